Background: an optimization exercise with open tools, aiming at small area, a short achievable clock period and few clock cycles. Do not read the settings as production practice. RTL that was checked went through simulation tests only; none was proved equivalent to the original. Order is by start time. A run may have started before the one above it ended, and the first run may already hold edits. Some runs may be left out. An edit can pass the tests and still lose a function that they never use. For runs 2 to 9, 12, 15, 17 to 21, 23 to 25, 27, 28, 30, 32, 36 to 49, 51 to 53, 60, 62, 64, 68, 72, 75, 76, 83 and 84, only the layout was checked, not whether the RTL still works. The flow treats the clock pin as an ideal source, which a real chip does not have. No activity file was given, so power comes from the tool's default toggle rates.

[flow/config.mk]
export PLATFORM = sky130hd
export DESIGN_NAME = mips
export DESIGN_NICKNAME = mips
export VERILOG_FILES = /design/flow/design.v
export SDC_FILE = /design/flow/constraint.sdc
export NUM_CORES = 8
export LEC_CHECK = 0
export CAP_MARGIN = 20
export CORE_MARGIN = 2
export CORE_UTILIZATION = 40
export SLEW_MARGIN = 20
[flow/constraint.sdc]
create_clock -name core_clock -period 10.0 [get_ports {clk}]
set_input_delay 2.0000 -clock core_clock [delete_from_list [all_inputs] [get_ports {clk}]]
set_output_delay 2.0000 -clock core_clock [all_outputs]
set_load 0.01 [all_outputs]
[flow/design.v]
module register #(
    parameter NUM_OF_BITS
) (
    input wire clk_i,
    input wire rst_ni,
    input wire clear_i,
    input wire ld_i,
    input wire [NUM_OF_BITS - 1 : 0] reg_di, 
    output reg [NUM_OF_BITS - 1 : 0] reg_qo
);
    always @(posedge clk_i , negedge rst_ni) begin
        if (!rst_ni)
            reg_qo <= 0;
        else if (clear_i)
            reg_qo <= 0;
        else if (ld_i)
            reg_qo <= reg_di;
    end
endmodule
module mux3_to_1 #(parameter num_bit)(input [num_bit-1:0]data1,data2,data3, input [1:0]sel,output [num_bit-1:0]out);
	assign out=~sel[1] ? (sel[0] ? data2 : data1 ) : data3;	
endmodule
module mux2_to_1 #(parameter num_bit)(input [num_bit-1:0]data1,data2, input sel,output [num_bit-1:0]out);
	assign out=~sel?data1:data2;
endmodule
module sign_extension(input [15:0]primary,input signed_imm, output [31:0] extended);
	assign extended=(signed_imm)?{{16{primary[15]}},primary}:{16'b0,primary};
endmodule
module shl2 #(parameter num_bit)(input [num_bit-1:0]adr, output [num_bit-1:0]sh_adr);
	assign sh_adr=adr<<2;
endmodule
module alu(input [31:0]data1,data2, input [3:0]alu_op,input [4:0]shamt,input signed_imm, output reg[31:0]alu_result, output zero_flag);
	always@(*) begin
		alu_result=32'b0;
		case (alu_op)
			4'b0000: 	alu_result=data1 & data2;
			4'b0001:	alu_result=data1 | data2;
			4'b0010:	alu_result=data1 + data2;
			4'b0011:	alu_result=data1 - data2;
			4'b0110: 	alu_result=data1 ^ data2;
			4'b0111: 	alu_result={data2[15:0],16'b0};
			4'b0101:    alu_result=~(data1 | data2);
			4'b1000:	alu_result=data2 << shamt;
			4'b1001:	alu_result=data2 >> shamt;
			4'b1010:	alu_result=$signed(data2) >>> shamt;
			4'b1011:	alu_result=data2 << data1[4:0];
			4'b1100:	alu_result=data2 >> data1[4:0];
			4'b1101:	alu_result=$signed(data2) >>> data1[4:0];
			4'b0100: begin
				alu_result= (data1 - data2);
				alu_result= alu_result[31] ? 32'b1:32'b0;
			end
		endcase
	end
	assign zero_flag=(alu_result==32'b0) ? 1'b1:1'b0;
endmodule
module adder(input clk,input [31:0] data1,data2, output [31:0]sum);
	wire co;
	assign {co,sum}=data1+data2;
endmodule
module reg_file(input clk,rst,RegWrite,input [4:0] read_reg1,read_reg2,write_reg,input [31:0]write_data,
		output [31:0]read_data1,read_data2);
	reg [31:0] register[0:31];
	integer i;
	always@(negedge clk, posedge rst) begin
		if(rst) begin
			for(i=0;i<32;i=i+1) register[i]<=32'b0;
		end
		else begin
			if(RegWrite && write_reg != 5'd0) register[write_reg]<=write_data;
		end
	end
	assign read_data1=register[read_reg1];
	assign read_data2=register[read_reg2];
endmodule
module pc(input clk, input rst, input ld_en_i, input [31:0]in,output reg[31:0]out);
	always @(posedge clk, posedge rst) begin
		if(rst) 
			out <= 32'b0;
		else if (ld_en_i)
			out <= in;
	end
endmodule
module controller(
	input      [5:0] opcode,
	input      [5:0] func,
	output reg RegDst,
	output reg DataC,
	output reg RegWrite,
	output reg Branch,
	output reg MemRead,
	output reg MemWrite,
	output reg [1:0] PCSrc_o,
	output reg [3:0] AluOperation,
	output reg imm_en_o,
	output reg signed_imm
	);
	always@(opcode,func) begin
		    {signed_imm, imm_en_o, RegDst,PCSrc_o,DataC,RegWrite,Branch,MemRead,MemWrite,AluOperation}=0;
			case(opcode) 
			6'b001011: begin
                RegDst = 1;	 
				RegWrite=1;
				AluOperation=4'b0100;
				imm_en_o = 1;
            end
            6'b001100: begin
				RegDst = 1;  
                RegWrite = 1;
                imm_en_o = 1;
                AluOperation = 4'b0000; 
            end
            6'b001101: begin
				RegDst = 1;  
                RegWrite = 1;
                imm_en_o = 1;
                AluOperation = 4'b0001; 
            end
            6'b001110: begin
				RegDst = 1;  
                RegWrite = 1;
                imm_en_o = 1;
                AluOperation = 4'b0110; 
            end
            6'b001111: begin
				RegDst = 1;  
                RegWrite = 1;
                imm_en_o = 1;
                AluOperation = 4'b0111;  
            end
            6'b000101: begin
                AluOperation=4'b0011;
				Branch=1;
				signed_imm=1;
            end
			6'b000000: begin
				RegDst=1'b0;  
				RegWrite=1;
				case (func)
				6'b100010: AluOperation = 4'b0011;  
				6'b101010: AluOperation = 4'b0100;  
				6'b100000: AluOperation = 4'b0010;  
				6'b100001: AluOperation = 4'b0010;  
				6'b100011: AluOperation = 4'b0011;  
				6'b101011: AluOperation = 4'b0100;  
				6'b100100: AluOperation = 4'b0000;  
				6'b100101: AluOperation = 4'b0001;  
				6'b100110: AluOperation = 4'b0110;  
				6'b100111: AluOperation = 4'b0101;  
				6'b000000: AluOperation = 4'b1000;  
				6'b000010: AluOperation = 4'b1001;  
				6'b000011: AluOperation = 4'b1010;  
				6'b000100: AluOperation = 4'b1011;  
				6'b000110: AluOperation = 4'b1100;  
				6'b000111: AluOperation = 4'b1101;  
				6'b001000: PCSrc_o = 2'b10;		    
				6'b001001: begin				    
					PCSrc_o = 2'b10;
					DataC=1;
					RegWrite=1;
				end	
				endcase
			 end
			6'b001000: begin
				signed_imm=1;
				RegWrite=1;
				RegDst = 1;  
				AluOperation=4'b0010;
				imm_en_o = 1;
			 end
			6'b001001: begin
				RegDst = 1;	 
				RegWrite=1;
				AluOperation=4'b0010;
				imm_en_o = 1;
			 end
			6'b001010: begin
				signed_imm=1;
				RegDst = 1;	 
				RegWrite=1;
				AluOperation=4'b0100;
				imm_en_o = 1;
			 end
			6'b100011: begin
				signed_imm=1;
				RegWrite=1;
				RegDst = 1;	 
				AluOperation=4'b0010;
				MemRead=1;
				imm_en_o = 1;
			 end
			6'b101011: begin
				AluOperation=4'b0010;
				MemWrite=1;
				imm_en_o=1;
				signed_imm=1;
			 end
			6'b000100: begin
				AluOperation=4'b0011;
				Branch=1;
				signed_imm=1;
			 end
			6'b000010: begin
				PCSrc_o = 2'b01;
			 end
			6'b000011: begin
				RegDst=2'b10;
				DataC=1;
				RegWrite=1;
				PCSrc_o = 2'b01;
			 end
			endcase
	end
endmodule
module mips_stall_controller (
    input wire [4:0] rs_i,
    input wire [4:0] rt_i,
    input wire MemRead_EX_i,
    input wire MemRead_MEM_i,
    input wire [4:0] write_reg_EX_i,
    input wire [4:0] write_reg_MEM_i,
    input wire RegWrite_EX_i,
    input wire RegWrite_MEM_i,
    output reg stall_o,
    output reg [1:0] Asrc_o,
    output reg [1:0] Bsrc_o
);
    always @(*) begin
        stall_o = 0;
        if (write_reg_EX_i != 0)
            if (MemRead_EX_i & 
                ((write_reg_EX_i == rs_i) | (write_reg_EX_i == rt_i)))  
                stall_o = 1'b1;
    end
    always @(*) begin
        Asrc_o = 0;
        Bsrc_o = 0;
        if ( (write_reg_EX_i != 0) & (write_reg_EX_i == rs_i) & RegWrite_EX_i)
            Asrc_o = 01;
        else if ( (write_reg_MEM_i != 0) & (write_reg_MEM_i == rs_i) & RegWrite_MEM_i)
            Asrc_o = 10;
        if ((write_reg_EX_i != 0) & (write_reg_EX_i == rt_i) & RegWrite_EX_i)
            Bsrc_o = 01;
        else if ((write_reg_MEM_i != 0) & (write_reg_MEM_i == rt_i) & RegWrite_MEM_i)
            Bsrc_o = 10;
    end
endmodule
`timescale 1ns/1ns
module mips(
	input wire clk,
	input wire rst,
	output wire [31:0] INST_ADDR,
	input wire [31:0] INST_DATA,
	output wire [31:0] DMEM_ADDR,
	output wire DMEM_WE,
	output wire [31:0] DMEM_WDATA,
	input wire [31:0] DMEM_RDATA
	);
	wire MemRead_ID_ctrl, MemRead_ID, MemRead_EX , MemRead_MEM; 
	wire MemWrite_ID_ctrl, MemWrite_ID, MemWrite_EX , MemWrite_MEM;
	wire RegWrite_ID_ctrl, RegWrite_ID, RegWrite_EX, RegWrite_MEM, RegWrite_WB;
	wire [31:0] write_data_reg_MEM, write_data_reg_WB;
	wire [31:0] alu_result_EX, alu_result_MEM;
	wire [31:0] instruction_instmem, instruction_IF, instruction_ID,instruction_EX;
	wire [4:0] 	write_reg_EX, write_reg_MEM, write_reg_WB;
	wire [31:0] read_data1_reg_ID, read_data1_EX, read_data1_ID;
	wire [31:0] read_data_rt_ID, read_data2_ID, read_data2_EX;  
	wire [31:0] read_data2_reg_ID, read_data2_reg_EX, read_data2_reg_MEM;
	wire [31:0] imm_extended_ID, imm_extended_EX;
	wire imm_en;
	wire [4:0] write_reg;
	wire [31:0] write_data;
	wire DataC_ID_ctrl, DataC_ID, DataC_EX, DataC_MEM, DataC_WB;
	wire signed_imm_ID,signed_imm_EX;
	wire write_reg_sel_ID, write_reg_sel_EX;
	wire [31:0] read_data_mem;
	wire [3:0] AluOperation_ID, AluOperation_EX;
	wire [31:0] in_pc, pc_IF, pc_ID;
	wire [31:0] pc4_IF, pc4_ID, pc4_EX, pc4_MEM, pc4_WB;
	wire [4:0] rd_ID, rd_EX, rt_ID, rt_EX, rs_ID;
	wire [1:0] PCSrc_ID_ctrl, PCSrc_ID;
	wire Branch_ID_ctrl, Branch_ID, Branch_EX;
	wire zero_EX;
	wire stall;
	wire [1:0] Asrc, Bsrc;
	wire flush_branch, flush_jmp;
	assign flush_branch = (instruction_EX[31:26]==6'b000100 && zero_EX && Branch_EX) | 
				(instruction_EX[31:26]== 6'b000101 && (~zero_EX) && Branch_EX) ;
	assign flush_jmp = (PCSrc_ID == 2'b01) | (PCSrc_ID == 2'b10);
	mips_stall_controller stall_controller(
		.rs_i(rs_ID),
		.rt_i(rt_ID),
		.MemRead_EX_i(MemRead_EX),
		.MemRead_MEM_i(MemRead_MEM),
		.write_reg_EX_i(write_reg_EX),
		.write_reg_MEM_i(write_reg_MEM),
		.RegWrite_EX_i(RegWrite_EX),
		.RegWrite_MEM_i(RegWrite_MEM),
		.stall_o(stall),
		.Asrc_o(Asrc),
		.Bsrc_o(Bsrc)
	);
	pc PC(.clk(clk),.rst(rst),.ld_en_i(~stall), .in(in_pc),.out(pc_IF));
	adder adder_of_pc(.clk(clk),.data1(pc_IF),.data2(32'd4),.sum(pc4_IF));
	assign INST_ADDR = pc_IF;
	assign instruction_IF = INST_DATA;
	assign in_pc = (instruction_EX[31:26]==6'b000100 && zero_EX && Branch_EX) ?  (pc_ID + (imm_extended_EX << 2)) :  
				(instruction_EX[31:26]== 6'b000101 && (~zero_EX) && Branch_EX) ?  (pc_ID + (imm_extended_EX << 2)) :  
				(PCSrc_ID == 2'b00) ?  pc4_IF:
				(PCSrc_ID == 2'b01) ?  {pc_IF[31:28], instruction_ID[25:0] ,2'b00} :
				(PCSrc_ID == 2'b10) ?  read_data1_ID : 32'd0; 
	assign rs_ID = instruction_ID[25:21];
	assign rt_ID = instruction_ID[20:16];
	assign rd_ID = instruction_ID[15:11];
	register #(96) IF_ID_preg(
		.clk_i (clk),
		.rst_ni(~rst),
		.clear_i(flush_branch | flush_jmp),
		.ld_i(~stall),
		.reg_di({pc_IF, pc4_IF, instruction_IF}),
		.reg_qo({pc_ID, pc4_ID, instruction_ID})
	);
	controller CU(
		.opcode(instruction_ID[31:26]),
		.func(instruction_ID[5:0]),
		.RegDst(write_reg_sel_ID),
		.PCSrc_o(PCSrc_ID_ctrl),
		.DataC(DataC_ID_ctrl),
		.RegWrite(RegWrite_ID_ctrl),
		.Branch(Branch_ID_ctrl),
		.MemRead(MemRead_ID_ctrl),
		.MemWrite(MemWrite_ID_ctrl),
		.AluOperation(AluOperation_ID),
		.imm_en_o(imm_en),
		.signed_imm(signed_imm_ID)
		);
	assign {RegWrite_ID, Branch_ID, MemRead_ID, MemWrite_ID, DataC_ID, PCSrc_ID} = stall | flush_branch ? 0 :
					 {RegWrite_ID_ctrl, Branch_ID_ctrl, MemRead_ID_ctrl, MemWrite_ID_ctrl, DataC_ID_ctrl, PCSrc_ID_ctrl};
	reg_file RegFile(.clk(clk), .rst(rst), .RegWrite(RegWrite_WB),.read_reg1(rs_ID),
					.read_reg2(rt_ID), .write_reg(write_reg),.write_data(write_data),
					.read_data1(read_data1_reg_ID),.read_data2(read_data2_reg_ID));
	sign_extension sign_ext(.primary(instruction_ID[15:0]),.signed_imm(signed_imm_ID),.extended(imm_extended_ID));
	wire [31:0] fwd_EX, fwd_MEM;
	assign fwd_EX = DataC_EX ? pc4_EX : alu_result_EX;
	assign fwd_MEM = DataC_MEM ? pc4_MEM : write_data_reg_MEM;
	assign read_data1_ID = Asrc == 2'b00 ? read_data1_reg_ID :
						Asrc == 2'b01 ? 	fwd_EX	:
						Asrc == 2'b10 ? 	fwd_MEM : 32'b0;
	assign read_data_rt_ID = Bsrc == 2'b00 ? read_data2_reg_ID :
						Bsrc == 2'b01 ? 	fwd_EX	:
						Bsrc == 2'b10 ? 	fwd_MEM : 32'b0;
	mux2_to_1 #(32) read_data2_mux (.data1(read_data_rt_ID),.data2(imm_extended_ID),.sel(imm_en),.out(read_data2_ID));
	mux2_to_1 #(5) writereg_mux (.data1(write_reg_WB),.data2(5'd31),.sel(DataC_WB),.out(write_reg));
	mux2_to_1 #(32) writedata_mux (.data1(write_data_reg_WB),.data2(pc4_WB),.sel(DataC_WB),.out(write_data));
	register #(213) ID_EX_preg(
		.clk_i (clk),
		.rst_ni(~rst),
		.clear_i(1'b0),
		.ld_i(1'b1),
		.reg_di({pc4_ID, instruction_ID, Branch_ID, imm_extended_ID, write_reg_sel_ID, MemWrite_ID, MemRead_ID, 
				AluOperation_ID, RegWrite_ID, rd_ID, rt_ID, read_data1_ID, read_data2_ID, read_data_rt_ID,signed_imm_ID
				,DataC_ID}),
		.reg_qo({pc4_EX,instruction_EX,Branch_EX, imm_extended_EX, write_reg_sel_EX, MemWrite_EX, MemRead_EX, 
				AluOperation_EX, RegWrite_EX, rd_EX, rt_EX, read_data1_EX, read_data2_EX, read_data2_reg_EX,signed_imm_EX
				,DataC_EX})
	);
	alu ALU(
		.data1(read_data1_EX),
		.data2(read_data2_EX),
		.alu_op(AluOperation_EX),
		.alu_result(alu_result_EX),
		.zero_flag(zero_EX),
		.shamt(instruction_EX[10:6]),
		.signed_imm(signed_imm_EX)
		);
	wire [4:0] write_reg_rd_rt_EX;
	mux2_to_1 #(5) write_reg_mux (.data1(rd_EX),.data2(rt_EX),.sel(write_reg_sel_EX),.out(write_reg_rd_rt_EX));
	assign write_reg_EX = DataC_EX ? 5'd31 : write_reg_rd_rt_EX;
	register #(105) EX_MEM_preg(
		.clk_i (clk),
		.rst_ni(~rst),
		.clear_i(1'b0),
		.ld_i(1'b1),
		.reg_di({pc4_EX, MemWrite_EX, MemRead_EX, RegWrite_EX, write_reg_EX,
				 read_data2_reg_EX, alu_result_EX, DataC_EX}),
		.reg_qo({pc4_MEM,MemWrite_MEM, MemRead_MEM, RegWrite_MEM, write_reg_MEM,
				 read_data2_reg_MEM, alu_result_MEM,DataC_MEM})
	);
	assign DMEM_ADDR = alu_result_MEM;
	assign DMEM_WE = MemWrite_MEM;
	assign DMEM_WDATA = read_data2_reg_MEM;
	assign read_data_mem = MemRead_MEM ? DMEM_RDATA : 32'b0;
	mux2_to_1 #(32) write_data_reg_mux (.data1(alu_result_MEM),.data2(read_data_mem),
			.sel(MemRead_MEM),.out(write_data_reg_MEM)
			);
	register #(71) MEM_WB_preg(
		.clk_i (clk),
		.rst_ni(~rst),
		.clear_i(1'b0),
		.ld_i(1'b1),
		.reg_di({pc4_MEM,RegWrite_MEM, write_reg_MEM, write_data_reg_MEM,DataC_MEM}),
		.reg_qo({pc4_WB,RegWrite_WB, write_reg_WB, write_data_reg_WB,DataC_WB})
	);
endmodule
[flow/run.sh]
#!/bin/bash
# synth_recipe.tcl (not shown) runs the flow's synth.tcl, then flattens the netlist and writes it again
# the make line also repeats each setting of config.mk as NAME=value (left out here)
make -C /OpenROAD-flow-scripts/flow DESIGN_CONFIG=/design/flow/config.mk WORK_HOME=/design/flow/orfs CLKGATE_MAP_FILE= SYNTH_SCRIPT=/design/flow/synth_recipe.tcl finish
==> flow_metrics.env, run 1 <==
export IMPL_finalCritPeriodShare=0.936
export IMPL_slew_limit_headroom=0.0654
export IMPL_cts_tree="yes"
export IMPL_end_kind="register"
export IMPL_vias=79900
export IMPL_power_density_nw_per_um2=228
export IMPL_cp_num_buf_inv=3
export IMPL_ys_top_cells_by_area="dfrtn_1, dfrtp_1, a21oi_1"
export IMPL_grt_util_all_layers=0.421
export IMPL_ir_drop_mv=0.217
export IMPL_cpMostUsedCell="buf_4"
export IMPL_synth_async_reset_ratio=1.00
export IMPL_ys_flop_type="dfrtn_1"
export IMPL_postCtsHoldBufs=0
export IMPL_crit_path_top_delay_cell="dfrtp_1"
export IMPL_via_per_inst=7.04
export IMPL_dr_first_iter_drc_count=13800
export IMPL_cap_violations=0
export IMPL_fin_nets=8756
export IMPL_p_leak_nw=38.4
export IMPL_start_util=0.401
export IMPL_first_pass_iters=13
export IMPL_grt_pass1_wl_um=605000
export IMPL_hold_path_class="reg2reg"
export IMPL_grt_max_degree=162
export IMPL_worst_ep_required_time_ps=10750
export IMPL_clk_latency_ps=840
export IMPL_slew_violations=0
export IMPL_synth_warning_count=10
export IMPL_crit_fanout=23
export IMPL_cp_cell_sequence="and4b_1 -> mux2i_4 -> buf_4 -> nor3_1 -> nand3_1 -> and4_1 -> o2111a_1 -> nand4_1 -> or4_1 -> nor4_1 -> buf_4 -> nand4_1 -> nor4_1 -> nand4b_1 -> mux2i_4 -> nand2b_1 -> or3_1 -> ha_1 -> nor2b_1 -> and2_0 -> buf_4 -> a21oi_1 -> mux2_1 -> a21oi_1"
export IMPL_max_freq_ghz=0.107
export IMPL_rsz0062_at_grt="no"
export IMPL_wirelength_um=441000
export IMPL_core_area_um2=199000
export IMPL_areaGrowthSynthToFinish_pct=13.3
export IMPL_synthTopCellsByCount="dfrtn_1, nand2_1, a21oi_1"
export IMPL_grt_pass1_vias=75400
export IMPL_cp_arrival_ps=10110
export IMPL_die_w_um=451
export IMPL_synth_edf_count=0
export IMPL_num_io_pins=163
export IMPL_tns_ps=0
export IMPL_fin_skew_ps=114
export IMPL_min_period_ps=9360
export IMPL_stdcell_count=11400
export IMPL_root_buffer="clkbuf_16"
export IMPL_path_delay_family="simple AND/OR/NAND/NOR gates"
export IMPL_clkSinkCount=1492
export IMPL_dieArea_um2=203000
export IMPL_cpPeakStageDelay_ps=850
export IMPL_avgSynthCellArea_um2=9.11
export IMPL_syn_inst=8769
export IMPL_yosysSeqAreaShare=0.467
export IMPL_netlist_area_leader_share=0.321
export IMPL_cts_made_buffers=160
export IMPL_hold_viol_final=0
export IMPL_wl_per_cell_um=38.9
export IMPL_drive_above_1_share=0.104
export IMPL_hpwlAfterDp_um=283000
export IMPL_drc=0
export IMPL_grt_overflow_total=0
export IMPL_post_cts_setup_buffer_count=0
export IMPL_cts_resized_gates=0
export IMPL_antenna_found_initial=28
export IMPL_htreeDepth=4
export IMPL_yosysTopAreaCell="dfrtn_1"
export IMPL_path_clk_slew_ps=60
export IMPL_port_buffers=162
export IMPL_nFillCells=19100
export IMPL_worst_slew_pin_slew_ps=1400
export IMPL_synth_area_um2=79900
export IMPL_gp_congestion=1.10
export IMPL_finalSetupViolCount=0
export IMPL_clock_path_buffers=3
export IMPL_path_class="reg2reg"
export IMPL_row_count=164
export IMPL_drtAntennaViolNets=0
export IMPL_start_kind="register"
export IMPL_dpl_cell_count=11000
export IMPL_ys_seq_elements=1492
export IMPL_status="complete, no violations"
export IMPL_ys_types=92
export IMPL_synth_most_common_cell="dfrtn_1"
export IMPL_chipHeight_um=451
[path summary, 6_finish.rpt]
| path | start | end | slack, ps | depth (start not counted) |
|---|---|---|---|---|
| max | ID_EX_preg.reg_qo[112] | PC.out[12] | 640 | 24 |
| min reg2reg | ID_EX_preg.reg_qo[18] | EX_MEM_preg.reg_qo[49] | 340 | 0 |
| max reg2reg | ID_EX_preg.reg_qo[112] | PC.out[12] | 640 | 24 |
| min | ID_EX_preg.reg_qo[18] | EX_MEM_preg.reg_qo[49] | 340 | 0 |
| min in group asynchronous | rst | EX_MEM_preg.reg_qo[27] | 2110 | 3 |
| max in group asynchronous | rst | RegFile.register[2][8] | 2150 | 4 |
[state kept, by name, indices dropped and copies added, names as in the netlist]
name	count
RegFile.register	1024
MEM_WB_preg.reg_qo	71
ID_EX_preg.reg_qo	166
PC.out	32
IF_ID_preg.reg_qo	94
EX_MEM_preg.reg_qo	105
[cell type report]
class                           count  area, um^2  share of cell area
Tap cell                         2656        3320              0.0367
Sequential cell                  1492       37300               0.412
Clock buffer                      239        4820              0.0532
Inverter                          126         477             0.00526
Antenna cell                       20        50.0            0.000553
Timing Repair Buffer              508        4550              0.0503
Multi-Input combinational cell   6261       39500               0.436
Clock inverter                     50         562             0.00620
[kinds of logic (layout without fill, tap and decap cells)]
logic type,after synthesis,after routing,synth area share
DFF,1492,1492,0.467
adders and majority gates,141,141,0.0224
other,0,20,0
AOI/OAI and AO/OA,3182,3182,0.265
and+or+nand+nor,2475,2475,0.134
xor gates and xnor gates,121,121,0.0133
muxes,342,342,0.0455
buffers and inverters,1016,923,0.0524
[worst register-to-register path, delay by kind of cell, from the launching register on]
family / cells / cell delay [ps]
adders and majority gates: 1 / 260
DFF: 1 / 850
muxes: 3 / 1250
and+or+nand+nor: 14 / 5540
AOI/OAI and AO/OA: 3 / 490
buffers and inverters: 3 / 900
[cell usage in the layout, fill, tap and decap left out, types with 55 or more instances in the layout]
| master | count |
|---|---|
| nand4_1 | 149 |
| nand3_1 | 137 |
| xnor2_1 | 86 |
| clkdlybuf4s50_1 | 162 |
| a22o_1 | 330 |
| dfrtp_1 | 463 |
| a22oi_1 | 381 |
| buf_4 | 318 |
| inv_1 | 124 |
| mux2_2 | 83 |
| nor3_1 | 72 |
| dfrtn_1 | 1024 |
| a211oi_1 | 125 |
| clkbuf_16 | 166 |
| ha_1 | 137 |
| o21ai_0 | 629 |
| nand2_1 | 977 |
| a221oi_1 | 362 |
| o22ai_1 | 55 |
| nor2_1 | 790 |
| nor2_4 | 76 |
| mux2i_1 | 204 |
| o32ai_1 | 65 |
| a21oi_1 | 899 |
[power breakdown]
| part | leakage (nW) | internal [W] | switching [W] | total (W) |
|---|---|---|---|---|
| clock network | 2.66 | 0.00352 | 0.00271 | 0.00623 |
| registers | 19.8 | 0.00731 | 0.00130 | 0.00861 |
| logic | 15.9 | 0.00191 | 0.00390 | 0.00581 |
| total | 38.4 | 0.0127 | 0.00790 | 0.0206 |
[stage by stage]
step | cell area (um^2) | worst slack, ps | util | hold WS, ps | total power [W]
floorplan | 79900 | -17140 | - | 331 | 0.0115
global placement | 85100 | 982 | 0.427 | 334 | 0.0141
detailed placement | 85100 | 968 | 0.427 | 336 | 0.0142
CTS | 90500 | 885 | 0.454 | 348 | 0.0203
global route | 90500 | 477 | 0.454 | 356 | 0.0213
finish | 90600 | 635 | 0.455 | 339 | 0.0206
[routing by layer]
metal | vias to the layer above | track usage | routed length [um]
li1 | 31800 | - | -
met1 | 38900 | 0.509 | 154000
met2 | 6955 | 0.599 | 181000
met3 | 2281 | 0.163 | 62000
met4 | 20 | 0.322 | 44000
met5 | - | 0.0166 | 588
Testbench counts, summed over its fixed seeds: cycles 90,895.
==> run 2: changes to the inputs <==
==> flow/design.v (replaced) <==
`timescale 1ns/1ns
module mips(
	input wire clk,
	input wire rst,
	output wire [31:0] INST_ADDR,
	input wire [31:0] INST_DATA,
	output wire [31:0] DMEM_ADDR,
	output wire DMEM_WE,
	output wire [31:0] DMEM_WDATA,
	input wire [31:0] DMEM_RDATA
	);
	reg  [31:0] pc;
	reg  [31:0] ras;
	reg         e_ld, e_st, e_br, e_bne, e_pred, e_jr;
	reg  [4:0]  e_rd;                    
	reg         e_sub;                   
	reg         r_add, r_slt, r_log, r_sh, r_b;    
	reg  [1:0]  e_lop;                   
	reg         e_shl, e_sra;
	reg  [4:0]  e_sa;
	reg  [31:0] e_a, e_b, e_s, e_alt;
	reg         m_we, m_ld;
	reg  [4:0]  m_rd;
	reg  [31:0] m_res, m_wd;
	reg  [31:0] rf [1:31];
	reg  [31:1] rf_v;
	wire [31:0] e_bx = e_sub ? ~e_b : e_b;
	wire [31:0] sum = e_a + e_bx + {31'b0, e_sub};
	reg  [31:0] lg;
	always @(*) begin
		case (e_lop)
			2'd0: lg = e_a & e_b;
			2'd1: lg = e_a | e_b;
			2'd2: lg = e_a ^ e_b;
			default: lg = ~(e_a | e_b);
		endcase
	end
	function automatic [31:0] rev32(input [31:0] x);
		integer k;
		for (k = 0; k < 32; k = k + 1) rev32[k] = x[31-k];
	endfunction
	wire [31:0] sh_in = e_shl ? rev32(e_b) : e_b;
	wire        sh_fill = e_sra & e_b[31];
	wire [32:0] sh_ext = $signed({sh_fill, sh_in}) >>> e_sa;
	wire [31:0] sh_out = e_shl ? rev32(sh_ext[31:0]) : sh_ext[31:0];
	wire [31:0] alu = ({32{r_add}} & sum)
	                | ({32{r_slt}} & {31'b0, sum[31]})
	                | ({32{r_log}} & lg)
	                | ({32{r_sh}}  & sh_out)
	                | ({32{r_b}}   & e_b);
	wire taken  = (e_a == e_b) ^ e_bne;
	wire mis_br = e_br & (taken ^ e_pred);
	wire mis_jr = e_jr & (e_a != pc);
	wire mis    = mis_br | mis_jr;
	wire [31:0] redirect = e_jr ? e_a : e_alt;
	wire [31:0] m_val = m_ld ? DMEM_RDATA : m_res;
	assign DMEM_ADDR  = m_res;
	assign DMEM_WE    = m_we;
	assign DMEM_WDATA = m_wd;
	wire [31:0] ins = INST_DATA;
	assign INST_ADDR = pc;
	wire [5:0]  op  = ins[31:26];
	wire [4:0]  rs  = ins[25:21];
	wire [4:0]  rt  = ins[20:16];
	wire [4:0]  rdf = ins[15:11];
	wire [4:0]  shamt = ins[10:6];
	wire [5:0]  fn  = ins[5:0];
	wire [15:0] imm = ins[15:0];
	wire is_r    = (op == 6'd0);
	wire is_jr   = is_r & (fn == 6'b001000);
	wire is_jalr = is_r & (fn == 6'b001001);
	wire is_j    = (op == 6'd2);
	wire is_jal  = (op == 6'd3);
	wire is_beq  = (op == 6'd4);
	wire is_bne  = (op == 6'd5);
	wire is_br   = is_beq | is_bne;
	wire is_lw   = (op == 6'b100011);
	wire is_sw   = (op == 6'b101011);
	wire is_ia   = (op[5:3] == 3'b001);           
	wire is_lui  = (op == 6'b001111);
	wire sh_const = is_r & (fn == 6'd0 || fn == 6'd2 || fn == 6'd3);
	wire sh_var   = is_r & (fn == 6'd4 || fn == 6'd6 || fn == 6'd7);
	wire uses_rs = (is_r & ~sh_const) | (is_ia & ~is_lui) | is_lw | is_sw | is_br;
	wire uses_rt = (is_r & ~is_jalr) | is_sw | is_br;
	reg  [4:0] dst;
	always @(*) begin
		if (is_r) dst = is_jalr ? 5'd31 : rdf;
		else if (is_ia | is_lw) dst = rt;
		else if (is_jal) dst = 5'd31;
		else dst = 5'd0;
	end
	reg f_sub, f_add, f_slt, f_log, f_sh, f_b, f_shl, f_sra;
	reg [1:0] f_lop;
	always @(*) begin
		{f_sub, f_add, f_slt, f_log, f_sh, f_b, f_shl, f_sra} = 8'b0;
		f_lop = 2'd0;
		if (is_r) begin
			case (fn)
				6'b100000, 6'b100001: f_add = 1'b1;
				6'b100010, 6'b100011: begin f_add = 1'b1; f_sub = 1'b1; end
				6'b101010, 6'b101011: begin f_slt = 1'b1; f_sub = 1'b1; end
				6'b100100: f_log = 1'b1;
				6'b100101: begin f_log = 1'b1; f_lop = 2'd1; end
				6'b100110: begin f_log = 1'b1; f_lop = 2'd2; end
				6'b100111: begin f_log = 1'b1; f_lop = 2'd3; end
				6'b000000, 6'b000100: begin f_sh = 1'b1; f_shl = 1'b1; end
				6'b000010, 6'b000110: f_sh = 1'b1;
				6'b000011, 6'b000111: begin f_sh = 1'b1; f_sra = 1'b1; end
				6'b001001: f_b = 1'b1;                  
				default: f_log = 1'b1;                  
			endcase
		end else begin
			case (op)
				6'b001000, 6'b001001, 6'b100011, 6'b101011: f_add = 1'b1;
				6'b001010, 6'b001011: begin f_slt = 1'b1; f_sub = 1'b1; end
				6'b001100: f_log = 1'b1;
				6'b001101: begin f_log = 1'b1; f_lop = 2'd1; end
				6'b001110: begin f_log = 1'b1; f_lop = 2'd2; end
				default: f_b = 1'b1;                    
			endcase
		end
	end
	wire sext = (op == 6'b001000) | (op == 6'b001010) | is_lw | is_sw | is_br;
	wire [31:0] pc4 = pc + 32'd4;
	wire [31:0] immv = is_lui ? {imm, 16'b0} :
	                   (is_jal | is_jalr) ? pc4 :
	                   {{16{sext & imm[15]}}, imm};
	wire b_imm = ~((is_r & ~is_jalr) | is_br);
	function automatic [31:0] rf_read(input [4:0] r);
		integer k;
		begin
			rf_read = 32'b0;
			for (k = 1; k < 32; k = k + 1)
				rf_read = rf_read | ({32{(r == k) & rf_v[k]}} & rf[k]);
		end
	endfunction
	wire e_w = (e_rd != 5'd0);
	wire m_w = (m_rd != 5'd0);
	wire rs_e = e_w & (rs == e_rd);
	wire rt_e = e_w & (rt == e_rd);
	wire rs_m = m_w & (rs == m_rd);
	wire rt_m = m_w & (rt == m_rd);
	wire [31:0] rs_val = rs_e ? alu : rs_m ? m_val : rf_read(rs);
	wire [31:0] rt_val = rt_e ? alu : rt_m ? m_val : rf_read(rt);
	wire stall = e_ld & ((uses_rs & rs_e) | (uses_rt & rt_e));
	wire adv = ~stall & ~mis;         
	wire pred_t = is_bne | (is_beq & imm[15]);
	wire [31:0] btgt = pc4 + {{14{imm[15]}}, imm, 2'b00};
	reg [31:0] npc;
	always @(*) begin
		if (is_j | is_jal) npc = {pc4[31:28], ins[25:0], 2'b00};
		else if (is_br & pred_t) npc = btgt;
		else if (is_jr) npc = ras;
		else npc = pc4;
	end
	always @(posedge clk or posedge rst) begin
		if (rst) begin
			pc <= 32'b0;
			ras <= 32'b0;
		end else begin
			if (mis) pc <= redirect;
			else if (~stall) pc <= npc;
			if (adv & (is_jal | is_jalr)) ras <= pc4;
		end
	end
	always @(posedge clk or posedge rst) begin
		if (rst) begin
			{e_ld, e_st, e_br, e_bne, e_pred, e_jr} <= 6'b0;
			e_rd <= 5'd0;
			m_we <= 1'b0;
			m_ld <= 1'b0;
			m_rd <= 5'd0;
		end else begin
			if (adv) begin
				e_ld <= is_lw;
				e_st <= is_sw;
				e_br <= is_br;
				e_bne <= is_bne;
				e_pred <= pred_t;
				e_jr <= is_jr | is_jalr;
				e_rd <= dst;
			end else begin
				{e_ld, e_st, e_br, e_bne, e_pred, e_jr} <= 6'b0;
				e_rd <= 5'd0;
			end
			m_we <= e_st;
			m_ld <= e_ld;
			m_rd <= e_rd;
		end
	end
	always @(posedge clk) begin
		e_sub <= f_sub;
		r_add <= f_add;
		r_slt <= f_slt;
		r_log <= f_log;
		r_sh  <= f_sh;
		r_b   <= f_b;
		e_lop <= f_lop;
		e_shl <= f_shl;
		e_sra <= f_sra;
		e_sa  <= sh_var ? rs_val[4:0] : shamt;
		e_a   <= rs_val;
		e_b   <= b_imm ? immv : rt_val;
		e_s   <= rt_val;
		e_alt <= pred_t ? pc4 : btgt;
		m_res <= alu;
		m_wd  <= e_s;
	end
	always @(posedge clk or posedge rst) begin
		if (rst) rf_v <= 31'b0;
		else if (m_w) rf_v[m_rd] <= 1'b1;
	end
	always @(posedge clk) begin
		if (m_w) rf[m_rd] <= m_val;
	end
endmodule
==> run 2 against run 1 <==
Now fails the layout checks on capacitance limit; maximum frequency grew 47%; clock skew shrank 90 ps; largest cell class is now sequential cells; via count shrank 27%; utilization grew 0.085 points; area after synthesis shrank 18%; register-to-register slack gained 3400 ps; highest routed layer unchanged; wire length shrank 26%; global-route usage shrank 4.2 points; critical path depth shrank 16; sequential power shrank 25%; clock power shrank 17%.
==> flow_metrics.env, run 2 <==
export IMPL_synth_simple_area_share=0.0914
export IMPL_crit_path_top_delay_cell="o31ai_1"
export IMPL_rrSetupSlack_ps=4040
export IMPL_gr_usage_met2=0.548
export IMPL_grt_pass1_wl_um=443000
export IMPL_met3_usage=0.166
export IMPL_netlist_area_leader_share=0.455
export IMPL_cts_made_buffers=136
export IMPL_grt_util_all_layers=0.379
export IMPL_status="failed layout checks"
export IMPL_wl_met3_um=51700
export IMPL_clk_latency_ps=820
export IMPL_vias=58400
export IMPL_wirelength_um=328000
export IMPL_syn_inst=5550
export IMPL_r2r_start="m_rd[0]"
export IMPL_rsz0062_at_grt="no"
export IMPL_check_faults="capacitance limit"
export IMPL_synthMuxAreaShare=0.0475
export IMPL_cp_num_buf_inv=3
export IMPL_grt_pass1_vias=54600
export IMPL_first_pass_iters=13
export IMPL_synth_xor_area_share=0.0222
export IMPL_path_clk_slew_ps=60
export IMPL_clkSinkCount=1312
export IMPL_min_period_ps=6360
export IMPL_synth_most_common_cell="edfxtp_1"
export IMPL_wl_per_cell_um=41.8
export IMPL_ys_types=96
export IMPL_slew_violations=0
export IMPL_start_kind="input port"
export IMPL_tns_ps=0
export IMPL_wl_met2_um=135000
export IMPL_cp_startpoint="INST_DATA[23]"
export IMPL_row_count=148
export IMPL_dpl_cell_count=7575
export IMPL_chipHeight_um=408
export IMPL_yosys_area_share_adder=0.0266
export IMPL_hold_viol_final=0
export IMPL_cap_violations=1
export IMPL_drive_above_1_share=0.116
export IMPL_cp_arrival_ps=7050
export IMPL_gp_congestion=1.05
export IMPL_nFillCells=14800
export IMPL_p_leak_nw=25.7
export IMPL_cts_resized_gates=0
export IMPL_top_layer="met5"
export IMPL_ys_seq_elements=1312
export IMPL_path_class="in2reg"
## run 2: cell count changes in the layout (fill, tap and decap cells not counted), sizes merged, moves of 170 or more
cell    before  now
a21oi      900  213
nor2       867  279
dfrtn     1024    0
dfxtp        0  207
o21ai      638  240
edfxtp       0  992
buf        346  176
nand2      988  268
dfrtp      468  113
## run 2: power breakdown
group          internal [W]  switching, W  total [W]  leakage, nW
clock network       0.00289       0.00227    0.00516         2.20
registers           0.00614      0.000333    0.00648         12.1
logic              0.000829       0.00143    0.00225         11.4
total               0.00986       0.00403     0.0139         25.7
## run 2: cell type report
cell class,count,share of cell area
clock inverter,71,0.00922
antenna,8,0.000270
clock buffer,180,0.0509
inverter,162,0.00824
tap,2175,0.0367
timing repair buffer,339,0.0398
multi-input combinational,3588,0.358
sequential,1312,0.497
## run 2: per-stage QoR
stage | power, W | worst slack, ps | hold WS, ps | cell area (um^2) | util
final | 0.0139 | 3640 | 326 | 74100 | 0.455
after global routing | 0.0142 | 3900 | 329 | 74000 | 0.455
after floorplan | 0.00776 | 5010 | 310 | 65400 | -
after detailed placement | 0.00873 | 3150 | 312 | 69500 | 0.428
after CTS | 0.0138 | 4000 | 326 | 74000 | 0.455
after global placement | 0.00871 | 3210 | 314 | 69500 | 0.428
==> run 3: changes to the inputs <==
--- a/flow/config.mk
+++ b/flow/config.mk
@@ -7,2 +7,3 @@
 export LEC_CHECK = 0
+export ABC_CLOCK_PERIOD_IN_PS = 3500
 export CAP_MARGIN = 20
@@ -10,2 +11,3 @@
 export CORE_UTILIZATION = 40
+export SETUP_SLACK_MARGIN = 5
 export SLEW_MARGIN = 20
==> run 3 against run 2 <==
The run now finishes clean; area after synthesis unchanged; global-route usage is essentially flat; first-iteration DRC count is 1.3% higher; worst setup slack improved by 1100 ps; non-clock buffer count grew 8; sequential share of layout area decreased by 0.18 points; combinational power about the same; critical path type unchanged; highest routed layer unchanged.
==> flow_metrics.env, run 3 <==
export IMPL_n_all_buffers=347
export IMPL_grt_overflow_total=0
export IMPL_clk_latency_ps=820
export IMPL_dominant_cells="sequential cells"
export IMPL_largest_register_ffs=992
export IMPL_num_io_pins=163
export IMPL_min_period_ps=5230
export IMPL_core_area_um2=163000
export IMPL_clkbuf_count=180
export IMPL_clkSinkCount=1312
export IMPL_cp_num_buf_inv=2
export IMPL_end_kind="register"
export IMPL_tns_ps=0
export IMPL_finalCritPeriodShare=0.523
export IMPL_path_delay_family="simple AND/OR/NAND/NOR gates"
export IMPL_synth_edf_count=992
export IMPL_antenna_cells=10
export IMPL_clk_share=0.0599
export IMPL_yosysTopAreaCell="edfxtp_1"
export IMPL_hold_depth=0
export IMPL_synth_most_common_cell="edfxtp_1"
export IMPL_vias=58800
export IMPL_grt_pass1_wl_um=443000
export IMPL_antenna_found_initial=13
export IMPL_hpwlAfterDp_um=195000
export IMPL_rrSetupSlack_ps=5140
export IMPL_cts_tree="yes"
export IMPL_rsz0062_at_grt="yes"
export IMPL_cpPeakStageDelay_ps=990
export IMPL_ys_top_cells_by_area="edfxtp_1, dfxtp_1, a22oi_1"
export IMPL_taps=2175
export IMPL_start_kind="input port"
export IMPL_power_density_nw_per_um2=187
export IMPL_row_count=148
export IMPL_crit_fanout=19
export IMPL_drc=0
export IMPL_min_to="m_wd[2]"
export IMPL_cap_violations=0
export IMPL_holdCritStartpoint="e_s[2]"
export IMPL_multi_input_area_um2=26700
export IMPL_status="complete, no violations"
export IMPL_grt_util_all_layers=0.379
export IMPL_netlist_area_leader_share=0.455
export IMPL_synth_async_reset_ratio=0.0861
export IMPL_finalPower_w=0.0139
export IMPL_synth_area_um2=65400
export IMPL_ys_types=96
export IMPL_drive_above_1_share=0.123
export IMPL_path_class="in2reg"
-- run 3: cell counts after synthesis --
No cell type changed its count.
-- run 3: where the power goes --
group / internal (W) / leakage, nW / switching (W)
clock network: 0.00289 / 2.20 / 0.00226
registers: 0.00614 / 12.1 / 0.000336
logic: 0.000837 / 11.6 / 0.00144
total: 0.00987 / 25.9 / 0.00404
-- run 3: kinds of logic after synthesis --
family	Yosys count	synth area share
AOI/OAI and AO/OA	1855	0.211
xor gates and xnor gates	166	0.0222
adders and majority gates	138	0.0266
buffers and inverters	650	0.0388
DFF	1312	0.562
muxes	226	0.0475
and+or+nand+nor	1203	0.0914
-- run 3: per-stage QoR --
step           cell area [um^2]  setup WS [ps]  cells  hold slack [ps]
6_report                  74300           4770   7845              325
2_1_floorplan             65400           5010   5550              310
3_5_place_dp              69500           3150   7575              312
5_1_grt                   74300           4900   7835              329
3_3_place_gp              69500           3210   7573              314
4_1_cts                   74100           4950   7830              326
-- run 3: per-layer routing --
layer,track usage,wire length [um],vias up
li1,-,-,22200
met1,0.441,107000,28200
met2,0.549,135000,6285
met3,0.163,51800,2126
met4,0.293,34400,22
met5,0.00517,333,-
==> run 4: changes to the inputs <==
--- a/flow/design.v
+++ b/flow/design.v
@@ -1 +1,33 @@
+module g_a222oi(input a1, a2, b1, b2, c1, c2, output y);
+	assign y = ~((a1 & a2) | (b1 & b2) | (c1 & c2));
+endmodule
+module g_a22oi(input a1, a2, b1, b2, output y);
+	assign y = ~((a1 & a2) | (b1 & b2));
+endmodule
+module g_nand4(input a, b, c, d, output y);
+	assign y = ~(a & b & c & d);
+endmodule
+module g_nand3(input a, b, c, output y);
+	assign y = ~(a & b & c);
+endmodule
+module g_or3(input a, b, c, output y);
+	assign y = a | b | c;
+endmodule
+module g_a22o(input a1, a2, b1, b2, output y);
+	assign y = (a1 & a2) | (b1 & b2);
+endmodule
+module g_rd32(input [31:0] s, input [31:0] d, output q);
+	wire [10:0] y;
+	wire z0, z1, z2;
+	genvar i;
+	generate for (i = 0; i < 10; i = i + 1) begin : g
+		g_a222oi u(.a1(s[3*i]), .a2(d[3*i]), .b1(s[3*i+1]), .b2(d[3*i+1]),
+		           .c1(s[3*i+2]), .c2(d[3*i+2]), .y(y[i]));
+	end endgenerate
+	g_a22oi u10(.a1(s[30]), .a2(d[30]), .b1(s[31]), .b2(d[31]), .y(y[10]));
+	g_nand4 n0(.a(y[0]), .b(y[1]), .c(y[2]), .d(y[3]), .y(z0));
+	g_nand4 n1(.a(y[4]), .b(y[5]), .c(y[6]), .d(y[7]), .y(z1));
+	g_nand3 n2(.a(y[8]), .b(y[9]), .c(y[10]), .y(z2));
+	g_or3 o(.a(z0), .b(z1), .c(z2), .y(q));
+endmodule
 `timescale 1ns/1ns
@@ -15,2 +47,5 @@
 	reg  [4:0]  e_rd;                    
+	reg         e_fa, e_fb;              
+	reg         e_ui;                    
+	reg         e_sv;                    
 	reg         e_sub;                   
@@ -20,3 +55,3 @@
 	reg  [4:0]  e_sa;
-	reg  [31:0] e_a, e_b, e_s, e_alt;
+	reg  [31:0] e_a, e_b, e_imm, e_alt;
 	reg         m_we, m_ld;
@@ -26,4 +61,8 @@
 	reg  [31:1] rf_v;
-	wire [31:0] e_bx = e_sub ? ~e_b : e_b;
-	wire [31:0] sum = e_a + e_bx + {31'b0, e_sub};
+	wire [31:0] a = e_fa ? m_res : e_a;
+	wire [31:0] bf = e_fb ? m_res : e_b;
+	wire [31:0] b = e_ui ? e_imm : bf;
+	wire [4:0]  sa = e_sv ? a[4:0] : e_sa;
+	wire [31:0] bx = e_sub ? ~b : b;
+	wire [31:0] sum = a + bx + {31'b0, e_sub};
 	reg  [31:0] lg;
@@ -31,6 +70,6 @@
 		case (e_lop)
-			2'd0: lg = e_a & e_b;
-			2'd1: lg = e_a | e_b;
-			2'd2: lg = e_a ^ e_b;
-			default: lg = ~(e_a | e_b);
+			2'd0: lg = a & b;
+			2'd1: lg = a | b;
+			2'd2: lg = a ^ b;
+			default: lg = ~(a | b);
 		endcase
@@ -41,5 +80,5 @@
 	endfunction
-	wire [31:0] sh_in = e_shl ? rev32(e_b) : e_b;
-	wire        sh_fill = e_sra & e_b[31];
-	wire [32:0] sh_ext = $signed({sh_fill, sh_in}) >>> e_sa;
+	wire [31:0] sh_in = e_shl ? rev32(b) : b;
+	wire        sh_fill = e_sra & b[31];
+	wire [32:0] sh_ext = $signed({sh_fill, sh_in}) >>> sa;
 	wire [31:0] sh_out = e_shl ? rev32(sh_ext[31:0]) : sh_ext[31:0];
@@ -49,9 +88,10 @@
 	                | ({32{r_sh}}  & sh_out)
-	                | ({32{r_b}}   & e_b);
-	wire taken  = (e_a == e_b) ^ e_bne;
+	                | ({32{r_b}}   & b);
+	wire taken  = (a == bf) ^ e_bne;
 	wire mis_br = e_br & (taken ^ e_pred);
-	wire mis_jr = e_jr & (e_a != pc);
+	wire mis_jr = e_jr & (a != pc);
 	wire mis    = mis_br | mis_jr;
-	wire [31:0] redirect = e_jr ? e_a : e_alt;
+	wire [31:0] redirect = e_jr ? a : e_alt;
 	wire [31:0] m_val = m_ld ? DMEM_RDATA : m_res;
+	wire m_w = (m_rd != 5'd0);
 	assign DMEM_ADDR  = m_res;
@@ -127,19 +167,30 @@
 	                   {{16{sext & imm[15]}}, imm};
-	wire b_imm = ~((is_r & ~is_jalr) | is_br);
-	function automatic [31:0] rf_read(input [4:0] r);
-		integer k;
-		begin
-			rf_read = 32'b0;
-			for (k = 1; k < 32; k = k + 1)
-				rf_read = rf_read | ({32{(r == k) & rf_v[k]}} & rf[k]);
-		end
-	endfunction
+	wire ui = ~((is_r & ~is_jalr) | is_br);
+	wire rs_m = m_w & (rs == m_rd);
+	wire rt_m = m_w & (rt == m_rd);
+	wire [31:1] rf_en;
+	genvar gk, gb;
+	generate for (gk = 1; gk < 32; gk = gk + 1) begin : en
+		assign rf_en[gk] = rf_v[gk] & (m_rd != gk);
+	end endgenerate
+	wire [31:0] sel_a, sel_b;
+	generate for (gk = 1; gk < 32; gk = gk + 1) begin : sel
+		assign sel_a[gk-1] = (rs == gk) & rf_en[gk];
+		assign sel_b[gk-1] = (rt == gk) & rf_en[gk];
+	end endgenerate
+	assign sel_a[31] = rs_m;
+	assign sel_b[31] = rt_m;
+	wire [31:0] rs_val, rt_val;
+	generate for (gb = 0; gb < 32; gb = gb + 1) begin : rdp
+		wire [31:0] d;
+		for (gk = 1; gk < 32; gk = gk + 1) begin : c
+			assign d[gk-1] = rf[gk][gb];
+		end
+		assign d[31] = m_val[gb];
+		g_rd32 ua(.s(sel_a), .d(d), .q(rs_val[gb]));
+		g_rd32 ub(.s(sel_b), .d(d), .q(rt_val[gb]));
+	end endgenerate
 	wire e_w = (e_rd != 5'd0);
-	wire m_w = (m_rd != 5'd0);
 	wire rs_e = e_w & (rs == e_rd);
 	wire rt_e = e_w & (rt == e_rd);
-	wire rs_m = m_w & (rs == m_rd);
-	wire rt_m = m_w & (rt == m_rd);
-	wire [31:0] rs_val = rs_e ? alu : rs_m ? m_val : rf_read(rs);
-	wire [31:0] rt_val = rt_e ? alu : rt_m ? m_val : rf_read(rt);
 	wire stall = e_ld & ((uses_rs & rs_e) | (uses_rt & rt_e));
@@ -191,2 +242,6 @@
 	always @(posedge clk) begin
+		e_fa  <= rs_e;
+		e_fb  <= rt_e;
+		e_ui  <= ui;
+		e_sv  <= sh_var;
 		e_sub <= f_sub;
@@ -200,9 +255,9 @@
 		e_sra <= f_sra;
-		e_sa  <= sh_var ? rs_val[4:0] : shamt;
+		e_sa  <= shamt;
 		e_a   <= rs_val;
-		e_b   <= b_imm ? immv : rt_val;
-		e_s   <= rt_val;
+		e_b   <= rt_val;
+		e_imm <= immv;
 		e_alt <= pred_t ? pc4 : btgt;
 		m_res <= alu;
-		m_wd  <= e_s;
+		m_wd  <= bf;
 	end
@@ -212,5 +267,11 @@
 	end
-	always @(posedge clk) begin
-		if (m_w) rf[m_rd] <= m_val;
-	end
-endmodule
+	generate for (gk = 1; gk < 32; gk = gk + 1) begin : wr
+		wire we = (m_rd == gk);
+		wire wen = ~we;
+		for (gb = 0; gb < 32; gb = gb + 1) begin : b
+			wire nx;
+			g_a22o m(.a1(we), .a2(m_val[gb]), .b1(wen), .b2(rf[gk][gb]), .y(nx));
+			always @(posedge clk) rf[gk][gb] <= nx;
+		end
+	end endgenerate
+endmodule
--- a/flow/config.mk
+++ b/flow/config.mk
@@ -7,3 +7,2 @@
 export LEC_CHECK = 0
-export ABC_CLOCK_PERIOD_IN_PS = 3500
 export CAP_MARGIN = 20
@@ -13 +12,3 @@
 export SLEW_MARGIN = 20
+export SYNTH_HIERARCHICAL = 1
+export SYNTH_MINIMUM_KEEP_SIZE = 0
==> run 4 against run 3 <==
Global-route usage decreased by 2.3 points; register-to-register slack got worse by 100 ps; clock power increased by about 10%; clock-buffer cell count increased by 33; area after synthesis decreased by 4.4%.
==> flow_metrics.env, run 4 <==
export IMPL_start_kind="register"
export IMPL_hold_viol_final=0
export IMPL_grt_pass1_wl_um=417000
export IMPL_p_sw_w=0.00456
export IMPL_multi_input_area_share=0.477
export IMPL_cpMostUsedCell="mux2_2"
export IMPL_cp_startpoint="e_fb"
export IMPL_antenna_cells=8
export IMPL_ys_flop_type="dfxtp_1"
export IMPL_path_delay_family="compound AO/OA/AOI/OAI gates"
export IMPL_top_register="rf"
export IMPL_gr_usage_met2=0.514
export IMPL_sh_seq_area=0.367
export IMPL_layout_commonest_cell="dfxtp_1"
export IMPL_wl_per_cell_um=35.2
export IMPL_tns_ps=0
export IMPL_fin_skew_ps=53.4
export IMPL_drc=0
export IMPL_status="complete, no violations"
export IMPL_grt_overflow_total=0
export IMPL_grt_use_met1=0.452
export IMPL_taps=2058
export IMPL_start_util=0.402
export IMPL_drtAntennaViolNets=0
export IMPL_power_combinational_w=0.00276
export IMPL_path_class="reg2reg"
export IMPL_end_kind="register"
export IMPL_holdWs_ps=363
export IMPL_gp_congestion=1.02
export IMPL_finalPower_w=0.0149
export IMPL_netlist_area_leader_share=0.385
export IMPL_min_to="m_we"
export IMPL_p_int_w=0.0104
export IMPL_power_density_nw_per_um2=203
export IMPL_synth_warning_count=9
export IMPL_final_cell_mix="dfxtp_1, a22o_1, a222oi_1, nand2_1, nor2_1"
export IMPL_finalCritPeriodShare=0.496
export IMPL_holdCritStartpoint="e_st"
export IMPL_avgSynthCellArea_um2=10.5
export IMPL_synth_async_reset_ratio=0.0859
export IMPL_power_top_group="sequential cells"
export IMPL_fin_nets=6465
export IMPL_seq_cells=1316
export IMPL_cts_tree="yes"
export IMPL_ys_seq_elements=1316
export IMPL_vias=61500
export IMPL_synth_area_um2=62500
export IMPL_cp_cell_sequence="buf_6 -> mux2_2 -> mux2_2 -> xor2_1 -> ha_1 -> a2111oi_2 -> inv_1 -> a21oi_1 -> o41ai_1 -> o31ai_2 -> o211ai_1 -> o21ai_1 -> xnor2_1 -> a221o_1"
export IMPL_cap_violations=0
run 4: changes by cell type in the layout (fill, tap and decap cells not counted), moves of 63 or more:
| cell | delta |
|---|---|
| a221oi_1 | -252 |
| a222oi_1 | +587 |
| a22o_1 | +739 |
| a22oi_1 | -397 |
| a22oi_2 | +64 |
| dfxtp_1 | +996 |
| edfxtp_1 | -992 |
| or3_1 | +63 |
| xnor2_1 | +91 |
run 4: logic make-up (layout without fill, tap and decap cells):
kind of cell | count (synthesis) | count (layout) | share of synthesized area
mux | 293 | 293 | 0.0602
compound gates | 2430 | 2430 | 0.331
buf+inv | 372 | 789 | 0.0243
simple gates | 1162 | 1162 | 0.0912
xor+xnor | 247 | 247 | 0.0346
flops | 1316 | 1316 | 0.430
fa+ha+maj | 139 | 139 | 0.0281
other cells | 0 | 8 | 0
run 4: through the flow:
step | utilization | instance area [um^2] | worst slack [ps]
after floorplan | - | 62700 | 5000
after global placement | 0.437 | 68100 | 3980
after detailed placement | 0.437 | 68100 | 3980
after CTS | 0.470 | 73200 | 5000
after global routing | 0.471 | 73300 | 5000
final | 0.471 | 73300 | 5040
run 4: repair_timing:
action,in CTS,in global routing
resized for setup,15,21
buffers inserted,3,1
gates cloned,0,0
endpoints found under the setup margin,50,65
pin swaps,2,0
==> run 5: changes to the inputs <==
==> flow/flow/run.sh (new file) <==
#!/bin/bash
set -euo pipefail
MARGIN=7
bash standard.sh synth > synth.log 2>&1
bash standard.sh SETUP_SLACK_MARGIN=$MARGIN finish > layout.log 2>&1
==> flow/standard.sh (new file) <==
#!/bin/bash
# synth_recipe.tcl (not shown) runs the flow's synth.tcl, then flattens the netlist and writes it again
# the make line also repeats each setting of config.mk as NAME=value (left out here)
make -C /OpenROAD-flow-scripts/flow DESIGN_CONFIG=/design/flow/config.mk WORK_HOME=/design/flow/orfs CLKGATE_MAP_FILE= SYNTH_SCRIPT=/design/flow/synth_recipe.tcl "${@:-finish}"
--- a/flow/config.mk
+++ b/flow/config.mk
@@ -10,3 +10,2 @@
 export CORE_UTILIZATION = 40
-export SETUP_SLACK_MARGIN = 5
 export SLEW_MARGIN = 20
removed: flow/run.sh
==> run 5 against run 4 <==
Still clean on timing, DRC and antenna; clock skew up 0.75 ps; power up 12%; worst setup slack better by 710 ps; critical path type unchanged; critical endpoint is now m_res[12]; largest power group unchanged.
==> flow_metrics.env, run 5 <==
export IMPL_fin_nets=7124
export IMPL_path_clk_slew_ps=70
export IMPL_top_register="rf"
export IMPL_hpwlAfterDp_um=187000
export IMPL_hold_path_class="reg2reg"
export IMPL_holdCritStartpoint="e_st"
export IMPL_seq_cells=1316
export IMPL_synthTopCellsByCount="dfxtp_1, a22o_1, a222oi_1"
export IMPL_syn_inst=5959
export IMPL_max_freq_ghz=0.236
export IMPL_largest_register_ffs=992
export IMPL_power_combinational_w=0.00472
export IMPL_power_density_nw_per_um2=193
export IMPL_wl_per_cell_um=37.7
export IMPL_swShare=0.323
export IMPL_cts_resized_gates=1698
export IMPL_grt_pass1_vias=62400
export IMPL_status="complete, no violations"
export IMPL_synth_edf_count=0
export IMPL_slew_limit_headroom=0.305
export IMPL_areaGrowthSynthToFinish_pct=38.2
export IMPL_ys_types=94
export IMPL_r2r_start="e_fb"
export IMPL_synth_xor_area_share=0.0346
export IMPL_p_int_w=0.0113
export IMPL_min_to="m_we"
export IMPL_synthMuxAreaShare=0.0602
export IMPL_wl_met1_um=120000
export IMPL_multi_input_cells=4276
export IMPL_start_kind="register"
export IMPL_wirelength_um=343000
export IMPL_dominant_cells="multi-input combinational cells"
export IMPL_ys_flop_type="dfxtp_1"
export IMPL_wl_met2_um=137000
export IMPL_yosysSeqAreaShare=0.430
export IMPL_synth_area_um2=62500
export IMPL_tns_ps=0
export IMPL_reg2regPathDepth=18
export IMPL_gp_congestion=0.962
export IMPL_clock_path_buffers=3
export IMPL_synth_most_common_cell="dfxtp_1"
export IMPL_cts_made_buffers=140
export IMPL_clk_latency_ps=820
export IMPL_worst_ep_required_time_ps=10570
export IMPL_clk_share=0.0568
export IMPL_final_cell_mix="dfxtp_1, a22o_1, a222oi_1, buf_4, buf_6"
export IMPL_end_kind="register"
export IMPL_inverters=170
export IMPL_min_period_ps=4240
-- run 5: changes by cell type in the layout (fill, tap and decap cells not counted), moves of 39 or more --
cell,change
nor3_4,+43
o21ai_0,-69
buf_6,+255
dfxtp_1,-57
ha_1,-46
buf_4,+294
clkdlybuf4s50_1,-120
buf_12,+121
nand2_1,-57
buf_16,+49
a21oi_1,-60
nor2_1,-39
-- run 5: modules after synthesis (local to each module, per instance), excerpt --
module	copies in the design	flip-flops and latches
g_nand3	64	0
g_nand4	128	0
g_or3	64	0
g_a22o	992	0
g_a22oi	64	0
g_a222oi	640	0
mips	1	1316
-- run 5: worst max-delay path, cell delays in order (launching register included) --
cell and delay [ps]:
dfxtp_4 400, buf_12 140, mux2_4 360, mux2_4 330, xor2_1 160, ha_2 380
buf_6 90, buf_6 80, buf_6 90, buf_6 100, o21ai_4 60, o21ai_4 260
buf_6 140, a21oi_4 50, o221ai_2 180, a21oi_2 90, xnor2_1 130, a222oi_1 590
o221ai_1 330
-- run 5: stage by stage --
step	worst slack, ps	power [W]	instance area [um^2]	cells
floorplan	5480	0.00826	64000	5959
global placement	3810	0.00929	68800	8175
detailed placement	3780	0.00934	68800	8175
CTS	5840	0.0160	83700	8947
global route	5810	0.0171	86400	9092
finish	5760	0.0167	86400	9102
--- run 6: outline of the changes from run 5 ---
flow/design.v: 277 -> 808 lines; modules unchanged: 7
  ks_add32: new, 502 lines, not shown
  g_a21o: new, 3 lines
  g_aoi21: new, 3 lines
  g_oai21: new, 3 lines
  g_nand2: new, 3 lines
  g_nor2: new, 3 lines
  g_inv: new, 3 lines
  g_xor2: new, 3 lines
  g_xnor2: new, 3 lines
  g_ha: new, 4 lines
  mips: edited, 244 -> 245 lines, not shown
==> module g_a21o as of run 6 <==
module g_a21o(input a1, a2, b1, output y);
	assign y = (a1 & a2) | b1;
endmodule
==> module g_aoi21 as of run 6 <==
module g_aoi21(input a1, a2, b1, output y);
	assign y = ~((a1 & a2) | b1);
endmodule
==> module g_oai21 as of run 6 <==
module g_oai21(input a1, a2, b1, output y);
	assign y = ~((a1 | a2) & b1);
endmodule
==> module g_nand2 as of run 6 <==
module g_nand2(input a, b, output y);
	assign y = ~(a & b);
endmodule
==> module g_nor2 as of run 6 <==
module g_nor2(input a, b, output y);
	assign y = ~(a | b);
endmodule
==> module g_inv as of run 6 <==
module g_inv(input a, output y);
	assign y = ~a;
endmodule
==> module g_xor2 as of run 6 <==
module g_xor2(input a, b, output y);
	assign y = a ^ b;
endmodule
==> module g_xnor2 as of run 6 <==
module g_xnor2(input a, b, output y);
	assign y = ~(a ^ b);
endmodule
==> module g_ha as of run 6 <==
module g_ha(input a, b, output s, c);
	assign s = a ^ b;
	assign c = a & b;
endmodule
--- a/flow/flow/run.sh
+++ b/flow/flow/run.sh
@@ -2,3 +2,3 @@
 set -euo pipefail
-MARGIN=7
+MARGIN=6.5
 bash standard.sh synth > synth.log 2>&1
==> run 6 against run 5 <==
Cell area decreased by 4.4%; critical path type is now in2reg; still clean; final cell count down 1.5%; sequential power down 0.8%; clock-buffer cell count rose by 4; largest cell class unchanged; highest routed layer unchanged; worst setup slack improved by 290 ps.
==> flow_metrics.env, run 6 <==
export IMPL_status="complete, no violations"
export IMPL_die_w_um=397
export IMPL_crit_fanout=3
export IMPL_multi_input_area_um2=38100
export IMPL_gr_usage_met2=0.546
export IMPL_synthMuxAreaShare=0.0463
export IMPL_final_core_util=0.537
export IMPL_num_io_pins=163
export IMPL_wl_met1_um=121000
export IMPL_ys_flop_type="dfxtp_1"
export IMPL_clkSinkCount=1321
export IMPL_largest_register_ffs=992
export IMPL_dpl_cell_count=8218
export IMPL_dieArea_um2=158000
export IMPL_slew_violations=0
export IMPL_inverters=125
export IMPL_chipHeight_um=397
export IMPL_multi_input_area_share=0.462
export IMPL_clkbuf_count=206
export IMPL_n_all_buffers=848
export IMPL_yosysSeqAreaShare=0.436
export IMPL_grt_util_all_layers=0.392
export IMPL_port_buffers=162
export IMPL_cp_cell_sequence="buf_12 -> clkinv_8 -> ha_4 -> inv_2 -> fa_2 -> a211oi_2 -> o211ai_1 -> a32oi_2 -> buf_4 -> o211ai_1 -> xnor2_2 -> o211ai_1 -> a22oi_1 -> o21ai_1"
export IMPL_p_clk_w=0.00565
export IMPL_end_kind="register"
export IMPL_root_buffer="clkbuf_16"
export IMPL_first_pass_iters=14
export IMPL_hold_path_class="reg2reg"
export IMPL_synth_compound_area_frac=0.346
export IMPL_top_usage_layer="met2"
export IMPL_power_sequential_w=0.00630
export IMPL_sh_seq_area=0.329
export IMPL_pwr_share_seq=0.406
export IMPL_grt_use_met1=0.500
export IMPL_layout_commonest_cell="dfxtp_1"
export IMPL_synth_area_um2=61900
export IMPL_areaGrowthSynthToFinish_pct=33.4
export IMPL_hpwlAfterDp_um=194000
export IMPL_grt_pass1_vias=59900
export IMPL_clkPwrFrac=0.364
export IMPL_synth_most_common_cell="dfxtp_1"
export IMPL_rsz0062_at_grt="yes"
export IMPL_clock_path_buffers=3
export IMPL_top_layer="met5"
export IMPL_synth_simple_area_share=0.102
export IMPL_fin_nets=6933
export IMPL_nFillCells=13200
export IMPL_cap_violations=0
## run 6: cell count changes after synthesis, moves of 23 or more
cell / change
xnor2_1: -24
nor2_1: +61
a21oi_2: +70
ha_1: -63
nand2_1: +60
o21ai_0: -53
buf_2: +23
a22oi_1: +23
mux2_4: -30
a221oi_1: +25
a21oi_1: -30
mux2i_1: +23
inv_1: -46
o21ai_1: +47
## run 6: timing repair
action,in CTS,in global routing
setup endpoints to repair,415,216
endpoints found under the hold margin,0,0
hold buffers,0,0
resized for setup,1063,462
cloned,33,27
setup buffers,252,162
pin swaps,253,315
## run 6: worst max path at each step
stage	startpoint	to	slack, ps	cells past startpoint
after global routing	INST_DATA[0]	pc[18]	5970	14
after detailed placement	INST_DATA[23]	e_sa[3]	4160	8
after CTS	INST_DATA[0]	pc[28]	6180	15
after floorplan	INST_DATA[0]	pc[28]	5580	14
after global placement	INST_DATA[23]	e_sa[3]	4200	8
final	INST_DATA[0]	pc[22]	6050	14
## run 6: Yosys stat by module (local to each module, per instance), excerpt
module / flip-flops and latches / cells
g_oai21: 0 / 1
g_nor2: 0 / 1
g_nand3: 0 / 1
g_ha: 0 / 1
g_aoi21: 0 / 1
g_nand4: 0 / 1
g_a22oi: 0 / 1
g_xor2: 0 / 1
==> run 7: changes to the inputs <==
==> flow/run.sh (new file) <==
#!/bin/bash
# synth_recipe.tcl (not shown) runs the flow's synth.tcl, then flattens the netlist and writes it again
# the make line also repeats each setting of config.mk as NAME=value (left out here)
make -C /OpenROAD-flow-scripts/flow DESIGN_CONFIG=/design/flow/config.mk WORK_HOME=/design/flow/orfs CLKGATE_MAP_FILE= SYNTH_SCRIPT=/design/flow/synth_recipe.tcl finish
--- a/flow/config.mk
+++ b/flow/config.mk
@@ -10,2 +10,3 @@
 export CORE_UTILIZATION = 40
+export SETUP_SLACK_MARGIN = 5
 export SLEW_MARGIN = 20
removed: flow/flow/run.sh
removed: flow/standard.sh
==> run 7 against run 6 <==
Non-clock buffer count down 478; critical path depth is 1 lower; register-to-register slack worse by 1300 ps; cell area shrank 12%; wire length decreased by 9.8%; sequential share of layout area rose by 4.4 points; largest power group unchanged; worst setup slack got worse by 1100 ps.
==> flow_metrics.env, run 7 <==
export IMPL_status="complete, no violations"
export IMPL_wl_per_cell_um=36.0
export IMPL_via_per_inst=7.37
export IMPL_power_combinational_w=0.00257
export IMPL_clock_path_buffers=3
export IMPL_synth_edf_count=0
export IMPL_buffer_area_frac=0.0441
export IMPL_end_kind="register"
export IMPL_fin_nets=6451
export IMPL_wl_met2_um=126000
export IMPL_ys_flop_type="dfxtp_1"
export IMPL_synth_async_reset_ratio=0.0855
export IMPL_antenna_cells=4
export IMPL_regArea_um2=27000
export IMPL_grt_pass1_wl_um=428000
export IMPL_gr_usage_met2=0.530
export IMPL_cpPeakStageDelay_ps=1150
export IMPL_multi_input_area_share=0.476
export IMPL_synthMuxAreaShare=0.0463
export IMPL_crit_fanout=7
export IMPL_htreeDepth=4
export IMPL_yosysTopAreaCell="dfxtp_1"
export IMPL_p_clk_w=0.00539
export IMPL_grt_pass1_vias=57600
export IMPL_clk_latency_ps=810
export IMPL_final_cell_mix="dfxtp_1, a22o_1, a222oi_1, nand2_1, nor2_1"
export IMPL_synth_xor_area_share=0.0321
export IMPL_synth_warning_count=9
export IMPL_synth_simple_area_share=0.102
export IMPL_netlist_area_leader_share=0.390
export IMPL_wl_met1_um=113000
export IMPL_top_usage_layer="met2"
export IMPL_ys_top_cells_by_area="dfxtp_1, a22o_1, a222oi_1"
export IMPL_ir_drop_mv=0.164
export IMPL_final_core_util=0.471
export IMPL_top_layer="met5"
export IMPL_start_kind="register"
export IMPL_slew_violations=0
export IMPL_areaGrowthSynthToFinish_pct=16.9
export IMPL_holdCritStartpoint="e_st"
export IMPL_layout_commonest_cell="dfxtp_1"
export IMPL_combinationalPowerShare=0.178
export IMPL_drive_above_1_share=0.129
export IMPL_r2r_end="m_res[23]"
export IMPL_top_register="rf"
export IMPL_root_buffer="clkbuf_16"
export IMPL_yosys_area_share_adder=0.0153
export IMPL_tns_ps=0
export IMPL_pwr_share_seq=0.447
run 7: cell counts after synthesis:
No cell type changed its count.
run 7: worst max-delay path by stage:
stage / slack [ps] / from / end / cells past startpoint
2_1_floorplan: 5010 / rst / e_bne / 1
3_3_place_gp: 3860 / INST_DATA[1] / pc[27] / 11
3_5_place_dp: 3820 / INST_DATA[1] / pc[27] / 11
4_1_cts: 4960 / INST_DATA[1] / pc[27] / 11
5_1_grt: 4990 / e_fa / m_res[23] / 14
6_report: 4930 / m_res[19] / m_res[23] / 13
run 7: stage by stage:
| step | cell area (um^2) | std cells | total power (W) | hold slack, ps |
|---|---|---|---|---|
| floorplan | 62100 | 6015 | 0.00800 | 331 |
| global placement | 67500 | 8211 | 0.00897 | 335 |
| detailed placement | 67500 | 8211 | 0.00899 | 350 |
| CTS | 72300 | 8461 | 0.0143 | 364 |
| global route | 72400 | 8461 | 0.0149 | 364 |
| finish | 72400 | 8465 | 0.0144 | 358 |
run 7: timing repair:
| action | in CTS | in global routing |
|---|---|---|
| endpoints found under the setup margin | 31 | 36 |
| setup buffers | 0 | 0 |
| hold endpoints to repair | 0 | 0 |
| pin swaps | 0 | 3 |
| gates resized for setup | 18 | 27 |
## Run 8: large edit since run 7, in outline
flow/design.v: 808 -> 1049 lines; modules unchanged: 17
  ks_add16c: new, 196 lines, not shown
  g_buf: new, 3 lines
  g_rd32f: new, 15 lines, not shown
  mips: edited, 245 -> 272 lines, not shown
==> module g_buf as of run 8 <==
module g_buf(input a, output y);
	assign y = a;
endmodule
removed: flow/run.sh
==> flow/flow/run.sh (new file) <==
#!/bin/bash
set -euo pipefail
MARGIN=6.5
bash standard.sh synth > synth.log 2>&1
SYNTH_ODB=orfs/results/sky130hd/mips/base/1_synth.odb openroad -no_init -exit flow/downsize.tcl > downsize.log 2>&1
bash standard.sh SETUP_SLACK_MARGIN=$MARGIN finish > layout.log 2>&1
==> flow/flow/downsize.tcl (new file) <==
# Set every combinational cell that synthesis mapped to a larger drive
# strength back to its smallest variant; the timing repair later in the flow
# sizes up the cells that need it.
set odb $::env(SYNTH_ODB)
read_db $odb
set db [ord::get_db]
set n 0
foreach inst [[ord::get_db_block] getInsts] {
  set m [$inst getMaster]
  set name [$m getName]
  if {[regexp {^sky130_fd_sc_hd__(df|edf|sdf|dl|sdl|conb|tap|fill|decap|diode)} $name]} { continue }
  if {[regexp {^(sky130_fd_sc_hd__[a-z0-9]+)_([0-9]+)$} $name -> base size] && $size > 1} {
    foreach s {1 0} {
      set nm [$db findMaster ${base}_$s]
      if {$nm ne "NULL" && $nm ne ""} {
        $inst swapMaster $nm
        incr n
        break
      }
    }
  }
}
puts "downsized $n cells"
write_db $odb
==> flow/standard.sh (new file) <==
#!/bin/bash
# synth_recipe.tcl (not shown) runs the flow's synth.tcl, then flattens the netlist and writes it again
# the make line also repeats each setting of config.mk as NAME=value (left out here)
make -C /OpenROAD-flow-scripts/flow DESIGN_CONFIG=/design/flow/config.mk WORK_HOME=/design/flow/orfs CLKGATE_MAP_FILE= SYNTH_SCRIPT=/design/flow/synth_recipe.tcl "${@:-finish}"
--- a/flow/config.mk
+++ b/flow/config.mk
@@ -10,3 +10,2 @@
 export CORE_UTILIZATION = 40
-export SETUP_SLACK_MARGIN = 5
 export SLEW_MARGIN = 20
==> run 8 against run 7 <==
Register-to-register slack gained 1300 ps; global-route usage is 3.0 points higher; area after synthesis is 2.8% higher; die area rose by 2.8%; worst hold slack improved by 0.52 ps; maximum frequency is 11% higher; final cell count is 11% higher; worst setup slack gained 510 ps; critical endpoint is now pc[31].
==> flow_metrics.env, run 8 <==
export IMPL_r2r_end="pc[31]"
export IMPL_start_kind="input port"
export IMPL_hold_depth=0
export IMPL_clock_path_buffers=3
export IMPL_clkSinkCount=1330
export IMPL_grt_use_met1=0.498
export IMPL_end_kind="register"
export IMPL_cap_violations=0
export IMPL_first_pass_iters=9
export IMPL_reg2regPathDepth=17
export IMPL_tns_ps=0
export IMPL_met3_usage=0.127
export IMPL_min_period_ps=4560
export IMPL_worst_slew_pin_slew_ps=1210
export IMPL_syn_inst=6552
export IMPL_power_top_group="sequential cells"
export IMPL_path_class="in2reg"
export IMPL_finalSetupViolCount=0
export IMPL_top_register="rf"
export IMPL_combinationalPowerShare=0.274
export IMPL_dieArea_um2=162000
export IMPL_cp_depth=18
export IMPL_final_cell_mix="dfxtp_1, a22oi_1, a22o_1, buf_4, nor2_1"
export IMPL_crit_path_top_delay_cell="or3b_4"
export IMPL_status="complete, no violations"
export IMPL_dominant_cells="multi-input combinational cells"
export IMPL_multi_input_cells=4903
export IMPL_hold_viol_final=0
export IMPL_hpwlAfterDp_um=212000
export IMPL_gr_usage_met2=0.579
export IMPL_cts_tree="yes"
export IMPL_finalCritPeriodShare=0.456
export IMPL_max_freq_ghz=0.219
export IMPL_wirelength_um=346000
export IMPL_port_buffers=162
export IMPL_ir_drop_mv=0.179
export IMPL_vias=68100
export IMPL_largest_register_ffs=992
export IMPL_pwr_share_seq=0.376
export IMPL_hold_path_class="reg2reg"
export IMPL_inverters=83
export IMPL_grt_pass1_wl_um=472000
export IMPL_power_sequential_w=0.00631
export IMPL_path_delay_family="compound AO/OA/AOI/OAI gates"
export IMPL_gp_congestion=1.04
export IMPL_buffer_area_frac=0.0884
export IMPL_p_leak_nw=32.1
export IMPL_p_int_w=0.0112
export IMPL_num_io_pins=163
==> run 8: how the worst max path moves through the flow <==
stage                       from      to  slack, ps
finish              INST_DATA[0]  pc[31]       5440
global route        INST_DATA[0]  pc[31]       5320
CTS                 INST_DATA[0]  pc[31]       5440
detailed placement  INST_DATA[0]  pc[24]       3620
global placement    INST_DATA[0]  pc[24]       3590
floorplan           INST_DATA[0]  pc[24]       5100
==> run 8: stage by stage <==
| step | instances | util | setup WS [ps] | cell area, um^2 | hold slack (ps) |
|---|---|---|---|---|---|
| final | 9374 | 0.519 | 5440 | 82100 | 358 |
| after global routing | 9359 | 0.519 | 5320 | 82100 | 381 |
| after CTS | 9229 | 0.502 | 5440 | 79300 | 357 |
| after detailed placement | 8774 | 0.444 | 3620 | 70200 | 335 |
| after global placement | 8774 | 0.444 | 3590 | 70200 | 335 |
| after floorplan | 6553 | - | 5100 | 65300 | 331 |
==> run 8: repair_timing <==
item	4_1_cts	5_1_grt
endpoints found under the setup margin	411	182
gates cloned	13	9
gates resized for setup	932	414
pin swaps	54	153
setup buffers	178	120
==> run 9: changes to the inputs <==
--- a/flow/flow/run.sh
+++ b/flow/flow/run.sh
@@ -2,3 +2,3 @@
 set -euo pipefail
-MARGIN=6.5
+MARGIN=7
 bash standard.sh synth > synth.log 2>&1
==> run 9 against run 8 <==
Sequential cell count did not move; non-clock buffer count is 365 higher; utilization is 5.7 points higher; critical path type unchanged; largest cell class unchanged; still clean; global-route usage grew 2.6 points.
==> flow_metrics.env, run 9 <==
export IMPL_final_cell_mix="dfxtp_1, a22o_1, a22oi_1, buf_4, nand4_1"
export IMPL_final_core_util=0.576
export IMPL_power_density_nw_per_um2=193
export IMPL_root_buffer="clkbuf_16"
export IMPL_clkSinkCount=1330
export IMPL_grt_pass1_wl_um=501000
export IMPL_synth_warning_count=9
export IMPL_swShare=0.338
export IMPL_drive_above_1_share=0.339
export IMPL_cts_made_buffers=148
export IMPL_grt_overflow_total=0
export IMPL_holdWs_ps=366
export IMPL_die_w_um=403
export IMPL_crit_fanout=5
export IMPL_drc=0
export IMPL_fin_skew_ps=36.6
export IMPL_antenna_found_initial=19
export IMPL_port_buffers=162
export IMPL_top_layer="met5"
export IMPL_clkPwrFrac=0.332
export IMPL_dpl_cell_count=8771
export IMPL_wl_met1_um=130000
export IMPL_status="complete, no violations"
export IMPL_top_usage_layer="met2"
export IMPL_cp_arrival_ps=5190
export IMPL_vias=72100
export IMPL_p_sw_w=0.00593
export IMPL_hold_viol_final=0
export IMPL_finalPower_w=0.0176
export IMPL_start_util=0.403
export IMPL_max_freq_ghz=0.222
export IMPL_clock_path_buffers=3
export IMPL_end_kind="register"
export IMPL_path_clk_slew_ps=70
export IMPL_syn_inst=6552
export IMPL_stdcell_area_um2=91100
export IMPL_grt_pass1_vias=64800
export IMPL_hpwlAfterDp_um=211000
export IMPL_fin_nets=7682
export IMPL_areaGrowthSynthToFinish_pct=43.0
export IMPL_worst_slack_ps=5510
export IMPL_top_register="rf"
export IMPL_combinationalPowerShare=0.305
export IMPL_largest_register_ffs=992
export IMPL_finalSetupViolCount=0
export IMPL_first_pass_iters=11
export IMPL_htreeDepth=4
export IMPL_wl_met2_um=151000
export IMPL_pwr_share_seq=0.363
[run 9: power groups by stage]
stage                     Combinational, W  Sequential (W)  Clock (W)
after floorplan                    0.00233         0.00631          0
after global placement             0.00322         0.00664          0
after detailed placement           0.00324         0.00664          0
after CTS                          0.00449         0.00633    0.00580
after global routing               0.00557         0.00642    0.00603
final                              0.00536         0.00638    0.00583
[run 9: cell type report]
type | instances | area (um^2) | share of cell area
Antenna cell | 9 | 22.5 | 0.000247
Timing Repair Buffer | 1072 | 12700 | 0.140
Clock inverter | 45 | 744 | 0.00817
Clock buffer | 224 | 4410 | 0.0485
Multi-Input combinational cell | 4907 | 42700 | 0.469
Sequential cell | 1330 | 27500 | 0.302
Timing Repair inverter | 1 | 6.26 | 0.0000687
Inverter | 82 | 397 | 0.00435
Tap cell | 2072 | 2590 | 0.0285
[run 9: worst paths after layout]
kind | startpoint | end | slack, ps | cells after the start
min in group asynchronous | rst | ras[16] | 1780 | 3
hold reg to reg | e_st | m_we | 370 | 0
setup reg to reg | pc[5] | pc[24] | 6260 | 17
setup / recovery | INST_DATA[0] | pc[31] | 5510 | 18
max in group asynchronous | rst | pc[2] | 7160 | 4
hold / removal | e_st | m_we | 370 | 0
==> run 10: changes to the inputs <==
--- a/flow/design.v
+++ b/flow/design.v
@@ -744,2 +744,8 @@
 endmodule
+module g_and3(input a, b, c, output y);
+	assign y = a & b & c;
+endmodule
+module g_mux2(input a0, a1, s, output y);
+	assign y = s ? a1 : a0;
+endmodule
 module g_buf(input a, output y);
@@ -797,2 +803,3 @@
 	reg         x_b, x_bn, x_m, x_mn, x_i, x_in;
+	reg         h_b, h_br, h_m, h_mr;
 	reg         e_sub;                   
@@ -821,3 +828,4 @@
 	endfunction
-	wire [31:0] sh_in = r_sll ? rev32(bx) : bx;
+	wire [31:0] sh_in = ({32{h_b}} & e_b) | ({32{h_br}} & rev32(e_b))
+	                  | ({32{h_m}} & m_res) | ({32{h_mr}} & rev32(m_res));
 	wire        sh_fill = e_sra & bx[31];
@@ -921,6 +929,8 @@
 	end endgenerate
+	wire [3:0] rs_h = 4'b1 << rs[4:3], rt_h = 4'b1 << rt[4:3];
+	wire [7:0] rs_l = 8'b1 << rs[2:0], rt_l = 8'b1 << rt[2:0];
 	wire [31:0] sel_a, sel_b;
 	generate for (gk = 1; gk < 32; gk = gk + 1) begin : sel
-		assign sel_a[gk-1] = (rs == gk) & rf_en[gk];
-		assign sel_b[gk-1] = (rt == gk) & rf_en[gk];
+		g_and3 da(.a(rs_h[gk/8]), .b(rs_l[gk%8]), .c(rf_en[gk]), .y(sel_a[gk-1]));
+		g_and3 db(.a(rt_h[gk/8]), .b(rt_l[gk%8]), .c(rf_en[gk]), .y(sel_b[gk-1]));
 	end endgenerate
@@ -952,3 +962,8 @@
 	wire [13:0] hi_m = hi - 14'd1;
-	wire [13:0] bhi = (bco == imm[15]) ? hi : bco ? hi_p : hi_m;
+	wire [13:0] bx0 = imm[15] ? hi : hi_p;        
+	wire [13:0] bx1 = imm[15] ? hi_m : hi;        
+	wire [13:0] bhi;
+	generate for (gb = 0; gb < 14; gb = gb + 1) begin : bsel
+		g_mux2 m(.a0(bx1[gb]), .a1(bx0[gb]), .s(bco), .y(bhi[gb]));
+	end endgenerate
 	wire [31:0] btgt = {bhi, blo, pc[1:0]};
@@ -1013,2 +1028,6 @@
 		x_in  <= ui & f_sub;
+		h_b   <= ~rt_e & ~f_sll;
+		h_br  <= ~rt_e & f_sll;
+		h_m   <= rt_e & ~f_sll;
+		h_mr  <= rt_e & f_sll;
 		e_sub <= f_sub;
--- a/flow/flow/run.sh
+++ b/flow/flow/run.sh
@@ -2,3 +2,3 @@
 set -euo pipefail
-MARGIN=7
+MARGIN=6
 bash standard.sh synth > synth.log 2>&1
==> run 10 against run 9 <==
Sequential cell count grew 4; critical endpoint is now e_a[2]; power shrank 12%; still clean on timing, DRC and antenna; area after synthesis is 0.56% lower; sequential power increased by 4.9%; worst hold slack improved by 21 ps; cell area shrank 18%; via count fell by 9.5%; non-clock buffer count fell by 657; clock power fell by 2%.
==> flow_metrics.env, run 10 <==
export IMPL_path_delay_family="simple AND/OR/NAND/NOR gates"
export IMPL_cpPeakStageDelay_ps=600
export IMPL_grt_pass1_wl_um=450000
export IMPL_min_period_ps=4170
export IMPL_synth_area_um2=63300
export IMPL_cp_num_buf_inv=2
export IMPL_avgSynthCellArea_um2=9.76
export IMPL_hold_viol_final=0
export IMPL_multi_input_area_um2=35700
export IMPL_rrSetupSlack_ps=5990
export IMPL_finalPower_w=0.0155
export IMPL_worst_ep_required_time_ps=10620
export IMPL_slew_violations=0
export IMPL_hold_path_class="reg2reg"
export IMPL_cp_startpoint="INST_DATA[25]"
export IMPL_sh_seq_area=0.368
export IMPL_cts_tree="yes"
export IMPL_num_io_pins=163
export IMPL_wirelength_um=325000
export IMPL_clkbuf_count=225
export IMPL_drtAntennaViolNets=0
export IMPL_multi_input_area_share=0.477
export IMPL_worst_slack_ps=5830
export IMPL_wl_per_cell_um=36.1
export IMPL_layout_commonest_cell="dfxtp_1"
export IMPL_tns_ps=0
export IMPL_htreeDepth=4
export IMPL_reg2regPathDepth=12
export IMPL_dominant_cells="multi-input combinational cells"
export IMPL_path_class="in2reg"
export IMPL_drc=0
export IMPL_clkSinkCount=1334
export IMPL_port_buffers=162
export IMPL_finalCritPeriodShare=0.417
export IMPL_start_util=0.401
export IMPL_path_clk_slew_ps=60
export IMPL_dr_first_iter_drc_count=12000
export IMPL_stdcell_area_um2=74700
export IMPL_largest_register_ffs=992
export IMPL_gp_congestion=1.04
export IMPL_grt_overflow_total=0
export IMPL_postCtsHoldBufs=0
export IMPL_syn_inst=6490
export IMPL_top_register="rf"
export IMPL_status="complete, no violations"
export IMPL_regArea_um2=27400
export IMPL_antenna_found_initial=18
export IMPL_nFillCells=14900
export IMPL_worst_slew_pin_slew_ps=1070
run 10: repair_timing:
item | CTS | global route
cloned | 9 | 1
endpoints found under the setup margin | 263 | 148
pin swaps | 15 | 7
buffers inserted | 18 | 19
gates resized for setup | 198 | 88
run 10: per-layer routing:
layer | vias up | routed length, um | global-route usage
li1 | 26700 | - | -
met1 | 32000 | 129000 | 0.517
met2 | 5392 | 129000 | 0.524
met3 | 1040 | 47800 | 0.141
met4 | 26 | 19600 | 0.196
met5 | - | 176 | 0
run 10: worst min path at each step:
stage                     startpoint   end  slack [ps]  cells after the start
after floorplan                 e_st  m_we         330                      0
after global placement          e_st  m_we         380                      0
after detailed placement        e_st  m_we         390                      0
after CTS                       e_st  m_we         400                      0
after global routing            e_st  m_we         390                      0
final                           e_st  m_we         390                      0
run 10: stage by stage:
stage	utilization	hold WS, ps
2_1_floorplan	-	331
5_1_grt	0.473	393
3_5_place_dp	0.435	387
4_1_cts	0.471	402
3_3_place_gp	0.435	384
6_report	0.473	387
run 10: power by group:
group,switching [W],total [W],internal [W]
Sequential,0.000712,0.00669,0.00597
Clock,0.00242,0.00574,0.00332
Combinational,0.00177,0.00305,0.00128
Testbench counts for the RTL of run 10, summed over its fixed seeds: cycles 75,343.
==> run 11: changes to the inputs <==
--- a/flow/flow/run.sh
+++ b/flow/flow/run.sh
@@ -2,3 +2,3 @@
 set -euo pipefail
-MARGIN=6
+MARGIN=6.5
 bash standard.sh synth > synth.log 2>&1
==> run 11 against run 10 <==
Still clean on timing, DRC and antenna; sequential power is 3% lower; first-iteration DRC count rose by 4.5%; area after synthesis did not move; clock skew down 1.5 ps; cell area grew 2.3%; largest cell class unchanged.
==> flow_metrics.env, run 11 <==
export IMPL_grt_overflow_total=0
export IMPL_dr_first_iter_drc_count=12500
export IMPL_ir_drop_mv=0.180
export IMPL_status="complete, no violations"
export IMPL_areaGrowthSynthToFinish_pct=20.6
export IMPL_post_cts_setup_buffer_count=106
export IMPL_dpl_cell_count=8645
export IMPL_holdWs_ps=358
export IMPL_hold_viol_final=0
export IMPL_num_io_pins=163
export IMPL_finalPower_w=0.0157
export IMPL_pre_cts_slack_ps=4290
export IMPL_drtAntennaViolNets=0
export IMPL_slew_violations=0
export IMPL_stdcell_count=9063
export IMPL_place_area_um2=68700
export IMPL_wl_per_cell_um=35.7
export IMPL_cts_resized_gates=676
export IMPL_top_register="rf"
export IMPL_cp_arrival_ps=4350
export IMPL_crit_fanout=9
export IMPL_stdcell_area_um2=76400
export IMPL_worst_slew_pin_slew_ps=1080
export IMPL_wirelength_um=324000
export IMPL_final_cell_mix="dfxtp_1, a22oi_1, a22o_1, nor2_1, nand2_1"
export IMPL_hold_path_class="reg2reg"
export IMPL_max_freq_ghz=0.271
export IMPL_start_kind="input port"
export IMPL_gp_congestion=1.01
export IMPL_worst_slack_ps=6300
export IMPL_clock_path_buffers=3
export IMPL_first_pass_iters=7
export IMPL_crit_path_top_delay_cell="a222oi_1"
export IMPL_via_per_inst=7.28
export IMPL_final_core_util=0.484
export IMPL_cp_num_buf_inv=2
export IMPL_rsz0062_at_grt="yes"
export IMPL_layout_commonest_cell="dfxtp_1"
export IMPL_drc=0
export IMPL_cpMostUsedCell="o21ai_4"
export IMPL_cpPeakStageDelay_ps=330
export IMPL_antenna_found_initial=20
export IMPL_dieArea_um2=162000
export IMPL_p_leak_nw=30.0
export IMPL_grt_pass1_vias=60100
export IMPL_end_kind="register"
export IMPL_slew_limit_headroom=0.280
export IMPL_synth_warning_count=9
export IMPL_syn_inst=6490
run 11: worst paths after layout:
kind | startpoint | cells past startpoint | slack [ps] | end
max in group asynchronous | rst | 4 | 6950 | pc[20]
setup / recovery | INST_DATA[2] | 12 | 6300 | pc[23]
hold reg to reg | e_st | 0 | 360 | m_we
min in group asynchronous | rst | 3 | 1810 | m_ld
hold / removal | e_st | 0 | 360 | m_we
setup reg to reg | m_rd[3] | 9 | 6430 | e_a[16]
run 11: cell type report:
class                      count  area, um^2  area share
clock buffer                 222        4420      0.0578
tap                         2072        2590      0.0339
timing repair buffer         484        4280      0.0561
clock inverter                48         696     0.00911
multi-input combinational   4828       36600       0.479
inverter                      66         251     0.00329
antenna                        9        22.5    0.000295
sequential                  1334       27500       0.361
run 11: where the power goes:
part	leakage [nW]	switching, W	internal (W)
Clock	2.50	0.00241	0.00334
Sequential	11.4	0.000528	0.00597
Combinational	16.1	0.00202	0.00142
Total	30.0	0.00495	0.0107
run 11: routing by layer:
metal / global-route usage / part of all wire
met5: 0 / 0.00030
met4: 0.210 / 0.066
met2: 0.535 / 0.41
met1: 0.502 / 0.38
met3: 0.128 / 0.15
==> run 12: changes to the inputs <==
--- a/flow/design.v
+++ b/flow/design.v
@@ -750,2 +750,5 @@
 endmodule
+module g_a221o(input a1, a2, b1, b2, c1, output y);
+	assign y = (a1 & a2) | (b1 & b2) | c1;
+endmodule
 module g_buf(input a, output y);
@@ -833,4 +836,3 @@
 	wire [31:0] sr = sh_ext[31:0];
-	wire [31:0] oth = ({32{r_slt}} & {31'b0, sum[31]})
-	                | ({32{r_and}} & g)
+	wire [31:0] oth = ({32{r_and}} & g)
 	                | ({32{r_or}}  & pg)
@@ -842,3 +844,4 @@
 	wire [31:0] alu;
-	generate for (gb = 0; gb < 32; gb = gb + 1) begin : res
+	g_a221o r0(.a1(r_add), .a2(sum[0]), .b1(r_slt), .b2(sum[31]), .c1(oth[0]), .y(alu[0]));
+	generate for (gb = 1; gb < 32; gb = gb + 1) begin : res
 		g_a21o r(.a1(r_add), .a2(sum[gb]), .b1(oth[gb]), .y(alu[gb]));
@@ -853,3 +856,5 @@
 	wire m_w = (m_rd != 5'd0);
-	assign DMEM_ADDR  = m_res;
+	reg  [31:0] m_adr;
+	always @(posedge clk) if (e_ld | e_st) m_adr <= alu;
+	assign DMEM_ADDR  = m_adr;
 	assign DMEM_WE    = m_we;
@@ -857,3 +862,3 @@
 	wire [31:0] ins = INST_DATA;
-	assign INST_ADDR = pc;
+	assign INST_ADDR = pc_o;
 	wire [5:0]  op  = ins[31:26];
@@ -971,4 +976,5 @@
 	always @(*) begin
-		if (is_j | is_jal) npc = {pc4[31:28], ins[25:0], 2'b00};
-		else if (is_br & pred_t) npc = btgt;
+		if (mis) npc = redirect;
+		else if (stall) npc = pc;
+		else if (is_j | is_jal) npc = {pc4[31:28], ins[25:0], 2'b00};
 		else if (is_jr) npc = ras;
@@ -976,2 +982,15 @@
 	end
+	wire take_bt = ~mis & ~stall & is_br & pred_t;
+	wire [13:0] nx0 = take_bt ? bx0 : npc[31:18];    
+	wire [13:0] nx1 = take_bt ? bx1 : npc[31:18];    
+	wire [31:0] pc_d;
+	generate for (gb = 0; gb < 14; gb = gb + 1) begin : pch
+		g_mux2 m(.a0(nx1[gb]), .a1(nx0[gb]), .s(bco), .y(pc_d[18+gb]));
+	end
+	for (gb = 0; gb < 16; gb = gb + 1) begin : pcl
+		g_mux2 m(.a0(npc[2+gb]), .a1(blo[gb]), .s(take_bt), .y(pc_d[2+gb]));
+	end endgenerate
+	assign pc_d[1:0] = npc[1:0];
+	reg [31:0] pc_o;
+	always @(posedge clk) pc_o <= rst ? 32'b0 : pc_d;
 	always @(posedge clk or posedge rst) begin
@@ -981,4 +1000,3 @@
 		end else begin
-			if (mis) pc <= redirect;
-			else if (~stall) pc <= npc;
+			pc <= pc_d;
 			if (is_jal | is_jalr) ras <= pc4;
==> run 12 against run 11 <==
Still clean; critical path depth unchanged; combinational power decreased by 4%; clock skew grew 5.9 ps; worst hold slack improved by 13 ps; area after synthesis increased by 4.1%; non-clock buffer count is 19 lower; die area rose by 4.0%; largest cell class unchanged; sequential cell count is 64 higher; wire length increased by 5.0%; clock-buffer cell count rose by 3.
==> flow_metrics.env, run 12 <==
export IMPL_syn_inst=6699
export IMPL_chipHeight_um=410
export IMPL_first_pass_iters=8
export IMPL_areaGrowthSynthToFinish_pct=20.9
export IMPL_status="complete, no violations"
export IMPL_min_period_ps=3930
export IMPL_port_buffers=162
export IMPL_tns_ps=0
export IMPL_worst_slack_ps=6070
export IMPL_gp_congestion=1.02
export IMPL_drive_above_1_share=0.151
export IMPL_grt_pass1_wl_um=466000
export IMPL_start_util=0.404
export IMPL_fin_skew_ps=57.1
export IMPL_synth_warning_count=9
export IMPL_grt_pass1_vias=60500
export IMPL_drc=0
export IMPL_synth_area_um2=65900
export IMPL_wl_per_cell_um=36.3
export IMPL_clkSinkCount=1398
export IMPL_drtAntennaViolNets=0
export IMPL_pre_cts_slack_ps=3020
export IMPL_stdcell_area_um2=79700
export IMPL_worst_ep_required_time_ps=10680
export IMPL_place_area_um2=71500
export IMPL_clk_latency_ps=840
export IMPL_max_freq_ghz=0.254
export IMPL_cap_violations=0
export IMPL_core_area_um2=163000
export IMPL_crit_fanout=11
export IMPL_cp_arrival_ps=4610
export IMPL_hpwlAfterDp_um=213000
export IMPL_ir_drop_mv=0.199
export IMPL_worst_slew_pin_slew_ps=1100
export IMPL_cts_resized_gates=631
export IMPL_clock_path_buffers=3
export IMPL_slew_limit_headroom=0.266
export IMPL_top_register="rf"
export IMPL_power_density_nw_per_um2=204
export IMPL_num_io_pins=163
export IMPL_final_core_util=0.489
export IMPL_hold_path_class="reg2reg"
export IMPL_vias=66700
export IMPL_hold_viol_final=0
export IMPL_die_w_um=410
export IMPL_htreeDepth=4
export IMPL_dpl_cell_count=8964
export IMPL_path_clk_slew_ps=70
export IMPL_end_kind="register"
run 12: power breakdown:
part           internal [W]  leakage (nW)  switching [W]  total, W
registers           0.00625          12.0       0.000786   0.00704
clock network       0.00340          2.59        0.00256   0.00597
logic               0.00145          16.8        0.00184   0.00329
run 12: final timing paths:
path / cells past startpoint / start / end
max: 12 / INST_DATA[3] / pc_o[25]
min: 0 / e_st / m_we
max reg2reg: 10 / pc[12] / pc_o[25]
min reg2reg: 0 / e_st / m_we
max in group asynchronous: 3 / rst / m_rd[0]
min in group asynchronous: 2 / rst / pc[22]
run 12: layer usage:
layer,routed length [um],track usage
met5,85,0
met4,22900,0.211
met3,46700,0.126
met2,139000,0.541
met1,132000,0.507
run 12: critical path, stage by stage:
cell      delay, ps
buf_6           150
or4b_4          480
o211ai_1        310
nand3_2         190
a32o_4          430
buf_12          180
buf_16          160
nand2_2          70
a31o_1          160
o21ai_1          60
mux2_4          280
nor2b_1         130
run 12: area by class of cell:
type	count	area (um^2)
well taps	2175	2720
clock buffers	225	4510
diodes	6	15.0
clock inverters	62	779
inverters	71	274
multi-input cells	4963	38000
fillers	15100	83400
flip-flops and latches	1398	29000
repair buffers	465	4360
==> run 13: changes to the inputs <==
--- a/flow/design.v
+++ b/flow/design.v
@@ -750,5 +750,2 @@
 endmodule
-module g_a221o(input a1, a2, b1, b2, c1, output y);
-	assign y = (a1 & a2) | (b1 & b2) | c1;
-endmodule
 module g_buf(input a, output y);
@@ -836,3 +833,4 @@
 	wire [31:0] sr = sh_ext[31:0];
-	wire [31:0] oth = ({32{r_and}} & g)
+	wire [31:0] oth = ({32{r_slt}} & {31'b0, sum[31]})
+	                | ({32{r_and}} & g)
 	                | ({32{r_or}}  & pg)
@@ -844,4 +842,3 @@
 	wire [31:0] alu;
-	g_a221o r0(.a1(r_add), .a2(sum[0]), .b1(r_slt), .b2(sum[31]), .c1(oth[0]), .y(alu[0]));
-	generate for (gb = 1; gb < 32; gb = gb + 1) begin : res
+	generate for (gb = 0; gb < 32; gb = gb + 1) begin : res
 		g_a21o r(.a1(r_add), .a2(sum[gb]), .b1(oth[gb]), .y(alu[gb]));
@@ -856,5 +853,3 @@
 	wire m_w = (m_rd != 5'd0);
-	reg  [31:0] m_adr;
-	always @(posedge clk) if (e_ld | e_st) m_adr <= alu;
-	assign DMEM_ADDR  = m_adr;
+	assign DMEM_ADDR  = m_res;
 	assign DMEM_WE    = m_we;
@@ -862,3 +857,3 @@
 	wire [31:0] ins = INST_DATA;
-	assign INST_ADDR = pc_o;
+	assign INST_ADDR = pc;
 	wire [5:0]  op  = ins[31:26];
@@ -976,5 +971,4 @@
 	always @(*) begin
-		if (mis) npc = redirect;
-		else if (stall) npc = pc;
-		else if (is_j | is_jal) npc = {pc4[31:28], ins[25:0], 2'b00};
+		if (is_j | is_jal) npc = {pc4[31:28], ins[25:0], 2'b00};
+		else if (is_br & pred_t) npc = btgt;
 		else if (is_jr) npc = ras;
@@ -982,15 +976,2 @@
 	end
-	wire take_bt = ~mis & ~stall & is_br & pred_t;
-	wire [13:0] nx0 = take_bt ? bx0 : npc[31:18];    
-	wire [13:0] nx1 = take_bt ? bx1 : npc[31:18];    
-	wire [31:0] pc_d;
-	generate for (gb = 0; gb < 14; gb = gb + 1) begin : pch
-		g_mux2 m(.a0(nx1[gb]), .a1(nx0[gb]), .s(bco), .y(pc_d[18+gb]));
-	end
-	for (gb = 0; gb < 16; gb = gb + 1) begin : pcl
-		g_mux2 m(.a0(npc[2+gb]), .a1(blo[gb]), .s(take_bt), .y(pc_d[2+gb]));
-	end endgenerate
-	assign pc_d[1:0] = npc[1:0];
-	reg [31:0] pc_o;
-	always @(posedge clk) pc_o <= rst ? 32'b0 : pc_d;
 	always @(posedge clk or posedge rst) begin
@@ -1000,3 +981,4 @@
 		end else begin
-			pc <= pc_d;
+			if (mis) pc <= redirect;
+			else if (~stall) pc <= npc;
 			if (is_jal | is_jalr) ras <= pc4;
==> flow/flow/run.sh (replaced) <==
#!/bin/bash
set -euo pipefail
MARGIN=6.5
bash standard.sh synth > synth.log 2>&1
SYNTH_ODB=orfs/results/sky130hd/mips/base/1_synth.odb openroad -no_init -exit flow/downsize.tcl > downsize.log 2>&1
bash standard.sh SETUP_SLACK_MARGIN=$MARGIN "CTS_ARGS=-sink_clustering_enable -repair_clock_nets -dont_use_dummy_load" finish > layout.log 2>&1
==> run 13 against run 12 <==
Wire length decreased by 4.9%; power decreased by 10%; combinational power increased by 5%; clock-buffer cell count decreased by 77; highest routed layer unchanged; clock skew increased by 33 ps; non-clock buffer count increased by 23; largest cell class unchanged; sequential share of layout area increased by 0.33 points; worst hold slack got worse by 12 ps; area after synthesis decreased by 3.9%; synthesized cell count decreased by 3.1%; register-to-register slack improved by 260 ps.
==> flow_metrics.env, run 13 <==
export IMPL_cap_violations=0
export IMPL_cp_cell_sequence="buf_4 -> ha_4 -> a21oi_1 -> o21ai_1 -> a21oi_2 -> o21ai_4 -> buf_12 -> buf_16 -> mux2_4 -> a222oi_1 -> o211ai_1 -> o21ai_1 -> mux2i_1"
export IMPL_synth_area_um2=63300
export IMPL_min_period_ps=3670
export IMPL_final_core_util=0.475
export IMPL_status="complete, no violations"
export IMPL_path_clk_slew_ps=60
export IMPL_vias=65800
export IMPL_clkPwrFrac=0.321
export IMPL_root_buffer="clkbuf_16"
export IMPL_top_register="rf"
export IMPL_finalCritPeriodShare=0.367
export IMPL_grt_pass1_wl_um=448000
export IMPL_pre_cts_slack_ps=4290
export IMPL_stdcell_count=8942
export IMPL_stdcell_area_um2=75000
export IMPL_grt_pass1_vias=59700
export IMPL_p_leak_nw=29.4
export IMPL_power_combinational_w=0.00344
export IMPL_fin_skew_ps=90.4
export IMPL_drtAntennaViolNets=0
export IMPL_worst_slack_ps=6330
export IMPL_core_area_um2=158000
export IMPL_tns_ps=0
export IMPL_hpwlAfterDp_um=193000
export IMPL_end_kind="register"
export IMPL_avgSynthCellArea_um2=9.76
export IMPL_nFillCells=14800
export IMPL_path_delay_family="compound AO/OA/AOI/OAI gates"
export IMPL_power_density_nw_per_um2=195
export IMPL_p_clk_w=0.00471
export IMPL_rrSetupSlack_ps=6400
export IMPL_cp_arrival_ps=4300
export IMPL_largest_register_ffs=992
export IMPL_path_class="in2reg"
export IMPL_hold_path_class="reg2reg"
export IMPL_hold_viol_final=0
export IMPL_htreeDepth=4
export IMPL_cpPeakStageDelay_ps=300
export IMPL_grt_max_degree=85
export IMPL_clkSinkCount=1334
export IMPL_dpl_cell_count=8645
export IMPL_layout_commonest_cell="dfxtp_1"
export IMPL_die_w_um=402
export IMPL_rsz0062_at_grt="yes"
export IMPL_final_cell_mix="dfxtp_1, a22oi_1, a22o_1, nor2_1, nand2_1"
export IMPL_holdWs_ps=359
export IMPL_antenna_found_initial=20
export IMPL_swShare=0.319
[run 13: final cells by class]
class,count,area (um^2),area share
multi-input combinational,4827,36600,0.488
tap,2072,2590,0.0346
sequential,1334,27600,0.367
antenna,7,17.5,0.000234
clock buffer,148,3700,0.0494
inverter,66,255,0.00340
timing repair buffer,488,4300,0.0573
[run 13: final timing paths]
| kind | startpoint | to | depth (start not counted) |
|---|---|---|---|
| worst max register to register | m_rd[0] | e_b[19] | 12 |
| min in group asynchronous | rst | ras[6] | 3 |
| worst min register to register | e_st | m_we | 0 |
| worst min-delay path | e_st | m_we | 0 |
| worst max-delay path | INST_DATA[9] | pc[19] | 13 |
| max in group asynchronous | rst | pc[20] | 4 |
[run 13: repair_timing]
item | CTS | global route
cloned | 10 | 3
setup buffers | 103 | 26
setup endpoints to repair | 353 | 208
gates resized for setup | 642 | 181
pin swaps | 36 | 33
hold buffers | 0 | 0
[run 13: per-layer routing]
layer	vias to the layer above	global-route usage	part of all wire
met3	1165	0.124	0.15
met2	5571	0.536	0.41
met1	32300	0.498	0.38
met4	24	0.208	0.065
li1	26700	-	-
met5	-	0	0.00055
Testbench counts for the RTL of run 13, summed over its fixed seeds: cycles 75,343.
==> run 14: changes to the inputs <==
==> flow/flow/run.sh (replaced) <==
#!/bin/bash
set -euo pipefail
MARGIN=6.5
bash standard.sh synth > synth.log 2>&1
SYNTH_ODB=orfs/results/sky130hd/mips/base/1_synth.odb openroad -no_init -exit flow/downsize.tcl > downsize.log 2>&1
bash standard.sh SETUP_SLACK_MARGIN=$MARGIN "CTS_ARGS=-sink_clustering_enable -repair_clock_nets -dont_use_dummy_load -buf_list {sky130_fd_sc_hd__clkbuf_4 sky130_fd_sc_hd__clkbuf_8} -sink_clustering_size 30" finish > layout.log 2>&1
==> run 14 against run 13 <==
Global-route usage down 0.58 points; clock-buffer cell count up 71; first-iteration DRC count down 6.3%; worst setup slack better by 38 ps; sequential cell count unchanged; critical path type unchanged.
==> flow_metrics.env, run 14 <==
export IMPL_avgSynthCellArea_um2=9.76
export IMPL_hold_viol_final=0
export IMPL_htreeDepth=4
export IMPL_finalPower_w=0.0140
export IMPL_clock_path_buffers=3
export IMPL_clkPwrFrac=0.286
export IMPL_areaGrowthSynthToFinish_pct=17.0
export IMPL_gr_usage_met2=0.531
export IMPL_grt_overflow_total=0
export IMPL_drc=0
export IMPL_status="complete, no violations"
export IMPL_port_buffers=162
export IMPL_met3_usage=0.123
export IMPL_top_usage_layer="met2"
export IMPL_min_period_ps=3630
export IMPL_antenna_cells=10
export IMPL_finalCritPeriodShare=0.363
export IMPL_worst_ep_required_time_ps=10940
export IMPL_wl_met3_um=46000
export IMPL_r2r_end="e_a[24]"
export IMPL_end_kind="register"
export IMPL_power_density_nw_per_um2=188
export IMPL_max_freq_ghz=0.275
export IMPL_grt_pass1_vias=59500
export IMPL_buffer_area_frac=0.0561
export IMPL_path_clk_slew_ps=60
export IMPL_rsz0062_at_grt="yes"
export IMPL_min_to="m_we"
export IMPL_clkSinkCount=1334
export IMPL_place_area_um2=68700
export IMPL_regArea_um2=27600
export IMPL_holdWs_ps=359
export IMPL_synth_area_um2=63300
export IMPL_clk_latency_ps=1000
export IMPL_tns_ps=0
export IMPL_grt_pass1_wl_um=443000
export IMPL_slew_violations=0
export IMPL_antenna_found_initial=13
export IMPL_grt_max_degree=85
export IMPL_stdcell_area_um2=74100
export IMPL_r2r_start="m_rd[2]"
export IMPL_pwr_share_seq=0.466
export IMPL_drive_above_1_share=0.155
export IMPL_holdCritStartpoint="e_st"
export IMPL_inverters=66
export IMPL_taps=2072
export IMPL_rrSetupSlack_ps=6390
export IMPL_top_layer="met5"
export IMPL_p_leak_nw=28.9
-- run 14: power by group through the flow --
stage / Combinational [W] / Clock (W) / Sequential (W)
finish: 0.00346 / 0.00399 / 0.00651
global route: 0.00362 / 0.00423 / 0.00656
CTS: 0.00329 / 0.00400 / 0.00648
detailed placement: 0.00262 / 0 / 0.00686
global placement: 0.00259 / 0 / 0.00685
floorplan: 0.00197 / 0 / 0.00644
-- run 14: critical path, stage by stage --
cell           delay [ps]
dlygate4sd2_1         460
nor2b_4               550
and3_4                690
a22oi_1               220
nand4_1               260
nor2_1                220
nand2_1                90
-- run 14: per-stage QoR --
stage	instances	utilization	setup slack, ps
2_1_floorplan	6491	-	5830
3_3_place_gp	8645	0.435	4310
3_5_place_dp	8645	0.435	4290
4_1_cts	8966	0.464	6360
5_1_grt	8995	0.469	6360
6_report	9003	0.470	6370
-- run 14: timing repair --
| action | in CTS | in global routing |
|---|---|---|
| resized for setup | 835 | 180 |
| cloned | 3 | 2 |
| setup buffers | 99 | 25 |
| pin swaps | 17 | 33 |
| endpoints found under the setup margin | 347 | 208 |
==> run 15: changes to the inputs <==
--- a/flow/design.v
+++ b/flow/design.v
@@ -750,2 +750,11 @@
 endmodule
+module g_a221o(input a1, a2, b1, b2, c1, output y);
+	assign y = (a1 & a2) | (b1 & b2) | c1;
+endmodule
+module g_pcsel(input sm, r, sh, p, sb, c, b1, b0, so, o, output y);
+	assign y = (sm & r) | (sh & p) | (sb & c & b1) | (sb & ~c & b0) | (so & o);
+endmodule
+module g_pcsel_lo(input sm, r, sh, p, sb, b, so, o, output y);
+	assign y = (sm & r) | (sh & p) | (sb & b) | (so & o);
+endmodule
 module g_buf(input a, output y);
@@ -833,4 +842,3 @@
 	wire [31:0] sr = sh_ext[31:0];
-	wire [31:0] oth = ({32{r_slt}} & {31'b0, sum[31]})
-	                | ({32{r_and}} & g)
+	wire [31:0] oth = ({32{r_and}} & g)
 	                | ({32{r_or}}  & pg)
@@ -842,3 +850,4 @@
 	wire [31:0] alu;
-	generate for (gb = 0; gb < 32; gb = gb + 1) begin : res
+	g_a221o r0(.a1(r_add), .a2(sum[0]), .b1(r_slt), .b2(sum[31]), .c1(oth[0]), .y(alu[0]));
+	generate for (gb = 1; gb < 32; gb = gb + 1) begin : res
 		g_a21o r(.a1(r_add), .a2(sum[gb]), .b1(oth[gb]), .y(alu[gb]));
@@ -853,3 +862,9 @@
 	wire m_w = (m_rd != 5'd0);
-	assign DMEM_ADDR  = m_res;
+	reg  [31:0] m_adr;
+	wire [31:0] alu_o;
+	generate for (gb = 0; gb < 32; gb = gb + 1) begin : aob
+		g_buf b(.a(alu[gb]), .y(alu_o[gb]));
+	end endgenerate
+	always @(posedge clk) m_adr <= alu_o;
+	assign DMEM_ADDR  = m_adr;
 	assign DMEM_WE    = m_we;
@@ -857,3 +872,3 @@
 	wire [31:0] ins = INST_DATA;
-	assign INST_ADDR = pc;
+	assign INST_ADDR = pc_o;
 	wire [5:0]  op  = ins[31:26];
@@ -931,3 +946,3 @@
 	wire [7:0] rs_l = 8'b1 << rs[2:0], rt_l = 8'b1 << rt[2:0];
-	wire [31:0] sel_a, sel_b;
+	wire [31:0] sel_a, sel_b, sel_a2, sel_b2;
 	generate for (gk = 1; gk < 32; gk = gk + 1) begin : sel
@@ -935,3 +950,7 @@
 		g_and3 db(.a(rt_h[gk/8]), .b(rt_l[gk%8]), .c(rf_en[gk]), .y(sel_b[gk-1]));
+		g_and3 da2(.a(rs_l[gk%8]), .b(rs_h[gk/8]), .c(rf_en[gk]), .y(sel_a2[gk-1]));
+		g_and3 db2(.a(rt_l[gk%8]), .b(rt_h[gk/8]), .c(rf_en[gk]), .y(sel_b2[gk-1]));
 	end endgenerate
+	assign sel_a2[31] = rs_m;
+	assign sel_b2[31] = rt_m;
 	assign sel_a[31] = rs_m;
@@ -945,4 +964,4 @@
 		assign d[31] = m_val[gb];
-		g_rd32f ua(.s(sel_a), .d(d), .q(rs_val[gb]));
-		g_rd32f ub(.s(sel_b), .d(d), .q(rt_val[gb]));
+		g_rd32f ua(.s(gb < 16 ? sel_a : sel_a2), .d(d), .q(rs_val[gb]));
+		g_rd32f ub(.s(gb < 16 ? sel_b : sel_b2), .d(d), .q(rt_val[gb]));
 	end endgenerate
@@ -969,8 +988,31 @@
 	wire [31:0] btgt = {bhi, blo, pc[1:0]};
-	reg [31:0] npc;
-	always @(*) begin
-		if (is_j | is_jal) npc = {pc4[31:28], ins[25:0], 2'b00};
-		else if (is_br & pred_t) npc = btgt;
-		else if (is_jr) npc = ras;
-		else npc = pc4;
+	wire bt_dec = is_br & pred_t;
+	wire [31:0] oth_pc = (is_j | is_jal) ? {pc4[31:28], ins[25:0], 2'b00} :
+	                     is_jr ? ras : pc4;
+	wire s_mis = mis;
+	wire s_hold = ~mis & stall;
+	wire s_bt = ~mis & ~stall & bt_dec;
+	wire s_oth = ~mis & ~stall & ~bt_dec;
+	wire [31:0] pc_d;
+	generate for (gb = 0; gb < 14; gb = gb + 1) begin : pch
+		g_pcsel m(.sm(s_mis), .r(redirect[18+gb]), .sh(s_hold), .p(pc[18+gb]),
+		          .sb(s_bt), .c(bco), .b1(bx0[gb]), .b0(bx1[gb]),
+		          .so(s_oth), .o(oth_pc[18+gb]), .y(pc_d[18+gb]));
+	end
+	for (gb = 0; gb < 16; gb = gb + 1) begin : pcl
+		g_pcsel_lo m(.sm(s_mis), .r(redirect[2+gb]), .sh(s_hold), .p(pc[2+gb]),
+		             .sb(s_bt), .b(blo[gb]), .so(s_oth), .o(oth_pc[2+gb]), .y(pc_d[2+gb]));
+	end
+	for (gb = 0; gb < 2; gb = gb + 1) begin : pcb
+		g_pcsel_lo m(.sm(s_mis), .r(redirect[gb]), .sh(s_hold), .p(pc[gb]),
+		             .sb(s_bt), .b(pc[gb]), .so(s_oth), .o(oth_pc[gb]), .y(pc_d[gb]));
+	end endgenerate
+	reg [31:0] pc_o;
+	wire [31:0] pc_od;
+	generate for (gb = 0; gb < 32; gb = gb + 1) begin : pob
+		g_buf b(.a(pc_d[gb]), .y(pc_od[gb]));
+	end endgenerate
+	always @(posedge clk or posedge rst) begin
+		if (rst) pc_o <= 32'b0;
+		else pc_o <= pc_od;
 	end
@@ -981,4 +1023,3 @@
 		end else begin
-			if (mis) pc <= redirect;
-			else if (~stall) pc <= npc;
+			pc <= pc_d;
 			if (is_jal | is_jalr) ras <= pc4;
==> flow/flow/run.sh (replaced) <==
#!/bin/bash
set -euo pipefail
MARGIN=6.5
bash standard.sh synth > synth.log 2>&1
SYNTH_ODB=orfs/results/sky130hd/mips/base/1_synth.odb openroad -no_init -exit flow/downsize.tcl > downsize.log 2>&1
bash standard.sh SETUP_SLACK_MARGIN=$MARGIN "CTS_ARGS=-sink_clustering_enable -repair_clock_nets -dont_use_dummy_load -buf_list sky130_fd_sc_hd__clkbuf_8 -sink_clustering_size 20" finish > layout.log 2>&1
==> run 15 against run 14 <==
Maximum frequency shrank 0.55%; clock power grew 6.3%; clock skew shrank 0.90 ps; clock-buffer cell count grew 16; sequential share of layout area grew 1.3 points; critical path depth shrank 6; via count is essentially flat; power shrank 0.81%; area after synthesis grew 3.2%; combinational power shrank 23%; critical endpoint is now INST_ADDR[26]; largest power group unchanged.
==> flow_metrics.env, run 15 <==
export IMPL_areaGrowthSynthToFinish_pct=14.5
export IMPL_slew_violations=0
export IMPL_postCtsHoldBufs=0
export IMPL_die_w_um=408
export IMPL_start_kind="register"
export IMPL_via_per_inst=7.12
export IMPL_hold_viol_final=0
export IMPL_path_clk_slew_ps=60
export IMPL_p_sw_w=0.00445
export IMPL_wirelength_um=318000
export IMPL_row_count=148
export IMPL_swShare=0.322
export IMPL_pwr_share_seq=0.502
export IMPL_path_delay_family="flip-flops"
export IMPL_synth_warning_count=9
export IMPL_cpPeakStageDelay_ps=470
export IMPL_stdcell_count=9180
export IMPL_cts_tree="yes"
export IMPL_cp_cell_sequence="buf_6"
export IMPL_gp_congestion=1.02
export IMPL_htreeDepth=4
export IMPL_holdWs_ps=351
export IMPL_gr_usage_met2=0.510
export IMPL_rsz0062_at_grt="yes"
export IMPL_cp_num_buf_inv=1
export IMPL_top_register="rf"
export IMPL_largest_register_ffs=992
export IMPL_combinationalPowerShare=0.192
export IMPL_path_class="reg2out"
export IMPL_final_core_util=0.460
export IMPL_worst_slew_pin_slew_ps=1090
export IMPL_max_freq_ghz=0.274
export IMPL_start_util=0.402
export IMPL_clkPwrFrac=0.306
export IMPL_finalCritPeriodShare=0.365
export IMPL_clk_latency_ps=1030
export IMPL_status="complete, no violations"
export IMPL_hpwlAfterDp_um=207000
export IMPL_pre_cts_slack_ps=3690
export IMPL_wl_met2_um=130000
export IMPL_grt_max_degree=71
export IMPL_vias=65300
export IMPL_tns_ps=0
export IMPL_drtAntennaViolNets=0
export IMPL_clkSinkCount=1398
export IMPL_p_leak_nw=29.6
export IMPL_met3_usage=0.115
export IMPL_stdcell_area_um2=74800
export IMPL_p_int_w=0.00940
-- run 15: repair_timing --
| item | CTS | global route |
|---|---|---|
| endpoints found under the setup margin | 579 | 309 |
| gates cloned | 5 | 2 |
| gates resized for setup | 710 | 169 |
| buffers inserted | 35 | 18 |
| pin swaps | 20 | 33 |
-- run 15: layout make-up --
| class | count | area share |
|---|---|---|
| Clock buffer | 235 | 0.0433 |
| Antenna cell | 10 | 0.000335 |
| Tap cell | 2175 | 0.0364 |
| Sequential cell | 1398 | 0.385 |
| Inverter | 77 | 0.00405 |
| Multi-Input combinational cell | 4913 | 0.490 |
| Timing Repair Buffer | 372 | 0.0408 |
-- run 15: power groups by stage --
stage	registers, W	clock network, W	logic, W
floorplan	0.00668	0	0.00183
global placement	0.00700	0	0.00252
detailed placement	0.00701	0	0.00255
CTS	0.00691	0.00426	0.00255
global route	0.00700	0.00449	0.00283
finish	0.00695	0.00424	0.00266
-- run 15: worst paths after layout --
check,from,endpoint,slack [ps],cells past startpoint
max reg2reg,m_res[0],m_res[4],6460,12
max,pc_o[26],INST_ADDR[26],6350,1
max in group asynchronous,rst,pc[2],7390,3
min,e_st,m_we,350,0
min in group asynchronous,rst,pc_o[16],1330,2
min reg2reg,e_st,m_we,350,0
==> run 16: changes to the inputs <==
==> flow/design.v: back to that of run 10 <==
==> flow/flow/run.sh (replaced) <==
#!/bin/bash
set -euo pipefail
MARGIN=6.5
bash standard.sh synth > synth.log 2>&1
SYNTH_ODB=orfs/results/sky130hd/mips/base/1_synth.odb openroad -no_init -exit flow/downsize.tcl > downsize.log 2>&1
bash standard.sh SETUP_SLACK_MARGIN=$MARGIN MATCH_CELL_FOOTPRINT=0 "CTS_ARGS=-sink_clustering_enable -repair_clock_nets -dont_use_dummy_load -buf_list sky130_fd_sc_hd__clkbuf_8 -sink_clustering_size 20" finish > layout.log 2>&1
==> run 16 against run 15 <==
Register-to-register slack got worse by 110 ps; synthesized cell count fell by 3.0%; clock skew fell by 21 ps; power rose by 1.4%; first-iteration DRC count rose by 1.5%; largest power group unchanged; maximum frequency rose by 0.14%.
==> flow_metrics.env, run 16 <==
export IMPL_synth_warning_count=9
export IMPL_wl_per_cell_um=36.2
export IMPL_multi_input_area_share=0.490
export IMPL_pre_cts_slack_ps=4210
export IMPL_cp_num_buf_inv=0
export IMPL_dr_first_iter_drc_count=11600
export IMPL_clkSinkCount=1334
export IMPL_post_cts_setup_buffer_count=110
export IMPL_hpwlAfterDp_um=202000
export IMPL_worst_slew_pin_slew_ps=1240
export IMPL_multi_input_cells=4819
export IMPL_cts_tree="yes"
export IMPL_dpl_cell_count=8653
export IMPL_slew_violations=0
export IMPL_clkPwrFrac=0.285
export IMPL_cts_resized_gates=739
export IMPL_start_util=0.401
export IMPL_rrSetupSlack_ps=6350
export IMPL_drc=0
export IMPL_first_pass_iters=11
export IMPL_end_kind="register"
export IMPL_worst_ep_required_time_ps=10820
export IMPL_holdCritStartpoint="e_st"
export IMPL_num_io_pins=163
export IMPL_status="complete, no violations"
export IMPL_dieArea_um2=162000
export IMPL_place_area_um2=68600
export IMPL_root_buffer="clkbuf_8"
export IMPL_min_period_ps=3650
export IMPL_pwr_share_seq=0.465
export IMPL_ir_drop_mv=0.138
export IMPL_path_delay_family="compound AO/OA/AOI/OAI gates"
export IMPL_start_kind="register"
export IMPL_drive_above_1_share=0.153
export IMPL_antenna_found_initial=23
export IMPL_clk_latency_ps=1000
export IMPL_finalPower_w=0.0140
export IMPL_drtAntennaViolNets=0
export IMPL_grt_max_degree=85
export IMPL_max_freq_ghz=0.274
export IMPL_cp_startpoint="e_b[20]"
export IMPL_grt_util_all_layers=0.382
export IMPL_tns_ps=0
export IMPL_rsz0062_at_grt="yes"
export IMPL_grt_pass1_wl_um=453000
export IMPL_stdcell_area_um2=74300
export IMPL_areaGrowthSynthToFinish_pct=17.3
export IMPL_clkbuf_count=219
export IMPL_synth_area_um2=63300
[run 16: final timing paths]
path / cells past startpoint / endpoint
worst max-delay path: 13 / m_res[0]
worst min-delay path: 0 / m_we
worst max register to register: 13 / m_res[0]
worst min register to register: 0 / m_we
max in group asynchronous: 3 / pc[9]
min in group asynchronous: 2 / pc[17]
[run 16: worst register-to-register path, stage by stage (launching register included)]
cell and delay (ps):
dfxtp_2 540, mux2i_1 390, nand3_1 280, ha_1 490, a21oi_2 280, o21ai_1 120, a21oi_1 190, o21ai_1 110
a21oi_2 250, xnor2_1 170, a22oi_1 200, nand3_1 120, a221o_1 280, a21o_1 150
[run 16: power groups by stage]
| stage | clock [W] | combinational [W] | sequential, W |
|---|---|---|---|
| final | 0.00400 | 0.00351 | 0.00653 |
| after global routing | 0.00422 | 0.00366 | 0.00658 |
| after CTS | 0.00400 | 0.00330 | 0.00650 |
| after detailed placement | 0 | 0.00269 | 0.00685 |
| after global placement | 0 | 0.00266 | 0.00684 |
| after floorplan | 0 | 0.00195 | 0.00643 |
[run 16: metal layers]
layer	track usage	part of all wire	up-vias
li1	-	-	26800
met1	0.500	0.38	32200
met4	0.195	0.060	24
met2	0.550	0.41	5527
met3	0.137	0.14	1182
met5	0	0.00046	-
Testbench counts for the RTL of run 16, summed over its fixed seeds: cycles 75,343.
==> run 17: changes to the inputs <==
==> flow/design.v: back to that of run 15 <==
==> run 17 against run 16 <==
Still clean; combinational power down 24%; final cell count up 1.9%; clock power increased by 5.3%; maximum frequency rose by 0.64%; die area increased by 3.1%; clock skew is 7.4 ps lower; sequential power rose by 6.4%; worst setup slack improved by 23 ps; critical path type is now in2reg.
==> flow_metrics.env, run 17 <==
export IMPL_htreeDepth=4
export IMPL_min_to="m_we"
export IMPL_cp_cell_sequence="clkbuf_2 -> nand2_1 -> nor2_2 -> and3_2 -> a22oi_1 -> nand4_1 -> nor2_4 -> nand2_1"
export IMPL_drc=0
export IMPL_r2r_end="m_res[0]"
export IMPL_end_kind="register"
export IMPL_rrSetupSlack_ps=6490
export IMPL_worst_slew_pin_slew_ps=1270
export IMPL_max_freq_ghz=0.276
export IMPL_status="complete, no violations"
export IMPL_first_pass_iters=12
export IMPL_power_combinational_w=0.00266
export IMPL_clk_latency_ps=1030
export IMPL_hpwlAfterDp_um=205000
export IMPL_rsz0062_at_grt="yes"
export IMPL_vias=66100
export IMPL_crit_path_top_delay_cell="and3_2"
export IMPL_drive_above_1_share=0.132
export IMPL_via_per_inst=7.20
export IMPL_regArea_um2=28800
export IMPL_clkPwrFrac=0.305
export IMPL_top_register="rf"
export IMPL_areaGrowthSynthToFinish_pct=14.8
export IMPL_start_kind="input port"
export IMPL_p_int_w=0.00936
export IMPL_pwr_share_seq=0.503
export IMPL_finalCritPeriodShare=0.362
export IMPL_holdCritStartpoint="e_st"
export IMPL_power_top_group="sequential cells"
export IMPL_final_cell_mix="dfxtp_1, a22oi_1, a22o_1, nand2_1, nor2_1"
export IMPL_cp_depth=8
export IMPL_cts_tree="yes"
export IMPL_dieArea_um2=167000
export IMPL_syn_inst=6692
export IMPL_cpPeakStageDelay_ps=740
export IMPL_top_layer="met5"
export IMPL_clkSinkCount=1398
export IMPL_stdcell_area_um2=75000
export IMPL_path_class="in2reg"
export IMPL_fin_nets=7117
export IMPL_drtAntennaViolNets=0
export IMPL_crit_fanout=16
export IMPL_start_util=0.402
export IMPL_multi_input_area_um2=36700
export IMPL_tns_ps=0
export IMPL_avgSynthCellArea_um2=9.76
export IMPL_r2r_start="m_res[27]"
export IMPL_swShare=0.323
export IMPL_nFillCells=15400
-- run 17: through the flow --
stage / setup slack (ps) / power [W] / std cells / util / hold slack [ps]
2_1_floorplan: 5610 / 0.00851 / 6693 / - / 331
3_5_place_dp: 3490 / 0.00952 / 8871 / 0.432 / 336
3_3_place_gp: 3590 / 0.00949 / 8871 / 0.432 / 335
4_1_cts: 6360 / 0.0136 / 9143 / 0.456 / 357
6_report: 6380 / 0.0138 / 9183 / 0.462 / 357
5_1_grt: 6370 / 0.0143 / 9162 / 0.462 / 362
-- run 17: layout make-up --
| class | count | area share |
|---|---|---|
| tap | 2175 | 0.0363 |
| clock buffer | 232 | 0.0426 |
| sequential | 1398 | 0.384 |
| antenna | 22 | 0.000734 |
| inverter | 77 | 0.00407 |
| timing repair buffer | 367 | 0.0434 |
| multi-input combinational | 4912 | 0.489 |
-- run 17: timing repair --
action / CTS / global route
buffers inserted: 36 / 16
pin swaps: 19 / 53
gates cloned: 4 / 2
hold buffers: 0 / 0
endpoints found under the setup margin: 438 / 262
gates resized for setup: 462 / 223
-- run 17: per-layer routing --
layer,track usage,up-vias
met5,0,-
met4,0.170,20
met3,0.139,997
met2,0.507,5517
met1,0.495,32400
li1,-,27100
==> run 18: changes to the inputs <==
--- a/flow/config.mk
+++ b/flow/config.mk
@@ -9,3 +9,4 @@
 export CORE_MARGIN = 2
-export CORE_UTILIZATION = 40
+export CORE_UTILIZATION = 60
+export PLACE_DENSITY = 0.72
 export SLEW_MARGIN = 20
==> run 18 against run 17 <==
Utilization grew 22 points; largest power group unchanged; still clean on timing, DRC and antenna; combinational power is essentially flat; sequential share of layout area grew 0.44 points; critical endpoint is now pc[5]; highest routed layer unchanged; critical path type is now reg2reg.
==> flow_metrics.env, run 18 <==
export IMPL_dieArea_um2=112000
export IMPL_drive_above_1_share=0.121
export IMPL_num_io_pins=163
export IMPL_crit_fanout=9
export IMPL_finalPower_w=0.0137
export IMPL_avgSynthCellArea_um2=9.76
export IMPL_cp_startpoint="m_res[7]"
export IMPL_via_per_inst=8.00
export IMPL_path_clk_slew_ps=50
export IMPL_layout_commonest_cell="dfxtp_1"
export IMPL_core_area_um2=108000
export IMPL_drc=0
export IMPL_wl_per_cell_um=35.5
export IMPL_slew_limit_headroom=0.286
export IMPL_slew_violations=0
export IMPL_antenna_found_initial=32
export IMPL_hpwlAfterDp_um=191000
export IMPL_holdWs_ps=359
export IMPL_areaGrowthSynthToFinish_pct=13.5
export IMPL_finalSetupViolCount=0
export IMPL_wl_met2_um=117000
export IMPL_finalCritPeriodShare=0.371
export IMPL_r2r_end="pc[5]"
export IMPL_clock_path_buffers=3
export IMPL_tns_ps=0
export IMPL_worst_slack_ps=6290
export IMPL_hold_path_class="reg2reg"
export IMPL_p_leak_nw=30.6
export IMPL_top_register="rf"
export IMPL_grt_util_all_layers=0.504
export IMPL_nFillCells=8497
export IMPL_start_util=0.603
export IMPL_pre_cts_slack_ps=3940
export IMPL_max_freq_ghz=0.270
export IMPL_clk_latency_ps=950
export IMPL_stdcell_area_um2=74200
export IMPL_ir_drop_mv=0.224
export IMPL_final_core_util=0.684
export IMPL_die_w_um=334
export IMPL_status="complete, no violations"
export IMPL_clkSinkCount=1398
export IMPL_stdcell_count=8395
export IMPL_rrSetupSlack_ps=6290
export IMPL_hold_viol_final=0
export IMPL_grt_pass1_vias=60000
export IMPL_fin_skew_ps=101
export IMPL_vias=67200
export IMPL_first_pass_iters=13
export IMPL_wl_met3_um=55800
[run 18: repair_timing]
| action | CTS | global route |
|---|---|---|
| pin swaps | 20 | 55 |
| resized for setup | 434 | 231 |
| setup buffers | 42 | 13 |
| endpoints found under the setup margin | 497 | 231 |
| cloned | 4 | 1 |
[run 18: layout make-up]
class	count	area (um^2)	share of cell area
multi-input cells	4912	36800	0.496
flip-flops and latches	1398	28800	0.388
repair buffers	357	3470	0.0467
clock buffers	217	2990	0.0403
well taps	1414	1770	0.0239
inverters	77	297	0.00400
diodes	20	50.0	0.000675
[run 18: critical path, cell delays in order, from the launching register on]
cell,delay [ps]
dfxtp_1,830
xnor2_1,200
nand4_1,100
nor4_1,390
nand4_1,150
o221ai_1,530
xnor2_1,210
o211ai_1,250
buf_6,190
buf_4,120
buf_6,90
nor2_4,40
clkbuf_16,180
a22oi_2,180
nand2_1,100
[run 18: report_power, final]
group	leakage [nW]	total, W	switching [W]	internal, W
registers	12.1	0.00701	0.000807	0.00621
clock network	1.56	0.00399	0.00209	0.00190
logic	17.0	0.00265	0.00150	0.00115
[run 18: metal layers]
layer / up-vias / track usage
met5: - / 0.00955
met4: 54 / 0.209
met3: 1268 / 0.260
met2: 6577 / 0.680
met1: 32200 / 0.669
li1: 27100 / -
==> run 19: changes to the inputs <==
--- a/flow/design.v
+++ b/flow/design.v
@@ -815,3 +815,3 @@
 	reg         s_m, s_a, s_c;
-	reg         r_add, r_slt, r_and, r_or, r_xor, r_nor, r_srl, r_sll, r_b;
+	reg         r_add, r_slt, r_and, r_or, r_xor, r_nor, r_srl, r_sll, r_b, r_l;
 	reg         e_sra;
@@ -848,3 +848,4 @@
 	                | ({32{r_sll}} & rev32(sr))
-	                | ({32{r_b}}   & bx);
+	                | ({32{r_b}}   & bx)
+	                | ({32{r_l}}   & e_alt);
 	wire [31:0] alu;
@@ -862,2 +863,3 @@
 	wire m_w = (m_rd != 5'd0);
+	always @(posedge clk) m_we <= ~rst & e_st;
 	reg  [31:0] m_adr;
@@ -903,5 +905,5 @@
 	end
-	reg f_sub, f_add, f_slt, f_and, f_or, f_xor, f_nor, f_srl, f_sll, f_sra, f_b;
+	reg f_sub, f_add, f_slt, f_and, f_or, f_xor, f_nor, f_srl, f_sll, f_sra, f_b, f_l;
 	always @(*) begin
-		{f_sub, f_add, f_slt, f_and, f_or, f_xor, f_nor, f_srl, f_sll, f_sra, f_b} = 11'b0;
+		{f_sub, f_add, f_slt, f_and, f_or, f_xor, f_nor, f_srl, f_sll, f_sra, f_b, f_l} = 12'b0;
 		if (is_r) begin
@@ -918,3 +920,3 @@
 				6'b000011, 6'b000111: begin f_srl = 1'b1; f_sra = 1'b1; end
-				6'b001001: f_b = 1'b1;                  
+				6'b001001: f_l = 1'b1;                  
 				default: f_and = 1'b1;                  
@@ -928,3 +930,4 @@
 				6'b001110: f_xor = 1'b1;
-				default: f_b = 1'b1;                    
+				6'b001111: f_b = 1'b1;                  
+				default: f_l = 1'b1;                    
 			endcase
@@ -934,5 +937,3 @@
 	wire [31:0] pc4 = pc + 32'd4;
-	wire [31:0] immv = is_lui ? {imm, 16'b0} :
-	                   (is_jal | is_jalr) ? pc4 :
-	                   {{16{sext & imm[15]}}, imm};
+	wire [31:0] immv = is_lui ? {imm, 16'b0} : {{16{sext & imm[15]}}, imm};
 	wire ui = ~((is_r & ~is_jalr) | is_br);
@@ -1014,6 +1015,3 @@
 	end endgenerate
-	always @(posedge clk or posedge rst) begin
-		if (rst) pc_o <= 32'b0;
-		else pc_o <= pc_od;
-	end
+	always @(posedge clk) pc_o <= rst ? 32'b0 : pc_od;
 	always @(posedge clk or posedge rst) begin
@@ -1032,3 +1030,2 @@
 			e_rd <= 5'd0;
-			m_we <= 1'b0;
 			m_ld <= 1'b0;
@@ -1050,3 +1047,2 @@
 			end
-			m_we <= e_st;
 			m_ld <= e_ld;
@@ -1088,2 +1084,3 @@
 		r_b   <= f_b;
+		r_l   <= f_l;
 		e_a   <= rs_val;
@@ -1091,3 +1088,3 @@
 		e_imm <= immv;
-		e_alt <= pred_t ? pc4 : btgt;
+		e_alt <= (pred_t | is_jal | is_jalr) ? pc4 : btgt;    
 		m_res <= alu;
==> flow/flow/run.sh (replaced) <==
#!/bin/bash
set -euo pipefail
MARGIN=6.5
bash standard.sh synth > synth.log 2>&1
SYNTH_ODB=orfs/results/sky130hd/mips/base/1_synth.odb openroad -no_init -exit flow/downsize.tcl > downsize.log 2>&1
bash standard.sh SETUP_SLACK_MARGIN=$MARGIN MATCH_CELL_FOOTPRINT=0 "CTS_ARGS=-sink_clustering_enable -repair_clock_nets -dont_use_dummy_load" finish > layout.log 2>&1
--- a/flow/config.mk
+++ b/flow/config.mk
@@ -9,4 +9,3 @@
 export CORE_MARGIN = 2
-export CORE_UTILIZATION = 60
-export PLACE_DENSITY = 0.72
+export CORE_UTILIZATION = 40
 export SLEW_MARGIN = 20
==> run 19 against run 18 <==
Clock skew is 14 ps higher; combinational power is 71% higher; sequential power is 7.6% higher; maximum frequency grew 3.2%.
==> flow_metrics.env, run 19 <==
export IMPL_port_buffers=162
export IMPL_core_area_um2=162000
export IMPL_row_count=148
export IMPL_top_register="rf"
export IMPL_hold_path_class="reg2reg"
export IMPL_cap_violations=0
export IMPL_die_w_um=408
export IMPL_grt_util_all_layers=0.371
export IMPL_wl_per_cell_um=35.8
export IMPL_htreeDepth=4
export IMPL_largest_register_ffs=992
export IMPL_p_clk_w=0.00486
export IMPL_via_per_inst=7.17
export IMPL_final_core_util=0.473
export IMPL_worst_slew_pin_slew_ps=1090
export IMPL_cp_arrival_ps=4340
export IMPL_path_clk_slew_ps=60
export IMPL_worst_ep_required_time_ps=10750
export IMPL_clk_latency_ps=850
export IMPL_power_density_nw_per_um2=220
export IMPL_drtAntennaViolNets=0
export IMPL_path_class="in2reg"
export IMPL_clock_path_buffers=3
export IMPL_top_usage_layer="met1"
export IMPL_end_kind="register"
export IMPL_fin_skew_ps=116
export IMPL_syn_inst=6688
export IMPL_grt_use_met1=0.526
export IMPL_power_combinational_w=0.00452
export IMPL_antenna_found_initial=24
export IMPL_pre_cts_slack_ps=4110
export IMPL_grt_pass1_vias=59000
export IMPL_p_leak_nw=31.7
export IMPL_max_freq_ghz=0.278
export IMPL_gr_usage_met2=0.510
export IMPL_synth_warning_count=9
export IMPL_holdWs_ps=450
export IMPL_pwr_share_seq=0.446
export IMPL_power_top_group="sequential cells"
export IMPL_combinationalPowerShare=0.267
export IMPL_rrSetupSlack_ps=6470
export IMPL_min_to="m_ld"
export IMPL_holdCritStartpoint="e_ld"
export IMPL_root_buffer="clkbuf_16"
export IMPL_start_util=0.402
export IMPL_power_sequential_w=0.00754
export IMPL_wirelength_um=329000
export IMPL_status="complete, no violations"
export IMPL_first_pass_iters=7
[run 19: layout make-up]
cell class,count,area share
Multi-Input combinational cell,4902,0.479
Sequential cell,1399,0.373
Timing Repair Buffer,452,0.0584
Clock buffer,152,0.0495
Tap cell,2175,0.0354
Inverter,82,0.00410
Antenna cell,11,0.000358
[run 19: how the worst max path moves through the flow]
stage | endpoint | slack [ps] | depth (start not counted)
finish | e_a[1] | 6400 | 7
global route | pc_o[19] | 6410 | 14
CTS | pc_o[28] | 6480 | 14
detailed placement | pc_o[6] | 4110 | 13
global placement | pc_o[30] | 4250 | 13
floorplan | pc_o[18] | 5480 | 12
[run 19: metal layers]
metal  share of wire  vias to the layer above
li1                -                    27100
met1            0.41                    32500
met2            0.40                     5351
met3            0.15                      816
met4           0.048                       22
met5         0.00073                        -
[run 19: critical path: stages]
cell	delay, ps
buf_4	210
nor2b_2	740
and3_2	660
a22oi_1	190
nand4_1	280
nor2_1	150
nand2_1	70
[run 19: repair_timing]
item,4_1_cts,5_1_grt
cloned,7,6
gates resized for setup,453,238
endpoints found under the hold margin,0,0
pin swaps,32,41
setup endpoints to repair,459,218
buffers inserted,60,58
==> run 20: changes to the inputs <==
--- a/flow/design.v
+++ b/flow/design.v
@@ -744,2 +744,5 @@
 endmodule
+module g_and2(input a, b, output y);
+	assign y = a & b;
+endmodule
 module g_and3(input a, b, c, output y);
@@ -945,4 +948,17 @@
 	end endgenerate
-	wire [3:0] rs_h = 4'b1 << rs[4:3], rt_h = 4'b1 << rt[4:3];
-	wire [7:0] rs_l = 8'b1 << rs[2:0], rt_l = 8'b1 << rt[2:0];
+	wire [4:0] rs_n, rt_n;
+	wire [3:0] rs_h, rt_h;
+	wire [7:0] rs_l, rt_l;
+	generate for (gk = 0; gk < 5; gk = gk + 1) begin : lit
+		g_inv ia(.a(rs[gk]), .y(rs_n[gk]));
+		g_inv ib(.a(rt[gk]), .y(rt_n[gk]));
+	end
+	for (gk = 0; gk < 4; gk = gk + 1) begin : pdh
+		g_and2 ha(.a(gk[1] ? rs[4] : rs_n[4]), .b(gk[0] ? rs[3] : rs_n[3]), .y(rs_h[gk]));
+		g_and2 hb(.a(gk[1] ? rt[4] : rt_n[4]), .b(gk[0] ? rt[3] : rt_n[3]), .y(rt_h[gk]));
+	end
+	for (gk = 0; gk < 8; gk = gk + 1) begin : pdl
+		g_and3 la(.a(gk[2] ? rs[2] : rs_n[2]), .b(gk[1] ? rs[1] : rs_n[1]), .c(gk[0] ? rs[0] : rs_n[0]), .y(rs_l[gk]));
+		g_and3 lb(.a(gk[2] ? rt[2] : rt_n[2]), .b(gk[1] ? rt[1] : rt_n[1]), .c(gk[0] ? rt[0] : rt_n[0]), .y(rt_l[gk]));
+	end endgenerate
 	wire [31:0] sel_a, sel_b, sel_a2, sel_b2;
==> flow/flow/run.sh (replaced) <==
#!/bin/bash
set -euo pipefail
MARGIN=6.5
bash standard.sh synth > synth.log 2>&1
SYNTH_ODB=orfs/results/sky130hd/mips/base/1_synth.odb openroad -no_init -exit flow/presize.tcl > presize.log 2>&1
bash standard.sh SETUP_SLACK_MARGIN=$MARGIN MATCH_CELL_FOOTPRINT=0 "CTS_ARGS=-sink_clustering_enable -repair_clock_nets -dont_use_dummy_load -buf_list sky130_fd_sc_hd__clkbuf_8 -sink_clustering_size 20" finish > layout.log 2>&1
==> flow/flow/presize.tcl (new file) <==
# Initial sizing of the combinational cells after the standard synthesis:
# each cell gets the drive strength its fanout asks for (smallest for one or
# a few loads, larger for wide nets); timing repair later in the flow sizes
# up what still needs it.
set odb $::env(SYNTH_ODB)
read_db $odb
set db [ord::get_db]
set n 0
foreach inst [[ord::get_db_block] getInsts] {
  set m [$inst getMaster]
  set name [$m getName]
  if {[regexp {^sky130_fd_sc_hd__(df|edf|sdf|dl|sdl|conb|tap|fill|decap|diode)} $name]} { continue }
  if {![regexp {^(sky130_fd_sc_hd__[a-z0-9]+)_([0-9]+)$} $name -> base size]} { continue }
  set fo 0
  foreach it [$inst getITerms] {
    if {[$it isOutputSignal]} {
      set net [$it getNet]
      if {$net ne "NULL" && $net ne ""} {
        set fo [expr {max($fo, [llength [$net getITerms]] + [llength [$net getBTerms]] - 1)}]
      }
    }
  }
  if {$fo >= 12} { set want {4 2 1 0} } elseif {$fo >= 5} { set want {2 1 0} } else { set want {1 0} }
  foreach s $want {
    set nm [$db findMaster ${base}_$s]
    if {$nm ne "NULL" && $nm ne ""} {
      if {[$nm getName] ne $name} { $inst swapMaster $nm; incr n }
      break
    }
  }
}
puts "resized $n cells"
write_db $odb
removed: flow/flow/downsize.tcl
==> run 20 against run 19 <==
Clock power shrank 13%; synthesized cell count shrank 0.33%; worst hold slack lost 3.0 ps; clock-buffer cell count grew 80; register-to-register slack lost 60 ps; combinational power shrank 2%; utilization shrank 1.7 points; final cell count shrank 0.16%; sequential cell count is the same.
==> flow_metrics.env, run 20 <==
export IMPL_rrSetupSlack_ps=6410
export IMPL_crit_path_top_delay_cell="dfrtp_4"
export IMPL_drive_above_1_share=0.148
export IMPL_drtAntennaViolNets=0
export IMPL_place_area_um2=70900
export IMPL_vias=65300
export IMPL_swShare=0.370
export IMPL_status="complete, no violations"
export IMPL_power_density_nw_per_um2=215
export IMPL_die_w_um=413
export IMPL_cp_depth=9
export IMPL_wirelength_um=334000
export IMPL_p_sw_w=0.00605
export IMPL_worst_slew_pin_slew_ps=1070
export IMPL_core_area_um2=167000
export IMPL_clock_path_buffers=3
export IMPL_hold_viol_final=0
export IMPL_slew_violations=0
export IMPL_hpwlAfterDp_um=210000
export IMPL_cp_cell_sequence="inv_2 -> ha_4 -> nand3_4 -> and2_2 -> and3_4 -> a22oi_1 -> nand4_1 -> nor2_1 -> nand2_1"
export IMPL_cpPeakStageDelay_ps=580
export IMPL_start_kind="register"
export IMPL_avgSynthCellArea_um2=10.1
export IMPL_antenna_found_initial=14
export IMPL_power_combinational_w=0.00442
export IMPL_root_buffer="clkbuf_8"
export IMPL_final_cell_mix="dfxtp_1, a22oi_1, a22o_1, nor2_1, nand2_1"
export IMPL_first_pass_iters=9
export IMPL_finalSetupViolCount=0
export IMPL_synth_area_um2=67000
export IMPL_syn_inst=6666
export IMPL_fin_nets=7076
export IMPL_clk_latency_ps=1040
export IMPL_ir_drop_mv=0.147
export IMPL_slew_limit_headroom=0.281
export IMPL_p_leak_nw=30.5
export IMPL_min_period_ps=3590
export IMPL_power_sequential_w=0.00772
export IMPL_cts_tree="yes"
export IMPL_grt_max_degree=60
export IMPL_pre_cts_slack_ps=4380
export IMPL_cp_arrival_ps=4360
export IMPL_top_register="rf"
export IMPL_cp_startpoint="m_rd[0]"
export IMPL_rsz0062_at_grt="yes"
export IMPL_cts_made_buffers=232
export IMPL_layout_commonest_cell="dfxtp_1"
export IMPL_pwr_share_seq=0.472
export IMPL_synth_warning_count=9
## run 20: area by class of cell
cell class                 count  area, um^2
inverter                      90         418
multi-input combinational   4899       37800
tap                         2204        2760
antenna                        9        22.5
timing repair buffer         325        3180
fill                       15700       90800
clock buffer                 232        3190
sequential                  1399       28700
## run 20: timing repair
action	4_1_cts	5_1_grt
gates resized for setup	358	143
buffers inserted	60	29
hold buffers	0	0
pin swaps	22	20
endpoints found under the setup margin	372	185
gates cloned	15	4
## run 20: worst min path at each step
stage / slack [ps] / cells past startpoint / from / end
floorplan: 350 / 0 / e_ld / m_ld
global placement: 430 / 1 / rf_v[16] / rf_v[16]
detailed placement: 440 / 1 / rf_v[13] / rf_v[13]
CTS: 450 / 1 / rf_v[13] / rf_v[13]
global route: 460 / 1 / rf_v[9] / rf_v[9]
finish: 450 / 1 / rf_v[13] / rf_v[13]
## run 20: layer usage
metal  wire (um)  vias to the layer above  share of wire  track usage
met5         110                        -        0.00033            0
met4       20800                       18          0.062        0.207
met3       46500                      958           0.14        0.133
met2      136000                     5145           0.41        0.515
met1      131000                    32300           0.39        0.495
li1            -                    26900              -            -
==> run 21: changes to the inputs <==
==> flow/flow/run.sh (replaced) <==
#!/bin/bash
set -euo pipefail
MARGIN=6.5
bash standard.sh synth > synth.log 2>&1
SYNTH_ODB=orfs/results/sky130hd/mips/base/1_synth.odb openroad -no_init -exit flow/presize.tcl > presize.log 2>&1
bash standard.sh SETUP_SLACK_MARGIN=$MARGIN MATCH_CELL_FOOTPRINT=0 "CTS_ARGS=-sink_clustering_enable -repair_clock_nets -dont_use_dummy_load" finish > layout.log 2>&1
==> run 21 against run 20 <==
Still clean; combinational power grew 2%; worst hold slack worse by 0.99 ps; sequential share of layout area fell by 0.55 points; via count is 0.22% lower; global-route usage shrank 0.13 points; non-clock buffer count increased by 11; final cell count fell by 0.76%; maximum frequency is 2.1% lower; clock power increased by 16%; critical path type unchanged; critical endpoint is now j_m; largest cell class unchanged.
==> flow_metrics.env, run 21 <==
export IMPL_status="complete, no violations"
export IMPL_dieArea_um2=171000
export IMPL_cpMostUsedCell="nand4_1"
export IMPL_worst_slew_pin_slew_ps=1040
export IMPL_cp_num_buf_inv=1
export IMPL_tns_ps=0
export IMPL_num_io_pins=163
export IMPL_reg2regPathDepth=9
export IMPL_ir_drop_mv=0.189
export IMPL_grt_pass1_vias=58900
export IMPL_worst_ep_required_time_ps=10570
export IMPL_cp_arrival_ps=4240
export IMPL_crit_path_top_delay_cell="dfxtp_1"
export IMPL_drtAntennaViolNets=0
export IMPL_gp_congestion=1.04
export IMPL_power_combinational_w=0.00451
export IMPL_top_register="rf"
export IMPL_path_clk_slew_ps=60
export IMPL_pwr_share_seq=0.450
export IMPL_areaGrowthSynthToFinish_pct=15.0
export IMPL_power_sequential_w=0.00770
export IMPL_antenna_found_initial=19
export IMPL_min_to="rf_v[15]"
export IMPL_hold_path_class="reg2reg"
export IMPL_hold_depth=1
export IMPL_cts_tree="yes"
export IMPL_cp_cell_sequence="xnor2_1 -> nand4_1 -> nor4_1 -> nand4_1 -> o221ai_4 -> xor2_4 -> a211o_4 -> buf_4 -> nor3_1"
export IMPL_synth_warning_count=9
export IMPL_finalSetupViolCount=0
export IMPL_vias=65200
export IMPL_core_area_um2=167000
export IMPL_via_per_inst=7.17
export IMPL_row_count=150
export IMPL_rrSetupSlack_ps=6330
export IMPL_layout_commonest_cell="dfxtp_1"
export IMPL_p_int_w=0.0110
export IMPL_clkSinkCount=1399
export IMPL_fin_nets=7004
export IMPL_power_density_nw_per_um2=222
export IMPL_finalCritPeriodShare=0.367
export IMPL_path_delay_family="simple AND/OR/NAND/NOR gates"
export IMPL_place_area_um2=70900
export IMPL_min_period_ps=3670
export IMPL_clock_path_buffers=3
export IMPL_fin_skew_ps=106
export IMPL_cp_startpoint="e_b[24]"
export IMPL_drc=0
export IMPL_final_cell_mix="dfxtp_1, a22oi_1, a22o_1, nor2_1, nand2_1"
export IMPL_r2r_end="j_m"
run 21: cell count changes in the layout (fill, tap and decap cells not counted), sizes merged:
cell	change
clkbuf	-87
dlymetal6s2s	+30
buf	-10
nand3	-5
diode	+2
run 21: layer usage:
layer  routed length (um)  global-route usage  share of wire  vias to the layer above
met2               134000               0.515           0.41                     5165
met4                20100               0.199          0.061                       20
met5                  336             0.00791         0.0010                        -
met1               132000               0.502           0.40                    32300
met3                44500               0.119           0.13                      877
li1                     -                   -              -                    26800
run 21: stage by stage:
step | worst slack [ps] | util | total power (W) | hold slack, ps | std cells
after floorplan | 5770 | - | 0.0101 | 354 | 6667
after detailed placement | 4380 | 0.425 | 0.0119 | 436 | 8809
after CTS | 6480 | 0.458 | 0.0168 | 448 | 9046
after global routing | 6400 | 0.462 | 0.0176 | 462 | 9077
final | 6330 | 0.462 | 0.0171 | 446 | 9088
after global placement | 4470 | 0.425 | 0.0118 | 429 | 8809
run 21: area by class of cell:
type,instances,area (um^2)
sequential,1399,28600
timing repair buffer,336,3490
clock buffer,154,3850
tap,2204,2760
inverter,90,420
multi-input combinational,4894,37900
fill,15600,89800
antenna,11,27.5
==> run 22: changes to the inputs <==
==> flow/design.v: back to that of run 10 <==
==> flow/flow/run.sh (replaced) <==
#!/bin/bash
set -euo pipefail
MARGIN=6.5
bash standard.sh synth > synth.log 2>&1
SYNTH_ODB=orfs/results/sky130hd/mips/base/1_synth.odb openroad -no_init -exit flow/downsize.tcl > downsize.log 2>&1
bash standard.sh SETUP_SLACK_MARGIN=$MARGIN "CTS_ARGS=-sink_clustering_enable -repair_clock_nets -dont_use_dummy_load -buf_list sky130_fd_sc_hd__clkbuf_8 -sink_clustering_size 20" finish > layout.log 2>&1
==> flow/flow/downsize.tcl (new file) <==
# Set every combinational cell that synthesis mapped to a larger drive
# strength back to its smallest variant; the timing repair later in the flow
# sizes up the cells that need it.
set odb $::env(SYNTH_ODB)
read_db $odb
set db [ord::get_db]
set n 0
foreach inst [[ord::get_db_block] getInsts] {
  set m [$inst getMaster]
  set name [$m getName]
  if {[regexp {^sky130_fd_sc_hd__(df|edf|sdf|dl|sdl|conb|tap|fill|decap|diode)} $name]} { continue }
  if {[regexp {^(sky130_fd_sc_hd__[a-z0-9]+)_([0-9]+)$} $name -> base size] && $size > 1} {
    foreach s {1 0} {
      set nm [$db findMaster ${base}_$s]
      if {$nm ne "NULL" && $nm ne ""} {
        $inst swapMaster $nm
        incr n
        break
      }
    }
  }
}
puts "downsized $n cells"
write_db $odb
removed: flow/flow/presize.tcl
==> run 22 against run 21 <==
Still clean on timing, DRC and antenna; utilization up 0.77 points; sequential power is 15% lower; sequential cell count decreased by 65; worst setup slack better by 34 ps; maximum frequency up 0.95%; global-route usage up 0.091 points; critical path type is now in2reg.
==> flow_metrics.env, run 22 <==
export IMPL_status="complete, no violations"
export IMPL_grt_overflow_total=0
export IMPL_met3_usage=0.123
export IMPL_syn_inst=6490
export IMPL_path_delay_family="simple AND/OR/NAND/NOR gates"
export IMPL_tns_ps=0
export IMPL_hold_depth=0
export IMPL_dieArea_um2=162000
export IMPL_finalPower_w=0.0140
export IMPL_layout_commonest_cell="dfxtp_1"
export IMPL_top_register="rf"
export IMPL_gr_usage_met2=0.531
export IMPL_wl_per_cell_um=35.3
export IMPL_drtAntennaViolNets=0
export IMPL_r2r_start="m_rd[2]"
export IMPL_slew_limit_headroom=0.272
export IMPL_final_cell_mix="dfxtp_1, a22oi_1, a22o_1, nor2_1, nand2_1"
export IMPL_synth_area_um2=63300
export IMPL_grt_max_degree=85
export IMPL_areaGrowthSynthToFinish_pct=17.0
export IMPL_clock_path_buffers=3
export IMPL_largest_register_ffs=992
export IMPL_stdcell_count=9003
export IMPL_start_util=0.401
export IMPL_cp_num_buf_inv=1
export IMPL_grt_pass1_wl_um=443000
export IMPL_hpwlAfterDp_um=193000
export IMPL_cap_violations=0
export IMPL_cpPeakStageDelay_ps=690
export IMPL_htreeDepth=4
export IMPL_path_clk_slew_ps=60
export IMPL_wl_met2_um=130000
export IMPL_gp_congestion=1.01
export IMPL_top_usage_layer="met2"
export IMPL_p_leak_nw=28.9
export IMPL_top_layer="met5"
export IMPL_place_area_um2=68700
export IMPL_grt_pass1_vias=59500
export IMPL_drc=0
export IMPL_wl_met3_um=46000
export IMPL_via_per_inst=7.26
export IMPL_finalCritPeriodShare=0.363
export IMPL_cp_cell_sequence="dlygate4sd2_1 -> nor2b_4 -> and3_4 -> a22oi_1 -> nand4_1 -> nor2_1 -> nand2_1"
export IMPL_antenna_found_initial=13
export IMPL_reg2regPathDepth=9
export IMPL_vias=65400
export IMPL_finalSetupViolCount=0
export IMPL_cts_tree="yes"
export IMPL_clk_latency_ps=1000
==> run 22: power by group <==
part | total, W | leakage [nW] | switching (W) | internal, W
clock | 0.00399 | 1.57 | 0.00208 | 0.00191
combinational | 0.00346 | 16.0 | 0.00200 | 0.00146
sequential | 0.00651 | 11.4 | 0.000534 | 0.00597
==> run 22: repair_timing <==
item                                    4_1_cts  5_1_grt
gates cloned                                  3        2
gates resized for setup                     835      180
buffers inserted                             99       25
endpoints found under the setup margin      347      208
pin swaps                                    17       33
==> run 22: worst max path at each step <==
stage | startpoint | endpoint | slack (ps)
after floorplan | INST_DATA[0] | pc[26] | 5830
after global placement | INST_DATA[0] | pc[26] | 4310
after detailed placement | INST_DATA[0] | pc[26] | 4290
after CTS | pc[3] | INST_ADDR[3] | 6360
after global routing | INST_DATA[0] | pc[26] | 6360
final | INST_DATA[25] | e_a[24] | 6370
==> run 22: cell type report <==
class | count | area [um^2] | share of cell area
Sequential cell | 1334 | 27600 | 0.372
Antenna cell | 10 | 25.0 | 0.000338
Tap cell | 2072 | 2590 | 0.0350
Inverter | 66 | 251 | 0.00339
Multi-Input combinational cell | 4820 | 36500 | 0.493
Clock buffer | 219 | 3010 | 0.0407
Timing Repair Buffer | 482 | 4160 | 0.0561
Testbench counts for the RTL of run 22, summed over its fixed seeds: cycles 75,343.
==> run 23: changes to the inputs <==
--- a/flow/design.v
+++ b/flow/design.v
@@ -744,2 +744,5 @@
 endmodule
+module g_and2(input a, b, output y);
+	assign y = a & b;
+endmodule
 module g_and3(input a, b, c, output y);
@@ -750,2 +753,17 @@
 endmodule
+module g_a221o(input a1, a2, b1, b2, c1, output y);
+	assign y = (a1 & a2) | (b1 & b2) | c1;
+endmodule
+module g_pcsel(input sm, r, sh, p, sb, c, b1, b0, so, o, output y);
+	assign y = (sm & r) | (sh & p) | (sb & c & b1) | (sb & ~c & b0) | (so & o);
+endmodule
+module g_pcsel_lo(input sm, r, sh, p, sb, b, so, o, output y);
+	assign y = (sm & r) | (sh & p) | (sb & b) | (so & o);
+endmodule
+module g_pcsel3(input sm, r, sb, c, b1, b0, so, o, output y);
+	assign y = (sm & r) | (sb & c & b1) | (sb & ~c & b0) | (so & o);
+endmodule
+module g_pcsel3_lo(input sm, r, sb, b, so, o, output y);
+	assign y = (sm & r) | (sb & b) | (so & o);
+endmodule
 module g_buf(input a, output y);
@@ -797,2 +815,3 @@
 	reg         e_ld, e_st, e_br, e_bx, e_jr;      
+	reg         e_rp;                    
 	reg  [4:0]  e_rd;                    
@@ -806,3 +825,3 @@
 	reg         s_m, s_a, s_c;
-	reg         r_add, r_slt, r_and, r_or, r_xor, r_nor, r_srl, r_sll, r_b;
+	reg         r_add, r_slt, r_and, r_or, r_xor, r_nor, r_srl, r_sll, r_b, r_l;
 	reg         e_sra;
@@ -833,4 +852,3 @@
 	wire [31:0] sr = sh_ext[31:0];
-	wire [31:0] oth = ({32{r_slt}} & {31'b0, sum[31]})
-	                | ({32{r_and}} & g)
+	wire [31:0] oth = ({32{r_and}} & g)
 	                | ({32{r_or}}  & pg)
@@ -840,5 +858,7 @@
 	                | ({32{r_sll}} & rev32(sr))
-	                | ({32{r_b}}   & bx);
+	                | ({32{r_b}}   & bx)
+	                | ({32{r_l}}   & e_alt);
 	wire [31:0] alu;
-	generate for (gb = 0; gb < 32; gb = gb + 1) begin : res
+	g_a221o r0(.a1(r_add), .a2(sum[0]), .b1(r_slt), .b2(sum[31]), .c1(oth[0]), .y(alu[0]));
+	generate for (gb = 1; gb < 32; gb = gb + 1) begin : res
 		g_a21o r(.a1(r_add), .a2(sum[gb]), .b1(oth[gb]), .y(alu[gb]));
@@ -849,3 +869,3 @@
 	wire mis_jr = (j_a & (e_a != pc)) | (j_m & (m_res != pc));
-	wire mis    = mis_br | mis_jr;
+	wire mis    = mis_br | mis_jr | e_rp;
 	wire [31:0] redirect = e_jr ? a : e_alt;
@@ -853,3 +873,10 @@
 	wire m_w = (m_rd != 5'd0);
-	assign DMEM_ADDR  = m_res;
+	always @(posedge clk) m_we <= ~rst & e_st;
+	reg  [31:0] m_adr;
+	wire [31:0] alu_o;
+	generate for (gb = 0; gb < 32; gb = gb + 1) begin : aob
+		g_buf b(.a(alu[gb]), .y(alu_o[gb]));
+	end endgenerate
+	always @(posedge clk) m_adr <= alu_o;
+	assign DMEM_ADDR  = m_adr;
 	assign DMEM_WE    = m_we;
@@ -857,3 +884,3 @@
 	wire [31:0] ins = INST_DATA;
-	assign INST_ADDR = pc;
+	assign INST_ADDR = pc_o;
 	wire [5:0]  op  = ins[31:26];
@@ -888,5 +915,5 @@
 	end
-	reg f_sub, f_add, f_slt, f_and, f_or, f_xor, f_nor, f_srl, f_sll, f_sra, f_b;
+	reg f_sub, f_add, f_slt, f_and, f_or, f_xor, f_nor, f_srl, f_sll, f_sra, f_b, f_l;
 	always @(*) begin
-		{f_sub, f_add, f_slt, f_and, f_or, f_xor, f_nor, f_srl, f_sll, f_sra, f_b} = 11'b0;
+		{f_sub, f_add, f_slt, f_and, f_or, f_xor, f_nor, f_srl, f_sll, f_sra, f_b, f_l} = 12'b0;
 		if (is_r) begin
@@ -903,3 +930,3 @@
 				6'b000011, 6'b000111: begin f_srl = 1'b1; f_sra = 1'b1; end
-				6'b001001: f_b = 1'b1;                  
+				6'b001001: f_l = 1'b1;                  
 				default: f_and = 1'b1;                  
@@ -913,3 +940,4 @@
 				6'b001110: f_xor = 1'b1;
-				default: f_b = 1'b1;                    
+				6'b001111: f_b = 1'b1;                  
+				default: f_l = 1'b1;                    
 			endcase
@@ -919,5 +947,3 @@
 	wire [31:0] pc4 = pc + 32'd4;
-	wire [31:0] immv = is_lui ? {imm, 16'b0} :
-	                   (is_jal | is_jalr) ? pc4 :
-	                   {{16{sext & imm[15]}}, imm};
+	wire [31:0] immv = is_lui ? {imm, 16'b0} : {{16{sext & imm[15]}}, imm};
 	wire ui = ~((is_r & ~is_jalr) | is_br);
@@ -929,5 +955,18 @@
 	end endgenerate
-	wire [3:0] rs_h = 4'b1 << rs[4:3], rt_h = 4'b1 << rt[4:3];
-	wire [7:0] rs_l = 8'b1 << rs[2:0], rt_l = 8'b1 << rt[2:0];
-	wire [31:0] sel_a, sel_b;
+	wire [4:0] rs_n, rt_n;
+	wire [3:0] rs_h, rt_h;
+	wire [7:0] rs_l, rt_l;
+	generate for (gk = 0; gk < 5; gk = gk + 1) begin : lit
+		g_inv ia(.a(rs[gk]), .y(rs_n[gk]));
+		g_inv ib(.a(rt[gk]), .y(rt_n[gk]));
+	end
+	for (gk = 0; gk < 4; gk = gk + 1) begin : pdh
+		g_and2 ha(.a(gk[1] ? rs[4] : rs_n[4]), .b(gk[0] ? rs[3] : rs_n[3]), .y(rs_h[gk]));
+		g_and2 hb(.a(gk[1] ? rt[4] : rt_n[4]), .b(gk[0] ? rt[3] : rt_n[3]), .y(rt_h[gk]));
+	end
+	for (gk = 0; gk < 8; gk = gk + 1) begin : pdl
+		g_and3 la(.a(gk[2] ? rs[2] : rs_n[2]), .b(gk[1] ? rs[1] : rs_n[1]), .c(gk[0] ? rs[0] : rs_n[0]), .y(rs_l[gk]));
+		g_and3 lb(.a(gk[2] ? rt[2] : rt_n[2]), .b(gk[1] ? rt[1] : rt_n[1]), .c(gk[0] ? rt[0] : rt_n[0]), .y(rt_l[gk]));
+	end endgenerate
+	wire [31:0] sel_a, sel_b, sel_a2, sel_b2;
 	generate for (gk = 1; gk < 32; gk = gk + 1) begin : sel
@@ -935,3 +974,7 @@
 		g_and3 db(.a(rt_h[gk/8]), .b(rt_l[gk%8]), .c(rf_en[gk]), .y(sel_b[gk-1]));
+		g_and3 da2(.a(rs_l[gk%8]), .b(rs_h[gk/8]), .c(rf_en[gk]), .y(sel_a2[gk-1]));
+		g_and3 db2(.a(rt_l[gk%8]), .b(rt_h[gk/8]), .c(rf_en[gk]), .y(sel_b2[gk-1]));
 	end endgenerate
+	assign sel_a2[31] = rs_m;
+	assign sel_b2[31] = rt_m;
 	assign sel_a[31] = rs_m;
@@ -945,4 +988,4 @@
 		assign d[31] = m_val[gb];
-		g_rd32f ua(.s(sel_a), .d(d), .q(rs_val[gb]));
-		g_rd32f ub(.s(sel_b), .d(d), .q(rt_val[gb]));
+		g_rd32f ua(.s(gb < 16 ? sel_a : sel_a2), .d(d), .q(rs_val[gb]));
+		g_rd32f ub(.s(gb < 16 ? sel_b : sel_b2), .d(d), .q(rt_val[gb]));
 	end endgenerate
@@ -953,4 +996,4 @@
 	g_buf fab(.a(rs_e), .y(rs_e2));       
-	wire stall = e_ld & ((uses_rs & rs_e) | (uses_rt & rt_e));
-	wire adv = ~stall & ~mis;         
+	wire hazard = e_ld & ((uses_rs & rs_e) | (uses_rt & rt_e));
+	wire adv = ~hazard & ~mis;        
 	wire pred_t = is_bne | (is_beq & imm[15]);
@@ -969,9 +1012,28 @@
 	wire [31:0] btgt = {bhi, blo, pc[1:0]};
-	reg [31:0] npc;
-	always @(*) begin
-		if (is_j | is_jal) npc = {pc4[31:28], ins[25:0], 2'b00};
-		else if (is_br & pred_t) npc = btgt;
-		else if (is_jr) npc = ras;
-		else npc = pc4;
+	wire bt_dec = is_br & pred_t;
+	wire [31:0] oth_pc = (is_j | is_jal) ? {pc4[31:28], ins[25:0], 2'b00} :
+	                     is_jr ? ras : pc4;
+	wire s_mis = mis;
+	wire s_bt = ~mis & bt_dec;
+	wire s_oth = ~mis & ~bt_dec;
+	wire [31:0] pc_d;
+	generate for (gb = 0; gb < 14; gb = gb + 1) begin : pch
+		g_pcsel3 m(.sm(s_mis), .r(redirect[18+gb]),
+		           .sb(s_bt), .c(bco), .b1(bx0[gb]), .b0(bx1[gb]),
+		           .so(s_oth), .o(oth_pc[18+gb]), .y(pc_d[18+gb]));
 	end
+	for (gb = 0; gb < 16; gb = gb + 1) begin : pcl
+		g_pcsel3_lo m(.sm(s_mis), .r(redirect[2+gb]),
+		              .sb(s_bt), .b(blo[gb]), .so(s_oth), .o(oth_pc[2+gb]), .y(pc_d[2+gb]));
+	end
+	for (gb = 0; gb < 2; gb = gb + 1) begin : pcb
+		g_pcsel3_lo m(.sm(s_mis), .r(redirect[gb]),
+		              .sb(s_bt), .b(pc[gb]), .so(s_oth), .o(oth_pc[gb]), .y(pc_d[gb]));
+	end endgenerate
+	reg [31:0] pc_o;
+	wire [31:0] pc_od;
+	generate for (gb = 0; gb < 32; gb = gb + 1) begin : pob
+		g_buf b(.a(pc_d[gb]), .y(pc_od[gb]));
+	end endgenerate
+	always @(posedge clk) pc_o <= rst ? 32'b0 : pc_od;
 	always @(posedge clk or posedge rst) begin
@@ -981,4 +1043,3 @@
 		end else begin
-			if (mis) pc <= redirect;
-			else if (~stall) pc <= npc;
+			pc <= pc_d;
 			if (is_jal | is_jalr) ras <= pc4;
@@ -988,6 +1049,5 @@
 		if (rst) begin
-			{e_ld, e_st, e_br, e_bx, e_jr} <= 5'b0;
+			{e_ld, e_st, e_br, e_bx, e_jr, e_rp} <= 6'b0;
 			{j_a, j_m} <= 2'b0;
 			e_rd <= 5'd0;
-			m_we <= 1'b0;
 			m_ld <= 1'b0;
@@ -1004,3 +1064,5 @@
 				e_rd <= dst;
+				e_rp <= 1'b0;
 			end else begin
+				e_rp <= hazard & ~mis;
 				{e_ld, e_st, e_br, e_bx, e_jr} <= 5'b0;
@@ -1009,3 +1071,2 @@
 			end
-			m_we <= e_st;
 			m_ld <= e_ld;
@@ -1047,2 +1108,3 @@
 		r_b   <= f_b;
+		r_l   <= f_l;
 		e_a   <= rs_val;
@@ -1050,3 +1112,3 @@
 		e_imm <= immv;
-		e_alt <= pred_t ? pc4 : btgt;
+		e_alt <= hazard ? pc : (pred_t | is_jal | is_jalr) ? pc4 : btgt;
 		m_res <= alu;
==> flow/flow/run.sh (replaced) <==
#!/bin/bash
set -euo pipefail
MARGIN=6.5
bash standard.sh synth > synth.log 2>&1
SYNTH_ODB=orfs/results/sky130hd/mips/base/1_synth.odb openroad -no_init -exit flow/presize.tcl > presize.log 2>&1
bash standard.sh SETUP_SLACK_MARGIN=$MARGIN MATCH_CELL_FOOTPRINT=0 "CTS_ARGS=-sink_clustering_enable -repair_clock_nets -dont_use_dummy_load -buf_list sky130_fd_sc_hd__clkbuf_8 -sink_clustering_size 20" finish > layout.log 2>&1
==> flow/flow/presize.tcl (new file) <==
# Initial sizing of the cells after the standard synthesis (flip-flops keep
# their type, only their drive strength may change):
# each cell gets the drive strength its fanout asks for (smallest for one or
# a few loads, larger for wide nets); timing repair later in the flow sizes
# up what still needs it.
set odb $::env(SYNTH_ODB)
read_db $odb
set db [ord::get_db]
set n 0
foreach inst [[ord::get_db_block] getInsts] {
  set m [$inst getMaster]
  set name [$m getName]
  if {[regexp {^sky130_fd_sc_hd__(edf|sdf|dl|sdl|conb|tap|fill|decap|diode|clk)} $name]} { continue }
  if {![regexp {^(sky130_fd_sc_hd__[a-z0-9]+)_([0-9]+)$} $name -> base size]} { continue }
  set fo 0
  foreach it [$inst getITerms] {
    if {[$it isOutputSignal]} {
      set net [$it getNet]
      if {$net ne "NULL" && $net ne ""} {
        set fo [expr {max($fo, [llength [$net getITerms]] + [llength [$net getBTerms]] - 1)}]
      }
    }
  }
  if {$fo >= 12} { set want {4 2 1 0} } elseif {$fo >= 5} { set want {2 1 0} } else { set want {1 0} }
  foreach s $want {
    set nm [$db findMaster ${base}_$s]
    if {$nm ne "NULL" && $nm ne ""} {
      if {[$nm getName] ne $name} { $inst swapMaster $nm; incr n }
      break
    }
  }
}
puts "resized $n cells"
write_db $odb
removed: flow/flow/downsize.tcl
==> run 23 against run 22 <==
Largest power group unchanged; clock-buffer cell count is 13 higher; sequential share of layout area is 0.24 points higher; clock power is 5.5% higher; utilization is 0.86 points lower; power is 19% higher.
==> flow_metrics.env, run 23 <==
export IMPL_worst_slew_pin_slew_ps=875
export IMPL_max_freq_ghz=0.273
export IMPL_chipHeight_um=414
export IMPL_clock_path_buffers=3
export IMPL_cts_resized_gates=410
export IMPL_ir_drop_mv=0.165
export IMPL_drtAntennaViolNets=0
export IMPL_gp_congestion=1.04
export IMPL_dr_first_iter_drc_count=12100
export IMPL_r2r_end="pc_o[16]"
export IMPL_gr_usage_met2=0.498
export IMPL_dpl_cell_count=8838
export IMPL_first_pass_iters=9
export IMPL_finalSetupViolCount=0
export IMPL_status="complete, no violations"
export IMPL_grt_pass1_vias=60100
export IMPL_post_cts_setup_buffer_count=66
export IMPL_root_buffer="clkbuf_8"
export IMPL_hold_path_class="reg2reg"
export IMPL_clkSinkCount=1400
export IMPL_top_usage_layer="met2"
export IMPL_dieArea_um2=171000
export IMPL_crit_path_top_delay_cell="or4_4"
export IMPL_power_combinational_w=0.00447
export IMPL_worst_ep_required_time_ps=10840
export IMPL_rrSetupSlack_ps=6390
export IMPL_cp_cell_sequence="buf_12 -> or3_4 -> or4_4 -> or3_4 -> or2_4 -> buf_12 -> nand2_8 -> o21ai_2 -> a222oi_1 -> inv_1 -> nor2b_1"
export IMPL_antenna_found_initial=27
export IMPL_num_io_pins=163
export IMPL_min_to="m_ld"
export IMPL_synth_warning_count=9
export IMPL_vias=66400
export IMPL_met3_usage=0.122
export IMPL_largest_register_ffs=992
export IMPL_p_clk_w=0.00421
export IMPL_final_cell_mix="dfxtp_1, a22oi_1, a22o_1, nor2_1, nand4_1"
export IMPL_tns_ps=0
export IMPL_crit_fanout=8
export IMPL_top_register="rf"
export IMPL_avgSynthCellArea_um2=9.97
export IMPL_cap_violations=0
export IMPL_cp_num_buf_inv=3
export IMPL_cts_made_buffers=232
export IMPL_grt_overflow_total=0
export IMPL_clk_latency_ps=1070
export IMPL_crit_end="pc_o[10]"
export IMPL_layout_commonest_cell="dfxtp_1"
export IMPL_drc=0
export IMPL_path_class="in2reg"
==> run 23: changes by cell type in the layout (fill, tap and decap cells not counted), moves of 32 or more <==
cell | previous run | this run
a22oi_1 | 1119 | 1184
and3_1 | 51 | 14
and3_4 | 22 | 128
buf_2 | 59 | 3
buf_4 | 272 | 119
buf_6 | 65 | 33
dfxtp_1 | 1144 | 1209
dlymetal6s2s_1 | 0 | 75
inv_4 | 0 | 34
o21ai_0 | 58 | 0
o21ai_1 | 107 | 166
==> run 23: layout make-up <==
type	count	area (um^2)
Clock buffer	232	3190
Antenna cell	12	30.0
Inverter	115	524
Fill cell	15600	89900
Multi-Input combinational cell	4924	38000
Timing Repair Buffer	341	3620
Tap cell	2204	2760
Timing Repair inverter	1	7.51
Sequential cell	1400	28800
==> run 23: metrics by stage <==
stage | util | total power (W) | instance area, um^2 | setup slack, ps
after CTS | 0.454 | 0.0162 | 75700 | 6260
final | 0.461 | 0.0166 | 76900 | 6340
after global placement | 0.424 | 0.0119 | 70700 | 4080
after floorplan | - | 0.0101 | 67200 | 5440
after detailed placement | 0.424 | 0.0120 | 70700 | 4080
after global routing | 0.461 | 0.0171 | 76900 | 6270
==> run 24: changes to the inputs <==
--- a/flow/design.v
+++ b/flow/design.v
@@ -768,2 +768,25 @@
 endmodule
+module g_pcsel5(input sm, r, sb, c, b1, b0, sj, j, sr, q, ss, f, output y);
+	assign y = (sm & r) | (sb & c & b1) | (sb & ~c & b0) | (sj & j) | (sr & q) | (ss & f);
+endmodule
+module g_pcsel5_lo(input sm, r, sb, b, sj, j, sr, q, ss, f, output y);
+	assign y = (sm & r) | (sb & b) | (sj & j) | (sr & q) | (ss & f);
+endmodule
+module g_fdec(input [5:0] op, input [5:0] fn, input imm15,
+              output jj, output bt, output jr, output lk, output pl,
+              output urs, output urt);
+	wire r = (op == 6'd0);
+	wire beq = (op == 6'd4), bne = (op == 6'd5);
+	wire jalr = r & (fn == 6'b001001);
+	wire shc = r & (fn == 6'd0 || fn == 6'd2 || fn == 6'd3);
+	wire ia = (op[5:3] == 3'b001), lui = (op == 6'b001111);
+	wire lw = (op == 6'b100011), sw = (op == 6'b101011);
+	assign jj = (op[5:1] == 5'b00001);                   
+	assign bt = bne | (beq & imm15);                      
+	assign jr = r & (fn == 6'b001000);
+	assign lk = (op == 6'd3) | jalr;                      
+	assign pl = bt | lk;                                  
+	assign urs = (r & ~shc) | (ia & ~lui) | lw | sw | beq | bne;
+	assign urt = (r & ~jalr) | sw | beq | bne;
+endmodule
 module g_buf(input a, output y);
@@ -906,4 +929,5 @@
 	wire sh_var   = is_r & (fn == 6'd4 || fn == 6'd6 || fn == 6'd7);
-	wire uses_rs = (is_r & ~sh_const) | (is_ia & ~is_lui) | is_lw | is_sw | is_br;
-	wire uses_rt = (is_r & ~is_jalr) | is_sw | is_br;
+	wire uses_rs, uses_rt, d_jj, d_bt, d_jr, d_lk, d_pl;
+	g_fdec fdec(.op(op), .fn(fn), .imm15(imm[15]), .jj(d_jj), .bt(d_bt), .jr(d_jr),
+	            .lk(d_lk), .pl(d_pl), .urs(uses_rs), .urt(uses_rt));
 	reg  [4:0] dst;
@@ -1012,21 +1036,23 @@
 	wire [31:0] btgt = {bhi, blo, pc[1:0]};
-	wire bt_dec = is_br & pred_t;
-	wire [31:0] oth_pc = (is_j | is_jal) ? {pc4[31:28], ins[25:0], 2'b00} :
-	                     is_jr ? ras : pc4;
+	wire [31:0] jt = {pc4[31:28], ins[25:0], 2'b00};
 	wire s_mis = mis;
-	wire s_bt = ~mis & bt_dec;
-	wire s_oth = ~mis & ~bt_dec;
+	wire s_bt  = ~mis & d_bt;
+	wire s_j   = ~mis & d_jj;
+	wire s_jr  = ~mis & d_jr;
+	wire s_seq = ~mis & ~d_bt & ~d_jj & ~d_jr;
 	wire [31:0] pc_d;
 	generate for (gb = 0; gb < 14; gb = gb + 1) begin : pch
-		g_pcsel3 m(.sm(s_mis), .r(redirect[18+gb]),
-		           .sb(s_bt), .c(bco), .b1(bx0[gb]), .b0(bx1[gb]),
-		           .so(s_oth), .o(oth_pc[18+gb]), .y(pc_d[18+gb]));
+		g_pcsel5 m(.sm(s_mis), .r(redirect[18+gb]), .sb(s_bt), .c(bco), .b1(bx0[gb]), .b0(bx1[gb]),
+		           .sj(s_j), .j(jt[18+gb]), .sr(s_jr), .q(ras[18+gb]), .ss(s_seq), .f(pc4[18+gb]),
+		           .y(pc_d[18+gb]));
 	end
 	for (gb = 0; gb < 16; gb = gb + 1) begin : pcl
-		g_pcsel3_lo m(.sm(s_mis), .r(redirect[2+gb]),
-		              .sb(s_bt), .b(blo[gb]), .so(s_oth), .o(oth_pc[2+gb]), .y(pc_d[2+gb]));
+		g_pcsel5_lo m(.sm(s_mis), .r(redirect[2+gb]), .sb(s_bt), .b(blo[gb]),
+		              .sj(s_j), .j(jt[2+gb]), .sr(s_jr), .q(ras[2+gb]), .ss(s_seq), .f(pc4[2+gb]),
+		              .y(pc_d[2+gb]));
 	end
 	for (gb = 0; gb < 2; gb = gb + 1) begin : pcb
-		g_pcsel3_lo m(.sm(s_mis), .r(redirect[gb]),
-		              .sb(s_bt), .b(pc[gb]), .so(s_oth), .o(oth_pc[gb]), .y(pc_d[gb]));
+		g_pcsel5_lo m(.sm(s_mis), .r(redirect[gb]), .sb(s_bt), .b(pc[gb]),
+		              .sj(s_j), .j(jt[gb]), .sr(s_jr), .q(ras[gb]), .ss(s_seq), .f(pc4[gb]),
+		              .y(pc_d[gb]));
 	end endgenerate
@@ -1044,3 +1070,3 @@
 			pc <= pc_d;
-			if (is_jal | is_jalr) ras <= pc4;
+			if (d_lk) ras <= pc4;
 		end
@@ -1112,3 +1138,4 @@
 		e_imm <= immv;
-		e_alt <= hazard ? pc : (pred_t | is_jal | is_jalr) ? pc4 : btgt;
+		e_alt <= ({32{hazard}} & pc) | ({32{~hazard & d_pl}} & pc4)
+		       | ({32{~hazard & ~d_pl}} & btgt);
 		m_res <= alu;
==> flow/flow/run.sh (replaced) <==
#!/bin/bash
set -euo pipefail
MARGIN=6.5
bash standard.sh synth > synth.log 2>&1
SYNTH_ODB=orfs/results/sky130hd/mips/base/1_synth.odb openroad -no_init -exit flow/downsize.tcl > downsize.log 2>&1
bash standard.sh SETUP_SLACK_MARGIN=$MARGIN MATCH_CELL_FOOTPRINT=0 "CTS_ARGS=-sink_clustering_enable -repair_clock_nets -dont_use_dummy_load -buf_list sky130_fd_sc_hd__clkbuf_8 -sink_clustering_size 20" finish > layout.log 2>&1
==> flow/flow/downsize.tcl (new file) <==
# Set every combinational cell that synthesis mapped to a larger drive
# strength back to its smallest variant; the timing repair later in the flow
# sizes up the cells that need it.
set odb $::env(SYNTH_ODB)
read_db $odb
set db [ord::get_db]
set n 0
foreach inst [[ord::get_db_block] getInsts] {
  set m [$inst getMaster]
  set name [$m getName]
  if {[regexp {^sky130_fd_sc_hd__(df|edf|sdf|dl|sdl|conb|tap|fill|decap|diode)} $name]} { continue }
  if {[regexp {^(sky130_fd_sc_hd__[a-z0-9]+)_([0-9]+)$} $name -> base size] && $size > 1} {
    foreach s {1 0} {
      set nm [$db findMaster ${base}_$s]
      if {$nm ne "NULL" && $nm ne ""} {
        $inst swapMaster $nm
        incr n
        break
      }
    }
  }
}
puts "downsized $n cells"
write_db $odb
removed: flow/flow/presize.tcl
==> run 24 against run 23 <==
Via count is 1.2% higher; cell area down 1.2%; maximum frequency is 0.65% lower; clock-buffer cell count shrank 2; synthesized cell count increased by 0.58%.
==> flow_metrics.env, run 24 <==
export IMPL_status="complete, no violations"
export IMPL_grt_pass1_vias=61200
export IMPL_grt_util_all_layers=0.383
export IMPL_place_area_um2=71000
export IMPL_num_io_pins=163
export IMPL_finalPower_w=0.0165
export IMPL_row_count=149
export IMPL_pre_cts_slack_ps=4370
export IMPL_wl_per_cell_um=36.7
export IMPL_chipHeight_um=410
export IMPL_clock_path_buffers=3
export IMPL_pwr_share_seq=0.467
export IMPL_crit_fanout=16
export IMPL_ir_drop_mv=0.220
export IMPL_syn_inst=6770
export IMPL_wirelength_um=341000
export IMPL_power_combinational_w=0.00463
export IMPL_finalSetupViolCount=0
export IMPL_holdCritStartpoint="e_ld"
export IMPL_combinationalPowerShare=0.281
export IMPL_die_w_um=410
export IMPL_path_clk_slew_ps=60
export IMPL_r2r_start="m_rd[0]"
export IMPL_worst_slew_pin_slew_ps=1140
export IMPL_final_core_util=0.462
export IMPL_cts_made_buffers=230
export IMPL_cts_tree="yes"
export IMPL_drive_above_1_share=0.138
export IMPL_stdcell_count=9279
export IMPL_p_leak_nw=30.8
export IMPL_avgSynthCellArea_um2=9.76
export IMPL_hold_path_class="reg2reg"
export IMPL_cp_cell_sequence="clkbuf_2 -> inv_1 -> and3_1 -> and3_2 -> a22oi_1 -> nand4_1 -> nor2_1 -> nand2_1"
export IMPL_end_kind="register"
export IMPL_start_util=0.402
export IMPL_synth_warning_count=9
export IMPL_power_top_group="sequential cells"
export IMPL_path_class="in2reg"
export IMPL_path_delay_family="simple AND/OR/NAND/NOR gates"
export IMPL_worst_slack_ps=6310
export IMPL_core_area_um2=164000
export IMPL_cp_num_buf_inv=2
export IMPL_fin_skew_ps=117
export IMPL_first_pass_iters=10
export IMPL_gp_congestion=1.03
export IMPL_stdcell_area_um2=76000
export IMPL_dpl_cell_count=8968
export IMPL_slew_limit_headroom=0.236
export IMPL_holdWs_ps=412
==> run 24: layout make-up <==
cell class	instances	area (um^2)	share of cell area
tap	2189	2740	0.0361
sequential	1400	28800	0.379
multi-input combinational	4963	37400	0.493
antenna	17	42.5	0.000560
inverter	105	405	0.00534
timing repair buffer	375	3370	0.0444
clock buffer	230	3170	0.0417
==> run 24: what timing repair did <==
action / CTS / global route
gates cloned: 6 / 6
buffers inserted: 18 / 34
pin swaps: 11 / 25
resized for setup: 563 / 224
hold buffers: 0 / 0
endpoints found under the setup margin: 458 / 280
==> run 24: worst paths after layout <==
| check | end | slack, ps | cells after the start |
|---|---|---|---|
| max | e_a[15] | 6310 | 8 |
| min | m_ld | 410 | 0 |
| max reg2reg | e_b[2] | 6370 | 11 |
| min reg2reg | m_ld | 410 | 0 |
| max in group asynchronous | rf_v[22] | 6760 | 5 |
| min in group asynchronous | e_ld | 1780 | 3 |
==> run 24: layer usage <==
layer / vias up / share of wire / GRT usage
li1: 27500 / - / -
met1: 32700 / 0.38 / 0.503
met3: 1216 / 0.15 / 0.144
met2: 5734 / 0.40 / 0.534
met5: - / 0.00062 / 0
met4: 32 / 0.069 / 0.219
==> run 25: changes to the inputs <==
--- a/flow/flow/run.sh
+++ b/flow/flow/run.sh
@@ -2,3 +2,3 @@
 set -euo pipefail
-MARGIN=6.5
+MARGIN=7
 bash standard.sh synth > synth.log 2>&1
==> run 25 against run 24 <==
Combinational power increased by 8.6%; cell area rose by 9.9%; highest routed layer unchanged; register-to-register slack improved by 300 ps; largest power group unchanged.
==> flow_metrics.env, run 25 <==
export IMPL_status="complete, no violations"
export IMPL_hold_viol_final=0
export IMPL_cp_cell_sequence="buf_6"
export IMPL_path_class="reg2out"
export IMPL_grt_pass1_vias=62700
export IMPL_pre_cts_slack_ps=4240
export IMPL_hold_depth=1
export IMPL_final_cell_mix="dfxtp_1, a22oi_1, a22o_1, buf_4, nand2_1"
export IMPL_areaGrowthSynthToFinish_pct=26.4
export IMPL_htreeDepth=4
export IMPL_final_core_util=0.508
export IMPL_dieArea_um2=168000
export IMPL_hpwlAfterDp_um=216000
export IMPL_min_to="rf_v[14]"
export IMPL_die_w_um=410
export IMPL_via_per_inst=7.37
export IMPL_clk_latency_ps=1050
export IMPL_drtAntennaViolNets=0
export IMPL_core_area_um2=164000
export IMPL_hold_path_class="reg2reg"
export IMPL_cap_violations=0
export IMPL_clock_path_buffers=3
export IMPL_grt_overflow_total=0
export IMPL_first_pass_iters=11
export IMPL_finalSetupViolCount=0
export IMPL_start_util=0.402
export IMPL_gp_congestion=1.05
export IMPL_top_register="rf"
export IMPL_layout_commonest_cell="dfxtp_1"
export IMPL_dr_first_iter_drc_count=13400
export IMPL_slew_limit_headroom=0.229
export IMPL_path_delay_family="flip-flops"
export IMPL_cpPeakStageDelay_ps=420
export IMPL_antenna_found_initial=36
export IMPL_holdWs_ps=450
export IMPL_crit_end="DMEM_WDATA[24]"
export IMPL_root_buffer="clkbuf_8"
export IMPL_start_kind="register"
export IMPL_finalCritPeriodShare=0.352
export IMPL_syn_inst=6770
export IMPL_num_io_pins=163
export IMPL_stdcell_count=9631
export IMPL_power_density_nw_per_um2=204
export IMPL_drc=0
export IMPL_chipHeight_um=410
export IMPL_cp_arrival_ps=1520
export IMPL_cts_made_buffers=230
export IMPL_largest_register_ffs=992
export IMPL_worst_ep_required_time_ps=8000
## run 25: cell type report
cell class / instances / area [um^2]
Antenna cell: 17 / 42.5
Clock buffer: 230 / 3170
Fill cell: 14900 / 80900
Inverter: 105 / 453
Multi-Input combinational cell: 4996 / 41000
Sequential cell: 1400 / 29000
Tap cell: 2189 / 2740
Timing Repair Buffer: 694 / 7170
## run 25: repair_timing
item / in CTS / in global routing
gates resized for setup: 1440 / 603
pin swaps: 112 / 301
buffers inserted: 126 / 221
endpoints found under the setup margin: 892 / 412
hold buffers: 0 / 0
cloned: 29 / 40
## run 25: metal layers
layer | global-route usage | wire (um)
met2 | 0.537 | 142000
met1 | 0.503 | 132000
met3 | 0.162 | 58000
met5 | 0.0101 | 532
met4 | 0.239 | 29600
## run 25: power breakdown
| part | internal [W] | total, W | switching, W |
|---|---|---|---|
| sequential | 0.00655 | 0.00782 | 0.00127 |
| clock | 0.00200 | 0.00422 | 0.00222 |
| combinational | 0.00203 | 0.00503 | 0.00300 |
## run 25: per-stage QoR
step | instance area [um^2] | power, W
finish | 83500 | 0.0171
global route | 83500 | 0.0175
CTS | 78600 | 0.0163
detailed placement | 71200 | 0.0119
global placement | 71200 | 0.0119
floorplan | 66900 | 0.00994
--- run 26: outline of the changes from run 25 ---
flow/design.v: 1157 -> 1068 lines; modules unchanged: 22
  mips: edited, 333 -> 285 lines, shown in part
  removed: g_and2, g_a221o, g_pcsel, g_pcsel_lo, g_pcsel3, g_pcsel3_lo, g_pcsel5, g_pcsel5_lo, g_fdec
==> module mips, changes in run 26, first 42 of 209 lines <==
@@ -14,3 +14,2 @@
 	reg         e_ld, e_st, e_br, e_bx, e_jr;      
-	reg         e_rp;                    
 	reg  [4:0]  e_rd;                    
@@ -24,6 +23,7 @@
 	reg         s_m, s_a, s_c;
-	reg         r_add, r_slt, r_and, r_or, r_xor, r_nor, r_srl, r_sll, r_b, r_l;
+	reg         r_add, r_slt, r_and, r_or, r_xor, r_nor, r_srl, r_sll, r_b;
 	reg         e_sra;
 	reg  [4:0]  e_sa;
-	reg  [31:0] e_a, e_b, e_imm, e_alt;
+	reg  [31:0] e_a, e_b;
+	reg  [31:0] e_x;
 	reg         m_we, m_ld;
@@ -37,3 +37,3 @@
 	               | ({32{x_m}} & m_res) | ({32{x_mn}} & ~m_res)
-	               | ({32{x_i}} & e_imm) | ({32{x_in}} & ~e_imm);
+	               | ({32{x_i}} & e_x) | ({32{x_in}} & ~e_x);
 	wire [4:0]  sa = ({5{s_m}} & m_res[4:0]) | ({5{s_a}} & e_a[4:0]) | ({5{s_c}} & e_sa);
@@ -51,3 +51,4 @@
 	wire [31:0] sr = sh_ext[31:0];
-	wire [31:0] oth = ({32{r_and}} & g)
+	wire [31:0] oth = ({32{r_slt}} & {31'b0, sum[31]})
+	                | ({32{r_and}} & g)
 	                | ({32{r_or}}  & pg)
@@ -57,7 +58,5 @@
 	                | ({32{r_sll}} & rev32(sr))
-	                | ({32{r_b}}   & bx)
-	                | ({32{r_l}}   & e_alt);
+	                | ({32{r_b}}   & bx);
 	wire [31:0] alu;
-	g_a221o r0(.a1(r_add), .a2(sum[0]), .b1(r_slt), .b2(sum[31]), .c1(oth[0]), .y(alu[0]));
-	generate for (gb = 1; gb < 32; gb = gb + 1) begin : res
+	generate for (gb = 0; gb < 32; gb = gb + 1) begin : res
 		g_a21o r(.a1(r_add), .a2(sum[gb]), .b1(oth[gb]), .y(alu[gb]));
@@ -68,14 +67,7 @@
 	wire mis_jr = (j_a & (e_a != pc)) | (j_m & (m_res != pc));
-	wire mis    = mis_br | mis_jr | e_rp;
-	wire [31:0] redirect = e_jr ? a : e_alt;
+	wire mis    = mis_br | mis_jr;
+	wire [31:0] redirect = e_jr ? a : e_x;
 	wire [31:0] m_val = m_ld ? DMEM_RDATA : m_res;
==> flow/flow/run.sh (replaced) <==
#!/bin/bash
set -euo pipefail
MARGIN=6.75
bash standard.sh synth > synth.log 2>&1
SYNTH_ODB=orfs/results/sky130hd/mips/base/1_synth.odb openroad -no_init -exit flow/downsize.tcl > downsize.log 2>&1
bash standard.sh SETUP_SLACK_MARGIN=$MARGIN "CTS_ARGS=-sink_clustering_enable -repair_clock_nets -dont_use_dummy_load -buf_list sky130_fd_sc_hd__clkbuf_8 -sink_clustering_size 20" finish > layout.log 2>&1
==> run 26 against run 25 <==
Power fell by 18%; utilization rose by 0.21 points; highest routed layer unchanged; worst hold slack got worse by 60 ps; non-clock buffer count rose by 3; largest cell class unchanged; sequential power fell by about 20%; first-iteration DRC count fell by 8.7%; maximum frequency fell by 2.8%; final cell count fell by 5.0%; wire length fell by 1.9%; still clean on timing, DRC and antenna; combinational power fell by 26%; clock power fell by 5.9%.
==> flow_metrics.env, run 26 <==
export IMPL_path_clk_slew_ps=70
export IMPL_min_period_ps=3620
export IMPL_via_per_inst=7.32
export IMPL_synth_warning_count=9
export IMPL_postCtsHoldBufs=0
export IMPL_slew_limit_headroom=0.179
export IMPL_cap_violations=0
export IMPL_hpwlAfterDp_um=216000
export IMPL_stdcell_area_um2=79600
export IMPL_grt_overflow_total=0
export IMPL_dr_first_iter_drc_count=12200
export IMPL_worst_slew_pin_slew_ps=1200
export IMPL_nFillCells=14100
export IMPL_cts_tree="yes"
export IMPL_r2r_end="m_res[0]"
export IMPL_gp_congestion=1.04
export IMPL_wl_per_cell_um=38.9
export IMPL_dieArea_um2=160000
export IMPL_clkPwrFrac=0.284
export IMPL_r2r_start="m_res[30]"
export IMPL_chipHeight_um=400
export IMPL_die_w_um=400
export IMPL_pwr_share_seq=0.450
export IMPL_fin_skew_ps=98.2
export IMPL_start_kind="register"
export IMPL_final_cell_mix="dfxtp_1, a22oi_1, a22o_1, buf_4, nand4_1"
export IMPL_power_top_group="sequential cells"
export IMPL_drtAntennaViolNets=0
export IMPL_grt_max_degree=64
export IMPL_wirelength_um=356000
export IMPL_p_leak_nw=30.8
export IMPL_cp_arrival_ps=1620
export IMPL_finalSetupViolCount=0
export IMPL_path_class="reg2out"
export IMPL_p_sw_w=0.00478
export IMPL_top_register="rf"
export IMPL_drive_above_1_share=0.241
export IMPL_cp_cell_sequence="buf_6"
export IMPL_status="complete, no violations"
export IMPL_min_to="m_we"
export IMPL_clkSinkCount=1302
export IMPL_end_kind="primary output"
export IMPL_rrSetupSlack_ps=6610
export IMPL_pre_cts_slack_ps=4330
export IMPL_synth_area_um2=62800
export IMPL_port_buffers=162
export IMPL_hold_path_class="reg2reg"
export IMPL_layout_commonest_cell="dfxtp_1"
export IMPL_p_clk_w=0.00397
-- run 26: layout make-up --
| class | instances | area, um^2 | share of cell area |
|---|---|---|---|
| multi-input cells | 4810 | 38900 | 0.488 |
| flip-flops and latches | 1302 | 27000 | 0.339 |
| repair buffers | 697 | 7890 | 0.0992 |
| clock buffers | 217 | 2990 | 0.0375 |
| well taps | 2058 | 2570 | 0.0324 |
| inverters | 61 | 240 | 0.00302 |
| diodes | 5 | 12.5 | 0.000157 |
-- run 26: worst max path at each step --
stage             startpoint             to  slack [ps]  cells after the start
4_1_cts               pc[21]  INST_ADDR[21]        6320                      1
6_report              pc[11]  INST_ADDR[11]        6380                      1
3_3_place_gp   INST_DATA[21]        e_a[11]        4310                      7
5_1_grt                pc[2]   INST_ADDR[2]        6350                      1
3_5_place_dp   INST_DATA[21]         e_a[9]        4330                      7
2_1_floorplan   INST_DATA[0]         pc[19]        5870                     10
-- run 26: layer usage --
metal	part of all wire	routed length [um]	track usage	vias to the layer above
li1	-	-	-	27100
met1	0.36	127000	0.512	32700
met2	0.40	143000	0.591	5839
met3	0.15	52000	0.160	1325
met4	0.095	34000	0.315	8
met5	0.00015	52	0	-
Testbench counts for the RTL of run 26, summed over its fixed seeds: cycles 75,343.
==> run 27: changes to the inputs <==
--- a/flow/design.v
+++ b/flow/design.v
@@ -750,2 +750,5 @@
 endmodule
+module g_a221o(input a1, a2, b1, b2, c1, output y);
+	assign y = (a1 & a2) | (b1 & b2) | c1;
+endmodule
 module g_buf(input a, output y);
@@ -834,4 +837,3 @@
 	wire [31:0] sr = sh_ext[31:0];
-	wire [31:0] oth = ({32{r_slt}} & {31'b0, sum[31]})
-	                | ({32{r_and}} & g)
+	wire [31:0] oth = ({32{r_and}} & g)
 	                | ({32{r_or}}  & pg)
@@ -843,3 +845,4 @@
 	wire [31:0] alu;
-	generate for (gb = 0; gb < 32; gb = gb + 1) begin : res
+	g_a221o r0(.a1(r_add), .a2(sum[0]), .b1(r_slt), .b2(sum[31]), .c1(oth[0]), .y(alu[0]));
+	generate for (gb = 1; gb < 32; gb = gb + 1) begin : res
 		g_a21o r(.a1(r_add), .a2(sum[gb]), .b1(oth[gb]), .y(alu[gb]));
--- a/flow/flow/run.sh
+++ b/flow/flow/run.sh
@@ -2,3 +2,3 @@
 set -euo pipefail
-MARGIN=6.75
+MARGIN=6.5
 bash standard.sh synth > synth.log 2>&1
==> run 27 against run 26 <==
Global-route usage down 1.4 points; power shrank 2.2%; clock power barely moved; combinational power shrank 7.5%; first-iteration DRC count grew 0.94%; final cell count down 0.73%.
==> flow_metrics.env, run 27 <==
export IMPL_cp_num_buf_inv=2
export IMPL_nFillCells=15000
export IMPL_cts_resized_gates=949
export IMPL_multi_input_area_um2=37600
export IMPL_vias=66500
export IMPL_first_pass_iters=10
export IMPL_dr_first_iter_drc_count=12400
export IMPL_dieArea_um2=162000
export IMPL_status="complete, no violations"
export IMPL_slew_limit_headroom=0.234
export IMPL_grt_max_degree=75
export IMPL_post_cts_setup_buffer_count=103
export IMPL_wirelength_um=346000
export IMPL_clkSinkCount=1302
export IMPL_worst_slack_ps=6360
export IMPL_regArea_um2=26800
export IMPL_chipHeight_um=403
export IMPL_path_clk_slew_ps=60
export IMPL_clock_path_buffers=3
export IMPL_multi_input_cells=4911
export IMPL_slew_violations=0
export IMPL_buffer_area_frac=0.0586
export IMPL_inverters=71
export IMPL_wl_per_cell_um=38.1
export IMPL_finalSetupViolCount=0
export IMPL_path_delay_family="flip-flops"
export IMPL_fin_nets=7138
export IMPL_drive_above_1_share=0.159
export IMPL_tns_ps=0
export IMPL_p_leak_nw=29.6
export IMPL_seq_cells=1302
export IMPL_clkbuf_count=218
export IMPL_root_buffer="clkbuf_8"
export IMPL_layout_commonest_cell="dfxtp_1"
export IMPL_num_io_pins=163
export IMPL_synth_area_um2=63500
export IMPL_n_all_buffers=505
export IMPL_rsz0062_at_grt="yes"
export IMPL_holdCritStartpoint="rf_v[19]"
export IMPL_final_cell_mix="dfxtp_1, a22oi_1, a22o_1, buf_4, nand4_1"
export IMPL_core_area_um2=158000
export IMPL_pre_cts_slack_ps=4210
export IMPL_min_period_ps=3640
export IMPL_syn_inst=6557
export IMPL_fin_skew_ps=103
export IMPL_hold_path_class="reg2reg"
export IMPL_end_kind="primary output"
export IMPL_cp_arrival_ps=1640
export IMPL_port_buffers=162
-- run 27: layer usage --
metal  up-vias  GRT usage  part of all wire
met1     32600      0.526              0.38
met3      1109      0.116              0.13
met2      5509      0.575              0.41
met4        14      0.279             0.083
li1      27200          -                 -
met5         -          0           0.00033
-- run 27: per-stage QoR --
step | power [W] | instances | hold WS [ps] | util | instance area, um^2
after global placement | 0.00915 | 8715 | 432 | 0.436 | 68900
after detailed placement | 0.00918 | 8715 | 434 | 0.436 | 68900
after global routing | 0.0140 | 9080 | 457 | 0.473 | 74700
after floorplan | 0.00794 | 6558 | 331 | - | 64300
after CTS | 0.0134 | 9041 | 448 | 0.468 | 73900
final | 0.0137 | 9083 | 446 | 0.473 | 74700
-- run 27: path summary, 6_finish.rpt --
kind	to	slack (ps)	cells after the start
setup / recovery	INST_ADDR[15]	6360	2
hold / removal	rf_v[19]	450	1
setup reg to reg	e_a[14]	6410	10
hold reg to reg	rf_v[19]	450	1
max in group asynchronous	pc[23]	6860	4
min in group asynchronous	pc[10]	1730	3
-- run 27: power breakdown --
group          internal [W]  switching (W)
clock               0.00190        0.00208
combinational       0.00135        0.00210
sequential          0.00576       0.000496
==> run 28: changes to the inputs <==
--- a/flow/flow/run.sh
+++ b/flow/flow/run.sh
@@ -2,3 +2,3 @@
 set -euo pipefail
-MARGIN=6.5
+MARGIN=6.3
 bash standard.sh synth > synth.log 2>&1
==> run 28 against run 27 <==
Non-clock buffer count down 33; still clean; critical path depth up 10; first-iteration DRC count down 3.0%; final cell count down 0.31%; highest routed layer unchanged; clock power about the same; maximum frequency down 3.9%; largest power group unchanged; area after synthesis unchanged; combinational power down 7.8%; worst setup slack worse by 150 ps; clock-buffer cell count unchanged; largest cell class unchanged.
==> flow_metrics.env, run 28 <==
export IMPL_clk_latency_ps=1040
export IMPL_multi_input_cells=4910
export IMPL_fin_skew_ps=120
export IMPL_vias=67200
export IMPL_cp_num_buf_inv=3
export IMPL_port_buffers=162
export IMPL_wl_per_cell_um=38.1
export IMPL_slew_limit_headroom=0.211
export IMPL_htreeDepth=4
export IMPL_hold_depth=0
export IMPL_clkbuf_count=218
export IMPL_worst_slack_ps=6210
export IMPL_cp_cell_sequence="clkinvlp_4 -> ha_4 -> nor2b_1 -> nand3_2 -> buf_4 -> and2_1 -> and3_1 -> buf_4 -> a22oi_1 -> nand4_1 -> nor2_4 -> nand2_1"
export IMPL_synth_area_um2=63500
export IMPL_path_clk_slew_ps=60
export IMPL_path_class="reg2reg"
export IMPL_areaGrowthSynthToFinish_pct=15.8
export IMPL_cpPeakStageDelay_ps=530
export IMPL_grt_overflow_total=0
export IMPL_sh_seq_area=0.364
export IMPL_slew_violations=0
export IMPL_worst_ep_required_time_ps=10830
export IMPL_cp_startpoint="m_rd[0]"
export IMPL_n_all_buffers=472
export IMPL_nFillCells=14900
export IMPL_buffer_area_frac=0.0542
export IMPL_ir_drop_mv=0.175
export IMPL_clock_path_buffers=3
export IMPL_drc=0
export IMPL_first_pass_iters=7
export IMPL_start_util=0.402
export IMPL_hold_viol_final=0
export IMPL_postCtsHoldBufs=0
export IMPL_p_int_w=0.00888
export IMPL_crit_path_top_delay_cell="dfrtp_4"
export IMPL_clk_share=0.0408
export IMPL_antenna_found_initial=23
export IMPL_drive_above_1_share=0.128
export IMPL_synth_warning_count=9
export IMPL_largest_register_ffs=992
export IMPL_via_per_inst=7.42
export IMPL_status="complete, no violations"
export IMPL_syn_inst=6557
export IMPL_fin_nets=7104
export IMPL_row_count=146
export IMPL_multi_input_area_um2=36900
export IMPL_cap_violations=0
export IMPL_regArea_um2=26800
export IMPL_crit_fanout=34
==> run 28: through the flow <==
| step | util | hold slack, ps | instances |
|---|---|---|---|
| floorplan | - | 331 | 6558 |
| global placement | 0.436 | 354 | 8725 |
| detailed placement | 0.436 | 346 | 8726 |
| CTS | 0.464 | 357 | 9028 |
| global route | 0.466 | 384 | 9048 |
| finish | 0.466 | 359 | 9055 |
==> run 28: what timing repair did <==
| item | CTS | global route |
|---|---|---|
| cloned | 3 | 2 |
| buffers inserted | 81 | 15 |
| endpoints found under the hold margin | 0 | 0 |
| resized for setup | 542 | 101 |
| pin swaps | 10 | 9 |
| endpoints found under the setup margin | 330 | 160 |
==> run 28: worst max path at each step <==
stage                         end  slack [ps]  cells past startpoint
global placement           pc[10]        4230                      9
global route            m_res[28]        6170                      9
floorplan                  pc[30]        5830                     11
CTS                 DMEM_ADDR[12]        6080                      1
finish                    e_a[22]        6210                     12
detailed placement         pc[30]        4270                     12
==> run 28: per-layer routing <==
| metal | vias up | global-route usage | part of all wire |
|---|---|---|---|
| li1 | 27200 | - | - |
| met1 | 32700 | 0.503 | 0.36 |
| met2 | 5958 | 0.581 | 0.41 |
| met3 | 1316 | 0.132 | 0.14 |
| met4 | 16 | 0.296 | 0.089 |
| met5 | - | 0 | 0.00030 |
==> run 29: changes to the inputs <==
--- a/flow/design.v
+++ b/flow/design.v
@@ -750,5 +750,2 @@
 endmodule
-module g_a221o(input a1, a2, b1, b2, c1, output y);
-	assign y = (a1 & a2) | (b1 & b2) | c1;
-endmodule
 module g_buf(input a, output y);
@@ -837,3 +834,4 @@
 	wire [31:0] sr = sh_ext[31:0];
-	wire [31:0] oth = ({32{r_and}} & g)
+	wire [31:0] oth = ({32{r_slt}} & {31'b0, sum[31]})
+	                | ({32{r_and}} & g)
 	                | ({32{r_or}}  & pg)
@@ -845,4 +843,3 @@
 	wire [31:0] alu;
-	g_a221o r0(.a1(r_add), .a2(sum[0]), .b1(r_slt), .b2(sum[31]), .c1(oth[0]), .y(alu[0]));
-	generate for (gb = 1; gb < 32; gb = gb + 1) begin : res
+	generate for (gb = 0; gb < 32; gb = gb + 1) begin : res
 		g_a21o r(.a1(r_add), .a2(sum[gb]), .b1(oth[gb]), .y(alu[gb]));
==> flow/flow/run.sh (replaced) <==
#!/bin/bash
set -euo pipefail
MARGIN=6.5
bash standard.sh synth > synth.log 2>&1
SYNTH_ODB=orfs/results/sky130hd/mips/base/1_synth.odb openroad -no_init -exit flow/downsize.tcl > downsize.log 2>&1
bash standard.sh SETUP_SLACK_MARGIN=$MARGIN "CTS_ARGS=-sink_clustering_enable -repair_clock_nets -dont_use_dummy_load -buf_list sky130_fd_sc_hd__clkbuf_8 -sink_clustering_size 20" "BUFFER_PORTS_ARGS=-buffer_cell sky130_fd_sc_hd__buf_4" finish > layout.log 2>&1
==> run 29 against run 28 <==
Area after synthesis is 1.3% lower; worst setup slack improved by 98 ps; global-route usage shrank 2.5 points; highest routed layer unchanged; wire length is 7.5% lower; register-to-register slack better by 130 ps; utilization increased by 0.20 points; power about the same; die area shrank 1.2%; critical path type is now in2reg.
==> flow_metrics.env, run 29 <==
export IMPL_final_cell_mix="dfxtp_1, a22oi_1, a22o_1, buf_4, nor2_1"
export IMPL_finalSetupViolCount=0
export IMPL_met3_usage=0.132
export IMPL_cts_resized_gates=267
export IMPL_clkSinkCount=1302
export IMPL_top_layer="met5"
export IMPL_port_buffers=162
export IMPL_cp_arrival_ps=4610
export IMPL_stdcell_area_um2=73000
export IMPL_post_cts_setup_buffer_count=103
export IMPL_path_class="in2reg"
export IMPL_clock_path_buffers=3
export IMPL_cts_tree="yes"
export IMPL_clk_share=0.0402
export IMPL_multi_input_area_um2=36200
export IMPL_power_sequential_w=0.00631
export IMPL_hold_viol_final=0
export IMPL_slew_limit_headroom=0.225
export IMPL_gr_usage_met2=0.539
export IMPL_power_density_nw_per_um2=184
export IMPL_areaGrowthSynthToFinish_pct=16.3
export IMPL_power_top_group="sequential cells"
export IMPL_start_kind="input port"
export IMPL_hpwlAfterDp_um=194000
export IMPL_place_area_um2=67800
export IMPL_slew_violations=0
export IMPL_worst_ep_required_time_ps=10920
export IMPL_drive_above_1_share=0.154
export IMPL_path_clk_slew_ps=60
export IMPL_sh_seq_area=0.369
export IMPL_taps=2058
export IMPL_first_pass_iters=12
export IMPL_dominant_cells="multi-input combinational cells"
export IMPL_power_combinational_w=0.00321
export IMPL_p_clk_w=0.00391
export IMPL_wl_per_cell_um=35.7
export IMPL_ir_drop_mv=0.134
export IMPL_gp_congestion=0.982
export IMPL_combinationalPowerShare=0.239
export IMPL_grt_overflow_total=0
export IMPL_grt_max_degree=68
export IMPL_crit_path_top_delay_cell="and3_2"
export IMPL_postCtsHoldBufs=0
export IMPL_multi_input_cells=4803
export IMPL_p_int_w=0.00896
export IMPL_status="complete, no violations"
export IMPL_n_all_buffers=489
export IMPL_worst_slew_pin_slew_ps=1160
export IMPL_via_per_inst=7.24
==> run 29: cell count changes in the layout (fill, tap and decap cells not counted), moves of 27 or more <==
cell / previous run / this run
dfxtp_1: 1152 / 1125
o21ai_1: 79 / 109
nor3_1: 56 / 24
nand2_1: 274 / 301
buf_4: 282 / 420
o21bai_1: 1 / 31
a21o_1: 63 / 34
a21oi_2: 10 / 41
clkdlybuf4s50_1: 33 / 0
buf_6: 19 / 48
xor2_1: 187 / 157
dlygate4sd2_1: 51 / 0
==> run 29: per-stage QoR <==
stage | setup WS [ps] | total power (W) | util | hold slack, ps | std cells
floorplan | 5870 | 0.00799 | - | 331 | 6436
global placement | 4870 | 0.00902 | 0.435 | 333 | 8585
detailed placement | 4870 | 0.00905 | 0.435 | 341 | 8585
CTS | 6300 | 0.0132 | 0.463 | 352 | 8902
global route | 6320 | 0.0138 | 0.468 | 353 | 8929
finish | 6310 | 0.0134 | 0.468 | 353 | 8932
==> run 29: worst paths after layout <==
kind,from,cells after the start,endpoint
max,INST_DATA[19],7,e_b[7]
min,e_st,0,m_we
max reg2reg,e_b[0],14,m_res[0]
min reg2reg,e_st,0,m_we
max in group asynchronous,rst,4,pc[21]
min in group asynchronous,rst,3,ras[19]
Testbench counts for the RTL of run 29, summed over its fixed seeds: cycles 75,343.
==> run 30: changes to the inputs <==
--- a/flow/design.v
+++ b/flow/design.v
@@ -750,2 +750,5 @@
 endmodule
+module g_a221o(input a1, a2, b1, b2, c1, output y);
+	assign y = (a1 & a2) | (b1 & b2) | c1;
+endmodule
 module g_buf(input a, output y);
@@ -834,4 +837,3 @@
 	wire [31:0] sr = sh_ext[31:0];
-	wire [31:0] oth = ({32{r_slt}} & {31'b0, sum[31]})
-	                | ({32{r_and}} & g)
+	wire [31:0] oth = ({32{r_and}} & g)
 	                | ({32{r_or}}  & pg)
@@ -843,3 +845,4 @@
 	wire [31:0] alu;
-	generate for (gb = 0; gb < 32; gb = gb + 1) begin : res
+	g_a221o r0(.a1(r_add), .a2(sum[0]), .b1(r_slt), .b2(sum[31]), .c1(oth[0]), .y(alu[0]));
+	generate for (gb = 1; gb < 32; gb = gb + 1) begin : res
 		g_a21o r(.a1(r_add), .a2(sum[gb]), .b1(oth[gb]), .y(alu[gb]));
==> run 30 against run 29 <==
Still clean on timing, DRC and antenna; via count is 2.4% higher; area after synthesis increased by 1.3%; cell area increased by 2.0%; synthesized cell count rose by 1.9%; sequential cell count is the same; worst setup slack better by 17 ps; final cell count is 1.4% higher; clock-buffer cell count up 6; sequential power decreased by 0.6%; maximum frequency rose by 0.46%; utilization increased by 0.32 points; critical path type is now reg2out; largest cell class unchanged; largest power group unchanged.
==> flow_metrics.env, run 30 <==
export IMPL_fin_skew_ps=98.1
export IMPL_p_leak_nw=29.5
export IMPL_antenna_cells=5
export IMPL_cp_cell_sequence="buf_6"
export IMPL_dpl_cell_count=8712
export IMPL_power_sequential_w=0.00627
export IMPL_hold_path_class="reg2reg"
export IMPL_port_buffers=162
export IMPL_swShare=0.340
export IMPL_start_util=0.402
export IMPL_place_area_um2=68500
export IMPL_clkPwrFrac=0.293
export IMPL_slew_limit_headroom=0.147
export IMPL_multi_input_cells=4909
export IMPL_p_clk_w=0.00400
export IMPL_cp_num_buf_inv=1
export IMPL_dr_first_iter_drc_count=11500
export IMPL_via_per_inst=7.31
export IMPL_grt_util_all_layers=0.403
export IMPL_power_combinational_w=0.00337
export IMPL_grt_pass1_vias=60900
export IMPL_gp_congestion=1.03
export IMPL_slew_violations=0
export IMPL_tns_ps=0
export IMPL_hold_viol_final=0
export IMPL_first_pass_iters=7
export IMPL_clkSinkCount=1302
export IMPL_areaGrowthSynthToFinish_pct=17.1
export IMPL_grt_max_degree=75
export IMPL_drtAntennaViolNets=0
export IMPL_power_top_group="sequential cells"
export IMPL_worst_ep_required_time_ps=8000
export IMPL_taps=2072
export IMPL_clk_share=0.0405
export IMPL_max_freq_ghz=0.272
export IMPL_n_all_buffers=482
export IMPL_num_io_pins=163
export IMPL_dieArea_um2=162000
export IMPL_die_w_um=403
export IMPL_p_int_w=0.00900
export IMPL_wl_per_cell_um=37.9
export IMPL_avgSynthCellArea_um2=9.69
export IMPL_root_buffer="clkbuf_8"
export IMPL_drc=0
export IMPL_cpPeakStageDelay_ps=540
export IMPL_antenna_found_initial=14
export IMPL_pre_cts_slack_ps=4920
export IMPL_status="complete, no violations"
export IMPL_min_period_ps=3680
==> run 30: cell types whose count changed in the layout (fill, tap and decap cells not counted), moves of 29 or more <==
cell / previous run / this run
nor2_1: 312 / 265
nor2_4: 8 / 51
buf_4: 420 / 385
nand2_1: 301 / 270
o21bai_1: 31 / 1
a21o_1: 34 / 63
nor3_1: 24 / 53
xnor2_1: 122 / 93
==> run 30: final timing paths <==
path	startpoint	to	slack [ps]	cells past startpoint
setup / recovery	pc[30]	INST_ADDR[30]	6320	1
hold / removal	rf_v[8]	rf_v[8]	450	1
setup reg to reg	m_rd[1]	e_b[21]	6420	12
hold reg to reg	rf_v[8]	rf_v[8]	450	1
max in group asynchronous	rst	m_rd[0]	7080	4
min in group asynchronous	rst	ras[23]	1300	3
==> run 30: per-layer routing <==
metal | global-route usage | vias to the layer above | wire length, um
met2 | 0.584 | 5367 | 141000
li1 | - | 27200 | -
met4 | 0.269 | 8 | 28600
met1 | 0.512 | 32600 | 128000
met5 | 0 | - | 57
met3 | 0.127 | 1117 | 45300
==> run 30: timing repair <==
| item | in CTS | in global routing |
|---|---|---|
| resized for setup | 420 | 126 |
| cloned | 2 | 2 |
| setup buffers | 97 | 23 |
| pin swaps | 40 | 24 |
| endpoints found under the setup margin | 328 | 206 |
==> run 31: changes to the inputs <==
--- a/flow/design.v
+++ b/flow/design.v
@@ -750,5 +750,2 @@
 endmodule
-module g_a221o(input a1, a2, b1, b2, c1, output y);
-	assign y = (a1 & a2) | (b1 & b2) | c1;
-endmodule
 module g_buf(input a, output y);
@@ -837,3 +834,4 @@
 	wire [31:0] sr = sh_ext[31:0];
-	wire [31:0] oth = ({32{r_and}} & g)
+	wire [31:0] oth = ({32{r_slt}} & {31'b0, sum[31]})
+	                | ({32{r_and}} & g)
 	                | ({32{r_or}}  & pg)
@@ -845,4 +843,3 @@
 	wire [31:0] alu;
-	g_a221o r0(.a1(r_add), .a2(sum[0]), .b1(r_slt), .b2(sum[31]), .c1(oth[0]), .y(alu[0]));
-	generate for (gb = 1; gb < 32; gb = gb + 1) begin : res
+	generate for (gb = 0; gb < 32; gb = gb + 1) begin : res
 		g_a21o r(.a1(r_add), .a2(sum[gb]), .b1(oth[gb]), .y(alu[gb]));
==> flow/flow/run.sh (replaced) <==
#!/bin/bash
set -euo pipefail
MARGIN=6.5
bash standard.sh synth > synth.log 2>&1
SYNTH_ODB=orfs/results/sky130hd/mips/base/1_synth.odb openroad -no_init -exit flow/downsize.tcl > downsize.log 2>&1
bash standard.sh SETUP_SLACK_MARGIN=$MARGIN "CTS_ARGS=-sink_clustering_enable -repair_clock_nets -dont_use_dummy_load -buf_list sky130_fd_sc_hd__clkbuf_8 -sink_clustering_size 20" finish > layout.log 2>&1
==> run 31 against run 30 <==
Worst setup slack better by 21 ps; clock skew is 100 ps higher; register-to-register slack hardly changed; area after synthesis is 1.3% lower; sequential share of layout area is 0.53 points higher; wire length is 7.0% lower; power is 1.4% lower; final cell count is 1.5% lower.
==> flow_metrics.env, run 31 <==
export IMPL_status="complete, no violations"
export IMPL_worst_ep_required_time_ps=8000
export IMPL_hold_viol_final=0
export IMPL_start_util=0.402
export IMPL_multi_input_area_share=0.501
export IMPL_combinationalPowerShare=0.241
export IMPL_grt_max_degree=65
export IMPL_cap_violations=0
export IMPL_root_buffer="clkbuf_8"
export IMPL_clk_latency_ps=1030
export IMPL_sh_seq_area=0.366
export IMPL_via_per_inst=7.29
export IMPL_cts_made_buffers=213
export IMPL_dpl_cell_count=8579
export IMPL_power_combinational_w=0.00324
export IMPL_htreeDepth=4
export IMPL_tns_ps=0
export IMPL_stdcell_count=8921
export IMPL_hold_path_class="reg2reg"
export IMPL_cp_num_buf_inv=1
export IMPL_cpPeakStageDelay_ps=540
export IMPL_inverters=61
export IMPL_grt_overflow_total=0
export IMPL_ir_drop_mv=0.125
export IMPL_cp_cell_sequence="buf_6"
export IMPL_slew_violations=0
export IMPL_dieArea_um2=160000
export IMPL_pwr_share_seq=0.468
export IMPL_power_top_group="sequential cells"
export IMPL_min_period_ps=3660
export IMPL_cp_arrival_ps=1660
export IMPL_gp_congestion=1.00
export IMPL_clkbuf_count=213
export IMPL_dr_first_iter_drc_count=11900
export IMPL_finalCritPeriodShare=0.366
export IMPL_die_w_um=400
export IMPL_drtAntennaViolNets=0
export IMPL_start_kind="register"
export IMPL_slew_limit_headroom=0.239
export IMPL_vias=65100
export IMPL_wl_per_cell_um=35.8
export IMPL_swShare=0.334
export IMPL_wirelength_um=319000
export IMPL_drive_above_1_share=0.161
export IMPL_antenna_found_initial=8
export IMPL_p_int_w=0.00896
export IMPL_multi_input_area_um2=36800
export IMPL_syn_inst=6435
export IMPL_regArea_um2=26900
run 31: layer usage:
metal | up-vias | routed length (um) | GRT usage
li1 | 26600 | - | -
met2 | 5557 | 130000 | 0.536
met1 | 31800 | 122000 | 0.501
met5 | - | 81 | 0
met3 | 1133 | 46900 | 0.135
met4 | 10 | 19400 | 0.194
run 31: metrics by stage:
stage / setup slack (ps) / util / cell area, um^2 / hold slack, ps / total power [W]
floorplan: 5870 / - / 63800 / 331 / 0.00799
global placement: 4280 / 0.437 / 68200 / 335 / 0.00903
detailed placement: 4300 / 0.437 / 68200 / 335 / 0.00907
CTS: 6310 / 0.465 / 72500 / 348 / 0.0132
global route: 6330 / 0.471 / 73500 / 354 / 0.0138
finish: 6340 / 0.471 / 73500 / 348 / 0.0134
run 31: what timing repair did:
item,CTS,global route
buffers inserted,98,20
hold buffers,0,0
endpoints found under the setup margin,357,192
cloned,3,2
pin swaps,19,23
gates resized for setup,840,228
run 31: path summary, 6_finish.rpt:
path	startpoint	cells past startpoint	endpoint	slack [ps]
max reg2reg	m_res[0]	12	m_res[18]	6430
max	pc[10]	1	INST_ADDR[10]	6340
min in group asynchronous	rst	3	ras[17]	1670
min	e_st	0	m_we	350
max in group asynchronous	rst	4	pc[16]	6750
min reg2reg	e_st	0	m_we	350
Testbench counts for the RTL of run 31, summed over its fixed seeds: cycles 75,343.
==> run 32: changes to the inputs <==
--- a/flow/design.v
+++ b/flow/design.v
@@ -744,2 +744,5 @@
 endmodule
+module g_and2(input a, b, output y);
+	assign y = a & b;
+endmodule
 module g_and3(input a, b, c, output y);
@@ -930,5 +933,18 @@
 	end endgenerate
-	wire [3:0] rs_h = 4'b1 << rs[4:3], rt_h = 4'b1 << rt[4:3];
-	wire [7:0] rs_l = 8'b1 << rs[2:0], rt_l = 8'b1 << rt[2:0];
-	wire [31:0] sel_a, sel_b;
+	wire [4:0] rs_n, rt_n;
+	wire [3:0] rs_h, rt_h;
+	wire [7:0] rs_l, rt_l;
+	generate for (gk = 0; gk < 5; gk = gk + 1) begin : lit
+		g_inv ia(.a(rs[gk]), .y(rs_n[gk]));
+		g_inv ib(.a(rt[gk]), .y(rt_n[gk]));
+	end
+	for (gk = 0; gk < 4; gk = gk + 1) begin : pdh
+		g_and2 ha(.a(gk[1] ? rs[4] : rs_n[4]), .b(gk[0] ? rs[3] : rs_n[3]), .y(rs_h[gk]));
+		g_and2 hb(.a(gk[1] ? rt[4] : rt_n[4]), .b(gk[0] ? rt[3] : rt_n[3]), .y(rt_h[gk]));
+	end
+	for (gk = 0; gk < 8; gk = gk + 1) begin : pdl
+		g_and3 la(.a(gk[2] ? rs[2] : rs_n[2]), .b(gk[1] ? rs[1] : rs_n[1]), .c(gk[0] ? rs[0] : rs_n[0]), .y(rs_l[gk]));
+		g_and3 lb(.a(gk[2] ? rt[2] : rt_n[2]), .b(gk[1] ? rt[1] : rt_n[1]), .c(gk[0] ? rt[0] : rt_n[0]), .y(rt_l[gk]));
+	end endgenerate
+	wire [31:0] sel_a, sel_b, sel_a2, sel_b2;
 	generate for (gk = 1; gk < 32; gk = gk + 1) begin : sel
@@ -936,3 +952,7 @@
 		g_and3 db(.a(rt_h[gk/8]), .b(rt_l[gk%8]), .c(rf_en[gk]), .y(sel_b[gk-1]));
+		g_and3 da2(.a(rs_l[gk%8]), .b(rs_h[gk/8]), .c(rf_en[gk]), .y(sel_a2[gk-1]));
+		g_and3 db2(.a(rt_l[gk%8]), .b(rt_h[gk/8]), .c(rf_en[gk]), .y(sel_b2[gk-1]));
 	end endgenerate
+	assign sel_a2[31] = rs_m;
+	assign sel_b2[31] = rt_m;
 	assign sel_a[31] = rs_m;
@@ -946,4 +966,4 @@
 		assign d[31] = m_val[gb];
-		g_rd32f ua(.s(sel_a), .d(d), .q(rs_val[gb]));
-		g_rd32f ub(.s(sel_b), .d(d), .q(rt_val[gb]));
+		g_rd32f ua(.s(gb < 16 ? sel_a : sel_a2), .d(d), .q(rs_val[gb]));
+		g_rd32f ub(.s(gb < 16 ? sel_b : sel_b2), .d(d), .q(rt_val[gb]));
 	end endgenerate
==> flow/flow/run.sh (replaced) <==
#!/bin/bash
set -euo pipefail
MARGIN=6.5
bash standard.sh synth > synth.log 2>&1
SYNTH_ODB=orfs/results/sky130hd/mips/base/1_synth.odb openroad -no_init -exit flow/presize.tcl > presize.log 2>&1
bash standard.sh SETUP_SLACK_MARGIN=$MARGIN "CTS_ARGS=-sink_clustering_enable -repair_clock_nets -dont_use_dummy_load -buf_list sky130_fd_sc_hd__clkbuf_8 -sink_clustering_size 20" "BUFFER_PORTS_ARGS=-buffer_cell sky130_fd_sc_hd__buf_4" finish > layout.log 2>&1
==> flow/flow/presize.tcl (new file) <==
# Initial sizing of the cells after the standard synthesis (flip-flops keep
# their type, only their drive strength may change):
# each cell gets the drive strength its fanout asks for (smallest for one or
# a few loads, larger for wide nets); timing repair later in the flow sizes
# up what still needs it.
set odb $::env(SYNTH_ODB)
read_db $odb
set db [ord::get_db]
set n 0
foreach inst [[ord::get_db_block] getInsts] {
  set m [$inst getMaster]
  set name [$m getName]
  if {[regexp {^sky130_fd_sc_hd__(edf|sdf|dl|sdl|conb|tap|fill|decap|diode|clk)} $name]} { continue }
  if {![regexp {^(sky130_fd_sc_hd__[a-z0-9]+)_([0-9]+)$} $name -> base size]} { continue }
  set fo 0
  foreach it [$inst getITerms] {
    if {[$it isOutputSignal]} {
      set net [$it getNet]
      if {$net ne "NULL" && $net ne ""} {
        set fo [expr {max($fo, [llength [$net getITerms]] + [llength [$net getBTerms]] - 1)}]
      }
    }
  }
  if {$fo >= 16} { set want {4 2 1 0} } elseif {$fo >= 8} { set want {2 1 0} } else { set want {1 0} }
  foreach s $want {
    set nm [$db findMaster ${base}_$s]
    if {$nm ne "NULL" && $nm ne ""} {
      if {[$nm getName] ne $name} { $inst swapMaster $nm; incr n }
      break
    }
  }
}
puts "resized $n cells"
write_db $odb
removed: flow/flow/downsize.tcl
==> run 32 against run 31 <==
Wire length rose by 5.3%; utilization is 0.45 points lower; power is 2.5% higher; sequential cell count is the same; critical endpoint is now INST_ADDR[22]; largest cell class unchanged; highest routed layer unchanged.
==> flow_metrics.env, run 32 <==
export IMPL_status="complete, no violations"
export IMPL_top_usage_layer="met2"
export IMPL_wirelength_um=336000
export IMPL_combinationalPowerShare=0.250
export IMPL_synth_warning_count=9
export IMPL_cpPeakStageDelay_ps=540
export IMPL_path_delay_family="flip-flops"
export IMPL_cp_cell_sequence="buf_6"
export IMPL_cap_violations=0
export IMPL_worst_ep_required_time_ps=8000
export IMPL_areaGrowthSynthToFinish_pct=16.0
export IMPL_p_sw_w=0.00471
export IMPL_power_combinational_w=0.00345
export IMPL_hold_viol_final=0
export IMPL_final_cell_mix="dfxtp_1, a22oi_1, a22o_1, nor2_1, buf_4"
export IMPL_cp_startpoint="pc[22]"
export IMPL_p_clk_w=0.00401
export IMPL_drive_above_1_share=0.178
export IMPL_gr_usage_met2=0.534
export IMPL_max_freq_ghz=0.275
export IMPL_wl_per_cell_um=37.1
export IMPL_core_area_um2=161000
export IMPL_root_buffer="clkbuf_8"
export IMPL_die_w_um=406
export IMPL_finalCritPeriodShare=0.364
export IMPL_start_util=0.402
export IMPL_swShare=0.342
export IMPL_hold_path_class="reg2reg"
export IMPL_wl_met3_um=48600
export IMPL_slew_limit_headroom=0.210
export IMPL_slew_violations=0
export IMPL_fin_nets=7033
export IMPL_avgSynthCellArea_um2=9.91
export IMPL_pwr_share_seq=0.459
export IMPL_nFillCells=15200
export IMPL_clkPwrFrac=0.291
export IMPL_port_buffers=162
export IMPL_r2r_end="m_res[2]"
export IMPL_r2r_start="m_res[1]"
export IMPL_row_count=147
export IMPL_p_leak_nw=29.2
export IMPL_end_kind="primary output"
export IMPL_p_int_w=0.00907
export IMPL_rsz0062_at_grt="yes"
export IMPL_via_per_inst=7.23
export IMPL_hold_depth=0
export IMPL_grt_overflow_total=0
export IMPL_vias=65600
export IMPL_cp_arrival_ps=1640
## run 32: metrics by stage
stage	util	cell area, um^2	total power [W]	setup WS (ps)	cells
2_1_floorplan	-	65200	0.00801	5900	6520
3_3_place_gp	0.426	68500	0.00908	4900	8661
3_5_place_dp	0.426	68500	0.00912	4910	8661
4_1_cts	0.459	73600	0.0134	6310	9013
5_1_grt	0.467	74900	0.0141	6330	9065
6_report	0.467	74900	0.0138	6360	9070
## run 32: how the worst max path moves through the flow
stage               endpoint  slack (ps)  depth (start not counted)
2_1_floorplan         pc[22]        5900                         11
3_3_place_gp           pc[7]        4900                          9
3_5_place_dp           pc[7]        4910                          9
4_1_cts        INST_ADDR[22]        6310                          1
5_1_grt        INST_ADDR[22]        6330                          1
6_report       INST_ADDR[22]        6360                          1
## run 32: layout make-up
| cell class | count | area (um^2) | area share |
|---|---|---|---|
| diodes | 8 | 20.0 | 0.000267 |
| clock buffers | 220 | 3030 | 0.0404 |
| inverters | 77 | 375 | 0.00501 |
| multi-input cells | 4891 | 38000 | 0.507 |
| flip-flops and latches | 1302 | 26900 | 0.359 |
| well taps | 2160 | 2700 | 0.0361 |
| repair buffers | 412 | 3890 | 0.0519 |
==> run 33: changes to the inputs <==
--- a/flow/design.v
+++ b/flow/design.v
@@ -744,5 +744,2 @@
 endmodule
-module g_and2(input a, b, output y);
-	assign y = a & b;
-endmodule
 module g_and3(input a, b, c, output y);
@@ -933,18 +930,5 @@
 	end endgenerate
-	wire [4:0] rs_n, rt_n;
-	wire [3:0] rs_h, rt_h;
-	wire [7:0] rs_l, rt_l;
-	generate for (gk = 0; gk < 5; gk = gk + 1) begin : lit
-		g_inv ia(.a(rs[gk]), .y(rs_n[gk]));
-		g_inv ib(.a(rt[gk]), .y(rt_n[gk]));
-	end
-	for (gk = 0; gk < 4; gk = gk + 1) begin : pdh
-		g_and2 ha(.a(gk[1] ? rs[4] : rs_n[4]), .b(gk[0] ? rs[3] : rs_n[3]), .y(rs_h[gk]));
-		g_and2 hb(.a(gk[1] ? rt[4] : rt_n[4]), .b(gk[0] ? rt[3] : rt_n[3]), .y(rt_h[gk]));
-	end
-	for (gk = 0; gk < 8; gk = gk + 1) begin : pdl
-		g_and3 la(.a(gk[2] ? rs[2] : rs_n[2]), .b(gk[1] ? rs[1] : rs_n[1]), .c(gk[0] ? rs[0] : rs_n[0]), .y(rs_l[gk]));
-		g_and3 lb(.a(gk[2] ? rt[2] : rt_n[2]), .b(gk[1] ? rt[1] : rt_n[1]), .c(gk[0] ? rt[0] : rt_n[0]), .y(rt_l[gk]));
-	end endgenerate
-	wire [31:0] sel_a, sel_b, sel_a2, sel_b2;
+	wire [3:0] rs_h = 4'b1 << rs[4:3], rt_h = 4'b1 << rt[4:3];
+	wire [7:0] rs_l = 8'b1 << rs[2:0], rt_l = 8'b1 << rt[2:0];
+	wire [31:0] sel_a, sel_b;
 	generate for (gk = 1; gk < 32; gk = gk + 1) begin : sel
@@ -952,7 +936,3 @@
 		g_and3 db(.a(rt_h[gk/8]), .b(rt_l[gk%8]), .c(rf_en[gk]), .y(sel_b[gk-1]));
-		g_and3 da2(.a(rs_l[gk%8]), .b(rs_h[gk/8]), .c(rf_en[gk]), .y(sel_a2[gk-1]));
-		g_and3 db2(.a(rt_l[gk%8]), .b(rt_h[gk/8]), .c(rf_en[gk]), .y(sel_b2[gk-1]));
 	end endgenerate
-	assign sel_a2[31] = rs_m;
-	assign sel_b2[31] = rt_m;
 	assign sel_a[31] = rs_m;
@@ -966,4 +946,4 @@
 		assign d[31] = m_val[gb];
-		g_rd32f ua(.s(gb < 16 ? sel_a : sel_a2), .d(d), .q(rs_val[gb]));
-		g_rd32f ub(.s(gb < 16 ? sel_b : sel_b2), .d(d), .q(rt_val[gb]));
+		g_rd32f ua(.s(sel_a), .d(d), .q(rs_val[gb]));
+		g_rd32f ub(.s(sel_b), .d(d), .q(rt_val[gb]));
 	end endgenerate
==> flow/flow/run.sh (replaced) <==
#!/bin/bash
set -euo pipefail
MARGIN=6.5
bash standard.sh synth > synth.log 2>&1
SYNTH_ODB=orfs/results/sky130hd/mips/base/1_synth.odb openroad -no_init -exit flow/downsize.tcl > downsize.log 2>&1
export RC_SCALE=1.2
H=$PWD/flow/rcscale.tcl
bash standard.sh SETUP_SLACK_MARGIN=$MARGIN "CTS_ARGS=-sink_clustering_enable -repair_clock_nets -dont_use_dummy_load -buf_list sky130_fd_sc_hd__clkbuf_8 -sink_clustering_size 20" \
  PRE_FLOORPLAN_TCL=$H PRE_GLOBAL_PLACE_TCL=$H PRE_RESIZE_TCL=$H PRE_CTS_TCL=$H PRE_GLOBAL_ROUTE_TCL=$H \
  finish > layout.log 2>&1
==> flow/flow/downsize.tcl (new file) <==
# Set every combinational cell that synthesis mapped to a larger drive
# strength back to its smallest variant; the timing repair later in the flow
# sizes up the cells that need it.
set odb $::env(SYNTH_ODB)
read_db $odb
set db [ord::get_db]
set n 0
foreach inst [[ord::get_db_block] getInsts] {
  set m [$inst getMaster]
  set name [$m getName]
  if {[regexp {^sky130_fd_sc_hd__(df|edf|sdf|dl|sdl|conb|tap|fill|decap|diode)} $name]} { continue }
  if {[regexp {^(sky130_fd_sc_hd__[a-z0-9]+)_([0-9]+)$} $name -> base size] && $size > 1} {
    foreach s {1 0} {
      set nm [$db findMaster ${base}_$s]
      if {$nm ne "NULL" && $nm ne ""} {
        $inst swapMaster $nm
        incr n
        break
      }
    }
  }
}
puts "downsized $n cells"
write_db $odb
==> flow/flow/rcscale.tcl (new file) <==
set k $::env(RC_SCALE)
foreach {layer c r} {
  li1  1.499e-04   7.176e-02
  met1 1.72375e-04 8.929e-04
  met2 1.36233e-04 8.929e-04
  met3 2.14962e-04 1.567e-04
  met4 1.48128e-04 1.567e-04
  met5 1.54087e-04 1.781e-05
} {
  set_layer_rc -layer $layer -capacitance [expr {$c * $k}] -resistance [expr {$r * $k}]
}
set_wire_rc -signal -layer met1
set_wire_rc -clock -layer met3
removed: flow/flow/presize.tcl
==> run 33 against run 32 <==
First-iteration DRC count is 2.4% higher; clock skew rose by 100 ps; still clean on timing, DRC and antenna; non-clock buffer count increased by 145; die area shrank 2.8%; maximum frequency grew 1.3%; worst hold slack got worse by 86 ps; critical path type unchanged.
==> flow_metrics.env, run 33 <==
export IMPL_postCtsHoldBufs=0
export IMPL_drtAntennaViolNets=0
export IMPL_cts_resized_gates=1089
export IMPL_drc=0
export IMPL_grt_use_met1=0.502
export IMPL_layout_commonest_cell="a22oi_1"
export IMPL_end_kind="primary output"
export IMPL_hold_path_class="reg2reg"
export IMPL_hpwlAfterDp_um=197000
export IMPL_drive_above_1_share=0.202
export IMPL_top_register="rf"
export IMPL_path_delay_family="flip-flops"
export IMPL_cap_violations=0
export IMPL_slew_violations=0
export IMPL_syn_inst=6435
export IMPL_status="complete, no violations"
export IMPL_finalSetupViolCount=0
export IMPL_start_util=0.402
export IMPL_die_w_um=400
export IMPL_grt_overflow_total=0
export IMPL_cp_arrival_ps=1590
export IMPL_cts_tree="yes"
export IMPL_largest_register_ffs=992
export IMPL_dr_first_iter_drc_count=11900
export IMPL_dieArea_um2=160000
export IMPL_path_class="reg2out"
export IMPL_port_buffers=162
export IMPL_first_pass_iters=9
export IMPL_wirelength_um=325000
export IMPL_antenna_found_initial=23
export IMPL_crit_path_top_delay_cell="dfrtp_4"
export IMPL_core_area_um2=156000
export IMPL_worst_slew_pin_slew_ps=1030
export IMPL_dpl_cell_count=8606
export IMPL_fin_skew_ps=208
export IMPL_p_leak_nw=29.5
export IMPL_grt_pass1_wl_um=445000
export IMPL_vias=65900
export IMPL_grt_pass1_vias=59600
export IMPL_max_freq_ghz=0.278
export IMPL_top_usage_layer="met2"
export IMPL_final_cell_mix="a22oi_1, dfxtp_1, a22o_1, nand4_1, nand2_1"
export IMPL_rsz0062_at_grt="yes"
export IMPL_gp_congestion=1.02
export IMPL_row_count=145
export IMPL_cts_made_buffers=236
export IMPL_slew_limit_headroom=0.310
export IMPL_clk_latency_ps=1080
export IMPL_wl_per_cell_um=36.0
## run 33: report_power, final
group          leakage [nW]  switching (W)  internal (W)
registers              11.1       0.000526       0.00577
logic                  16.7        0.00198       0.00144
clock network          1.70        0.00213       0.00205
## run 33: layout make-up
type	count	area (um^2)
tap	2058	2570
antenna	10	25.0
inverter	61	233
clock buffer	236	3250
multi-input combinational	4811	37700
timing repair buffer	557	5560
sequential	1302	26900
fill	14500	79700
## run 33: per-layer routing
metal / share of wire / wire (um)
met1: 0.38 / 124000
met2: 0.40 / 132000
met3: 0.15 / 49100
met4: 0.064 / 20800
met5: 0.00035 / 115
## run 33: worst paths after layout
kind,startpoint,slack (ps),end,cells after the start
max,pc[10],6410,INST_ADDR[10],1
min,e_st,360,m_we,0
max reg2reg,m_res[0],6500,m_res[19],10
min reg2reg,e_st,360,m_we,0
max in group asynchronous,rst,6790,m_rd[0],4
min in group asynchronous,rst,1570,rf_v[5],2
## run 33: through the flow
step	utilization	area (um^2)	power [W]	hold WS, ps	setup slack (ps)
after floorplan	-	63800	0.00799	331	5870
after global placement	0.439	68500	0.00927	334	4280
after detailed placement	0.439	68500	0.00913	342	4350
after CTS	0.477	74400	0.0140	357	6240
after global routing	0.489	76300	0.0148	361	6290
final	0.489	76300	0.0139	355	6410
Testbench counts for the RTL of run 33, summed over its fixed seeds: cycles 75,343.
==> run 34: changes to the inputs <==
--- a/flow/flow/run.sh
+++ b/flow/flow/run.sh
@@ -5,3 +5,3 @@
 SYNTH_ODB=orfs/results/sky130hd/mips/base/1_synth.odb openroad -no_init -exit flow/downsize.tcl > downsize.log 2>&1
-export RC_SCALE=1.2
+export RC_SCALE=1.4
 H=$PWD/flow/rcscale.tcl
==> run 34 against run 33 <==
Highest routed layer unchanged; global-route usage is 0.15 points lower; sequential power hardly changed; worst hold slack better by 22 ps; largest power group unchanged; clock skew is 100 ps lower; combinational power is 1% higher; critical endpoint is now INST_ADDR[3]; sequential share of layout area is 0.40 points lower; first-iteration DRC count is 0.62% higher; utilization is 0.44 points higher; critical path depth stayed put; clock power is 12% higher; final cell count is 0.56% higher.
==> flow_metrics.env, run 34 <==
export IMPL_status="complete, no violations"
export IMPL_nFillCells=14400
export IMPL_finalSetupViolCount=0
export IMPL_clkPwrFrac=0.325
export IMPL_top_layer="met5"
export IMPL_cp_arrival_ps=1640
export IMPL_holdCritStartpoint="e_st"
export IMPL_cpPeakStageDelay_ps=510
export IMPL_power_density_nw_per_um2=188
export IMPL_rsz0062_at_grt="yes"
export IMPL_wirelength_um=323000
export IMPL_crit_fanout=2
export IMPL_cts_resized_gates=1020
export IMPL_met3_usage=0.137
export IMPL_antenna_found_initial=16
export IMPL_via_per_inst=7.26
export IMPL_power_sequential_w=0.00630
export IMPL_top_register="rf"
export IMPL_postCtsHoldBufs=0
export IMPL_place_area_um2=68800
export IMPL_cts_tree="yes"
export IMPL_drc=0
export IMPL_start_util=0.402
export IMPL_fin_nets=7151
export IMPL_wl_met1_um=123000
export IMPL_grt_pass1_vias=60100
export IMPL_r2r_start="e_b[0]"
export IMPL_worst_slack_ps=6360
export IMPL_start_kind="register"
export IMPL_layout_commonest_cell="dfxtp_1"
export IMPL_p_clk_w=0.00470
export IMPL_grt_pass1_wl_um=445000
export IMPL_min_period_ps=3640
export IMPL_clk_latency_ps=1040
export IMPL_wl_met3_um=47700
export IMPL_hold_viol_final=0
export IMPL_regArea_um2=26900
export IMPL_cp_num_buf_inv=1
export IMPL_gr_usage_met2=0.537
export IMPL_slew_limit_headroom=0.328
export IMPL_first_pass_iters=9
export IMPL_gp_congestion=1.01
export IMPL_drive_above_1_share=0.207
export IMPL_pwr_share_seq=0.435
export IMPL_p_int_w=0.00973
export IMPL_fin_skew_ps=106
export IMPL_worst_ep_required_time_ps=8000
export IMPL_vias=66000
export IMPL_cp_startpoint="pc[3]"
-- run 34: cell count changes in the layout (fill, tap and decap cells not counted), sizes merged, moves of 2 or more --
cell,previous run,this run
buf,497,512
diode,10,8
clkbuf,255,297
clkdlybuf4s15,3,5
and3,79,74
dlymetal6s2s,1,3
inv,60,58
clkinvlp,1,3
-- run 34: path summary, 6_finish.rpt --
check | to | slack, ps | cells after the start
min in group asynchronous | ras[15] | 1560 | 3
worst max-delay path | INST_ADDR[3] | 6360 | 1
worst min register to register | m_we | 380 | 0
worst max register to register | m_res[0] | 6460 | 16
max in group asynchronous | pc[26] | 7710 | 3
worst min-delay path | m_we | 380 | 0
-- run 34: final cells by class --
class                      instances  share of cell area
clock buffer                     282              0.0504
inverter                          61             0.00312
tap                             2058              0.0335
sequential                      1302               0.349
antenna                            8            0.000260
multi-input combinational       4803               0.488
timing repair buffer             572              0.0755
-- run 34: per-stage QoR --
stage / cells / total power, W
final: 9086 / 0.0145
after global routing: 9080 / 0.0160
after CTS: 9024 / 0.0150
after detailed placement: 8646 / 0.00913
after global placement: 8646 / 0.00946
after floorplan: 6436 / 0.00799
==> run 35: changes to the inputs <==
--- a/flow/flow/run.sh
+++ b/flow/flow/run.sh
@@ -2,6 +2,6 @@
 set -euo pipefail
-MARGIN=6.5
+MARGIN=6.4
 bash standard.sh synth > synth.log 2>&1
 SYNTH_ODB=orfs/results/sky130hd/mips/base/1_synth.odb openroad -no_init -exit flow/downsize.tcl > downsize.log 2>&1
-export RC_SCALE=1.4
+export RC_SCALE=1.2
 H=$PWD/flow/rcscale.tcl
==> run 35 against run 34 <==
Synthesized cell count did not move; sequential power is essentially flat; first-iteration DRC count increased by 1.8%; via count decreased by 0.23%; wire length increased by 2.0%; power is 4.9% lower; still clean; cell area decreased by 2.8%; die area unchanged; maximum frequency is 0.67% higher.
==> flow_metrics.env, run 35 <==
export IMPL_hpwlAfterDp_um=199000
export IMPL_via_per_inst=7.32
export IMPL_clk_latency_ps=1010
export IMPL_cp_arrival_ps=1620
export IMPL_rsz0062_at_grt="yes"
export IMPL_grt_max_degree=73
export IMPL_rrSetupSlack_ps=6480
export IMPL_power_density_nw_per_um2=184
export IMPL_drtAntennaViolNets=0
export IMPL_dpl_cell_count=8608
export IMPL_wirelength_um=330000
export IMPL_cp_cell_sequence="buf_6"
export IMPL_num_io_pins=163
export IMPL_status="complete, no violations"
export IMPL_grt_pass1_wl_um=452000
export IMPL_layout_commonest_cell="dfxtp_1"
export IMPL_cp_startpoint="pc[20]"
export IMPL_regArea_um2=26900
export IMPL_final_cell_mix="dfxtp_1, a22oi_1, a22o_1, nand4_1, nand2_1"
export IMPL_worst_slew_pin_slew_ps=1080
export IMPL_clkSinkCount=1302
export IMPL_gr_usage_met2=0.546
export IMPL_wl_met1_um=126000
export IMPL_ir_drop_mv=0.136
export IMPL_crit_path_top_delay_cell="dfrtp_4"
export IMPL_pre_cts_slack_ps=4410
export IMPL_min_to="m_we"
export IMPL_start_kind="register"
export IMPL_gp_congestion=0.995
export IMPL_top_usage_layer="met2"
export IMPL_p_sw_w=0.00457
export IMPL_vias=65800
export IMPL_top_layer="met5"
export IMPL_largest_register_ffs=992
export IMPL_post_cts_setup_buffer_count=97
export IMPL_finalSetupViolCount=0
export IMPL_r2r_start="e_b[9]"
export IMPL_postCtsHoldBufs=0
export IMPL_pwr_share_seq=0.458
export IMPL_met3_usage=0.145
export IMPL_hold_viol_final=0
export IMPL_cp_depth=1
export IMPL_chipHeight_um=400
export IMPL_path_delay_family="flip-flops"
export IMPL_wl_per_cell_um=36.6
export IMPL_cts_tree="yes"
export IMPL_drc=0
export IMPL_holdWs_ps=347
export IMPL_die_w_um=400
[run 35: cell types whose count changed in the layout (fill, tap and decap cells not counted), sizes merged, moves of 3 or more]
cell | before | now
and3 | 74 | 77
clkdlybuf4s50 | 34 | 37
dlymetal6s2s | 3 | 0
buf | 512 | 464
diode | 8 | 4
dlygate4sd2 | 0 | 3
clkbuf | 297 | 247
[run 35: power groups by stage]
stage | clock [W] | sequential, W | combinational (W)
2_1_floorplan | 0 | 0.00620 | 0.00177
3_3_place_gp | 0 | 0.00658 | 0.00267
3_5_place_dp | 0 | 0.00653 | 0.00257
4_1_cts | 0.00434 | 0.00631 | 0.00329
5_1_grt | 0.00461 | 0.00639 | 0.00367
6_report | 0.00413 | 0.00631 | 0.00333
[run 35: area by class of cell]
type | instances | share of cell area
Sequential cell | 1302 | 0.360
Clock buffer | 234 | 0.0431
Multi-Input combinational cell | 4808 | 0.493
Tap cell | 2058 | 0.0344
Inverter | 61 | 0.00311
Timing Repair Buffer | 526 | 0.0669
Antenna cell | 4 | 0.000134
[run 35: worst max path at each step]
stage                     slack (ps)             to
after floorplan                 5870         pc[19]
after global placement          4230         pc[25]
after detailed placement        4410         pc[19]
after CTS                       6210  INST_ADDR[31]
after global routing            6240  INST_ADDR[31]
final                           6380  INST_ADDR[20]
==> run 36: changes to the inputs <==
--- a/flow/design.v
+++ b/flow/design.v
@@ -750,2 +750,5 @@
 endmodule
+module g_a221o(input a1, a2, b1, b2, c1, output y);
+	assign y = (a1 & a2) | (b1 & b2) | c1;
+endmodule
 module g_buf(input a, output y);
@@ -834,4 +837,3 @@
 	wire [31:0] sr = sh_ext[31:0];
-	wire [31:0] oth = ({32{r_slt}} & {31'b0, sum[31]})
-	                | ({32{r_and}} & g)
+	wire [31:0] oth = ({32{r_and}} & g)
 	                | ({32{r_or}}  & pg)
@@ -843,3 +845,4 @@
 	wire [31:0] alu;
-	generate for (gb = 0; gb < 32; gb = gb + 1) begin : res
+	g_a221o r0(.a1(r_add), .a2(sum[0]), .b1(r_slt), .b2(sum[31]), .c1(oth[0]), .y(alu[0]));
+	generate for (gb = 1; gb < 32; gb = gb + 1) begin : res
 		g_a21o r(.a1(r_add), .a2(sum[gb]), .b1(oth[gb]), .y(alu[gb]));
--- a/flow/flow/run.sh
+++ b/flow/flow/run.sh
@@ -2,3 +2,3 @@
 set -euo pipefail
-MARGIN=6.4
+MARGIN=6.5
 bash standard.sh synth > synth.log 2>&1
==> run 36 against run 35 <==
Still clean; die area rose by 1.3%; non-clock buffer count rose by 93; cell area rose by 4.4%; sequential share of layout area shrank 1.5 points; final cell count grew 2.9%; worst setup slack worse by 110 ps; clock power grew 2%; largest power group unchanged; highest routed layer unchanged.
==> flow_metrics.env, run 36 <==
export IMPL_cp_cell_sequence="buf_12 -> buf_6"
export IMPL_cp_arrival_ps=1730
export IMPL_layout_commonest_cell="a22oi_1"
export IMPL_grt_util_all_layers=0.420
export IMPL_r2r_start="m_rd[0]"
export IMPL_slew_violations=0
export IMPL_rsz0062_at_grt="yes"
export IMPL_start_util=0.402
export IMPL_reg2regPathDepth=13
export IMPL_clkSinkCount=1302
export IMPL_crit_fanout=2
export IMPL_gr_usage_met2=0.598
export IMPL_vias=69000
export IMPL_cp_num_buf_inv=2
export IMPL_slew_limit_headroom=0.249
export IMPL_start_kind="register"
export IMPL_nFillCells=14600
export IMPL_wirelength_um=367000
export IMPL_grt_max_degree=73
export IMPL_hold_path_class="reg2reg"
export IMPL_crit_path_top_delay_cell="dfrtp_2"
export IMPL_p_clk_w=0.00420
export IMPL_gp_congestion=1.04
export IMPL_finalSetupViolCount=0
export IMPL_swShare=0.341
export IMPL_top_usage_layer="met2"
export IMPL_end_kind="primary output"
export IMPL_path_delay_family="flip-flops"
export IMPL_status="complete, no violations"
export IMPL_hold_viol_final=0
export IMPL_place_area_um2=69100
export IMPL_fin_nets=7295
export IMPL_grt_pass1_vias=61800
export IMPL_path_class="reg2out"
export IMPL_pre_cts_slack_ps=4240
export IMPL_power_combinational_w=0.00367
export IMPL_min_to="rf_v[8]"
export IMPL_largest_register_ffs=992
export IMPL_via_per_inst=7.45
export IMPL_top_layer="met5"
export IMPL_finalCritPeriodShare=0.373
export IMPL_hpwlAfterDp_um=222000
export IMPL_cts_tree="yes"
export IMPL_tns_ps=0
export IMPL_clk_latency_ps=1040
export IMPL_antenna_found_initial=23
export IMPL_p_sw_w=0.00482
export IMPL_worst_slack_ps=6270
export IMPL_multi_input_area_um2=38700
==> run 36: cell type report <==
cell class / instances / area share
sequential: 1302 / 0.344
tap: 2072 / 0.0332
antenna: 16 / 0.000513
multi-input combinational: 4933 / 0.495
timing repair buffer: 619 / 0.0809
inverter: 71 / 0.00357
clock buffer: 239 / 0.0421
==> run 36: stage by stage <==
step | cells | hold slack, ps | power, W | utilization
4_1_cts | 9112 | 451 | 0.0142 | 0.478
6_report | 9252 | 446 | 0.0142 | 0.494
5_1_grt | 9238 | 463 | 0.0150 | 0.494
2_1_floorplan | 6558 | 331 | 0.00794 | -
3_3_place_gp | 8728 | 432 | 0.00938 | 0.437
3_5_place_dp | 8728 | 436 | 0.00919 | 0.437
==> run 36: worst max-delay path by stage <==
stage	from	to	slack, ps
floorplan	INST_DATA[0]	pc[30]	5830
global placement	INST_DATA[27]	pc[30]	4110
detailed placement	INST_DATA[27]	pc[30]	4240
CTS	pc[23]	INST_ADDR[23]	6110
global route	pc[23]	INST_ADDR[23]	6150
finish	pc[23]	INST_ADDR[23]	6270
==> run 36: what timing repair did <==
action,4_1_cts,5_1_grt
setup buffers,128,102
gates cloned,17,22
hold buffers,0,0
pin swaps,50,102
endpoints found under the setup margin,439,328
gates resized for setup,1169,410
==> run 37: changes to the inputs <==
--- a/flow/design.v
+++ b/flow/design.v
@@ -750,5 +750,2 @@
 endmodule
-module g_a221o(input a1, a2, b1, b2, c1, output y);
-	assign y = (a1 & a2) | (b1 & b2) | c1;
-endmodule
 module g_buf(input a, output y);
@@ -802,4 +799,2 @@
 	reg         e_fa_lo, e_fa_hi;
-	reg         c_ab, c_mb, c_am, c_mm;
-	reg         j_a, j_m;                
 	reg         e_fb;                    
@@ -837,3 +832,4 @@
 	wire [31:0] sr = sh_ext[31:0];
-	wire [31:0] oth = ({32{r_and}} & g)
+	wire [31:0] oth = ({32{r_slt}} & {31'b0, sum[31]})
+	                | ({32{r_and}} & g)
 	                | ({32{r_or}}  & pg)
@@ -845,10 +841,9 @@
 	wire [31:0] alu;
-	g_a221o r0(.a1(r_add), .a2(sum[0]), .b1(r_slt), .b2(sum[31]), .c1(oth[0]), .y(alu[0]));
-	generate for (gb = 1; gb < 32; gb = gb + 1) begin : res
+	generate for (gb = 0; gb < 32; gb = gb + 1) begin : res
 		g_a21o r(.a1(r_add), .a2(sum[gb]), .b1(oth[gb]), .y(alu[gb]));
 	end endgenerate
-	wire eq = (c_ab & (e_a == e_b)) | (c_mb & (m_res == e_b))
-	        | (c_am & (e_a == m_res)) | c_mm;
+	wire [31:0] bf = e_fb ? m_res : e_b;             
+	wire eq = (a == bf);
 	wire mis_br = e_br & (eq ^ e_bx);
-	wire mis_jr = (j_a & (e_a != pc)) | (j_m & (m_res != pc));
+	wire mis_jr = e_jr & (a != pc);
 	wire mis    = mis_br | mis_jr;
@@ -993,3 +988,2 @@
 			{e_ld, e_st, e_br, e_bx, e_jr} <= 5'b0;
-			{j_a, j_m} <= 2'b0;
 			e_rd <= 5'd0;
@@ -1005,4 +999,2 @@
 				e_jr <= is_jr | is_jalr;
-				j_a <= (is_jr | is_jalr) & ~rs_e;
-				j_m <= (is_jr | is_jalr) & rs_e;
 				e_rd <= dst;
@@ -1010,4 +1002,3 @@
 				{e_ld, e_st, e_br, e_bx, e_jr} <= 5'b0;
-				{j_a, j_m} <= 2'b0;
-				e_rd <= 5'd0;
+					e_rd <= 5'd0;
 			end
@@ -1021,6 +1012,2 @@
 		e_fa_hi <= rs_e2;
-		c_ab  <= ~rs_e & ~rt_e;
-		c_mb  <= rs_e & ~rt_e;
-		c_am  <= ~rs_e & rt_e;
-		c_mm  <= rs_e & rt_e;
 		e_fb  <= rt_e;
@@ -1055,3 +1042,3 @@
 		m_res <= alu;
-		m_wd  <= e_fb ? m_res : e_b;
+		m_wd  <= bf;
 	end
==> flow/flow/run.sh (replaced) <==
#!/bin/bash
set -euo pipefail
MARGIN=6.5
bash standard.sh synth > synth.log 2>&1
SYNTH_ODB=orfs/results/sky130hd/mips/base/1_synth.odb openroad -no_init -exit flow/downsize.tcl > downsize.log 2>&1
bash standard.sh SETUP_SLACK_MARGIN=$MARGIN "CTS_ARGS=-sink_clustering_enable -repair_clock_nets -dont_use_dummy_load -buf_list sky130_fd_sc_hd__clkbuf_8 -sink_clustering_size 20" finish > layout.log 2>&1
removed: flow/flow/rcscale.tcl
==> run 37 against run 36 <==
Still clean on timing, DRC and antenna; non-clock buffer count is 30 lower; register-to-register slack worse by 150 ps; worst hold slack worse by 92 ps; sequential share of layout area is 1.2 points higher; cell area is 4.2% lower; largest cell class unchanged.
==> flow_metrics.env, run 37 <==
export IMPL_hpwlAfterDp_um=197000
export IMPL_reg2regPathDepth=14
export IMPL_largest_register_ffs=992
export IMPL_finalCritPeriodShare=0.364
export IMPL_syn_inst=6415
export IMPL_hold_depth=0
export IMPL_rsz0062_at_grt="yes"
export IMPL_avgSynthCellArea_um2=9.69
export IMPL_clkbuf_count=217
export IMPL_final_core_util=0.485
export IMPL_synth_warning_count=9
export IMPL_sh_seq_area=0.357
export IMPL_slew_violations=0
export IMPL_path_class="in2reg"
export IMPL_status="complete, no violations"
export IMPL_swShare=0.331
export IMPL_crit_fanout=5
export IMPL_power_density_nw_per_um2=181
export IMPL_htreeDepth=4
export IMPL_drc=0
export IMPL_top_register="rf"
export IMPL_p_int_w=0.00904
export IMPL_buffer_area_frac=0.0717
export IMPL_root_buffer="clkbuf_8"
export IMPL_top_layer="met5"
export IMPL_multi_input_area_um2=36800
export IMPL_antenna_found_initial=11
export IMPL_wl_per_cell_um=35.7
export IMPL_multi_input_area_share=0.492
export IMPL_path_delay_family="compound AO/OA/AOI/OAI gates"
export IMPL_grt_pass1_vias=58900
export IMPL_rrSetupSlack_ps=6420
export IMPL_finalSetupViolCount=0
export IMPL_clk_latency_ps=980
export IMPL_wl_met1_um=120000
export IMPL_dpl_cell_count=8603
export IMPL_cts_tree="yes"
export IMPL_path_clk_slew_ps=60
export IMPL_taps=2044
export IMPL_regArea_um2=26700
export IMPL_die_w_um=398
export IMPL_cts_made_buffers=217
export IMPL_ir_drop_mv=0.146
export IMPL_clk_share=0.0399
export IMPL_p_clk_w=0.00394
export IMPL_final_cell_mix="dfxtp_1, a22oi_1, a22o_1, buf_4, nand2_1"
export IMPL_worst_ep_required_time_ps=10760
export IMPL_pwr_share_seq=0.462
export IMPL_cpPeakStageDelay_ps=300
[run 37: stage by stage]
stage | cell area, um^2 | total power, W | setup slack [ps]
2_1_floorplan | 63100 | 0.00791 | 5740
3_3_place_gp | 67800 | 0.00896 | 4060
3_5_place_dp | 67800 | 0.00900 | 4070
4_1_cts | 73200 | 0.0132 | 6350
5_1_grt | 74800 | 0.0139 | 6300
6_report | 74800 | 0.0135 | 6360
[run 37: timing repair]
action	CTS	global route
pin swaps	38	81
resized for setup	991	265
setup endpoints to repair	418	192
hold buffers	0	0
hold endpoints to repair	0	0
gates cloned	5	9
buffers inserted	128	69
[run 37: routing by layer]
metal  GRT usage  vias up
met5     0.00121        -
met3       0.131      993
met1       0.483    31800
met4       0.246        2
met2       0.553     5217
li1            -    26800
[run 37: worst max path at each step]
stage                  start             to  slack (ps)  depth (start not counted)
2_1_floorplan   INST_DATA[1]         pc[27]        5740                         11
3_3_place_gp   INST_DATA[29]         pc[19]        4060                          9
3_5_place_dp   INST_DATA[29]         pc[19]        4070                          9
4_1_cts               pc[23]  INST_ADDR[23]        6350                          2
5_1_grt         INST_DATA[0]         pc[28]        6300                         15
6_report        INST_DATA[9]         pc[28]        6360                         14
==> run 38: changes to the inputs <==
==> flow/flow/run.sh (replaced) <==
#!/bin/bash
set -euo pipefail
MARGIN=6.5
bash standard.sh synth > synth.log 2>&1
SYNTH_ODB=orfs/results/sky130hd/mips/base/1_synth.odb openroad -no_init -exit flow/downsize.tcl > downsize.log 2>&1
export RC_SCALE=1.2
H=$PWD/flow/rcscale.tcl
bash standard.sh SETUP_SLACK_MARGIN=$MARGIN "CTS_ARGS=-sink_clustering_enable -repair_clock_nets -dont_use_dummy_load -buf_list sky130_fd_sc_hd__clkbuf_8 -sink_clustering_size 20" \
  PRE_FLOORPLAN_TCL=$H PRE_GLOBAL_PLACE_TCL=$H PRE_RESIZE_TCL=$H PRE_CTS_TCL=$H PRE_GLOBAL_ROUTE_TCL=$H \
  finish > layout.log 2>&1
==> flow/flow/rcscale.tcl (new file) <==
set k $::env(RC_SCALE)
foreach {layer c r} {
  li1  1.499e-04   7.176e-02
  met1 1.72375e-04 8.929e-04
  met2 1.36233e-04 8.929e-04
  met3 2.14962e-04 1.567e-04
  met4 1.48128e-04 1.567e-04
  met5 1.54087e-04 1.781e-05
} {
  set_layer_rc -layer $layer -capacitance [expr {$c * $k}] -resistance [expr {$r * $k}]
}
set_wire_rc -signal -layer met1
set_wire_rc -clock -layer met3
==> run 38 against run 37 <==
Still clean on timing, DRC and antenna; clock skew grew 23 ps; first-iteration DRC count grew 9.4%; worst hold slack lost 5.2 ps; register-to-register slack gained 40 ps; combinational power grew 5%; sequential share of layout area shrank 1.6 points; critical path depth shrank 12; wire length grew 7.1%; critical path type is now reg2out; largest cell class unchanged.
==> flow_metrics.env, run 38 <==
export IMPL_status="complete, no violations"
export IMPL_dr_first_iter_drc_count=11900
export IMPL_gp_congestion=1.00
export IMPL_nFillCells=14300
export IMPL_hold_viol_final=0
export IMPL_layout_commonest_cell="a22oi_1"
export IMPL_vias=67200
export IMPL_fin_skew_ps=134
export IMPL_grt_overflow_total=0
export IMPL_num_io_pins=163
export IMPL_cp_cell_sequence="buf_12 -> buf_8"
export IMPL_cts_resized_gates=1279
export IMPL_rsz0062_at_grt="yes"
export IMPL_final_core_util=0.508
export IMPL_crit_path_top_delay_cell="dfrtp_1"
export IMPL_row_count=144
export IMPL_port_buffers=162
export IMPL_worst_slew_pin_slew_ps=942
export IMPL_drc=0
export IMPL_dpl_cell_count=8618
export IMPL_place_area_um2=68000
export IMPL_finalPower_w=0.0139
export IMPL_ir_drop_mv=0.153
export IMPL_synth_warning_count=9
export IMPL_slew_limit_headroom=0.370
export IMPL_start_util=0.403
export IMPL_syn_inst=6415
export IMPL_dieArea_um2=159000
export IMPL_wl_per_cell_um=37.5
export IMPL_grt_max_degree=66
export IMPL_postCtsHoldBufs=0
export IMPL_cp_arrival_ps=1620
export IMPL_stdcell_area_um2=78400
export IMPL_drive_above_1_share=0.228
export IMPL_path_clk_slew_ps=60
export IMPL_drtAntennaViolNets=0
export IMPL_final_cell_mix="a22oi_1, dfxtp_1, a22o_1, buf_4, nand2_1"
export IMPL_via_per_inst=7.31
export IMPL_fin_nets=7283
export IMPL_top_register="rf"
export IMPL_end_kind="primary output"
export IMPL_grt_pass1_wl_um=459000
export IMPL_min_period_ps=3620
export IMPL_finalSetupViolCount=0
export IMPL_p_leak_nw=30.6
export IMPL_max_freq_ghz=0.276
export IMPL_holdWs_ps=349
export IMPL_crit_fanout=2
export IMPL_tns_ps=0
run 38: layout make-up:
type | instances | area (um^2) | area share
Tap cell | 2044 | 2560 | 0.0326
Timing Repair Buffer | 714 | 7560 | 0.0964
Clock buffer | 233 | 3210 | 0.0409
Sequential cell | 1296 | 26700 | 0.341
Inverter | 95 | 367 | 0.00468
Antenna cell | 4 | 10.0 | 0.000128
Multi-Input combinational cell | 4814 | 38000 | 0.485
run 38: layer usage:
layer | part of all wire | global-route usage | wire (um)
met3 | 0.14 | 0.134 | 49300
met2 | 0.41 | 0.574 | 140000
met1 | 0.37 | 0.510 | 126000
met5 | 0.00018 | 0 | 63
met4 | 0.086 | 0.265 | 29700
run 38: final timing paths:
kind | start | to | slack [ps] | depth (start not counted)
max | pc[23] | INST_ADDR[23] | 6380 | 2
min reg2reg | e_st | m_we | 350 | 0
min in group asynchronous | rst | pc[20] | 1730 | 3
min | e_st | m_we | 350 | 0
max reg2reg | m_rd[0] | rf_v[27] | 6460 | 17
max in group asynchronous | rst | pc[30] | 7080 | 4
run 38: report_power, final:
part	internal, W	switching (W)	leakage (nW)
combinational	0.00147	0.00199	17.9
sequential	0.00575	0.000517	11.1
clock	0.00202	0.00210	1.68
total	0.00924	0.00461	30.6
==> run 39: changes to the inputs <==
--- a/flow/design.v
+++ b/flow/design.v
@@ -797,4 +797,7 @@
 	reg         e_ld, e_st, e_br, e_bx, e_jr;      
+	reg         e_cst;                   
 	reg  [4:0]  e_rd;                    
 	reg         e_fa_lo, e_fa_hi;
+	reg         c_ab, c_mb, c_am, c_mm;
+	reg         j_a, j_m;                
 	reg         e_fb;                    
@@ -844,6 +847,6 @@
 	end endgenerate
-	wire [31:0] bf = e_fb ? m_res : e_b;             
-	wire eq = (a == bf);
+	wire eq = (c_ab & (e_a == e_b)) | (c_mb & (m_res == e_b))
+	        | (c_am & (e_a == m_res)) | c_mm;
 	wire mis_br = e_br & (eq ^ e_bx);
-	wire mis_jr = e_jr & (a != pc);
+	wire mis_jr = (j_a & (e_a != pc)) | (j_m & (m_res != pc));
 	wire mis    = mis_br | mis_jr;
@@ -916,2 +919,4 @@
 	end
+	wire f_cst = is_lui | (((op == 6'b001000) | (op == 6'b001001) | (op == 6'b001101) |
+	                        (op == 6'b001110)) & (rs == 5'd0));
 	wire sext = (op == 6'b001000) | (op == 6'b001010) | is_lw | is_sw | is_br;
@@ -968,2 +973,3 @@
 	wire [31:0] btgt = {bhi, blo, pc[1:0]};
+	wire cst_hit = rs_e & e_cst;
 	reg [31:0] npc;
@@ -972,2 +978,3 @@
 		else if (is_br & pred_t) npc = btgt;
+		else if ((is_jr | is_jalr) & cst_hit) npc = e_x;
 		else if (is_jr) npc = ras;
@@ -987,3 +994,4 @@
 		if (rst) begin
-			{e_ld, e_st, e_br, e_bx, e_jr} <= 5'b0;
+			{e_ld, e_st, e_br, e_bx, e_jr, e_cst} <= 6'b0;
+			{j_a, j_m} <= 2'b0;
 			e_rd <= 5'd0;
@@ -999,6 +1007,11 @@
 				e_jr <= is_jr | is_jalr;
+				j_a <= (is_jr | is_jalr) & ~rs_e;
+				j_m <= (is_jr | is_jalr) & rs_e;
 				e_rd <= dst;
+				e_cst <= f_cst;
 			end else begin
+				e_cst <= 1'b0;
 				{e_ld, e_st, e_br, e_bx, e_jr} <= 5'b0;
-					e_rd <= 5'd0;
+				{j_a, j_m} <= 2'b0;
+				e_rd <= 5'd0;
 			end
@@ -1012,2 +1025,6 @@
 		e_fa_hi <= rs_e2;
+		c_ab  <= ~rs_e & ~rt_e;
+		c_mb  <= rs_e & ~rt_e;
+		c_am  <= ~rs_e & rt_e;
+		c_mm  <= rs_e & rt_e;
 		e_fb  <= rt_e;
@@ -1042,3 +1059,3 @@
 		m_res <= alu;
-		m_wd  <= bf;
+		m_wd  <= e_fb ? m_res : e_b;
 	end
==> flow/flow/run.sh (replaced) <==
#!/bin/bash
set -euo pipefail
MARGIN=6.5
bash standard.sh synth > synth.log 2>&1
SYNTH_ODB=orfs/results/sky130hd/mips/base/1_synth.odb openroad -no_init -exit flow/downsize.tcl > downsize.log 2>&1
bash standard.sh SETUP_SLACK_MARGIN=$MARGIN "CTS_ARGS=-sink_clustering_enable -repair_clock_nets -dont_use_dummy_load -buf_list sky130_fd_sc_hd__clkbuf_8 -sink_clustering_size 20" finish > layout.log 2>&1
removed: flow/flow/rcscale.tcl
==> run 39 against run 38 <==
Combinational power increased by 1%; worst setup slack got worse by 52 ps; register-to-register slack got worse by 20 ps; critical endpoint is now INST_ADDR[20]; sequential power increased by 1%; cell area decreased by 3.9%; clock skew decreased by 72 ps; global-route usage decreased by 1.5 points.
==> flow_metrics.env, run 39 <==
export IMPL_areaGrowthSynthToFinish_pct=18.6
export IMPL_status="complete, no violations"
export IMPL_final_cell_mix="a22oi_1, dfxtp_1, a22o_1, nand2_1, buf_4"
export IMPL_dr_first_iter_drc_count=12000
export IMPL_final_core_util=0.477
export IMPL_dieArea_um2=162000
export IMPL_cts_tree="yes"
export IMPL_drtAntennaViolNets=0
export IMPL_gr_usage_met2=0.556
export IMPL_dpl_cell_count=8740
export IMPL_slew_limit_headroom=0.127
export IMPL_first_pass_iters=12
export IMPL_finalSetupViolCount=0
export IMPL_start_kind="register"
export IMPL_finalCritPeriodShare=0.368
export IMPL_wl_per_cell_um=36.4
export IMPL_nFillCells=14900
export IMPL_met3_usage=0.138
export IMPL_worst_slew_pin_slew_ps=1290
export IMPL_via_per_inst=7.32
export IMPL_cts_resized_gates=959
export IMPL_num_io_pins=163
export IMPL_power_top_group="sequential cells"
export IMPL_hpwlAfterDp_um=202000
export IMPL_wirelength_um=333000
export IMPL_core_area_um2=158000
export IMPL_antenna_found_initial=14
export IMPL_grt_use_met1=0.486
export IMPL_path_clk_slew_ps=60
export IMPL_crit_fanout=2
export IMPL_max_freq_ghz=0.272
export IMPL_end_kind="primary output"
export IMPL_clk_latency_ps=990
export IMPL_die_w_um=403
export IMPL_hold_viol_final=0
export IMPL_tns_ps=0
export IMPL_drive_above_1_share=0.169
export IMPL_clock_path_buffers=3
export IMPL_power_density_nw_per_um2=183
export IMPL_min_period_ps=3680
export IMPL_grt_max_degree=65
export IMPL_p_clk_w=0.00397
export IMPL_htreeDepth=4
export IMPL_fin_nets=7190
export IMPL_worst_ep_required_time_ps=8000
export IMPL_grt_pass1_vias=60900
export IMPL_path_class="reg2out"
export IMPL_clkSinkCount=1303
export IMPL_syn_inst=6585
-- run 39: layout make-up --
cell class | count | area, um^2 | area share
Inverter | 72 | 278 | 0.00369
Multi-Input combinational cell | 4932 | 37600 | 0.499
Antenna cell | 7 | 17.5 | 0.000233
Timing Repair Buffer | 534 | 4920 | 0.0653
Sequential cell | 1303 | 26900 | 0.357
Clock buffer | 218 | 3000 | 0.0398
Tap cell | 2072 | 2590 | 0.0344
-- run 39: final timing paths --
check / start / to / slack [ps] / cells past startpoint
max: pc[20] / INST_ADDR[20] / 6320 / 2
min: e_st / m_we / 370 / 0
max reg2reg: e_b[9] / m_res[0] / 6440 / 13
min reg2reg: e_st / m_we / 370 / 0
max in group asynchronous: rst / pc[24] / 7250 / 3
min in group asynchronous: rst / ras[2] / 1480 / 2
-- run 39: critical path: stages (launching register included) --
cell     delay, ps
dfrtp_2        440
buf_6          140
buf_6          120
-- run 39: through the flow --
step / hold slack, ps / total power [W] / setup WS (ps) / instance area, um^2
after detailed placement: 346 / 0.00924 / 4020 / 69000
after global placement: 341 / 0.00920 / 3990 / 69000
after floorplan: 331 / 0.00809 / 5690 / 64400
after CTS: 373 / 0.0135 / 6280 / 73900
final: 367 / 0.0138 / 6320 / 75300
after global routing: 381 / 0.0142 / 6320 / 75300
==> run 40: changes to the inputs <==
--- a/flow/flow/run.sh
+++ b/flow/flow/run.sh
@@ -2,3 +2,3 @@
 set -euo pipefail
-MARGIN=6.5
+MARGIN=6.6
 bash standard.sh synth > synth.log 2>&1
==> run 40 against run 39 <==
Still clean on timing, DRC and antenna; sequential power is essentially flat; clock power is essentially flat; wire length grew 3.0%; first-iteration DRC count shrank 4.7%; worst setup slack lost 32 ps; sequential cell count is the same; non-clock buffer count grew 48; power grew 1.6%; synthesized cell count is the same; final cell count grew 0.59%; cell area grew 1.9%; highest routed layer unchanged.
==> flow_metrics.env, run 40 <==
export IMPL_crit_end="INST_ADDR[21]"
export IMPL_die_w_um=403
export IMPL_drc=0
export IMPL_n_all_buffers=582
export IMPL_multi_input_area_um2=38200
export IMPL_grt_pass1_vias=61300
export IMPL_antenna_cells=8
export IMPL_slew_violations=0
export IMPL_hpwlAfterDp_um=207000
export IMPL_hold_viol_final=0
export IMPL_clkSinkCount=1303
export IMPL_crit_fanout=2
export IMPL_worst_slew_pin_slew_ps=1130
export IMPL_status="complete, no violations"
export IMPL_sh_seq_area=0.351
export IMPL_cp_startpoint="pc[21]"
export IMPL_cp_arrival_ps=1710
export IMPL_port_buffers=162
export IMPL_cp_cell_sequence="buf_12 -> buf_6"
export IMPL_gp_congestion=1.07
export IMPL_reg2regPathDepth=12
export IMPL_multi_input_cells=4937
export IMPL_root_buffer="clkbuf_8"
export IMPL_stdcell_area_um2=76700
export IMPL_core_area_um2=158000
export IMPL_path_class="reg2out"
export IMPL_grt_overflow_total=0
export IMPL_worst_slack_ps=6290
export IMPL_crit_path_top_delay_cell="dfrtp_2"
export IMPL_rrSetupSlack_ps=6470
export IMPL_start_kind="register"
export IMPL_finalSetupViolCount=0
export IMPL_r2r_end="e_a[23]"
export IMPL_dr_first_iter_drc_count=11400
export IMPL_layout_commonest_cell="a22oi_1"
export IMPL_grt_max_degree=55
export IMPL_largest_register_ffs=992
export IMPL_synth_warning_count=9
export IMPL_wl_per_cell_um=37.3
export IMPL_grt_pass1_wl_um=470000
export IMPL_taps=2072
export IMPL_cp_num_buf_inv=2
export IMPL_cts_made_buffers=218
export IMPL_avgSynthCellArea_um2=9.65
export IMPL_path_delay_family="flip-flops"
export IMPL_drive_above_1_share=0.189
export IMPL_stdcell_count=9192
export IMPL_regArea_um2=26900
export IMPL_fin_skew_ps=94.7
==> run 40: how the worst min path moves through the flow <==
stage              from        to  slack, ps  depth (start not counted)
6_report       rf_v[20]  rf_v[20]        450                          1
2_1_floorplan      e_st      m_we        330                          0
3_3_place_gp   rf_v[20]  rf_v[20]        430                          1
3_5_place_dp   rf_v[20]  rf_v[20]        440                          1
4_1_cts         rf_v[5]   rf_v[5]        450                          1
5_1_grt        rf_v[28]  rf_v[28]        460                          1
==> run 40: report_power, final <==
part	switching [W]	leakage, nW	internal [W]
logic	0.00218	18.0	0.00153
clock network	0.00208	1.57	0.00190
registers	0.000530	11.1	0.00579
total	0.00479	30.7	0.00922
==> run 40: layer usage <==
metal	GRT usage	vias to the layer above
li1	-	27300
met1	0.507	32900
met2	0.574	5620
met3	0.136	1148
met4	0.256	14
met5	0	-
==> run 40: worst register-to-register path, stage by stage, from the launching register on <==
cell,delay [ps]
dfrtp_1,380
buf_6,200
nor3_4,380
buf_4,170
nand2_1,60
buf_6,220
and2_1,220
and3_1,190
buf_6,230
a22oi_1,270
nand4_1,430
nor2_1,460
nand2_1,120
==> run 40: what timing repair did <==
action                      CTS  global route
setup endpoints to repair   439           249
gates resized for setup    1154           295
cloned                       10             4
pin swaps                    45            81
setup buffers               136            67
==> run 41: changes to the inputs <==
==> flow/flow/run.sh (replaced) <==
#!/bin/bash
set -euo pipefail
MARGIN=6.5
bash standard.sh synth > synth.log 2>&1
SYNTH_ODB=orfs/results/sky130hd/mips/base/1_synth.odb openroad -no_init -exit flow/downsize.tcl > downsize.log 2>&1
export RC_SCALE=1.2
H=$PWD/flow/rcscale.tcl
bash standard.sh SETUP_SLACK_MARGIN=$MARGIN "CTS_ARGS=-sink_clustering_enable -repair_clock_nets -dont_use_dummy_load -buf_list sky130_fd_sc_hd__clkbuf_8 -sink_clustering_size 20" \
  PRE_FLOORPLAN_TCL=$H PRE_GLOBAL_PLACE_TCL=$H PRE_RESIZE_TCL=$H PRE_CTS_TCL=$H PRE_GLOBAL_ROUTE_TCL=$H \
  finish > layout.log 2>&1
==> flow/flow/rcscale.tcl (new file) <==
set k $::env(RC_SCALE)
foreach {layer c r} {
  li1  1.499e-04   7.176e-02
  met1 1.72375e-04 8.929e-04
  met2 1.36233e-04 8.929e-04
  met3 2.14962e-04 1.567e-04
  met4 1.48128e-04 1.567e-04
  met5 1.54087e-04 1.781e-05
} {
  set_layer_rc -layer $layer -capacitance [expr {$c * $k}] -resistance [expr {$r * $k}]
}
set_wire_rc -signal -layer met1
set_wire_rc -clock -layer met3
==> run 41 against run 40 <==
Clock-buffer cell count up 22; critical path type unchanged; first-iteration DRC count rose by 15%; synthesized cell count is the same; clock power rose by 6.3%; clock skew is 8.2 ps higher; final cell count increased by 1.3%; cell area grew 2.8%; global-route usage grew 0.78 points; largest power group unchanged; maximum frequency is 0.73% lower; sequential power is essentially flat; wire length increased by 3.1%; critical endpoint is now INST_ADDR[22].
==> flow_metrics.env, run 41 <==
export IMPL_wl_per_cell_um=38.0
export IMPL_dr_first_iter_drc_count=13100
export IMPL_status="complete, no violations"
export IMPL_power_sequential_w=0.00631
export IMPL_stdcell_count=9308
export IMPL_syn_inst=6585
export IMPL_start_kind="register"
export IMPL_p_sw_w=0.00487
export IMPL_clkPwrFrac=0.293
export IMPL_max_freq_ghz=0.268
export IMPL_ir_drop_mv=0.148
export IMPL_combinationalPowerShare=0.269
export IMPL_power_density_nw_per_um2=183
export IMPL_grt_pass1_vias=61600
export IMPL_slew_limit_headroom=0.279
export IMPL_port_buffers=162
export IMPL_clk_latency_ps=1030
export IMPL_wirelength_um=353000
export IMPL_place_area_um2=69300
export IMPL_power_combinational_w=0.00388
export IMPL_p_int_w=0.00955
export IMPL_crit_path_top_delay_cell="dfrtp_1"
export IMPL_clkSinkCount=1303
export IMPL_finalPower_w=0.0144
export IMPL_holdWs_ps=447
export IMPL_dpl_cell_count=8765
export IMPL_p_leak_nw=31.7
export IMPL_row_count=146
export IMPL_crit_fanout=2
export IMPL_power_top_group="sequential cells"
export IMPL_r2r_end="e_b[6]"
export IMPL_pwr_share_seq=0.438
export IMPL_worst_slew_pin_slew_ps=1050
export IMPL_finalSetupViolCount=0
export IMPL_tns_ps=0
export IMPL_p_clk_w=0.00423
export IMPL_drc=0
export IMPL_largest_register_ffs=992
export IMPL_fin_nets=7362
export IMPL_hpwlAfterDp_um=212000
export IMPL_synth_warning_count=9
export IMPL_layout_commonest_cell="a22oi_1"
export IMPL_num_io_pins=163
export IMPL_grt_overflow_total=0
export IMPL_postCtsHoldBufs=0
export IMPL_stdcell_area_um2=78900
export IMPL_cap_violations=0
export IMPL_core_area_um2=158000
export IMPL_holdCritStartpoint="rf_v[21]"
-- run 41: through the flow --
step                utilization  setup slack (ps)
floorplan                     -              5690
global placement          0.438              3920
detailed placement        0.439              4150
CTS                       0.483              6140
global route              0.499              6110
finish                    0.499              6270
-- run 41: final cells by class --
cell class / count / area [um^2]
diodes: 5 / 12.5
clock buffers: 240 / 3300
well taps: 2072 / 2590
multi-input cells: 4940 / 38800
repair buffers: 676 / 7010
inverters: 72 / 280
fillers: 14500 / 79100
flip-flops and latches: 1303 / 27000
-- run 41: worst max-delay path, delay by kind of cell (launching register included) --
kind	cells	cell delay (ps)
flip-flops	1	430
buffers and inverters	2	270
-- run 41: repair_timing --
item / CTS / global route
cloned: 12 / 17
pin swaps: 53 / 106
buffers inserted: 157 / 111
resized for setup: 1280 / 367
setup endpoints to repair: 585 / 263
-- run 41: metal layers --
layer  global-route usage  share of wire
met5                    0        0.00029
met4                0.277          0.088
met3                0.135           0.14
met1                0.517           0.37
met2                0.580           0.41
==> run 42: changes to the inputs <==
--- a/flow/design.v
+++ b/flow/design.v
@@ -750,2 +750,5 @@
 endmodule
+module g_a221o(input a1, a2, b1, b2, c1, output y);
+	assign y = (a1 & a2) | (b1 & b2) | c1;
+endmodule
 module g_buf(input a, output y);
@@ -800,4 +803,2 @@
 	reg         e_fa_lo, e_fa_hi;
-	reg         c_ab, c_mb, c_am, c_mm;
-	reg         j_a, j_m;                
 	reg         e_fb;                    
@@ -835,4 +836,3 @@
 	wire [31:0] sr = sh_ext[31:0];
-	wire [31:0] oth = ({32{r_slt}} & {31'b0, sum[31]})
-	                | ({32{r_and}} & g)
+	wire [31:0] oth = ({32{r_and}} & g)
 	                | ({32{r_or}}  & pg)
@@ -844,9 +844,10 @@
 	wire [31:0] alu;
-	generate for (gb = 0; gb < 32; gb = gb + 1) begin : res
+	g_a221o r0(.a1(r_add), .a2(sum[0]), .b1(r_slt), .b2(sum[31]), .c1(oth[0]), .y(alu[0]));
+	generate for (gb = 1; gb < 32; gb = gb + 1) begin : res
 		g_a21o r(.a1(r_add), .a2(sum[gb]), .b1(oth[gb]), .y(alu[gb]));
 	end endgenerate
-	wire eq = (c_ab & (e_a == e_b)) | (c_mb & (m_res == e_b))
-	        | (c_am & (e_a == m_res)) | c_mm;
+	wire [31:0] bf = e_fb ? m_res : e_b;             
+	wire eq = (a == bf);
 	wire mis_br = e_br & (eq ^ e_bx);
-	wire mis_jr = (j_a & (e_a != pc)) | (j_m & (m_res != pc));
+	wire mis_jr = e_jr & (a != pc);
 	wire mis    = mis_br | mis_jr;
@@ -995,3 +996,2 @@
 			{e_ld, e_st, e_br, e_bx, e_jr, e_cst} <= 6'b0;
-			{j_a, j_m} <= 2'b0;
 			e_rd <= 5'd0;
@@ -1007,4 +1007,2 @@
 				e_jr <= is_jr | is_jalr;
-				j_a <= (is_jr | is_jalr) & ~rs_e;
-				j_m <= (is_jr | is_jalr) & rs_e;
 				e_rd <= dst;
@@ -1014,4 +1012,3 @@
 				{e_ld, e_st, e_br, e_bx, e_jr} <= 5'b0;
-				{j_a, j_m} <= 2'b0;
-				e_rd <= 5'd0;
+					e_rd <= 5'd0;
 			end
@@ -1025,6 +1022,2 @@
 		e_fa_hi <= rs_e2;
-		c_ab  <= ~rs_e & ~rt_e;
-		c_mb  <= rs_e & ~rt_e;
-		c_am  <= ~rs_e & rt_e;
-		c_mm  <= rs_e & rt_e;
 		e_fb  <= rt_e;
@@ -1059,3 +1052,3 @@
 		m_res <= alu;
-		m_wd  <= e_fb ? m_res : e_b;
+		m_wd  <= bf;
 	end
==> flow/flow/run.sh (replaced) <==
#!/bin/bash
set -euo pipefail
MARGIN=6.4
bash standard.sh synth > synth.log 2>&1
SYNTH_ODB=orfs/results/sky130hd/mips/base/1_synth.odb openroad -no_init -exit flow/downsize.tcl > downsize.log 2>&1
bash standard.sh SETUP_SLACK_MARGIN=$MARGIN "CTS_ARGS=-sink_clustering_enable -repair_clock_nets -dont_use_dummy_load -buf_list sky130_fd_sc_hd__clkbuf_8 -sink_clustering_size 20" finish > layout.log 2>&1
removed: flow/flow/rcscale.tcl
==> run 42 against run 41 <==
Power is 7.8% lower; clock-buffer cell count fell by 23; via count down 4.0%; wire length is 7.6% lower; sequential power down 1%; sequential cell count decreased by 6; sequential share of layout area increased by 1.5 points; register-to-register slack got worse by 210 ps; highest routed layer unchanged.
==> flow_metrics.env, run 42 <==
export IMPL_p_leak_nw=29.7
export IMPL_post_cts_setup_buffer_count=112
export IMPL_clk_latency_ps=1020
export IMPL_power_density_nw_per_um2=177
export IMPL_status="complete, no violations"
export IMPL_htreeDepth=4
export IMPL_wirelength_um=326000
export IMPL_ir_drop_mv=0.155
export IMPL_vias=65500
export IMPL_start_kind="input port"
export IMPL_end_kind="register"
export IMPL_clkSinkCount=1297
export IMPL_core_area_um2=156000
export IMPL_rrSetupSlack_ps=6350
export IMPL_num_io_pins=163
export IMPL_postCtsHoldBufs=0
export IMPL_finalSetupViolCount=0
export IMPL_final_core_util=0.480
export IMPL_crit_end="e_b[14]"
export IMPL_fin_nets=7176
export IMPL_reg2regPathDepth=11
export IMPL_first_pass_iters=12
export IMPL_fin_skew_ps=140
export IMPL_start_util=0.402
export IMPL_syn_inst=6510
export IMPL_avgSynthCellArea_um2=9.64
export IMPL_wl_per_cell_um=35.8
export IMPL_grt_util_all_layers=0.386
export IMPL_synth_area_um2=62700
export IMPL_tns_ps=0
export IMPL_cpPeakStageDelay_ps=490
export IMPL_cp_startpoint="INST_DATA[16]"
export IMPL_max_freq_ghz=0.267
export IMPL_cts_tree="yes"
export IMPL_r2r_start="m_rd[3]"
export IMPL_via_per_inst=7.20
export IMPL_crit_path_top_delay_cell="nor2_2"
export IMPL_cap_violations=0
export IMPL_cp_cell_sequence="clkdlybuf4s50_1 -> buf_12 -> and3b_2 -> and3_4 -> buf_12 -> a22oi_1 -> nand4_1 -> nor2_2 -> nand2_1"
export IMPL_worst_ep_required_time_ps=10800
export IMPL_die_w_um=400
export IMPL_dr_first_iter_drc_count=11000
export IMPL_rsz0062_at_grt="yes"
export IMPL_cp_arrival_ps=4530
export IMPL_min_period_ps=3740
export IMPL_largest_register_ffs=992
export IMPL_slew_limit_headroom=0.202
export IMPL_grt_pass1_vias=59700
export IMPL_nFillCells=14700
-- run 42: stage by stage --
stage          cells  instance area (um^2)  total power, W  setup slack, ps
2_1_floorplan   6511                 63600         0.00790             5640
3_3_place_gp    8724                 68600         0.00893             4160
3_5_place_dp    8724                 68600         0.00896             4060
4_1_cts         9057                 73600          0.0131             6310
5_1_grt         9104                 74900          0.0137             6330
6_report        9107                 74900          0.0133             6260
-- run 42: report_power, final --
group / total, W / switching (W) / internal, W
combinational: 0.00311 / 0.00180 / 0.00131
sequential: 0.00624 / 0.000501 / 0.00574
clock: 0.00395 / 0.00206 / 0.00189
total: 0.0133 / 0.00436 / 0.00894
-- run 42: cell type report --
class                           count  area (um^2)  share of cell area
Multi-Input combinational cell   4861        37000               0.493
Sequential cell                  1297        26700               0.356
Timing Repair Buffer              569         5290              0.0706
Clock buffer                      217         2990              0.0399
Tap cell                         2058         2570              0.0344
Inverter                          100          387             0.00516
Antenna cell                        4         10.0            0.000134
Timing Repair inverter              1         7.51            0.000100
-- run 42: worst min-delay path by stage --
stage | start | to | slack [ps]
after floorplan | e_st | m_we | 330
after global placement | e_st | m_we | 340
after detailed placement | e_st | m_we | 350
after CTS | e_st | m_we | 360
after global routing | e_st | m_we | 370
final | e_st | m_we | 360
==> run 43: changes to the inputs <==
--- a/flow/flow/run.sh
+++ b/flow/flow/run.sh
@@ -2,3 +2,3 @@
 set -euo pipefail
-MARGIN=6.4
+MARGIN=6.5
 bash standard.sh synth > synth.log 2>&1
==> run 43 against run 42 <==
Maximum frequency up 0.15%; first-iteration DRC count up 1.2%; still clean on timing, DRC and antenna; via count up 0.60%; sequential share of layout area down 0.30 points; clock-buffer cell count down 2; wire length up 1.1%; synthesized cell count unchanged; clock skew down 17 ps; die area unchanged; largest power group unchanged; worst hold slack worse by 5.3 ps; area after synthesis unchanged; cell area up 0.82%.
==> flow_metrics.env, run 43 <==
export IMPL_start_util=0.402
export IMPL_postCtsHoldBufs=0
export IMPL_syn_inst=6510
export IMPL_status="complete, no violations"
export IMPL_num_io_pins=163
export IMPL_grt_util_all_layers=0.389
export IMPL_path_delay_family="simple AND/OR/NAND/NOR gates"
export IMPL_crit_fanout=32
export IMPL_place_area_um2=68600
export IMPL_worst_ep_required_time_ps=10780
export IMPL_slew_limit_headroom=0.257
export IMPL_wl_met2_um=135000
export IMPL_max_freq_ghz=0.268
export IMPL_wl_met1_um=123000
export IMPL_worst_slack_ps=6270
export IMPL_first_pass_iters=8
export IMPL_path_class="in2reg"
export IMPL_chipHeight_um=400
export IMPL_grt_overflow_total=0
export IMPL_top_usage_layer="met2"
export IMPL_drive_above_1_share=0.177
export IMPL_htreeDepth=4
export IMPL_post_cts_setup_buffer_count=133
export IMPL_cpPeakStageDelay_ps=520
export IMPL_grt_use_met1=0.498
export IMPL_pre_cts_slack_ps=4020
export IMPL_crit_path_top_delay_cell="clkdlybuf4s50_1"
export IMPL_rsz0062_at_grt="yes"
export IMPL_power_density_nw_per_um2=178
export IMPL_synth_warning_count=9
export IMPL_fin_skew_ps=123
export IMPL_dpl_cell_count=8719
export IMPL_hpwlAfterDp_um=201000
export IMPL_ir_drop_mv=0.141
export IMPL_stdcell_area_um2=75500
export IMPL_top_register="rf"
export IMPL_grt_pass1_wl_um=450000
export IMPL_tns_ps=0
export IMPL_gr_usage_met2=0.557
export IMPL_clock_path_buffers=3
export IMPL_dr_first_iter_drc_count=11100
export IMPL_gp_congestion=1.02
export IMPL_top_layer="met5"
export IMPL_start_kind="input port"
export IMPL_path_clk_slew_ps=60
export IMPL_row_count=145
export IMPL_root_buffer="clkbuf_8"
export IMPL_hold_viol_final=0
export IMPL_finalCritPeriodShare=0.373
-- run 43: power by group --
| group | switching [W] | leakage [nW] | internal [W] | total (W) |
|---|---|---|---|---|
| Sequential | 0.000520 | 11.1 | 0.00573 | 0.00625 |
| Combinational | 0.00185 | 17.4 | 0.00141 | 0.00326 |
| Clock | 0.00204 | 1.55 | 0.00187 | 0.00391 |
-- run 43: per-stage QoR --
stage	total power, W	util
floorplan	0.00790	-
global placement	0.00896	0.439
detailed placement	0.00898	0.440
CTS	0.0132	0.475
global route	0.0138	0.484
finish	0.0134	0.484
-- run 43: path summary, 6_finish.rpt --
path | cells after the start | endpoint | start
setup / recovery | 9 | e_b[8] | INST_DATA[20]
hold / removal | 0 | m_we | e_st
min in group asynchronous | 3 | ras[25] | rst
max in group asynchronous | 3 | rf_v[8] | rst
setup reg to reg | 10 | m_res[0] | e_b[10]
hold reg to reg | 0 | m_we | e_st
-- run 43: final cells by class --
cell class,instances,area [um^2],area share
Multi-Input combinational cell,4862,37100,0.492
Sequential cell,1297,26700,0.353
Timing Repair Buffer,605,5750,0.0761
Clock buffer,215,2960,0.0392
Tap cell,2058,2570,0.0341
Inverter,100,387,0.00512
Antenna cell,5,12.5,0.000166
Timing Repair inverter,1,7.51,0.0000994
==> run 44: changes to the inputs <==
--- a/flow/design.v
+++ b/flow/design.v
@@ -750,5 +750,2 @@
 endmodule
-module g_a221o(input a1, a2, b1, b2, c1, output y);
-	assign y = (a1 & a2) | (b1 & b2) | c1;
-endmodule
 module g_buf(input a, output y);
@@ -803,2 +800,4 @@
 	reg         e_fa_lo, e_fa_hi;
+	reg         c_ab, c_mb, c_am, c_mm;
+	reg         j_a, j_m;                
 	reg         e_fb;                    
@@ -836,3 +835,4 @@
 	wire [31:0] sr = sh_ext[31:0];
-	wire [31:0] oth = ({32{r_and}} & g)
+	wire [31:0] oth = ({32{r_slt}} & {31'b0, sum[31]})
+	                | ({32{r_and}} & g)
 	                | ({32{r_or}}  & pg)
@@ -844,10 +844,9 @@
 	wire [31:0] alu;
-	g_a221o r0(.a1(r_add), .a2(sum[0]), .b1(r_slt), .b2(sum[31]), .c1(oth[0]), .y(alu[0]));
-	generate for (gb = 1; gb < 32; gb = gb + 1) begin : res
+	generate for (gb = 0; gb < 32; gb = gb + 1) begin : res
 		g_a21o r(.a1(r_add), .a2(sum[gb]), .b1(oth[gb]), .y(alu[gb]));
 	end endgenerate
-	wire [31:0] bf = e_fb ? m_res : e_b;             
-	wire eq = (a == bf);
+	wire eq = (c_ab & (e_a == e_b)) | (c_mb & (m_res == e_b))
+	        | (c_am & (e_a == m_res)) | c_mm;
 	wire mis_br = e_br & (eq ^ e_bx);
-	wire mis_jr = e_jr & (a != pc);
+	wire mis_jr = (j_a & (e_a != pc)) | (j_m & (m_res != pc));
 	wire mis    = mis_br | mis_jr;
@@ -996,2 +995,3 @@
 			{e_ld, e_st, e_br, e_bx, e_jr, e_cst} <= 6'b0;
+			{j_a, j_m} <= 2'b0;
 			e_rd <= 5'd0;
@@ -1007,2 +1007,4 @@
 				e_jr <= is_jr | is_jalr;
+				j_a <= (is_jr | is_jalr) & ~rs_e;
+				j_m <= (is_jr | is_jalr) & rs_e;
 				e_rd <= dst;
@@ -1012,3 +1014,4 @@
 				{e_ld, e_st, e_br, e_bx, e_jr} <= 5'b0;
-					e_rd <= 5'd0;
+				{j_a, j_m} <= 2'b0;
+				e_rd <= 5'd0;
 			end
@@ -1022,2 +1025,6 @@
 		e_fa_hi <= rs_e2;
+		c_ab  <= ~rs_e & ~rt_e;
+		c_mb  <= rs_e & ~rt_e;
+		c_am  <= ~rs_e & rt_e;
+		c_mm  <= rs_e & rt_e;
 		e_fb  <= rt_e;
@@ -1052,3 +1059,3 @@
 		m_res <= alu;
-		m_wd  <= bf;
+		m_wd  <= e_fb ? m_res : e_b;
 	end
==> flow/flow/run.sh (replaced) <==
#!/bin/bash
set -euo pipefail
MARGIN=6.5
bash standard.sh synth > synth.log 2>&1
SYNTH_ODB=orfs/results/sky130hd/mips/base/1_synth.odb openroad -no_init -exit flow/downsize.tcl > downsize.log 2>&1
bash standard.sh SETUP_SLACK_MARGIN=$MARGIN "CTS_ARGS=-sink_clustering_enable -repair_clock_nets -dont_use_dummy_load -buf_list sky130_fd_sc_hd__clkbuf_8 -sink_clustering_size 20" "BUFFER_PORTS_ARGS=-buffer_cell sky130_fd_sc_hd__buf_4" finish > layout.log 2>&1
==> run 44 against run 43 <==
Combinational power is 9.5% higher; clock power hardly changed; die area is 1.3% higher; clock-buffer cell count stayed put; worst setup slack better by 65 ps; clock skew is 46 ps lower; maximum frequency is 1.8% higher; largest power group unchanged; synthesized cell count is 1.2% higher; sequential power is 0.8% higher; via count is 0.16% lower; utilization is 0.98 points lower; worst hold slack better by 94 ps.
==> flow_metrics.env, run 44 <==
export IMPL_status="complete, no violations"
export IMPL_worst_ep_required_time_ps=8000
export IMPL_power_density_nw_per_um2=184
export IMPL_via_per_inst=7.21
export IMPL_wirelength_um=329000
export IMPL_pre_cts_slack_ps=4500
export IMPL_cap_violations=0
export IMPL_synth_warning_count=9
export IMPL_crit_path_top_delay_cell="dfrtp_2"
export IMPL_slew_limit_headroom=0.211
export IMPL_drc=0
export IMPL_top_layer="met5"
export IMPL_wl_met2_um=135000
export IMPL_clkPwrFrac=0.285
export IMPL_reg2regPathDepth=14
export IMPL_clock_path_buffers=3
export IMPL_combinationalPowerShare=0.259
export IMPL_cpPeakStageDelay_ps=450
export IMPL_holdCritStartpoint="rf_v[21]"
export IMPL_grt_overflow_total=0
export IMPL_grt_pass1_wl_um=454000
export IMPL_areaGrowthSynthToFinish_pct=18.0
export IMPL_row_count=146
export IMPL_stdcell_area_um2=74900
export IMPL_r2r_end="m_res[0]"
export IMPL_holdWs_ps=448
export IMPL_slew_violations=0
export IMPL_avgSynthCellArea_um2=9.65
export IMPL_clkSinkCount=1303
export IMPL_cp_cell_sequence="buf_12 -> buf_6"
export IMPL_dieArea_um2=162000
export IMPL_crit_fanout=2
export IMPL_vias=65800
export IMPL_wl_met3_um=43600
export IMPL_dpl_cell_count=8753
export IMPL_start_util=0.402
export IMPL_die_w_um=403
export IMPL_ir_drop_mv=0.154
export IMPL_cts_tree="yes"
export IMPL_min_to="rf_v[21]"
export IMPL_hold_depth=1
export IMPL_synth_area_um2=63500
export IMPL_fin_skew_ps=77.0
export IMPL_grt_pass1_vias=60100
export IMPL_grt_util_all_layers=0.384
export IMPL_stdcell_count=9136
export IMPL_finalSetupViolCount=0
export IMPL_top_register="rf"
export IMPL_port_buffers=162
## run 44: worst reg2reg max path, delay by kind of cell (launching register included)
family	cells	cell delay (ps)
AOI/OAI and AO/OA	5	1020
muxes	1	350
and+or+nand+nor	5	790
adders and majority gates	1	510
buffers and inverters	1	210
xor gates and xnor gates	1	180
DFF	1	450
## run 44: metal layers
layer,track usage,vias to the layer above
met5,0,-
met4,0.255,12
met3,0.120,1083
met2,0.553,5300
met1,0.491,32200
li1,-,27200
## run 44: area by class of cell
class,instances,area [um^2]
tap,2072,2590
multi-input combinational,4933,37300
clock buffer,215,2960
sequential,1303,26900
inverter,72,278
antenna,3,7.51
timing repair buffer,538,4970
fill,14800,83100
## run 44: power by group through the flow
| stage | combinational, W | clock [W] | sequential (W) |
|---|---|---|---|
| after global routing | 0.00369 | 0.00415 | 0.00634 |
| after detailed placement | 0.00270 | 0 | 0.00656 |
| after CTS | 0.00329 | 0.00395 | 0.00627 |
| final | 0.00357 | 0.00393 | 0.00630 |
| after global placement | 0.00268 | 0 | 0.00655 |
| after floorplan | 0.00185 | 0 | 0.00624 |
## run 44: repair_timing
action,in CTS,in global routing
cloned,5,3
resized for setup,423,134
endpoints found under the setup margin,284,188
hold buffers,0,0
pin swaps,20,45
setup buffers,117,40
==> run 45: changes to the inputs <==
--- a/flow/design.v
+++ b/flow/design.v
@@ -750,2 +750,5 @@
 endmodule
+module g_a221o(input a1, a2, b1, b2, c1, output y);
+	assign y = (a1 & a2) | (b1 & b2) | c1;
+endmodule
 module g_buf(input a, output y);
@@ -800,4 +803,2 @@
 	reg         e_fa_lo, e_fa_hi;
-	reg         c_ab, c_mb, c_am, c_mm;
-	reg         j_a, j_m;                
 	reg         e_fb;                    
@@ -835,4 +836,3 @@
 	wire [31:0] sr = sh_ext[31:0];
-	wire [31:0] oth = ({32{r_slt}} & {31'b0, sum[31]})
-	                | ({32{r_and}} & g)
+	wire [31:0] oth = ({32{r_and}} & g)
 	                | ({32{r_or}}  & pg)
@@ -844,9 +844,10 @@
 	wire [31:0] alu;
-	generate for (gb = 0; gb < 32; gb = gb + 1) begin : res
+	g_a221o r0(.a1(r_add), .a2(sum[0]), .b1(r_slt), .b2(sum[31]), .c1(oth[0]), .y(alu[0]));
+	generate for (gb = 1; gb < 32; gb = gb + 1) begin : res
 		g_a21o r(.a1(r_add), .a2(sum[gb]), .b1(oth[gb]), .y(alu[gb]));
 	end endgenerate
-	wire eq = (c_ab & (e_a == e_b)) | (c_mb & (m_res == e_b))
-	        | (c_am & (e_a == m_res)) | c_mm;
+	wire [31:0] bf = e_fb ? m_res : e_b;             
+	wire eq = (a == bf);
 	wire mis_br = e_br & (eq ^ e_bx);
-	wire mis_jr = (j_a & (e_a != pc)) | (j_m & (m_res != pc));
+	wire mis_jr = e_jr & (a != pc);
 	wire mis    = mis_br | mis_jr;
@@ -995,3 +996,2 @@
 			{e_ld, e_st, e_br, e_bx, e_jr, e_cst} <= 6'b0;
-			{j_a, j_m} <= 2'b0;
 			e_rd <= 5'd0;
@@ -1007,4 +1007,2 @@
 				e_jr <= is_jr | is_jalr;
-				j_a <= (is_jr | is_jalr) & ~rs_e;
-				j_m <= (is_jr | is_jalr) & rs_e;
 				e_rd <= dst;
@@ -1014,4 +1012,3 @@
 				{e_ld, e_st, e_br, e_bx, e_jr} <= 5'b0;
-				{j_a, j_m} <= 2'b0;
-				e_rd <= 5'd0;
+					e_rd <= 5'd0;
 			end
@@ -1025,6 +1022,2 @@
 		e_fa_hi <= rs_e2;
-		c_ab  <= ~rs_e & ~rt_e;
-		c_mb  <= rs_e & ~rt_e;
-		c_am  <= ~rs_e & rt_e;
-		c_mm  <= rs_e & rt_e;
 		e_fb  <= rt_e;
@@ -1059,3 +1052,3 @@
 		m_res <= alu;
-		m_wd  <= e_fb ? m_res : e_b;
+		m_wd  <= bf;
 	end
==> run 45 against run 44 <==
First-iteration DRC count fell by 3.8%; wire length fell by 1.5%; critical endpoint is now m_res[0]; still clean on timing, DRC and antenna; critical path depth rose by 9; via count fell by 1.2%; synthesized cell count fell by 1.1%; final cell count fell by 0.72%; area after synthesis fell by 1.3%; largest cell class unchanged; worst hold slack got worse by 87 ps; worst setup slack got worse by 2.2 ps; highest routed layer unchanged.
==> flow_metrics.env, run 45 <==
export IMPL_num_io_pins=163
export IMPL_core_area_um2=156000
export IMPL_worst_slew_pin_slew_ps=1090
export IMPL_pwr_share_seq=0.469
export IMPL_wl_met2_um=134000
export IMPL_power_top_group="sequential cells"
export IMPL_via_per_inst=7.17
export IMPL_power_density_nw_per_um2=179
export IMPL_cap_violations=0
export IMPL_path_class="reg2reg"
export IMPL_finalSetupViolCount=0
export IMPL_final_cell_mix="dfxtp_1, a22oi_1, a22o_1, buf_4, nand2_1"
export IMPL_finalCritPeriodShare=0.367
export IMPL_top_usage_layer="met2"
export IMPL_hold_path_class="reg2reg"
export IMPL_dpl_cell_count=8707
export IMPL_stdcell_area_um2=74100
export IMPL_vias=65000
export IMPL_rsz0062_at_grt="yes"
export IMPL_stdcell_count=9070
export IMPL_root_buffer="clkbuf_8"
export IMPL_port_buffers=162
export IMPL_slew_limit_headroom=0.267
export IMPL_path_clk_slew_ps=50
export IMPL_wirelength_um=324000
export IMPL_start_util=0.402
export IMPL_power_sequential_w=0.00624
export IMPL_drive_above_1_share=0.164
export IMPL_postCtsHoldBufs=0
export IMPL_crit_fanout=10
export IMPL_power_combinational_w=0.00316
export IMPL_cts_made_buffers=214
export IMPL_grt_pass1_wl_um=445000
export IMPL_grt_max_degree=71
export IMPL_final_core_util=0.475
export IMPL_largest_register_ffs=992
export IMPL_clk_latency_ps=1010
export IMPL_pre_cts_slack_ps=4440
export IMPL_first_pass_iters=10
export IMPL_syn_inst=6510
export IMPL_fin_nets=7140
export IMPL_gp_congestion=1.01
export IMPL_antenna_found_initial=12
export IMPL_dr_first_iter_drc_count=11100
export IMPL_tns_ps=0
export IMPL_grt_overflow_total=0
export IMPL_dieArea_um2=160000
export IMPL_status="complete, no violations"
export IMPL_start_kind="register"
run 45: cell type report:
type,count,area [um^2]
multi-input cells,4861,36700
repair buffers,536,4810
well taps,2058,2570
fillers,14700,81900
diodes,3,7.51
inverters,100,387
clock buffers,214,2950
flip-flops and latches,1297,26700
repair inverters,1,7.51
run 45: critical path, cell delays in order, from the launching register on:
cell	delay, ps
dfxtp_4	410
a222oi_1	570
bufbuf_16	380
clkinvlp_4	80
buf_4	190
mux2_1	410
mux2i_1	230
mux2_2	240
mux2_1	210
a21boi_1	170
a221o_1	360
a221o_1	280
run 45: path summary, 6_finish.rpt:
kind,depth (start not counted),end,slack (ps),from
max in group asynchronous,4,m_rd[0],7050,rst
worst min-delay path,0,m_we,360,e_st
worst min register to register,0,m_we,360,e_st
worst max-delay path,11,m_res[0],6330,m_res[0]
min in group asynchronous,3,pc[12],1340,rst
worst max register to register,11,m_res[0],6330,m_res[0]
run 45: timing repair:
item | CTS | global route
setup buffers | 96 | 41
pin swaps | 25 | 46
endpoints found under the setup margin | 302 | 197
resized for setup | 402 | 120
gates cloned | 3 | 6
==> run 46: changes to the inputs <==
--- a/flow/design.v
+++ b/flow/design.v
@@ -750,5 +750,2 @@
 endmodule
-module g_a221o(input a1, a2, b1, b2, c1, output y);
-	assign y = (a1 & a2) | (b1 & b2) | c1;
-endmodule
 module g_buf(input a, output y);
@@ -803,2 +800,4 @@
 	reg         e_fa_lo, e_fa_hi;
+	reg         c_ab, c_mb, c_am, c_mm;
+	reg         j_a, j_m;                
 	reg         e_fb;                    
@@ -836,3 +835,4 @@
 	wire [31:0] sr = sh_ext[31:0];
-	wire [31:0] oth = ({32{r_and}} & g)
+	wire [31:0] oth = ({32{r_slt}} & {31'b0, sum[31]})
+	                | ({32{r_and}} & g)
 	                | ({32{r_or}}  & pg)
@@ -844,10 +844,9 @@
 	wire [31:0] alu;
-	g_a221o r0(.a1(r_add), .a2(sum[0]), .b1(r_slt), .b2(sum[31]), .c1(oth[0]), .y(alu[0]));
-	generate for (gb = 1; gb < 32; gb = gb + 1) begin : res
+	generate for (gb = 0; gb < 32; gb = gb + 1) begin : res
 		g_a21o r(.a1(r_add), .a2(sum[gb]), .b1(oth[gb]), .y(alu[gb]));
 	end endgenerate
-	wire [31:0] bf = e_fb ? m_res : e_b;             
-	wire eq = (a == bf);
+	wire eq = (c_ab & (e_a == e_b)) | (c_mb & (m_res == e_b))
+	        | (c_am & (e_a == m_res)) | c_mm;
 	wire mis_br = e_br & (eq ^ e_bx);
-	wire mis_jr = e_jr & (a != pc);
+	wire mis_jr = (j_a & (e_a != pc)) | (j_m & (m_res != pc));
 	wire mis    = mis_br | mis_jr;
@@ -860,3 +859,3 @@
 	wire [31:0] ins = INST_DATA;
-	assign INST_ADDR = pc;
+	assign INST_ADDR = pc_o;
 	wire [5:0]  op  = ins[31:26];
@@ -983,2 +982,8 @@
 	end
+	wire [31:0] pc_d = mis ? redirect : stall ? pc : npc;
+	reg  [31:0] pc_o;
+	wire [31:0] pc_od;
+	generate for (gb = 0; gb < 32; gb = gb + 1) begin : pob
+		g_buf b(.a(pc_d[gb]), .y(pc_od[gb]));
+	end endgenerate
 	always @(posedge clk or posedge rst) begin
@@ -986,6 +991,7 @@
 			pc <= 32'b0;
+			pc_o <= 32'b0;
 			ras <= 32'b0;
 		end else begin
-			if (mis) pc <= redirect;
-			else if (~stall) pc <= npc;
+			pc <= pc_d;
+			pc_o <= pc_od;
 			if (is_jal | is_jalr) ras <= pc4;
@@ -996,2 +1002,3 @@
 			{e_ld, e_st, e_br, e_bx, e_jr, e_cst} <= 6'b0;
+			{j_a, j_m} <= 2'b0;
 			e_rd <= 5'd0;
@@ -1007,2 +1014,4 @@
 				e_jr <= is_jr | is_jalr;
+				j_a <= (is_jr | is_jalr) & ~rs_e;
+				j_m <= (is_jr | is_jalr) & rs_e;
 				e_rd <= dst;
@@ -1012,3 +1021,4 @@
 				{e_ld, e_st, e_br, e_bx, e_jr} <= 5'b0;
-					e_rd <= 5'd0;
+				{j_a, j_m} <= 2'b0;
+				e_rd <= 5'd0;
 			end
@@ -1022,2 +1032,6 @@
 		e_fa_hi <= rs_e2;
+		c_ab  <= ~rs_e & ~rt_e;
+		c_mb  <= rs_e & ~rt_e;
+		c_am  <= ~rs_e & rt_e;
+		c_mm  <= rs_e & rt_e;
 		e_fb  <= rt_e;
@@ -1052,3 +1066,3 @@
 		m_res <= alu;
-		m_wd  <= bf;
+		m_wd  <= e_fb ? m_res : e_b;
 	end
==> run 46 against run 45 <==
Clock-buffer cell count rose by 6; critical path depth did not move; register-to-register slack improved by 90 ps; critical path type is now in2reg; largest power group unchanged; highest routed layer unchanged.
==> flow_metrics.env, run 46 <==
export IMPL_status="complete, no violations"
export IMPL_chipHeight_um=405
export IMPL_worst_ep_required_time_ps=10780
export IMPL_p_leak_nw=29.8
export IMPL_grt_pass1_vias=60600
export IMPL_fin_nets=7164
export IMPL_start_util=0.402
export IMPL_gr_usage_met2=0.566
export IMPL_num_io_pins=163
export IMPL_drc=0
export IMPL_path_class="in2reg"
export IMPL_top_register="rf"
export IMPL_wl_met3_um=46600
export IMPL_core_area_um2=160000
export IMPL_cap_violations=0
export IMPL_layout_commonest_cell="dfxtp_1"
export IMPL_worst_slew_pin_slew_ps=1160
export IMPL_cts_resized_gates=457
export IMPL_final_cell_mix="dfxtp_1, a22oi_1, a22o_1, buf_4, nand2_1"
export IMPL_syn_inst=6634
export IMPL_synth_warning_count=9
export IMPL_row_count=147
export IMPL_cpPeakStageDelay_ps=570
export IMPL_wl_met2_um=139000
export IMPL_power_density_nw_per_um2=185
export IMPL_slew_limit_headroom=0.225
export IMPL_crit_path_top_delay_cell="or4_4"
export IMPL_cp_num_buf_inv=3
export IMPL_holdWs_ps=310
export IMPL_end_kind="register"
export IMPL_port_buffers=162
export IMPL_path_delay_family="simple AND/OR/NAND/NOR gates"
export IMPL_gp_congestion=1.06
export IMPL_finalSetupViolCount=0
export IMPL_dieArea_um2=164000
export IMPL_clock_path_buffers=3
export IMPL_top_layer="met5"
export IMPL_wirelength_um=340000
export IMPL_stdcell_count=9201
export IMPL_clk_latency_ps=1000
export IMPL_drtAntennaViolNets=0
export IMPL_root_buffer="clkbuf_8"
export IMPL_wl_per_cell_um=36.9
export IMPL_wl_met1_um=127000
export IMPL_hold_path_class="reg2reg"
export IMPL_via_per_inst=7.16
export IMPL_grt_util_all_layers=0.395
export IMPL_max_freq_ghz=0.268
export IMPL_grt_use_met1=0.498
-- run 46: layout make-up --
class / count / area [um^2]
multi-input combinational: 4920 / 37600
inverter: 64 / 251
timing repair inverter: 1 / 5.00
clock buffer: 220 / 3030
antenna: 8 / 20.0
fill: 15100 / 84300
sequential: 1335 / 27700
tap: 2160 / 2700
timing repair buffer: 493 / 4640
-- run 46: through the flow --
step	instance area [um^2]	setup slack, ps	util	total power (W)
after global routing	75900	6230	0.474	0.0144
after global placement	69300	4510	0.432	0.00946
after CTS	74700	6370	0.466	0.0138
final	75900	6270	0.474	0.0140
after detailed placement	69300	4480	0.432	0.00948
after floorplan	65100	5520	-	0.00823
-- run 46: where the power goes --
| group | switching, W | internal (W) |
|---|---|---|
| Combinational | 0.00186 | 0.00136 |
| Clock | 0.00214 | 0.00192 |
| Sequential | 0.000813 | 0.00593 |
-- run 46: path summary, 6_finish.rpt --
kind | from | end | slack [ps] | depth (start not counted)
worst max-delay path | INST_DATA[30] | pc_o[19] | 6270 | 11
worst min register to register | e_st | m_we | 310 | 0
max in group asynchronous | rst | rf_v[24] | 7670 | 3
worst min-delay path | e_st | m_we | 310 | 0
worst max register to register | m_rd[0] | e_b[5] | 6420 | 13
min in group asynchronous | rst | ras[7] | 1090 | 2
==> run 47: changes to the inputs <==
--- a/flow/design.v
+++ b/flow/design.v
@@ -750,2 +750,5 @@
 endmodule
+module g_a221o(input a1, a2, b1, b2, c1, output y);
+	assign y = (a1 & a2) | (b1 & b2) | c1;
+endmodule
 module g_buf(input a, output y);
@@ -800,4 +803,2 @@
 	reg         e_fa_lo, e_fa_hi;
-	reg         c_ab, c_mb, c_am, c_mm;
-	reg         j_a, j_m;                
 	reg         e_fb;                    
@@ -835,4 +836,3 @@
 	wire [31:0] sr = sh_ext[31:0];
-	wire [31:0] oth = ({32{r_slt}} & {31'b0, sum[31]})
-	                | ({32{r_and}} & g)
+	wire [31:0] oth = ({32{r_and}} & g)
 	                | ({32{r_or}}  & pg)
@@ -844,9 +844,10 @@
 	wire [31:0] alu;
-	generate for (gb = 0; gb < 32; gb = gb + 1) begin : res
+	g_a221o r0(.a1(r_add), .a2(sum[0]), .b1(r_slt), .b2(sum[31]), .c1(oth[0]), .y(alu[0]));
+	generate for (gb = 1; gb < 32; gb = gb + 1) begin : res
 		g_a21o r(.a1(r_add), .a2(sum[gb]), .b1(oth[gb]), .y(alu[gb]));
 	end endgenerate
-	wire eq = (c_ab & (e_a == e_b)) | (c_mb & (m_res == e_b))
-	        | (c_am & (e_a == m_res)) | c_mm;
+	wire [31:0] bf = e_fb ? m_res : e_b;             
+	wire eq = (a == bf);
 	wire mis_br = e_br & (eq ^ e_bx);
-	wire mis_jr = (j_a & (e_a != pc)) | (j_m & (m_res != pc));
+	wire mis_jr = e_jr & (a != pc);
 	wire mis    = mis_br | mis_jr;
@@ -1002,3 +1003,2 @@
 			{e_ld, e_st, e_br, e_bx, e_jr, e_cst} <= 6'b0;
-			{j_a, j_m} <= 2'b0;
 			e_rd <= 5'd0;
@@ -1014,4 +1014,2 @@
 				e_jr <= is_jr | is_jalr;
-				j_a <= (is_jr | is_jalr) & ~rs_e;
-				j_m <= (is_jr | is_jalr) & rs_e;
 				e_rd <= dst;
@@ -1021,4 +1019,3 @@
 				{e_ld, e_st, e_br, e_bx, e_jr} <= 5'b0;
-				{j_a, j_m} <= 2'b0;
-				e_rd <= 5'd0;
+					e_rd <= 5'd0;
 			end
@@ -1032,6 +1029,2 @@
 		e_fa_hi <= rs_e2;
-		c_ab  <= ~rs_e & ~rt_e;
-		c_mb  <= rs_e & ~rt_e;
-		c_am  <= ~rs_e & rt_e;
-		c_mm  <= rs_e & rt_e;
 		e_fb  <= rt_e;
@@ -1066,3 +1059,3 @@
 		m_res <= alu;
-		m_wd  <= e_fb ? m_res : e_b;
+		m_wd  <= bf;
 	end
==> run 47 against run 46 <==
Global-route usage down 0.77 points; non-clock buffer count up 41; critical path type unchanged; via count up 0.80%; critical path depth down 2; sequential share of layout area about the same; wire length down 2.2%; sequential cell count down 6; clock skew up 29 ps; register-to-register slack about the same; clock power about the same; area after synthesis down 0.79%; largest power group unchanged; critical endpoint is now e_a[18]; die area down 0.78%; highest routed layer unchanged.
==> flow_metrics.env, run 47 <==
export IMPL_dr_first_iter_drc_count=11200
export IMPL_top_usage_layer="met2"
export IMPL_p_leak_nw=29.6
export IMPL_clk_latency_ps=1020
export IMPL_status="complete, no violations"
export IMPL_holdWs_ps=346
export IMPL_hpwlAfterDp_um=202000
export IMPL_max_freq_ghz=0.276
export IMPL_core_area_um2=159000
export IMPL_wl_met3_um=43900
export IMPL_clock_path_buffers=3
export IMPL_dpl_cell_count=8765
export IMPL_reg2regPathDepth=10
export IMPL_p_int_w=0.00925
export IMPL_tns_ps=0
export IMPL_grt_use_met1=0.475
export IMPL_postCtsHoldBufs=0
export IMPL_via_per_inst=7.25
export IMPL_worst_ep_required_time_ps=10840
export IMPL_crit_path_top_delay_cell="buf_4"
export IMPL_min_period_ps=3630
export IMPL_hold_viol_final=0
export IMPL_port_buffers=162
export IMPL_vias=66400
export IMPL_pwr_share_seq=0.482
export IMPL_slew_violations=0
export IMPL_swShare=0.331
export IMPL_first_pass_iters=10
export IMPL_r2r_end="m_res[30]"
export IMPL_finalSetupViolCount=0
export IMPL_cts_tree="yes"
export IMPL_finalCritPeriodShare=0.363
export IMPL_worst_slew_pin_slew_ps=1240
export IMPL_ir_drop_mv=0.140
export IMPL_path_clk_slew_ps=60
export IMPL_top_register="rf"
export IMPL_row_count=146
export IMPL_drtAntennaViolNets=0
export IMPL_path_class="in2reg"
export IMPL_nFillCells=15100
export IMPL_syn_inst=6608
export IMPL_finalPower_w=0.0138
export IMPL_clkSinkCount=1329
export IMPL_htreeDepth=4
export IMPL_areaGrowthSynthToFinish_pct=18.2
export IMPL_crit_fanout=32
export IMPL_stdcell_count=9158
export IMPL_cpPeakStageDelay_ps=570
export IMPL_combinationalPowerShare=0.226
## run 47: how the worst min path moves through the flow
stage          startpoint    to  slack (ps)  cells after the start
6_report             e_st  m_we         350                      0
4_1_cts              e_st  m_we         350                      0
3_5_place_dp         e_st  m_we         340                      0
2_1_floorplan        e_st  m_we         330                      0
3_3_place_gp         e_st  m_we         340                      0
5_1_grt              e_st  m_we         370                      0
## run 47: final cells by class
class                   count  area [um^2]  area share
multi-input cells        4887        37000       0.490
flip-flops and latches   1329        27500       0.364
repair buffers            534         4980      0.0659
clock buffers             220         3030      0.0401
well taps                2072         2590      0.0343
inverters                 104          402     0.00532
diodes                     12         30.0    0.000398
## run 47: power by group through the flow
| stage | clock [W] | sequential [W] | combinational, W |
|---|---|---|---|
| after floorplan | 0 | 0.00641 | 0.00184 |
| after global placement | 0 | 0.00672 | 0.00257 |
| after detailed placement | 0 | 0.00672 | 0.00259 |
| after CTS | 0.00404 | 0.00661 | 0.00286 |
| after global routing | 0.00426 | 0.00670 | 0.00327 |
| final | 0.00403 | 0.00666 | 0.00313 |
## run 47: repair_timing
item,in CTS,in global routing
setup endpoints to repair,280,201
pin swaps,11,35
setup buffers,82,65
cloned,9,5
gates resized for setup,307,219
==> run 48: changes to the inputs <==
--- a/flow/design.v
+++ b/flow/design.v
@@ -750,4 +750,7 @@
 endmodule
-module g_a221o(input a1, a2, b1, b2, c1, output y);
-	assign y = (a1 & a2) | (b1 & b2) | c1;
+module g_pcsel(input sm, r, sh, p, sb, c, b1, b0, so, o, output y);
+	assign y = (sm & r) | (sh & p) | (sb & c & b1) | (sb & ~c & b0) | (so & o);
+endmodule
+module g_pcsel_lo(input sm, r, sh, p, sb, b, so, o, output y);
+	assign y = (sm & r) | (sh & p) | (sb & b) | (so & o);
 endmodule
@@ -803,2 +806,4 @@
 	reg         e_fa_lo, e_fa_hi;
+	reg         c_ab, c_mb, c_am, c_mm;
+	reg         j_a, j_m;                
 	reg         e_fb;                    
@@ -836,3 +841,4 @@
 	wire [31:0] sr = sh_ext[31:0];
-	wire [31:0] oth = ({32{r_and}} & g)
+	wire [31:0] oth = ({32{r_slt}} & {31'b0, sum[31]})
+	                | ({32{r_and}} & g)
 	                | ({32{r_or}}  & pg)
@@ -844,10 +850,9 @@
 	wire [31:0] alu;
-	g_a221o r0(.a1(r_add), .a2(sum[0]), .b1(r_slt), .b2(sum[31]), .c1(oth[0]), .y(alu[0]));
-	generate for (gb = 1; gb < 32; gb = gb + 1) begin : res
+	generate for (gb = 0; gb < 32; gb = gb + 1) begin : res
 		g_a21o r(.a1(r_add), .a2(sum[gb]), .b1(oth[gb]), .y(alu[gb]));
 	end endgenerate
-	wire [31:0] bf = e_fb ? m_res : e_b;             
-	wire eq = (a == bf);
+	wire eq = (c_ab & (e_a == e_b)) | (c_mb & (m_res == e_b))
+	        | (c_am & (e_a == m_res)) | c_mm;
 	wire mis_br = e_br & (eq ^ e_bx);
-	wire mis_jr = e_jr & (a != pc);
+	wire mis_jr = (j_a & (e_a != pc)) | (j_m & (m_res != pc));
 	wire mis    = mis_br | mis_jr;
@@ -975,11 +980,28 @@
 	wire cst_hit = rs_e & e_cst;
-	reg [31:0] npc;
+	reg [31:0] onpc;
 	always @(*) begin
-		if (is_j | is_jal) npc = {pc4[31:28], ins[25:0], 2'b00};
-		else if (is_br & pred_t) npc = btgt;
-		else if ((is_jr | is_jalr) & cst_hit) npc = e_x;
-		else if (is_jr) npc = ras;
-		else npc = pc4;
+		if (is_j | is_jal) onpc = {pc4[31:28], ins[25:0], 2'b00};
+		else if ((is_jr | is_jalr) & cst_hit) onpc = e_x;
+		else if (is_jr) onpc = ras;
+		else onpc = pc4;
+	end
+	wire bt_dec = is_br & pred_t;
+	wire s_mis = mis;
+	wire s_hold = ~mis & stall;
+	wire s_bt = ~mis & ~stall & bt_dec;
+	wire s_oth = ~mis & ~stall & ~bt_dec;
+	wire [31:0] pc_d;
+	generate for (gb = 0; gb < 14; gb = gb + 1) begin : pch
+		g_pcsel m(.sm(s_mis), .r(redirect[18+gb]), .sh(s_hold), .p(pc[18+gb]),
+		          .sb(s_bt), .c(bco), .b1(bx0[gb]), .b0(bx1[gb]),
+		          .so(s_oth), .o(onpc[18+gb]), .y(pc_d[18+gb]));
 	end
-	wire [31:0] pc_d = mis ? redirect : stall ? pc : npc;
+	for (gb = 0; gb < 16; gb = gb + 1) begin : pcl
+		g_pcsel_lo m(.sm(s_mis), .r(redirect[2+gb]), .sh(s_hold), .p(pc[2+gb]),
+		             .sb(s_bt), .b(blo[gb]), .so(s_oth), .o(onpc[2+gb]), .y(pc_d[2+gb]));
+	end
+	for (gb = 0; gb < 2; gb = gb + 1) begin : pcb
+		g_pcsel_lo m(.sm(s_mis), .r(redirect[gb]), .sh(s_hold), .p(pc[gb]),
+		             .sb(s_bt), .b(pc[gb]), .so(s_oth), .o(onpc[gb]), .y(pc_d[gb]));
+	end endgenerate
 	reg  [31:0] pc_o;
@@ -1003,2 +1025,3 @@
 			{e_ld, e_st, e_br, e_bx, e_jr, e_cst} <= 6'b0;
+			{j_a, j_m} <= 2'b0;
 			e_rd <= 5'd0;
@@ -1014,2 +1037,4 @@
 				e_jr <= is_jr | is_jalr;
+				j_a <= (is_jr | is_jalr) & ~rs_e;
+				j_m <= (is_jr | is_jalr) & rs_e;
 				e_rd <= dst;
@@ -1019,3 +1044,4 @@
 				{e_ld, e_st, e_br, e_bx, e_jr} <= 5'b0;
-					e_rd <= 5'd0;
+				{j_a, j_m} <= 2'b0;
+				e_rd <= 5'd0;
 			end
@@ -1029,2 +1055,6 @@
 		e_fa_hi <= rs_e2;
+		c_ab  <= ~rs_e & ~rt_e;
+		c_mb  <= rs_e & ~rt_e;
+		c_am  <= ~rs_e & rt_e;
+		c_mm  <= rs_e & rt_e;
 		e_fb  <= rt_e;
@@ -1059,3 +1089,3 @@
 		m_res <= alu;
-		m_wd  <= bf;
+		m_wd  <= e_fb ? m_res : e_b;
 	end
==> flow/flow/run.sh (replaced) <==
#!/bin/bash
set -euo pipefail
MARGIN=6.5
bash standard.sh synth > synth.log 2>&1
SYNTH_ODB=orfs/results/sky130hd/mips/base/1_synth.odb openroad -no_init -exit flow/downsize.tcl > downsize.log 2>&1
bash standard.sh SETUP_SLACK_MARGIN=$MARGIN "CTS_ARGS=-sink_clustering_enable -repair_clock_nets -dont_use_dummy_load -buf_list sky130_fd_sc_hd__clkbuf_8 -sink_clustering_size 20" finish > layout.log 2>&1
==> run 48 against run 47 <==
Sequential cell count is 6 higher; die area is 0.81% higher; maximum frequency is 3.6% lower; combinational power is 5% higher; sequential share of layout area is 0.17 points lower; final cell count is 1.5% higher; register-to-register slack worse by 80 ps; critical path type unchanged.
==> flow_metrics.env, run 48 <==
export IMPL_status="complete, no violations"
export IMPL_swShare=0.345
export IMPL_gr_usage_met2=0.545
export IMPL_avgSynthCellArea_um2=9.68
export IMPL_core_area_um2=160000
export IMPL_cp_arrival_ps=4540
export IMPL_slew_violations=0
export IMPL_stdcell_count=9295
export IMPL_hold_path_class="reg2reg"
export IMPL_r2r_start="e_b[14]"
export IMPL_pwr_share_seq=0.481
export IMPL_root_buffer="clkbuf_8"
export IMPL_start_util=0.402
export IMPL_grt_max_degree=75
export IMPL_largest_register_ffs=992
export IMPL_fin_nets=7256
export IMPL_cpPeakStageDelay_ps=550
export IMPL_areaGrowthSynthToFinish_pct=18.7
export IMPL_clkPwrFrac=0.286
export IMPL_dpl_cell_count=8890
export IMPL_first_pass_iters=10
export IMPL_gp_congestion=1.03
export IMPL_drive_above_1_share=0.165
export IMPL_wirelength_um=342000
export IMPL_stdcell_area_um2=76400
export IMPL_num_io_pins=163
export IMPL_ir_drop_mv=0.145
export IMPL_crit_fanout=32
export IMPL_wl_per_cell_um=36.7
export IMPL_finalPower_w=0.0142
export IMPL_layout_commonest_cell="a22oi_1"
export IMPL_clkSinkCount=1335
export IMPL_pre_cts_slack_ps=3310
export IMPL_holdCritStartpoint="e_st"
export IMPL_p_int_w=0.00929
export IMPL_cap_violations=0
export IMPL_hold_viol_final=0
export IMPL_worst_ep_required_time_ps=10780
export IMPL_end_kind="register"
export IMPL_postCtsHoldBufs=0
export IMPL_met3_usage=0.164
export IMPL_holdWs_ps=396
export IMPL_final_cell_mix="a22oi_1, dfxtp_1, a22o_1, nand2_1, nand4_1"
export IMPL_syn_inst=6651
export IMPL_drtAntennaViolNets=0
export IMPL_cts_tree="yes"
export IMPL_port_buffers=162
export IMPL_wl_met2_um=136000
export IMPL_fin_skew_ps=152
==> run 48: area by class of cell <==
type                            instances  area [um^2]
Inverter                               83          315
Multi-Input combinational cell       4952        37400
Fill cell                           15100        83800
Sequential cell                      1335        27700
Clock buffer                          222         3060
Timing Repair Buffer                  533         5250
Tap cell                             2160         2700
Antenna cell                           10         25.0
==> run 48: power by group through the flow <==
| stage | clock network, W | registers (W) | logic, W |
|---|---|---|---|
| 6_report | 0.00406 | 0.00682 | 0.00330 |
| 5_1_grt | 0.00427 | 0.00684 | 0.00345 |
| 4_1_cts | 0.00406 | 0.00674 | 0.00301 |
| 3_5_place_dp | 0 | 0.00684 | 0.00273 |
| 3_3_place_gp | 0 | 0.00683 | 0.00273 |
| 2_1_floorplan | 0 | 0.00646 | 0.00183 |
==> run 48: worst paths after layout <==
check,end,slack (ps),depth (start not counted)
min in group asynchronous,pc[9],1660,3
max,e_b[29],6240,7
max reg2reg,m_res[0],6340,14
min reg2reg,m_we,400,0
max in group asynchronous,m_rd[1],7040,4
min,m_we,400,0
==> run 48: timing repair <==
action | CTS | global route
buffers inserted | 112 | 41
pin swaps | 42 | 44
endpoints found under the setup margin | 394 | 262
resized for setup | 1020 | 225
gates cloned | 15 | 5
==> run 49: changes to the inputs <==
==> flow/flow/run.sh (replaced) <==
#!/bin/bash
set -euo pipefail
MARGIN=6.5
bash standard.sh synth > synth.log 2>&1
SYNTH_ODB=orfs/results/sky130hd/mips/base/1_synth.odb openroad -no_init -exit flow/downsize.tcl > downsize.log 2>&1
bash standard.sh SETUP_SLACK_MARGIN=$MARGIN "CTS_ARGS=-sink_clustering_enable -repair_clock_nets -dont_use_dummy_load -buf_list sky130_fd_sc_hd__clkbuf_8 -sink_clustering_size 20" "BUFFER_PORTS_ARGS=-buffer_cell sky130_fd_sc_hd__buf_4" finish > layout.log 2>&1
==> run 49 against run 48 <==
Wire length increased by 0.38%; sequential cell count is the same; largest power group unchanged; area after synthesis unchanged; maximum frequency up 0.15%; utilization fell by 0.39 points; first-iteration DRC count decreased by 2.1%; via count shrank 0.48%; critical path depth up 1; global-route usage up 0.10 points; clock skew rose by 53 ps; clock power about the same; critical path type unchanged; register-to-register slack better by 40 ps; largest cell class unchanged.
==> flow_metrics.env, run 49 <==
export IMPL_hold_path_class="reg2reg"
export IMPL_gp_congestion=1.03
export IMPL_power_combinational_w=0.00316
export IMPL_max_freq_ghz=0.266
export IMPL_rrSetupSlack_ps=6380
export IMPL_met3_usage=0.152
export IMPL_cp_cell_sequence="buf_4 -> nor3b_1 -> and3_1 -> buf_4 -> a22oi_1 -> nand4_1 -> nor2_4 -> nand2_1"
export IMPL_first_pass_iters=8
export IMPL_stdcell_area_um2=75800
export IMPL_drive_above_1_share=0.164
export IMPL_finalPower_w=0.0141
export IMPL_hpwlAfterDp_um=215000
export IMPL_top_usage_layer="met2"
export IMPL_syn_inst=6651
export IMPL_slew_limit_headroom=0.265
export IMPL_crit_fanout=32
export IMPL_final_cell_mix="a22oi_1, dfxtp_1, a22o_1, nand2_1, buf_4"
export IMPL_htreeDepth=4
export IMPL_path_delay_family="simple AND/OR/NAND/NOR gates"
export IMPL_num_io_pins=163
export IMPL_wl_met3_um=52100
export IMPL_avgSynthCellArea_um2=9.68
export IMPL_grt_pass1_vias=61300
export IMPL_status="complete, no violations"
export IMPL_fin_skew_ps=206
export IMPL_power_top_group="sequential cells"
export IMPL_largest_register_ffs=992
export IMPL_power_sequential_w=0.00681
export IMPL_start_util=0.402
export IMPL_place_area_um2=69200
export IMPL_pwr_share_seq=0.484
export IMPL_swShare=0.346
export IMPL_clock_path_buffers=3
export IMPL_min_period_ps=3750
export IMPL_grt_overflow_total=0
export IMPL_top_register="rf"
export IMPL_fin_nets=7247
export IMPL_worst_slew_pin_slew_ps=1100
export IMPL_finalSetupViolCount=0
export IMPL_wirelength_um=343000
export IMPL_worst_ep_required_time_ps=10870
export IMPL_grt_util_all_layers=0.395
export IMPL_slew_violations=0
export IMPL_top_layer="met5"
export IMPL_final_core_util=0.473
export IMPL_layout_commonest_cell="a22oi_1"
export IMPL_die_w_um=405
export IMPL_clkPwrFrac=0.291
export IMPL_path_class="in2reg"
==> run 49: area by class of cell <==
| cell class | instances | area, um^2 | area share |
|---|---|---|---|
| timing repair buffer | 523 | 4910 | 0.0647 |
| tap | 2160 | 2700 | 0.0356 |
| clock buffer | 225 | 3100 | 0.0408 |
| antenna | 12 | 30.0 | 0.000396 |
| multi-input combinational | 4950 | 37000 | 0.488 |
| inverter | 83 | 319 | 0.00421 |
| sequential | 1335 | 27700 | 0.366 |
==> run 49: metrics by stage <==
step,setup WS (ps),hold WS (ps)
finish,6250,401
global route,6230,408
CTS,6230,405
detailed placement,4610,382
global placement,4670,390
floorplan,5430,331
==> run 49: final timing paths <==
check / start / to / cells after the start
setup reg to reg: e_x[11] / m_res[0] / 14
min in group asynchronous: rst / pc[12] / 3
max in group asynchronous: rst / pc_o[24] / 3
hold reg to reg: e_st / m_we / 0
setup / recovery: INST_DATA[23] / e_a[12] / 8
hold / removal: e_st / m_we / 0
==> run 49: what timing repair did <==
action | 4_1_cts | 5_1_grt
cloned | 5 | 5
gates resized for setup | 369 | 265
hold endpoints to repair | 0 | 0
buffers inserted | 86 | 55
pin swaps | 21 | 58
endpoints found under the setup margin | 325 | 264
==> run 50: changes to the inputs <==
==> flow/design.v: back to that of run 26 <==
==> flow/flow/run.sh (replaced) <==
#!/bin/bash
set -euo pipefail
MARGIN=6.5
bash standard.sh synth > synth.log 2>&1
SYNTH_ODB=orfs/results/sky130hd/mips/base/1_synth.odb openroad -no_init -exit flow/downsize.tcl > downsize.log 2>&1
bash standard.sh SETUP_SLACK_MARGIN=$MARGIN "CTS_ARGS=-sink_clustering_enable -repair_clock_nets -dont_use_dummy_load -buf_list sky130_fd_sc_hd__clkbuf_8 -sink_clustering_size 20" "BUFFER_PORTS_ARGS=-buffer_cell sky130_fd_sc_hd__buf_2" finish > layout.log 2>&1
==> run 50 against run 49 <==
Still clean on timing, DRC and antenna; maximum frequency is 0.63% higher; clock power fell by 4%; critical path depth increased by 5; worst hold slack got worse by 45 ps; first-iteration DRC count is 2.6% lower; final cell count down 4.1%; sequential share of layout area up 0.57 points; area after synthesis fell by 2.6%; largest power group unchanged.
==> flow_metrics.env, run 50 <==
export IMPL_status="complete, no violations"
export IMPL_drtAntennaViolNets=0
export IMPL_end_kind="register"
export IMPL_finalPower_w=0.0134
export IMPL_multi_input_area_um2=36300
export IMPL_dieArea_um2=160000
export IMPL_buffer_area_frac=0.0478
export IMPL_crit_fanout=6
export IMPL_nFillCells=14800
export IMPL_grt_max_degree=73
export IMPL_pwr_share_seq=0.470
export IMPL_core_area_um2=156000
export IMPL_vias=65000
export IMPL_clkSinkCount=1302
export IMPL_port_buffers=162
export IMPL_first_pass_iters=9
export IMPL_seq_cells=1302
export IMPL_stdcell_area_um2=72400
export IMPL_slew_violations=0
export IMPL_drc=0
export IMPL_wl_met1_um=121000
export IMPL_place_area_um2=67300
export IMPL_synth_warning_count=9
export IMPL_start_util=0.402
export IMPL_met3_usage=0.131
export IMPL_wirelength_um=315000
export IMPL_max_freq_ghz=0.268
export IMPL_worst_slack_ps=6270
export IMPL_postCtsHoldBufs=0
export IMPL_hold_path_class="reg2reg"
export IMPL_finalCritPeriodShare=0.373
export IMPL_power_density_nw_per_um2=185
export IMPL_multi_input_cells=4804
export IMPL_wl_met3_um=46700
export IMPL_layout_commonest_cell="dfxtp_1"
export IMPL_drive_above_1_share=0.151
export IMPL_grt_use_met1=0.495
export IMPL_top_usage_layer="met2"
export IMPL_dominant_cells="multi-input combinational cells"
export IMPL_wl_met2_um=128000
export IMPL_min_to="m_we"
export IMPL_antenna_found_initial=20
export IMPL_pre_cts_slack_ps=4840
export IMPL_gp_congestion=0.986
export IMPL_gr_usage_met2=0.527
export IMPL_clock_path_buffers=3
export IMPL_combinationalPowerShare=0.237
export IMPL_inverters=61
export IMPL_path_clk_slew_ps=50
-- run 50: how the worst max path moves through the flow --
stage | start | endpoint | slack, ps | depth (start not counted)
2_1_floorplan | INST_DATA[0] | pc[19] | 5870 | 10
3_3_place_gp | INST_DATA[29] | pc[19] | 4860 | 9
3_5_place_dp | INST_DATA[29] | pc[19] | 4840 | 9
4_1_cts | e_fa_lo | m_res[0] | 6260 | 13
5_1_grt | INST_DATA[0] | pc[18] | 6300 | 14
6_report | e_b[19] | m_res[0] | 6270 | 13
-- run 50: critical path, cell delays in order, from the launching register on --
cell and delay, ps:
dfxtp_1 700, mux2i_1 530, nand3_1 240, ha_1 520
nand2_1 140, nor2_1 190, nand2_1 120, nor2_1 150
a21oi_2 120, xnor2_1 180, a22oi_1 200, nand3_1 100
a221o_1 260, a21o_1 150
-- run 50: repair_timing --
action / 4_1_cts / 5_1_grt
cloned: 1 / 1
buffers inserted: 96 / 21
endpoints found under the setup margin: 277 / 188
resized for setup: 262 / 130
pin swaps: 9 / 18
Testbench counts for the RTL of run 50, summed over its fixed seeds: cycles 75,343.
==> run 51: changes to the inputs <==
--- a/flow/design.v
+++ b/flow/design.v
@@ -797,2 +797,3 @@
 	reg         e_ld, e_st, e_br, e_bx, e_jr;      
+	reg         e_cst;                   
 	reg  [4:0]  e_rd;                    
@@ -918,2 +919,4 @@
 	end
+	wire f_cst = is_lui | (((op == 6'b001000) | (op == 6'b001001) | (op == 6'b001101) |
+	                        (op == 6'b001110)) & (rs == 5'd0));
 	wire sext = (op == 6'b001000) | (op == 6'b001010) | is_lw | is_sw | is_br;
@@ -970,2 +973,3 @@
 	wire [31:0] btgt = {bhi, blo, pc[1:0]};
+	wire cst_hit = rs_e & e_cst;
 	reg [31:0] npc;
@@ -974,2 +978,3 @@
 		else if (is_br & pred_t) npc = btgt;
+		else if ((is_jr | is_jalr) & cst_hit) npc = e_x;
 		else if (is_jr) npc = ras;
@@ -989,3 +994,3 @@
 		if (rst) begin
-			{e_ld, e_st, e_br, e_bx, e_jr} <= 5'b0;
+			{e_ld, e_st, e_br, e_bx, e_jr, e_cst} <= 6'b0;
 			{j_a, j_m} <= 2'b0;
@@ -1005,3 +1010,5 @@
 				e_rd <= dst;
+				e_cst <= f_cst;
 			end else begin
+				e_cst <= 1'b0;
 				{e_ld, e_st, e_br, e_bx, e_jr} <= 5'b0;
==> run 51 against run 50 <==
Via count increased by 3.1%; worst setup slack improved by 47 ps; clock-buffer cell count increased by 4; first-iteration DRC count increased by 2.1%; synthesized cell count increased by 2.3%; sequential cell count increased by 1; area after synthesis increased by 1.3%; critical endpoint is now INST_ADDR[22].
==> flow_metrics.env, run 51 <==
export IMPL_crit_fanout=2
export IMPL_rsz0062_at_grt="yes"
export IMPL_via_per_inst=7.32
export IMPL_htreeDepth=4
export IMPL_inverters=72
export IMPL_min_period_ps=3680
export IMPL_path_class="reg2out"
export IMPL_drtAntennaViolNets=0
export IMPL_synth_area_um2=63500
export IMPL_port_buffers=162
export IMPL_areaGrowthSynthToFinish_pct=17.9
export IMPL_multi_input_area_um2=37500
export IMPL_worst_slew_pin_slew_ps=1220
export IMPL_antenna_cells=8
export IMPL_hpwlAfterDp_um=202000
export IMPL_place_area_um2=68200
export IMPL_final_cell_mix="a22oi_1, dfxtp_1, a22o_1, nand2_1, buf_4"
export IMPL_cp_arrival_ps=1680
export IMPL_fin_skew_ps=126
export IMPL_path_clk_slew_ps=60
export IMPL_end_kind="primary output"
export IMPL_gr_usage_met2=0.556
export IMPL_dominant_cells="multi-input combinational cells"
export IMPL_grt_util_all_layers=0.389
export IMPL_worst_ep_required_time_ps=8000
export IMPL_finalCritPeriodShare=0.368
export IMPL_gp_congestion=1.05
export IMPL_p_leak_nw=30.3
export IMPL_stdcell_count=9151
export IMPL_max_freq_ghz=0.271
export IMPL_drc=0
export IMPL_clkbuf_count=218
export IMPL_wl_met1_um=123000
export IMPL_crit_end="INST_ADDR[22]"
export IMPL_combinationalPowerShare=0.254
export IMPL_vias=67000
export IMPL_dr_first_iter_drc_count=12500
export IMPL_avgSynthCellArea_um2=9.65
export IMPL_rrSetupSlack_ps=6490
export IMPL_status="complete, no violations"
export IMPL_final_core_util=0.474
export IMPL_syn_inst=6585
export IMPL_wl_met3_um=48800
export IMPL_largest_register_ffs=992
export IMPL_top_layer="met5"
export IMPL_ir_drop_mv=0.130
export IMPL_grt_max_degree=65
export IMPL_regArea_um2=26900
export IMPL_p_int_w=0.00910
## run 51: power by group through the flow
stage	combinational, W	clock (W)	sequential, W
2_1_floorplan	0.00185	0	0.00624
3_3_place_gp	0.00257	0	0.00658
3_5_place_dp	0.00259	0	0.00659
4_1_cts	0.00324	0.00398	0.00627
5_1_grt	0.00360	0.00421	0.00635
6_report	0.00350	0.00397	0.00631
## run 51: stage by stage
stage | hold WS (ps) | setup WS (ps) | total power (W)
5_1_grt | 431 | 6300 | 0.0142
3_5_place_dp | 398 | 4470 | 0.00918
2_1_floorplan | 331 | 5690 | 0.00809
4_1_cts | 426 | 6280 | 0.0135
3_3_place_gp | 398 | 4470 | 0.00915
6_report | 417 | 6320 | 0.0138
## run 51: how the worst min path moves through the flow
stage,from,end,depth (start not counted)
global route,e_st,m_we,0
CTS,e_st,m_we,0
floorplan,e_st,m_we,0
finish,e_st,m_we,0
global placement,e_st,m_we,0
detailed placement,e_st,m_we,0
## run 51: timing repair
action / in CTS / in global routing
gates resized for setup: 432 / 202
setup endpoints to repair: 245 / 181
pin swaps: 37 / 39
cloned: 5 / 4
buffers inserted: 119 / 54
## run 51: worst max-delay path: stages (launching register included)
cell     delay (ps)
dfrtp_2         440
buf_12          150
buf_6           110
==> run 52: changes to the inputs <==
--- a/flow/design.v
+++ b/flow/design.v
@@ -750,2 +750,5 @@
 endmodule
+module g_a221o(input a1, a2, b1, b2, c1, output y);
+	assign y = (a1 & a2) | (b1 & b2) | c1;
+endmodule
 module g_buf(input a, output y);
@@ -835,4 +838,3 @@
 	wire [31:0] sr = sh_ext[31:0];
-	wire [31:0] oth = ({32{r_slt}} & {31'b0, sum[31]})
-	                | ({32{r_and}} & g)
+	wire [31:0] oth = ({32{r_and}} & g)
 	                | ({32{r_or}}  & pg)
@@ -844,3 +846,4 @@
 	wire [31:0] alu;
-	generate for (gb = 0; gb < 32; gb = gb + 1) begin : res
+	g_a221o r0(.a1(r_add), .a2(sum[0]), .b1(r_slt), .b2(sum[31]), .c1(oth[0]), .y(alu[0]));
+	generate for (gb = 1; gb < 32; gb = gb + 1) begin : res
 		g_a21o r(.a1(r_add), .a2(sum[gb]), .b1(oth[gb]), .y(alu[gb]));
==> run 52 against run 51 <==
Utilization down 0.42 points; cell area down 0.88%; wire length up 4.7%; via count down 0.48%; sequential cell count unchanged; final cell count down 0.27%; highest routed layer unchanged.
==> flow_metrics.env, run 52 <==
export IMPL_holdWs_ps=302
export IMPL_combinationalPowerShare=0.265
export IMPL_drive_above_1_share=0.160
export IMPL_p_int_w=0.00916
export IMPL_dpl_cell_count=8763
export IMPL_power_top_group="sequential cells"
export IMPL_worst_slew_pin_slew_ps=1010
export IMPL_swShare=0.354
export IMPL_drtAntennaViolNets=0
export IMPL_top_register="rf"
export IMPL_pwr_share_seq=0.455
export IMPL_wirelength_um=350000
export IMPL_clock_path_buffers=3
export IMPL_synth_area_um2=63500
export IMPL_status="complete, no violations"
export IMPL_clkPwrFrac=0.280
export IMPL_largest_register_ffs=992
export IMPL_core_area_um2=158000
export IMPL_syn_inst=6601
export IMPL_stdcell_count=9126
export IMPL_max_freq_ghz=0.271
export IMPL_cp_arrival_ps=1700
export IMPL_cts_made_buffers=215
export IMPL_num_io_pins=163
export IMPL_worst_slack_ps=6300
export IMPL_hpwlAfterDp_um=222000
export IMPL_hold_viol_final=0
export IMPL_top_layer="met5"
export IMPL_wl_met3_um=47900
export IMPL_stdcell_area_um2=74300
export IMPL_crit_path_top_delay_cell="dfrtp_4"
export IMPL_fin_skew_ps=108
export IMPL_die_w_um=403
export IMPL_wl_met1_um=131000
export IMPL_cpPeakStageDelay_ps=540
export IMPL_final_cell_mix="a22oi_1, dfxtp_1, a22o_1, nand2_1, buf_4"
export IMPL_fin_nets=7176
export IMPL_p_sw_w=0.00501
export IMPL_final_core_util=0.470
export IMPL_power_combinational_w=0.00376
export IMPL_worst_ep_required_time_ps=8000
export IMPL_synth_warning_count=9
export IMPL_p_clk_w=0.00396
export IMPL_rsz0062_at_grt="yes"
export IMPL_path_delay_family="flip-flops"
export IMPL_dr_first_iter_drc_count=12800
export IMPL_clkSinkCount=1303
export IMPL_start_kind="register"
export IMPL_nFillCells=14900
==> run 52: path summary, 6_finish.rpt <==
kind / startpoint / end / slack [ps] / depth (start not counted)
max in group asynchronous: rst / pc[23] / 7110 / 4
hold reg to reg: e_st / m_we / 300 / 0
min in group asynchronous: rst / ras[17] / 1230 / 3
setup / recovery: pc[31] / INST_ADDR[31] / 6300 / 1
setup reg to reg: pc[6] / e_cst / 6410 / 9
hold / removal: e_st / m_we / 300 / 0
==> run 52: what timing repair did <==
action                                 in CTS  in global routing
setup endpoints to repair                 259                223
setup buffers                              93                 35
cloned                                      6                  5
endpoints found under the hold margin       0                  0
pin swaps                                  21                 39
resized for setup                         411                166
==> run 52: final cells by class <==
cell class	instances	area (um^2)	share of cell area
multi-input cells	4951	37300	0.502
flip-flops and latches	1303	26900	0.363
repair buffers	502	4150	0.0559
clock buffers	215	2960	0.0399
well taps	2072	2590	0.0349
inverters	72	278	0.00374
diodes	9	22.5	0.000303
repair inverters	2	15.0	0.000202
==> run 52: per-layer routing <==
metal,GRT usage,vias up
met5,0,-
met4,0.281,10
met3,0.138,1112
met2,0.581,5488
met1,0.522,32800
li1,-,27300
==> run 53: changes to the inputs <==
==> flow/flow/run.sh (replaced) <==
#!/bin/bash
set -euo pipefail
MARGIN=6.5
bash standard.sh synth > synth.log 2>&1
SYNTH_ODB=orfs/results/sky130hd/mips/base/1_synth.odb openroad -no_init -exit flow/downsize.tcl > downsize.log 2>&1
bash standard.sh SETUP_SLACK_MARGIN=$MARGIN "CTS_ARGS=-sink_clustering_enable -repair_clock_nets -dont_use_dummy_load -buf_list sky130_fd_sc_hd__clkbuf_8 -sink_clustering_size 20" finish > layout.log 2>&1
==> run 53 against run 52 <==
Still clean; worst hold slack improved by 49 ps; sequential share of layout area decreased by 0.33 points; area after synthesis unchanged; non-clock buffer count increased by 9; sequential power about the same; first-iteration DRC count decreased by 1.6%; clock power about the same; die area unchanged; synthesized cell count unchanged; critical endpoint is now e_a[2]; largest cell class unchanged; largest power group unchanged.
==> flow_metrics.env, run 53 <==
export IMPL_final_core_util=0.473
export IMPL_hpwlAfterDp_um=211000
export IMPL_clkSinkCount=1303
export IMPL_path_delay_family="simple AND/OR/NAND/NOR gates"
export IMPL_cpPeakStageDelay_ps=670
export IMPL_synth_warning_count=9
export IMPL_dpl_cell_count=8769
export IMPL_worst_slack_ps=6330
export IMPL_final_cell_mix="dfxtp_1, a22oi_1, a22o_1, nand2_1, nand4_1"
export IMPL_fin_nets=7185
export IMPL_tns_ps=0
export IMPL_path_class="in2reg"
export IMPL_slew_limit_headroom=0.228
export IMPL_clk_latency_ps=1000
export IMPL_synth_area_um2=63500
export IMPL_grt_pass1_vias=60300
export IMPL_finalSetupViolCount=0
export IMPL_row_count=146
export IMPL_gp_congestion=1.03
export IMPL_grt_pass1_wl_um=465000
export IMPL_cap_violations=0
export IMPL_crit_fanout=6
export IMPL_grt_util_all_layers=0.396
export IMPL_combinationalPowerShare=0.263
export IMPL_finalCritPeriodShare=0.367
export IMPL_power_sequential_w=0.00645
export IMPL_chipHeight_um=403
export IMPL_p_leak_nw=29.1
export IMPL_status="complete, no violations"
export IMPL_clkPwrFrac=0.279
export IMPL_avgSynthCellArea_um2=9.63
export IMPL_clock_path_buffers=3
export IMPL_rsz0062_at_grt="yes"
export IMPL_ir_drop_mv=0.122
export IMPL_grt_max_degree=68
export IMPL_finalPower_w=0.0141
export IMPL_core_area_um2=158000
export IMPL_end_kind="register"
export IMPL_die_w_um=403
export IMPL_grt_overflow_total=0
export IMPL_vias=66600
export IMPL_num_io_pins=163
export IMPL_hold_viol_final=0
export IMPL_via_per_inst=7.29
export IMPL_cts_made_buffers=215
export IMPL_p_int_w=0.00917
export IMPL_min_period_ps=3670
export IMPL_dr_first_iter_drc_count=12600
export IMPL_wl_per_cell_um=37.2
==> run 53: cell count changes in the layout (fill, tap and decap cells not counted), sizes merged, moves of 2 or more <==
cell | previous run | this run
clkinv | 3 | 8
inv | 67 | 62
clkdlybuf4s15 | 0 | 2
and3 | 90 | 92
clkdlybuf4s50 | 0 | 31
dlymetal6s2s | 0 | 4
buf | 491 | 460
clkbuf | 225 | 227
==> run 53: worst paths after layout <==
check	startpoint	end	slack, ps	cells after the start
max	DMEM_RDATA[2]	e_a[2]	6330	6
min	e_st	m_we	350	0
max reg2reg	e_b[7]	m_res[30]	6440	10
min reg2reg	e_st	m_we	350	0
max in group asynchronous	rst	pc[30]	7050	4
min in group asynchronous	rst	e_st	1650	3
==> run 53: final cells by class <==
class / instances / area [um^2]
diodes: 8 / 20.0
clock buffers: 215 / 2960
fillers: 14900 / 83200
inverters: 72 / 278
multi-input cells: 4951 / 37400
flip-flops and latches: 1303 / 26900
well taps: 2072 / 2590
repair buffers: 511 / 4660
repair inverters: 2 / 15.0
==> run 53: per-layer routing <==
metal  GRT usage  part of all wire  vias up
met5           0          0.000041        -
met4       0.257             0.081        2
met3       0.137              0.14     1116
met2       0.565              0.41     5755
met1       0.505              0.37    32400
li1            -                 -    27300
==> run 54: changes to the inputs <==
--- a/flow/design.v
+++ b/flow/design.v
@@ -825,3 +825,10 @@
 	               | ({32{x_i}} & e_x) | ({32{x_in}} & ~e_x);
-	wire [4:0]  sa = ({5{s_m}} & m_res[4:0]) | ({5{s_a}} & e_a[4:0]) | ({5{s_c}} & e_sa);
+	wire [4:0]  sa;
+	generate for (gb = 0; gb < 5; gb = gb + 1) begin : sam
+		wire n0, n1, n2;
+		g_nand2 u0(.a(s_m), .b(m_res[gb]), .y(n0));
+		g_nand2 u1(.a(s_a), .b(e_a[gb]), .y(n1));
+		g_nand2 u2(.a(s_c), .b(e_sa[gb]), .y(n2));
+		g_nand3 u3(.a(n0), .b(n1), .c(n2), .y(sa[gb]));
+	end endgenerate
 	wire [31:0] sum, p, g;
@@ -853,3 +860,3 @@
 	wire mis_br = e_br & (eq ^ e_bx);
-	wire mis_jr = (j_a & (e_a != pc)) | (j_m & (m_res != pc));
+	wire mis_jr = e_jr & ((j_a & (e_a != pc)) | (j_m & (m_res != pc)));
 	wire mis    = mis_br | mis_jr;
@@ -997,4 +1004,3 @@
 		if (rst) begin
-			{e_ld, e_st, e_br, e_bx, e_jr, e_cst} <= 6'b0;
-			{j_a, j_m} <= 2'b0;
+			{e_ld, e_st, e_br, e_bx, e_jr} <= 5'b0;
 			e_rd <= 5'd0;
@@ -1010,10 +1016,5 @@
 				e_jr <= is_jr | is_jalr;
-				j_a <= (is_jr | is_jalr) & ~rs_e;
-				j_m <= (is_jr | is_jalr) & rs_e;
 				e_rd <= dst;
-				e_cst <= f_cst;
 			end else begin
-				e_cst <= 1'b0;
 				{e_ld, e_st, e_br, e_bx, e_jr} <= 5'b0;
-				{j_a, j_m} <= 2'b0;
 				e_rd <= 5'd0;
@@ -1028,2 +1029,5 @@
 		e_fa_hi <= rs_e2;
+		j_a   <= ~rs_e;
+		j_m   <= rs_e;
+		e_cst <= f_cst;
 		c_ab  <= ~rs_e & ~rt_e;
==> flow/flow/run.sh (replaced) <==
#!/bin/bash
set -euo pipefail
MARGIN=6.5
bash standard.sh synth > synth.log 2>&1
SYNTH_ODB=orfs/results/sky130hd/mips/base/1_synth.odb openroad -no_init -exit flow/downsize.tcl > downsize.log 2>&1
bash standard.sh SETUP_SLACK_MARGIN=$MARGIN "CTS_ARGS=-sink_clustering_enable -repair_clock_nets -dont_use_dummy_load -buf_list sky130_fd_sc_hd__clkbuf_8 -sink_clustering_size 20" "BUFFER_PORTS_ARGS=-buffer_cell sky130_fd_sc_hd__buf_2" finish > layout.log 2>&1
==> run 54 against run 53 <==
Still clean; sequential cell count is 1 lower; final cell count is 0.84% lower; power is 2.5% lower; sequential share of layout area is 0.37 points higher; non-clock buffer count is 45 lower; largest power group unchanged.
==> flow_metrics.env, run 54 <==
export IMPL_fin_nets=7100
export IMPL_max_freq_ghz=0.271
export IMPL_cp_startpoint="INST_DATA[17]"
export IMPL_cap_violations=0
export IMPL_crit_path_top_delay_cell="nor3b_2"
export IMPL_fin_skew_ps=165
export IMPL_place_area_um2=68100
export IMPL_status="complete, no violations"
export IMPL_drtAntennaViolNets=0
export IMPL_crit_end="e_b[30]"
export IMPL_finalCritPeriodShare=0.369
export IMPL_finalSetupViolCount=0
export IMPL_wl_met3_um=41200
export IMPL_hold_path_class="reg2reg"
export IMPL_largest_register_ffs=992
export IMPL_min_period_ps=3690
export IMPL_finalPower_w=0.0137
export IMPL_root_buffer="clkbuf_8"
export IMPL_grt_util_all_layers=0.391
export IMPL_areaGrowthSynthToFinish_pct=16.1
export IMPL_hpwlAfterDp_um=208000
export IMPL_top_register="rf"
export IMPL_tns_ps=0
export IMPL_min_to="m_we"
export IMPL_grt_pass1_vias=59700
export IMPL_gr_usage_met2=0.568
export IMPL_ir_drop_mv=0.152
export IMPL_antenna_found_initial=20
export IMPL_clkSinkCount=1302
export IMPL_grt_overflow_total=0
export IMPL_worst_slew_pin_slew_ps=1220
export IMPL_port_buffers=162
export IMPL_row_count=146
export IMPL_top_usage_layer="met2"
export IMPL_wirelength_um=334000
export IMPL_vias=65400
export IMPL_hold_viol_final=0
export IMPL_clock_path_buffers=3
export IMPL_synth_area_um2=63600
export IMPL_drc=0
export IMPL_dr_first_iter_drc_count=11300
export IMPL_r2r_end="m_res[0]"
export IMPL_avgSynthCellArea_um2=9.70
export IMPL_drive_above_1_share=0.153
export IMPL_end_kind="register"
export IMPL_core_area_um2=158000
export IMPL_slew_limit_headroom=0.190
export IMPL_num_io_pins=163
export IMPL_cts_made_buffers=219
run 54: worst max-delay path: cells and delay by family:
family | cells | cell delay [ps]
simple gates | 5 | 1550
buf+inv | 2 | 750
compound gates | 1 | 180
run 54: final cells by class:
cell class	count	area, um^2
antenna	16	40.0
tap	2072	2590
clock buffer	219	3010
inverter	71	294
sequential	1302	26800
fill	15000	84300
multi-input combinational	4911	37300
timing repair buffer	466	3800
run 54: report_power, final:
group / switching (W) / internal (W) / total, W / leakage [nW]
clock: 0.00208 / 0.00191 / 0.00399 / 1.57
combinational: 0.00205 / 0.00138 / 0.00343 / 16.2
sequential: 0.000521 / 0.00579 / 0.00631 / 11.1
run 54: metrics by stage:
step / util / worst slack, ps / hold slack, ps / std cells
after floorplan: - / 5810 / 331 / 6565
after global placement: 0.431 / 4970 / 402 / 8700
after detailed placement: 0.431 / 4840 / 395 / 8700
after CTS: 0.462 / 6370 / 408 / 9008
after global routing: 0.467 / 6360 / 424 / 9045
final: 0.467 / 6310 / 404 / 9057
run 54: what timing repair did:
item,4_1_cts,5_1_grt
setup buffers,87,32
endpoints found under the setup margin,252,201
resized for setup,354,153
pin swaps,18,43
gates cloned,2,1
hold buffers,0,0
Testbench counts for the RTL of run 54, summed over its fixed seeds: cycles 74,576.
==> run 55: changes to the inputs <==
==> flow/flow/run.sh (replaced) <==
#!/bin/bash
set -euo pipefail
MARGIN=6.75
bash standard.sh synth > synth.log 2>&1
SYNTH_ODB=orfs/results/sky130hd/mips/base/1_synth.odb openroad -no_init -exit flow/downsize.tcl > downsize.log 2>&1
bash standard.sh SETUP_SLACK_MARGIN=$MARGIN "CTS_ARGS=-sink_clustering_enable -repair_clock_nets -dont_use_dummy_load -buf_list sky130_fd_sc_hd__clkbuf_8 -sink_clustering_size 20" "BUFFER_PORTS_ARGS=-buffer_cell sky130_fd_sc_hd__buf_2" \
  MATCH_CELL_FOOTPRINT=0 "SETUP_MOVE_SEQUENCE=unbuffer,sizeup,swap" finish > layout.log 2>&1
==> run 55 against run 54 <==
Critical path type unchanged; utilization rose by 0.66 points; critical path depth rose by 1; via count is 0.18% higher; synthesized cell count did not move; sequential power grew 5.7%; die area stayed put.
==> flow_metrics.env, run 55 <==
export IMPL_start_util=0.402
export IMPL_path_class="in2reg"
export IMPL_wl_met2_um=136000
export IMPL_power_sequential_w=0.00667
export IMPL_cpPeakStageDelay_ps=780
export IMPL_port_buffers=162
export IMPL_dr_first_iter_drc_count=11600
export IMPL_place_area_um2=68300
export IMPL_layout_commonest_cell="dfxtp_1"
export IMPL_post_cts_setup_buffer_count=0
export IMPL_grt_overflow_total=0
export IMPL_dpl_cell_count=8720
export IMPL_syn_inst=6564
export IMPL_synth_warning_count=9
export IMPL_cts_tree="yes"
export IMPL_fin_nets=6999
export IMPL_start_kind="input port"
export IMPL_crit_fanout=22
export IMPL_drtAntennaViolNets=0
export IMPL_holdWs_ps=368
export IMPL_first_pass_iters=12
export IMPL_grt_use_met1=0.493
export IMPL_p_int_w=0.00897
export IMPL_end_kind="register"
export IMPL_gp_congestion=1.07
export IMPL_pre_cts_slack_ps=4760
export IMPL_stdcell_count=8945
export IMPL_path_delay_family="simple AND/OR/NAND/NOR gates"
export IMPL_p_leak_nw=28.8
export IMPL_grt_max_degree=61
export IMPL_cts_made_buffers=219
export IMPL_power_combinational_w=0.00289
export IMPL_swShare=0.338
export IMPL_hold_viol_final=0
export IMPL_power_density_nw_per_um2=181
export IMPL_rsz0062_at_grt="yes"
export IMPL_dieArea_um2=162000
export IMPL_top_register="rf"
export IMPL_core_area_um2=158000
export IMPL_grt_util_all_layers=0.393
export IMPL_worst_slew_pin_slew_ps=1070
export IMPL_antenna_found_initial=10
export IMPL_drive_above_1_share=0.171
export IMPL_slew_limit_headroom=0.279
export IMPL_areaGrowthSynthToFinish_pct=17.8
export IMPL_avgSynthCellArea_um2=9.70
export IMPL_status="complete, no violations"
export IMPL_slew_violations=0
export IMPL_cap_violations=0
==> run 55: cell types whose count changed in the layout (fill, tap and decap cells not counted), moves of 16 or more <==
cell	before	now
buf_12	23	51
a22oi_2	2	23
buf_6	57	130
mux4_1	24	8
nor2_4	23	42
dfxtp_1	1137	1095
buf_2	101	56
buf_4	278	122
a22oi_1	1101	1080
o21ai_0	95	73
mux4_2	0	16
dfxtp_2	32	62
==> run 55: area by class of cell <==
class | instances | area (um^2)
Fill cell | 14800 | 83200
Multi-Input combinational cell | 4910 | 38300
Sequential cell | 1302 | 26900
Timing Repair Buffer | 366 | 3770
Clock buffer | 219 | 3010
Tap cell | 2072 | 2590
Inverter | 71 | 298
Antenna cell | 5 | 12.5
==> run 55: path summary, 6_finish.rpt <==
kind | from | end | slack [ps] | cells past startpoint
max | INST_DATA[4] | pc[12] | 6000 | 9
min | e_st | m_we | 370 | 0
max reg2reg | m_res[2] | m_res[29] | 6340 | 9
min reg2reg | e_st | m_we | 370 | 0
max in group asynchronous | rst | pc[27] | 7090 | 4
min in group asynchronous | rst | ras[19] | 1420 | 3
==> run 55: timing repair <==
action                     in CTS  in global routing
resized for setup             720                319
pin swaps                      93                114
cloned                          0                  0
hold buffers                    0                  0
setup endpoints to repair     416                320
==> run 56: changes to the inputs <==
--- a/flow/flow/run.sh
+++ b/flow/flow/run.sh
@@ -2,3 +2,3 @@
 set -euo pipefail
-MARGIN=6.75
+MARGIN=7
 bash standard.sh synth > synth.log 2>&1
==> run 56 against run 55 <==
Sequential share of layout area is 0.47 points lower; cell area is 1.4% higher; power is 0.17% higher; via count is 0.97% lower.
==> flow_metrics.env, run 56 <==
export IMPL_grt_overflow_total=0
export IMPL_die_w_um=403
export IMPL_swShare=0.340
export IMPL_dpl_cell_count=8697
export IMPL_core_area_um2=158000
export IMPL_p_sw_w=0.00461
export IMPL_postCtsHoldBufs=0
export IMPL_cts_resized_gates=1124
export IMPL_slew_limit_headroom=0.317
export IMPL_power_density_nw_per_um2=178
export IMPL_cap_violations=0
export IMPL_holdWs_ps=360
export IMPL_multi_input_area_um2=39500
export IMPL_areaGrowthSynthToFinish_pct=19.5
export IMPL_start_util=0.402
export IMPL_grt_util_all_layers=0.389
export IMPL_stdcell_count=8925
export IMPL_end_kind="register"
export IMPL_stdcell_area_um2=76000
export IMPL_finalPower_w=0.0136
export IMPL_num_io_pins=163
export IMPL_clk_latency_ps=1010
export IMPL_finalSetupViolCount=0
export IMPL_path_delay_family="compound AO/OA/AOI/OAI gates"
export IMPL_ir_drop_mv=0.143
export IMPL_combinationalPowerShare=0.210
export IMPL_status="complete, no violations"
export IMPL_regArea_um2=27000
export IMPL_port_buffers=162
export IMPL_synth_warning_count=9
export IMPL_p_int_w=0.00895
export IMPL_drive_above_1_share=0.199
export IMPL_min_period_ps=3790
export IMPL_gp_congestion=1.02
export IMPL_largest_register_ffs=992
export IMPL_synth_area_um2=63600
export IMPL_nFillCells=14800
export IMPL_clkPwrFrac=0.293
export IMPL_hold_viol_final=0
export IMPL_hpwlAfterDp_um=209000
export IMPL_cp_num_buf_inv=1
export IMPL_worst_slack_ps=6210
export IMPL_first_pass_iters=9
export IMPL_vias=64900
export IMPL_slew_violations=0
export IMPL_path_class="in2reg"
export IMPL_pre_cts_slack_ps=4840
export IMPL_grt_max_degree=67
export IMPL_finalCritPeriodShare=0.379
[run 56: metal layers]
layer,vias to the layer above,GRT usage,share of wire
li1,26800,-,-
met1,31900,0.489,0.37
met2,5070,0.567,0.42
met3,1105,0.123,0.13
met4,6,0.265,0.083
met5,-,0,0.00013
[run 56: cell type report]
class / count / share of cell area
sequential: 1302 / 0.355
tap: 2072 / 0.0341
timing repair buffer: 342 / 0.0481
clock buffer: 218 / 0.0395
inverter: 71 / 0.00426
multi-input combinational: 4910 / 0.519
antenna: 10 / 0.000329
[run 56: power by group through the flow]
stage / combinational, W / clock (W) / sequential [W]
after floorplan: 0.00181 / 0 / 0.00622
after global placement: 0.00241 / 0 / 0.00666
after detailed placement: 0.00243 / 0 / 0.00667
after CTS: 0.00267 / 0.00399 / 0.00665
after global routing: 0.00301 / 0.00420 / 0.00675
final: 0.00286 / 0.00398 / 0.00673
[run 56: path summary, 6_finish.rpt]
check / startpoint / endpoint / slack [ps] / cells past startpoint
setup / recovery: INST_DATA[0] / pc[21] / 6210 / 12
hold / removal: e_st / m_we / 360 / 0
setup reg to reg: m_res[2] / m_res[0] / 6310 / 9
hold reg to reg: e_st / m_we / 360 / 0
max in group asynchronous: rst / rf_v[4] / 7480 / 4
min in group asynchronous: rst / pc[7] / 1330 / 3
==> run 57: changes to the inputs <==
==> flow/flow/run.sh (replaced) <==
#!/bin/bash
set -euo pipefail
MARGIN=6.5
bash standard.sh synth > synth.log 2>&1
SYNTH_ODB=orfs/results/sky130hd/mips/base/1_synth.odb openroad -no_init -exit flow/downsize.tcl > downsize.log 2>&1
bash standard.sh SETUP_SLACK_MARGIN=$MARGIN "CTS_ARGS=-sink_clustering_enable -repair_clock_nets -dont_use_dummy_load -buf_list sky130_fd_sc_hd__clkbuf_8 -sink_clustering_size 20" finish > layout.log 2>&1
==> run 57 against run 56 <==
Register-to-register slack improved by 100 ps; first-iteration DRC count rose by 9.7%; global-route usage grew 0.21 points; highest routed layer unchanged; clock skew rose by 26 ps; worst setup slack improved by 170 ps; final cell count grew 1.6%.
==> flow_metrics.env, run 57 <==
export IMPL_status="complete, no violations"
export IMPL_slew_limit_headroom=0.257
export IMPL_worst_ep_required_time_ps=10770
export IMPL_core_area_um2=158000
export IMPL_pwr_share_seq=0.463
export IMPL_htreeDepth=4
export IMPL_drtAntennaViolNets=0
export IMPL_antenna_found_initial=19
export IMPL_p_clk_w=0.00398
export IMPL_ir_drop_mv=0.125
export IMPL_worst_slack_ps=6380
export IMPL_root_buffer="clkbuf_8"
export IMPL_holdWs_ps=459
export IMPL_hold_path_class="reg2reg"
export IMPL_drive_above_1_share=0.153
export IMPL_wirelength_um=336000
export IMPL_cts_made_buffers=218
export IMPL_stdcell_count=9064
export IMPL_nFillCells=15000
export IMPL_areaGrowthSynthToFinish_pct=16.6
export IMPL_slew_violations=0
export IMPL_finalPower_w=0.0137
export IMPL_power_combinational_w=0.00336
export IMPL_hold_viol_final=0
export IMPL_synth_warning_count=9
export IMPL_layout_commonest_cell="dfxtp_1"
export IMPL_finalCritPeriodShare=0.362
export IMPL_pre_cts_slack_ps=4330
export IMPL_max_freq_ghz=0.276
export IMPL_cp_arrival_ps=4390
export IMPL_p_sw_w=0.00461
export IMPL_path_clk_slew_ps=50
export IMPL_clk_latency_ps=990
export IMPL_place_area_um2=68900
export IMPL_dr_first_iter_drc_count=12200
export IMPL_worst_slew_pin_slew_ps=1110
export IMPL_path_class="in2reg"
export IMPL_via_per_inst=7.29
export IMPL_swShare=0.338
export IMPL_power_density_nw_per_um2=184
export IMPL_dpl_cell_count=8694
export IMPL_final_core_util=0.469
export IMPL_clkPwrFrac=0.291
export IMPL_drc=0
export IMPL_num_io_pins=163
export IMPL_port_buffers=162
export IMPL_p_int_w=0.00904
export IMPL_wl_per_cell_um=37.0
export IMPL_clock_path_buffers=3
run 57: final cells by class:
type | count | area share
timing repair inverter | 1 | 0.0000674
multi-input combinational | 4911 | 0.504
inverter | 71 | 0.00395
tap | 2072 | 0.0349
sequential | 1302 | 0.362
clock buffer | 218 | 0.0404
timing repair buffer | 481 | 0.0545
antenna | 8 | 0.000270
run 57: path summary, 6_finish.rpt:
path                                 from  slack, ps  depth (start not counted)  endpoint
setup / recovery           DMEM_RDATA[26]       6380                          7   e_b[26]
hold / removal                       e_st        460                          0      m_we
setup reg to reg                  e_b[16]       6410                         10  m_res[0]
hold reg to reg                      e_st        460                          0      m_we
max in group asynchronous             rst       6760                          4    pc[20]
min in group asynchronous             rst       1730                          3      m_we
run 57: layer usage:
metal	wire length, um	track usage	share of wire	vias to the layer above
met5	68	0	0.00020	-
met4	31100	0.291	0.093	4
met3	43300	0.109	0.13	1152
met2	138000	0.569	0.41	5627
met1	123000	0.493	0.37	32200
li1	-	-	-	27100
run 57: what timing repair did:
action                     in CTS  in global routing
setup buffers                 104                 34
gates cloned                    3                  3
resized for setup             902                142
hold buffers                    0                  0
pin swaps                      35                 38
setup endpoints to repair     361                192
==> run 58: changes to the inputs <==
==> flow/flow/run.sh (replaced) <==
#!/bin/bash
set -euo pipefail
MARGIN=6.5
bash standard.sh synth > synth.log 2>&1
SYNTH_ODB=orfs/results/sky130hd/mips/base/1_synth.odb openroad -no_init -exit flow/downsize.tcl > downsize.log 2>&1
bash standard.sh SETUP_SLACK_MARGIN=$MARGIN "CTS_ARGS=-sink_clustering_enable -repair_clock_nets -dont_use_dummy_load -buf_list sky130_fd_sc_hd__clkbuf_8 -sink_clustering_size 20" "BUFFER_PORTS_ARGS=-buffer_cell sky130_fd_sc_hd__buf_4" finish > layout.log 2>&1
==> run 58 against run 57 <==
Still clean; non-clock buffer count grew 11; final cell count grew 0.17%; register-to-register slack lost 30 ps; power grew 0.84%; cell area grew 0.30%; clock skew shrank 7.4 ps; synthesized cell count is the same; maximum frequency shrank 1.8%; worst hold slack lost 85 ps; sequential power is essentially flat; wire length grew 0.83%; sequential share of layout area shrank 0.12 points; critical path type unchanged.
==> flow_metrics.env, run 58 <==
export IMPL_grt_pass1_wl_um=465000
export IMPL_finalSetupViolCount=0
export IMPL_reg2regPathDepth=11
export IMPL_power_density_nw_per_um2=185
export IMPL_crit_end="e_b[14]"
export IMPL_worst_ep_required_time_ps=10920
export IMPL_antenna_found_initial=18
export IMPL_drtAntennaViolNets=0
export IMPL_p_leak_nw=29.1
export IMPL_grt_max_degree=46
export IMPL_path_clk_slew_ps=60
export IMPL_finalCritPeriodShare=0.369
export IMPL_place_area_um2=68600
export IMPL_finalPower_w=0.0138
export IMPL_syn_inst=6564
export IMPL_grt_overflow_total=0
export IMPL_clkSinkCount=1302
export IMPL_fin_nets=7128
export IMPL_synth_area_um2=63600
export IMPL_regArea_um2=26900
export IMPL_hpwlAfterDp_um=209000
export IMPL_slew_violations=0
export IMPL_slew_limit_headroom=0.140
export IMPL_areaGrowthSynthToFinish_pct=17.0
export IMPL_final_cell_mix="dfxtp_1, a22oi_1, a22o_1, buf_4, nor2_1"
export IMPL_max_freq_ghz=0.271
export IMPL_gp_congestion=1.08
export IMPL_antenna_cells=10
export IMPL_dr_first_iter_drc_count=11900
export IMPL_vias=66600
export IMPL_path_class="in2reg"
export IMPL_wl_per_cell_um=37.3
export IMPL_holdCritStartpoint="e_st"
export IMPL_dieArea_um2=162000
export IMPL_clk_share=0.0405
export IMPL_r2r_start="m_rd[2]"
export IMPL_sh_seq_area=0.361
export IMPL_clkbuf_count=219
export IMPL_taps=2072
export IMPL_nFillCells=15000
export IMPL_multi_input_area_um2=37300
export IMPL_min_to="m_we"
export IMPL_root_buffer="clkbuf_8"
export IMPL_hold_viol_final=0
export IMPL_hold_depth=0
export IMPL_multi_input_area_share=0.501
export IMPL_final_core_util=0.470
export IMPL_status="complete, no violations"
export IMPL_stdcell_count=9079
## run 58: changes by cell type in the layout (fill, tap and decap cells not counted), moves of 13 or more
cell and delta:
and3_1 +16, and3_4 -17, buf_12 +13, buf_2 -69, buf_4 +96, buf_6 +18, clkdlybuf4s50_1 -32, dfxtp_2 +16
## run 58: where the power goes
part	switching [W]	internal, W
Sequential	0.000544	0.00579
Clock	0.00208	0.00191
Combinational	0.00207	0.00138
Total	0.00469	0.00908
## run 58: layer usage
metal	share of wire	global-route usage	wire length, um	vias to the layer above
met3	0.14	0.139	47200	1367
met4	0.10	0.320	34100	14
met1	0.35	0.478	119000	32300
met5	0.00022	0	74	-
li1	-	-	-	27100
met2	0.41	0.564	138000	5776
## run 58: what timing repair did
action | 4_1_cts | 5_1_grt
gates cloned | 1 | 4
endpoints found under the setup margin | 285 | 222
pin swaps | 22 | 28
endpoints found under the hold margin | 0 | 0
gates resized for setup | 370 | 141
buffers inserted | 87 | 47
## run 58: critical path, cell delays in order
cell and delay [ps]:
buf_4 250, nand2_1 80, nor2_1 620, and3_1 270
buf_4 490, a22oi_1 190, nand4_1 370, nor2_2 190
nand2_1 100
==> run 59: changes to the inputs <==
==> flow/flow/run.sh (replaced) <==
#!/bin/bash
set -euo pipefail
MARGIN=6.4
bash standard.sh synth > synth.log 2>&1
SYNTH_ODB=orfs/results/sky130hd/mips/base/1_synth.odb openroad -no_init -exit flow/downsize.tcl > downsize.log 2>&1
export RC_SCALE=1.1
H=$PWD/flow/rcscale.tcl
bash standard.sh SETUP_SLACK_MARGIN=$MARGIN "CTS_ARGS=-sink_clustering_enable -repair_clock_nets -dont_use_dummy_load -buf_list sky130_fd_sc_hd__clkbuf_8 -sink_clustering_size 20" \
  PRE_FLOORPLAN_TCL=$H PRE_GLOBAL_PLACE_TCL=$H PRE_RESIZE_TCL=$H PRE_CTS_TCL=$H PRE_GLOBAL_ROUTE_TCL=$H \
  finish > layout.log 2>&1
==> flow/flow/rcscale.tcl (new file) <==
set k $::env(RC_SCALE)
foreach {layer c r} {
  li1  1.499e-04   7.176e-02
  met1 1.72375e-04 8.929e-04
  met2 1.36233e-04 8.929e-04
  met3 2.14962e-04 1.567e-04
  met4 1.48128e-04 1.567e-04
  met5 1.54087e-04 1.781e-05
} {
  set_layer_rc -layer $layer -capacitance [expr {$c * $k}] -resistance [expr {$r * $k}]
}
set_wire_rc -signal -layer met1
set_wire_rc -clock -layer met3
==> run 59 against run 58 <==
Via count decreased by 0.50%; utilization increased by 0.31 points; combinational power about the same.
==> flow_metrics.env, run 59 <==
export IMPL_p_sw_w=0.00475
export IMPL_cp_num_buf_inv=2
export IMPL_inverters=72
export IMPL_core_area_um2=158000
export IMPL_multi_input_cells=4911
export IMPL_drtAntennaViolNets=0
export IMPL_dr_first_iter_drc_count=11200
export IMPL_reg2regPathDepth=11
export IMPL_largest_register_ffs=992
export IMPL_num_io_pins=163
export IMPL_cp_startpoint="INST_DATA[20]"
export IMPL_start_kind="input port"
export IMPL_antenna_found_initial=19
export IMPL_grt_max_degree=60
export IMPL_slew_limit_headroom=0.187
export IMPL_stdcell_count=9094
export IMPL_finalCritPeriodShare=0.377
export IMPL_fin_skew_ps=92.5
export IMPL_seq_cells=1302
export IMPL_pre_cts_slack_ps=4350
export IMPL_hold_depth=0
export IMPL_cpPeakStageDelay_ps=690
export IMPL_nFillCells=15100
export IMPL_cp_depth=8
export IMPL_sh_seq_area=0.358
export IMPL_grt_overflow_total=0
export IMPL_layout_commonest_cell="dfxtp_1"
export IMPL_clkSinkCount=1302
export IMPL_row_count=146
export IMPL_syn_inst=6564
export IMPL_clkbuf_count=231
export IMPL_dpl_cell_count=8709
export IMPL_start_util=0.402
export IMPL_hold_viol_final=0
export IMPL_r2r_end="e_b[5]"
export IMPL_cts_tree="yes"
export IMPL_status="complete, no violations"
export IMPL_clk_share=0.0424
export IMPL_multi_input_area_um2=37400
export IMPL_pwr_share_seq=0.455
export IMPL_dominant_cells="multi-input combinational cells"
export IMPL_p_leak_nw=29.2
export IMPL_end_kind="register"
export IMPL_cp_arrival_ps=4650
export IMPL_hold_path_class="reg2reg"
export IMPL_top_register="rf"
export IMPL_path_clk_slew_ps=60
export IMPL_r2r_start="m_rd[1]"
export IMPL_p_int_w=0.00919
==> run 59: metal layers <==
layer | up-vias | track usage | part of all wire
met5 | - | 0 | 0.00035
met4 | 16 | 0.320 | 0.097
met3 | 1259 | 0.126 | 0.13
met2 | 5448 | 0.582 | 0.41
met1 | 32400 | 0.492 | 0.36
li1 | 27100 | - | -
==> run 59: through the flow <==
stage / utilization / instance area (um^2) / hold slack, ps / power [W]
floorplan: - / 64500 / 331 / 0.00806
global placement: 0.436 / 69000 / 332 / 0.00941
detailed placement: 0.436 / 69000 / 337 / 0.00932
CTS: 0.469 / 74200 / 350 / 0.0139
global route: 0.474 / 74900 / 358 / 0.0146
finish: 0.474 / 74900 / 346 / 0.0139
==> run 59: power groups by stage <==
| stage | clock network (W) | registers [W] | logic, W |
|---|---|---|---|
| 3_3_place_gp | 0 | 0.00667 | 0.00274 |
| 3_5_place_dp | 0 | 0.00664 | 0.00268 |
| 4_1_cts | 0.00423 | 0.00632 | 0.00338 |
| 6_report | 0.00412 | 0.00634 | 0.00348 |
| 5_1_grt | 0.00447 | 0.00640 | 0.00370 |
| 2_1_floorplan | 0 | 0.00622 | 0.00183 |
==> run 60: changes to the inputs <==
--- a/flow/design.v
+++ b/flow/design.v
@@ -864,2 +864,6 @@
 	wire [31:0] m_val = m_ld ? DMEM_RDATA : m_res;
+	wire [31:0] m_valr;
+	generate for (gb = 0; gb < 32; gb = gb + 1) begin : mvr
+		g_mux2 m(.a0(m_res[gb]), .a1(DMEM_RDATA[gb]), .s(m_ld), .y(m_valr[gb]));
+	end endgenerate
 	wire m_w = (m_rd != 5'd0);
@@ -958,3 +962,3 @@
 		end
-		assign d[31] = m_val[gb];
+		assign d[31] = m_valr[gb];
 		g_rd32f ua(.s(sel_a), .d(d), .q(rs_val[gb]));
==> flow/flow/run.sh (replaced) <==
#!/bin/bash
set -euo pipefail
MARGIN=6.5
bash standard.sh synth > synth.log 2>&1
SYNTH_ODB=orfs/results/sky130hd/mips/base/1_synth.odb openroad -no_init -exit flow/downsize.tcl > downsize.log 2>&1
bash standard.sh SETUP_SLACK_MARGIN=$MARGIN "CTS_ARGS=-sink_clustering_enable -repair_clock_nets -dont_use_dummy_load -buf_list sky130_fd_sc_hd__clkbuf_8 -sink_clustering_size 20" finish > layout.log 2>&1
removed: flow/flow/rcscale.tcl
==> run 60 against run 59 <==
Still clean on timing, DRC and antenna; critical path depth fell by 7; sequential share of layout area down 0.28 points; synthesized cell count is 0.49% higher.
==> flow_metrics.env, run 60 <==
export IMPL_status="complete, no violations"
export IMPL_p_clk_w=0.00397
export IMPL_combinationalPowerShare=0.255
export IMPL_grt_pass1_wl_um=467000
export IMPL_n_all_buffers=533
export IMPL_worst_ep_required_time_ps=8000
export IMPL_cp_arrival_ps=1600
export IMPL_gp_congestion=1.01
export IMPL_min_period_ps=3600
export IMPL_multi_input_cells=4942
export IMPL_finalSetupViolCount=0
export IMPL_antenna_cells=11
export IMPL_cpPeakStageDelay_ps=520
export IMPL_taps=2072
export IMPL_antenna_found_initial=20
export IMPL_worst_slew_pin_slew_ps=1100
export IMPL_drive_above_1_share=0.159
export IMPL_path_class="reg2out"
export IMPL_p_leak_nw=29.5
export IMPL_wirelength_um=341000
export IMPL_cp_cell_sequence="buf_6"
export IMPL_hpwlAfterDp_um=208000
export IMPL_grt_max_degree=69
export IMPL_crit_fanout=2
export IMPL_buffer_area_frac=0.0643
export IMPL_chipHeight_um=404
export IMPL_multi_input_area_um2=37900
export IMPL_sh_seq_area=0.356
export IMPL_regArea_um2=26800
export IMPL_ir_drop_mv=0.141
export IMPL_drtAntennaViolNets=0
export IMPL_clkPwrFrac=0.287
export IMPL_p_int_w=0.00908
export IMPL_syn_inst=6596
export IMPL_wl_per_cell_um=37.3
export IMPL_post_cts_setup_buffer_count=110
export IMPL_inverters=72
export IMPL_top_register="rf"
export IMPL_seq_cells=1302
export IMPL_dr_first_iter_drc_count=11700
export IMPL_nFillCells=15000
export IMPL_max_freq_ghz=0.278
export IMPL_pre_cts_slack_ps=4300
export IMPL_root_buffer="clkbuf_8"
export IMPL_power_combinational_w=0.00352
export IMPL_cts_resized_gates=889
export IMPL_clk_share=0.0394
export IMPL_htreeDepth=4
export IMPL_pwr_share_seq=0.458
run 60: through the flow:
stage / instance area [um^2] / hold slack [ps] / util / total power, W / instances
after global placement: 69500 / 332 / 0.438 / 0.00929 / 8764
final: 75500 / 345 / 0.476 / 0.0138 / 9148
after floorplan: 64900 / 331 / - / 0.00807 / 6597
after CTS: 74500 / 348 / 0.470 / 0.0136 / 9093
after global routing: 75400 / 357 / 0.476 / 0.0142 / 9140
after detailed placement: 69500 / 336 / 0.438 / 0.00931 / 8764
run 60: routing by layer:
metal  up-vias  part of all wire  global-route usage  wire [um]
met1     32800              0.38               0.507     128000
li1      27300                 -                   -          -
met2      5374              0.41               0.568     140000
met4        16             0.075               0.238      25500
met5         -           0.00035                   0        118
met3      1092              0.14               0.139      47300
run 60: path summary, 6_finish.rpt:
check | from | to | slack, ps | depth (start not counted)
max | pc[10] | INST_ADDR[10] | 6400 | 1
min | e_st | m_we | 350 | 0
max reg2reg | m_rd[2] | e_b[10] | 6410 | 11
min reg2reg | e_st | m_we | 350 | 0
max in group asynchronous | rst | m_rd[0] | 6830 | 4
min in group asynchronous | rst | pc[10] | 1770 | 3
==> run 61: changes to the inputs <==
--- a/flow/design.v
+++ b/flow/design.v
@@ -864,6 +864,2 @@
 	wire [31:0] m_val = m_ld ? DMEM_RDATA : m_res;
-	wire [31:0] m_valr;
-	generate for (gb = 0; gb < 32; gb = gb + 1) begin : mvr
-		g_mux2 m(.a0(m_res[gb]), .a1(DMEM_RDATA[gb]), .s(m_ld), .y(m_valr[gb]));
-	end endgenerate
 	wire m_w = (m_rd != 5'd0);
@@ -962,3 +958,3 @@
 		end
-		assign d[31] = m_valr[gb];
+		assign d[31] = m_val[gb];
 		g_rd32f ua(.s(sel_a), .d(d), .q(rs_val[gb]));
--- a/flow/config.mk
+++ b/flow/config.mk
@@ -10,2 +10,3 @@
 export CORE_UTILIZATION = 40
+export PLACE_DENSITY = 0.8
 export SLEW_MARGIN = 20
==> run 61 against run 60 <==
Worst hold slack gained 8.1 ps; synthesized cell count shrank 0.49%; sequential share of layout area rose by 0.75 points; clock skew decreased by 8.5 ps; cell area decreased by 2.0%; non-clock buffer count is 51 lower; combinational power is 3% lower; final cell count fell by 1.1%; worst setup slack got worse by 72 ps; critical path type is now in2reg; highest routed layer unchanged.
==> flow_metrics.env, run 61 <==
export IMPL_slew_violations=0
export IMPL_power_sequential_w=0.00631
export IMPL_clock_path_buffers=3
export IMPL_cpPeakStageDelay_ps=590
export IMPL_vias=68200
export IMPL_status="complete, no violations"
export IMPL_grt_pass1_wl_um=448000
export IMPL_combinationalPowerShare=0.252
export IMPL_wirelength_um=319000
export IMPL_die_w_um=403
export IMPL_antenna_found_initial=16
export IMPL_worst_slew_pin_slew_ps=1220
export IMPL_crit_path_top_delay_cell="nor2_1"
export IMPL_post_cts_setup_buffer_count=93
export IMPL_finalPower_w=0.0135
export IMPL_cp_cell_sequence="clkdlybuf4s18_2 -> nor2_1 -> and3_1 -> buf_4 -> a22oi_1 -> nand4_1 -> nor2_1 -> nand2_1"
export IMPL_chipHeight_um=403
export IMPL_num_io_pins=163
export IMPL_areaGrowthSynthToFinish_pct=16.2
export IMPL_ir_drop_mv=0.119
export IMPL_first_pass_iters=14
export IMPL_wl_met2_um=127000
export IMPL_hold_path_class="reg2reg"
export IMPL_end_kind="register"
export IMPL_crit_fanout=32
export IMPL_hpwlAfterDp_um=192000
export IMPL_power_top_group="sequential cells"
export IMPL_grt_max_degree=69
export IMPL_regArea_um2=26800
export IMPL_p_leak_nw=28.9
export IMPL_gp_congestion=1.05
export IMPL_via_per_inst=7.53
export IMPL_synth_area_um2=63600
export IMPL_top_usage_layer="met2"
export IMPL_htreeDepth=4
export IMPL_max_freq_ghz=0.272
export IMPL_power_combinational_w=0.00341
export IMPL_p_clk_w=0.00381
export IMPL_stdcell_area_um2=73900
export IMPL_cpMostUsedCell="nor2_1"
export IMPL_power_density_nw_per_um2=183
export IMPL_grt_use_met1=0.440
export IMPL_synth_warning_count=9
export IMPL_port_buffers=162
export IMPL_dr_first_iter_drc_count=13500
export IMPL_met3_usage=0.151
export IMPL_wl_met3_um=49200
export IMPL_cts_made_buffers=206
export IMPL_path_class="in2reg"
-- run 61: changes by cell type in the layout (fill, tap and decap cells not counted), sizes merged --
cell	change
clkbuf	-7
clkinvlp	-1
clkdlybuf4s15	-14
dlygate4sd2	-2
clkinv	-3
mux2	-32
clkdlybuf4s18	+2
buf	-41
diode	-4
inv	+4
bufbuf	+1
-- run 61: area by class of cell --
type | instances | area share
diodes | 7 | 0.000237
clock buffers | 206 | 0.0384
inverters | 71 | 0.00408
multi-input cells | 4910 | 0.503
flip-flops and latches | 1302 | 0.363
well taps | 2072 | 0.0351
repair buffers | 482 | 0.0560
repair inverters | 1 | 0.0000677
-- run 61: per-stage QoR --
stage | utilization | instances
floorplan | - | 6565
global placement | 0.436 | 8707
detailed placement | 0.436 | 8707
CTS | 0.463 | 9009
global route | 0.467 | 9046
finish | 0.467 | 9051
-- run 61: path summary, 6_finish.rpt --
check	startpoint	endpoint	slack, ps	cells past startpoint
setup reg to reg	e_b[6]	m_res[0]	6370	10
min in group asynchronous	rst	ras[0]	1790	3
setup / recovery	INST_DATA[23]	e_a[9]	6320	8
hold / removal	e_st	m_we	350	0
hold reg to reg	e_st	m_we	350	0
max in group asynchronous	rst	pc[22]	6800	4
Testbench counts for the RTL of run 61, summed over its fixed seeds: cycles 74,576.
==> run 62: changes to the inputs <==
--- a/flow/design.v
+++ b/flow/design.v
@@ -864,2 +864,6 @@
 	wire [31:0] m_val = m_ld ? DMEM_RDATA : m_res;
+	wire [31:0] m_valr;
+	generate for (gb = 0; gb < 32; gb = gb + 1) begin : mvr
+		g_mux2 m(.a0(m_res[gb]), .a1(DMEM_RDATA[gb]), .s(m_ld), .y(m_valr[gb]));
+	end endgenerate
 	wire m_w = (m_rd != 5'd0);
@@ -958,3 +962,3 @@
 		end
-		assign d[31] = m_val[gb];
+		assign d[31] = m_valr[gb];
 		g_rd32f ua(.s(sel_a), .d(d), .q(rs_val[gb]));
--- a/flow/config.mk
+++ b/flow/config.mk
@@ -10,3 +10,3 @@
 export CORE_UTILIZATION = 40
-export PLACE_DENSITY = 0.8
+export PLACE_DENSITY = 0.7
 export SLEW_MARGIN = 20
==> run 62 against run 61 <==
Utilization up 0.55 points; non-clock buffer count rose by 38; sequential power is essentially flat; register-to-register slack got worse by 30 ps; combinational power about the same; sequential cell count unchanged; via count down 0.42%; maximum frequency is 0.52% higher; wire length rose by 1.8%; clock-buffer cell count up 5.
==> flow_metrics.env, run 62 <==
export IMPL_path_class="reg2reg"
export IMPL_antenna_found_initial=26
export IMPL_areaGrowthSynthToFinish_pct=17.1
export IMPL_combinationalPowerShare=0.251
export IMPL_final_cell_mix="dfxtp_1, a22oi_1, a22o_1, nor2_1, buf_4"
export IMPL_crit_fanout=7
export IMPL_final_core_util=0.473
export IMPL_finalSetupViolCount=0
export IMPL_grt_pass1_wl_um=452000
export IMPL_start_kind="register"
export IMPL_postCtsHoldBufs=0
export IMPL_clk_latency_ps=990
export IMPL_drive_above_1_share=0.149
export IMPL_worst_ep_required_time_ps=10760
export IMPL_min_period_ps=3660
export IMPL_grt_max_degree=75
export IMPL_clkSinkCount=1302
export IMPL_fin_nets=7179
export IMPL_path_delay_family="compound AO/OA/AOI/OAI gates"
export IMPL_cp_arrival_ps=4410
export IMPL_cp_num_buf_inv=0
export IMPL_cts_made_buffers=211
export IMPL_dr_first_iter_drc_count=12600
export IMPL_core_area_um2=159000
export IMPL_hold_path_class="reg2reg"
export IMPL_port_buffers=162
export IMPL_p_clk_w=0.00389
export IMPL_p_int_w=0.00902
export IMPL_gp_congestion=1.03
export IMPL_slew_limit_headroom=0.146
export IMPL_ir_drop_mv=0.144
export IMPL_slew_violations=0
export IMPL_htreeDepth=4
export IMPL_worst_slack_ps=6340
export IMPL_hold_depth=0
export IMPL_tns_ps=0
export IMPL_reg2regPathDepth=10
export IMPL_status="complete, no violations"
export IMPL_synth_area_um2=64000
export IMPL_cp_depth=10
export IMPL_wl_per_cell_um=35.5
export IMPL_avgSynthCellArea_um2=9.70
export IMPL_cpMostUsedCell="a21oi_1"
export IMPL_p_leak_nw=29.4
export IMPL_chipHeight_um=404
export IMPL_cp_cell_sequence="mux2i_1 -> nand3_1 -> ha_1 -> a21oi_1 -> o21ai_1 -> a21oi_1 -> o21ai_1 -> a21oi_1 -> xnor2_1 -> a21o_1"
export IMPL_synth_warning_count=9
export IMPL_root_buffer="clkbuf_8"
export IMPL_cts_tree="yes"
-- run 62: layout make-up --
| class | count | area, um^2 |
|---|---|---|
| well taps | 2072 | 2590 |
| multi-input cells | 4943 | 37700 |
| repair buffers | 520 | 4610 |
| flip-flops and latches | 1302 | 26900 |
| clock buffers | 211 | 2900 |
| diodes | 12 | 30.0 |
| inverters | 71 | 294 |
| fillers | 14800 | 83600 |
| repair inverters | 1 | 5.00 |
-- run 62: per-stage QoR --
step,cells,area (um^2),power (W)
2_1_floorplan,6597,64900,0.00807
3_3_place_gp,8754,69400,0.00917
3_5_place_dp,8754,69400,0.00923
4_1_cts,9072,74000,0.0133
5_1_grt,9121,74900,0.0140
6_report,9132,75000,0.0137
-- run 62: repair_timing --
item                                    in CTS  in global routing
endpoints found under the setup margin     386                203
gates resized for setup                    800                183
gates cloned                                 4                  1
setup buffers                              103                 46
pin swaps                                   18                 46
-- run 62: metal layers --
metal,track usage,wire length (um),vias to the layer above
li1,-,-,27300
met1,0.469,116000,32900
met2,0.526,129000,6265
met3,0.157,52000,1399
met4,0.242,26100,22
met5,0.00714,288,-
==> run 63: changes to the inputs <==
--- a/flow/design.v
+++ b/flow/design.v
@@ -864,6 +864,2 @@
 	wire [31:0] m_val = m_ld ? DMEM_RDATA : m_res;
-	wire [31:0] m_valr;
-	generate for (gb = 0; gb < 32; gb = gb + 1) begin : mvr
-		g_mux2 m(.a0(m_res[gb]), .a1(DMEM_RDATA[gb]), .s(m_ld), .y(m_valr[gb]));
-	end endgenerate
 	wire m_w = (m_rd != 5'd0);
@@ -962,3 +958,3 @@
 		end
-		assign d[31] = m_valr[gb];
+		assign d[31] = m_val[gb];
 		g_rd32f ua(.s(sel_a), .d(d), .q(rs_val[gb]));
==> run 63 against run 62 <==
Critical path depth down 9; combinational power about the same; non-clock buffer count shrank 33; first-iteration DRC count rose by 4.1%; sequential cell count did not move; highest routed layer unchanged; cell area shrank 1.0%.
==> flow_metrics.env, run 63 <==
export IMPL_die_w_um=403
export IMPL_wl_per_cell_um=36.6
export IMPL_root_buffer="clkbuf_8"
export IMPL_tns_ps=0
export IMPL_combinationalPowerShare=0.250
export IMPL_path_clk_slew_ps=50
export IMPL_r2r_start="e_b[2]"
export IMPL_hold_viol_final=0
export IMPL_wl_met3_um=51400
export IMPL_synth_area_um2=63600
export IMPL_grt_overflow_total=0
export IMPL_synth_warning_count=9
export IMPL_power_density_nw_per_um2=184
export IMPL_cp_num_buf_inv=1
export IMPL_drtAntennaViolNets=0
export IMPL_grt_pass1_wl_um=462000
export IMPL_crit_end="INST_ADDR[10]"
export IMPL_power_sequential_w=0.00633
export IMPL_top_usage_layer="met2"
export IMPL_cp_arrival_ps=1650
export IMPL_via_per_inst=7.49
export IMPL_clk_latency_ps=1020
export IMPL_cts_made_buffers=214
export IMPL_cp_depth=1
export IMPL_regArea_um2=26800
export IMPL_top_layer="met5"
export IMPL_nFillCells=14900
export IMPL_hold_path_class="reg2reg"
export IMPL_clkSinkCount=1302
export IMPL_postCtsHoldBufs=0
export IMPL_rsz0062_at_grt="yes"
export IMPL_drive_above_1_share=0.152
export IMPL_cap_violations=0
export IMPL_power_combinational_w=0.00342
export IMPL_grt_pass1_vias=62600
export IMPL_hpwlAfterDp_um=202000
export IMPL_min_period_ps=3650
export IMPL_areaGrowthSynthToFinish_pct=16.6
export IMPL_grt_util_all_layers=0.388
export IMPL_fin_nets=7117
export IMPL_finalCritPeriodShare=0.365
export IMPL_vias=67900
export IMPL_cp_cell_sequence="buf_6"
export IMPL_chipHeight_um=403
export IMPL_dieArea_um2=162000
export IMPL_path_delay_family="flip-flops"
export IMPL_start_util=0.402
export IMPL_status="complete, no violations"
export IMPL_p_leak_nw=29.0
run 63: what timing repair did:
| action | CTS | global route |
|---|---|---|
| setup endpoints to repair | 350 | 213 |
| pin swaps | 22 | 28 |
| gates resized for setup | 848 | 174 |
| setup buffers | 91 | 22 |
| cloned | 4 | 1 |
run 63: stage by stage:
| stage | power (W) | hold slack, ps | worst slack, ps | instance area [um^2] | util |
|---|---|---|---|---|---|
| floorplan | 0.00806 | 331 | 5810 | 64500 | - |
| global placement | 0.00924 | 337 | 4490 | 69100 | 0.437 |
| detailed placement | 0.00927 | 335 | 4330 | 69100 | 0.437 |
| CTS | 0.0134 | 346 | 6330 | 73500 | 0.465 |
| global route | 0.0140 | 351 | 6340 | 74200 | 0.469 |
| finish | 0.0137 | 347 | 6350 | 74200 | 0.469 |
run 63: cell type report:
cell class | count | area share
repair inverters | 1 | 0.0000675
inverters | 71 | 0.00391
repair buffers | 487 | 0.0563
multi-input cells | 4911 | 0.503
clock buffers | 214 | 0.0397
flip-flops and latches | 1302 | 0.362
diodes | 12 | 0.000405
well taps | 2072 | 0.0349
Testbench counts for the RTL of run 63, summed over its fixed seeds: cycles 74,576.
==> run 64: changes to the inputs <==
--- a/flow/design.v
+++ b/flow/design.v
@@ -800,2 +800,3 @@
 	reg         e_ld, e_st, e_br, e_bx, e_jr;      
+	reg         e_kill;                  
 	reg         e_cst;                   
@@ -859,4 +860,6 @@
 	        | (c_am & (e_a == m_res)) | c_mm;
-	wire mis_br = e_br & (eq ^ e_bx);
-	wire mis_jr = e_jr & ((j_a & (e_a != pc)) | (j_m & (m_res != pc)));
+	wire e_ldq = e_ld & ~e_kill;
+	wire e_stq = e_st & ~e_kill;
+	wire mis_br = e_br & ~e_kill & (eq ^ e_bx);
+	wire mis_jr = e_jr & ~e_kill & ((j_a & (e_a != pc)) | (j_m & (m_res != pc)));
 	wire mis    = mis_br | mis_jr;
@@ -962,3 +965,3 @@
 	end endgenerate
-	wire e_w = (e_rd != 5'd0);
+	wire e_w = (e_rd != 5'd0) & ~e_kill;
 	wire rs_e = e_w & (rs == e_rd);
@@ -967,3 +970,3 @@
 	g_buf fab(.a(rs_e), .y(rs_e2));       
-	wire stall = e_ld & ((uses_rs & rs_e) | (uses_rt & rt_e));
+	wire stall = e_ldq & ((uses_rs & rs_e) | (uses_rt & rt_e));
 	wire adv = ~stall & ~mis;         
@@ -1005,2 +1008,3 @@
 			{e_ld, e_st, e_br, e_bx, e_jr} <= 5'b0;
+			e_kill <= 1'b1;
 			e_rd <= 5'd0;
@@ -1010,16 +1014,12 @@
 		end else begin
-			if (adv) begin
-				e_ld <= is_lw;
-				e_st <= is_sw;
-				e_br <= is_br;
-				e_bx <= is_bne ^ pred_t;
-				e_jr <= is_jr | is_jalr;
-				e_rd <= dst;
-			end else begin
-				{e_ld, e_st, e_br, e_bx, e_jr} <= 5'b0;
-				e_rd <= 5'd0;
-			end
-			m_we <= e_st;
-			m_ld <= e_ld;
-			m_rd <= e_rd;
+			e_ld <= is_lw;
+			e_st <= is_sw;
+			e_br <= is_br;
+			e_bx <= is_bne ^ pred_t;
+			e_jr <= is_jr | is_jalr;
+			e_rd <= dst;
+			e_kill <= ~adv;
+			m_we <= e_stq;
+			m_ld <= e_ldq;
+			m_rd <= e_w ? e_rd : 5'd0;
 		end
==> run 64 against run 63 <==
Largest cell class unchanged; still clean; power fell by 2.2%; worst hold slack better by 100 ps; cell area decreased by 0.47%; final cell count fell by 0.19%; synthesized cell count hardly changed; via count decreased by 2.6%; maximum frequency down 2.4%; sequential power is 1% lower; wire length shrank 3.8%; critical path type is now in2reg; sequential cell count increased by 1; area after synthesis decreased by 0.69%.
==> flow_metrics.env, run 64 <==
export IMPL_status="complete, no violations"
export IMPL_drive_above_1_share=0.151
export IMPL_grt_max_degree=65
export IMPL_top_register="rf"
export IMPL_areaGrowthSynthToFinish_pct=16.8
export IMPL_vias=66200
export IMPL_final_core_util=0.472
export IMPL_rrSetupSlack_ps=6420
export IMPL_worst_slack_ps=6260
export IMPL_via_per_inst=7.31
export IMPL_largest_register_ffs=992
export IMPL_drc=0
export IMPL_wl_per_cell_um=35.3
export IMPL_path_clk_slew_ps=60
export IMPL_avgSynthCellArea_um2=9.63
export IMPL_drtAntennaViolNets=0
export IMPL_r2r_end="e_a[11]"
export IMPL_hold_viol_final=0
export IMPL_start_kind="input port"
export IMPL_htreeDepth=4
export IMPL_postCtsHoldBufs=0
export IMPL_wirelength_um=320000
export IMPL_path_class="in2reg"
export IMPL_grt_pass1_wl_um=446000
export IMPL_multi_input_area_um2=36900
export IMPL_slew_violations=0
export IMPL_root_buffer="clkbuf_8"
export IMPL_max_freq_ghz=0.268
export IMPL_holdCritStartpoint="rf_v[18]"
export IMPL_first_pass_iters=9
export IMPL_finalSetupViolCount=0
export IMPL_grt_pass1_vias=60900
export IMPL_nFillCells=14800
export IMPL_finalCritPeriodShare=0.374
export IMPL_antenna_found_initial=15
export IMPL_cp_startpoint="DMEM_RDATA[4]"
export IMPL_grt_util_all_layers=0.375
export IMPL_power_density_nw_per_um2=181
export IMPL_cts_made_buffers=208
export IMPL_min_period_ps=3740
export IMPL_rsz0062_at_grt="yes"
export IMPL_grt_overflow_total=0
export IMPL_regArea_um2=26900
export IMPL_hold_depth=1
export IMPL_worst_slew_pin_slew_ps=1170
export IMPL_fin_nets=7117
export IMPL_clk_latency_ps=1000
export IMPL_p_leak_nw=28.9
export IMPL_clkSinkCount=1303
## run 64: layout make-up
class	instances	share of cell area
timing repair buffer	487	0.0578
clock buffer	208	0.0388
sequential	1303	0.364
antenna	9	0.000305
tap	2058	0.0349
multi-input combinational	4919	0.500
inverter	69	0.00391
## run 64: timing repair
action / in CTS / in global routing
endpoints found under the setup margin: 329 / 192
setup buffers: 101 / 21
pin swaps: 18 / 43
gates resized for setup: 882 / 196
gates cloned: 9 / 1
## run 64: routing by layer
metal / GRT usage / routed length [um] / up-vias
met3: 0.149 / 48700 / 1203
met5: 0.00535 / 154 / -
met4: 0.262 / 27700 / 12
li1: - / - / 27000
met2: 0.532 / 129000 / 5774
met1: 0.460 / 114000 / 32200
## run 64: report_power, final
group	internal, W	leakage (nW)	switching [W]
clock	0.00182	1.50	0.00202
sequential	0.00576	11.1	0.000502
combinational	0.00130	16.3	0.00198
## run 64: worst max-delay path, stage by stage
cell	delay [ps]
clkdlybuf4s50_1	560
mux2_1	400
buf_6	220
a22oi_1	230
nand4_1	340
nor2_4	410
nand2_1	240
## run 64: through the flow
step | hold slack [ps] | area [um^2]
floorplan | 420 | 64100
global placement | 429 | 68600
detailed placement | 436 | 68600
CTS | 448 | 73100
global route | 470 | 73800
finish | 447 | 73800
==> run 65: changes to the inputs <==
--- a/flow/design.v
+++ b/flow/design.v
@@ -800,3 +800,2 @@
 	reg         e_ld, e_st, e_br, e_bx, e_jr;      
-	reg         e_kill;                  
 	reg         e_cst;                   
@@ -860,6 +859,4 @@
 	        | (c_am & (e_a == m_res)) | c_mm;
-	wire e_ldq = e_ld & ~e_kill;
-	wire e_stq = e_st & ~e_kill;
-	wire mis_br = e_br & ~e_kill & (eq ^ e_bx);
-	wire mis_jr = e_jr & ~e_kill & ((j_a & (e_a != pc)) | (j_m & (m_res != pc)));
+	wire mis_br = e_br & (eq ^ e_bx);
+	wire mis_jr = e_jr & ((j_a & (e_a != pc)) | (j_m & (m_res != pc)));
 	wire mis    = mis_br | mis_jr;
@@ -965,3 +962,3 @@
 	end endgenerate
-	wire e_w = (e_rd != 5'd0) & ~e_kill;
+	wire e_w = (e_rd != 5'd0);
 	wire rs_e = e_w & (rs == e_rd);
@@ -970,3 +967,3 @@
 	g_buf fab(.a(rs_e), .y(rs_e2));       
-	wire stall = e_ldq & ((uses_rs & rs_e) | (uses_rt & rt_e));
+	wire stall = e_ld & ((uses_rs & rs_e) | (uses_rt & rt_e));
 	wire adv = ~stall & ~mis;         
@@ -1008,3 +1005,2 @@
 			{e_ld, e_st, e_br, e_bx, e_jr} <= 5'b0;
-			e_kill <= 1'b1;
 			e_rd <= 5'd0;
@@ -1014,12 +1010,16 @@
 		end else begin
-			e_ld <= is_lw;
-			e_st <= is_sw;
-			e_br <= is_br;
-			e_bx <= is_bne ^ pred_t;
-			e_jr <= is_jr | is_jalr;
-			e_rd <= dst;
-			e_kill <= ~adv;
-			m_we <= e_stq;
-			m_ld <= e_ldq;
-			m_rd <= e_w ? e_rd : 5'd0;
+			if (adv) begin
+				e_ld <= is_lw;
+				e_st <= is_sw;
+				e_br <= is_br;
+				e_bx <= is_bne ^ pred_t;
+				e_jr <= is_jr | is_jalr;
+				e_rd <= dst;
+			end else begin
+				{e_ld, e_st, e_br, e_bx, e_jr} <= 5'b0;
+				e_rd <= 5'd0;
+			end
+			m_we <= e_st;
+			m_ld <= e_ld;
+			m_rd <= e_rd;
 		end
--- a/flow/config.mk
+++ b/flow/config.mk
@@ -10,3 +10,3 @@
 export CORE_UTILIZATION = 40
-export PLACE_DENSITY = 0.7
+export PLACE_DENSITY = 0.75
 export SLEW_MARGIN = 20
==> run 65 against run 64 <==
Clock power rose by 1%; die area rose by 0.69%; non-clock buffer count rose by 18; clock skew rose by 18 ps; utilization fell by 0.086 points; combinational power rose by 5%; cell area rose by 0.86%; power rose by 2.0%; clock-buffer cell count rose by 3.
==> flow_metrics.env, run 65 <==
export IMPL_status="complete, no violations"
export IMPL_gp_congestion=1.06
export IMPL_chipHeight_um=403
export IMPL_vias=67000
export IMPL_num_io_pins=163
export IMPL_top_usage_layer="met2"
export IMPL_power_density_nw_per_um2=183
export IMPL_port_buffers=162
export IMPL_max_freq_ghz=0.271
export IMPL_end_kind="register"
export IMPL_grt_pass1_vias=61200
export IMPL_syn_inst=6564
export IMPL_clock_path_buffers=3
export IMPL_min_period_ps=3680
export IMPL_worst_slew_pin_slew_ps=1330
export IMPL_cpPeakStageDelay_ps=780
export IMPL_avgSynthCellArea_um2=9.70
export IMPL_slew_limit_headroom=0.105
export IMPL_via_per_inst=7.37
export IMPL_cp_cell_sequence="clkbuf_4 -> nor3_2 -> and3_2 -> a22oi_1 -> nand4_1 -> nor2_1 -> nand2_1"
export IMPL_start_kind="input port"
export IMPL_post_cts_setup_buffer_count=100
export IMPL_synth_warning_count=9
export IMPL_largest_register_ffs=992
export IMPL_wl_per_cell_um=35.5
export IMPL_die_w_um=403
export IMPL_grt_pass1_wl_um=450000
export IMPL_met3_usage=0.141
export IMPL_drive_above_1_share=0.151
export IMPL_ir_drop_mv=0.137
export IMPL_clkSinkCount=1302
export IMPL_wl_met2_um=130000
export IMPL_clk_latency_ps=980
export IMPL_worst_ep_required_time_ps=10890
export IMPL_grt_overflow_total=0
export IMPL_grt_use_met1=0.464
export IMPL_cts_tree="yes"
export IMPL_row_count=146
export IMPL_holdWs_ps=357
export IMPL_hold_viol_final=0
export IMPL_finalSetupViolCount=0
export IMPL_path_clk_slew_ps=60
export IMPL_finalCritPeriodShare=0.368
export IMPL_start_util=0.402
export IMPL_grt_util_all_layers=0.374
export IMPL_tns_ps=0
export IMPL_synth_area_um2=63600
export IMPL_cts_made_buffers=211
export IMPL_fin_skew_ps=128
run 65: stage by stage:
step	instances	util	cell area [um^2]	total power [W]	setup slack, ps
floorplan	6565	-	64500	0.00806	5810
global placement	8714	0.436	69000	0.00921	4330
detailed placement	8714	0.436	69000	0.00926	4350
CTS	9028	0.464	73500	0.0133	6390
global route	9075	0.471	74400	0.0140	6400
finish	9088	0.471	74500	0.0136	6320
run 65: where the power goes:
group,internal [W],total (W),switching (W)
sequential,0.00579,0.00632,0.000539
combinational,0.00137,0.00346,0.00208
clock,0.00184,0.00387,0.00202
run 65: worst paths after layout:
path | to | cells past startpoint | startpoint | slack, ps
worst max-delay path | e_b[25] | 7 | INST_DATA[17] | 6320
worst min-delay path | m_we | 0 | e_st | 360
worst max register to register | e_a[5] | 12 | m_rd[1] | 6440
worst min register to register | m_we | 0 | e_st | 360
max in group asynchronous | pc[23] | 4 | rst | 6990
min in group asynchronous | pc[30] | 3 | rst | 1740
run 65: area by class of cell:
cell class,instances,area (um^2)
diodes,15,37.5
clock buffers,211,2900
fillers,14800,83700
inverters,71,300
multi-input cells,4911,37400
flip-flops and latches,1302,26900
well taps,2072,2590
repair buffers,505,4380
repair inverters,1,5.00
Testbench counts for the RTL of run 65, summed over its fixed seeds: cycles 74,576.
==> run 66: changes to the inputs <==
--- a/flow/config.mk
+++ b/flow/config.mk
@@ -10,3 +10,3 @@
 export CORE_UTILIZATION = 40
-export PLACE_DENSITY = 0.75
+export PLACE_DENSITY = 0.65
 export SLEW_MARGIN = 20
==> run 66 against run 65 <==
Clock-buffer cell count rose by 6; power rose by 0.52%; clock power rose by 3%; non-clock buffer count fell by 22; final cell count fell by 0.20%; critical endpoint is now e_a[6]; still clean on timing, DRC and antenna; global-route usage rose by 2.6 points.
==> flow_metrics.env, run 66 <==
export IMPL_power_top_group="sequential cells"
export IMPL_ir_drop_mv=0.150
export IMPL_core_area_um2=158000
export IMPL_grt_overflow_total=0
export IMPL_hold_path_class="reg2reg"
export IMPL_final_core_util=0.469
export IMPL_cts_resized_gates=852
export IMPL_power_density_nw_per_um2=185
export IMPL_dpl_cell_count=8715
export IMPL_worst_slew_pin_slew_ps=1150
export IMPL_worst_ep_required_time_ps=10780
export IMPL_multi_input_area_um2=37200
export IMPL_clkSinkCount=1302
export IMPL_syn_inst=6564
export IMPL_status="complete, no violations"
export IMPL_synth_warning_count=9
export IMPL_path_delay_family="simple AND/OR/NAND/NOR gates"
export IMPL_p_clk_w=0.00397
export IMPL_end_kind="register"
export IMPL_tns_ps=0
export IMPL_pre_cts_slack_ps=4320
export IMPL_first_pass_iters=9
export IMPL_crit_path_top_delay_cell="nor2_1"
export IMPL_slew_violations=0
export IMPL_htreeDepth=4
export IMPL_num_io_pins=163
export IMPL_row_count=146
export IMPL_place_area_um2=69000
export IMPL_drive_above_1_share=0.152
export IMPL_port_buffers=162
export IMPL_swShare=0.339
export IMPL_postCtsHoldBufs=0
export IMPL_largest_register_ffs=992
export IMPL_cp_num_buf_inv=2
export IMPL_p_sw_w=0.00464
export IMPL_grt_max_degree=59
export IMPL_synth_area_um2=63600
export IMPL_layout_commonest_cell="dfxtp_1"
export IMPL_top_register="rf"
export IMPL_stdcell_area_um2=74200
export IMPL_grt_pass1_vias=62700
export IMPL_die_w_um=403
export IMPL_path_clk_slew_ps=60
export IMPL_areaGrowthSynthToFinish_pct=16.6
export IMPL_clk_latency_ps=1020
export IMPL_finalSetupViolCount=0
export IMPL_max_freq_ghz=0.274
export IMPL_combinationalPowerShare=0.250
export IMPL_cap_violations=0
==> run 66: cell count changes in the layout (fill, tap and decap cells not counted), sizes merged, moves of 3 or more <==
cell	change
inv	+5
clkdlybuf4s15	-26
clkdlybuf4s50	+3
dlygate4sd2	-6
dlymetal6s2s	-3
clkbuf	+3
buf	+11
clkinvlp	-3
diode	-5
==> run 66: final cells by class <==
cell class | instances | area share
flip-flops and latches | 1302 | 0.362
diodes | 10 | 0.000337
repair inverters | 1 | 0.0000674
inverters | 71 | 0.00379
well taps | 2072 | 0.0349
clock buffers | 217 | 0.0402
repair buffers | 483 | 0.0571
multi-input cells | 4914 | 0.502
==> run 66: per-layer routing <==
layer,global-route usage,part of all wire,vias up
li1,-,-,27100
met1,0.491,0.36,32700
met2,0.569,0.40,6319
met3,0.144,0.14,1552
met4,0.307,0.094,14
met5,0.00803,0.00072,-
==> run 66: final timing paths <==
check / from / endpoint / slack [ps] / cells past startpoint
worst max register to register: e_b[30] / e_jr / 6390 / 9
max in group asynchronous: rst / pc[25] / 6860 / 4
worst min-delay path: e_st / m_we / 340 / 0
min in group asynchronous: rst / m_we / 1690 / 3
worst max-delay path: INST_DATA[22] / e_a[6] / 6360 / 8
worst min register to register: e_st / m_we / 340 / 0
==> run 67: changes to the inputs <==
==> flow/flow/run.sh (replaced) <==
#!/bin/bash
set -euo pipefail
MARGIN=6.5
bash standard.sh synth > synth.log 2>&1
SYNTH_ODB=orfs/results/sky130hd/mips/base/1_synth.odb openroad -no_init -exit flow/presize.tcl > presize.log 2>&1
bash standard.sh SETUP_SLACK_MARGIN=$MARGIN "CTS_ARGS=-sink_clustering_enable -repair_clock_nets -dont_use_dummy_load -buf_list sky130_fd_sc_hd__clkbuf_8 -sink_clustering_size 20" "BUFFER_PORTS_ARGS=-buffer_cell sky130_fd_sc_hd__buf_4" finish > layout.log 2>&1
==> flow/flow/presize.tcl (new file) <==
# Initial sizing of the cells after the standard synthesis (flip-flops keep
# their type, only their drive strength may change):
# each cell gets the drive strength its fanout asks for (smallest for one or
# a few loads, larger for wide nets); timing repair later in the flow sizes
# up what still needs it.
set odb $::env(SYNTH_ODB)
read_db $odb
set db [ord::get_db]
set n 0
foreach inst [[ord::get_db_block] getInsts] {
  set m [$inst getMaster]
  set name [$m getName]
  if {[regexp {^sky130_fd_sc_hd__(edf|sdf|dl|sdl|conb|tap|fill|decap|diode|clk)} $name]} { continue }
  if {![regexp {^(sky130_fd_sc_hd__[a-z0-9]+)_([0-9]+)$} $name -> base size]} { continue }
  set fo 0
  foreach it [$inst getITerms] {
    if {[$it isOutputSignal]} {
      set net [$it getNet]
      if {$net ne "NULL" && $net ne ""} {
        set fo [expr {max($fo, [llength [$net getITerms]] + [llength [$net getBTerms]] - 1)}]
      }
    }
  }
  if {$fo >= 16} { set want {4 2 1 0} } elseif {$fo >= 8} { set want {2 1 0} } else { set want {1 0} }
  foreach s $want {
    set nm [$db findMaster ${base}_$s]
    if {$nm ne "NULL" && $nm ne ""} {
      if {[$nm getName] ne $name} { $inst swapMaster $nm; incr n }
      break
    }
  }
}
puts "resized $n cells"
write_db $odb
--- a/flow/config.mk
+++ b/flow/config.mk
@@ -10,3 +10,3 @@
 export CORE_UTILIZATION = 40
-export PLACE_DENSITY = 0.65
+export PLACE_DENSITY = 0.7
 export SLEW_MARGIN = 20
removed: flow/flow/downsize.tcl
==> run 67 against run 66 <==
Critical path depth is 1 lower; sequential power hardly changed; utilization is 0.55 points lower; global-route usage is 1.6 points lower; combinational power is 2% higher; non-clock buffer count is 102 lower; worst hold slack better by 4.1 ps; sequential cell count stayed put; first-iteration DRC count is 1.6% higher; still clean.
==> flow_metrics.env, run 67 <==
export IMPL_status="complete, no violations"
export IMPL_final_cell_mix="dfxtp_1, a22oi_1, a22o_1, nor2_1, nand2_1"
export IMPL_regArea_um2=26800
export IMPL_areaGrowthSynthToFinish_pct=15.0
export IMPL_r2r_end="e_a[13]"
export IMPL_pre_cts_slack_ps=4670
export IMPL_start_util=0.403
export IMPL_cap_violations=0
export IMPL_taps=2160
export IMPL_fin_skew_ps=132
export IMPL_top_usage_layer="met2"
export IMPL_tns_ps=0
export IMPL_finalSetupViolCount=0
export IMPL_r2r_start="m_rd[1]"
export IMPL_sh_seq_area=0.360
export IMPL_reg2regPathDepth=11
export IMPL_crit_fanout=32
export IMPL_worst_slack_ps=6220
export IMPL_min_to="m_we"
export IMPL_syn_inst=6564
export IMPL_clock_path_buffers=3
export IMPL_pwr_share_seq=0.461
export IMPL_gr_usage_met2=0.554
export IMPL_power_density_nw_per_um2=184
export IMPL_buffer_area_frac=0.0472
export IMPL_drc=0
export IMPL_hold_depth=0
export IMPL_slew_violations=0
export IMPL_clk_share=0.0390
export IMPL_dr_first_iter_drc_count=12800
export IMPL_cts_tree="yes"
export IMPL_multi_input_area_share=0.512
export IMPL_rsz0062_at_grt="yes"
export IMPL_nFillCells=15000
export IMPL_antenna_found_initial=18
export IMPL_wl_per_cell_um=37.4
export IMPL_end_kind="register"
export IMPL_top_register="rf"
export IMPL_hold_path_class="reg2reg"
export IMPL_num_io_pins=163
export IMPL_grt_max_degree=70
export IMPL_chipHeight_um=406
export IMPL_p_int_w=0.00904
export IMPL_dominant_cells="multi-input combinational cells"
export IMPL_via_per_inst=7.50
export IMPL_row_count=147
export IMPL_clkbuf_count=211
export IMPL_max_freq_ghz=0.265
export IMPL_gp_congestion=1.08
==> run 67: power groups by stage <==
stage,logic (W),registers (W),clock network [W]
finish,0.00350,0.00632,0.00390
global route,0.00360,0.00636,0.00407
CTS,0.00315,0.00628,0.00387
detailed placement,0.00257,0.00659,0
global placement,0.00255,0.00657,0
floorplan,0.00186,0.00622,0
==> run 67: metrics by stage <==
step / util / cell area, um^2 / cells
after floorplan: - / 65400 / 6565
after global placement: 0.426 / 68500 / 8689
after detailed placement: 0.426 / 68500 / 8689
after CTS: 0.456 / 73300 / 9005
after global routing: 0.464 / 74400 / 9056
final: 0.464 / 74400 / 9063
==> run 67: metal layers <==
layer | share of wire | vias to the layer above
met2 | 0.40 | 6514
li1 | - | 27000
met4 | 0.096 | 22
met3 | 0.15 | 1804
met1 | 0.35 | 32600
met5 | 0.00078 | -
==> run 67: what timing repair did <==
item / in CTS / in global routing
cloned: 8 / 13
pin swaps: 9 / 41
setup endpoints to repair: 256 / 188
buffers inserted: 97 / 36
hold buffers: 0 / 0
resized for setup: 323 / 182
==> run 67: worst max-delay path: stages <==
cell and delay [ps]:
buf_4 180, nor3_2 820, and3_4 770, a22oi_1 180, nand4_1 220, nor2_1 100
nand2_1 280
==> run 68: changes to the inputs <==
--- a/flow/design.v
+++ b/flow/design.v
@@ -744,2 +744,5 @@
 endmodule
+module g_and2(input a, b, output y);
+	assign y = a & b;
+endmodule
 module g_and3(input a, b, c, output y);
@@ -943,4 +946,17 @@
 	end endgenerate
-	wire [3:0] rs_h = 4'b1 << rs[4:3], rt_h = 4'b1 << rt[4:3];
-	wire [7:0] rs_l = 8'b1 << rs[2:0], rt_l = 8'b1 << rt[2:0];
+	wire [4:0] rs_n, rt_n;
+	wire [3:0] rs_h, rt_h;
+	wire [7:0] rs_l, rt_l;
+	generate for (gk = 0; gk < 5; gk = gk + 1) begin : lit
+		g_inv ia(.a(rs[gk]), .y(rs_n[gk]));
+		g_inv ib(.a(rt[gk]), .y(rt_n[gk]));
+	end
+	for (gk = 0; gk < 4; gk = gk + 1) begin : pdh
+		g_and2 ha(.a(gk[1] ? rs[4] : rs_n[4]), .b(gk[0] ? rs[3] : rs_n[3]), .y(rs_h[gk]));
+		g_and2 hb(.a(gk[1] ? rt[4] : rt_n[4]), .b(gk[0] ? rt[3] : rt_n[3]), .y(rt_h[gk]));
+	end
+	for (gk = 0; gk < 8; gk = gk + 1) begin : pdl
+		g_and3 la(.a(gk[2] ? rs[2] : rs_n[2]), .b(gk[1] ? rs[1] : rs_n[1]), .c(gk[0] ? rs[0] : rs_n[0]), .y(rs_l[gk]));
+		g_and3 lb(.a(gk[2] ? rt[2] : rt_n[2]), .b(gk[1] ? rt[1] : rt_n[1]), .c(gk[0] ? rt[0] : rt_n[0]), .y(rt_l[gk]));
+	end endgenerate
 	wire [31:0] sel_a, sel_b;
==> flow/flow/run.sh (replaced) <==
#!/bin/bash
set -euo pipefail
MARGIN=6.5
bash standard.sh synth > synth.log 2>&1
SYNTH_ODB=orfs/results/sky130hd/mips/base/1_synth.odb openroad -no_init -exit flow/presize.tcl > presize.log 2>&1
bash standard.sh SETUP_SLACK_MARGIN=$MARGIN "CTS_ARGS=-sink_clustering_enable -repair_clock_nets -dont_use_dummy_load -buf_list sky130_fd_sc_hd__clkbuf_8 -sink_clustering_size 20" finish > layout.log 2>&1
==> run 68 against run 67 <==
Sequential cell count is the same; final cell count up 0.47%; largest power group unchanged; largest cell class unchanged; clock-buffer cell count decreased by 3; via count down 0.31%; sequential share of layout area fell by 0.17 points; wire length shrank 0.27%; die area is essentially flat; worst hold slack worse by 1.8 ps; utilization up 0.24 points.
==> flow_metrics.env, run 68 <==
export IMPL_status="complete, no violations"
export IMPL_num_io_pins=163
export IMPL_path_class="in2reg"
export IMPL_cp_arrival_ps=4640
export IMPL_via_per_inst=7.44
export IMPL_finalCritPeriodShare=0.376
export IMPL_drtAntennaViolNets=0
export IMPL_crit_end="e_a[19]"
export IMPL_cp_depth=7
export IMPL_fin_skew_ps=99.8
export IMPL_wirelength_um=338000
export IMPL_syn_inst=6551
export IMPL_clkSinkCount=1302
export IMPL_tns_ps=0
export IMPL_place_area_um2=68700
export IMPL_cpPeakStageDelay_ps=820
export IMPL_dieArea_um2=165000
export IMPL_met3_usage=0.139
export IMPL_pwr_share_seq=0.460
export IMPL_avgSynthCellArea_um2=9.88
export IMPL_slew_limit_headroom=0.192
export IMPL_power_combinational_w=0.00370
export IMPL_htreeDepth=4
export IMPL_hold_path_class="reg2reg"
export IMPL_p_clk_w=0.00386
export IMPL_hold_viol_final=0
export IMPL_p_int_w=0.00911
export IMPL_combinationalPowerShare=0.264
export IMPL_p_sw_w=0.00489
export IMPL_slew_violations=0
export IMPL_stdcell_area_um2=74800
export IMPL_grt_overflow_total=0
export IMPL_largest_register_ffs=992
export IMPL_cts_made_buffers=208
export IMPL_gp_congestion=1.06
export IMPL_worst_slew_pin_slew_ps=1200
export IMPL_max_freq_ghz=0.266
export IMPL_worst_slack_ps=6240
export IMPL_holdCritStartpoint="e_st"
export IMPL_synth_warning_count=9
export IMPL_cp_num_buf_inv=1
export IMPL_worst_ep_required_time_ps=10880
export IMPL_crit_fanout=16
export IMPL_fin_nets=7066
export IMPL_antenna_found_initial=22
export IMPL_final_core_util=0.466
export IMPL_path_clk_slew_ps=60
export IMPL_first_pass_iters=9
export IMPL_finalSetupViolCount=0
==> run 68: changes by cell type in the layout (fill, tap and decap cells not counted), moves of 19 or more <==
cell,delta
o21bai_1,-27
nor2_4,+32
nor2_1,-44
clkdlybuf4s50_1,+33
buf_2,+47
mux2i_1,+19
nand2_1,+27
a22oi_1,+28
a21o_1,+31
and3_2,+23
buf_4,-89
o32ai_1,+20
==> run 68: layer usage <==
layer,up-vias,share of wire,wire length (um)
met1,32400,0.35,118000
met3,1641,0.16,53700
met2,6568,0.39,133000
met4,26,0.097,32900
met5,-,0.00085,289
li1,27100,-,-
==> run 68: layout make-up <==
class / instances / area [um^2] / share of cell area
Multi-Input combinational cell: 4955 / 38500 / 0.514
Sequential cell: 1302 / 26800 / 0.359
Timing Repair Buffer: 394 / 3560 / 0.0475
Clock buffer: 208 / 2860 / 0.0383
Tap cell: 2160 / 2700 / 0.0361
Inverter: 76 / 372 / 0.00497
Antenna cell: 11 / 27.5 / 0.000368
==> run 68: repair_timing <==
action	CTS	global route
pin swaps	26	73
gates resized for setup	910	181
setup endpoints to repair	346	179
buffers inserted	121	43
gates cloned	14	33
==> run 69: changes to the inputs <==
--- a/flow/design.v
+++ b/flow/design.v
@@ -744,5 +744,2 @@
 endmodule
-module g_and2(input a, b, output y);
-	assign y = a & b;
-endmodule
 module g_and3(input a, b, c, output y);
@@ -946,17 +943,4 @@
 	end endgenerate
-	wire [4:0] rs_n, rt_n;
-	wire [3:0] rs_h, rt_h;
-	wire [7:0] rs_l, rt_l;
-	generate for (gk = 0; gk < 5; gk = gk + 1) begin : lit
-		g_inv ia(.a(rs[gk]), .y(rs_n[gk]));
-		g_inv ib(.a(rt[gk]), .y(rt_n[gk]));
-	end
-	for (gk = 0; gk < 4; gk = gk + 1) begin : pdh
-		g_and2 ha(.a(gk[1] ? rs[4] : rs_n[4]), .b(gk[0] ? rs[3] : rs_n[3]), .y(rs_h[gk]));
-		g_and2 hb(.a(gk[1] ? rt[4] : rt_n[4]), .b(gk[0] ? rt[3] : rt_n[3]), .y(rt_h[gk]));
-	end
-	for (gk = 0; gk < 8; gk = gk + 1) begin : pdl
-		g_and3 la(.a(gk[2] ? rs[2] : rs_n[2]), .b(gk[1] ? rs[1] : rs_n[1]), .c(gk[0] ? rs[0] : rs_n[0]), .y(rs_l[gk]));
-		g_and3 lb(.a(gk[2] ? rt[2] : rt_n[2]), .b(gk[1] ? rt[1] : rt_n[1]), .c(gk[0] ? rt[0] : rt_n[0]), .y(rt_l[gk]));
-	end endgenerate
+	wire [3:0] rs_h = 4'b1 << rs[4:3], rt_h = 4'b1 << rt[4:3];
+	wire [7:0] rs_l = 8'b1 << rs[2:0], rt_l = 8'b1 << rt[2:0];
 	wire [31:0] sel_a, sel_b;
==> flow/flow/run.sh (replaced) <==
#!/bin/bash
set -euo pipefail
MARGIN=6.5
bash standard.sh synth > synth.log 2>&1
SYNTH_ODB=orfs/results/sky130hd/mips/base/1_synth.odb openroad -no_init -exit flow/downsize.tcl > downsize.log 2>&1
bash standard.sh SETUP_SLACK_MARGIN=$MARGIN "CTS_ARGS=-sink_clustering_enable -repair_clock_nets -dont_use_dummy_load -buf_list sky130_fd_sc_hd__clkbuf_8 -sink_clustering_size 20" finish > layout.log 2>&1
==> flow/flow/downsize.tcl (new file) <==
# Set every combinational cell that synthesis mapped to a larger drive
# strength back to its smallest variant; the timing repair later in the flow
# sizes up the cells that need it.
set odb $::env(SYNTH_ODB)
read_db $odb
set db [ord::get_db]
set n 0
foreach inst [[ord::get_db_block] getInsts] {
  set m [$inst getMaster]
  set name [$m getName]
  if {[regexp {^sky130_fd_sc_hd__(df|edf|sdf|dl|sdl|conb|tap|fill|decap|diode)} $name]} { continue }
  if {[regexp {^(sky130_fd_sc_hd__[a-z0-9]+)_([0-9]+)$} $name -> base size] && $size > 1} {
    foreach s {1 0} {
      set nm [$db findMaster ${base}_$s]
      if {$nm ne "NULL" && $nm ne ""} {
        $inst swapMaster $nm
        incr n
        break
      }
    }
  }
}
puts "downsized $n cells"
write_db $odb
--- a/flow/config.mk
+++ b/flow/config.mk
@@ -11,3 +11,3 @@
 export PLACE_DENSITY = 0.7
-export SLEW_MARGIN = 20
+export SLEW_MARGIN = 60
 export SYNTH_HIERARCHICAL = 1
removed: flow/flow/presize.tcl
==> run 69 against run 68 <==
Clock skew rose by 6.4 ps; still clean on timing, DRC and antenna; critical path depth fell by 6; combinational power fell by 5.9%; highest routed layer unchanged; critical path type is now reg2out.
==> flow_metrics.env, run 69 <==
export IMPL_status="complete, no violations"
export IMPL_wirelength_um=332000
export IMPL_syn_inst=6564
export IMPL_r2r_start="m_rd[0]"
export IMPL_holdCritStartpoint="e_st"
export IMPL_crit_end="INST_ADDR[10]"
export IMPL_wl_per_cell_um=36.5
export IMPL_avgSynthCellArea_um2=9.70
export IMPL_hold_viol_final=0
export IMPL_crit_path_top_delay_cell="dfrtp_4"
export IMPL_clkSinkCount=1302
export IMPL_max_freq_ghz=0.275
export IMPL_drc=0
export IMPL_cp_num_buf_inv=1
export IMPL_cap_violations=0
export IMPL_row_count=146
export IMPL_top_usage_layer="met2"
export IMPL_layout_commonest_cell="dfxtp_1"
export IMPL_final_core_util=0.474
export IMPL_pre_cts_slack_ps=4470
export IMPL_worst_ep_required_time_ps=8000
export IMPL_met3_usage=0.146
export IMPL_num_io_pins=163
export IMPL_dieArea_um2=162000
export IMPL_cts_made_buffers=214
export IMPL_holdWs_ps=352
export IMPL_clk_latency_ps=1010
export IMPL_chipHeight_um=403
export IMPL_gp_congestion=1.03
export IMPL_path_delay_family="flip-flops"
export IMPL_finalPower_w=0.0137
export IMPL_via_per_inst=7.49
export IMPL_place_area_um2=69700
export IMPL_cp_depth=1
export IMPL_grt_util_all_layers=0.388
export IMPL_stdcell_area_um2=74900
export IMPL_tns_ps=0
export IMPL_htreeDepth=4
export IMPL_cp_arrival_ps=1630
export IMPL_end_kind="primary output"
export IMPL_finalCritPeriodShare=0.363
export IMPL_slew_limit_headroom=0.543
export IMPL_rrSetupSlack_ps=6450
export IMPL_wl_met2_um=134000
export IMPL_wl_met3_um=51000
export IMPL_min_period_ps=3630
export IMPL_dpl_cell_count=8741
export IMPL_cts_tree="yes"
export IMPL_start_kind="register"
-- run 69: worst reg2reg max path: stages, from the launching register on --
cell and delay [ps]:
dfrtp_2 450, inv_1 150, ha_2 300, nor2b_2 250, nand3_2 100, buf_6 260
and2_1 240, and3_1 180, buf_4 290, a22oi_1 300, nand4_1 310, nor2_2 490
nand2_1 130
-- run 69: power by group --
| part | total, W | leakage (nW) | internal, W | switching [W] |
|---|---|---|---|---|
| Clock | 0.00393 | 1.54 | 0.00187 | 0.00206 |
| Sequential | 0.00633 | 11.1 | 0.00578 | 0.000548 |
| Combinational | 0.00348 | 16.6 | 0.00140 | 0.00208 |
-- run 69: what timing repair did --
action	in CTS	in global routing
pin swaps	16	32
resized for setup	743	167
endpoints found under the setup margin	310	192
setup buffers	84	34
cloned	3	1
-- run 69: cell type report --
class / instances / area (um^2)
Fill cell: 14800 / 83300
Multi-Input combinational cell: 4910 / 37400
Sequential cell: 1302 / 26900
Timing Repair Buffer: 517 / 4760
Clock buffer: 214 / 2950
Tap cell: 2072 / 2590
Inverter: 71 / 323
Antenna cell: 8 / 20.0
Testbench counts for the RTL of run 69, summed over its fixed seeds: cycles 74,576.
==> run 70: changes to the inputs <==
--- a/flow/config.mk
+++ b/flow/config.mk
@@ -11,3 +11,3 @@
 export PLACE_DENSITY = 0.7
-export SLEW_MARGIN = 60
+export SLEW_MARGIN = 75
 export SYNTH_HIERARCHICAL = 1
==> run 70 against run 69 <==
Sequential power is essentially flat; clock-buffer cell count stayed put; sequential cell count stayed put; maximum frequency down 0.48%; global-route usage increased by 0.30 points; highest routed layer unchanged.
==> flow_metrics.env, run 70 <==
export IMPL_holdWs_ps=345
export IMPL_holdCritStartpoint="e_st"
export IMPL_drc=0
export IMPL_antenna_found_initial=16
export IMPL_path_class="reg2out"
export IMPL_synth_area_um2=63600
export IMPL_hold_viol_final=0
export IMPL_finalSetupViolCount=0
export IMPL_stdcell_area_um2=77400
export IMPL_via_per_inst=7.50
export IMPL_wirelength_um=334000
export IMPL_worst_ep_required_time_ps=8000
export IMPL_row_count=146
export IMPL_grt_pass1_wl_um=465000
export IMPL_r2r_start="m_rd[1]"
export IMPL_swShare=0.344
export IMPL_layout_commonest_cell="a22oi_1"
export IMPL_status="complete, no violations"
export IMPL_areaGrowthSynthToFinish_pct=21.7
export IMPL_slew_violations=0
export IMPL_cpPeakStageDelay_ps=530
export IMPL_wl_per_cell_um=36.4
export IMPL_p_int_w=0.00910
export IMPL_clock_path_buffers=3
export IMPL_ir_drop_mv=0.121
export IMPL_core_area_um2=158000
export IMPL_cp_arrival_ps=1650
export IMPL_max_freq_ghz=0.274
export IMPL_grt_overflow_total=0
export IMPL_gp_congestion=1.03
export IMPL_chipHeight_um=403
export IMPL_crit_fanout=2
export IMPL_cts_made_buffers=214
export IMPL_dr_first_iter_drc_count=13400
export IMPL_drtAntennaViolNets=0
export IMPL_power_density_nw_per_um2=179
export IMPL_fin_skew_ps=116
export IMPL_port_buffers=162
export IMPL_crit_path_top_delay_cell="dfrtp_4"
export IMPL_path_clk_slew_ps=60
export IMPL_root_buffer="clkbuf_8"
export IMPL_finalPower_w=0.0139
export IMPL_num_io_pins=163
export IMPL_tns_ps=0
export IMPL_rsz0062_at_grt="yes"
export IMPL_vias=68700
export IMPL_dpl_cell_count=8804
export IMPL_pre_cts_slack_ps=4710
export IMPL_grt_pass1_vias=63100
## run 70: layout make-up
type,instances,area (um^2)
diodes,12,30.0
inverters,71,365
fillers,14600,80800
clock buffers,214,2950
well taps,2072,2590
repair buffers,579,6360
flip-flops and latches,1302,27000
multi-input cells,4910,38200
## run 70: what timing repair did
action / 4_1_cts / 5_1_grt
resized for setup: 561 / 64
setup endpoints to repair: 171 / 132
hold buffers: 0 / 0
pin swaps: 12 / 17
buffers inserted: 79 / 20
gates cloned: 3 / 0
## run 70: path summary, 6_finish.rpt
kind / slack (ps) / to
max: 6350 / INST_ADDR[30]
min in group asynchronous: 1310 / e_bx
min: 350 / m_we
max in group asynchronous: 7840 / rf_v[18]
max reg2reg: 6460 / e_a[5]
min reg2reg: 350 / m_we
## run 70: power by group through the flow
stage / sequential, W / clock (W) / combinational [W]
after CTS: 0.00629 / 0.00391 / 0.00333
after detailed placement: 0.00664 / 0 / 0.00280
after global routing: 0.00636 / 0.00412 / 0.00369
final: 0.00633 / 0.00394 / 0.00359
after global placement: 0.00659 / 0 / 0.00264
after floorplan: 0.00622 / 0 / 0.00183
## run 70: metal layers
metal  wire (um)  global-route usage
met1      117000               0.475
met2      135000               0.561
met3       50400               0.150
met4       31500               0.282
met5         249                   0
==> run 71: changes to the inputs <==
--- a/flow/config.mk
+++ b/flow/config.mk
@@ -10,4 +10,5 @@
 export CORE_UTILIZATION = 40
+export GPL_ROUTABILITY_DRIVEN = 0
 export PLACE_DENSITY = 0.7
-export SLEW_MARGIN = 75
+export SLEW_MARGIN = 20
 export SYNTH_HIERARCHICAL = 1
==> run 71 against run 70 <==
Sequential share of layout area increased by 1.5 points; critical path type is now in2reg; synthesized cell count unchanged; still clean on timing, DRC and antenna; power decreased by 2.7%; global-route usage decreased by 2.3 points; maximum frequency decreased by 1.1%.
==> flow_metrics.env, run 71 <==
export IMPL_status="complete, no violations"
export IMPL_wl_per_cell_um=35.1
export IMPL_avgSynthCellArea_um2=9.70
export IMPL_slew_violations=0
export IMPL_grt_pass1_wl_um=443000
export IMPL_hpwlAfterDp_um=188000
export IMPL_hold_depth=0
export IMPL_stdcell_area_um2=74000
export IMPL_via_per_inst=7.55
export IMPL_combinationalPowerShare=0.250
export IMPL_cpPeakStageDelay_ps=900
export IMPL_cp_num_buf_inv=1
export IMPL_synth_area_um2=63600
export IMPL_cp_cell_sequence="clkbuf_2 -> nor3_2 -> and3_2 -> a22oi_1 -> nand4_1 -> nor2_1 -> nand2_1"
export IMPL_clkSinkCount=1302
export IMPL_dieArea_um2=162000
export IMPL_cts_tree="yes"
export IMPL_layout_commonest_cell="dfxtp_1"
export IMPL_cts_made_buffers=205
export IMPL_die_w_um=403
export IMPL_tns_ps=0
export IMPL_multi_input_area_um2=37200
export IMPL_end_kind="register"
export IMPL_vias=68500
export IMPL_largest_register_ffs=992
export IMPL_grt_util_all_layers=0.368
export IMPL_power_sequential_w=0.00632
export IMPL_fin_skew_ps=101
export IMPL_grt_overflow_total=0
export IMPL_pwr_share_seq=0.468
export IMPL_worst_ep_required_time_ps=10930
export IMPL_finalSetupViolCount=0
export IMPL_post_cts_setup_buffer_count=99
export IMPL_pre_cts_slack_ps=4480
export IMPL_holdWs_ps=353
export IMPL_dr_first_iter_drc_count=14300
export IMPL_crit_end="e_b[13]"
export IMPL_power_density_nw_per_um2=182
export IMPL_slew_limit_headroom=0.143
export IMPL_p_clk_w=0.00380
export IMPL_crit_fanout=16
export IMPL_clk_latency_ps=990
export IMPL_first_pass_iters=15
export IMPL_areaGrowthSynthToFinish_pct=16.3
export IMPL_rsz0062_at_grt="yes"
export IMPL_postCtsHoldBufs=0
export IMPL_ir_drop_mv=0.129
export IMPL_path_delay_family="simple AND/OR/NAND/NOR gates"
export IMPL_worst_slew_pin_slew_ps=1250
-- run 71: cell count changes in the layout (fill, tap and decap cells not counted), sizes merged, moves of 3 or more --
| cell | change |
|---|---|
| clkbuf | -29 |
| buf | -89 |
| clkinvlp | +3 |
| clkdlybuf4s15 | +14 |
| clkinv | -4 |
| diode | +7 |
-- run 71: cell type report --
class,count,share of cell area
well taps,2072,0.0350
diodes,19,0.000643
multi-input cells,4911,0.503
flip-flops and latches,1302,0.363
repair inverters,1,0.0000676
clock buffers,205,0.0381
repair buffers,482,0.0565
inverters,71,0.00389
-- run 71: worst reg2reg max path: stages, from the launching register on --
cell     delay (ps)
dfrtp_2         480
inv_1           170
ha_4            240
nor2b_4         260
nand2_1          90
buf_4           340
and2_1          290
and3_1          190
buf_4           320
a22oi_1         350
nand4_1         340
nor2_1          340
nand2_1          90
-- run 71: per-layer routing --
layer / global-route usage / routed length [um] / up-vias
met5: 0.0172 / 504 / -
met4: 0.281 / 31600 / 32
met3: 0.167 / 54000 / 1888
met2: 0.512 / 124000 / 7046
met1: 0.438 / 108000 / 32400
li1: - / - / 27100
==> run 72: changes to the inputs <==
--- a/flow/design.v
+++ b/flow/design.v
@@ -800,2 +800,4 @@
 	reg         e_ld, e_st, e_br, e_bx, e_jr;      
+	reg         e_kill;                  
+	reg         e_rp;                    
 	reg         e_cst;                   
@@ -859,6 +861,8 @@
 	        | (c_am & (e_a == m_res)) | c_mm;
-	wire mis_br = e_br & (eq ^ e_bx);
-	wire mis_jr = e_jr & ((j_a & (e_a != pc)) | (j_m & (m_res != pc)));
-	wire mis    = mis_br | mis_jr;
-	wire [31:0] redirect = e_jr ? a : e_x;
+	wire e_ldq = e_ld & ~e_kill;
+	wire e_stq = e_st & ~e_kill;
+	wire mis_br = e_br & ~e_kill & (eq ^ e_bx);
+	wire mis_jr = e_jr & ~e_kill & ((j_a & (e_a != pc)) | (j_m & (m_res != pc)));
+	wire mis    = mis_br | mis_jr | e_rp;
+	wire [31:0] redirect = (e_jr & ~e_kill) ? a : e_x;
 	wire [31:0] m_val = m_ld ? DMEM_RDATA : m_res;
@@ -962,3 +966,3 @@
 	end endgenerate
-	wire e_w = (e_rd != 5'd0);
+	wire e_w = (e_rd != 5'd0) & ~e_kill;
 	wire rs_e = e_w & (rs == e_rd);
@@ -967,4 +971,4 @@
 	g_buf fab(.a(rs_e), .y(rs_e2));       
-	wire stall = e_ld & ((uses_rs & rs_e) | (uses_rt & rt_e));
-	wire adv = ~stall & ~mis;         
+	wire hazard = e_ldq & ((uses_rs & rs_e) | (uses_rt & rt_e));
+	wire adv = ~hazard & ~mis;        
 	wire pred_t = is_bne | (is_beq & imm[15]);
@@ -998,3 +1002,3 @@
 			if (mis) pc <= redirect;
-			else if (~stall) pc <= npc;
+			else pc <= npc;
 			if (is_jal | is_jalr) ras <= pc4;
@@ -1005,2 +1009,4 @@
 			{e_ld, e_st, e_br, e_bx, e_jr} <= 5'b0;
+			e_kill <= 1'b1;
+			e_rp <= 1'b0;
 			e_rd <= 5'd0;
@@ -1010,16 +1016,13 @@
 		end else begin
-			if (adv) begin
-				e_ld <= is_lw;
-				e_st <= is_sw;
-				e_br <= is_br;
-				e_bx <= is_bne ^ pred_t;
-				e_jr <= is_jr | is_jalr;
-				e_rd <= dst;
-			end else begin
-				{e_ld, e_st, e_br, e_bx, e_jr} <= 5'b0;
-				e_rd <= 5'd0;
-			end
-			m_we <= e_st;
-			m_ld <= e_ld;
-			m_rd <= e_rd;
+			e_ld <= is_lw;
+			e_st <= is_sw;
+			e_br <= is_br;
+			e_bx <= is_bne ^ pred_t;
+			e_jr <= is_jr | is_jalr;
+			e_rd <= dst;
+			e_kill <= ~adv;
+			e_rp <= hazard & ~mis;
+			m_we <= e_stq;
+			m_ld <= e_ldq;
+			m_rd <= e_w ? e_rd : 5'd0;
 		end
@@ -1064,3 +1067,3 @@
 		e_b   <= rt_val;
-		e_x   <= is_br ? (pred_t ? pc4 : btgt) : immv;
+		e_x   <= hazard ? pc : is_br ? (pred_t ? pc4 : btgt) : immv;
 		m_res <= alu;
--- a/flow/config.mk
+++ b/flow/config.mk
@@ -10,3 +10,2 @@
 export CORE_UTILIZATION = 40
-export GPL_ROUTABILITY_DRIVEN = 0
 export PLACE_DENSITY = 0.7
==> run 72 against run 71 <==
Non-clock buffer count is 25 lower; worst hold slack better by 100 ps; via count hardly changed; area after synthesis is 0.69% higher; clock power is 2% higher; worst setup slack better by 51 ps; maximum frequency is 1.4% higher; final cell count is 0.39% lower; largest cell class unchanged.
==> flow_metrics.env, run 72 <==
export IMPL_wl_per_cell_um=36.5
export IMPL_start_util=0.404
export IMPL_worst_slew_pin_slew_ps=1190
export IMPL_cpPeakStageDelay_ps=740
export IMPL_rsz0062_at_grt="yes"
export IMPL_r2r_end="m_res[12]"
export IMPL_combinationalPowerShare=0.245
export IMPL_synth_area_um2=64100
export IMPL_path_class="reg2reg"
export IMPL_start_kind="register"
export IMPL_final_cell_mix="dfxtp_1, a22oi_1, a22o_1, nand2_1, nand4_1"
export IMPL_row_count=146
export IMPL_min_to="rf_v[12]"
export IMPL_postCtsHoldBufs=0
export IMPL_first_pass_iters=9
export IMPL_clk_latency_ps=1020
export IMPL_pwr_share_seq=0.466
export IMPL_grt_util_all_layers=0.381
export IMPL_chipHeight_um=404
export IMPL_areaGrowthSynthToFinish_pct=15.8
export IMPL_grt_pass1_vias=63400
export IMPL_finalCritPeriodShare=0.364
export IMPL_cts_tree="yes"
export IMPL_layout_commonest_cell="dfxtp_1"
export IMPL_slew_limit_headroom=0.209
export IMPL_end_kind="register"
export IMPL_holdCritStartpoint="rf_v[12]"
export IMPL_clock_path_buffers=3
export IMPL_hpwlAfterDp_um=196000
export IMPL_cp_startpoint="e_b[12]"
export IMPL_num_io_pins=163
export IMPL_p_sw_w=0.00454
export IMPL_grt_max_degree=63
export IMPL_drive_above_1_share=0.138
export IMPL_max_freq_ghz=0.275
export IMPL_worst_ep_required_time_ps=10820
export IMPL_antenna_found_initial=20
export IMPL_via_per_inst=7.58
export IMPL_finalPower_w=0.0135
export IMPL_status="complete, no violations"
export IMPL_ir_drop_mv=0.160
export IMPL_clkSinkCount=1304
export IMPL_gp_congestion=1.05
export IMPL_syn_inst=6557
export IMPL_slew_violations=0
export IMPL_finalSetupViolCount=0
export IMPL_drc=0
export IMPL_cts_made_buffers=210
export IMPL_hold_depth=1
==> run 72: metrics by stage <==
| step | setup slack [ps] | cells | hold slack, ps | utilization |
|---|---|---|---|---|
| after floorplan | 5950 | 6558 | 420 | - |
| after global placement | 4500 | 8688 | 431 | 0.436 |
| after detailed placement | 4460 | 8688 | 438 | 0.436 |
| after CTS | 6390 | 8996 | 451 | 0.464 |
| after global routing | 6390 | 9021 | 473 | 0.467 |
| final | 6360 | 9028 | 457 | 0.467 |
==> run 72: per-layer routing <==
layer,wire length [um],vias up,GRT usage
li1,-,27000,-
met1,114000,32600,0.458
met2,131000,6745,0.535
met3,52000,1970,0.159
met4,31900,24,0.293
met5,337,-,0.0161
==> run 72: final cells by class <==
class	instances	area (um^2)	area share
Timing Repair inverter	1	7.51	0.000101
Inverter	73	324	0.00437
Antenna cell	8	20.0	0.000270
Tap cell	2072	2590	0.0350
Timing Repair Buffer	457	3970	0.0535
Multi-Input combinational cell	4903	37500	0.505
Clock buffer	210	2890	0.0390
Sequential cell	1304	26900	0.363
==> run 72: critical path, delay by kind of cell, from the launching register on <==
family / cells / cell delay [ps]
compound gates: 4 / 1650
flops: 1 / 680
mux: 1 / 540
fa+ha+maj: 1 / 450
simple gates: 1 / 200
==> run 73: changes to the inputs <==
--- a/flow/design.v
+++ b/flow/design.v
@@ -800,4 +800,2 @@
 	reg         e_ld, e_st, e_br, e_bx, e_jr;      
-	reg         e_kill;                  
-	reg         e_rp;                    
 	reg         e_cst;                   
@@ -861,8 +859,6 @@
 	        | (c_am & (e_a == m_res)) | c_mm;
-	wire e_ldq = e_ld & ~e_kill;
-	wire e_stq = e_st & ~e_kill;
-	wire mis_br = e_br & ~e_kill & (eq ^ e_bx);
-	wire mis_jr = e_jr & ~e_kill & ((j_a & (e_a != pc)) | (j_m & (m_res != pc)));
-	wire mis    = mis_br | mis_jr | e_rp;
-	wire [31:0] redirect = (e_jr & ~e_kill) ? a : e_x;
+	wire mis_br = e_br & (eq ^ e_bx);
+	wire mis_jr = e_jr & ((j_a & (e_a != pc)) | (j_m & (m_res != pc)));
+	wire mis    = mis_br | mis_jr;
+	wire [31:0] redirect = e_jr ? a : e_x;
 	wire [31:0] m_val = m_ld ? DMEM_RDATA : m_res;
@@ -966,3 +962,3 @@
 	end endgenerate
-	wire e_w = (e_rd != 5'd0) & ~e_kill;
+	wire e_w = (e_rd != 5'd0);
 	wire rs_e = e_w & (rs == e_rd);
@@ -971,4 +967,4 @@
 	g_buf fab(.a(rs_e), .y(rs_e2));       
-	wire hazard = e_ldq & ((uses_rs & rs_e) | (uses_rt & rt_e));
-	wire adv = ~hazard & ~mis;        
+	wire stall = e_ld & ((uses_rs & rs_e) | (uses_rt & rt_e));
+	wire adv = ~stall & ~mis;         
 	wire pred_t = is_bne | (is_beq & imm[15]);
@@ -1002,3 +998,3 @@
 			if (mis) pc <= redirect;
-			else pc <= npc;
+			else if (~stall) pc <= npc;
 			if (is_jal | is_jalr) ras <= pc4;
@@ -1009,4 +1005,2 @@
 			{e_ld, e_st, e_br, e_bx, e_jr} <= 5'b0;
-			e_kill <= 1'b1;
-			e_rp <= 1'b0;
 			e_rd <= 5'd0;
@@ -1016,13 +1010,16 @@
 		end else begin
-			e_ld <= is_lw;
-			e_st <= is_sw;
-			e_br <= is_br;
-			e_bx <= is_bne ^ pred_t;
-			e_jr <= is_jr | is_jalr;
-			e_rd <= dst;
-			e_kill <= ~adv;
-			e_rp <= hazard & ~mis;
-			m_we <= e_stq;
-			m_ld <= e_ldq;
-			m_rd <= e_w ? e_rd : 5'd0;
+			if (adv) begin
+				e_ld <= is_lw;
+				e_st <= is_sw;
+				e_br <= is_br;
+				e_bx <= is_bne ^ pred_t;
+				e_jr <= is_jr | is_jalr;
+				e_rd <= dst;
+			end else begin
+				{e_ld, e_st, e_br, e_bx, e_jr} <= 5'b0;
+				e_rd <= 5'd0;
+			end
+			m_we <= e_st;
+			m_ld <= e_ld;
+			m_rd <= e_rd;
 		end
@@ -1067,3 +1064,3 @@
 		e_b   <= rt_val;
-		e_x   <= hazard ? pc : is_br ? (pred_t ? pc4 : btgt) : immv;
+		e_x   <= is_br ? (pred_t ? pc4 : btgt) : immv;
 		m_res <= alu;
--- a/flow/flow/run.sh
+++ b/flow/flow/run.sh
@@ -2,3 +2,3 @@
 set -euo pipefail
-MARGIN=6.5
+MARGIN=6.6
 bash standard.sh synth > synth.log 2>&1
==> run 73 against run 72 <==
Sequential power grew 0.6%; worst setup slack gained 24 ps; register-to-register slack gained 150 ps; clock power shrank 1%; sequential share of layout area shrank 0.53 points; first-iteration DRC count shrank 3.1%; power grew 1.6%; critical path type is now reg2out; sequential cell count shrank 2; critical endpoint is now INST_ADDR[30]; via count shrank 0.74%.
==> flow_metrics.env, run 73 <==
export IMPL_grt_pass1_wl_um=462000
export IMPL_crit_path_top_delay_cell="dfrtp_4"
export IMPL_via_per_inst=7.47
export IMPL_rsz0062_at_grt="yes"
export IMPL_grt_pass1_vias=63000
export IMPL_cpPeakStageDelay_ps=530
export IMPL_postCtsHoldBufs=0
export IMPL_hpwlAfterDp_um=200000
export IMPL_syn_inst=6564
export IMPL_finalSetupViolCount=0
export IMPL_htreeDepth=4
export IMPL_finalPower_w=0.0137
export IMPL_gp_congestion=1.04
export IMPL_pre_cts_slack_ps=4230
export IMPL_dr_first_iter_drc_count=13200
export IMPL_synth_warning_count=9
export IMPL_holdWs_ps=432
export IMPL_path_clk_slew_ps=50
export IMPL_ir_drop_mv=0.154
export IMPL_cp_num_buf_inv=1
export IMPL_status="complete, no violations"
export IMPL_drtAntennaViolNets=0
export IMPL_cts_resized_gates=959
export IMPL_stdcell_count=9088
export IMPL_worst_slack_ps=6380
export IMPL_core_area_um2=158000
export IMPL_port_buffers=162
export IMPL_avgSynthCellArea_um2=9.70
export IMPL_areaGrowthSynthToFinish_pct=18.1
export IMPL_worst_slew_pin_slew_ps=1240
export IMPL_path_class="reg2out"
export IMPL_hold_path_class="reg2reg"
export IMPL_synth_area_um2=63600
export IMPL_vias=67900
export IMPL_end_kind="primary output"
export IMPL_max_freq_ghz=0.277
export IMPL_place_area_um2=69200
export IMPL_cp_cell_sequence="buf_6"
export IMPL_cts_made_buffers=209
export IMPL_p_leak_nw=29.3
export IMPL_fin_skew_ps=89.1
export IMPL_root_buffer="clkbuf_8"
export IMPL_tns_ps=0
export IMPL_row_count=146
export IMPL_first_pass_iters=10
export IMPL_largest_register_ffs=992
export IMPL_layout_commonest_cell="dfxtp_1"
export IMPL_clkSinkCount=1302
export IMPL_wirelength_um=330000
-- run 73: path summary, 6_finish.rpt --
check / startpoint / cells past startpoint / to / slack [ps]
min: e_st / 0 / m_we / 430
min in group asynchronous: rst / 3 / rf_v[28] / 1800
max: pc[30] / 1 / INST_ADDR[30] / 6380
min reg2reg: e_st / 0 / m_we / 430
max in group asynchronous: rst / 4 / pc[15] / 7010
max reg2reg: m_rd[1] / 12 / e_a[25] / 6510
-- run 73: per-layer routing --
layer | vias up | global-route usage | wire, um
li1 | 27100 | - | -
met1 | 32600 | 0.477 | 117000
met2 | 6465 | 0.550 | 133000
met3 | 1687 | 0.138 | 48700
met4 | 14 | 0.290 | 31400
met5 | - | 0 | 94
-- run 73: layout make-up --
type,count,area (um^2)
fill,14800,83000
clock buffer,209,2880
antenna,9,22.5
sequential,1302,26900
multi-input combinational,4911,37700
timing repair buffer,513,4790
tap,2072,2590
inverter,71,298
timing repair inverter,1,5.00
-- run 73: power breakdown --
part	leakage [nW]	switching [W]	internal (W)
clock	1.50	0.00203	0.00182
sequential	11.1	0.000529	0.00578
combinational	16.7	0.00207	0.00144
total	29.3	0.00463	0.00905
Testbench counts for the RTL of run 73, summed over its fixed seeds: cycles 74,576.
==> run 74: changes to the inputs <==
--- a/flow/flow/run.sh
+++ b/flow/flow/run.sh
@@ -2,3 +2,3 @@
 set -euo pipefail
-MARGIN=6.6
+MARGIN=6.7
 bash standard.sh synth > synth.log 2>&1
==> run 74 against run 73 <==
Utilization rose by 0.60 points; largest cell class unchanged; cell area rose by 1.3%; clock-buffer cell count rose by 1; highest routed layer unchanged; critical endpoint is now INST_ADDR[28].
==> flow_metrics.env, run 74 <==
export IMPL_status="complete, no violations"
export IMPL_row_count=146
export IMPL_place_area_um2=69000
export IMPL_hold_depth=0
export IMPL_crit_fanout=2
export IMPL_top_usage_layer="met2"
export IMPL_top_register="rf"
export IMPL_hold_viol_final=0
export IMPL_stdcell_count=9105
export IMPL_cpPeakStageDelay_ps=530
export IMPL_drc=0
export IMPL_grt_use_met1=0.465
export IMPL_tns_ps=0
export IMPL_syn_inst=6564
export IMPL_grt_max_degree=69
export IMPL_layout_commonest_cell="a22oi_1"
export IMPL_areaGrowthSynthToFinish_pct=19.6
export IMPL_clkSinkCount=1302
export IMPL_gp_congestion=1.08
export IMPL_cts_made_buffers=210
export IMPL_largest_register_ffs=992
export IMPL_holdWs_ps=346
export IMPL_end_kind="primary output"
export IMPL_synth_warning_count=9
export IMPL_hpwlAfterDp_um=199000
export IMPL_path_clk_slew_ps=60
export IMPL_rsz0062_at_grt="yes"
export IMPL_vias=68000
export IMPL_top_layer="met5"
export IMPL_stdcell_area_um2=76100
export IMPL_finalPower_w=0.0138
export IMPL_cp_arrival_ps=1620
export IMPL_rrSetupSlack_ps=6480
export IMPL_grt_overflow_total=0
export IMPL_worst_ep_required_time_ps=8000
export IMPL_grt_pass1_vias=62800
export IMPL_clock_path_buffers=3
export IMPL_nFillCells=14700
export IMPL_dr_first_iter_drc_count=13300
export IMPL_met3_usage=0.151
export IMPL_crit_path_top_delay_cell="dfrtp_4"
export IMPL_fin_nets=7152
export IMPL_p_leak_nw=29.6
export IMPL_min_to="m_we"
export IMPL_core_area_um2=158000
export IMPL_cap_violations=0
export IMPL_port_buffers=162
export IMPL_dpl_cell_count=8704
export IMPL_holdCritStartpoint="e_st"
## run 74: area by class of cell
class,count,area (um^2),area share
antenna,12,30.0,0.000395
sequential,1302,26900,0.354
tap,2072,2590,0.0341
inverter,71,308,0.00404
multi-input combinational,4917,38400,0.504
clock buffer,210,2890,0.0380
timing repair buffer,520,4950,0.0651
timing repair inverter,1,5.00,0.0000658
## run 74: where the power goes
group / internal (W) / total (W) / switching (W)
registers: 0.00578 / 0.00634 / 0.000556
logic: 0.00149 / 0.00359 / 0.00210
clock network: 0.00183 / 0.00388 / 0.00205
## run 74: how the worst max path moves through the flow
stage / from / to / slack (ps) / depth (start not counted)
after floorplan: INST_DATA[0] / pc[21] / 5820 / 11
after global placement: INST_DATA[0] / pc[21] / 4320 / 12
after detailed placement: INST_DATA[0] / pc[21] / 4310 / 12
after CTS: pc[28] / INST_ADDR[28] / 6390 / 1
after global routing: INST_DATA[0] / pc[21] / 6370 / 13
final: pc[28] / INST_ADDR[28] / 6380 / 1
## run 74: repair_timing
action | in CTS | in global routing
cloned | 12 | 5
pin swaps | 52 | 75
gates resized for setup | 1121 | 268
endpoints found under the setup margin | 399 | 277
setup buffers | 124 | 38
==> run 75: changes to the inputs <==
--- a/flow/design.v
+++ b/flow/design.v
@@ -860,3 +860,3 @@
 	wire mis_br = e_br & (eq ^ e_bx);
-	wire mis_jr = e_jr & ((j_a & (e_a != pc)) | (j_m & (m_res != pc)));
+	wire mis_jr = (j_a & (e_a != pc)) | (j_m & (m_res != pc));
 	wire mis    = mis_br | mis_jr;
@@ -1004,3 +1004,4 @@
 		if (rst) begin
-			{e_ld, e_st, e_br, e_bx, e_jr} <= 5'b0;
+			{e_ld, e_st, e_br, e_bx, e_jr, e_cst} <= 6'b0;
+			{j_a, j_m} <= 2'b0;
 			e_rd <= 5'd0;
@@ -1016,5 +1017,10 @@
 				e_jr <= is_jr | is_jalr;
+				j_a <= (is_jr | is_jalr) & ~rs_e;
+				j_m <= (is_jr | is_jalr) & rs_e;
 				e_rd <= dst;
+				e_cst <= f_cst;
 			end else begin
+				e_cst <= 1'b0;
 				{e_ld, e_st, e_br, e_bx, e_jr} <= 5'b0;
+				{j_a, j_m} <= 2'b0;
 				e_rd <= 5'd0;
@@ -1029,5 +1035,2 @@
 		e_fa_hi <= rs_e2;
-		j_a   <= ~rs_e;
-		j_m   <= rs_e;
-		e_cst <= f_cst;
 		c_ab  <= ~rs_e & ~rt_e;
--- a/flow/flow/run.sh
+++ b/flow/flow/run.sh
@@ -2,3 +2,3 @@
 set -euo pipefail
-MARGIN=6.7
+MARGIN=6.6
 bash standard.sh synth > synth.log 2>&1
==> run 75 against run 74 <==
Sequential power is essentially flat; non-clock buffer count grew 77; register-to-register slack gained 20 ps; wire length grew 5.2%; sequential share of layout area shrank 0.66 points; critical path depth is the same; combinational power grew 1%; die area grew 1.3%; clock power shrank 1%; final cell count grew 2.8%; worst setup slack lost 39 ps; maximum frequency shrank 1.1%; critical endpoint is now INST_ADDR[8]; largest cell class unchanged; largest power group unchanged.
==> flow_metrics.env, run 75 <==
export IMPL_status="complete, no violations"
export IMPL_finalPower_w=0.0138
export IMPL_stdcell_area_um2=77500
export IMPL_top_register="rf"
export IMPL_wl_met1_um=120000
export IMPL_pre_cts_slack_ps=4160
export IMPL_core_area_um2=160000
export IMPL_top_layer="met5"
export IMPL_power_density_nw_per_um2=178
export IMPL_hold_viol_final=0
export IMPL_max_freq_ghz=0.274
export IMPL_num_io_pins=163
export IMPL_met3_usage=0.147
export IMPL_finalCritPeriodShare=0.366
export IMPL_clock_path_buffers=3
export IMPL_syn_inst=6664
export IMPL_grt_max_degree=61
export IMPL_wl_met2_um=138000
export IMPL_finalSetupViolCount=0
export IMPL_top_usage_layer="met2"
export IMPL_final_core_util=0.483
export IMPL_r2r_end="e_b[20]"
export IMPL_row_count=147
export IMPL_min_period_ps=3660
export IMPL_wirelength_um=345000
export IMPL_path_delay_family="flip-flops"
export IMPL_synth_area_um2=64500
export IMPL_dpl_cell_count=8927
export IMPL_clk_latency_ps=980
export IMPL_drive_above_1_share=0.174
export IMPL_root_buffer="clkbuf_8"
export IMPL_holdWs_ps=348
export IMPL_cpPeakStageDelay_ps=550
export IMPL_stdcell_count=9362
export IMPL_avgSynthCellArea_um2=9.68
export IMPL_grt_use_met1=0.479
export IMPL_crit_path_top_delay_cell="dfrtp_4"
export IMPL_grt_pass1_vias=62800
export IMPL_htreeDepth=4
export IMPL_grt_pass1_wl_um=470000
export IMPL_slew_limit_headroom=0.210
export IMPL_cap_violations=0
export IMPL_grt_util_all_layers=0.393
export IMPL_die_w_um=406
export IMPL_start_util=0.402
export IMPL_rsz0062_at_grt="yes"
export IMPL_cp_arrival_ps=1660
export IMPL_path_clk_slew_ps=60
export IMPL_start_kind="register"
-- run 75: worst max-delay path by stage --
| stage | startpoint | endpoint | slack [ps] | cells past startpoint |
|---|---|---|---|---|
| final | pc[8] | INST_ADDR[8] | 6340 | 1 |
| after global placement | INST_DATA[0] | pc[27] | 4220 | 12 |
| after detailed placement | INST_DATA[5] | pc[25] | 4160 | 9 |
| after global routing | pc[8] | INST_ADDR[8] | 6310 | 1 |
| after CTS | pc[8] | INST_ADDR[8] | 6310 | 1 |
| after floorplan | INST_DATA[5] | pc[27] | 5670 | 9 |
-- run 75: power by group --
part | internal, W | switching (W)
Clock | 0.00180 | 0.00204
Combinational | 0.00145 | 0.00219
Sequential | 0.00578 | 0.000542
Total | 0.00903 | 0.00477
-- run 75: repair_timing --
| action | in CTS | in global routing |
|---|---|---|
| cloned | 10 | 17 |
| resized for setup | 1046 | 352 |
| pin swaps | 46 | 92 |
| setup endpoints to repair | 388 | 274 |
| setup buffers | 115 | 79 |
-- run 75: final cells by class --
class / instances / area (um^2)
diodes: 8 / 20.0
clock buffers: 206 / 2840
fillers: 14800 / 82900
inverters: 76 / 304
multi-input cells: 5011 / 38600
flip-flops and latches: 1303 / 26900
well taps: 2160 / 2700
repair buffers: 597 / 6100
repair inverters: 1 / 5.00
==> run 76: changes to the inputs <==
--- a/flow/design.v
+++ b/flow/design.v
@@ -860,3 +860,3 @@
 	wire mis_br = e_br & (eq ^ e_bx);
-	wire mis_jr = (j_a & (e_a != pc)) | (j_m & (m_res != pc));
+	wire mis_jr = e_jr & ((j_a & (e_a != pc)) | (j_m & (m_res != pc)));
 	wire mis    = mis_br | mis_jr;
@@ -864,2 +864,6 @@
 	wire [31:0] m_val = m_ld ? DMEM_RDATA : m_res;
+	wire [31:0] m_valr;
+	generate for (gb = 0; gb < 32; gb = gb + 1) begin : mvr
+		g_mux2 m(.a0(m_res[gb]), .a1(DMEM_RDATA[gb]), .s(m_ld), .y(m_valr[gb]));
+	end endgenerate
 	wire m_w = (m_rd != 5'd0);
@@ -958,3 +962,3 @@
 		end
-		assign d[31] = m_val[gb];
+		assign d[31] = m_valr[gb];
 		g_rd32f ua(.s(sel_a), .d(d), .q(rs_val[gb]));
@@ -1004,4 +1008,3 @@
 		if (rst) begin
-			{e_ld, e_st, e_br, e_bx, e_jr, e_cst} <= 6'b0;
-			{j_a, j_m} <= 2'b0;
+			{e_ld, e_st, e_br, e_bx, e_jr} <= 5'b0;
 			e_rd <= 5'd0;
@@ -1017,10 +1020,5 @@
 				e_jr <= is_jr | is_jalr;
-				j_a <= (is_jr | is_jalr) & ~rs_e;
-				j_m <= (is_jr | is_jalr) & rs_e;
 				e_rd <= dst;
-				e_cst <= f_cst;
 			end else begin
-				e_cst <= 1'b0;
 				{e_ld, e_st, e_br, e_bx, e_jr} <= 5'b0;
-				{j_a, j_m} <= 2'b0;
 				e_rd <= 5'd0;
@@ -1035,2 +1033,5 @@
 		e_fa_hi <= rs_e2;
+		j_a   <= ~rs_e;
+		j_m   <= rs_e;
+		e_cst <= f_cst;
 		c_ab  <= ~rs_e & ~rt_e;
==> run 76 against run 75 <==
Sequential power hardly changed; die area is 0.75% lower; power is 0.76% higher; clock power is 2% higher; clock skew is 51 ps higher; wire length is 1.7% lower; sequential cell count is 1 lower; non-clock buffer count is 63 lower; clock-buffer cell count is 7 higher; sequential share of layout area is 0.56 points higher; area after synthesis is 0.76% lower; synthesized cell count is 1.0% lower; critical endpoint is now pc[21]; largest cell class unchanged; highest routed layer unchanged.
==> flow_metrics.env, run 76 <==
export IMPL_status="complete, no violations"
export IMPL_p_leak_nw=29.6
export IMPL_synth_area_um2=64000
export IMPL_grt_use_met1=0.492
export IMPL_pwr_share_seq=0.455
export IMPL_cts_tree="yes"
export IMPL_holdWs_ps=348
export IMPL_clk_latency_ps=1020
export IMPL_core_area_um2=159000
export IMPL_stdcell_count=9145
export IMPL_via_per_inst=7.49
export IMPL_gp_congestion=1.05
export IMPL_end_kind="register"
export IMPL_power_combinational_w=0.00367
export IMPL_row_count=146
export IMPL_postCtsHoldBufs=0
export IMPL_top_register="rf"
export IMPL_combinationalPowerShare=0.264
export IMPL_syn_inst=6596
export IMPL_stdcell_area_um2=76000
export IMPL_wl_met3_um=54200
export IMPL_p_int_w=0.00916
export IMPL_pre_cts_slack_ps=4420
export IMPL_slew_violations=0
export IMPL_chipHeight_um=404
export IMPL_worst_slew_pin_slew_ps=1110
export IMPL_max_freq_ghz=0.280
export IMPL_p_sw_w=0.00476
export IMPL_rsz0062_at_grt="yes"
export IMPL_wl_per_cell_um=37.0
export IMPL_clkSinkCount=1302
export IMPL_start_kind="input port"
export IMPL_clkPwrFrac=0.281
export IMPL_clock_path_buffers=3
export IMPL_crit_fanout=5
export IMPL_finalSetupViolCount=0
export IMPL_grt_overflow_total=0
export IMPL_multi_input_area_um2=38300
export IMPL_dpl_cell_count=8746
export IMPL_final_core_util=0.479
export IMPL_path_clk_slew_ps=60
export IMPL_drtAntennaViolNets=0
export IMPL_synth_warning_count=9
export IMPL_ir_drop_mv=0.125
export IMPL_worst_slack_ps=6420
export IMPL_drive_above_1_share=0.173
export IMPL_met3_usage=0.160
export IMPL_antenna_found_initial=25
export IMPL_port_buffers=162
run 76: timing repair:
| action | in CTS | in global routing |
|---|---|---|
| pin swaps | 40 | 63 |
| endpoints found under the setup margin | 392 | 239 |
| setup buffers | 134 | 33 |
| cloned | 9 | 2 |
| gates resized for setup | 1001 | 250 |
run 76: path summary, 6_finish.rpt:
path | start | endpoint | slack (ps) | depth (start not counted)
max | INST_DATA[0] | pc[21] | 6420 | 13
max reg2reg | m_rd[0] | e_a[17] | 6440 | 12
max in group asynchronous | rst | pc[11] | 6840 | 4
min in group asynchronous | rst | pc[23] | 1820 | 2
min reg2reg | e_st | m_we | 350 | 0
min | e_st | m_we | 350 | 0
run 76: cell type report:
cell class                      count  area share
Clock buffer                      213      0.0386
Timing Repair inverter              3    0.000230
Antenna cell                        7    0.000230
Multi-Input combinational cell   4943       0.504
Timing Repair Buffer              534      0.0656
Sequential cell                  1302       0.353
Tap cell                         2072      0.0341
Inverter                           71     0.00408
run 76: worst max-delay path: stages:
cell     delay, ps
buf_12         100
ha_4           210
a21o_4         210
a21oi_4        190
o21ai_4         80
a21oi_4        190
o21ai_4         90
buf_12         160
mux2_4         300
a221o_1        300
o22ai_1        120
a21oi_1         80
mux2_4         270
==> run 77: changes to the inputs <==
--- a/flow/design.v
+++ b/flow/design.v
@@ -864,6 +864,2 @@
 	wire [31:0] m_val = m_ld ? DMEM_RDATA : m_res;
-	wire [31:0] m_valr;
-	generate for (gb = 0; gb < 32; gb = gb + 1) begin : mvr
-		g_mux2 m(.a0(m_res[gb]), .a1(DMEM_RDATA[gb]), .s(m_ld), .y(m_valr[gb]));
-	end endgenerate
 	wire m_w = (m_rd != 5'd0);
@@ -962,3 +958,3 @@
 		end
-		assign d[31] = m_valr[gb];
+		assign d[31] = m_val[gb];
 		g_rd32f ua(.s(sel_a), .d(d), .q(rs_val[gb]));
==> flow/flow/run.sh (replaced) <==
#!/bin/bash
set -euo pipefail
MARGIN=6.6
bash standard.sh synth > synth.log 2>&1
SYNTH_ODB=orfs/results/sky130hd/mips/base/1_synth.odb openroad -no_init -exit flow/downsize.tcl > downsize.log 2>&1
bash standard.sh SETUP_SLACK_MARGIN=$MARGIN "CTS_ARGS=-sink_clustering_enable -repair_clock_nets -dont_use_dummy_load -buf_list sky130_fd_sc_hd__clkbuf_16 -sink_clustering_size 30 -sink_clustering_max_diameter 80" finish > layout.log 2>&1
==> run 77 against run 76 <==
Largest cell class unchanged; largest power group unchanged; first-iteration DRC count fell by 9.4%; cell area decreased by 0.68%; utilization down 0.22 points; still clean on timing, DRC and antenna; sequential cell count unchanged; final cell count shrank 1.5%.
==> flow_metrics.env, run 77 <==
export IMPL_status="complete, no violations"
export IMPL_slew_violations=0
export IMPL_start_util=0.402
export IMPL_buffer_area_frac=0.0724
export IMPL_place_area_um2=69200
export IMPL_power_sequential_w=0.00629
export IMPL_pre_cts_slack_ps=4230
export IMPL_cts_resized_gates=856
export IMPL_swShare=0.344
export IMPL_gp_congestion=1.04
export IMPL_final_cell_mix="dfxtp_1, a22oi_1, a22o_1, nor2_1, buf_4"
export IMPL_worst_ep_required_time_ps=10520
export IMPL_grt_util_all_layers=0.385
export IMPL_largest_register_ffs=992
export IMPL_grt_pass1_vias=62300
export IMPL_cpPeakStageDelay_ps=340
export IMPL_nFillCells=14700
export IMPL_clock_path_buffers=3
export IMPL_wirelength_um=331000
export IMPL_sh_seq_area=0.355
export IMPL_wl_per_cell_um=36.8
export IMPL_n_all_buffers=567
export IMPL_slew_limit_headroom=0.162
export IMPL_dieArea_um2=162000
export IMPL_vias=67600
export IMPL_fin_skew_ps=105
export IMPL_hold_path_class="reg2reg"
export IMPL_path_delay_family="compound AO/OA/AOI/OAI gates"
export IMPL_cp_cell_sequence="buf_4 -> ha_4 -> nand2_2 -> nor2_2 -> nand2_2 -> o21ai_4 -> buf_12 -> buf_12 -> mux2_4 -> o32a_1 -> o21ai_1 -> a2111oi_2 -> a221oi_1 -> mux2i_1"
export IMPL_path_class="in2reg"
export IMPL_power_top_group="sequential cells"
export IMPL_fin_nets=7057
export IMPL_avgSynthCellArea_um2=9.70
export IMPL_finalPower_w=0.0131
export IMPL_port_buffers=162
export IMPL_post_cts_setup_buffer_count=138
export IMPL_combinationalPowerShare=0.285
export IMPL_p_leak_nw=29.4
export IMPL_cts_made_buffers=73
export IMPL_finalSetupViolCount=0
export IMPL_p_int_w=0.00862
export IMPL_inverters=72
export IMPL_path_clk_slew_ps=80
export IMPL_cts_tree="yes"
export IMPL_stdcell_area_um2=75500
export IMPL_multi_input_area_share=0.509
export IMPL_top_register="rf"
export IMPL_final_core_util=0.477
export IMPL_holdWs_ps=403
[run 77: changes by cell type in the layout (fill, tap and decap cells not counted), moves of 23 or more]
cell           before  now
buf_2              44   21
buf_6             104   78
clkbuf_16           2   75
clkbuf_8          213    0
dlygate4sd2_1       0   52
mux2_1            141  105
nor2_4             30   62
[run 77: routing by layer]
| layer | GRT usage | vias up | part of all wire |
|---|---|---|---|
| met2 | 0.550 | 6400 | 0.40 |
| met4 | 0.292 | 10 | 0.097 |
| li1 | - | 27000 | - |
| met1 | 0.479 | 32600 | 0.35 |
| met5 | 0 | - | 0.00024 |
| met3 | 0.128 | 1687 | 0.15 |
[run 77: final timing paths]
check	start	to	slack, ps	cells past startpoint
worst max register to register	pc[3]	e_x[30]	6470	10
worst min register to register	e_st	m_we	400	0
max in group asynchronous	rst	pc[6]	6890	4
worst max-delay path	INST_DATA[8]	pc[25]	6170	14
min in group asynchronous	rst	rf_v[28]	1940	3
worst min-delay path	e_st	m_we	400	0
[run 77: worst reg2reg max path, cell delays in order (launching register included)]
cell	delay (ps)
dfrtp_2	450
buf_4	260
ha_1	390
and4_1	280
nand2_1	280
nor3_1	490
nand4_1	210
xor2_2	400
nor2_1	110
o221ai_1	370
o21ai_1	130
Testbench counts for the RTL of run 77, summed over its fixed seeds: cycles 74,576.
==> run 78: changes to the inputs <==
==> flow/flow/run.sh (replaced) <==
#!/bin/bash
set -euo pipefail
MARGIN=6.55
bash standard.sh synth > synth.log 2>&1
SYNTH_ODB=orfs/results/sky130hd/mips/base/1_synth.odb openroad -no_init -exit flow/downsize.tcl > downsize.log 2>&1
bash standard.sh SETUP_SLACK_MARGIN=$MARGIN "CTS_ARGS=-sink_clustering_enable -repair_clock_nets -dont_use_dummy_load -buf_list sky130_fd_sc_hd__clkbuf_8 -sink_clustering_size 20" finish > layout.log 2>&1
==> run 78 against run 77 <==
Clock power grew 25%; highest routed layer unchanged; first-iteration DRC count shrank 1.9%; largest cell class unchanged; register-to-register slack about the same.
==> flow_metrics.env, run 78 <==
export IMPL_clock_path_buffers=3
export IMPL_wl_per_cell_um=36.1
export IMPL_max_freq_ghz=0.275
export IMPL_status="complete, no violations"
export IMPL_drtAntennaViolNets=0
export IMPL_tns_ps=0
export IMPL_cp_depth=8
export IMPL_hold_viol_final=0
export IMPL_htreeDepth=4
export IMPL_vias=67200
export IMPL_ir_drop_mv=0.110
export IMPL_cp_arrival_ps=4450
export IMPL_wirelength_um=328000
export IMPL_top_register="rf"
export IMPL_row_count=146
export IMPL_dpl_cell_count=8725
export IMPL_p_leak_nw=29.2
export IMPL_worst_ep_required_time_ps=10810
export IMPL_cp_cell_sequence="buf_2 -> and3b_2 -> and3_1 -> buf_4 -> a22oi_1 -> nand4_1 -> nor2_2 -> nand2_1"
export IMPL_power_density_nw_per_um2=183
export IMPL_crit_end="e_b[21]"
export IMPL_p_int_w=0.00901
export IMPL_min_to="m_we"
export IMPL_r2r_end="m_res[0]"
export IMPL_port_buffers=162
export IMPL_grt_max_degree=69
export IMPL_clk_latency_ps=960
export IMPL_finalPower_w=0.0137
export IMPL_place_area_um2=69100
export IMPL_chipHeight_um=403
export IMPL_drc=0
export IMPL_path_class="in2reg"
export IMPL_stdcell_count=9088
export IMPL_final_cell_mix="dfxtp_1, a22oi_1, a22o_1, nor2_1, nand2_1"
export IMPL_via_per_inst=7.40
export IMPL_r2r_start="e_b[21]"
export IMPL_cp_num_buf_inv=2
export IMPL_start_util=0.402
export IMPL_die_w_um=403
export IMPL_combinationalPowerShare=0.252
export IMPL_areaGrowthSynthToFinish_pct=17.4
export IMPL_path_clk_slew_ps=60
export IMPL_dieArea_um2=162000
export IMPL_cp_startpoint="INST_DATA[18]"
export IMPL_dr_first_iter_drc_count=13100
export IMPL_synth_area_um2=63600
export IMPL_fin_skew_ps=108
export IMPL_gp_congestion=1.08
export IMPL_grt_util_all_layers=0.383
## run 78: final cells by class
type	instances	area, um^2	share of cell area
clock buffer	212	2920	0.0390
antenna	17	42.5	0.000569
tap	2072	2590	0.0347
timing repair inverter	1	5.00	0.0000670
sequential	1302	26900	0.359
multi-input combinational	4911	37600	0.503
timing repair buffer	502	4460	0.0596
inverter	71	289	0.00387
## run 78: power groups by stage
stage | logic (W) | registers, W | clock network [W]
after floorplan | 0.00184 | 0.00622 | 0
after global placement | 0.00261 | 0.00660 | 0
after detailed placement | 0.00263 | 0.00662 | 0
after CTS | 0.00319 | 0.00629 | 0.00388
after global routing | 0.00355 | 0.00636 | 0.00408
final | 0.00345 | 0.00633 | 0.00389
## run 78: repair_timing
action,CTS,global route
pin swaps,18,44
setup buffers,94,36
gates cloned,3,1
setup endpoints to repair,386,242
gates resized for setup,926,231
## run 78: metal layers
layer	wire (um)	global-route usage	vias to the layer above	part of all wire
met1	114000	0.464	32400	0.35
met3	50500	0.152	1432	0.15
met4	29800	0.275	22	0.091
met2	134000	0.549	6250	0.41
met5	161	0.00208	-	0.00049
li1	-	-	27100	-
==> run 79: changes to the inputs <==
--- a/flow/flow/run.sh
+++ b/flow/flow/run.sh
@@ -2,3 +2,3 @@
 set -euo pipefail
-MARGIN=6.55
+MARGIN=6.6
 bash standard.sh synth > synth.log 2>&1
--- a/flow/config.mk
+++ b/flow/config.mk
@@ -11,3 +11,3 @@
 export PLACE_DENSITY = 0.7
-export SLEW_MARGIN = 20
+export SLEW_MARGIN = 40
 export SYNTH_HIERARCHICAL = 1
==> run 79 against run 78 <==
Still clean; global-route usage grew 0.36 points; die area stayed put; combinational power grew 4%; critical path depth fell by 7; synthesized cell count stayed put; sequential cell count is the same; largest power group unchanged.
==> flow_metrics.env, run 79 <==
export IMPL_cp_cell_sequence="buf_6"
export IMPL_first_pass_iters=10
export IMPL_crit_fanout=2
export IMPL_power_density_nw_per_um2=183
export IMPL_p_sw_w=0.00466
export IMPL_p_leak_nw=29.4
export IMPL_postCtsHoldBufs=0
export IMPL_num_io_pins=163
export IMPL_cts_made_buffers=213
export IMPL_r2r_end="e_a[13]"
export IMPL_chipHeight_um=403
export IMPL_core_area_um2=158000
export IMPL_top_register="rf"
export IMPL_layout_commonest_cell="dfxtp_1"
export IMPL_finalSetupViolCount=0
export IMPL_drc=0
export IMPL_clkbuf_count=213
export IMPL_crit_path_top_delay_cell="dfrtp_4"
export IMPL_p_clk_w=0.00390
export IMPL_reg2regPathDepth=12
export IMPL_hold_viol_final=0
export IMPL_slew_violations=0
export IMPL_drive_above_1_share=0.172
export IMPL_path_clk_slew_ps=50
export IMPL_max_freq_ghz=0.275
export IMPL_worst_ep_required_time_ps=8000
export IMPL_dr_first_iter_drc_count=13200
export IMPL_ir_drop_mv=0.155
export IMPL_grt_max_degree=61
export IMPL_dpl_cell_count=8728
export IMPL_finalPower_w=0.0138
export IMPL_wirelength_um=331000
export IMPL_cp_num_buf_inv=1
export IMPL_row_count=146
export IMPL_vias=67800
export IMPL_stdcell_count=9094
export IMPL_hold_depth=0
export IMPL_status="complete, no violations"
export IMPL_finalCritPeriodShare=0.363
export IMPL_clk_share=0.0389
export IMPL_grt_util_all_layers=0.386
export IMPL_multi_input_area_share=0.501
export IMPL_cts_tree="yes"
export IMPL_slew_limit_headroom=0.343
export IMPL_inverters=72
export IMPL_synth_area_um2=63600
export IMPL_drtAntennaViolNets=0
export IMPL_antenna_cells=6
export IMPL_port_buffers=162
[run 79: repair_timing]
action,4_1_cts,5_1_grt
buffers inserted,111,28
endpoints found under the setup margin,374,264
hold endpoints to repair,0,0
pin swaps,26,52
resized for setup,958,246
cloned,6,1
[run 79: per-layer routing]
metal  vias to the layer above  GRT usage  routed length (um)  share of wire
met5                         -    0.00743                 211        0.00064
met4                         8      0.284               30300          0.092
met3                      1614      0.144               49700           0.15
met2                      6508      0.549              134000           0.40
met1                     32600      0.475              117000           0.35
li1                      27100          -                   -              -
[run 79: how the worst max path moves through the flow]
stage	start	end	slack [ps]	cells after the start
4_1_cts	pc[30]	INST_ADDR[30]	6340	1
3_5_place_dp	INST_DATA[16]	pc[26]	4220	10
2_1_floorplan	INST_DATA[0]	pc[21]	5810	11
5_1_grt	pc[29]	INST_ADDR[29]	6360	1
3_3_place_gp	INST_DATA[20]	pc[25]	4190	10
6_report	pc[29]	INST_ADDR[29]	6370	1
[run 79: through the flow]
| stage | instance area (um^2) | hold WS (ps) |
|---|---|---|
| 2_1_floorplan | 64800 | 331 |
| 3_3_place_gp | 69200 | 411 |
| 3_5_place_dp | 69300 | 394 |
| 4_1_cts | 74300 | 424 |
| 5_1_grt | 75300 | 435 |
| 6_report | 75300 | 390 |
==> run 80: changes to the inputs <==
--- a/flow/config.mk
+++ b/flow/config.mk
@@ -11,3 +11,3 @@
 export PLACE_DENSITY = 0.7
-export SLEW_MARGIN = 40
+export SLEW_MARGIN = 50
 export SYNTH_HIERARCHICAL = 1
==> run 80 against run 79 <==
Still clean; power decreased by 0.77%; clock skew increased by 23 ps; maximum frequency about the same; largest power group unchanged; critical path type unchanged.
==> flow_metrics.env, run 80 <==
export IMPL_holdCritStartpoint="e_st"
export IMPL_synth_warning_count=9
export IMPL_largest_register_ffs=992
export IMPL_wl_per_cell_um=36.3
export IMPL_final_cell_mix="dfxtp_1, a22oi_1, a22o_1, nor2_1, nand2_1"
export IMPL_cap_violations=0
export IMPL_pwr_share_seq=0.462
export IMPL_clkSinkCount=1302
export IMPL_drc=0
export IMPL_avgSynthCellArea_um2=9.70
export IMPL_syn_inst=6564
export IMPL_cp_cell_sequence="buf_6"
export IMPL_gp_congestion=1.04
export IMPL_dr_first_iter_drc_count=13200
export IMPL_stdcell_count=9091
export IMPL_wl_met2_um=134000
export IMPL_status="complete, no violations"
export IMPL_power_sequential_w=0.00632
export IMPL_dpl_cell_count=8732
export IMPL_drtAntennaViolNets=0
export IMPL_layout_commonest_cell="dfxtp_1"
export IMPL_top_layer="met5"
export IMPL_path_class="reg2out"
export IMPL_clkPwrFrac=0.283
export IMPL_wl_met3_um=49700
export IMPL_power_top_group="sequential cells"
export IMPL_worst_slack_ps=6370
export IMPL_end_kind="primary output"
export IMPL_p_int_w=0.00906
export IMPL_hold_depth=0
export IMPL_first_pass_iters=9
export IMPL_hold_path_class="reg2reg"
export IMPL_num_io_pins=163
export IMPL_finalPower_w=0.0137
export IMPL_wirelength_um=330000
export IMPL_clock_path_buffers=3
export IMPL_p_clk_w=0.00387
export IMPL_via_per_inst=7.44
export IMPL_ir_drop_mv=0.138
export IMPL_grt_pass1_vias=62400
export IMPL_rrSetupSlack_ps=6540
export IMPL_grt_max_degree=69
export IMPL_slew_limit_headroom=0.492
export IMPL_cp_depth=1
export IMPL_synth_area_um2=63600
export IMPL_grt_overflow_total=0
export IMPL_p_leak_nw=29.3
export IMPL_hold_viol_final=0
export IMPL_crit_fanout=2
==> run 80: worst max path at each step <==
stage	slack [ps]	to
floorplan	5810	pc[21]
global placement	4190	pc[25]
detailed placement	4320	pc[23]
CTS	6360	INST_ADDR[29]
global route	6350	INST_ADDR[29]
finish	6370	INST_ADDR[29]
==> run 80: timing repair <==
action                     CTS  global route
pin swaps                   20            40
setup buffers              100            37
gates resized for setup    928           225
setup endpoints to repair  361           266
gates cloned                 3             1
==> run 80: through the flow <==
| step | hold slack [ps] | utilization |
|---|---|---|
| 3_5_place_dp | 374 | 0.439 |
| 6_report | 384 | 0.475 |
| 2_1_floorplan | 331 | - |
| 4_1_cts | 405 | 0.468 |
| 5_1_grt | 418 | 0.475 |
| 3_3_place_gp | 411 | 0.438 |
==> run 80: cell type report <==
| cell class | instances | area (um^2) | area share |
|---|---|---|---|
| multi-input combinational | 4910 | 37600 | 0.500 |
| sequential | 1302 | 26900 | 0.357 |
| timing repair buffer | 519 | 4860 | 0.0647 |
| clock buffer | 210 | 2890 | 0.0384 |
| tap | 2072 | 2590 | 0.0345 |
| inverter | 71 | 337 | 0.00448 |
| antenna | 7 | 17.5 | 0.000233 |
==> run 81: changes to the inputs <==
--- a/flow/config.mk
+++ b/flow/config.mk
@@ -11,3 +11,3 @@
 export PLACE_DENSITY = 0.7
-export SLEW_MARGIN = 50
+export SLEW_MARGIN = 30
 export SYNTH_HIERARCHICAL = 1
==> run 81 against run 80 <==
Area after synthesis unchanged; sequential share of layout area about the same; power increased by 0.15%; global-route usage increased by 0.10 points; sequential cell count did not move; worst setup slack better by 26 ps; clock-buffer cell count decreased by 1; register-to-register slack got worse by 60 ps; clock power about the same.
==> flow_metrics.env, run 81 <==
export IMPL_clock_path_buffers=3
export IMPL_start_util=0.402
export IMPL_post_cts_setup_buffer_count=102
export IMPL_row_count=146
export IMPL_root_buffer="clkbuf_8"
export IMPL_holdWs_ps=390
export IMPL_slew_violations=0
export IMPL_pwr_share_seq=0.460
export IMPL_first_pass_iters=8
export IMPL_synth_warning_count=9
export IMPL_status="complete, no violations"
export IMPL_grt_pass1_vias=63100
export IMPL_min_period_ps=3600
export IMPL_cpPeakStageDelay_ps=530
export IMPL_multi_input_area_um2=37800
export IMPL_wl_met3_um=49500
export IMPL_areaGrowthSynthToFinish_pct=18.2
export IMPL_top_usage_layer="met2"
export IMPL_r2r_start="m_rd[0]"
export IMPL_path_class="reg2out"
export IMPL_cts_resized_gates=956
export IMPL_worst_slew_pin_slew_ps=1120
export IMPL_clkSinkCount=1302
export IMPL_via_per_inst=7.46
export IMPL_cp_cell_sequence="buf_6"
export IMPL_cts_tree="yes"
export IMPL_drive_above_1_share=0.173
export IMPL_hold_depth=0
export IMPL_grt_util_all_layers=0.387
export IMPL_num_io_pins=163
export IMPL_dieArea_um2=162000
export IMPL_slew_limit_headroom=0.254
export IMPL_htreeDepth=4
export IMPL_fin_skew_ps=93.8
export IMPL_regArea_um2=26900
export IMPL_path_delay_family="flip-flops"
export IMPL_swShare=0.340
export IMPL_met3_usage=0.144
export IMPL_pre_cts_slack_ps=4240
export IMPL_tns_ps=0
export IMPL_die_w_um=403
export IMPL_rsz0062_at_grt="yes"
export IMPL_path_clk_slew_ps=60
export IMPL_top_layer="met5"
export IMPL_stdcell_area_um2=75200
export IMPL_wirelength_um=331000
export IMPL_final_cell_mix="dfxtp_1, a22oi_1, a22o_1, nor2_1, buf_4"
export IMPL_wl_met2_um=133000
export IMPL_avgSynthCellArea_um2=9.70
run 81: how the worst max path moves through the flow:
stage	slack (ps)	from	depth (start not counted)	end
2_1_floorplan	5810	INST_DATA[0]	11	pc[21]
4_1_cts	6350	pc[30]	1	INST_ADDR[30]
6_report	6400	pc[29]	1	INST_ADDR[29]
3_5_place_dp	4240	INST_DATA[17]	10	pc[26]
5_1_grt	6380	pc[27]	2	INST_ADDR[27]
3_3_place_gp	4190	INST_DATA[20]	10	pc[25]
run 81: area by class of cell:
| cell class | instances | area share |
|---|---|---|
| flip-flops and latches | 1302 | 0.357 |
| repair buffers | 518 | 0.0631 |
| clock buffers | 209 | 0.0382 |
| well taps | 2072 | 0.0345 |
| inverters | 71 | 0.00398 |
| multi-input cells | 4911 | 0.503 |
| diodes | 8 | 0.000266 |
| repair inverters | 1 | 0.0000665 |
run 81: power groups by stage:
stage	Combinational [W]	Sequential, W	Clock, W
2_1_floorplan	0.00186	0.00623	0
3_3_place_gp	0.00263	0.00658	0
3_5_place_dp	0.00265	0.00660	0
4_1_cts	0.00325	0.00627	0.00385
5_1_grt	0.00364	0.00634	0.00407
6_report	0.00353	0.00631	0.00386
==> run 82: changes to the inputs <==
--- a/flow/flow/run.sh
+++ b/flow/flow/run.sh
@@ -2,3 +2,3 @@
 set -euo pipefail
-MARGIN=6.6
+MARGIN=6.7
 bash standard.sh synth > synth.log 2>&1
--- a/flow/config.mk
+++ b/flow/config.mk
@@ -11,3 +11,3 @@
 export PLACE_DENSITY = 0.7
-export SLEW_MARGIN = 30
+export SLEW_MARGIN = 40
 export SYNTH_HIERARCHICAL = 1
==> run 82 against run 81 <==
Still clean on timing, DRC and antenna; final cell count is essentially flat; area after synthesis unchanged; sequential power about the same; largest power group unchanged.
==> flow_metrics.env, run 82 <==
export IMPL_status="complete, no violations"
export IMPL_via_per_inst=7.46
export IMPL_top_layer="met5"
export IMPL_root_buffer="clkbuf_8"
export IMPL_min_period_ps=3630
export IMPL_cap_violations=0
export IMPL_final_core_util=0.480
export IMPL_finalPower_w=0.0138
export IMPL_drtAntennaViolNets=0
export IMPL_r2r_end="e_x[29]"
export IMPL_met3_usage=0.152
export IMPL_cts_tree="yes"
export IMPL_min_to="m_we"
export IMPL_gr_usage_met2=0.535
export IMPL_clkSinkCount=1302
export IMPL_place_area_um2=69100
export IMPL_hold_depth=0
export IMPL_cp_num_buf_inv=3
export IMPL_start_util=0.402
export IMPL_port_buffers=162
export IMPL_cpPeakStageDelay_ps=300
export IMPL_holdWs_ps=346
export IMPL_drc=0
export IMPL_grt_max_degree=69
export IMPL_slew_violations=0
export IMPL_swShare=0.339
export IMPL_wl_met3_um=50000
export IMPL_layout_commonest_cell="a22oi_1"
export IMPL_r2r_start="pc[4]"
export IMPL_synth_area_um2=63600
export IMPL_num_io_pins=163
export IMPL_rrSetupSlack_ps=6570
export IMPL_worst_slew_pin_slew_ps=1010
export IMPL_die_w_um=403
export IMPL_cts_made_buffers=208
export IMPL_core_area_um2=158000
export IMPL_chipHeight_um=403
export IMPL_power_density_nw_per_um2=181
export IMPL_cp_arrival_ps=4360
export IMPL_end_kind="register"
export IMPL_vias=67800
export IMPL_largest_register_ffs=992
export IMPL_gp_congestion=1.08
export IMPL_stdcell_count=9097
export IMPL_grt_util_all_layers=0.379
export IMPL_first_pass_iters=10
export IMPL_path_delay_family="compound AO/OA/AOI/OAI gates"
export IMPL_wl_met1_um=115000
export IMPL_p_sw_w=0.00466
run 82: cell type report:
type | count | area (um^2) | area share
flip-flops and latches | 1302 | 27000 | 0.355
repair buffers | 521 | 4960 | 0.0653
repair inverters | 1 | 5.00 | 0.0000659
diodes | 7 | 17.5 | 0.000231
inverters | 71 | 332 | 0.00436
multi-input cells | 4915 | 38200 | 0.503
well taps | 2072 | 2590 | 0.0341
clock buffers | 208 | 2860 | 0.0377
run 82: power groups by stage:
stage / Sequential (W) / Clock [W] / Combinational (W)
6_report: 0.00633 / 0.00385 / 0.00359
5_1_grt: 0.00636 / 0.00405 / 0.00369
4_1_cts: 0.00629 / 0.00383 / 0.00327
3_5_place_dp: 0.00664 / 0 / 0.00252
3_3_place_gp: 0.00662 / 0 / 0.00249
2_1_floorplan: 0.00622 / 0 / 0.00183
run 82: timing repair:
action                                  in CTS  in global routing
gates cloned                                12                  2
gates resized for setup                   1091                266
hold endpoints to repair                     0                  0
endpoints found under the setup margin     354                273
setup buffers                              127                 34
pin swaps                                   60                 47
run 82: worst register-to-register path, delay by kind of cell, from the launching register on:
family                    cells  cell delay [ps]
and+or+nand+nor               5             1850
xor gates and xnor gates      1              290
buffers and inverters         1              240
AOI/OAI and AO/OA             2              520
DFF                           1              420
==> run 83: changes to the inputs <==
--- a/flow/design.v
+++ b/flow/design.v
@@ -864,2 +864,6 @@
 	wire [31:0] m_val = m_ld ? DMEM_RDATA : m_res;
+	wire [31:0] m_valr;
+	generate for (gb = 0; gb < 32; gb = gb + 1) begin : mvr
+		g_mux2 m(.a0(m_res[gb]), .a1(DMEM_RDATA[gb]), .s(m_ld), .y(m_valr[gb]));
+	end endgenerate
 	wire m_w = (m_rd != 5'd0);
@@ -958,3 +962,3 @@
 		end
-		assign d[31] = m_val[gb];
+		assign d[31] = m_valr[gb];
 		g_rd32f ua(.s(sel_a), .d(d), .q(rs_val[gb]));
--- a/flow/flow/run.sh
+++ b/flow/flow/run.sh
@@ -2,3 +2,3 @@
 set -euo pipefail
-MARGIN=6.7
+MARGIN=6.6
 bash standard.sh synth > synth.log 2>&1
==> run 83 against run 82 <==
Power is 0.60% higher; die area is 0.56% higher; worst setup slack better by 22 ps; via count is 0.84% higher; clock power is 2% higher; largest power group unchanged; sequential share of layout area hardly changed; still clean on timing, DRC and antenna; critical endpoint is now INST_ADDR[30]; sequential power hardly changed; area after synthesis is 0.57% higher.
==> flow_metrics.env, run 83 <==
export IMPL_power_sequential_w=0.00634
export IMPL_crit_end="INST_ADDR[30]"
export IMPL_p_sw_w=0.00474
export IMPL_grt_pass1_vias=62000
export IMPL_cap_violations=0
export IMPL_final_cell_mix="dfxtp_1, a22oi_1, a22o_1, nor2_1, nand2_1"
export IMPL_top_register="rf"
export IMPL_dpl_cell_count=8750
export IMPL_cp_startpoint="pc[30]"
export IMPL_cp_num_buf_inv=1
export IMPL_core_area_um2=159000
export IMPL_min_period_ps=3610
export IMPL_htreeDepth=4
export IMPL_crit_path_top_delay_cell="dfrtp_4"
export IMPL_end_kind="primary output"
export IMPL_postCtsHoldBufs=0
export IMPL_chipHeight_um=404
export IMPL_fin_nets=7184
export IMPL_p_clk_w=0.00393
export IMPL_via_per_inst=7.49
export IMPL_combinationalPowerShare=0.258
export IMPL_num_io_pins=163
export IMPL_power_density_nw_per_um2=183
export IMPL_reg2regPathDepth=10
export IMPL_cp_depth=1
export IMPL_status="complete, no violations"
export IMPL_hold_path_class="reg2reg"
export IMPL_vias=68400
export IMPL_fin_skew_ps=134
export IMPL_antenna_found_initial=26
export IMPL_grt_overflow_total=0
export IMPL_largest_register_ffs=992
export IMPL_clkPwrFrac=0.284
export IMPL_worst_slew_pin_slew_ps=980
export IMPL_avgSynthCellArea_um2=9.70
export IMPL_drc=0
export IMPL_finalCritPeriodShare=0.361
export IMPL_r2r_end="m_res[30]"
export IMPL_rrSetupSlack_ps=6420
export IMPL_grt_util_all_layers=0.392
export IMPL_rsz0062_at_grt="yes"
export IMPL_pre_cts_slack_ps=4400
export IMPL_start_util=0.404
export IMPL_dieArea_um2=163000
export IMPL_p_leak_nw=29.5
export IMPL_hpwlAfterDp_um=203000
export IMPL_die_w_um=404
export IMPL_path_clk_slew_ps=60
export IMPL_first_pass_iters=10
## run 83: cell type report
class                      instances  area (um^2)
timing repair buffer             523         4860
sequential                      1302        26800
timing repair inverter             1         5.00
fill                           14800        82900
antenna                           12         30.0
tap                             2072         2590
inverter                          71          332
clock buffer                     213         2930
multi-input combinational       4943        38100
## run 83: how the worst min path moves through the flow
stage                     from  cells past startpoint  endpoint  slack (ps)
after global routing      e_st                      0      m_we         370
after CTS                 e_st                      0      m_we         350
after floorplan           e_st                      0      m_we         330
after detailed placement  e_st                      0      m_we         330
final                     e_st                      0      m_we         350
after global placement    e_st                      0      m_we         330
## run 83: metal layers
metal	vias up	part of all wire	global-route usage
li1	27300	-	-
met1	32900	0.36	0.492
met2	6617	0.39	0.549
met3	1586	0.16	0.156
met4	24	0.088	0.259
met5	-	0.0010	0.00833
## run 83: repair_timing
action	CTS	global route
gates cloned	6	1
gates resized for setup	952	206
buffers inserted	123	32
endpoints found under the setup margin	353	235
pin swaps	31	44
hold endpoints to repair	0	0
## run 83: through the flow
step                utilization  hold WS, ps
global route              0.477          369
finish                    0.477          350
floorplan                     -          331
CTS                       0.471          345
global placement          0.438          332
detailed placement        0.439          335
==> run 84: changes to the inputs <==
--- a/flow/design.v
+++ b/flow/design.v
@@ -800,2 +800,3 @@
 	reg         e_ld, e_st, e_br, e_bx, e_jr;      
+	reg         e_kill;                  
 	reg         e_cst;                   
@@ -859,4 +860,6 @@
 	        | (c_am & (e_a == m_res)) | c_mm;
-	wire mis_br = e_br & (eq ^ e_bx);
-	wire mis_jr = e_jr & ((j_a & (e_a != pc)) | (j_m & (m_res != pc)));
+	wire e_ldq = e_ld & ~e_kill;
+	wire e_stq = e_st & ~e_kill;
+	wire mis_br = e_br & ~e_kill & (eq ^ e_bx);
+	wire mis_jr = e_jr & ~e_kill & ((j_a & (e_a != pc)) | (j_m & (m_res != pc)));
 	wire mis    = mis_br | mis_jr;
@@ -864,6 +867,2 @@
 	wire [31:0] m_val = m_ld ? DMEM_RDATA : m_res;
-	wire [31:0] m_valr;
-	generate for (gb = 0; gb < 32; gb = gb + 1) begin : mvr
-		g_mux2 m(.a0(m_res[gb]), .a1(DMEM_RDATA[gb]), .s(m_ld), .y(m_valr[gb]));
-	end endgenerate
 	wire m_w = (m_rd != 5'd0);
@@ -962,3 +961,3 @@
 		end
-		assign d[31] = m_valr[gb];
+		assign d[31] = m_val[gb];
 		g_rd32f ua(.s(sel_a), .d(d), .q(rs_val[gb]));
@@ -966,3 +965,3 @@
 	end endgenerate
-	wire e_w = (e_rd != 5'd0);
+	wire e_w = (e_rd != 5'd0) & ~e_kill;
 	wire rs_e = e_w & (rs == e_rd);
@@ -971,3 +970,3 @@
 	g_buf fab(.a(rs_e), .y(rs_e2));       
-	wire stall = e_ld & ((uses_rs & rs_e) | (uses_rt & rt_e));
+	wire stall = e_ldq & ((uses_rs & rs_e) | (uses_rt & rt_e));
 	wire adv = ~stall & ~mis;         
@@ -1009,2 +1008,3 @@
 			{e_ld, e_st, e_br, e_bx, e_jr} <= 5'b0;
+			e_kill <= 1'b1;
 			e_rd <= 5'd0;
@@ -1014,16 +1014,12 @@
 		end else begin
-			if (adv) begin
-				e_ld <= is_lw;
-				e_st <= is_sw;
-				e_br <= is_br;
-				e_bx <= is_bne ^ pred_t;
-				e_jr <= is_jr | is_jalr;
-				e_rd <= dst;
-			end else begin
-				{e_ld, e_st, e_br, e_bx, e_jr} <= 5'b0;
-				e_rd <= 5'd0;
-			end
-			m_we <= e_st;
-			m_ld <= e_ld;
-			m_rd <= e_rd;
+			e_ld <= is_lw;
+			e_st <= is_sw;
+			e_br <= is_br;
+			e_bx <= is_bne ^ pred_t;
+			e_jr <= is_jr | is_jalr;
+			e_rd <= dst;
+			e_kill <= ~adv;
+			m_we <= e_stq;
+			m_ld <= e_ldq;
+			m_rd <= e_w ? e_rd : 5'd0;
 		end
==> run 84 against run 83 <==
Still clean; sequential share of layout area hardly changed; worst hold slack better by 98 ps; maximum frequency is 2.2% lower; largest cell class unchanged.
==> flow_metrics.env, run 84 <==
export IMPL_crit_end="INST_ADDR[24]"
export IMPL_clk_latency_ps=990
export IMPL_avgSynthCellArea_um2=9.63
export IMPL_core_area_um2=157000
export IMPL_reg2regPathDepth=12
export IMPL_min_period_ps=3690
export IMPL_largest_register_ffs=992
export IMPL_fin_skew_ps=144
export IMPL_grt_pass1_wl_um=465000
export IMPL_wirelength_um=341000
export IMPL_dr_first_iter_drc_count=12800
export IMPL_syn_inst=6562
export IMPL_pre_cts_slack_ps=4250
export IMPL_die_w_um=401
export IMPL_cp_arrival_ps=1690
export IMPL_final_core_util=0.486
export IMPL_path_clk_slew_ps=60
export IMPL_rsz0062_at_grt="yes"
export IMPL_cpPeakStageDelay_ps=550
export IMPL_areaGrowthSynthToFinish_pct=20.4
export IMPL_min_to="rf_v[10]"
export IMPL_slew_violations=0
export IMPL_antenna_found_initial=22
export IMPL_port_buffers=162
export IMPL_hold_path_class="reg2reg"
export IMPL_r2r_start="m_rd[1]"
export IMPL_grt_util_all_layers=0.397
export IMPL_synth_warning_count=9
export IMPL_drive_above_1_share=0.177
export IMPL_gp_congestion=1.04
export IMPL_finalCritPeriodShare=0.369
export IMPL_start_util=0.404
export IMPL_hold_viol_final=0
export IMPL_gr_usage_met2=0.574
export IMPL_path_class="reg2out"
export IMPL_row_count=145
export IMPL_top_layer="met5"
export IMPL_chipHeight_um=401
export IMPL_drc=0
export IMPL_dpl_cell_count=8717
export IMPL_dieArea_um2=161000
export IMPL_ir_drop_mv=0.120
export IMPL_fin_nets=7206
export IMPL_holdWs_ps=448
export IMPL_status="complete, no violations"
export IMPL_crit_fanout=2
export IMPL_cp_cell_sequence="buf_6"
export IMPL_top_register="rf"
export IMPL_drtAntennaViolNets=0
export IMPL_hpwlAfterDp_um=206000
export IMPL_grt_pass1_vias=61500
export IMPL_clkSinkCount=1303
export IMPL_cp_startpoint="pc[24]"
export IMPL_start_kind="register"
export IMPL_cts_made_buffers=211
export IMPL_end_kind="primary output"
export IMPL_wl_met1_um=120000
export IMPL_htreeDepth=4
export IMPL_finalSetupViolCount=0
export IMPL_path_delay_family="flip-flops"
export IMPL_synth_area_um2=63200
export IMPL_wl_per_cell_um=37.3
export IMPL_tns_ps=0
export IMPL_cap_violations=0
export IMPL_root_buffer="clkbuf_8"
export IMPL_max_freq_ghz=0.271
export IMPL_nFillCells=14500
export IMPL_top_usage_layer="met2"
export IMPL_vias=67200
export IMPL_clock_path_buffers=3
export IMPL_grt_use_met1=0.484
==> run 84: cell count changes in the layout (fill, tap and decap cells not counted), sizes merged, moves of 11 or more <==
| cell | change |
|---|---|
| a221o | +16 |
| o21ai | +31 |
| o21bai | -11 |
| nor3 | -18 |
| buf | +28 |
| o221ai | +12 |
| a21o | +15 |
| nand2 | +11 |
| mux2 | -42 |
| mux4 | -14 |
| nand3 | +29 |
==> run 84: report_power, final <==
part	switching [W]	internal [W]	leakage, nW
clock	0.00205	0.00184	1.52
combinational	0.00209	0.00143	17.1
sequential	0.000519	0.00576	11.1
==> run 84: final cells by class <==
class	count	area, um^2	share of cell area
Antenna cell	9	22.5	0.000296
Clock buffer	211	2900	0.0382
Inverter	69	289	0.00380
Multi-Input combinational cell	4928	37500	0.493
Sequential cell	1303	26900	0.354
Tap cell	2058	2570	0.0339
Timing Repair Buffer	564	5790	0.0762
==> run 84: repair_timing <==
action,in CTS,in global routing
resized for setup,1087,259
gates cloned,16,11
setup endpoints to repair,428,265
pin swaps,57,68
hold buffers,0,0
buffers inserted,134,44

## re-timing with driven ports
Ports are ideal in the flow. The routed layouts listed here were re-timed in OpenROAD. Step 1 assumes that a clkbuf_16 drives the clock port and a buf_2 every other input. Step 2 adds t to the input delays and takes it off the output delays; t is the mean of the earliest and latest rising clock arrival at the registers after step 1. Input paths then give back, and output paths get back, about the clock's delay inside the block. Slacks: ideal ports / drivers / drivers and shift; pairs: ideal ports / drivers.
run	t, ns	setup slack, ns	hold slack, ns
run 2	0.889	3.642 / 3.692 / 2.802	0.326 / 0.326 / 0.326
run 3	0.891	4.765 / 4.820 / 3.929	0.325 / 0.325 / 0.325
run 4	0.873	5.040 / 5.040 / 4.213	0.363 / 0.363 / 0.363
run 5	0.873	5.755 / 5.755 / 5.146	0.350 / 0.350 / 0.350
run 6	0.883	6.048 / 6.072 / 5.190	0.349 / 0.349 / 0.349
run 7	0.873	4.932 / 4.932 / 4.116	0.358 / 0.358 / 0.358
run 8	0.885	5.438 / 5.482 / 4.597	0.358 / 0.358 / 0.358
run 9	0.875	5.505 / 5.548 / 4.673	0.366 / 0.366 / 0.366
run 10	0.875	5.834 / 5.877 / 5.002	0.387 / 0.387 / 0.387
run 11	0.876	6.305 / 6.329 / 5.453	0.358 / 0.358 / 0.358
run 12	0.899	6.066 / 6.106 / 5.207	0.371 / 0.371 / 0.371
run 13	0.856	6.330 / 6.336 / 5.481	0.359 / 0.359 / 0.359
run 14	0.996	6.368 / 6.294 / 5.298	0.359 / 0.359 / 0.359
run 15	1.044	6.348 / 6.259 / 5.369	0.351 / 0.351 / 0.351
run 16	1.009	6.353 / 6.318 / 5.382	0.348 / 0.348 / 0.348
run 17	1.042	6.376 / 6.316 / 5.309	0.357 / 0.357 / 0.357
run 18	0.964	6.290 / 6.290 / 5.393	0.359 / 0.359 / 0.359
run 19	0.884	6.404 / 6.439 / 5.555	0.450 / 0.450 / 0.450
run 20	1.052	6.412 / 6.412 / 5.457	0.447 / 0.447 / 0.447
run 21	0.882	6.334 / 6.334 / 5.543	0.446 / 0.446 / 0.446
run 22	0.996	6.368 / 6.294 / 5.298	0.359 / 0.359 / 0.359
run 23	1.062	6.336 / 6.362 / 5.299	0.410 / 0.410 / 0.410
run 24	1.043	6.312 / 6.359 / 5.315	0.412 / 0.412 / 0.412
run 25	1.043	6.477 / 6.388 / 5.707	0.450 / 0.450 / 0.450
run 26	1.006	6.378 / 6.303 / 5.552	0.390 / 0.390 / 0.390
run 27	1.026	6.356 / 6.273 / 5.387	0.446 / 0.446 / 0.446
run 28	1.061	6.207 / 6.206 / 5.192	0.359 / 0.359 / 0.359
run 29	1.019	6.305 / 6.297 / 5.286	0.353 / 0.353 / 0.353
run 30	1.023	6.322 / 6.246 / 5.385	0.449 / 0.449 / 0.449
run 31	1.011	6.344 / 6.265 / 5.360	0.348 / 0.348 / 0.348
run 32	1.014	6.360 / 6.270 / 5.412	0.441 / 0.441 / 0.441
run 33	1.042	6.407 / 6.330 / 5.403	0.355 / 0.355 / 0.355
run 34	1.058	6.358 / 6.277 / 5.343	0.377 / 0.377 / 0.377
run 35	1.018	6.382 / 6.304 / 5.349	0.347 / 0.347 / 0.347
run 36	1.069	6.270 / 6.195 / 5.373	0.446 / 0.446 / 0.446
run 37	1.016	6.356 / 6.313 / 5.311	0.355 / 0.355 / 0.355
run 38	1.054	6.376 / 6.295 / 5.392	0.349 / 0.349 / 0.349
run 39	1.038	6.325 / 6.250 / 5.367	0.367 / 0.367 / 0.367
run 40	1.031	6.293 / 6.218 / 5.404	0.445 / 0.445 / 0.445
run 41	1.067	6.266 / 6.178 / 5.336	0.447 / 0.447 / 0.447
run 42	1.020	6.261 / 6.299 / 5.288	0.359 / 0.359 / 0.359
run 43	0.999	6.267 / 6.309 / 5.309	0.354 / 0.354 / 0.354
run 44	1.038	6.331 / 6.243 / 5.324	0.448 / 0.448 / 0.448
run 45	1.026	6.329 / 6.311 / 5.327	0.361 / 0.361 / 0.361
run 46	1.021	6.267 / 6.304 / 5.283	0.310 / 0.310 / 0.310
run 47	1.021	6.375 / 6.303 / 5.282	0.346 / 0.346 / 0.346
run 48	1.029	6.240 / 6.295 / 5.266	0.396 / 0.396 / 0.396
run 49	1.025	6.246 / 6.155 / 5.130	0.401 / 0.401 / 0.401
run 50	0.994	6.270 / 6.270 / 5.323	0.356 / 0.356 / 0.356
run 51	1.028	6.316 / 6.241 / 5.324	0.417 / 0.417 / 0.417
run 52	1.044	6.304 / 6.234 / 5.263	0.302 / 0.302 / 0.302
run 53	1.046	6.327 / 6.267 / 5.333	0.352 / 0.352 / 0.352
run 54	1.012	6.309 / 6.248 / 5.236	0.404 / 0.404 / 0.404
run 55	1.025	5.996 / 6.057 / 5.032	0.368 / 0.368 / 0.368
run 56	1.026	6.214 / 6.161 / 5.221	0.360 / 0.360 / 0.360
run 57	1.012	6.379 / 6.307 / 5.330	0.459 / 0.459 / 0.459
run 58	1.032	6.313 / 6.303 / 5.277	0.373 / 0.373 / 0.373
run 59	1.076	6.226 / 6.220 / 5.144	0.346 / 0.346 / 0.346
run 60	1.014	6.397 / 6.322 / 5.364	0.345 / 0.345 / 0.345
run 61	1.010	6.325 / 6.304 / 5.295	0.353 / 0.353 / 0.353
run 62	0.984	6.344 / 6.331 / 5.347	0.372 / 0.372 / 0.372
run 63	1.046	6.354 / 6.267 / 5.337	0.347 / 0.347 / 0.347
run 64	1.015	6.262 / 6.279 / 5.290	0.447 / 0.447 / 0.447
run 65	1.002	6.316 / 6.316 / 5.321	0.357 / 0.357 / 0.357
run 66	1.050	6.356 / 6.280 / 5.274	0.343 / 0.343 / 0.343
run 67	1.030	6.222 / 6.219 / 5.212	0.347 / 0.347 / 0.347
run 68	1.031	6.243 / 6.224 / 5.193	0.345 / 0.345 / 0.345
run 69	1.038	6.367 / 6.292 / 5.296	0.352 / 0.352 / 0.352
run 70	1.040	6.350 / 6.265 / 5.433	0.345 / 0.345 / 0.345
run 71	1.023	6.309 / 6.301 / 5.278	0.353 / 0.353 / 0.353
run 72	1.023	6.359 / 6.312 / 5.377	0.457 / 0.457 / 0.457
run 73	1.016	6.383 / 6.306 / 5.469	0.432 / 0.432 / 0.432
run 74	1.012	6.383 / 6.306 / 5.403	0.346 / 0.346 / 0.346
run 75	1.014	6.344 / 6.259 / 5.421	0.348 / 0.348 / 0.348
run 76	1.008	6.424 / 6.364 / 5.424	0.348 / 0.348 / 0.348
run 77	0.776	6.174 / 6.213 / 5.437	0.403 / 0.403 / 0.403
run 78	0.995	6.362 / 6.294 / 5.409	0.352 / 0.352 / 0.352
run 79	1.028	6.369 / 6.283 / 5.474	0.390 / 0.390 / 0.390
run 80	1.038	6.370 / 6.293 / 5.448	0.384 / 0.384 / 0.384
run 81	1.024	6.396 / 6.311 / 5.450	0.390 / 0.390 / 0.390
run 82	1.024	6.370 / 6.307 / 5.374	0.346 / 0.346 / 0.346
run 83	1.016	6.392 / 6.312 / 5.429	0.350 / 0.350 / 0.350
run 84	0.998	6.310 / 6.238 / 5.393	0.448 / 0.448 / 0.448
The setup slack of run 49, which loses most, moves by -0.091 ns with the drivers and by -1.116 ns with both steps.
